From an optimization exercise on the open Yosys and OpenROAD flow, aimed at small area; shortcuts taken in it are not production practice.
RTL that was checked went through simulation tests only; none was proved equivalent to the original.
The runs stand in the order in which they began. Some may have run side by side, so a run need not build on the results above it, and the first need not be the original design.
Some runs may be left out. An edit can pass the tests and still lose a function that they never use.
No functional check of the RTL was part of runs 3, 6 to 8, 11, 13, 16 to 19, 23 to 27, 31, 33, 35, 38 to 44, 47 to 49, 51 to 53 and 56.

**flow/run.sh**
```bash
#!/bin/bash
# synth_recipe.tcl (not shown) runs the flow's synth.tcl, then flattens the netlist and writes it again
# the make line also repeats each setting of config.mk as NAME=value (left out here)
make -C /OpenROAD-flow-scripts/flow DESIGN_CONFIG=/design/flow/config.mk WORK_HOME=/design/flow/orfs CLKGATE_MAP_FILE= SYNTH_SCRIPT=/design/flow/synth_recipe.tcl finish
```
**flow/config.mk**
```make
export PLATFORM = sky130hd
export DESIGN_NAME = Decoder
export DESIGN_NICKNAME = Decoder
export VERILOG_FILES = /design/flow/design.v
export SDC_FILE = /design/flow/constraint.sdc
export NUM_CORES = 4
export LEC_CHECK = 0
export CAP_MARGIN = 20
export CORE_MARGIN = 2
export CORE_UTILIZATION = 40
export SLEW_MARGIN = 20
```
**flow/constraint.sdc**
```tcl
create_clock -name core_clock -period 10.0 [get_ports {clk}]
set_input_delay 2.0000 -clock core_clock [delete_from_list [all_inputs] [get_ports {clk}]]
set_output_delay 2.0000 -clock core_clock [all_outputs]
set_load 0.01 [all_outputs]
```
**flow/design.v**
```verilog
module Decode_1xEP(
    input wire [15:0] scaledRange,       
    input wire [15:0] m_value_in,
    input wire [16:0] new_m_value_in,
    output reg [16:0] value_shifted_out,
    output reg [15:0] m_value_out, 
    output reg bin_out
);
    always @(*) begin
        bin_out = (new_m_value_in >= scaledRange);
        if (bin_out)
            m_value_out = new_m_value_in - scaledRange;
        else
            m_value_out = new_m_value_in;
        value_shifted_out = m_value_in << 1;
    end
endmodule
module DecodeBinEP #(parameter BIN_WIDTH = 4)(
    input [8:0] m_range,       
    input [15:0] m_value_in,
    input [16:0] new_m_value_in0,
    input [16:0] new_m_value_in1,
    input [16:0] new_m_value_in2,
    input [16:0] new_m_value_in3,
    input [1:0] n_bin,                   
    output wire [16:0] m_value0_out,
    output wire [16:0] m_value1_out, 
    output wire [16:0] m_value2_out,
    output wire [16:0] m_value3_out,
    output reg [BIN_WIDTH - 1:0] bin_out,
    output reg [15:0] m_value_out  
);
    reg [15:0] scaledRange;  
    wire [15:0] m_value1;
    wire [15:0] m_value2;
    wire [15:0] m_value3;
    wire [15:0] m_value4;
    wire bin_out1;
    wire bin_out2;
    wire bin_out3;
    wire bin_out4;
    Decode_1xEP decode1 (
        .scaledRange(scaledRange),
        .m_value_in(m_value_in),
        .new_m_value_in(new_m_value_in0),
        .value_shifted_out(m_value0_out),
        .m_value_out(m_value1),
        .bin_out(bin_out1)
    );
    Decode_1xEP decode2 (
        .scaledRange(scaledRange),
        .m_value_in(m_value1),
        .new_m_value_in(new_m_value_in1),
        .value_shifted_out(m_value1_out),
        .m_value_out(m_value2),
        .bin_out(bin_out2)
    );
    Decode_1xEP decode3 (
        .scaledRange(scaledRange),
        .m_value_in(m_value2),
        .new_m_value_in(new_m_value_in2),
        .value_shifted_out(m_value2_out),
        .m_value_out(m_value3),
        .bin_out(bin_out3)
    );
    Decode_1xEP decode4 (
        .scaledRange(scaledRange),
        .m_value_in(m_value3),
        .new_m_value_in(new_m_value_in3),
        .value_shifted_out(m_value3_out),
        .m_value_out(m_value4),
        .bin_out(bin_out4)
    );
    always @(*) begin
        scaledRange = m_range << 7;
        case (n_bin)
            2'b00: m_value_out = m_value1;
            2'b01: m_value_out = m_value2;
            2'b10: m_value_out = m_value3;
            2'b11: m_value_out = m_value4;
        endcase
        case (n_bin)
            2'b00: bin_out = {3'b000, bin_out1};
            2'b01: bin_out = {2'b00, bin_out2, bin_out1};
            2'b10: bin_out = {1'b0, bin_out3, bin_out2, bin_out1};
            2'b11: bin_out = {bin_out4, bin_out3, bin_out2, bin_out1};
        endcase
    end
endmodule
module RenormTableROM (
    input wire [4:0] addr,        
    output reg [2:0] data_out     
);
    always @(*) begin
        case (addr)
            5'd0:  data_out = 3'd6;
            5'd1:  data_out = 3'd5;
            5'd2:  data_out = 3'd4;
            5'd3:  data_out = 3'd4;
            5'd4:  data_out = 3'd3;
            5'd5:  data_out = 3'd3;
            5'd6:  data_out = 3'd3;
            5'd7:  data_out = 3'd3;
            5'd8:  data_out = 3'd2;
            5'd9:  data_out = 3'd2;
            5'd10: data_out = 3'd2;
            5'd11: data_out = 3'd2;
            5'd12: data_out = 3'd2;
            5'd13: data_out = 3'd2;
            5'd14: data_out = 3'd2;
            5'd15: data_out = 3'd2;
            5'd16: data_out = 3'd1;
            5'd17: data_out = 3'd1;
            5'd18: data_out = 3'd1;
            5'd19: data_out = 3'd1;
            5'd20: data_out = 3'd1;
            5'd21: data_out = 3'd1;
            5'd22: data_out = 3'd1;
            5'd23: data_out = 3'd1;
            5'd24: data_out = 3'd1;
            5'd25: data_out = 3'd1;
            5'd26: data_out = 3'd1;
            5'd27: data_out = 3'd1;
            5'd28: data_out = 3'd1;
            5'd29: data_out = 3'd1;
            5'd30: data_out = 3'd1;
            5'd31: data_out = 3'd1;
            default: data_out = 3'd0;   
        endcase
    end
endmodule
module getLPS(
    input wire [7:0] state,
    input wire [8:0] range,   
    output reg [7:0] lps
);
    reg [15:0] q;
    reg [15:0] q_shifted;
    reg [8:0] range_shifted;
    reg [15:0] mult_result;
    reg [15:0] add_result;
    always @(*) begin
        if (state[7]) 
            q = {8'b0, state} ^ 16'h00FF;
        else 
            q = {8'b0, state};
        q_shifted = q >> 2;
        range_shifted = range >> 5;
        mult_result = q_shifted * {7'b0, range_shifted};
        add_result = mult_result >> 1;
        lps = add_result[7:0] + 4;
    end
endmodule
module DecodeBin #(parameter BIN_WIDTH = 3)(
    input wire [8:0] m_range_in,        
    input wire [15:0] m_value_in,       
    input wire [7:0] pState_in,         
    output reg [BIN_WIDTH - 1:0] bin_out,   
    output reg lps,                
    output reg mps_renorm,             
    output reg [2:0] numBits_out,       
    output reg [8:0] m_range_out,       
    output reg [15:0] m_value_out       
);
    wire [7:0] ivlLpsRange;  
    wire [4:0] romIndex;     
    wire [2:0] renormTableData;  
    reg [15:0] scaledRange;  
    reg [2:0] numBits;       
    RenormTableROM ROM (
        .addr(romIndex), 
        .data_out(renormTableData)
    );
    getLPS getLPS (
        .state(pState_in),
        .range(m_range_in),
        .lps(ivlLpsRange)
    );
    assign romIndex = ivlLpsRange >> 3;
    always @(*) begin
        numBits = 1;
        mps_renorm = 1;      
        lps = 0;         
        scaledRange = (m_range_in - ivlLpsRange) << 7;
        bin_out = pState_in >> 7;  
        m_range_out = m_range_in - ivlLpsRange;
        if (m_value_in >= scaledRange) begin
            numBits = renormTableData;  
            m_value_out = (m_value_in - scaledRange) << numBits;
            m_range_out = ivlLpsRange << numBits;
            bin_out = ~bin_out;  
            lps = 1;
        end
        else begin
            m_value_out = m_value_in;
            if (m_range_out < 256) begin
                mps_renorm = 0;
                numBits = 1;  
                m_range_out = m_range_out << numBits;
                m_value_out = m_value_in << numBits;
            end
        end
        numBits_out = numBits;
    end
endmodule
module Decoder #(parameter BIN_WIDTH = 4)(
    input clk,                
    input reset,              
    input bypass,             
    input [7:0] pState_in,    
    input [1:0] n_bin,              
    input [15:0] m_value_binRE_in,
    input [16:0] m_value_binEP0_in,
    input [16:0] m_value_binEP1_in,
    input [16:0] m_value_binEP2_in,
    input [16:0] m_value_binEP3_in,
    output wire [BIN_WIDTH - 1:0] bin,    
    output wire [15:0] m_value_binRE_out,      
    output wire [16:0] m_value_binEP0_out,
    output wire [16:0] m_value_binEP1_out,
    output wire [16:0] m_value_binEP2_out,
    output wire [16:0] m_value_binEP3_out,
    output wire [2:0] numBits,                  
    output wire mps_renorm,
    output wire lps
);
    reg [8:0] m_range;               
    reg [15:0] m_value;               
    wire [BIN_WIDTH - 1:0] bin_out_binEP;
    wire [BIN_WIDTH - 1:0] bin_out_bin;
    wire [15:0] m_value_out_binEP;            
    wire [15:0] m_value_out;               
    wire [8:0] m_range_out_bin;               
    wire [8:0] m_range_out;               
    DecodeBinEP #(BIN_WIDTH) decodeBinEP (
        .m_range(m_range),
        .m_value_in(m_value),
        .new_m_value_in0(m_value_binEP0_in),
        .new_m_value_in1(m_value_binEP1_in),
        .new_m_value_in2(m_value_binEP2_in),
        .new_m_value_in3(m_value_binEP3_in),
        .m_value_out(m_value_out_binEP),
        .m_value0_out(m_value_binEP0_out),
        .m_value1_out(m_value_binEP1_out),
        .m_value2_out(m_value_binEP2_out),
        .m_value3_out(m_value_binEP3_out),
        .bin_out(bin_out_binEP),
        .n_bin(n_bin)
    );
    DecodeBin #(BIN_WIDTH) decodeBin (
        .m_range_in(m_range),
        .m_value_in(m_value),
        .pState_in(pState_in),
        .bin_out(bin_out_bin),
        .lps(lps),
        .mps_renorm(mps_renorm),
        .numBits_out(numBits),
        .m_range_out(m_range_out_bin),
        .m_value_out(m_value_binRE_out)
    );
    assign m_value_out = bypass ? m_value_out_binEP : m_value_binRE_in;
    assign bin = bypass ? bin_out_binEP : bin_out_bin;
    assign m_range_out = bypass ? m_range : m_range_out_bin;
    always @(posedge clk or posedge reset) begin
        if (reset) begin
            m_range <= 9'd510;           
            m_value <= 16'd36049;        
        end else begin
            m_value <= m_value_out;
            if (!bypass) begin
                m_range <= m_range_out;
            end
        end
    end
endmodule
```
==> impl_metrics.tcl, run 1 <==
set metrics [dict create \
    finalCritPeriodShare 0.979 \
    relSlewSlack 0.315 \
    cp_max_fo 5 \
    hpwl_um 20200 \
    clkTransAtPathRegs_ps 60 \
    cts_tree "done" \
    via_per_inst 5.71 \
    synth_area_um2 6360 \
    slowest_delay_ps 540 \
    antenna_found_initial 0 \
    holdBufCountCts 0 \
    finClkSkew_ps 3.63 \
    routed_wl_um 25100 \
    report.final.setup_viol 0 \
    hold_path_class "flip-flop to flip-flop" \
    tns_ps 0 \
    ys_types 97 \
    outcome "finished clean" \
    avgRoutedWirePerCell_um 20.0 \
    fp.dieH_um 130 \
    drc 0 \
    start_util 0.405 \
    diodes 0 \
    worst_pin_slew_ps 1020 \
    drt_iter0_markers 496 \
    cts_max_level 1 \
    clk_latency_ps 260 \
    critPathCaptureType "output port" \
    grt_pass1_wl_um 37900 \
    grt_usage 0.285 \
    worstPathRequired_ps 8000 \
    fmax_mhz 102 \
    cts_root_buf "clkbuf_16" \
    final_util 0.609 \
    cp.arrival_ps 7790 \
    synthesis.yosys.warnings 6 \
    first_pass_iters 5 \
    grt-ovfl-total 0 \
    fin_crit_ps 9790 \
    synthToLayoutAreaGrowth_pct 50.6 \
    nNetsFinal 1216 \
    path_buf_inv 10 \
    die_x_um 130 \
    syn_inst 784 \
    postSynthAreaPerCell_um2 8.11 \
    async_flop_share 1.00 \
    finalHoldViolations 0 \
    cp.depth 30 \
    coreArea_um2 15700 \
    crit_slowest_cell "fa_1" \
    ys_ff_latch 25 \
    worst_path_most_repeated_cell "buf_4" \
    dp_cells 1223 \
    ys.flop_type "dfstp_2" \
    final_cells 1256 \
    r2r_cells 24 \
    ant_nets 0 \
    synth_enable_flop_cells 0 \
    slew_violations 0 \
    ios 190 \
    max_cap_violations 0 \
    clock-sinks 25 \
    die-area_um2 16900 \
    crit_type "primary input to output port" \
    placementRows 46 \
    layout-drive-gt1-share 0.260 \
    crit_family "adder cells" \
    clockBufferDepth 2 \
    dr_total_vias 7173 \
    hold_depth 2 \
    cp-start-kind "primary input" \
    yosysSeqAreaShare 0.101 \
    grt_pass1_vias 7096 \
    numCtsBuffers 3 \
    place_congestion 0.960 \
    grt_max_degree 35 \
    portBuffers 183 \
]
## worst register-to-register path, delay by kind of cell (launching register included)
family,cells,cell delay [ps]
xor gates and xnor gates,2,350
buffers and inverters,5,630
adders and majority gates,6,2250
and+or+nand+nor,7,1380
AOI/OAI and AO/OA,4,940
DFF,1,600
## cell type report
type | instances | area (µm²)
Fill cell | 1363 | 6140
Multi-Input combinational cell | 648 | 5600
Timing Repair Buffer | 302 | 2740
Sequential cell | 25 | 644
Tap cell | 216 | 270
Inverter | 61 | 234
Clock buffer | 3 | 75.1
Clock inverter | 1 | 5.00
## cell families after synthesis
group,share of synthesized area
xor gates and xnor gates,0.0644
adders and majority gates,0.169
other,0.000590
buffers and inverters,0.0872
and+or+nand+nor,0.182
muxes,0.130
AOI/OAI and AO/OA,0.265
DFF,0.101
## layout by cell type (no fill, tap or decap), types with 19 or more instances in the layout
cell type        instances
o21ai_0                 48
and2_1                  20
nand2_1                 44
xnor2_1                 19
mux2i_1                 25
nor2_1                  40
mux2_2                  32
buf_4                  111
clkdlybuf4s50_1        154
a21oi_1                 32
ha_1                    58
inv_1                   52
## final timing paths
kind	from	endpoint	slack, ps
worst max-delay path	pState_in[7]	m_value_binRE_out[1]	210
worst min-delay path	m_range[0]	m_range[0]	750
worst max register to register	m_range[6]	m_range[2]	3750
worst min register to register	m_range[0]	m_range[0]	750
max in group asynchronous	reset	m_range[0]	7210
min in group asynchronous	reset	m_value[5]	2230
## cells in the mapped netlist (12+ instances only)
library cell	count	share of area
ha_1	66	0.13
inv_1	59	0.035
o21ai_0	50	0.039
nand2_1	49	0.029
nor2_1	43	0.025
a21oi_1	35	0.028
mux2_2	32	0.057
xnor2_1	27	0.037
buf_4	25	0.030
mux2i_1	25	0.039
and2_1	21	0.021
clkbuf_1	18	0.011
nor2b_1	18	0.018
xor2_1	16	0.022
dfstp_2	15	0.062
nor3_1	13	0.010
a22oi_1	12	0.014
fa_1	12	0.038
nand3_1	12	0.0094
## flip-flops by register name (all words and copies together), names as in the netlist
signal	cells
m_value	16
m_range	9
## metrics by stage
step	hold WS (ps)	instance area, µm²	setup WS, ps
after floorplan	530	6380	51.8
after global placement	716	8870	-778
after detailed placement	724	8870	-889
after CTS	736	9250	1.80
after global routing	765	9570	-18.8
final	749	9570	212
## routing by layer
layer	vias to the layer above	track usage	share of wire
li1	3413	-	-
met1	3429	0.376	0.43
met2	291	0.510	0.50
met3	40	0.0189	0.051
met4	0	0.0670	0.022
met5	-	0	0
## what timing repair did
| action | in CTS | in global routing |
|---|---|---|
| setup endpoints to repair | 25 | 25 |
| gates cloned | 1 | 0 |
| resized for setup | 94 | 51 |
| pin swaps | 25 | 40 |
| buffers inserted | 20 | 9 |
Power of run 1 is not shown: default switching activity piles up to over one toggle a cycle in this logic, so the estimate is an artifact.
==> run 2: changes to the inputs <==
--- a/flow/config.mk
+++ b/flow/config.mk
@@ -5,6 +5,7 @@
 export SDC_FILE = /design/flow/constraint.sdc
 export NUM_CORES = 4
 export LEC_CHECK = 0
+export ABC_AREA = 1
 export CAP_MARGIN = 20
 export CORE_MARGIN = 2
 export CORE_UTILIZATION = 40
==> impl_metrics.tcl, run 2 <==
set metrics [dict create \
    outcome "finished clean" \
    yosysMostFrequentCell "nand2_1" \
    slew_violations 0 \
    ys.flop_type "dfstp_2" \
    portBuffers 183 \
    hold_depth 2 \
    die-area_um2 17400 \
    clockBufferDepth 2 \
    ant_nets 0 \
    yosysSeqAreaShare 0.0988 \
    drc 0 \
    slowest_delay_ps 550 \
    ys_types 54 \
    fp.dieH_um 132 \
    worst_path_most_repeated_cell "nand2_1" \
    r2r-end "m_range[8]" \
    crit_type "primary input to output port" \
    r2r_cells 31 \
    clkTransAtPathRegs_ps 70 \
    synth_common_cells "281 x nand2_1, 133 x inv_1, 98 x nand3_1, 79 x nor2_1, 66 x ha_1" \
    die_x_um 132 \
    worst_slack_ps 291 \
    cts_tree "done" \
    ios 190 \
    start_util 0.409 \
    final_common_cell "nand2_1" \
    finalCritPeriodShare 0.971 \
    place_congestion 0.961 \
    synth_enable_flop_cells 0 \
    grt_pass1_wl_um 38500 \
    avgRoutedWirePerCell_um 16.1 \
    first_pass_iters 5 \
    synthToLayoutAreaGrowth_pct 42.4 \
    clk_latency_ps 260 \
    cp.arrival_ps 7710 \
    cp-start-kind "primary input" \
    placementRows 46 \
    relSlewSlack 0.341 \
    cts_root_buf "clkbuf_16" \
    grt-ovfl-total 0 \
    mostFrequentLayoutCells "277 x nand2_1, 157 x clkdlybuf4s50_1, 128 x inv_1" \
    r2r_slack_ps 3800 \
    report.final.setup_viol 0 \
    holdBufCountCts 0 \
    hpwl_um 20100 \
    via_per_inst 5.17 \
    diodes 0 \
    synth_area_um2 6530 \
    holdPathEnd "m_range[7]" \
    finalHoldViolations 0 \
    crit_slowest_cell "fa_1" \
    cp_max_fo 8 \
    synth.area.top_cells "nand2_1 16%, ha_1 13%, inv_1 7.7%" \
    dp_worst_setup_slack_ps -613 \
    top_register "m_value" \
    grt_max_degree 32 \
    finClkSkew_ps 2.54 \
    largest_register_ffs 16 \
    layout-drive-gt1-share 0.171 \
    syn_inst 1058 \
    r2r-start "m_range[6]" \
    critPathCaptureType "output port" \
    hold_path_class "flip-flop to flip-flop" \
    synth.largest_area_cell "nand2_1" \
    worstPathRequired_ps 8000 \
    postSynthAreaPerCell_um2 6.17 \
    numCtsBuffers 3 \
    worstHoldStart "m_range[7]" \
    ys_ff_latch 25 \
    clock-sinks 25 \
    synth_top_area_frac 0.162 \
    fmax_mhz 103 \
    fin_crit_ps 9710 \
    rsz0062_at_grt "yes" \
    async_flop_share 1.00 \
    drt_iter0_markers 495 \
    grt_usage 0.273 \
    antenna_found_initial 0 \
    dr_total_vias 7793 \
    max_cap_violations 0 \
    nNetsFinal 1466 \
    coreArea_um2 15900 \
    routed_wl_um 24200 \
    worst_pin_slew_ps 985 \
    cts_max_level 1 \
    synthesis.yosys.warnings 6 \
    largestRegisters "m_value (16), m_range (9)" \
    grt_pass1_vias 7452 \
]
-- run 2: worst max path at each step --
stage	start	end	slack (ps)	cells past startpoint
after floorplan	pState_in[7]	m_value_binRE_out[12]	340	33
after global placement	pState_in[7]	m_value_binRE_out[12]	-530	33
after detailed placement	pState_in[7]	m_value_binRE_out[9]	-610	35
after CTS	pState_in[2]	m_value_binRE_out[12]	-10	36
after global routing	pState_in[3]	m_value_binRE_out[4]	-90	32
final	pState_in[4]	m_value_binRE_out[5]	290	32
-- run 2: critical path: cells and delay by family --
family / cells / cell delay, ps
adder cells (fa/ha/maj): 6 / 2460
buffers and inverters: 10 / 1460
AND/OR/NAND/NOR: 10 / 1010
AO/OA/AOI/OAI: 4 / 480
XOR/XNOR: 2 / 330
-- run 2: cell type report --
cell class                 instances  area [µm²]
inverter                         137         514
fill                            1639        6650
tap                              216         270
multi-input combinational        845        5250
clock inverter                     1        7.51
clock buffer                       3        75.1
timing repair buffer             279        2530
sequential                        25         644
-- run 2: cell families (layout without fill, tap and decap cells) --
group / count (synthesis) / in the layout / share of synthesized area
fa+ha+maj: 78 / 78 / 0.163
buf+inv: 191 / 420 / 0.135
compound gates: 181 / 181 / 0.176
xor+xnor: 39 / 39 / 0.0523
other cells: 1 / 4 / 0.000575
flops: 25 / 25 / 0.0988
simple gates: 543 / 543 / 0.375
-- run 2: layer usage --
| metal | vias to the layer above | wire (µm) | global-route usage |
|---|---|---|---|
| met5 | - | 0 | 0 |
| met4 | 0 | 634 | 0.0725 |
| met3 | 44 | 1280 | 0.0340 |
| met2 | 246 | 11600 | 0.480 |
| met1 | 3536 | 10600 | 0.351 |
| li1 | 3967 | - | - |
-- run 2: stage by stage --
stage          cell area (µm²)  instances  TNS [ps]  hold WS, ps  utilization
3_5_place_dp              8970       1493    -12550          513        0.562
4_1_cts                   9170       1502     -11.8          525        0.575
3_3_place_gp              8960       1493    -10610          511        0.562
6_report                  9290       1506         0          521        0.583
5_1_grt                   9290       1506      -195          537        0.583
2_1_floorplan             6540       1061         0          491            -
-- run 2: repair_timing --
action / CTS / global route
setup buffers: 5 / 4
gates resized for setup: 60 / 45
pin swaps: 6 / 17
cloned: 0 / 0
setup endpoints to repair: 25 / 25
Power of run 2 is left out for the same reason.
==> run 3: changes to the inputs <==
==> flow/design.v (replaced) <==
module SubRipple #(parameter W = 9)(
    input  wire [W-1:0] a,
    input  wire [W-1:0] b,
    output wire [W-1:0] d,
    output wire         ge
);
    wire [W:0] c;
    assign c[0] = 1'b1;
    genvar i;
    generate
        for (i = 0; i < W; i = i + 1) begin : g
            wire nb = ~b[i];
            assign d[i] = a[i] ^ nb ^ c[i];
            assign c[i+1] = (a[i] & nb) | (c[i] & (a[i] | nb));
        end
    endgenerate
    assign ge = c[W];
endmodule
module Decode_1xEP(
    input  wire [8:0]  m_range,
    input  wire [16:0] e,
    output wire        bin_out,
    output wire [15:0] v
);
    wire [8:0] d;
    wire ge;
    SubRipple #(9) sub (.a(e[15:7]), .b(m_range), .d(d), .ge(ge));
    assign bin_out = e[16] | ge;
    assign v = {bin_out ? d : e[15:7], e[6:0]};
endmodule
module AddRipple #(parameter W = 4)(
    input  wire [W-1:0] a,
    input  wire [W-1:0] b,
    input  wire         ci,
    output wire [W-1:0] s,
    output wire         co
);
    wire [W:0] c;
    assign c[0] = ci;
    genvar i;
    generate
        for (i = 0; i < W; i = i + 1) begin : g
            assign s[i] = a[i] ^ b[i] ^ c[i];
            assign c[i+1] = (a[i] & b[i]) | (c[i] & (a[i] | b[i]));
        end
    endgenerate
    assign co = c[W];
endmodule
module Decoder #(parameter BIN_WIDTH = 4)(
    input clk,
    input reset,
    input bypass,
    input [7:0] pState_in,
    input [1:0] n_bin,
    input [15:0] m_value_binRE_in,
    input [16:0] m_value_binEP0_in,
    input [16:0] m_value_binEP1_in,
    input [16:0] m_value_binEP2_in,
    input [16:0] m_value_binEP3_in,
    output wire [BIN_WIDTH - 1:0] bin,
    output wire [15:0] m_value_binRE_out,
    output wire [16:0] m_value_binEP0_out,
    output wire [16:0] m_value_binEP1_out,
    output wire [16:0] m_value_binEP2_out,
    output wire [16:0] m_value_binEP3_out,
    output wire [2:0] numBits,
    output wire mps_renorm,
    output wire lps
);
    reg [8:0] m_range;
    reg [15:0] m_value;
    wire b0, b1, b2, b3;
    wire [15:0] v0, v1, v2, v3;
    Decode_1xEP ep0 (.m_range(m_range), .e(m_value_binEP0_in), .bin_out(b0), .v(v0));
    Decode_1xEP ep1 (.m_range(m_range), .e(m_value_binEP1_in), .bin_out(b1), .v(v1));
    Decode_1xEP ep2 (.m_range(m_range), .e(m_value_binEP2_in), .bin_out(b2), .v(v2));
    Decode_1xEP ep3 (.m_range(m_range), .e(m_value_binEP3_in), .bin_out(b3), .v(v3));
    assign m_value_binEP0_out = {m_value, 1'b0};
    assign m_value_binEP1_out = {v0, 1'b0};
    assign m_value_binEP2_out = {v1, 1'b0};
    assign m_value_binEP3_out = {v2, 1'b0};
    reg [15:0] v_ep;
    reg [3:0] bin_ep;
    always @(*) begin
        case (n_bin)
            2'd0: begin v_ep = v0; bin_ep = {3'b000, b0}; end
            2'd1: begin v_ep = v1; bin_ep = {2'b00, b1, b0}; end
            2'd2: begin v_ep = v2; bin_ep = {1'b0, b2, b1, b0}; end
            default: begin v_ep = v3; bin_ep = {b3, b2, b1, b0}; end
        endcase
    end
    wire [4:0] q = pState_in[6:2] ^ {5{pState_in[7]}};
    wire [3:0] r = m_range[8:5];
    wire [4:0] pp0 = q & {5{r[0]}};
    wire [4:0] pp1 = q & {5{r[1]}};
    wire [4:0] pp2 = q & {5{r[2]}};
    wire [4:0] pp3 = q & {5{r[3]}};
    wire [4:0] s1; wire c1;
    AddRipple #(5) a1 (.a({1'b0, pp0[4:1]}), .b(pp1), .ci(1'b0), .s(s1), .co(c1));
    wire [4:0] s2; wire c2;
    AddRipple #(5) a2 (.a({c1, s1[4:1]}), .b(pp2), .ci(1'b0), .s(s2), .co(c2));
    wire [4:0] s3; wire c3;
    AddRipple #(5) a3 (.a({c2, s2[4:1]}), .b(pp3), .ci(1'b0), .s(s3), .co(c3));
    wire [8:0] prod = {c3, s3, s2[0], s1[0], pp0[0]};
    wire [5:0] lhi; wire lco;
    AddRipple #(6) a4 (.a(prod[8:3]), .b(6'd0), .ci(1'b1), .s(lhi), .co(lco));
    wire [7:0] lpsr = {lhi, prod[2:1]};
    wire [8:0] rl; wire rl_ge;
    SubRipple #(9) srl (.a(m_range), .b({1'b0, lpsr}), .d(rl), .ge(rl_ge));
    wire [8:0] vd; wire is_lps;
    SubRipple #(9) svd (.a(m_value[15:7]), .b(rl), .d(vd), .ge(is_lps));
    reg [2:0] nb;
    always @(*) begin
        casez (lpsr[7:3])
            5'b1????: nb = 3'd1;
            5'b01???: nb = 3'd2;
            5'b001??: nb = 3'd3;
            5'b0001?: nb = 3'd4;
            5'b00001: nb = 3'd5;
            default:  nb = 3'd6;
        endcase
    end
    assign lps = is_lps;
    assign mps_renorm = is_lps | rl[8];
    assign numBits = is_lps ? nb : 3'd1;
    wire [2:0] sh = {numBits[2:1], is_lps ? nb[0] : ~rl[8]};
    wire [15:0] x = {is_lps ? vd : m_value[15:7], m_value[6:0]};
    assign m_value_binRE_out = x << sh;
    wire [8:0] y = is_lps ? {1'b0, lpsr} : rl;
    wire [8:0] rng_re = y << sh;
    wire [3:0] bin_re = is_lps ? {3'b111, ~pState_in[7]} : {3'b000, pState_in[7]};
    assign bin = bypass ? bin_ep : bin_re;
    always @(posedge clk or posedge reset) begin
        if (reset) begin
            m_range <= 9'd510;
            m_value <= 16'd36049;
        end else begin
            m_value <= bypass ? v_ep : m_value_binRE_in;
            if (!bypass)
                m_range <= rng_re;
        end
    end
endmodule
==> flow/flow/run.sh (new file) <==
#!/bin/bash
# Standard ORFS layout, but the port buffers use the smallest buffer cell.
set -euo pipefail
export BUFFER_PORTS_ARGS="-buffer_cell sky130_fd_sc_hd__buf_1"
bash standard.sh > standard.log 2>&1
==> flow/standard.sh (new file) <==
#!/bin/bash
# synth_recipe.tcl (not shown) runs the flow's synth.tcl, then flattens the netlist and writes it again
# the make line also repeats each setting of config.mk as NAME=value (left out here)
make -C /OpenROAD-flow-scripts/flow DESIGN_CONFIG=/design/flow/config.mk WORK_HOME=/design/flow/orfs CLKGATE_MAP_FILE= SYNTH_SCRIPT=/design/flow/synth_recipe.tcl "${@:-finish}"
--- a/flow/config.mk
+++ b/flow/config.mk
@@ -8,5 +8,5 @@
 export ABC_AREA = 1
 export CAP_MARGIN = 20
 export CORE_MARGIN = 2
-export CORE_UTILIZATION = 40
+export CORE_UTILIZATION = 60
 export SLEW_MARGIN = 20
removed: flow/run.sh
==> impl_metrics.tcl, run 3 <==
set metrics [dict create \
    dr_total_vias 6171 \
    critPathCaptureType "output port" \
    diodes 0 \
    synth_enable_flop_cells 0 \
    r2r_cells 40 \
    synthesis.yosys.warnings 1 \
    clockBufferDepth 2 \
    hpwl_um 12400 \
    relSlewSlack 0.270 \
    cts_tree "done" \
    clk_latency_ps 270 \
    worstPathRequired_ps 8000 \
    ys.flop_type "dfstp_2" \
    ios 190 \
    grt_max_degree 32 \
    fp.dieH_um 94.3 \
    synthToLayoutAreaGrowth_pct 41.0 \
    crit_type "primary input to output port" \
    crit_family "adder cells" \
    finalCritPeriodShare 1.09 \
    synth_area_um2 4890 \
    place_congestion 0.899 \
    synth_top_area_frac 0.209 \
    layout-drive-gt1-share 0.277 \
    clock-sinks 25 \
    largest_register_ffs 16 \
    ys_types 42 \
    final_cells 1012 \
    slowest_delay_ps 560 \
    largestRegisters "m_value (16), m_range (9)" \
    grt-ovfl-total 0 \
    mostFrequentLayoutCells "156 x nand2_1, 156 x buf_1, 90 x inv_1" \
    first_pass_iters 6 \
    synth_common_cells "181 x nand2_1, 102 x inv_1, 51 x fa_1, 49 x nand3_1, 47 x o21ai_0" \
    drt_iter0_markers 589 \
    synth.area.top_cells "fa_1 21%, nand2_1 14%, dfstp_2 8.1%" \
    grt_pass1_vias 5759 \
    grt_usage 0.391 \
    ys_ff_latch 25 \
    coreArea_um2 7810 \
    portBuffers 183 \
    finClkSkew_ps 1.26 \
    cts_max_level 1 \
    syn_inst 697 \
    start_util 0.626 \
    cp_max_fo 5 \
    crit_slowest_cell "fa_2" \
    clkTransAtPathRegs_ps 80 \
    dp_cells 984 \
    final_util 0.883 \
    r2r-start "m_range[6]" \
    worst_path_most_repeated_cell "fa_2" \
    hold_path_class "flip-flop to flip-flop" \
    yosysMostFrequentCell "nand2_1" \
    slew_violations 0 \
    finalHoldViolations 0 \
    postSynthAreaPerCell_um2 7.02 \
    numCtsBuffers 3 \
    cp-start-kind "primary input" \
    holdBufCountCts 0 \
    die_x_um 94.3 \
    holdPathEnd "m_range[6]" \
    async_flop_share 1.00 \
    drc 0 \
    via_per_inst 6.10 \
    outcome "failed layout checks" \
    routed_wl_um 19900 \
    fmax_mhz 91.5 \
    nNetsFinal 1080 \
    dp_worst_setup_slack_ps -655 \
    avgRoutedWirePerCell_um 19.7 \
    fin_area_um2 6900 \
    worstHoldStart "m_range[6]" \
    violatedChecks "negative setup slack" \
    worst_slack_ps -928 \
    yosysSeqAreaShare 0.132 \
    top_register "m_value" \
    report.final.setup_viol 25 \
    die-area_um2 8890 \
    max_cap_violations 0 \
    fin_crit_ps 10930 \
    worst_pin_slew_ps 1090 \
    cp.arrival_ps 8930 \
    rsz0062_at_grt "yes" \
    ant_nets 0 \
    tns_ps -15820 \
    dpl-instance-area_um2 6060 \
    whs_ps 565 \
    cts_root_buf "clkbuf_8" \
    path_buf_inv 10 \
    placementRows 32 \
    hold_depth 2 \
    r2r-end "m_range[6]" \
    synth.largest_area_cell "fa_1" \
    antenna_found_initial 0 \
    grt_pass1_wl_um 27300 \
    r2r_slack_ps 2180 \
]
run 3: changes by cell type after synthesis, moves of 21 or more:
| cell | previous run | this run |
|---|---|---|
| a21oi_1 | 57 | 23 |
| nand2_1 | 281 | 181 |
| nand3_1 | 98 | 49 |
| nor2_1 | 79 | 42 |
| ha_1 | 66 | 21 |
| inv_1 | 133 | 102 |
| o21ai_0 | 26 | 47 |
| fa_1 | 12 | 51 |
run 3: logic make-up after synthesis:
logic type                 synth area share
AOI/OAI and AO/OA                     0.153
adders and majority gates             0.262
muxes                               0.00691
and+or+nand+nor                       0.267
DFF                                   0.132
buffers and inverters                 0.155
xor gates and xnor gates             0.0233
other                              0.000767
run 3: layout make-up:
type	instances	area (µm²)
multi-input cells	519	4190
fillers	428	911
clock buffers	4	45.0
repair buffers	258	1480
flip-flops and latches	25	644
well taps	102	128
inverters	104	404
run 3: how the worst max path moves through the flow:
stage	from	end	slack (ps)	cells past startpoint
final	pState_in[7]	m_value_binRE_out[14]	-930	37
after detailed placement	pState_in[7]	m_value_binRE_out[4]	-650	35
after global routing	pState_in[7]	m_value_binRE_out[14]	-1070	40
after CTS	pState_in[7]	m_value_binRE_out[14]	-410	39
after global placement	pState_in[7]	m_value_binRE_out[8]	-540	33
after floorplan	pState_in[7]	m_value_binRE_out[13]	-90	36
run 3: what timing repair did:
item,4_1_cts,5_1_grt
gates cloned,4,1
pin swaps,36,37
buffers inserted,17,8
endpoints found under the setup margin,23,24
gates resized for setup,105,49
run 3: worst register-to-register path: cells and delay by family, from the launching register on:
| kind | cells | cell delay [ps] |
|---|---|---|
| AND/OR/NAND/NOR | 11 | 1120 |
| adder cells (fa/ha/maj) | 13 | 4290 |
| AO/OA/AOI/OAI | 2 | 340 |
| buffers and inverters | 14 | 1350 |
| flip-flops | 1 | 650 |
run 3: metal layers:
layer | track usage | part of all wire
met1 | 0.467 | 0.35
met4 | 0.179 | 0.068
met3 | 0.0722 | 0.11
met2 | 0.679 | 0.48
met5 | 0 | 0
Power of run 3 is left out for the same reason.
==> run 4: changes to the inputs <==
--- a/flow/design.v
+++ b/flow/design.v
@@ -22,11 +22,16 @@
     output wire        bin_out,
     output wire [15:0] v
 );
-    wire [8:0] d;
-    wire ge;
-    SubRipple #(9) sub (.a(e[15:7]), .b(m_range), .d(d), .ge(ge));
-    assign bin_out = e[16] | ge;
-    assign v = {bin_out ? d : e[15:7], e[6:0]};
+    wire [9:0] br;
+    assign br[0] = 1'b0;
+    genvar i;
+    generate
+        for (i = 0; i < 9; i = i + 1) begin : g
+            assign br[i+1] = (~e[7+i] & m_range[i]) | (~(e[7+i] ^ m_range[i]) & br[i]);
+        end
+    endgenerate
+    assign bin_out = e[16] | ~br[9];
+    assign v = {e[15:7] ^ ({9{bin_out}} & (m_range ^ br[8:0])), e[6:0]};
 endmodule
 module AddRipple #(parameter W = 4)(
     input  wire [W-1:0] a,
@@ -100,15 +105,20 @@
     wire [4:0] s2; wire c2;
     AddRipple #(5) a2 (.a({c1, s1[4:1]}), .b(pp2), .ci(1'b0), .s(s2), .co(c2));
     wire [4:0] s3; wire c3;
-    AddRipple #(5) a3 (.a({c2, s2[4:1]}), .b(pp3), .ci(1'b0), .s(s3), .co(c3));
-    wire [8:0] prod = {c3, s3, s2[0], s1[0], pp0[0]};
-    wire [5:0] lhi; wire lco;
-    AddRipple #(6) a4 (.a(prod[8:3]), .b(6'd0), .ci(1'b1), .s(lhi), .co(lco));
-    wire [7:0] lpsr = {lhi, prod[2:1]};
+    AddRipple #(5) a3 (.a({c2, s2[4:1]}), .b(pp3), .ci(1'b1), .s(s3), .co(c3));
+    wire [7:0] lpsr = {c3, s3, s2[0], s1[0]};
     wire [8:0] rl; wire rl_ge;
     SubRipple #(9) srl (.a(m_range), .b({1'b0, lpsr}), .d(rl), .ge(rl_ge));
-    wire [8:0] vd; wire is_lps;
-    SubRipple #(9) svd (.a(m_value[15:7]), .b(rl), .d(vd), .ge(is_lps));
+    wire [8:0] a_lo; wire a_ge;
+    SubRipple #(9) sva (.a(m_value[15:7]), .b(m_range), .d(a_lo), .ge(a_ge));
+    wire [7:0] t_lo; wire t_c8;
+    AddRipple #(8) at (.a(a_lo[7:0]), .b(lpsr), .ci(1'b0), .s(t_lo), .co(t_c8));
+    wire t8 = a_lo[8] ^ t_c8;
+    wire c9 = a_lo[8] & t_c8;
+    wire t9 = ~a_ge ^ c9;             
+    wire t10 = ~a_ge & ~c9;           
+    wire [8:0] vd = {t8, t_lo};
+    wire is_lps = ~t10 & (rl_ge | t9);
     reg [2:0] nb;
     always @(*) begin
         casez (lpsr[7:3])
--- a/flow/config.mk
+++ b/flow/config.mk
@@ -8,5 +8,5 @@
 export ABC_AREA = 1
 export CAP_MARGIN = 20
 export CORE_MARGIN = 2
-export CORE_UTILIZATION = 60
+export CORE_UTILIZATION = 50
 export SLEW_MARGIN = 20
==> impl_metrics.tcl, run 4 <==
set metrics [dict create \
    die-area_um2 12500 \
    postSynthAreaPerCell_um2 6.36 \
    fillCellCount 1057 \
    synth_area_um2 5830 \
    grt_max_degree 31 \
    place_congestion 0.871 \
    synth.area.top_cells "nand2_1 14%, ha_1 9.7%, fa_1 8.6%" \
    grt-ovfl-total 0 \
    dp_worst_setup_slack_ps -686 \
    yosysSeqAreaShare 0.111 \
    drt_iter0_markers 406 \
    crit_family "adder cells" \
    ys.flop_type "dfstp_2" \
    crit_type "primary input to output port" \
    layout-drive-gt1-share 0.253 \
    worstPathRequired_ps 8000 \
    dp_cells 1236 \
    finalHoldViolations 0 \
    mostFrequentLayoutCells "203 x nand2_1, 160 x buf_1, 120 x inv_1" \
    clockBufferDepth 2 \
    ys_types 39 \
    largestRegisters "m_value (16), m_range (9)" \
    cts_tree "done" \
    start_util 0.510 \
    cp.arrival_ps 8460 \
    first_pass_iters 5 \
    crit_slowest_cell "fa_2" \
    placementRows 39 \
    hold_path_class "flip-flop to flip-flop" \
    dpl-instance-area_um2 6830 \
    slew_violations 0 \
    ys_ff_latch 25 \
    fp.dieH_um 112 \
    fmax_mhz 95.6 \
    fin_crit_ps 10460 \
    hpwl_um 12800 \
    synth.largest_area_cell "nand2_1" \
    ios 190 \
    synthToLayoutAreaGrowth_pct 29.6 \
    violatedChecks "negative setup slack" \
    ant_nets 0 \
    diodes 0 \
    worst_path_most_repeated_cell "fa_2" \
    report.final.setup_viol 17 \
    cp_max_fo 6 \
    avgRoutedWirePerCell_um 12.9 \
    whs_ps 585 \
    path_buf_inv 11 \
    critPathCaptureType "output port" \
    nNetsFinal 1292 \
    synthesis.yosys.warnings 1 \
    clk_latency_ps 260 \
    largest_register_ffs 16 \
    worst_pin_slew_ps 980 \
    drc 0 \
    top_register "m_value" \
    via_per_inst 4.93 \
    yosysMostFrequentCell "nand2_1" \
    portBuffers 183 \
    finalCritPeriodShare 1.05 \
    slowest_delay_ps 610 \
    synth_enable_flop_cells 0 \
    max_cap_violations 0 \
    async_flop_share 1.00 \
    numCtsBuffers 3 \
    clkTransAtPathRegs_ps 60 \
    clock-sinks 25 \
    tns_ps -6290 \
    synth_top_area_frac 0.142 \
    routed_wl_um 16400 \
    rsz0062_at_grt "yes" \
    grt_pass1_wl_um 26500 \
    grt_usage 0.252 \
    antenna_found_initial 0 \
    final_common_cell "nand2_1" \
    grt_pass1_vias 5695 \
    worst_slack_ps -465 \
    dr_total_vias 6241 \
    final_cells 1267 \
    outcome "failed layout checks" \
    final_util 0.662 \
    finClkSkew_ps 4.23 \
    relSlewSlack 0.344 \
    synth_common_cells "221 x nand2_1, 128 x inv_1, 86 x nand3_1, 69 x nor2_1, 58 x o21ai_0" \
    cts_root_buf "clkbuf_16" \
    fin_area_um2 7550 \
    cts_max_level 1 \
    coreArea_um2 11400 \
    cp-start-kind "primary input" \
    syn_inst 916 \
    die_x_um 112 \
]
-- run 4: cell count changes in the layout (fill, tap and decap cells not counted), sizes merged, moves of 15 or more --
cell,delta
nand3,+48
inv,+29
a21oi,-17
ha,+24
o211ai,-15
and2,+29
nand2,+77
xor2,+32
fa,-26
nor2,+26
-- run 4: logic make-up (layout without fill, tap and decap cells) --
logic type                 count (synthesis)  in the layout  synth area share
AOI/OAI and AO/OA                         91             91            0.0895
xor gates and xnor gates                  42             42            0.0631
adders and majority gates                 70             70             0.182
buffers and inverters                    195            399             0.153
DFF                                       25             25             0.111
muxes                                      5              5           0.00859
other                                      1              4          0.000643
and+or+nand+nor                          487            488             0.392
-- run 4: metal layers --
metal	routed length, µm	track usage	vias to the layer above	part of all wire
li1	-	-	3272	-
met1	7500	0.359	2803	0.46
met2	7940	0.428	152	0.48
met3	742	0.0196	14	0.045
met4	195	0.0431	0	0.012
met5	0	0	-	0
-- run 4: area by class of cell --
cell class | count | area, µm² | area share
Inverter | 136 | 520 | 0.0689
Multi-Input combinational cell | 700 | 4690 | 0.621
Timing Repair inverter | 1 | 6.26 | 0.000828
Clock buffer | 3 | 75.1 | 0.00994
Sequential cell | 25 | 644 | 0.0853
Tap cell | 143 | 179 | 0.0237
Clock inverter | 1 | 5.00 | 0.000662
Timing Repair Buffer | 258 | 1430 | 0.189
-- run 4: path summary, 6_finish.rpt --
| path | start | to | slack (ps) | cells past startpoint |
|---|---|---|---|---|
| worst max-delay path | pState_in[2] | m_value_binRE_out[7] | -460 | 37 |
| worst min-delay path | m_range[1] | m_range[1] | 590 | 2 |
| worst max register to register | m_range[5] | m_range[7] | 2580 | 37 |
| worst min register to register | m_range[1] | m_range[1] | 590 | 2 |
| max in group asynchronous | reset | m_value[13] | 7550 | 2 |
| min in group asynchronous | reset | m_value[1] | 1890 | 2 |
-- run 4: timing repair --
action / CTS / global route
pin swaps: 33 / 34
resized for setup: 70 / 61
setup endpoints to repair: 18 / 24
gates cloned: 2 / 1
setup buffers: 18 / 6
hold buffers: 0 / 0
Power of run 4 is left out for the same reason.
==> run 5: changes to the inputs <==
==> flow/flow/run.sh (replaced) <==
#!/bin/bash
# Standard ORFS layout with two changes:
#  1. after the standard synthesis, the combinational logic of its netlist is re-mapped by
#     ABC with an area-oriented script (flip-flops are kept exactly as synthesized);
#  2. the port buffers use the smallest buffer cell.
set -euo pipefail
HERE=$(pwd)
R=$HERE/orfs/results/sky130hd/Decoder/base
LIB=$FLOW_HOME/platforms/sky130hd/lib/sky130_fd_sc_hd__tt_025C_1v80.lib
DU=""
for c in probe_p_8 probec_p_8 lpflow_bleeder_1 lpflow_clkbufkapwr_1 lpflow_clkbufkapwr_16 \
  lpflow_clkbufkapwr_2 lpflow_clkbufkapwr_4 lpflow_clkbufkapwr_8 lpflow_clkinvkapwr_1 \
  lpflow_clkinvkapwr_16 lpflow_clkinvkapwr_2 lpflow_clkinvkapwr_4 lpflow_clkinvkapwr_8 \
  lpflow_inputiso0n_1 lpflow_inputiso0p_1 lpflow_inputiso1n_1 lpflow_inputiso1p_1 \
  lpflow_isobufsrc_1 lpflow_isobufsrc_16 lpflow_isobufsrc_2 lpflow_isobufsrc_4 \
  lpflow_isobufsrc_8 lpflow_isobufsrckapwr_16; do
  DU="$DU -dont_use sky130_fd_sc_hd__$c"
done

bash standard.sh synth > synth.log 2>&1
cp $R/1_2_yosys.v $HERE/std_synth.v

yosys -l $HERE/resyn.log -p "
read_liberty -ignore_miss_func -overwrite -setattr liberty_cell $LIB
blackbox sky130_fd_sc_hd__df*
read_verilog -overwrite $HERE/std_synth.v
hierarchy -top Decoder
flatten
opt_clean
abc -liberty $LIB $DU -script $HERE/flow/resyn.abc
opt_clean -purge
read_liberty -lib -overwrite $LIB
hilomap -singleton -hicell sky130_fd_sc_hd__conb_1 HI -locell sky130_fd_sc_hd__conb_1 LO
insbuf -buf sky130_fd_sc_hd__buf_1 A X
splitnets
opt_clean -purge
check -assert -mapped
stat -liberty $LIB
write_verilog -noattr -nohex -nodec $HERE/resyn.v
" > /dev/null

cp $HERE/resyn.v $R/1_2_yosys.v
rm -f $R/1_synth.odb $R/1_synth.sdc

export BUFFER_PORTS_ARGS="-buffer_cell sky130_fd_sc_hd__buf_1"
bash standard.sh > standard.log 2>&1
==> flow/flow/resyn.abc (new file) <==
strash
dc2
dch -f
amap -F 10 -A 50 -C 5000
topo
==> impl_metrics.tcl, run 5 <==
set metrics [dict create \
    cp.arrival_ps 7650 \
    via_per_inst 5.88 \
    grt.busiest_layer "met2" \
    worst_pin_slew_ps 1120 \
    diodes 0 \
    largest_register_ffs 16 \
    postSynthAreaPerCell_um2 5.56 \
    clock-sinks 25 \
    synth_area_um2 4380 \
    ant_nets 0 \
    fin_crit_ps 9650 \
    ios 190 \
    clk_latency_ps 270 \
    use_met3 0.0252 \
    relSlewSlack 0.256 \
    place_congestion 0.945 \
    cts_max_level 1 \
    dpl-instance-area_um2 5430 \
    whs_ps 727 \
    numCtsBuffers 3 \
    die_x_um 97.6 \
    r2r-start "m_range[6]" \
    clockBufferDepth 2 \
    syn_inst 788 \
    routed_wl_um 16200 \
    synthToLayoutAreaGrowth_pct 31.0 \
    drc 0 \
    r2r_cells 42 \
    grt_max_degree 38 \
    first_pass_iters 5 \
    holdPathEnd "m_range[1]" \
    drt_iter0_markers 416 \
    grt-ovfl-total 0 \
    worstHoldStart "m_range[1]" \
    final_util 0.668 \
    cts_tree "done" \
    r2r_slack_ps 3290 \
    clkTransAtPathRegs_ps 90 \
    cp-start-kind "primary input" \
    layout-drive-gt1-share 0.130 \
    fp.dieH_um 97.6 \
    antenna_found_initial 0 \
    hold_depth 2 \
    nNetsFinal 1090 \
    slowest_delay_ps 360 \
    placementRows 34 \
    worstPathRequired_ps 8000 \
    cts_root_buf "clkbuf_8" \
    slew_violations 0 \
    fin_area_um2 5740 \
    start_util 0.510 \
    r2r-end "m_range[7]" \
    coreArea_um2 8590 \
    final_common_cell "buf_1" \
    fmax_mhz 104 \
    largestRegisters "m_value (16), m_range (9)" \
    mostFrequentLayoutCells "182 x buf_1, 147 x nor2_1, 99 x o21ai_0" \
    portBuffers 183 \
    grtUsageMet1 0.441 \
    finClkSkew_ps 1.67 \
    hold_path_class "flip-flop to flip-flop" \
    max_cap_violations 0 \
    grt_pass1_vias 5530 \
    met2_usage 0.534 \
    cp_max_fo 14 \
    outcome "finished clean" \
    top_register "m_value" \
    grt_pass1_wl_um 25500 \
    finalHoldViolations 0 \
    hpwl_um 12700 \
    synthesis.yosys.warnings 1 \
    report.final.setup_viol 0 \
    grt_usage 0.316 \
    avgRoutedWirePerCell_um 14.7 \
    tns_ps 0 \
    dr_total_vias 6472 \
    crit_type "primary input to output port" \
    critPathCaptureType "output port" \
    die-area_um2 9520 \
    finalCritPeriodShare 0.965 \
    crit_slowest_cell "or3_1" \
]
[run 5: changes by cell type in the layout (fill, tap and decap cells not counted), moves of 77 or more]
cell / before / now
clkinv_1: 4 / 81
inv_1: 120 / 0
nand2_1: 203 / 79
nand3_1: 84 / 2
nor2_1: 61 / 147
[run 5: cell type report]
class                   instances  area [µm²]
clock buffers                   4        45.0
fillers                       836        2860
inverters                      88         340
multi-input cells             637        3470
flip-flops and latches         25         644
well taps                     108         135
repair buffers                238        1100
[run 5: worst max path at each step]
| stage | startpoint | to | slack (ps) | cells after the start |
|---|---|---|---|---|
| 2_1_floorplan | pState_in[7] | m_value_binRE_out[9] | 50 | 39 |
| 3_3_place_gp | pState_in[7] | m_value_binRE_out[9] | 50 | 44 |
| 3_5_place_dp | pState_in[7] | m_value_binRE_out[9] | -220 | 44 |
| 4_1_cts | pState_in[7] | m_value_binRE_out[9] | 80 | 43 |
| 5_1_grt | pState_in[7] | m_value_binRE_out[15] | -160 | 45 |
| 6_report | pState_in[7] | m_value_binRE_out[13] | 350 | 40 |
[run 5: worst max-delay path, delay by kind of cell]
family	cells	cell delay, ps
AOI/OAI and AO/OA	15	2220
xor gates and xnor gates	1	100
buffers and inverters	9	1130
and+or+nand+nor	15	2190
[run 5: layer usage]
layer  vias to the layer above  wire (µm)
li1                       3232          -
met1                      2929       7040
met2                       286       7660
met3                        25       1190
met4                         0        319
met5                         -          0
[run 5: through the flow]
stage	setup WS (ps)	std cells
4_1_cts	84.6	1089
5_1_grt	-163	1100
3_3_place_gp	51.3	1085
6_report	348	1100
3_5_place_dp	-218	1085
2_1_floorplan	54.6	791
[run 5: timing repair]
action,CTS,global route
hold buffers,0,0
setup endpoints to repair,15,24
buffers inserted,0,11
gates resized for setup,11,61
pin swaps,1,14
Power of run 5 is left out for the same reason.
==> run 6: changes to the inputs <==
--- a/flow/design.v
+++ b/flow/design.v
@@ -133,11 +133,13 @@
     assign lps = is_lps;
     assign mps_renorm = is_lps | rl[8];
     assign numBits = is_lps ? nb : 3'd1;
-    wire [2:0] sh = {numBits[2:1], is_lps ? nb[0] : ~rl[8]};
-    wire [15:0] x = {is_lps ? vd : m_value[15:7], m_value[6:0]};
-    assign m_value_binRE_out = x << sh;
-    wire [8:0] y = is_lps ? {1'b0, lpsr} : rl;
-    wire [8:0] rng_re = y << sh;
+    wire [15:0] re_lps = {vd, m_value[6:0]} << nb;
+    wire [15:0] re_mps = rl[8] ? m_value : {m_value[14:0], 1'b0};
+    assign m_value_binRE_out = is_lps ? re_lps : re_mps;
+    wire [7:0] lps_sh = lpsr << nb;
+    wire [8:0] rng_lps = {1'b1, lps_sh};   
+    wire [8:0] rng_mps = rl[8] ? rl : {rl[7:0], 1'b0};
+    wire [8:0] rng_re = is_lps ? rng_lps : rng_mps;
     wire [3:0] bin_re = is_lps ? {3'b111, ~pState_in[7]} : {3'b000, pState_in[7]};
     assign bin = bypass ? bin_ep : bin_re;
     always @(posedge clk or posedge reset) begin
==> impl_metrics.tcl, run 6 <==
set metrics [dict create \
    fp.dieH_um 99.0 \
    postSynthAreaPerCell_um2 5.65 \
    cp.arrival_ps 7600 \
    fmax_mhz 104 \
    drt_iter0_markers 486 \
    ant_nets 0 \
    multi_input_comb_area_um2 3510 \
    grt-ovfl-total 0 \
    r2r_cells 43 \
    r2r_slack_ps 3210 \
    synthToLayoutAreaGrowth_pct 24.8 \
    die-area_um2 9790 \
    cp-start-kind "primary input" \
    coreArea_um2 8720 \
    worstPathRequired_ps 8000 \
    numCtsBuffers 3 \
    mostFrequentLayoutCells "181 x buf_1, 169 x nor2_1, 93 x o21ai_0" \
    slowest_delay_ps 360 \
    cts_max_level 1 \
    via_per_inst 6.08 \
    grt_max_degree 44 \
    crit_type "primary input to output port" \
    grt_pass1_wl_um 26800 \
    layout-drive-gt1-share 0.0949 \
    largestRegisters "m_value (16), m_range (9)" \
    clk_latency_ps 270 \
    synth_area_um2 4510 \
    cts_tree "done" \
    report.final.setup_viol 0 \
    place_congestion 0.985 \
    critPathCaptureType "output port" \
    ios 190 \
    finClkSkew_ps 1.52 \
    syn_inst 798 \
    diodes 0 \
    fillCellCount 904 \
    relSlewSlack 0.250 \
    drc 0 \
    r2r-start "m_range[6]" \
    placementRows 34 \
    clock-sinks 25 \
    hpwl_um 13700 \
    dr_total_vias 6612 \
    die_x_um 99.0 \
    critPathLaunch "pState_in[7]" \
    worst_path_most_repeated_cell "nor2_1" \
    finalHoldViolations 0 \
    worst_pin_slew_ps 1120 \
    portBuffers 183 \
    start_util 0.517 \
    max_cap_violations 0 \
    fin_crit_ps 9600 \
    cts_root_buf "clkbuf_8" \
    slew_violations 0 \
    clkTransAtPathRegs_ps 80 \
    nNetsFinal 1078 \
    routed_wl_um 17500 \
    holdBufCountCts 0 \
    avgRoutedWirePerCell_um 16.1 \
    clockBufferDepth 2 \
    cp_max_fo 7 \
    grt_usage 0.329 \
    antenna_found_initial 0 \
    final_common_cell "buf_1" \
    ff_latch_area_um2 644 \
    crit_slowest_cell "or3_4" \
    first_pass_iters 8 \
    hold_path_class "flip-flop to flip-flop" \
    synthesis.yosys.warnings 1 \
    critical_path.endpoint "m_value_binRE_out[1]" \
    r2r-end "m_range[6]" \
    grt_pass1_vias 5698 \
    top_register "m_value" \
    final_util 0.645 \
    outcome "finished clean" \
    whs_ps 687 \
    tns_ps 0 \
    largest_register_ffs 16 \
    finalCritPeriodShare 0.960 \
]
[run 6: what timing repair did]
item,4_1_cts,5_1_grt
pin swaps,0,5
resized for setup,6,47
setup endpoints to repair,17,25
setup buffers,0,3
[run 6: worst max-delay path, delay by kind of cell]
| family | cells | cell delay, ps |
|---|---|---|
| AO/OA/AOI/OAI | 11 | 1490 |
| XOR/XNOR | 1 | 170 |
| buffers and inverters | 8 | 1020 |
| AND/OR/NAND/NOR | 24 | 2910 |
[run 6: metrics by stage]
| step | instances | instance area (µm²) | worst slack, ps |
|---|---|---|---|
| final | 1088 | 5630 | 396 |
| after global routing | 1088 | 5630 | -82.2 |
| after CTS | 1085 | 5480 | 80.9 |
| after detailed placement | 1081 | 5420 | -427 |
| after global placement | 1081 | 5420 | -177 |
| after floorplan | 801 | 4530 | 33.0 |
[run 6: layout make-up]
class / count / area share
flip-flops and latches: 25 / 0.115
clock buffers: 3 / 0.00734
multi-input cells: 643 / 0.625
inverters: 92 / 0.0620
repair buffers: 216 / 0.167
clock inverters: 1 / 0.000889
well taps: 108 / 0.0240
[run 6: worst min-delay path by stage]
stage | from | to | depth (start not counted)
detailed placement | m_range[1] | m_range[1] | 2
global route | m_range[1] | m_range[1] | 2
floorplan | m_range[1] | m_range[1] | 2
global placement | m_range[1] | m_range[1] | 2
finish | m_range[1] | m_range[1] | 2
CTS | m_range[1] | m_range[1] | 2
[run 6: routing by layer]
metal | vias up | global-route usage | part of all wire | wire length (µm)
met5 | - | 0 | 0 | 0
met4 | 0 | 0.0980 | 0.021 | 368
met3 | 33 | 0.0156 | 0.095 | 1660
met2 | 353 | 0.540 | 0.46 | 8110
met1 | 2986 | 0.468 | 0.42 | 7330
li1 | 3240 | - | - | -
Power of run 6 is left out for the same reason.
==> run 7: changes to the inputs <==
--- a/flow/flow/run.sh
+++ b/flow/flow/run.sh
@@ -43,4 +43,6 @@
 rm -f $R/1_synth.odb $R/1_synth.sdc
 
 export BUFFER_PORTS_ARGS="-buffer_cell sky130_fd_sc_hd__buf_1"
+# remove the pass-through buffers of synthesis at floorplan instead of repairing timing there
+export REMOVE_ABC_BUFFERS=1
 bash standard.sh > standard.log 2>&1
--- a/flow/config.mk
+++ b/flow/config.mk
@@ -9,4 +9,5 @@
 export CAP_MARGIN = 20
 export CORE_MARGIN = 2
 export CORE_UTILIZATION = 50
+export GPL_TIMING_DRIVEN = 0
 export SLEW_MARGIN = 20
==> impl_metrics.tcl, run 7 <==
set metrics [dict create \
    outcome "finished clean" \
    cts_max_level 1 \
    dp_worst_setup_slack_ps -2370 \
    cp_max_fo 12 \
    dr_total_vias 6603 \
    finalHoldViolations 0 \
    fmax_mhz 102 \
    fin_crit_ps 9780 \
    cts_root_buf "clkbuf_8" \
    worst_pin_slew_ps 970 \
    worstHoldStart "m_range[1]" \
    mostFrequentLayoutCells "178 x buf_1, 157 x nor2_1, 89 x o21ai_0" \
    top_register "m_value" \
    drt_iter0_markers 479 \
    clock-sinks 25 \
    report.final.setup_viol 0 \
    final_common_cell "buf_1" \
    drc 0 \
    cts_tree "done" \
    final_cells 1075 \
    cp-start-kind "primary input" \
    routed_wl_um 17200 \
    clkTransAtPathRegs_ps 90 \
    synthesis.yosys.warnings 1 \
    cp.arrival_ps 7780 \
    r2r_cells 42 \
    die-area_um2 9790 \
    via_per_inst 6.14 \
    slowest_delay_ps 380 \
    relSlewSlack 0.351 \
    dp_cells 1055 \
    place_congestion 0.940 \
    largest_register_ffs 16 \
    postSynthAreaPerCell_um2 5.65 \
    grt_pass1_wl_um 26800 \
    grt_pass1_vias 5769 \
    final_util 0.658 \
    hold_path_class "flip-flop to flip-flop" \
    r2r_slack_ps 2860 \
    r2r-start "m_range[6]" \
    antenna_found_initial 0 \
    worstPathRequired_ps 8000 \
    finalCritPeriodShare 0.978 \
    r2r-end "m_range[4]" \
    critPathLaunch "pState_in[7]" \
    grt_usage 0.325 \
    avgRoutedWirePerCell_um 16.0 \
    holdBufCountCts 0 \
    fp.dieH_um 99.0 \
    syn_inst 798 \
    synth_area_um2 4510 \
    crit_slowest_cell "or3_1" \
    layout-drive-gt1-share 0.118 \
    critical_path.endpoint "m_value_binRE_out[15]" \
    clockBufferDepth 2 \
    grt-ovfl-total 0 \
    worst_slack_ps 219 \
    first_pass_iters 5 \
    slew_violations 0 \
    crit_type "primary input to output port" \
    numCtsBuffers 3 \
    ios 190 \
    synthToLayoutAreaGrowth_pct 27.2 \
    diodes 0 \
    placementRows 34 \
    nNetsFinal 1065 \
    finClkSkew_ps 5.02 \
    hpwl_um 13000 \
    max_cap_violations 0 \
    ant_nets 0 \
    critPathCaptureType "output port" \
    start_util 0.517 \
    grt_max_degree 44 \
    portBuffers 183 \
    largestRegisters "m_value (16), m_range (9)" \
    coreArea_um2 8720 \
    clk_latency_ps 270 \
    die_x_um 99.0 \
]
==> run 7: cell type report <==
cell class                 count  area (µm²)
inverter                      92         373
timing repair buffer         202         863
multi-input combinational    643        3670
timing repair inverter         1        5.00
clock buffer                   3        41.3
clock inverter                 1        7.51
fill                         848        2990
sequential                    25         644
tap                          108         135
==> run 7: worst min-delay path by stage <==
stage | depth (start not counted) | slack (ps) | to
4_1_cts | 2 | 670 | m_range[1]
3_5_place_dp | 2 | 660 | m_range[1]
6_report | 2 | 670 | m_range[1]
5_1_grt | 2 | 730 | m_range[1]
3_3_place_gp | 2 | 650 | m_range[1]
2_1_floorplan | 2 | 580 | m_range[1]
==> run 7: repair_timing <==
action / 4_1_cts / 5_1_grt
resized for setup: 43 / 62
setup endpoints to repair: 31 / 25
cloned: 0 / 1
pin swaps: 6 / 16
buffers inserted: 7 / 8
==> run 7: worst max-delay path, delay by kind of cell <==
kind	cells	cell delay, ps
XOR/XNOR	1	160
AND/OR/NAND/NOR	17	2300
buffers and inverters	9	1020
AO/OA/AOI/OAI	16	2290
==> run 7: per-layer routing <==
layer / part of all wire / GRT usage / vias to the layer above / wire, µm
met5: 0 / 0 / - / 0
met4: 0.023 / 0.0917 / 0 / 396
met3: 0.094 / 0.0255 / 37 / 1620
met2: 0.46 / 0.522 / 373 / 7860
met1: 0.43 / 0.467 / 2963 / 7310
li1: - / - / 3230 / -
==> run 7: metrics by stage <==
step	setup TNS [ps]	instance area (µm²)	hold WS (ps)
2_1_floorplan	-1300	4370	581
3_3_place_gp	-41620	5190	655
3_5_place_dp	-39030	5260	660
4_1_cts	0	5500	674
5_1_grt	-2020	5740	728
6_report	0	5740	672
Power of run 7 is left out for the same reason.
==> run 8: changes to the inputs <==
--- a/flow/flow/run.sh
+++ b/flow/flow/run.sh
@@ -1,7 +1,8 @@
 #!/bin/bash
 # Standard ORFS layout with two changes:
 #  1. after the standard synthesis, the combinational logic of its netlist is re-mapped by
-#     ABC with an area-oriented script (flip-flops are kept exactly as synthesized);
+#     ABC with area-oriented scripts, a few rounds, keeping the smallest result (the
+#     flip-flops are kept exactly as the standard synthesis made them);
 #  2. the port buffers use the smallest buffer cell.
 set -euo pipefail
 HERE=$(pwd)
@@ -20,16 +21,45 @@
 bash standard.sh synth > synth.log 2>&1
 cp $R/1_2_yosys.v $HERE/std_synth.v
 
-yosys -l $HERE/resyn.log -p "
+# one round: re-map the combinational logic of $1 with ABC script $3 into $2
+remap() {
+  yosys -l $2.log -p "
 read_liberty -ignore_miss_func -overwrite -setattr liberty_cell $LIB
 blackbox sky130_fd_sc_hd__df*
-read_verilog -overwrite $HERE/std_synth.v
+read_verilog -overwrite $1
 hierarchy -top Decoder
 flatten
 opt_clean
-abc -liberty $LIB $DU -script $HERE/flow/resyn.abc
+abc -liberty $LIB $DU -script $3
 opt_clean -purge
 read_liberty -lib -overwrite $LIB
+tee -o $2.stat stat -liberty $LIB
+write_verilog -noattr -nohex -nodec $2
+" > /dev/null
+  awk '/Chip area/{print $NF}' $2.stat
+}
+
+mkdir -p remap
+best=$HERE/std_synth.v
+best_area=1e9
+cur=$HERE/std_synth.v
+for round in 1 2 3 4 5; do
+  round_best=""; round_area=1e9
+  for s in s5 s9 s10; do
+    out=$HERE/remap/r${round}_$s.v
+    a=$(remap $cur $out $HERE/flow/$s.abc)
+    echo "round $round $s area $a" >> remap/summary.txt
+    if awk "BEGIN{exit !($a < $round_area)}"; then round_area=$a; round_best=$out; fi
+  done
+  cur=$round_best
+  if awk "BEGIN{exit !($round_area < $best_area)}"; then best_area=$round_area; best=$round_best; fi
+done
+echo "best $best $best_area" >> remap/summary.txt
+
+yosys -l $HERE/finalize.log -p "
+read_liberty -lib -overwrite $LIB
+read_verilog $best
+hierarchy -top Decoder
 hilomap -singleton -hicell sky130_fd_sc_hd__conb_1 HI -locell sky130_fd_sc_hd__conb_1 LO
 insbuf -buf sky130_fd_sc_hd__buf_1 A X
 splitnets
@@ -43,6 +73,4 @@
 rm -f $R/1_synth.odb $R/1_synth.sdc
 
 export BUFFER_PORTS_ARGS="-buffer_cell sky130_fd_sc_hd__buf_1"
-# remove the pass-through buffers of synthesis at floorplan instead of repairing timing there
-export REMOVE_ABC_BUFFERS=1
 bash standard.sh > standard.log 2>&1
==> flow/flow/s10.abc (new file) <==
strash
dc2
dch -f
amap -F 10 -A 50 -C 5000
topo
==> flow/flow/s5.abc (new file) <==
strash
balance
 rewrite
 refactor
 balance
 rewrite
 rewrite -z
 balance
 refactor -z
 rewrite -z
 balance
dch -f
amap
topo
==> flow/flow/s9.abc (new file) <==
strash
balance
 rewrite
 refactor
 balance
 rewrite
 rewrite -z
 balance
 refactor -z
 rewrite -z
 balance
balance
 rewrite
 refactor
 balance
 rewrite
 rewrite -z
 balance
 refactor -z
 rewrite -z
 balance
balance
 rewrite
 refactor
 balance
 rewrite
 rewrite -z
 balance
 refactor -z
 rewrite -z
 balance
dch -f
amap
topo
--- a/flow/config.mk
+++ b/flow/config.mk
@@ -9,5 +9,4 @@
 export CAP_MARGIN = 20
 export CORE_MARGIN = 2
 export CORE_UTILIZATION = 50
-export GPL_TIMING_DRIVEN = 0
 export SLEW_MARGIN = 20
removed: flow/flow/resyn.abc
==> impl_metrics.tcl, run 8 <==
set metrics [dict create \
    outcome "finished clean" \
    slew_violations 0 \
    worst_path_most_repeated_cell "nor2_1" \
    crit_slowest_cell "o21ai_1" \
    first_pass_iters 5 \
    place_congestion 0.964 \
    cts_root_buf "clkbuf_8" \
    synthToLayoutAreaGrowth_pct 24.4 \
    fillCellCount 868 \
    final_util 0.636 \
    drt_iter0_markers 537 \
    fin_crit_ps 9550 \
    worstPathRequired_ps 8000 \
    start_util 0.511 \
    largestRegisters "m_value (16), m_range (9)" \
    clock-sinks 25 \
    antenna_found_initial 0 \
    syn_inst 810 \
    coreArea_um2 8680 \
    via_per_inst 6.01 \
    largest_register_ffs 16 \
    layout-drive-gt1-share 0.0762 \
    mostFrequentLayoutCells "237 x nor2_1, 182 x buf_1, 93 x a21oi_1" \
    clk_latency_ps 280 \
    avgRoutedWirePerCell_um 15.4 \
    critPathCaptureType "output port" \
    slowest_delay_ps 360 \
    fp.dieH_um 98.2 \
    cts_max_level 1 \
    max_cap_violations 0 \
    tns_ps 0 \
    final_common_cell "nor2_1" \
    portBuffers 183 \
    postSynthAreaPerCell_um2 5.48 \
    r2r_cells 35 \
    top_register "m_value" \
    hold_path_class "flip-flop to flip-flop" \
    ff_latch_area_um2 644 \
    cts_tree "done" \
    finalCritPeriodShare 0.955 \
    finalHoldViolations 0 \
    cp.arrival_ps 7550 \
    clkTransAtPathRegs_ps 90 \
    relSlewSlack 0.270 \
    drc 0 \
    cp_max_fo 15 \
    worst_slack_ps 452 \
    grt_pass1_vias 5686 \
    numCtsBuffers 3 \
    ant_nets 0 \
    worst_pin_slew_ps 1090 \
    finClkSkew_ps 6.75 \
    placementRows 34 \
    hpwl_um 13500 \
    synth_area_um2 4440 \
    grt_max_degree 33 \
    cp-start-kind "primary input" \
    die_x_um 98.2 \
    whs_ps 663 \
    cp.depth 36 \
    ios 190 \
    clockBufferDepth 2 \
    hold_depth 2 \
    holdBufCountCts 0 \
    grt-ovfl-total 0 \
    crit_type "primary input to output port" \
    die-area_um2 9650 \
    report.final.setup_viol 0 \
    diodes 0 \
    grt_pass1_wl_um 26500 \
    nNetsFinal 1096 \
    fmax_mhz 105 \
    routed_wl_um 17000 \
    crit_family "compound AO/OA/AOI/OAI gates" \
    dp_worst_setup_slack_ps 144 \
    multi_input_comb_area_um2 3470 \
    path_buf_inv 6 \
    dr_total_vias 6651 \
    grt_usage 0.324 \
    synthesis.yosys.warnings 1 \
]
## run 8: changes by cell type in the layout (fill, tap and decap cells not counted), sizes merged, moves of 5 or more
cell    change
a211o       -6
clkinv     -24
o22ai       +6
nor2       +65
inv         -5
a22oi      -12
o21ai      -30
nor2b       +6
o32a        +5
a211oi      +9
nor3       +26
buf        +23
## run 8: area by class of cell
type / instances / area share
clock inverter: 1 / 0.00136
multi-input combinational: 684 / 0.628
timing repair buffer: 222 / 0.178
tap: 108 / 0.0245
sequential: 25 / 0.117
inverter: 63 / 0.0435
clock buffer: 3 / 0.00748
## run 8: path summary, 6_finish.rpt
path | from | endpoint | slack (ps)
worst min-delay path | m_range[2] | m_range[2] | 660
worst max register to register | m_range[5] | m_range[2] | 3700
worst max-delay path | pState_in[7] | bin[3] | 450
worst min register to register | m_range[2] | m_range[2] | 660
min in group asynchronous | reset | m_range[0] | 1750
max in group asynchronous | reset | m_value[14] | 7830
## run 8: timing repair
item	CTS	global route
gates resized for setup	0	25
setup buffers	0	3
setup endpoints to repair	0	25
## run 8: layer usage
layer,part of all wire,GRT usage,up-vias
li1,-,-,3277
met3,0.093,0.0265,34
met1,0.43,0.470,2972
met5,0,0,-
met2,0.46,0.524,368
met4,0.019,0.0790,0
## run 8: tightest hold or removal path: stages, from the launching register on
cell and delay [ps]:
dfstp_2 390, clkinv_1 180, o22ai_1 100
## run 8: stage by stage
step / instances / instance area, µm²
after floorplan: 813 / 4450
after global placement: 1099 / 5390
after detailed placement: 1099 / 5390
after CTS: 1103 / 5440
after global routing: 1106 / 5520
final: 1106 / 5520
Power of run 8 is not shown: the default activity estimate is doubtful for this run.
==> run 9: changes to the inputs <==
--- a/flow/design.v
+++ b/flow/design.v
@@ -84,16 +84,13 @@
     assign m_value_binEP1_out = {v0, 1'b0};
     assign m_value_binEP2_out = {v1, 1'b0};
     assign m_value_binEP3_out = {v2, 1'b0};
-    reg [15:0] v_ep;
-    reg [3:0] bin_ep;
-    always @(*) begin
-        case (n_bin)
-            2'd0: begin v_ep = v0; bin_ep = {3'b000, b0}; end
-            2'd1: begin v_ep = v1; bin_ep = {2'b00, b1, b0}; end
-            2'd2: begin v_ep = v2; bin_ep = {1'b0, b2, b1, b0}; end
-            default: begin v_ep = v3; bin_ep = {b3, b2, b1, b0}; end
-        endcase
-    end
+    wire sel0 = bypass & ~n_bin[1] & ~n_bin[0];
+    wire sel1 = bypass & ~n_bin[1] &  n_bin[0];
+    wire sel2 = bypass &  n_bin[1] & ~n_bin[0];
+    wire sel3 = bypass &  n_bin[1] &  n_bin[0];
+    wire [15:0] v_next = ({16{sel0}} & v0) | ({16{sel1}} & v1) | ({16{sel2}} & v2) |
+                         ({16{sel3}} & v3) | ({16{~bypass}} & m_value_binRE_in);
+    wire [3:0] bin_ep = {sel3 & b3, (sel2 | sel3) & b2, ~sel0 & b1, b0};
     wire [4:0] q = pState_in[6:2] ^ {5{pState_in[7]}};
     wire [3:0] r = m_range[8:5];
     wire [4:0] pp0 = q & {5{r[0]}};
@@ -147,7 +144,7 @@
             m_range <= 9'd510;
             m_value <= 16'd36049;
         end else begin
-            m_value <= bypass ? v_ep : m_value_binRE_in;
+            m_value <= v_next;
             if (!bypass)
                 m_range <= rng_re;
         end
==> impl_metrics.tcl, run 9 <==
set metrics [dict create \
    outcome "finished clean" \
    clockBufferDepth 2 \
    dp_worst_setup_slack_ps 69.6 \
    cts_resized 0 \
    mostFrequentLayoutCells "182 x buf_1, 180 x nor2_1, 106 x nand2_1" \
    critical_path.endpoint "m_value_binRE_out[4]" \
    slowest_delay_ps 300 \
    crit_slowest_cell "or2_0" \
    r2r_cells 32 \
    placementRows 34 \
    post_cts_buffers 0 \
    postSynthAreaPerCell_um2 5.54 \
    drt_iter0_markers 442 \
    ff_latch_area_um2 644 \
    nNetsFinal 1055 \
    cp_max_fo 8 \
    clk_latency_ps 270 \
    critPathCaptureType "output port" \
    crit_type "primary input to output port" \
    coreArea_um2 8590 \
    multi_input_comb_area_um2 3420 \
    finalCritPeriodShare 0.942 \
    largestRegisters "m_value (16), m_range (9)" \
    ios 190 \
    hold_path_class "flip-flop to flip-flop" \
    top_layer "met4" \
    finClkSkew_ps 2.95 \
    synthToLayoutAreaGrowth_pct 21.8 \
    fp.dieH_um 97.3 \
    start_util 0.507 \
    fin_crit_ps 9420 \
    grt_pass1_vias 5614 \
    clkTransAtPathRegs_ps 80 \
    top_register "m_value" \
    largest_register_ffs 16 \
    fillCellCount 877 \
    worst_slack_ps 579 \
    holdBufCountCts 0 \
    die_x_um 97.3 \
    clock-sinks 25 \
    max_cap_violations 0 \
    portBuffers 183 \
    fmax_mhz 106 \
    relSlewSlack 0.247 \
    first_pass_iters 6 \
    report.final.setup_viol 0 \
    grt_usage 0.327 \
    wl_met1_um 7230 \
    worst_path_most_repeated_cell "nor2_1" \
    syn_inst 786 \
    finalHoldViolations 0 \
    worst_pin_slew_ps 1120 \
    layout-drive-gt1-share 0.0606 \
    wl_met2_um 7450 \
    dr_total_vias 6437 \
    hpwl_um 13100 \
    avgRoutedWirePerCell_um 15.5 \
    dr_wl_met3_um 1510 \
    diodes 0 \
    r2r-start "m_range[5]" \
    cts_max_level 1 \
    r2r_slack_ps 3760 \
    via_per_inst 6.04 \
    drc 0 \
    worstPathRequired_ps 8000 \
    final_common_cell "buf_1" \
    place_congestion 0.943 \
    cp.arrival_ps 7420 \
    cts_root_buf "clkbuf_8" \
    r2r-end "m_range[6]" \
    cp-start-kind "primary input" \
    critPathLaunch "pState_in[7]" \
    routed_wl_um 16500 \
    slew_violations 0 \
    grt_max_degree 26 \
    cts_tree "done" \
    numCtsBuffers 3 \
    fin_area_um2 5310 \
    synthesis.yosys.warnings 1 \
    dpl-instance-area_um2 5210 \
    grt_pass1_wl_um 26100 \
    die-area_um2 9470 \
    antenna_found_initial 0 \
    ant_nets 0 \
    synth_area_um2 4360 \
    grt-ovfl-total 0 \
]
-- run 9: per-layer routing --
layer | GRT usage | vias up
met5 | 0 | -
met4 | 0.0962 | 0
met3 | 0.0345 | 30
met2 | 0.533 | 343
met1 | 0.459 | 2893
li1 | - | 3171
-- run 9: cell type report --
class,count,share of cell area
flip-flops and latches,25,0.121
clock inverters,1,0.000943
repair buffers,205,0.161
inverters,54,0.0384
well taps,108,0.0255
clock buffers,3,0.00778
multi-input cells,669,0.645
-- run 9: through the flow --
step / utilization / TNS (ps) / hold WS [ps] / std cells
final: 0.617 / 0 / 712 / 1065
after global routing: 0.617 / -116 / 765 / 1065
after CTS: 0.612 / 0 / 700 / 1065
after detailed placement: 0.606 / 0 / 680 / 1061
after global placement: 0.606 / 0 / 666 / 1061
after floorplan: - / 0 / 586 / 789
-- run 9: worst min path at each step --
stage	startpoint	to	slack, ps	cells after the start
2_1_floorplan	m_range[4]	m_range[4]	590	2
3_3_place_gp	m_range[2]	m_range[2]	670	2
3_5_place_dp	m_range[4]	m_range[4]	680	2
4_1_cts	m_range[4]	m_range[4]	700	2
5_1_grt	m_range[4]	m_range[4]	760	2
6_report	m_range[2]	m_range[2]	710	2
-- run 9: worst max-delay path: cells and delay by family --
| family | cells | cell delay, ps |
|---|---|---|
| compound gates | 18 | 3070 |
| buf+inv | 4 | 610 |
| simple gates | 13 | 1690 |
Power of run 9 is left out: the tool's default activity adds up to more than one toggle a clock period on the data nets, which glitch-free logic cannot reach.
==> run 10: changes to the inputs <==
--- a/flow/flow/run.sh
+++ b/flow/flow/run.sh
@@ -73,4 +73,5 @@
 rm -f $R/1_synth.odb $R/1_synth.sdc
 
 export BUFFER_PORTS_ARGS="-buffer_cell sky130_fd_sc_hd__buf_1"
+export GPL_KEEP_OVERFLOW=0
 bash standard.sh > standard.log 2>&1
==> impl_metrics.tcl, run 10 <==
set metrics [dict create \
    grt_usage 0.330 \
    diodes 0 \
    routed_wl_um 17000 \
    cp.arrival_ps 7590 \
    placementRows 34 \
    max_cap_violations 0 \
    mostFrequentLayoutCells "182 x buf_1, 174 x nor2_1, 104 x nand2_1" \
    start_util 0.507 \
    fin_crit_ps 9590 \
    fp.dieH_um 97.3 \
    outcome "finished clean" \
    final_common_cell "buf_1" \
    finalHoldViolations 0 \
    portBuffers 183 \
    coreArea_um2 8590 \
    crit_type "primary input to output port" \
    fillCellCount 879 \
    worst_path_most_repeated_cell "nand2_1" \
    place_congestion 0.933 \
    fmax_mhz 104 \
    clock-sinks 25 \
    synthToLayoutAreaGrowth_pct 25.2 \
    largestRegisters "m_value (16), m_range (9)" \
    dr_total_vias 6546 \
    postSynthAreaPerCell_um2 5.54 \
    numCtsBuffers 3 \
    report.final.setup_viol 0 \
    nNetsFinal 1049 \
    multi_input_comb_area_um2 3600 \
    cp_max_fo 14 \
    drt_iter0_markers 621 \
    hold_path_class "flip-flop to flip-flop" \
    rsz0062_at_grt "yes" \
    cts_max_level 1 \
    worstHoldStart "m_range[2]" \
    first_pass_iters 7 \
    ant_nets 0 \
    hpwl_um 12900 \
    grt_pass1_vias 5567 \
    avgRoutedWirePerCell_um 16.0 \
    slowest_delay_ps 280 \
    finalCritPeriodShare 0.959 \
    cts_tree "done" \
    synth_area_um2 4360 \
    clk_latency_ps 260 \
    antenna_found_initial 0 \
    crit_slowest_cell "a21oi_4" \
    clockBufferDepth 2 \
    grt-ovfl-total 0 \
    cts_root_buf "clkbuf_8" \
    worst_pin_slew_ps 950 \
    drc 0 \
    critPathCaptureType "output port" \
    via_per_inst 6.18 \
    relSlewSlack 0.364 \
    finClkSkew_ps 2.66 \
    cp-start-kind "primary input" \
    grt_pass1_wl_um 26500 \
    ios 190 \
    slew_violations 0 \
    layout-drive-gt1-share 0.0831 \
    clkTransAtPathRegs_ps 80 \
    syn_inst 786 \
    die_x_um 97.3 \
    top_register "m_value" \
    r2r-start "m_range[5]" \
    worstPathRequired_ps 8000 \
    critPathLaunch "pState_in[7]" \
    ff_latch_area_um2 644 \
    synthesis.yosys.warnings 1 \
    tns_ps 0 \
    grt_max_degree 26 \
    largest_register_ffs 16 \
    die-area_um2 9470 \
]
==> run 10: layout make-up <==
| class | count | area share |
|---|---|---|
| tap | 108 | 0.0248 |
| inverter | 54 | 0.0402 |
| clock buffer | 3 | 0.00757 |
| sequential | 25 | 0.118 |
| timing repair buffer | 196 | 0.147 |
| timing repair inverter | 1 | 0.000918 |
| clock inverter | 1 | 0.000918 |
| multi-input combinational | 671 | 0.661 |
==> run 10: critical path, delay by kind of cell <==
family / cells / cell delay, ps
AO/OA/AOI/OAI: 14 / 2370
buffers and inverters: 7 / 990
AND/OR/NAND/NOR: 17 / 2220
==> run 10: path summary, 6_finish.rpt <==
check | to | slack [ps] | depth (start not counted)
min in group asynchronous | m_value[2] | 1760 | 2
min reg2reg | m_range[2] | 720 | 2
min | m_range[2] | 720 | 2
max in group asynchronous | m_value[13] | 7850 | 2
max reg2reg | m_range[4] | 3480 | 33
max | m_value_binRE_out[13] | 410 | 38
==> run 10: routing by layer <==
layer | global-route usage | part of all wire
met1 | 0.480 | 0.43
met2 | 0.547 | 0.46
met3 | 0.0230 | 0.097
met4 | 0.0588 | 0.018
met5 | 0 | 0
==> run 10: repair_timing <==
action / CTS / global route
hold buffers: 0 / 0
buffers inserted: 5 / 5
gates resized for setup: 23 / 36
pin swaps: 2 / 4
cloned: 1 / 2
endpoints found under the setup margin: 26 / 25
==> run 10: per-stage QoR <==
step,setup slack [ps],instance area [µm²],hold WS [ps],instances,util
after floorplan,16.3,4370,586,789,-
after global placement,-2200,5040,666,1039,0.586
final,408,5450,715,1059,0.635
after detailed placement,-2240,5090,695,1042,0.593
after CTS,6.19,5250,712,1052,0.611
after global routing,-46.9,5450,762,1059,0.635
Power of run 10 is left out for the same reason.
==> run 11: changes to the inputs <==
--- a/flow/design.v
+++ b/flow/design.v
@@ -116,25 +116,23 @@
     wire t10 = ~a_ge & ~c9;           
     wire [8:0] vd = {t8, t_lo};
     wire is_lps = ~t10 & (rl_ge | t9);
-    reg [2:0] nb;
-    always @(*) begin
-        casez (lpsr[7:3])
-            5'b1????: nb = 3'd1;
-            5'b01???: nb = 3'd2;
-            5'b001??: nb = 3'd3;
-            5'b0001?: nb = 3'd4;
-            5'b00001: nb = 3'd5;
-            default:  nb = 3'd6;
-        endcase
-    end
+    wire lz2 = ~|lpsr[7:4];
+    wire [7:0] l1 = lz2 ? {lpsr[3:0], 4'b0000} : lpsr;
+    wire lz1 = ~|l1[7:6];
+    wire [7:0] l2 = lz1 ? {l1[5:0], 2'b00} : l1;
+    wire lz0 = ~l2[7];
+    wire [6:0] l3 = lz0 ? l2[5:0] << 1 : l2[6:0];
+    wire [2:0] nb = {lz2, lz1, lz0} + 3'd1;
     assign lps = is_lps;
     assign mps_renorm = is_lps | rl[8];
     assign numBits = is_lps ? nb : 3'd1;
-    wire [15:0] re_lps = {vd, m_value[6:0]} << nb;
+    wire [15:0] sh0 = {vd[7:0], m_value[6:0], 1'b0};
+    wire [15:0] sh1 = lz2 ? {sh0[11:0], 4'b0000} : sh0;
+    wire [15:0] sh2 = lz1 ? {sh1[13:0], 2'b00} : sh1;
+    wire [15:0] re_lps = lz0 ? {sh2[14:0], 1'b0} : sh2;
     wire [15:0] re_mps = rl[8] ? m_value : {m_value[14:0], 1'b0};
     assign m_value_binRE_out = is_lps ? re_lps : re_mps;
-    wire [7:0] lps_sh = lpsr << nb;
-    wire [8:0] rng_lps = {1'b1, lps_sh};   
+    wire [8:0] rng_lps = {1'b1, l3, 1'b0};
     wire [8:0] rng_mps = rl[8] ? rl : {rl[7:0], 1'b0};
     wire [8:0] rng_re = is_lps ? rng_lps : rng_mps;
     wire [3:0] bin_re = is_lps ? {3'b111, ~pState_in[7]} : {3'b000, pState_in[7]};
--- a/flow/flow/run.sh
+++ b/flow/flow/run.sh
@@ -73,5 +73,4 @@
 rm -f $R/1_synth.odb $R/1_synth.sdc
 
 export BUFFER_PORTS_ARGS="-buffer_cell sky130_fd_sc_hd__buf_1"
-export GPL_KEEP_OVERFLOW=0
 bash standard.sh > standard.log 2>&1
==> impl_metrics.tcl, run 11 <==
set metrics [dict create \
    fin_crit_ps 9540 \
    mostFrequentLayoutCells "212 x nor2_1, 181 x buf_1, 82 x nand2_1" \
    grt-ovfl-total 0 \
    synthToLayoutAreaGrowth_pct 27.9 \
    dr_wl_met3_um 1580 \
    worstHoldStart "m_range[7]" \
    fp.dieH_um 96.4 \
    die_x_um 96.4 \
    critPathCaptureType "output port" \
    dr_total_vias 6502 \
    final_common_cell "nor2_1" \
    max_cap_violations 0 \
    whs_ps 602 \
    clock-sinks 25 \
    nNetsFinal 1068 \
    placementRows 33 \
    worstPathRequired_ps 8000 \
    syn_inst 775 \
    numCtsBuffers 3 \
    hpwl_um 12800 \
    routed_wl_um 16400 \
    portBuffers 183 \
    via_per_inst 6.05 \
    holdBufCountCts 0 \
    cts_tree "done" \
    grt_pass1_wl_um 24500 \
    drt_iter0_markers 547 \
    critPathLaunch "pState_in[7]" \
    relSlewSlack 0.271 \
    ant_nets 0 \
    diodes 0 \
    hold_path_class "flip-flop to flip-flop" \
    crit_type "primary input to output port" \
    avgRoutedWirePerCell_um 15.3 \
    fillCellCount 846 \
    finalHoldViolations 0 \
    cp-start-kind "primary input" \
    cp_max_fo 8 \
    ios 190 \
    die-area_um2 9290 \
    grt_usage 0.329 \
    drc 0 \
    final_util 0.661 \
    antenna_found_initial 1 \
    report.final.setup_viol 0 \
    largest_register_ffs 16 \
    grt_max_degree 29 \
    fmax_mhz 105 \
    first_pass_iters 7 \
    wl_met2_um 7560 \
    layout-drive-gt1-share 0.101 \
    worst_path_most_repeated_cell "o21ai_0" \
    slew_violations 0 \
    cts_root_buf "clkbuf_8" \
    cp.arrival_ps 7540 \
    coreArea_um2 8260 \
    start_util 0.517 \
    cts_max_level 1 \
    synthesis.yosys.warnings 1 \
    slowest_delay_ps 320 \
    finClkSkew_ps 3.64 \
    top_layer "met5" \
    outcome "finished clean" \
    worst_pin_slew_ps 1090 \
    r2r-start "m_range[5]" \
    largestRegisters "m_value (16), m_range (9)" \
    place_congestion 0.996 \
    clk_latency_ps 270 \
    top_register "m_value" \
    postSynthAreaPerCell_um2 5.51 \
    finalCritPeriodShare 0.954 \
    clockBufferDepth 2 \
    grt_pass1_vias 5458 \
    clkTransAtPathRegs_ps 80 \
    wl_met1_um 6800 \
    synth_area_um2 4270 \
    crit_slowest_cell "a32o_1" \
]
==> run 11: metrics by stage <==
step,worst slack [ps],std cells,setup TNS [ps],cell area (µm²)
5_1_grt,-78.5,1075,-186,5460
4_1_cts,85.9,1069,0,5300
6_report,459,1075,0,5460
2_1_floorplan,84.0,778,0,4280
3_3_place_gp,161,1065,0,5260
3_5_place_dp,-44.4,1065,-84.5,5260
==> run 11: metal layers <==
metal / track usage / vias to the layer above
met5: 0 / -
met4: 0.112 / 2
met3: 0.0310 / 50
met2: 0.541 / 395
met1: 0.453 / 2884
li1: - / 3171
==> run 11: worst paths after layout <==
kind | endpoint | slack, ps | depth (start not counted)
max | m_value_binRE_out[5] | 460 | 37
min | m_range[7] | 600 | 1
max reg2reg | m_range[6] | 3210 | 34
min reg2reg | m_range[7] | 600 | 1
max in group asynchronous | m_value[14] | 7850 | 2
min in group asynchronous | m_value[5] | 1750 | 2
==> run 11: timing repair <==
item | in CTS | in global routing
endpoints found under the setup margin | 4 | 25
gates cloned | 0 | 0
pin swaps | 0 | 4
setup buffers | 0 | 6
gates resized for setup | 2 | 39
==> run 11: cell type report <==
cell class,count,area (µm²),share of cell area
clock buffers,4,45.0,0.00825
multi-input cells,664,3420,0.626
repair buffers,229,1030,0.190
well taps,105,131,0.0241
flip-flops and latches,25,644,0.118
inverters,48,185,0.0339
==> run 11: worst max-delay path, delay by kind of cell <==
family	cells	cell delay, ps
compound gates	15	2680
buf+inv	7	970
simple gates	15	1900
Power of run 11 is left out for the same reason.
==> run 12: changes to the inputs <==
--- a/flow/design.v
+++ b/flow/design.v
@@ -116,23 +116,25 @@
     wire t10 = ~a_ge & ~c9;           
     wire [8:0] vd = {t8, t_lo};
     wire is_lps = ~t10 & (rl_ge | t9);
-    wire lz2 = ~|lpsr[7:4];
-    wire [7:0] l1 = lz2 ? {lpsr[3:0], 4'b0000} : lpsr;
-    wire lz1 = ~|l1[7:6];
-    wire [7:0] l2 = lz1 ? {l1[5:0], 2'b00} : l1;
-    wire lz0 = ~l2[7];
-    wire [6:0] l3 = lz0 ? l2[5:0] << 1 : l2[6:0];
-    wire [2:0] nb = {lz2, lz1, lz0} + 3'd1;
+    reg [2:0] nb;
+    always @(*) begin
+        casez (lpsr[7:3])
+            5'b1????: nb = 3'd1;
+            5'b01???: nb = 3'd2;
+            5'b001??: nb = 3'd3;
+            5'b0001?: nb = 3'd4;
+            5'b00001: nb = 3'd5;
+            default:  nb = 3'd6;
+        endcase
+    end
     assign lps = is_lps;
     assign mps_renorm = is_lps | rl[8];
     assign numBits = is_lps ? nb : 3'd1;
-    wire [15:0] sh0 = {vd[7:0], m_value[6:0], 1'b0};
-    wire [15:0] sh1 = lz2 ? {sh0[11:0], 4'b0000} : sh0;
-    wire [15:0] sh2 = lz1 ? {sh1[13:0], 2'b00} : sh1;
-    wire [15:0] re_lps = lz0 ? {sh2[14:0], 1'b0} : sh2;
+    wire [15:0] re_lps = {vd, m_value[6:0]} << nb;
     wire [15:0] re_mps = rl[8] ? m_value : {m_value[14:0], 1'b0};
     assign m_value_binRE_out = is_lps ? re_lps : re_mps;
-    wire [8:0] rng_lps = {1'b1, l3, 1'b0};
+    wire [7:0] lps_sh = lpsr << nb;
+    wire [8:0] rng_lps = {1'b1, lps_sh};   
     wire [8:0] rng_mps = rl[8] ? rl : {rl[7:0], 1'b0};
     wire [8:0] rng_re = is_lps ? rng_lps : rng_mps;
     wire [3:0] bin_re = is_lps ? {3'b111, ~pState_in[7]} : {3'b000, pState_in[7]};
--- a/flow/flow/run.sh
+++ b/flow/flow/run.sh
@@ -73,4 +73,5 @@
 rm -f $R/1_synth.odb $R/1_synth.sdc
 
 export BUFFER_PORTS_ARGS="-buffer_cell sky130_fd_sc_hd__buf_1"
+export SETUP_MOVE_SEQUENCE=unbuffer,sizeup,swap
 bash standard.sh > standard.log 2>&1
==> impl_metrics.tcl, run 12 <==
set metrics [dict create \
    synthesis.yosys.warnings 1 \
    cts_tree "done" \
    numCtsBuffers 3 \
    fmax_mhz 106 \
    portBuffers 183 \
    outcome "finished clean" \
    top_register "m_value" \
    fp.dieH_um 97.3 \
    clkTransAtPathRegs_ps 80 \
    slew_violations 0 \
    ios 190 \
    fillCellCount 877 \
    cts_max_level 1 \
    critPathCaptureType "output port" \
    die-area_um2 9470 \
    finalCritPeriodShare 0.942 \
    synthToLayoutAreaGrowth_pct 21.8 \
    hold_path_class "flip-flop to flip-flop" \
    grt_pass1_vias 5614 \
    drc 0 \
    ant_nets 0 \
    grt_max_degree 26 \
    worst_pin_slew_ps 1120 \
    clock-sinks 25 \
    hpwl_um 13100 \
    worst_path_most_repeated_cell "nor2_1" \
    first_pass_iters 6 \
    worstPathRequired_ps 8000 \
    crit_slowest_cell "or2_0" \
    postSynthAreaPerCell_um2 5.54 \
    nNetsFinal 1055 \
    via_per_inst 6.04 \
    diodes 0 \
    synth_area_um2 4360 \
    routed_wl_um 16500 \
    grt_pass1_wl_um 26100 \
    slowest_delay_ps 300 \
    mostFrequentLayoutCells "182 x buf_1, 180 x nor2_1, 106 x nand2_1" \
    fin_crit_ps 9420 \
    dr_total_vias 6437 \
    cp_max_fo 8 \
    max_cap_violations 0 \
    report.final.setup_viol 0 \
    layout-drive-gt1-share 0.0606 \
    drt_iter0_markers 442 \
    clk_latency_ps 270 \
    cp-start-kind "primary input" \
    crit_type "primary input to output port" \
    start_util 0.507 \
    largest_register_ffs 16 \
    final_common_cell "buf_1" \
    placementRows 34 \
    grt-ovfl-total 0 \
    cts_root_buf "clkbuf_8" \
    clockBufferDepth 2 \
    antenna_found_initial 0 \
    avgRoutedWirePerCell_um 15.5 \
    syn_inst 786 \
    tns_ps 0 \
    cp.arrival_ps 7420 \
    grt_usage 0.327 \
    finClkSkew_ps 2.95 \
    relSlewSlack 0.247 \
    coreArea_um2 8590 \
    die_x_um 97.3 \
    place_congestion 0.943 \
    largestRegisters "m_value (16), m_range (9)" \
    finalHoldViolations 0 \
    holdBufCountCts 0 \
]
==> run 12: cell count changes in the layout (fill, tap and decap cells not counted), moves of 10 or more <==
| cell | before | now |
|---|---|---|
| nor2_1 | 212 | 180 |
| o21ai_0 | 56 | 87 |
| buf_4 | 46 | 22 |
| nand2_1 | 82 | 106 |
| o22a_1 | 2 | 17 |
| o22ai_1 | 64 | 50 |
| a21oi_1 | 79 | 69 |
| clkinv_1 | 42 | 52 |
==> run 12: timing repair <==
item | 4_1_cts | 5_1_grt
buffers inserted | 0 | 0
resized for setup | 0 | 19
setup endpoints to repair | 0 | 25
==> run 12: routing by layer <==
layer | vias up | share of wire | global-route usage
met1 | 2893 | 0.44 | 0.459
li1 | 3171 | - | -
met3 | 30 | 0.091 | 0.0345
met5 | - | 0 | 0
met2 | 343 | 0.45 | 0.533
met4 | 0 | 0.018 | 0.0962
==> run 12: layout make-up <==
class	instances	area (µm²)	share of cell area
well taps	108	135	0.0255
flip-flops and latches	25	644	0.121
multi-input cells	669	3420	0.645
clock buffers	3	41.3	0.00778
repair buffers	205	853	0.161
clock inverters	1	5.00	0.000943
inverters	54	204	0.0384
==> run 12: per-stage QoR <==
stage,area (µm²),utilization,hold slack (ps),setup WS (ps),std cells
2_1_floorplan,4370,-,586,16.3,789
3_3_place_gp,5210,0.606,666,270,1061
3_5_place_dp,5210,0.606,680,69.6,1061
4_1_cts,5260,0.612,700,38.1,1065
5_1_grt,5310,0.617,765,-35.4,1065
6_report,5310,0.617,712,579,1065
==> run 12: final timing paths <==
check	from	slack, ps	depth (start not counted)	end
setup / recovery	pState_in[7]	580	35	m_value_binRE_out[4]
hold / removal	m_range[2]	710	2	m_range[2]
setup reg to reg	m_range[5]	3760	32	m_range[6]
hold reg to reg	m_range[2]	710	2	m_range[2]
max in group asynchronous	reset	7860	2	m_value[14]
min in group asynchronous	reset	1750	2	m_value[1]
==> run 12: worst max-delay path: cells and delay by family <==
| family | cells | cell delay, ps |
|---|---|---|
| AND/OR/NAND/NOR | 13 | 1690 |
| buffers and inverters | 4 | 610 |
| AO/OA/AOI/OAI | 18 | 3070 |
Power of run 12 is left out for the same reason.
==> run 13: changes to the inputs <==
--- a/flow/design.v
+++ b/flow/design.v
@@ -116,25 +116,23 @@
     wire t10 = ~a_ge & ~c9;           
     wire [8:0] vd = {t8, t_lo};
     wire is_lps = ~t10 & (rl_ge | t9);
-    reg [2:0] nb;
-    always @(*) begin
-        casez (lpsr[7:3])
-            5'b1????: nb = 3'd1;
-            5'b01???: nb = 3'd2;
-            5'b001??: nb = 3'd3;
-            5'b0001?: nb = 3'd4;
-            5'b00001: nb = 3'd5;
-            default:  nb = 3'd6;
-        endcase
-    end
+    wire lz2 = ~|lpsr[7:4];
+    wire [7:0] l1 = lz2 ? {lpsr[3:0], 4'b0000} : lpsr;
+    wire lz1 = ~|l1[7:6];
+    wire [7:0] l2 = lz1 ? {l1[5:0], 2'b00} : l1;
+    wire lz0 = ~l2[7];
+    wire [6:0] l3 = lz0 ? l2[5:0] << 1 : l2[6:0];
+    wire [2:0] nb = {lz2, lz1, lz0} + 3'd1;
     assign lps = is_lps;
     assign mps_renorm = is_lps | rl[8];
     assign numBits = is_lps ? nb : 3'd1;
-    wire [15:0] re_lps = {vd, m_value[6:0]} << nb;
+    wire [15:0] sh0 = {vd[7:0], m_value[6:0], 1'b0};
+    wire [15:0] sh1 = lz2 ? {sh0[11:0], 4'b0000} : sh0;
+    wire [15:0] sh2 = lz1 ? {sh1[13:0], 2'b00} : sh1;
+    wire [15:0] re_lps = lz0 ? {sh2[14:0], 1'b0} : sh2;
     wire [15:0] re_mps = rl[8] ? m_value : {m_value[14:0], 1'b0};
     assign m_value_binRE_out = is_lps ? re_lps : re_mps;
-    wire [7:0] lps_sh = lpsr << nb;
-    wire [8:0] rng_lps = {1'b1, lps_sh};   
+    wire [8:0] rng_lps = {1'b1, l3, 1'b0};
     wire [8:0] rng_mps = rl[8] ? rl : {rl[7:0], 1'b0};
     wire [8:0] rng_re = is_lps ? rng_lps : rng_mps;
     wire [3:0] bin_re = is_lps ? {3'b111, ~pState_in[7]} : {3'b000, pState_in[7]};
--- a/flow/flow/run.sh
+++ b/flow/flow/run.sh
@@ -73,5 +73,4 @@
 rm -f $R/1_synth.odb $R/1_synth.sdc
 
 export BUFFER_PORTS_ARGS="-buffer_cell sky130_fd_sc_hd__buf_1"
-export SETUP_MOVE_SEQUENCE=unbuffer,sizeup,swap
 bash standard.sh > standard.log 2>&1
--- a/flow/config.mk
+++ b/flow/config.mk
@@ -6,7 +6,7 @@
 export NUM_CORES = 4
 export LEC_CHECK = 0
 export ABC_AREA = 1
-export CAP_MARGIN = 20
+export CAP_MARGIN = 0
 export CORE_MARGIN = 2
 export CORE_UTILIZATION = 50
-export SLEW_MARGIN = 20
+export SLEW_MARGIN = 0
==> impl_metrics.tcl, run 13 <==
set metrics [dict create \
    worst_slack_ps 502 \
    grt_max_degree 29 \
    syn_inst 775 \
    fmax_mhz 105 \
    fillCellCount 846 \
    holdPathEnd "m_range[7]" \
    placementRows 33 \
    fp.dieH_um 96.4 \
    grt_pass1_wl_um 24500 \
    crit_slowest_cell "a32o_1" \
    nNetsFinal 1068 \
    drt_iter0_markers 525 \
    clk_latency_ps 270 \
    antenna_found_initial 1 \
    slew_violations 0 \
    finClkSkew_ps 2.47 \
    final_util 0.660 \
    top_register "m_value" \
    numCtsBuffers 3 \
    hold_depth 1 \
    grt-ovfl-total 0 \
    first_pass_iters 6 \
    final_common_cell "nor2_1" \
    ant_nets 0 \
    clockBufferDepth 2 \
    avgRoutedWirePerCell_um 15.3 \
    cp-start-kind "primary input" \
    layout-drive-gt1-share 0.0990 \
    die_x_um 96.4 \
    start_util 0.517 \
    grt_usage 0.329 \
    via_per_inst 6.05 \
    r2r-start "m_range[5]" \
    largestRegisters "m_value (16), m_range (9)" \
    relSlewSlack 0.217 \
    worst_pin_slew_ps 1170 \
    postSynthAreaPerCell_um2 5.51 \
    worstHoldStart "m_range[7]" \
    outcome "finished clean" \
    mostFrequentLayoutCells "213 x nor2_1, 181 x buf_1, 82 x nand2_1" \
    portBuffers 183 \
    cts_max_level 1 \
    hpwl_um 12800 \
    synthesis.yosys.warnings 1 \
    worstPathRequired_ps 8000 \
    r2r-end "m_range[6]" \
    critPathCaptureType "output port" \
    dp_worst_setup_slack_ps -44.4 \
    cp_max_fo 8 \
    drc 0 \
    grt_pass1_vias 5458 \
    ios 190 \
    r2r_slack_ps 3250 \
    clkTransAtPathRegs_ps 80 \
    die-area_um2 9290 \
    final_cells 1075 \
    largest_register_ffs 16 \
    finalCritPeriodShare 0.950 \
    hold_path_class "flip-flop to flip-flop" \
    crit_type "primary input to output port" \
    routed_wl_um 16400 \
    dr_total_vias 6503 \
    synth_area_um2 4270 \
    worst_path_most_repeated_cell "nor2_1" \
    coreArea_um2 8260 \
    clock-sinks 25 \
    dp_cells 1065 \
    cp.arrival_ps 7500 \
    synthToLayoutAreaGrowth_pct 27.8 \
    finalHoldViolations 0 \
    cts_root_buf "clkbuf_8" \
    fin_crit_ps 9500 \
    slowest_delay_ps 310 \
    place_congestion 0.996 \
    cts_tree "done" \
    r2r_cells 38 \
    max_cap_violations 0 \
    report.final.setup_viol 0 \
    whs_ps 605 \
    diodes 0 \
]
-- run 13: cell types whose count changed in the layout (fill, tap and decap cells not counted), moves of 14 or more --
cell     previous run  this run
nand2_1           106        82
o22ai_1            50        64
o21ai_0            87        56
nor2_1            180       213
buf_4              22        46
o22a_1             17         2
-- run 13: layout make-up --
type                            instances  area (µm²)  area share
Multi-Input combinational cell        664        3410       0.626
Sequential cell                        25         644       0.118
Inverter                               48         185      0.0340
Tap cell                              105         131      0.0241
Clock buffer                            4        45.0     0.00826
Timing Repair Buffer                  229        1030       0.190
-- run 13: how the worst max path moves through the flow --
stage	startpoint	to	slack, ps	cells past startpoint
2_1_floorplan	pState_in[3]	m_value_binRE_out[5]	80	34
3_5_place_dp	pState_in[7]	m_value_binRE_out[15]	-40	39
3_3_place_gp	pState_in[7]	m_value_binRE_out[15]	160	39
5_1_grt	pState_in[7]	m_value_binRE_out[5]	-80	41
4_1_cts	pState_in[7]	m_value_binRE_out[1]	90	35
6_report	pState_in[7]	m_value_binRE_out[5]	500	41
-- run 13: metal layers --
metal	GRT usage	up-vias	wire [µm]
met3	0.0310	33	1580
met4	0.112	2	303
met5	0	-	7
met2	0.541	376	7640
li1	-	3173	-
met1	0.453	2919	6910
-- run 13: through the flow --
| step | area [µm²] | TNS [ps] |
|---|---|---|
| after floorplan | 4280 | 0 |
| after global placement | 5260 | 0 |
| final | 5450 | 0 |
| after detailed placement | 5260 | -84.5 |
| after CTS | 5300 | 0 |
| after global routing | 5450 | -185 |
-- run 13: repair_timing --
item | 4_1_cts | 5_1_grt
hold buffers | 0 | 0
resized for setup | 2 | 39
pin swaps | 0 | 4
buffers inserted | 0 | 6
setup endpoints to repair | 4 | 25
-- run 13: critical path, delay by kind of cell --
kind	cells	cell delay (ps)
and+or+nand+nor	20	2280
AOI/OAI and AO/OA	15	2320
buffers and inverters	6	890
Power of run 13 is left out for the same reason.
==> run 14: changes to the inputs <==
--- a/flow/design.v
+++ b/flow/design.v
@@ -116,23 +116,25 @@
     wire t10 = ~a_ge & ~c9;           
     wire [8:0] vd = {t8, t_lo};
     wire is_lps = ~t10 & (rl_ge | t9);
-    wire lz2 = ~|lpsr[7:4];
-    wire [7:0] l1 = lz2 ? {lpsr[3:0], 4'b0000} : lpsr;
-    wire lz1 = ~|l1[7:6];
-    wire [7:0] l2 = lz1 ? {l1[5:0], 2'b00} : l1;
-    wire lz0 = ~l2[7];
-    wire [6:0] l3 = lz0 ? l2[5:0] << 1 : l2[6:0];
-    wire [2:0] nb = {lz2, lz1, lz0} + 3'd1;
+    reg [2:0] nb;
+    always @(*) begin
+        casez (lpsr[7:3])
+            5'b1????: nb = 3'd1;
+            5'b01???: nb = 3'd2;
+            5'b001??: nb = 3'd3;
+            5'b0001?: nb = 3'd4;
+            5'b00001: nb = 3'd5;
+            default:  nb = 3'd6;
+        endcase
+    end
     assign lps = is_lps;
     assign mps_renorm = is_lps | rl[8];
     assign numBits = is_lps ? nb : 3'd1;
-    wire [15:0] sh0 = {vd[7:0], m_value[6:0], 1'b0};
-    wire [15:0] sh1 = lz2 ? {sh0[11:0], 4'b0000} : sh0;
-    wire [15:0] sh2 = lz1 ? {sh1[13:0], 2'b00} : sh1;
-    wire [15:0] re_lps = lz0 ? {sh2[14:0], 1'b0} : sh2;
+    wire [15:0] re_lps = {vd, m_value[6:0]} << nb;
     wire [15:0] re_mps = rl[8] ? m_value : {m_value[14:0], 1'b0};
     assign m_value_binRE_out = is_lps ? re_lps : re_mps;
-    wire [8:0] rng_lps = {1'b1, l3, 1'b0};
+    wire [7:0] lps_sh = lpsr << nb;
+    wire [8:0] rng_lps = {1'b1, lps_sh};   
     wire [8:0] rng_mps = rl[8] ? rl : {rl[7:0], 1'b0};
     wire [8:0] rng_re = is_lps ? rng_lps : rng_mps;
     wire [3:0] bin_re = is_lps ? {3'b111, ~pState_in[7]} : {3'b000, pState_in[7]};
==> impl_metrics.tcl, run 14 <==
set metrics [dict create \
    top_register "m_value" \
    finalHoldViolations 0 \
    final_cells 1065 \
    placementRows 34 \
    diodes 0 \
    fp.dieH_um 97.3 \
    clock-sinks 25 \
    holdBufCountCts 0 \
    coreArea_um2 8590 \
    critPathCaptureType "output port" \
    report.final.setup_viol 0 \
    cts_root_buf "clkbuf_8" \
    hpwl_um 13100 \
    drc 0 \
    final_util 0.616 \
    synth_area_um2 4360 \
    clkTransAtPathRegs_ps 80 \
    antenna_found_initial 0 \
    wl_met2_um 7520 \
    slew_violations 0 \
    first_pass_iters 6 \
    top_layer "met4" \
    ant_nets 0 \
    grt_usage 0.327 \
    r2r-end "m_range[4]" \
    finalCritPeriodShare 0.942 \
    cp-start-kind "primary input" \
    numCtsBuffers 3 \
    drt_iter0_markers 451 \
    dr_wl_met3_um 1440 \
    dpl-instance-area_um2 5210 \
    postSynthAreaPerCell_um2 5.54 \
    mostFrequentLayoutCells "182 x buf_1, 181 x nor2_1, 106 x nand2_1" \
    largestRegisters "m_value (16), m_range (9)" \
    die_x_um 97.3 \
    wl_met1_um 7250 \
    routed_wl_um 16500 \
    worst_pin_slew_ps 1300 \
    r2r_slack_ps 3780 \
    holdPathEnd "m_range[0]" \
    synthToLayoutAreaGrowth_pct 21.6 \
    fin_area_um2 5300 \
    dr_total_vias 6409 \
    avgRoutedWirePerCell_um 15.5 \
    crit_type "primary input to output port" \
    start_util 0.507 \
    cts_tree "done" \
    dp_cells 1061 \
    grt-ovfl-total 0 \
    post_cts_buffers 0 \
    clockBufferDepth 2 \
    grt_pass1_wl_um 26100 \
    relSlewSlack 0.129 \
    r2r_cells 34 \
    max_cap_violations 0 \
    via_per_inst 6.02 \
    largest_register_ffs 16 \
    worstHoldStart "m_range[0]" \
    place_congestion 0.943 \
    finClkSkew_ps 0.905 \
    syn_inst 786 \
    grt_max_degree 26 \
    clk_latency_ps 270 \
    nNetsFinal 1055 \
    grt_pass1_vias 5614 \
    worstPathRequired_ps 8000 \
    synthesis.yosys.warnings 1 \
    slowest_delay_ps 300 \
    cts_max_level 1 \
    final_common_cell "buf_1" \
    fin_crit_ps 9420 \
    portBuffers 183 \
    tns_ps 0 \
    r2r-start "m_range[5]" \
    layout-drive-gt1-share 0.0585 \
    outcome "finished clean" \
    cp.arrival_ps 7420 \
    cp_max_fo 8 \
    ios 190 \
    die-area_um2 9470 \
    worst_path_most_repeated_cell "nor2_1" \
    hold_path_class "flip-flop to flip-flop" \
    fmax_mhz 106 \
    fillCellCount 879 \
    cts_resized 0 \
    hold_depth 2 \
    crit_slowest_cell "or2_0" \
]
## run 14: per-layer routing
| metal | track usage | up-vias |
|---|---|---|
| li1 | - | 3176 |
| met1 | 0.459 | 2881 |
| met2 | 0.533 | 327 |
| met3 | 0.0345 | 25 |
| met4 | 0.0962 | 0 |
| met5 | 0 | - |
## run 14: how the worst max path moves through the flow
stage	from	endpoint	cells after the start
floorplan	pState_in[7]	m_value_binRE_out[7]	25
global placement	pState_in[7]	m_value_binRE_out[15]	36
detailed placement	pState_in[7]	m_value_binRE_out[15]	36
CTS	pState_in[7]	m_value_binRE_out[15]	36
global route	pState_in[7]	m_value_binRE_out[4]	36
finish	pState_in[7]	m_value_binRE_out[4]	35
## run 14: area by class of cell
cell class,instances,area [µm²],area share
Clock buffer,3,41.3,0.00779
Tap cell,108,135,0.0255
Sequential cell,25,644,0.122
Multi-Input combinational cell,669,3410,0.645
Timing Repair Buffer,205,853,0.161
Inverter,54,204,0.0385
Clock inverter,1,5.00,0.000945
## run 14: worst max-delay path: cells and delay by family
kind            cells  cell delay (ps)
compound gates     18             3060
simple gates       13             1710
buf+inv             4              610
## run 14: stage by stage
| step | hold slack, ps | setup slack, ps |
|---|---|---|
| after detailed placement | 680 | 69.6 |
| after floorplan | 586 | 16.3 |
| after CTS | 700 | 38.1 |
| final | 713 | 580 |
| after global placement | 666 | 270 |
| after global routing | 765 | -35.4 |
Power of run 14 is left out for the same reason.
==> run 15: changes to the inputs <==
--- a/flow/flow/run.sh
+++ b/flow/flow/run.sh
@@ -73,4 +73,6 @@
 rm -f $R/1_synth.odb $R/1_synth.sdc
 
 export BUFFER_PORTS_ARGS="-buffer_cell sky130_fd_sc_hd__buf_1"
+# size gates for timing before placement with a margin for the wires to come
+SETUP_SLACK_MARGIN=1.0 bash standard.sh floorplan > standard_floorplan.log 2>&1
 bash standard.sh > standard.log 2>&1
==> impl_metrics.tcl, run 15 <==
set metrics [dict create \
    hold_path_class "flip-flop to flip-flop" \
    place_congestion 0.969 \
    drt_iter0_markers 507 \
    critPathLaunch "pState_in[7]" \
    worst_path_most_repeated_cell "nor2_1" \
    first_pass_iters 8 \
    cp-start-kind "primary input" \
    fp.dieH_um 97.3 \
    dp_worst_setup_slack_ps 132 \
    tns_ps 0 \
    grt-ovfl-total 0 \
    dr_total_vias 6488 \
    nNetsFinal 1055 \
    max_cap_violations 0 \
    worst_pin_slew_ps 1240 \
    fmax_mhz 107 \
    top_register "m_value" \
    coreArea_um2 8590 \
    postSynthAreaPerCell_um2 5.54 \
    die_x_um 97.3 \
    drc 0 \
    via_per_inst 6.09 \
    cts_tree "done" \
    syn_inst 786 \
    post_cts_buffers 0 \
    crit_family "compound AO/OA/AOI/OAI gates" \
    antenna_found_initial 0 \
    ff_latch_area_um2 644 \
    synthesis.yosys.warnings 1 \
    crit_slowest_cell "or2_0" \
    mostFrequentLayoutCells "182 x buf_1, 180 x nor2_1, 106 x nand2_1" \
    cp.depth 37 \
    clkTransAtPathRegs_ps 80 \
    finalCritPeriodShare 0.937 \
    grt_pass1_vias 5532 \
    clk_latency_ps 270 \
    finClkSkew_ps 3.63 \
    diodes 0 \
    critPathCaptureType "output port" \
    synthToLayoutAreaGrowth_pct 22.7 \
    cts_max_level 1 \
    final_common_cell "buf_1" \
    avgRoutedWirePerCell_um 15.4 \
    path_buf_inv 4 \
    worstPathRequired_ps 8000 \
    cts_root_buf "clkbuf_8" \
    clockBufferDepth 2 \
    critical_path.endpoint "m_value_binRE_out[4]" \
    finalHoldViolations 0 \
    worst_slack_ps 634 \
    report.final.setup_viol 0 \
    die-area_um2 9470 \
    grt_max_degree 26 \
    grt_usage 0.320 \
    hold_depth 2 \
    multi_input_comb_area_um2 3450 \
    r2r-end "m_range[6]" \
    clock-sinks 25 \
    cp.arrival_ps 7370 \
    relSlewSlack 0.172 \
    hpwl_um 13200 \
    start_util 0.507 \
    r2r_cells 35 \
    layout-drive-gt1-share 0.0637 \
    cp_max_fo 12 \
    portBuffers 183 \
    slew_violations 0 \
    ant_nets 0 \
    ios 190 \
    routed_wl_um 16400 \
    r2r_slack_ps 3600 \
    fillCellCount 865 \
    fin_crit_ps 9370 \
    placementRows 34 \
    synth_area_um2 4360 \
    largestRegisters "m_value (16), m_range (9)" \
    largest_register_ffs 16 \
    grt_pass1_wl_um 25600 \
    slowest_delay_ps 290 \
    numCtsBuffers 3 \
    outcome "finished clean" \
    crit_type "primary input to output port" \
    r2r-start "m_range[6]" \
]
-- run 15: final cells by class --
| class | instances | area share |
|---|---|---|
| clock inverters | 1 | 0.000937 |
| inverters | 54 | 0.0398 |
| well taps | 108 | 0.0253 |
| flip-flops and latches | 25 | 0.121 |
| clock buffers | 3 | 0.00773 |
| multi-input cells | 669 | 0.645 |
| repair buffers | 205 | 0.160 |
-- run 15: per-stage QoR --
step,hold WS [ps],utilization,cells,cell area [µm²]
after global placement,644,0.610,1061,5240
final,679,0.622,1065,5340
after CTS,675,0.615,1065,5290
after global routing,742,0.622,1065,5340
after floorplan,586,-,789,4400
after detailed placement,655,0.610,1061,5240
-- run 15: tightest hold or removal path, cell delays in order (launching register included) --
cell	delay (ps)
dfstp_2	410
clkinv_1	160
a21oi_1	100
-- run 15: timing repair --
item | 4_1_cts | 5_1_grt
hold endpoints to repair | 0 | 0
hold buffers | 0 | 0
gates resized for setup | 0 | 19
setup endpoints to repair | 0 | 25
-- run 15: routing by layer --
metal  vias up  GRT usage  part of all wire
met5         -          0                 0
met4         0      0.115             0.022
met3        33     0.0288             0.091
met2       352      0.518              0.46
met1      2928      0.446              0.42
li1       3175          -                 -
-- run 15: how the worst min path moves through the flow --
stage | to | startpoint | slack, ps
6_report | m_range[4] | m_range[4] | 680
5_1_grt | m_range[2] | m_range[2] | 740
2_1_floorplan | m_range[4] | m_range[4] | 590
4_1_cts | m_range[4] | m_range[4] | 670
3_3_place_gp | m_range[4] | m_range[4] | 640
3_5_place_dp | m_range[4] | m_range[4] | 650
Power of run 15 is left out for the same reason.
==> run 16: changes to the inputs <==
--- a/flow/design.v
+++ b/flow/design.v
@@ -116,25 +116,23 @@
     wire t10 = ~a_ge & ~c9;           
     wire [8:0] vd = {t8, t_lo};
     wire is_lps = ~t10 & (rl_ge | t9);
-    reg [2:0] nb;
-    always @(*) begin
-        casez (lpsr[7:3])
-            5'b1????: nb = 3'd1;
-            5'b01???: nb = 3'd2;
-            5'b001??: nb = 3'd3;
-            5'b0001?: nb = 3'd4;
-            5'b00001: nb = 3'd5;
-            default:  nb = 3'd6;
-        endcase
-    end
+    wire lz2 = ~|lpsr[7:4];
+    wire [7:0] l1 = lz2 ? {lpsr[3:0], 4'b0000} : lpsr;
+    wire lz1 = ~|l1[7:6];
+    wire [7:0] l2 = lz1 ? {l1[5:0], 2'b00} : l1;
+    wire lz0 = ~l2[7];
+    wire [6:0] l3 = lz0 ? l2[5:0] << 1 : l2[6:0];
+    wire [2:0] nb = {lz2, lz1, lz0} + 3'd1;
     assign lps = is_lps;
     assign mps_renorm = is_lps | rl[8];
     assign numBits = is_lps ? nb : 3'd1;
-    wire [15:0] re_lps = {vd, m_value[6:0]} << nb;
+    wire [15:0] sh0 = {vd[7:0], m_value[6:0], 1'b0};
+    wire [15:0] sh1 = lz2 ? {sh0[11:0], 4'b0000} : sh0;
+    wire [15:0] sh2 = lz1 ? {sh1[13:0], 2'b00} : sh1;
+    wire [15:0] re_lps = lz0 ? {sh2[14:0], 1'b0} : sh2;
     wire [15:0] re_mps = rl[8] ? m_value : {m_value[14:0], 1'b0};
     assign m_value_binRE_out = is_lps ? re_lps : re_mps;
-    wire [7:0] lps_sh = lpsr << nb;
-    wire [8:0] rng_lps = {1'b1, lps_sh};   
+    wire [8:0] rng_lps = {1'b1, l3, 1'b0};
     wire [8:0] rng_mps = rl[8] ? rl : {rl[7:0], 1'b0};
     wire [8:0] rng_re = is_lps ? rng_lps : rng_mps;
     wire [3:0] bin_re = is_lps ? {3'b111, ~pState_in[7]} : {3'b000, pState_in[7]};
--- a/flow/flow/run.sh
+++ b/flow/flow/run.sh
@@ -43,9 +43,9 @@
 best=$HERE/std_synth.v
 best_area=1e9
 cur=$HERE/std_synth.v
-for round in 1 2 3 4 5; do
+for round in 1 2 3 4 5 6 7 8; do
   round_best=""; round_area=1e9
-  for s in s5 s9 s10; do
+  for s in s5 s9 s10 s13 s14; do
     out=$HERE/remap/r${round}_$s.v
     a=$(remap $cur $out $HERE/flow/$s.abc)
     echo "round $round $s area $a" >> remap/summary.txt
@@ -73,6 +73,4 @@
 rm -f $R/1_synth.odb $R/1_synth.sdc
 
 export BUFFER_PORTS_ARGS="-buffer_cell sky130_fd_sc_hd__buf_1"
-# size gates for timing before placement with a margin for the wires to come
-SETUP_SLACK_MARGIN=1.0 bash standard.sh floorplan > standard_floorplan.log 2>&1
 bash standard.sh > standard.log 2>&1
==> flow/flow/s13.abc (new file) <==
strash
dc2
dch -f
amap
topo
==> flow/flow/s14.abc (new file) <==
strash
balance
 rewrite
 refactor
 balance
 rewrite
 rewrite -z
 balance
 refactor -z
 rewrite -z
 balance
dc2
dch -f
amap -F 20 -A 100 -C 10000
topo
==> impl_metrics.tcl, run 16 <==
set metrics [dict create \
    outcome "finished clean" \
    fmax_mhz 104 \
    numCtsBuffers 3 \
    layout-drive-gt1-share 0.0998 \
    grt_pass1_wl_um 23800 \
    report.final.setup_viol 0 \
    worst_path_most_repeated_cell "nor2_1" \
    clock-sinks 25 \
    drc 0 \
    start_util 0.516 \
    cp_max_fo 13 \
    grt-ovfl-total 0 \
    routed_wl_um 16300 \
    ant_nets 0 \
    cts_root_buf "clkbuf_8" \
    critPathLaunch "pState_in[7]" \
    r2r_cells 41 \
    relSlewSlack 0.225 \
    synth_area_um2 4240 \
    avgRoutedWirePerCell_um 15.1 \
    multi_input_comb_area_um2 3370 \
    grt_pass1_vias 5270 \
    fin_crit_ps 9650 \
    die_x_um 96.1 \
    finalHoldViolations 0 \
    finClkSkew_ps 1.13 \
    cp-start-kind "primary input" \
    cts_max_level 1 \
    worstPathRequired_ps 8000 \
    max_cap_violations 0 \
    cts_tree "done" \
    grt_max_degree 29 \
    grtUsageMet1 0.438 \
    crit_family "compound AO/OA/AOI/OAI gates" \
    holdBufCountCts 0 \
    drt_iter0_markers 534 \
    ff_latch_area_um2 644 \
    synthToLayoutAreaGrowth_pct 28.6 \
    largestRegisters "m_value (16), m_range (9)" \
    fillCellCount 800 \
    final_common_cell "nor2_1" \
    slowest_delay_ps 220 \
    placementRows 33 \
    path_buf_inv 10 \
    ios 190 \
    die-area_um2 9240 \
    top_register "m_value" \
    nNetsFinal 1070 \
    portBuffers 183 \
    cp.depth 44 \
    clk_latency_ps 270 \
    antenna_found_initial 0 \
    synthesis.yosys.warnings 1 \
    mostFrequentLayoutCells "186 x nor2_1, 182 x buf_1, 103 x nand2_1" \
    r2r_slack_ps 3580 \
    clockBufferDepth 2 \
    place_congestion 0.953 \
    crit_type "primary input to output port" \
    crit_slowest_cell "nor2b_2" \
    largest_register_ffs 16 \
    syn_inst 771 \
    met2_usage 0.556 \
    fp.dieH_um 96.1 \
    clkTransAtPathRegs_ps 90 \
    postSynthAreaPerCell_um2 5.50 \
    grt_usage 0.322 \
    hpwl_um 12900 \
    coreArea_um2 8220 \
    critPathCaptureType "output port" \
    dr_total_vias 6446 \
    first_pass_iters 5 \
    slew_violations 0 \
    fin_area_um2 5460 \
    diodes 0 \
    critical_path.endpoint "m_value_binRE_out[8]" \
    dpl-instance-area_um2 5300 \
    hold_path_class "flip-flop to flip-flop" \
    cp.arrival_ps 7650 \
    r2r-start "m_range[5]" \
    worst_pin_slew_ps 1160 \
    finalCritPeriodShare 0.965 \
    use_met3 0.0211 \
    grt.busiest_layer "met2" \
    via_per_inst 5.99 \
    r2r-end "m_range[1]" \
]
run 16: cell count changes in the layout (fill, tap and decap cells not counted), moves of 5 or more:
| cell | before | now |
|---|---|---|
| nor2b_1 | 16 | 7 |
| a21oi_1 | 70 | 84 |
| o22a_1 | 17 | 3 |
| a211oi_1 | 9 | 24 |
| o221ai_1 | 8 | 1 |
| o21ai_0 | 86 | 95 |
| nor2_1 | 180 | 186 |
| buf_4 | 22 | 51 |
| a21oi_2 | 1 | 6 |
| nor3_1 | 40 | 12 |
run 16: metrics by stage:
step / setup TNS, ps / hold slack (ps) / setup WS, ps / cells / utilization
after floorplan: 0 / 585 / 64.1 / 774 / -
after global placement: 0 / 630 / 59.7 / 1070 / 0.645
after detailed placement: -3020 / 638 / -251 / 1070 / 0.645
after CTS: 0 / 656 / 31.5 / 1074 / 0.653
after global routing: -1450 / 696 / -124 / 1077 / 0.664
final: 0 / 665 / 354 / 1077 / 0.664
run 16: worst min path at each step:
stage | from | slack, ps | depth (start not counted) | end
after floorplan | m_range[4] | 590 | 2 | m_range[4]
after global placement | m_range[2] | 630 | 2 | m_range[2]
after detailed placement | m_range[7] | 640 | 1 | m_range[7]
after CTS | m_range[7] | 660 | 1 | m_range[7]
after global routing | m_range[7] | 700 | 1 | m_range[7]
final | m_range[7] | 670 | 1 | m_range[7]
run 16: repair_timing:
action,in CTS,in global routing
pin swaps,0,3
setup buffers,0,3
endpoints found under the setup margin,20,25
gates resized for setup,4,30
run 16: cell type report:
cell class | instances | share of cell area
multi-input combinational | 659 | 0.617
clock inverter | 1 | 0.000917
inverter | 49 | 0.0339
clock buffer | 3 | 0.00757
tap | 105 | 0.0241
timing repair buffer | 235 | 0.198
sequential | 25 | 0.118
run 16: worst register-to-register path: cells and delay by family, from the launching register on:
kind,cells,cell delay [ps]
simple gates,18,2180
compound gates,16,2340
buf+inv,7,1170
flops,1,660
run 16: layer usage:
| metal | up-vias | share of wire |
|---|---|---|
| met2 | 317 | 0.48 |
| met5 | - | 0 |
| li1 | 3214 | - |
| met3 | 21 | 0.076 |
| met1 | 2894 | 0.43 |
| met4 | 0 | 0.015 |
Power of run 16 is left out for the same reason.
==> run 17: changes to the inputs <==
--- a/flow/flow/run.sh
+++ b/flow/flow/run.sh
@@ -73,4 +73,5 @@
 rm -f $R/1_synth.odb $R/1_synth.sdc
 
 export BUFFER_PORTS_ARGS="-buffer_cell sky130_fd_sc_hd__buf_1"
+export GPL_KEEP_OVERFLOW=0.3
 bash standard.sh > standard.log 2>&1
==> impl_metrics.tcl, run 17 <==
set metrics [dict create \
    r2r-end "m_range[2]" \
    cp.arrival_ps 7530 \
    cp_max_fo 11 \
    routed_wl_um 16300 \
    grt_pass1_wl_um 24100 \
    cp-start-kind "primary input" \
    drt_iter0_markers 461 \
    place_congestion 0.983 \
    synthToLayoutAreaGrowth_pct 34.2 \
    syn_inst 771 \
    top_register "m_value" \
    hpwl_um 13000 \
    dp_cells 1103 \
    r2r_slack_ps 3610 \
    dr_total_vias 6530 \
    hold_depth 2 \
    dp_worst_setup_slack_ps 40.9 \
    layout-drive-gt1-share 0.134 \
    clk_latency_ps 280 \
    final_cells 1107 \
    final_common_cell "nor2_1" \
    fmax_mhz 105 \
    ios 190 \
    clock-sinks 25 \
    cts_max_level 1 \
    crit_slowest_cell "o21ai_0" \
    drc 0 \
    mostFrequentLayoutCells "182 x nor2_1, 180 x buf_1, 104 x nand2_1" \
    clkTransAtPathRegs_ps 80 \
    grt_max_degree 26 \
    worst_path_most_repeated_cell "buf_4" \
    r2r-start "m_range[5]" \
    grt_pass1_vias 5396 \
    fin_crit_ps 9530 \
    finalCritPeriodShare 0.953 \
    via_per_inst 5.90 \
    worstHoldStart "m_range[4]" \
    grt-ovfl-total 0 \
    hold_path_class "flip-flop to flip-flop" \
    largest_register_ffs 16 \
    holdPathEnd "m_range[4]" \
    portBuffers 183 \
    outcome "finished clean" \
    tns_ps 0 \
    cts_root_buf "clkbuf_8" \
    cts_tree "done" \
    relSlewSlack 0.261 \
    r2r_cells 42 \
    postSynthAreaPerCell_um2 5.50 \
    worstPathRequired_ps 8000 \
    slew_violations 0 \
    die_x_um 96.1 \
    slowest_delay_ps 280 \
    first_pass_iters 8 \
    rsz0062_at_grt "no" \
    avgRoutedWirePerCell_um 14.7 \
    synth_area_um2 4240 \
    ant_nets 0 \
    nNetsFinal 1100 \
    holdBufCountCts 0 \
    crit_type "primary input to output port" \
    diodes 0 \
    coreArea_um2 8220 \
    synthesis.yosys.warnings 1 \
    placementRows 33 \
    report.final.setup_viol 0 \
    grt_usage 0.325 \
    critPathCaptureType "output port" \
    numCtsBuffers 3 \
    die-area_um2 9240 \
    start_util 0.516 \
    finClkSkew_ps 4.95 \
    antenna_found_initial 0 \
    finalHoldViolations 0 \
    worst_slack_ps 472 \
    worst_pin_slew_ps 1100 \
    clockBufferDepth 2 \
    largestRegisters "m_value (16), m_range (9)" \
    fp.dieH_um 96.1 \
    max_cap_violations 0 \
]
-- run 17: critical path: cells and delay by family --
kind,cells,cell delay [ps]
AOI/OAI and AO/OA,16,1940
and+or+nand+nor,16,1760
buffers and inverters,13,1810
-- run 17: worst max path at each step --
stage                      start                   end  slack [ps]  cells after the start
finish              pState_in[7]  m_value_binRE_out[8]         470                     45
global route        pState_in[7]  m_value_binRE_out[7]          30                     45
CTS                 pState_in[7]  m_value_binRE_out[8]          70                     47
detailed placement  pState_in[7]  m_value_binRE_out[8]          40                     47
global placement    pState_in[7]  m_value_binRE_out[7]         270                     47
floorplan           pState_in[7]  m_value_binRE_out[8]          60                     35
-- run 17: stage by stage --
step	hold slack, ps	util	area [µm²]
2_1_floorplan	585	-	4260
3_3_place_gp	635	0.675	5550
3_5_place_dp	647	0.675	5550
4_1_cts	659	0.681	5600
5_1_grt	697	0.693	5700
6_report	670	0.693	5700
-- run 17: metal layers --
layer / up-vias / share of wire / track usage
li1: 3251 / - / -
met1: 2918 / 0.42 / 0.444
met2: 330 / 0.48 / 0.541
met3: 31 / 0.084 / 0.0290
met4: 0 / 0.022 / 0.102
met5: - / 0 / 0
-- run 17: repair_timing --
action                                  CTS  global route
gates cloned                              0             0
endpoints found under the setup margin    2            25
setup buffers                             0             0
gates resized for setup                   1            43
pin swaps                                 0             6
-- run 17: layout make-up --
cell class	instances	area, µm²
multi-input combinational	659	3380
timing repair buffer	265	1310
fill	829	2520
sequential	25	644
tap	105	131
inverter	49	185
clock buffer	4	45.0
Power of run 17 is left out for the same reason.
==> run 18: changes to the inputs <==
--- a/flow/design.v
+++ b/flow/design.v
@@ -122,7 +122,17 @@
     wire [7:0] l2 = lz1 ? {l1[5:0], 2'b00} : l1;
     wire lz0 = ~l2[7];
     wire [6:0] l3 = lz0 ? l2[5:0] << 1 : l2[6:0];
-    wire [2:0] nb = {lz2, lz1, lz0} + 3'd1;
+    reg [2:0] nb;
+    always @(*) begin
+        casez (lpsr[7:3])
+            5'b1????: nb = 3'd1;
+            5'b01???: nb = 3'd2;
+            5'b001??: nb = 3'd3;
+            5'b0001?: nb = 3'd4;
+            5'b00001: nb = 3'd5;
+            default:  nb = 3'd6;
+        endcase
+    end
     assign lps = is_lps;
     assign mps_renorm = is_lps | rl[8];
     assign numBits = is_lps ? nb : 3'd1;
==> impl_metrics.tcl, run 18 <==
set metrics [dict create \
    largestRegisters "m_value (16), m_range (9)" \
    worst_path_most_repeated_cell "buf_4" \
    grt_pass1_wl_um 26900 \
    start_util 0.523 \
    worstHoldStart "m_range[1]" \
    first_pass_iters 7 \
    synthesis.yosys.warnings 1 \
    ios 190 \
    worst_pin_slew_ps 1240 \
    top_register "m_value" \
    clk_latency_ps 270 \
    cp.arrival_ps 7650 \
    crit_slowest_cell "or3_4" \
    cts_root_buf "clkbuf_8" \
    fin_crit_ps 9650 \
    worstPathRequired_ps 8000 \
    final_common_cell "buf_1" \
    coreArea_um2 8300 \
    crit_type "primary input to output port" \
    drt_iter0_markers 512 \
    synthToLayoutAreaGrowth_pct 36.9 \
    via_per_inst 6.05 \
    worst_slack_ps 352 \
    holdBufCountCts 0 \
    routed_wl_um 17100 \
    top_layer "met4" \
    avgRoutedWirePerCell_um 15.6 \
    die_x_um 97.1 \
    hpwl_um 13500 \
    nNetsFinal 1086 \
    portBuffers 183 \
    clockBufferDepth 2 \
    dr_wl_met3_um 1550 \
    place_congestion 0.939 \
    tns_ps 0 \
    max_cap_violations 0 \
    whs_ps 697 \
    fmax_mhz 104 \
    fin_area_um2 5940 \
    dr_total_vias 6613 \
    synth_area_um2 4340 \
    slowest_delay_ps 390 \
    outcome "finished clean" \
    layout-drive-gt1-share 0.154 \
    r2r-start "m_range[6]" \
    ant_nets 0 \
    clkTransAtPathRegs_ps 80 \
    cp_max_fo 17 \
    finalCritPeriodShare 0.965 \
    placementRows 33 \
    cts_max_level 1 \
    critPathLaunch "pState_in[7]" \
    wl_met1_um 6980 \
    postSynthAreaPerCell_um2 5.78 \
    finClkSkew_ps 1.77 \
    drc 0 \
    dp_worst_setup_slack_ps -58.8 \
    grt_usage 0.332 \
    report.final.setup_viol 0 \
    slew_violations 0 \
    grt_max_degree 32 \
    grt_pass1_vias 5936 \
    die-area_um2 9440 \
    wl_met2_um 8130 \
    cts_tree "done" \
    hold_path_class "flip-flop to flip-flop" \
    antenna_found_initial 0 \
    grt-ovfl-total 0 \
    finalHoldViolations 0 \
    cp-start-kind "primary input" \
    dpl-instance-area_um2 5670 \
    largest_register_ffs 16 \
    syn_inst 751 \
    diodes 0 \
    critPathCaptureType "output port" \
    relSlewSlack 0.167 \
    mostFrequentLayoutCells "181 x buf_1, 128 x nor2_1, 105 x o21ai_0" \
    clock-sinks 25 \
    fp.dieH_um 97.1 \
    numCtsBuffers 3 \
]
[run 18: area by class of cell]
class | instances | area (µm²)
fillers | 752 | 2360
well taps | 105 | 131
multi-input cells | 601 | 3420
inverters | 87 | 338
clock buffers | 4 | 45.0
flip-flops and latches | 25 | 644
repair buffers | 271 | 1350
[run 18: through the flow]
step,instances,utilization
2_1_floorplan,754,-
3_3_place_gp,1083,0.683
4_1_cts,1087,0.689
5_1_grt,1093,0.715
3_5_place_dp,1083,0.683
6_report,1093,0.715
[run 18: timing repair]
| item | 4_1_cts | 5_1_grt |
|---|---|---|
| gates resized for setup | 3 | 53 |
| setup endpoints to repair | 2 | 25 |
| setup buffers | 0 | 6 |
| pin swaps | 0 | 9 |
[run 18: path summary, 6_finish.rpt]
check	endpoint	slack [ps]	cells after the start
worst min register to register	m_range[1]	700	2
worst min-delay path	m_range[1]	700	2
worst max-delay path	m_value_binRE_out[12]	350	39
worst max register to register	m_range[6]	3290	39
max in group asynchronous	m_value[12]	7850	2
min in group asynchronous	m_value[2]	1760	2
[run 18: routing by layer]
layer | up-vias | GRT usage
met3 | 45 | 0.0317
met5 | - | 0
li1 | 3232 | -
met4 | 0 | 0.105
met2 | 377 | 0.574
met1 | 2959 | 0.436
[run 18: critical path: cells and delay by family]
family / cells / cell delay, ps
simple gates: 14 / 2210
compound gates: 15 / 2190
buf+inv: 10 / 1240
Power of run 18 is not shown: the default activity estimate is doubtful for this run.
==> run 19: changes to the inputs <==
--- a/flow/design.v
+++ b/flow/design.v
@@ -122,17 +122,7 @@
     wire [7:0] l2 = lz1 ? {l1[5:0], 2'b00} : l1;
     wire lz0 = ~l2[7];
     wire [6:0] l3 = lz0 ? l2[5:0] << 1 : l2[6:0];
-    reg [2:0] nb;
-    always @(*) begin
-        casez (lpsr[7:3])
-            5'b1????: nb = 3'd1;
-            5'b01???: nb = 3'd2;
-            5'b001??: nb = 3'd3;
-            5'b0001?: nb = 3'd4;
-            5'b00001: nb = 3'd5;
-            default:  nb = 3'd6;
-        endcase
-    end
+    wire [2:0] nb = {lz2, lz1, lz0} + 3'd1;
     assign lps = is_lps;
     assign mps_renorm = is_lps | rl[8];
     assign numBits = is_lps ? nb : 3'd1;
--- a/flow/flow/run.sh
+++ b/flow/flow/run.sh
@@ -73,5 +73,5 @@
 rm -f $R/1_synth.odb $R/1_synth.sdc
 
 export BUFFER_PORTS_ARGS="-buffer_cell sky130_fd_sc_hd__buf_1"
-export GPL_KEEP_OVERFLOW=0.3
+export RECOVER_POWER=100
 bash standard.sh > standard.log 2>&1
==> impl_metrics.tcl, run 19 <==
set metrics [dict create \
    hold_path_class "flip-flop to flip-flop" \
    coreArea_um2 8220 \
    clockBufferDepth 2 \
    place_congestion 0.953 \
    drc 0 \
    nNetsFinal 1070 \
    worst_pin_slew_ps 2020 \
    die-area_um2 9240 \
    top_register "m_value" \
    hpwl_um 12900 \
    numCtsBuffers 3 \
    layout-drive-gt1-share 0.0895 \
    finalCritPeriodShare 0.965 \
    cp-start-kind "primary input" \
    crit_slowest_cell "a21oi_2" \
    ios 190 \
    cts_root_buf "clkbuf_8" \
    relSlewSlack -0.355 \
    routed_wl_um 16200 \
    max_cap_violations 1 \
    clk_latency_ps 270 \
    start_util 0.516 \
    grt_pass1_wl_um 23800 \
    mostFrequentLayoutCells "186 x nor2_1, 182 x buf_1, 103 x nand2_1" \
    largest_register_ffs 16 \
    postSynthAreaPerCell_um2 5.50 \
    outcome "failed layout checks" \
    cts_tree "done" \
    first_pass_iters 7 \
    critPathCaptureType "output port" \
    fmax_mhz 104 \
    report.final.setup_viol 0 \
    avgRoutedWirePerCell_um 15.0 \
    worstPathRequired_ps 8000 \
    synthesis.yosys.warnings 1 \
    whs_ps 665 \
    fin_crit_ps 9650 \
    synthToLayoutAreaGrowth_pct 28.3 \
    grt_usage 0.322 \
    die_x_um 96.1 \
    placementRows 33 \
    crit_type "primary input to output port" \
    via_per_inst 5.97 \
    violatedChecks "max-capacitance violations, max-slew violations" \
    cp.arrival_ps 7650 \
    grt_pass1_vias 5270 \
    cp_max_fo 13 \
    slowest_delay_ps 220 \
    finalHoldViolations 0 \
    portBuffers 183 \
    synth_area_um2 4240 \
    cts_max_level 1 \
    holdBufCountCts 0 \
    syn_inst 771 \
    ant_nets 0 \
    dr_total_vias 6433 \
    slew_violations 17 \
    final_common_cell "nor2_1" \
    drt_iter0_markers 521 \
    fp.dieH_um 96.1 \
    antenna_found_initial 0 \
    grt-ovfl-total 0 \
    largestRegisters "m_value (16), m_range (9)" \
    clkTransAtPathRegs_ps 90 \
    worst_path_most_repeated_cell "nor2_1" \
    finClkSkew_ps 4.83 \
    clock-sinks 25 \
    grt_max_degree 29 \
    diodes 0 \
]
[run 19: worst paths after layout]
kind	start	endpoint	slack, ps	cells past startpoint
max in group asynchronous	reset	m_value[14]	7830	2
worst min-delay path	m_range[2]	m_range[2]	670	2
worst min register to register	m_range[2]	m_range[2]	670	2
min in group asynchronous	reset	m_value[1]	1760	2
worst max-delay path	pState_in[7]	m_value_binRE_out[8]	350	44
worst max register to register	m_range[5]	m_range[1]	3560	41
[run 19: stage by stage]
step	setup slack (ps)	cell area [µm²]	util	setup TNS, ps	cells
5_1_grt	-124	5440	0.663	-1450	1077
6_report	355	5440	0.663	0	1077
2_1_floorplan	64.1	4260	-	0	774
4_1_cts	31.5	5360	0.653	0	1074
3_5_place_dp	-251	5300	0.645	-3020	1070
3_3_place_gp	59.7	5300	0.645	0	1070
[run 19: metal layers]
metal,part of all wire,track usage,up-vias
met2,0.48,0.556,304
met4,0.016,0.0762,0
met1,0.43,0.438,2909
met3,0.080,0.0211,23
li1,-,-,3197
met5,0,0,-
[run 19: what timing repair did]
action,CTS,global route
gates resized for setup,4,30
pin swaps,0,3
endpoints found under the hold margin,0,0
endpoints found under the setup margin,20,25
setup buffers,0,3
[run 19: cell type report]
| class | count | area (µm²) |
|---|---|---|
| fill | 801 | 2770 |
| tap | 105 | 131 |
| multi-input combinational | 659 | 3360 |
| timing repair buffer | 235 | 1070 |
| sequential | 25 | 644 |
| inverter | 49 | 185 |
| clock inverter | 1 | 5.00 |
| clock buffer | 3 | 41.3 |
[run 19: worst max-delay path, delay by kind of cell]
kind / cells / cell delay (ps)
and+or+nand+nor: 18 / 2010
buffers and inverters: 10 / 1300
AOI/OAI and AO/OA: 16 / 2310
Power of run 19 is left out: the tool's default activity adds up to more than one toggle a clock period on the data nets, which glitch-free logic cannot reach.
==> run 20: changes to the inputs <==
--- a/flow/design.v
+++ b/flow/design.v
@@ -116,23 +116,25 @@
     wire t10 = ~a_ge & ~c9;           
     wire [8:0] vd = {t8, t_lo};
     wire is_lps = ~t10 & (rl_ge | t9);
-    wire lz2 = ~|lpsr[7:4];
-    wire [7:0] l1 = lz2 ? {lpsr[3:0], 4'b0000} : lpsr;
-    wire lz1 = ~|l1[7:6];
-    wire [7:0] l2 = lz1 ? {l1[5:0], 2'b00} : l1;
-    wire lz0 = ~l2[7];
-    wire [6:0] l3 = lz0 ? l2[5:0] << 1 : l2[6:0];
-    wire [2:0] nb = {lz2, lz1, lz0} + 3'd1;
+    reg [2:0] nb;
+    always @(*) begin
+        casez (lpsr[7:3])
+            5'b1????: nb = 3'd1;
+            5'b01???: nb = 3'd2;
+            5'b001??: nb = 3'd3;
+            5'b0001?: nb = 3'd4;
+            5'b00001: nb = 3'd5;
+            default:  nb = 3'd6;
+        endcase
+    end
     assign lps = is_lps;
     assign mps_renorm = is_lps | rl[8];
     assign numBits = is_lps ? nb : 3'd1;
-    wire [15:0] sh0 = {vd[7:0], m_value[6:0], 1'b0};
-    wire [15:0] sh1 = lz2 ? {sh0[11:0], 4'b0000} : sh0;
-    wire [15:0] sh2 = lz1 ? {sh1[13:0], 2'b00} : sh1;
-    wire [15:0] re_lps = lz0 ? {sh2[14:0], 1'b0} : sh2;
+    wire [15:0] re_lps = {vd, m_value[6:0]} << nb;
     wire [15:0] re_mps = rl[8] ? m_value : {m_value[14:0], 1'b0};
     assign m_value_binRE_out = is_lps ? re_lps : re_mps;
-    wire [8:0] rng_lps = {1'b1, l3, 1'b0};
+    wire [7:0] lps_sh = lpsr << nb;
+    wire [8:0] rng_lps = {1'b1, lps_sh};   
     wire [8:0] rng_mps = rl[8] ? rl : {rl[7:0], 1'b0};
     wire [8:0] rng_re = is_lps ? rng_lps : rng_mps;
     wire [3:0] bin_re = is_lps ? {3'b111, ~pState_in[7]} : {3'b000, pState_in[7]};
--- a/flow/flow/run.sh
+++ b/flow/flow/run.sh
@@ -43,9 +43,9 @@
 best=$HERE/std_synth.v
 best_area=1e9
 cur=$HERE/std_synth.v
-for round in 1 2 3 4 5 6 7 8; do
+for round in 1 2 3 4 5; do
   round_best=""; round_area=1e9
-  for s in s5 s9 s10 s13 s14; do
+  for s in s5 s9 s10; do
     out=$HERE/remap/r${round}_$s.v
     a=$(remap $cur $out $HERE/flow/$s.abc)
     echo "round $round $s area $a" >> remap/summary.txt
removed: flow/flow/s13.abc
removed: flow/flow/s14.abc
==> impl_metrics.tcl, run 20 <==
set metrics [dict create \
    outcome "failed layout checks" \
    violatedChecks "max-capacitance violations, max-slew violations" \
    slew_violations 16 \
    worst_path_most_repeated_cell "nor2_1" \
    clock-sinks 25 \
    clk_latency_ps 270 \
    drt_iter0_markers 512 \
    cp.arrival_ps 7410 \
    worstPathRequired_ps 8000 \
    dr_total_vias 6416 \
    cts_tree "done" \
    grt_max_degree 26 \
    crit_family "compound AO/OA/AOI/OAI gates" \
    diodes 0 \
    crit_slowest_cell "o21ai_0" \
    hpwl_um 13100 \
    clkTransAtPathRegs_ps 80 \
    ff_latch_area_um2 644 \
    synthToLayoutAreaGrowth_pct 21.1 \
    cp_max_fo 8 \
    fmax_mhz 106 \
    final_util 0.614 \
    holdBufCountCts 0 \
    synth_area_um2 4360 \
    first_pass_iters 6 \
    die_x_um 97.3 \
    cts_max_level 1 \
    drc 0 \
    relSlewSlack -0.303 \
    cp-start-kind "primary input" \
    grt-ovfl-total 0 \
    final_common_cell "buf_1" \
    mostFrequentLayoutCells "182 x buf_1, 181 x nor2_1, 106 x nand2_1" \
    ios 190 \
    clockBufferDepth 2 \
    die-area_um2 9470 \
    crit_type "primary input to output port" \
    critPathCaptureType "output port" \
    fillCellCount 887 \
    layout-drive-gt1-share 0.0460 \
    portBuffers 183 \
    antenna_found_initial 0 \
    grt_pass1_vias 5614 \
    report.final.setup_viol 0 \
    path_buf_inv 4 \
    avgRoutedWirePerCell_um 15.5 \
    worst_pin_slew_ps 1940 \
    multi_input_comb_area_um2 3410 \
    numCtsBuffers 3 \
    hold_path_class "flip-flop to flip-flop" \
    dp_cells 1061 \
    finClkSkew_ps 1.67 \
    coreArea_um2 8590 \
    largest_register_ffs 16 \
    start_util 0.507 \
    nNetsFinal 1055 \
    post_cts_buffers 0 \
    via_per_inst 6.02 \
    place_congestion 0.943 \
    finalCritPeriodShare 0.941 \
    finalHoldViolations 0 \
    postSynthAreaPerCell_um2 5.54 \
    top_register "m_value" \
    largestRegisters "m_value (16), m_range (9)" \
    placementRows 34 \
    max_cap_violations 1 \
    cts_resized 0 \
    routed_wl_um 16500 \
    fin_crit_ps 9410 \
    grt_pass1_wl_um 26100 \
    fp.dieH_um 97.3 \
    ant_nets 0 \
    cts_root_buf "clkbuf_8" \
    synthesis.yosys.warnings 1 \
    final_cells 1065 \
    syn_inst 786 \
    grt_usage 0.327 \
    slowest_delay_ps 320 \
]
==> run 20: changes by cell type in the layout (fill, tap and decap cells not counted), sizes merged, moves of 3 or more <==
cell	change
a211oi	-14
a21oi	-18
buf	-33
clkbuf	+3
clkinv	+4
nand3	+4
nor2	-8
nor2b	+8
nor3	+28
nor4	-4
o21a	+4
o21ai	-9
o221ai	+7
o22a	+14
==> run 20: per-stage QoR <==
stage | TNS, ps | cell area [µm²] | hold slack [ps] | worst slack, ps
detailed placement | 0 | 5210 | 680 | 69.6
CTS | 0 | 5260 | 700 | 38.1
global route | -121 | 5280 | 765 | -35.8
global placement | 0 | 5210 | 666 | 270
finish | 0 | 5280 | 711 | 595
floorplan | 0 | 4370 | 586 | 16.3
==> run 20: cell type report <==
type / instances / share of cell area
multi-input cells: 669 / 0.646
repair buffers: 205 / 0.158
flip-flops and latches: 25 / 0.122
inverters: 54 / 0.0387
well taps: 108 / 0.0256
clock buffers: 3 / 0.00783
clock inverters: 1 / 0.000949
==> run 20: worst reg2reg max path, delay by kind of cell (launching register included) <==
kind	cells	cell delay, ps
and+or+nand+nor	11	1780
AOI/OAI and AO/OA	17	2770
buffers and inverters	4	1080
DFF	1	600
==> run 20: final timing paths <==
path,from,cells past startpoint,to,slack [ps]
worst max-delay path,pState_in[7],35,m_value_binRE_out[4],590
worst min register to register,m_range[2],2,m_range[2],710
min in group asynchronous,reset,2,m_value[1],1750
worst max register to register,m_range[5],32,m_range[6],3680
worst min-delay path,m_range[2],2,m_range[2],710
max in group asynchronous,reset,2,m_value[14],7860
==> run 20: metal layers <==
metal | GRT usage | routed length (µm) | vias to the layer above
met1 | 0.459 | 7360 | 2910
met4 | 0.0962 | 284 | 0
met2 | 0.533 | 7510 | 311
met5 | 0 | 0 | -
met3 | 0.0345 | 1380 | 23
li1 | - | - | 3172
Power of run 20 is left out for the same reason.
==> run 21: changes to the inputs <==
--- a/flow/flow/run.sh
+++ b/flow/flow/run.sh
@@ -73,5 +73,4 @@
 rm -f $R/1_synth.odb $R/1_synth.sdc
 
 export BUFFER_PORTS_ARGS="-buffer_cell sky130_fd_sc_hd__buf_1"
-export RECOVER_POWER=100
 bash standard.sh > standard.log 2>&1
--- a/flow/config.mk
+++ b/flow/config.mk
@@ -8,5 +8,5 @@
 export ABC_AREA = 1
 export CAP_MARGIN = 0
 export CORE_MARGIN = 2
-export CORE_UTILIZATION = 50
+export CORE_UTILIZATION = 75
 export SLEW_MARGIN = 0
==> impl_metrics.tcl, run 21 <==
set metrics [dict create \
    outcome "aborted with a tool error" \
    lastStage "global placement" \
    tool.error "[ERROR GPL-0301] Utilization 100.163 % exceeds 100%." \
    syn_inst 786 \
    ios 190 \
    synthesis.yosys.warnings 1 \
    die_x_um 80.2 \
    portBuffers 183 \
    synth_area_um2 4360 \
    start_util 0.781 \
    placementRows 27 \
    postSynthAreaPerCell_um2 5.54 \
    fp.dieH_um 80.2 \
]
==> run 22: changes to the inputs <==
--- a/flow/config.mk
+++ b/flow/config.mk
@@ -8,5 +8,5 @@
 export ABC_AREA = 1
 export CAP_MARGIN = 0
 export CORE_MARGIN = 2
-export CORE_UTILIZATION = 75
+export CORE_UTILIZATION = 65
 export SLEW_MARGIN = 0
==> impl_metrics.tcl, run 22 <==
set metrics [dict create \
    outcome "finished clean" \
    hold_depth 2 \
    tns_ps 0 \
    grt_pass1_vias 5743 \
    ant_nets 0 \
    holdBufCountCts 0 \
    numCtsBuffers 3 \
    post_cts_buffers 0 \
    worst_path_most_repeated_cell "o21ai_0" \
    fmax_mhz 106 \
    syn_inst 786 \
    r2r_slack_ps 3360 \
    worstHoldStart "m_range[2]" \
    path_buf_inv 6 \
    antenna_found_initial 0 \
    cp.arrival_ps 7470 \
    die-area_um2 7370 \
    coreArea_um2 6420 \
    largest_register_ffs 16 \
    critPathLaunch "pState_in[7]" \
    nNetsFinal 1055 \
    finClkSkew_ps 5.66 \
    clkTransAtPathRegs_ps 90 \
    clockBufferDepth 2 \
    ff_latch_area_um2 644 \
    finalHoldViolations 0 \
    fin_crit_ps 9470 \
    via_per_inst 6.60 \
    ios 190 \
    grt_usage 0.426 \
    slew_violations 0 \
    synthesis.yosys.warnings 1 \
    r2r-end "m_range[4]" \
    grt-ovfl-total 0 \
    report.final.setup_viol 0 \
    synth_area_um2 4360 \
    first_pass_iters 23 \
    top_register "m_value" \
    clk_latency_ps 270 \
    r2r_cells 35 \
    drt_iter0_markers 894 \
    final_common_cell "buf_1" \
    cts_tree "done" \
    grt_max_degree 26 \
    cp-start-kind "primary input" \
    grt_pass1_wl_um 25800 \
    crit_type "primary input to output port" \
    avgRoutedWirePerCell_um 16.2 \
    mostFrequentLayoutCells "182 x buf_1, 180 x nor2_1, 106 x nand2_1" \
    start_util 0.678 \
    r2r-start "m_range[6]" \
    diodes 0 \
    cp_max_fo 8 \
    cts_resized 0 \
    fillCellCount 486 \
    relSlewSlack 0.101 \
    portBuffers 183 \
    critPathCaptureType "output port" \
    worstPathRequired_ps 8000 \
    worst_pin_slew_ps 1340 \
    fp.dieH_um 85.9 \
    cp.depth 35 \
    clock-sinks 25 \
    place_congestion 1.02 \
    hold_path_class "flip-flop to flip-flop" \
    layout-drive-gt1-share 0.0606 \
    slowest_delay_ps 370 \
    critical_path.endpoint "m_value_binRE_out[4]" \
    routed_wl_um 16800 \
    max_cap_violations 0 \
    cts_max_level 1 \
    largestRegisters "m_value (16), m_range (9)" \
    postSynthAreaPerCell_um2 5.54 \
    synthToLayoutAreaGrowth_pct 21.1 \
    crit_family "compound AO/OA/AOI/OAI gates" \
    finalCritPeriodShare 0.947 \
    die_x_um 85.9 \
    dr_total_vias 6826 \
    cts_root_buf "clkbuf_8" \
    crit_slowest_cell "o21ai_1" \
    hpwl_um 13100 \
    drc 0 \
    placementRows 29 \
    multi_input_comb_area_um2 3430 \
]
==> run 22: routing by layer <==
metal  vias up  part of all wire  global-route usage
met3        80              0.13              0.0616
met1      2975              0.37               0.546
met4         0             0.035               0.186
met2       576              0.46               0.714
met5         -                 0                   0
li1       3195                 -                   -
==> run 22: how the worst min path moves through the flow <==
stage / slack (ps) / endpoint
after floorplan: 590 / m_range[4]
after global placement: 650 / m_range[2]
after detailed placement: 670 / m_range[4]
after CTS: 680 / m_range[4]
after global routing: 760 / m_range[2]
final: 700 / m_range[2]
==> run 22: tightest hold or removal path, cell delays in order (launching register included) <==
cell	delay (ps)
dfstp_2	370
clkinv_1	210
a21oi_1	110
==> run 22: per-stage QoR <==
| step | std cells | hold slack [ps] | util | cell area, µm² | setup WS, ps |
|---|---|---|---|---|---|
| CTS | 1034 | 680 | 0.813 | 5220 | 20.4 |
| detailed placement | 1030 | 666 | 0.805 | 5170 | 44.2 |
| global placement | 1030 | 651 | 0.805 | 5170 | 243 |
| floorplan | 789 | 586 | - | 4370 | 16.3 |
| global route | 1034 | 757 | 0.821 | 5280 | -4.09 |
| finish | 1034 | 701 | 0.821 | 5280 | 532 |
==> run 22: final cells by class <==
cell class / instances / area share
clock buffers: 3 / 0.00783
clock inverters: 1 / 0.00142
inverters: 54 / 0.0387
multi-input cells: 669 / 0.650
flip-flops and latches: 25 / 0.122
well taps: 77 / 0.0183
repair buffers: 205 / 0.162
Power of run 22 is left out for the same reason.
==> run 23: changes to the inputs <==
--- a/flow/design.v
+++ b/flow/design.v
@@ -116,6 +116,12 @@
     wire t10 = ~a_ge & ~c9;           
     wire [8:0] vd = {t8, t_lo};
     wire is_lps = ~t10 & (rl_ge | t9);
+    wire lz2 = ~|lpsr[7:4];
+    wire [7:0] l1 = lz2 ? {lpsr[3:0], 4'b0000} : lpsr;
+    wire lz1 = ~|l1[7:6];
+    wire [7:0] l2 = lz1 ? {l1[5:0], 2'b00} : l1;
+    wire lz0 = ~l2[7];
+    wire [6:0] l3 = lz0 ? l2[5:0] << 1 : l2[6:0];
     reg [2:0] nb;
     always @(*) begin
         casez (lpsr[7:3])
@@ -130,11 +136,13 @@
     assign lps = is_lps;
     assign mps_renorm = is_lps | rl[8];
     assign numBits = is_lps ? nb : 3'd1;
-    wire [15:0] re_lps = {vd, m_value[6:0]} << nb;
+    wire [15:0] sh0 = {vd[7:0], m_value[6:0], 1'b0};
+    wire [15:0] sh1 = lz2 ? {sh0[11:0], 4'b0000} : sh0;
+    wire [15:0] sh2 = lz1 ? {sh1[13:0], 2'b00} : sh1;
+    wire [15:0] re_lps = lz0 ? {sh2[14:0], 1'b0} : sh2;
     wire [15:0] re_mps = rl[8] ? m_value : {m_value[14:0], 1'b0};
     assign m_value_binRE_out = is_lps ? re_lps : re_mps;
-    wire [7:0] lps_sh = lpsr << nb;
-    wire [8:0] rng_lps = {1'b1, lps_sh};   
+    wire [8:0] rng_lps = {1'b1, l3, 1'b0};
     wire [8:0] rng_mps = rl[8] ? rl : {rl[7:0], 1'b0};
     wire [8:0] rng_re = is_lps ? rng_lps : rng_mps;
     wire [3:0] bin_re = is_lps ? {3'b111, ~pState_in[7]} : {3'b000, pState_in[7]};
--- a/flow/flow/run.sh
+++ b/flow/flow/run.sh
@@ -3,6 +3,7 @@
 #  1. after the standard synthesis, the combinational logic of its netlist is re-mapped by
 #     ABC with area-oriented scripts, a few rounds, keeping the smallest result (the
 #     flip-flops are kept exactly as the standard synthesis made them);
+#     then the smallest netlist is re-mapped once more with gate sizing for a delay target;
 #  2. the port buffers use the smallest buffer cell.
 set -euo pipefail
 HERE=$(pwd)
@@ -43,9 +44,9 @@
 best=$HERE/std_synth.v
 best_area=1e9
 cur=$HERE/std_synth.v
-for round in 1 2 3 4 5; do
+for round in 1 2 3 4 5 6 7 8; do
   round_best=""; round_area=1e9
-  for s in s5 s9 s10; do
+  for s in s5 s9 s10 s13 s14; do
     out=$HERE/remap/r${round}_$s.v
     a=$(remap $cur $out $HERE/flow/$s.abc)
     echo "round $round $s area $a" >> remap/summary.txt
@@ -55,6 +56,11 @@
   if awk "BEGIN{exit !($round_area < $best_area)}"; then best_area=$round_area; best=$round_best; fi
 done
 echo "best $best $best_area" >> remap/summary.txt
+
+# re-map the smallest netlist once more and size its gates for a delay target with ABC
+a=$(remap $best $HERE/remap/sized.v $HERE/flow/size.abc)
+echo "sized $a" >> remap/summary.txt
+best=$HERE/remap/sized.v
 
 yosys -l $HERE/finalize.log -p "
 read_liberty -lib -overwrite $LIB
==> flow/flow/s13.abc (new file) <==
strash
dc2
dch -f
amap
topo
==> flow/flow/s14.abc (new file) <==
strash
balance
 rewrite
 refactor
 balance
 rewrite
 rewrite -z
 balance
 refactor -z
 rewrite -z
 balance
dc2
dch -f
amap -F 20 -A 100 -C 10000
topo
==> flow/flow/size.abc (new file) <==
strash
dc2
dch -f
amap -F 10 -A 50 -C 5000
topo
upsize -D 4500
dnsize -D 4500
--- a/flow/config.mk
+++ b/flow/config.mk
@@ -8,5 +8,5 @@
 export ABC_AREA = 1
 export CAP_MARGIN = 0
 export CORE_MARGIN = 2
-export CORE_UTILIZATION = 65
+export CORE_UTILIZATION = 50
 export SLEW_MARGIN = 0
==> impl_metrics.tcl, run 23 <==
set metrics [dict create \
    outcome "finished clean" \
    fin_crit_ps 9580 \
    fillCellCount 958 \
    drt_iter0_markers 505 \
    largest_register_ffs 16 \
    ant_nets 0 \
    place_congestion 0.941 \
    clkTransAtPathRegs_ps 90 \
    grt_max_degree 32 \
    cp_max_fo 11 \
    routed_wl_um 16800 \
    finClkSkew_ps 2.42 \
    grt-ovfl-total 0 \
    numCtsBuffers 3 \
    synthToLayoutAreaGrowth_pct 19.2 \
    report.final.setup_viol 0 \
    antenna_found_initial 1 \
    synthesis.yosys.warnings 1 \
    critical_path.endpoint "m_value_binRE_out[2]" \
    critPathCaptureType "output port" \
    finalHoldViolations 0 \
    hold_path_class "flip-flop to flip-flop" \
    relSlewSlack 0.389 \
    cts_root_buf "clkbuf_8" \
    portBuffers 183 \
    avgRoutedWirePerCell_um 15.9 \
    crit_type "primary input to output port" \
    rsz0062_at_grt "no" \
    crit_family "simple AND/OR/NAND/NOR gates" \
    ios 190 \
    first_pass_iters 11 \
    fp.dieH_um 101 \
    nNetsFinal 1044 \
    grt_pass1_vias 5608 \
    finalCritPeriodShare 0.958 \
    r2r_slack_ps 3900 \
    coreArea_um2 9150 \
    via_per_inst 6.02 \
    final_cells 1057 \
    die-area_um2 10100 \
    slowest_delay_ps 360 \
    holdBufCountCts 0 \
    largestRegisters "m_value (16), m_range (9)" \
    mostFrequentLayoutCells "182 x buf_1, 152 x nor2_1, 82 x o21ai_0" \
    final_common_cell "buf_1" \
    clockBufferDepth 2 \
    postSynthAreaPerCell_um2 6.01 \
    clk_latency_ps 270 \
    cp-start-kind "primary input" \
    start_util 0.511 \
    clock-sinks 25 \
    final_util 0.609 \
    r2r-end "m_range[5]" \
    r2r_cells 36 \
    cp.depth 37 \
    path_buf_inv 5 \
    synth_area_um2 4680 \
    worstPathRequired_ps 8000 \
    grt_usage 0.313 \
    tns_ps 0 \
    syn_inst 779 \
    placementRows 35 \
    cp.arrival_ps 7580 \
    hpwl_um 13100 \
    layout-drive-gt1-share 0.104 \
    die_x_um 101 \
    critPathLaunch "pState_in[7]" \
    max_cap_violations 0 \
    crit_slowest_cell "or3_4" \
    cts_max_level 1 \
    grt_pass1_wl_um 26100 \
    cts_tree "done" \
    fmax_mhz 104 \
    diodes 0 \
    r2r-start "m_range[5]" \
    worst_pin_slew_ps 911 \
    whs_ps 701 \
    slew_violations 0 \
    dr_total_vias 6362 \
    top_register "m_value" \
    dp_cells 1046 \
    worst_path_most_repeated_cell "nor2_1" \
    drc 0 \
]
## run 23: stage by stage
stage,instance area (µm²),setup WS (ps)
floorplan,4690,1310
global placement,5470,530
detailed placement,5470,298
CTS,5510,286
global route,5580,125
finish,5580,424
## run 23: how the worst min path moves through the flow
| stage | endpoint | slack (ps) | from | cells after the start |
|---|---|---|---|---|
| after floorplan | m_range[1] | 590 | m_range[1] | 2 |
| after global placement | m_range[1] | 670 | m_range[1] | 2 |
| after detailed placement | m_range[1] | 680 | m_range[1] | 2 |
| after CTS | m_range[1] | 700 | m_range[1] | 2 |
| after global routing | m_range[1] | 720 | m_range[1] | 2 |
| final | m_range[1] | 700 | m_range[1] | 2 |
## run 23: what timing repair did
action                     4_1_cts  5_1_grt
gates resized for setup          0        3
setup endpoints to repair        0       11
buffers inserted                 0        6
## run 23: worst min-delay path, stage by stage, from the launching register on
cell and delay [ps]:
dfstp_2 400, clkinv_1 170, o22ai_1 120
## run 23: final cells by class
type	count	area (µm²)	share of cell area
inverter	92	374	0.0671
multi-input combinational	625	3560	0.638
tap	111	139	0.0249
sequential	25	644	0.116
clock buffer	4	45.0	0.00808
timing repair buffer	200	816	0.146
## run 23: routing by layer
layer | global-route usage | wire length [µm]
met5 | 0 | 0
met4 | 0.0653 | 178
met3 | 0.0347 | 1510
met2 | 0.534 | 7990
met1 | 0.427 | 7090
Power of run 23 is not shown: the default activity estimate is doubtful for this run.
==> run 24: changes to the inputs <==
--- a/flow/design.v
+++ b/flow/design.v
@@ -122,17 +122,7 @@
     wire [7:0] l2 = lz1 ? {l1[5:0], 2'b00} : l1;
     wire lz0 = ~l2[7];
     wire [6:0] l3 = lz0 ? l2[5:0] << 1 : l2[6:0];
-    reg [2:0] nb;
-    always @(*) begin
-        casez (lpsr[7:3])
-            5'b1????: nb = 3'd1;
-            5'b01???: nb = 3'd2;
-            5'b001??: nb = 3'd3;
-            5'b0001?: nb = 3'd4;
-            5'b00001: nb = 3'd5;
-            default:  nb = 3'd6;
-        endcase
-    end
+    wire [2:0] nb = {lz2, lz1, lz0} + 3'd1;
     assign lps = is_lps;
     assign mps_renorm = is_lps | rl[8];
     assign numBits = is_lps ? nb : 3'd1;
==> impl_metrics.tcl, run 24 <==
set metrics [dict create \
    cts_tree "done" \
    drt_iter0_markers 417 \
    antenna_found_initial 0 \
    fin_crit_ps 9540 \
    avgRoutedWirePerCell_um 16.7 \
    synth_area_um2 4580 \
    critPathCaptureType "output port" \
    slew_violations 0 \
    hold_path_class "flip-flop to flip-flop" \
    clockBufferDepth 2 \
    nNetsFinal 1041 \
    first_pass_iters 7 \
    start_util 0.520 \
    worst_path_most_repeated_cell "nand2_1" \
    crit_family "compound AO/OA/AOI/OAI gates" \
    portBuffers 183 \
    r2r_slack_ps 4010 \
    r2r-start "m_range[5]" \
    hold_depth 2 \
    dp_cells 1040 \
    hpwl_um 14200 \
    largest_register_ffs 16 \
    path_buf_inv 6 \
    fin_area_um2 5550 \
    grt-ovfl-total 0 \
    coreArea_um2 8810 \
    drc 0 \
    dpl-instance-area_um2 5410 \
    largestRegisters "m_value (16), m_range (9)" \
    final_cells 1051 \
    dr_total_vias 6449 \
    finalCritPeriodShare 0.954 \
    tns_ps 0 \
    synthToLayoutAreaGrowth_pct 21.3 \
    finalHoldViolations 0 \
    cp-start-kind "primary input" \
    cp.arrival_ps 7540 \
    finClkSkew_ps 3.96 \
    r2r-end "m_range[6]" \
    grt_pass1_wl_um 27200 \
    cts_max_level 1 \
    final_common_cell "buf_1" \
    outcome "finished clean" \
    top_register "m_value" \
    report.final.setup_viol 0 \
    crit_slowest_cell "or3_4" \
    slowest_delay_ps 360 \
    worst_pin_slew_ps 1200 \
    final_util 0.630 \
    place_congestion 0.925 \
    numCtsBuffers 3 \
    ant_nets 0 \
    clk_latency_ps 270 \
    routed_wl_um 17600 \
    die_x_um 99.7 \
    fp.dieH_um 99.7 \
    clkTransAtPathRegs_ps 80 \
    relSlewSlack 0.196 \
    holdPathEnd "m_range[4]" \
    clock-sinks 25 \
    ios 190 \
    grt_max_degree 26 \
    grt_pass1_vias 5847 \
    worstPathRequired_ps 8000 \
    synthesis.yosys.warnings 1 \
    grt_usage 0.337 \
    syn_inst 767 \
    via_per_inst 6.14 \
    placementRows 34 \
    crit_type "primary input to output port" \
    max_cap_violations 0 \
    worstHoldStart "m_range[4]" \
    r2r_cells 38 \
    cts_root_buf "clkbuf_8" \
    die-area_um2 9940 \
    mostFrequentLayoutCells "181 x buf_1, 152 x nor2_1, 82 x o21ai_0" \
    diodes 0 \
    postSynthAreaPerCell_um2 5.97 \
    cp_max_fo 12 \
    layout-drive-gt1-share 0.106 \
    fmax_mhz 105 \
]
==> run 24: worst register-to-register path: cells and delay by family (launching register included) <==
kind	cells	cell delay, ps
compound gates	17	2630
buf+inv	5	610
simple gates	16	2000
flops	1	690
==> run 24: how the worst max path moves through the flow <==
| stage | endpoint | slack (ps) | cells after the start | start |
|---|---|---|---|---|
| floorplan | m_value_binRE_out[10] | 1320 | 36 | pState_in[7] |
| finish | m_value_binRE_out[12] | 460 | 38 | pState_in[7] |
| CTS | m_value_binRE_out[10] | 130 | 38 | pState_in[7] |
| global placement | m_value_binRE_out[10] | 320 | 38 | pState_in[7] |
| global route | m_value_binRE_out[7] | -4 | 36 | pState_in[7] |
| detailed placement | m_value_binRE_out[10] | 140 | 38 | pState_in[7] |
==> run 24: final cells by class <==
class | count | area [µm²]
multi-input combinational | 626 | 3530
clock buffer | 3 | 41.3
timing repair buffer | 210 | 892
inverter | 78 | 300
clock inverter | 1 | 5.00
fill | 923 | 3250
sequential | 25 | 644
tap | 108 | 135
==> run 24: what timing repair did <==
item / CTS / global route
hold buffers: 0 / 0
setup buffers: 0 / 7
gates resized for setup: 0 / 14
setup endpoints to repair: 0 / 24
hold endpoints to repair: 0 / 0
==> run 24: through the flow <==
stage	hold WS (ps)	worst slack, ps
finish	678	464
global route	717	-4.27
CTS	671	131
detailed placement	657	143
global placement	636	323
floorplan	576	1320
==> run 24: layer usage <==
metal / track usage / wire, µm / vias up
li1: - / - / 3140
met1: 0.432 / 7320 / 2951
met2: 0.588 / 8500 / 320
met5: 0 / 0 / -
met3: 0.0281 / 1330 / 38
met4: 0.131 / 430 / 0
Power of run 24 is left out: the tool's default activity adds up to more than one toggle a clock period on the data nets, which glitch-free logic cannot reach.
==> run 25: changes to the inputs <==
--- a/flow/design.v
+++ b/flow/design.v
@@ -117,10 +117,10 @@
     wire [8:0] vd = {t8, t_lo};
     wire is_lps = ~t10 & (rl_ge | t9);
     wire lz2 = ~|lpsr[7:4];
+    wire lz1 = (lpsr[7:5] == 3'b001) | (lpsr[7:4] == 4'b0001);
+    wire lz0 = (lpsr[7:6] == 2'b01) | (lpsr[7:4] == 4'b0001) | (lpsr[7:2] == 6'b000001);
     wire [7:0] l1 = lz2 ? {lpsr[3:0], 4'b0000} : lpsr;
-    wire lz1 = ~|l1[7:6];
     wire [7:0] l2 = lz1 ? {l1[5:0], 2'b00} : l1;
-    wire lz0 = ~l2[7];
     wire [6:0] l3 = lz0 ? l2[5:0] << 1 : l2[6:0];
     wire [2:0] nb = {lz2, lz1, lz0} + 3'd1;
     assign lps = is_lps;
--- a/flow/flow/run.sh
+++ b/flow/flow/run.sh
@@ -3,7 +3,6 @@
 #  1. after the standard synthesis, the combinational logic of its netlist is re-mapped by
 #     ABC with area-oriented scripts, a few rounds, keeping the smallest result (the
 #     flip-flops are kept exactly as the standard synthesis made them);
-#     then the smallest netlist is re-mapped once more with gate sizing for a delay target;
 #  2. the port buffers use the smallest buffer cell.
 set -euo pipefail
 HERE=$(pwd)
@@ -44,9 +43,9 @@
 best=$HERE/std_synth.v
 best_area=1e9
 cur=$HERE/std_synth.v
-for round in 1 2 3 4 5 6 7 8; do
+for round in 1 2 3 4 5; do
   round_best=""; round_area=1e9
-  for s in s5 s9 s10 s13 s14; do
+  for s in s5 s9 s10; do
     out=$HERE/remap/r${round}_$s.v
     a=$(remap $cur $out $HERE/flow/$s.abc)
     echo "round $round $s area $a" >> remap/summary.txt
@@ -56,11 +55,6 @@
   if awk "BEGIN{exit !($round_area < $best_area)}"; then best_area=$round_area; best=$round_best; fi
 done
 echo "best $best $best_area" >> remap/summary.txt
-
-# re-map the smallest netlist once more and size its gates for a delay target with ABC
-a=$(remap $best $HERE/remap/sized.v $HERE/flow/size.abc)
-echo "sized $a" >> remap/summary.txt
-best=$HERE/remap/sized.v
 
 yosys -l $HERE/finalize.log -p "
 read_liberty -lib -overwrite $LIB
removed: flow/flow/s13.abc
removed: flow/flow/s14.abc
removed: flow/flow/size.abc
==> impl_metrics.tcl, run 25 <==
set metrics [dict create \
    worstHoldStart "m_range[1]" \
    syn_inst 741 \
    routed_wl_um 15900 \
    hold_path_class "flip-flop to flip-flop" \
    r2r_cells 36 \
    die-area_um2 9310 \
    worstPathRequired_ps 8000 \
    finalHoldViolations 0 \
    ios 190 \
    clockBufferDepth 2 \
    fmax_mhz 105 \
    cts_max_level 1 \
    numCtsBuffers 3 \
    avgRoutedWirePerCell_um 15.6 \
    first_pass_iters 9 \
    slew_violations 0 \
    outcome "finished clean" \
    diodes 0 \
    crit_slowest_cell "o41ai_4" \
    drt_iter0_markers 727 \
    drc 0 \
    fin_crit_ps 9560 \
    rsz0062_at_grt "no" \
    largestRegisters "m_value (16), m_range (9)" \
    portBuffers 183 \
    finalCritPeriodShare 0.956 \
    cp-start-kind "primary input" \
    largest_register_ffs 16 \
    clock-sinks 25 \
    grt_pass1_wl_um 23500 \
    mostFrequentLayoutCells "182 x buf_1, 139 x nor2_1, 94 x o21ai_0" \
    postSynthAreaPerCell_um2 5.77 \
    r2r_slack_ps 3210 \
    synthesis.yosys.warnings 1 \
    holdBufCountCts 0 \
    grt_pass1_vias 5087 \
    worst_pin_slew_ps 1200 \
    via_per_inst 6.09 \
    holdPathEnd "m_range[1]" \
    grt_max_degree 35 \
    cts_root_buf "clkbuf_8" \
    max_cap_violations 0 \
    dr_total_vias 6241 \
    die_x_um 96.5 \
    final_cells 1024 \
    antenna_found_initial 0 \
    whs_ps 722 \
    critPathCaptureType "output port" \
    r2r-end "m_range[3]" \
    ant_nets 0 \
    final_common_cell "buf_1" \
    report.final.setup_viol 0 \
    synth_area_um2 4280 \
    clk_latency_ps 270 \
    grt_usage 0.316 \
    nNetsFinal 1017 \
    layout-drive-gt1-share 0.0762 \
    synthToLayoutAreaGrowth_pct 24.5 \
    hold_depth 2 \
    crit_family "simple AND/OR/NAND/NOR gates" \
    cp.arrival_ps 7560 \
    finClkSkew_ps 4.91 \
    crit_type "primary input to output port" \
    tns_ps 0 \
    path_buf_inv 6 \
    coreArea_um2 8260 \
    start_util 0.518 \
    placementRows 33 \
    place_congestion 0.949 \
    hpwl_um 12500 \
    relSlewSlack 0.192 \
    fp.dieH_um 96.5 \
    cp_max_fo 9 \
    clkTransAtPathRegs_ps 90 \
    worst_path_most_repeated_cell "nor2_1" \
    cts_tree "done" \
    slowest_delay_ps 390 \
    top_register "m_value" \
    dp_cells 1018 \
    r2r-start "m_range[5]" \
    grt-ovfl-total 0 \
]
-- run 25: timing repair --
item	in CTS	in global routing
gates resized for setup	3	18
pin swaps	0	7
setup buffers	1	1
setup endpoints to repair	14	24
-- run 25: cell type report --
class | instances | area, µm²
clock buffer | 4 | 45.0
sequential | 25 | 644
multi-input combinational | 599 | 3300
timing repair buffer | 212 | 906
fill | 832 | 2930
tap | 105 | 131
inverter | 79 | 300
-- run 25: per-layer routing --
layer / vias to the layer above / global-route usage / share of wire
met1: 2753 / 0.450 / 0.43
li1: 3079 / - / -
met2: 386 / 0.513 / 0.45
met4: 0 / 0.0810 / 0.016
met5: - / 0 / 0
met3: 23 / 0.0310 / 0.10
-- run 25: stage by stage --
step	util	setup WS, ps	cell area [µm²]
2_1_floorplan	-	21.0	4340
3_3_place_gp	0.632	85.0	5220
3_5_place_dp	0.632	-176	5220
4_1_cts	0.638	80.2	5270
5_1_grt	0.645	1.55	5330
6_report	0.645	439	5330
-- run 25: worst min-delay path: stages (launching register included) --
cell	delay [ps]
dfstp_2	400
clkinv_1	180
a22oi_1	120
-- run 25: worst max path at each step --
stage,startpoint,end,cells after the start
after floorplan,pState_in[7],m_value_binRE_out[5],32
after global placement,pState_in[7],m_value_binRE_out[5],34
after detailed placement,pState_in[7],m_value_binRE_out[5],34
after CTS,pState_in[7],m_value_binRE_out[9],35
after global routing,pState_in[7],m_value_binRE_out[3],34
final,pState_in[7],m_value_binRE_out[3],33
Power of run 25 is not shown: the default activity estimate is doubtful for this run.
==> run 26: changes to the inputs <==
--- a/flow/design.v
+++ b/flow/design.v
@@ -117,12 +117,22 @@
     wire [8:0] vd = {t8, t_lo};
     wire is_lps = ~t10 & (rl_ge | t9);
     wire lz2 = ~|lpsr[7:4];
-    wire lz1 = (lpsr[7:5] == 3'b001) | (lpsr[7:4] == 4'b0001);
-    wire lz0 = (lpsr[7:6] == 2'b01) | (lpsr[7:4] == 4'b0001) | (lpsr[7:2] == 6'b000001);
     wire [7:0] l1 = lz2 ? {lpsr[3:0], 4'b0000} : lpsr;
+    wire lz1 = ~|l1[7:6];
     wire [7:0] l2 = lz1 ? {l1[5:0], 2'b00} : l1;
+    wire lz0 = ~l2[7];
     wire [6:0] l3 = lz0 ? l2[5:0] << 1 : l2[6:0];
-    wire [2:0] nb = {lz2, lz1, lz0} + 3'd1;
+    reg [2:0] nb;
+    always @(*) begin
+        casez (lpsr[7:3])
+            5'b1????: nb = 3'd1;
+            5'b01???: nb = 3'd2;
+            5'b001??: nb = 3'd3;
+            5'b0001?: nb = 3'd4;
+            5'b00001: nb = 3'd5;
+            default:  nb = 3'd6;
+        endcase
+    end
     assign lps = is_lps;
     assign mps_renorm = is_lps | rl[8];
     assign numBits = is_lps ? nb : 3'd1;
==> impl_metrics.tcl, run 26 <==
set metrics [dict create \
    max_cap_violations 0 \
    dp_cells 1053 \
    cp.arrival_ps 7340 \
    cts_root_buf "clkbuf_8" \
    finalHoldViolations 0 \
    via_per_inst 5.99 \
    report.final.setup_viol 0 \
    drc 0 \
    crit_type "primary input to output port" \
    antenna_found_initial 0 \
    grt_pass1_vias 5152 \
    dr_total_vias 6342 \
    hold_path_class "flip-flop to flip-flop" \
    ant_nets 0 \
    grt_pass1_wl_um 23700 \
    clock-sinks 25 \
    coreArea_um2 8220 \
    hpwl_um 12700 \
    numCtsBuffers 3 \
    final_util 0.643 \
    diodes 0 \
    clkTransAtPathRegs_ps 80 \
    worst_path_most_repeated_cell "nor2_1" \
    largest_register_ffs 16 \
    cts_max_level 1 \
    avgRoutedWirePerCell_um 14.8 \
    worstPathRequired_ps 8000 \
    synthesis.yosys.warnings 1 \
    worst_pin_slew_ps 1260 \
    routed_wl_um 15700 \
    cp_max_fo 7 \
    clockBufferDepth 2 \
    worst_slack_ps 660 \
    ios 190 \
    holdBufCountCts 0 \
    slew_violations 0 \
    final_cells 1059 \
    syn_inst 770 \
    top_register "m_value" \
    clk_latency_ps 270 \
    portBuffers 183 \
    dr_wl_met3_um 1380 \
    die-area_um2 9230 \
    crit_slowest_cell "a211oi_1" \
    fin_crit_ps 9340 \
    largestRegisters "m_value (16), m_range (9)" \
    first_pass_iters 7 \
    tns_ps 0 \
    mostFrequentLayoutCells "200 x nor2_1, 181 x buf_1, 103 x nand2_1" \
    placementRows 33 \
    top_layer "met4" \
    fp.dieH_um 96.1 \
    critPathCaptureType "output port" \
    synthToLayoutAreaGrowth_pct 24.7 \
    finalCritPeriodShare 0.934 \
    nNetsFinal 1052 \
    layout-drive-gt1-share 0.0744 \
    finClkSkew_ps 7.06 \
    final_common_cell "nor2_1" \
    fmax_mhz 107 \
    grt-ovfl-total 0 \
    drt_iter0_markers 402 \
    start_util 0.516 \
    grt_usage 0.323 \
    grt_max_degree 27 \
    wl_met1_um 6790 \
    ff_latch_area_um2 644 \
    relSlewSlack 0.155 \
    postSynthAreaPerCell_um2 5.51 \
    slowest_delay_ps 250 \
    die_x_um 96.1 \
    cts_tree "done" \
    fillCellCount 861 \
    wl_met2_um 7270 \
    multi_input_comb_area_um2 3320 \
    synth_area_um2 4240 \
    dp_worst_setup_slack_ps -50.0 \
    cp-start-kind "primary input" \
    place_congestion 0.962 \
    outcome "finished clean" \
]
==> run 26: worst paths after layout <==
kind	cells past startpoint	start	slack [ps]	end
setup reg to reg	39	m_range[6]	3490	m_range[6]
setup / recovery	43	pState_in[7]	660	m_value_binRE_out[2]
max in group asynchronous	2	reset	7840	m_value[14]
hold reg to reg	2	m_range[4]	670	m_range[4]
min in group asynchronous	2	reset	1750	m_value[5]
hold / removal	2	m_range[4]	670	m_range[4]
==> run 26: what timing repair did <==
item / 4_1_cts / 5_1_grt
setup endpoints to repair: 8 / 25
gates resized for setup: 1 / 26
pin swaps: 0 / 3
setup buffers: 0 / 2
==> run 26: per-layer routing <==
layer / track usage / vias up
met2: 0.528 / 308
li1: - / 3156
met5: 0 / -
met1: 0.454 / 2854
met3: 0.0266 / 24
met4: 0.0917 / 0
==> run 26: worst max-delay path, delay by kind of cell <==
kind	cells	cell delay, ps
and+or+nand+nor	19	1890
AOI/OAI and AO/OA	18	2570
buffers and inverters	6	860
==> run 26: metrics by stage <==
step	area [µm²]	hold WS, ps
finish	5290	675
global route	5290	725
CTS	5230	673
detailed placement	5180	650
global placement	5180	630
floorplan	4250	585
==> run 26: layout make-up <==
| class | count | share of cell area |
|---|---|---|
| clock buffers | 3 | 0.00781 |
| clock inverters | 1 | 0.000947 |
| inverters | 47 | 0.0334 |
| multi-input cells | 660 | 0.629 |
| flip-flops and latches | 25 | 0.122 |
| well taps | 105 | 0.0249 |
| repair buffers | 218 | 0.182 |
Power of run 26 is not shown: the default activity estimate is doubtful for this run.
==> run 27: changes to the inputs <==
--- a/flow/flow/run.sh
+++ b/flow/flow/run.sh
@@ -3,7 +3,8 @@
 #  1. after the standard synthesis, the combinational logic of its netlist is re-mapped by
 #     ABC with area-oriented scripts, a few rounds, keeping the smallest result (the
 #     flip-flops are kept exactly as the standard synthesis made them);
-#  2. the port buffers use the smallest buffer cell.
+#  2. the port buffers use the smallest buffer cell, constant outputs share one tie cell and
+#     the clock tree gets no dummy loads.
 set -euo pipefail
 HERE=$(pwd)
 R=$HERE/orfs/results/sky130hd/Decoder/base
@@ -73,4 +74,7 @@
 rm -f $R/1_synth.odb $R/1_synth.sdc
 
 export BUFFER_PORTS_ARGS="-buffer_cell sky130_fd_sc_hd__buf_1"
+export SKIP_REPAIR_TIE_FANOUT=1
+# clock tree without dummy loads
+export CTS_ARGS="-sink_clustering_enable -repair_clock_nets -dont_use_dummy_load"
 bash standard.sh > standard.log 2>&1
==> impl_metrics.tcl, run 27 <==
set metrics [dict create \
    clock-sinks 25 \
    holdPathEnd "m_range[4]" \
    grt_max_degree 27 \
    crit_type "primary input to output port" \
    numCtsBuffers 3 \
    worst_path_most_repeated_cell "nand2_1" \
    hold_depth 2 \
    hpwl_um 12700 \
    r2r_cells 35 \
    synthesis.yosys.warnings 1 \
    critPathCaptureType "output port" \
    syn_inst 770 \
    finClkSkew_ps 11.2 \
    via_per_inst 5.98 \
    cp-start-kind "primary input" \
    die_x_um 96.1 \
    mostFrequentLayoutCells "200 x nor2_1, 180 x buf_1, 103 x nand2_1" \
    grt_pass1_vias 5056 \
    cp.arrival_ps 7540 \
    cts_max_level 1 \
    clkTransAtPathRegs_ps 70 \
    worstPathRequired_ps 8000 \
    grt_usage 0.321 \
    fin_crit_ps 9540 \
    clk_latency_ps 270 \
    ios 190 \
    top_register "m_value" \
    whs_ps 667 \
    antenna_found_initial 0 \
    relSlewSlack 0.157 \
    slew_violations 0 \
    finalHoldViolations 0 \
    cp_max_fo 13 \
    final_common_cell "nor2_1" \
    worstHoldStart "m_range[4]" \
    cts_root_buf "clkbuf_8" \
    max_cap_violations 0 \
    placementRows 33 \
    drt_iter0_markers 489 \
    hold_path_class "flip-flop to flip-flop" \
    dr_total_vias 6314 \
    synth_area_um2 4240 \
    crit_slowest_cell "nor3_1" \
    first_pass_iters 6 \
    outcome "finished clean" \
    grt_pass1_wl_um 23700 \
    synthToLayoutAreaGrowth_pct 24.5 \
    fp.dieH_um 96.1 \
    ant_nets 0 \
    avgRoutedWirePerCell_um 15.1 \
    place_congestion 1.04 \
    postSynthAreaPerCell_um2 5.51 \
    slowest_delay_ps 340 \
    fmax_mhz 105 \
    diodes 0 \
    report.final.setup_viol 0 \
    clockBufferDepth 2 \
    start_util 0.516 \
    largestRegisters "m_value (16), m_range (9)" \
    worst_pin_slew_ps 1260 \
    drc 0 \
    nNetsFinal 1049 \
    cts_tree "done" \
    largest_register_ffs 16 \
    grt-ovfl-total 0 \
    r2r-end "m_range[6]" \
    coreArea_um2 8220 \
    die-area_um2 9230 \
    routed_wl_um 16000 \
    finalCritPeriodShare 0.954 \
    r2r-start "m_range[6]" \
    portBuffers 183 \
    layout-drive-gt1-share 0.0789 \
    r2r_slack_ps 3440 \
]
-- run 27: critical path, delay by kind of cell --
family	cells	cell delay (ps)
compound gates	16	2640
buf+inv	6	1130
simple gates	16	1760
-- run 27: what timing repair did --
item / 4_1_cts / 5_1_grt
hold buffers: 0 / 0
buffers inserted: 0 / 1
resized for setup: 3 / 27
endpoints found under the setup margin: 17 / 25
-- run 27: layout make-up --
| class | count | area, µm² |
|---|---|---|
| inverter | 47 | 176 |
| tap | 105 | 131 |
| timing repair buffer | 218 | 953 |
| sequential | 25 | 644 |
| multi-input combinational | 657 | 3330 |
| fill | 845 | 2940 |
| clock buffer | 3 | 41.3 |
-- run 27: metal layers --
| layer | vias up | GRT usage | wire (µm) |
|---|---|---|---|
| met4 | 0 | 0.0762 | 285 |
| met1 | 2791 | 0.460 | 6850 |
| li1 | 3149 | - | - |
| met2 | 349 | 0.519 | 7350 |
| met3 | 25 | 0.0290 | 1480 |
| met5 | - | 0 | 0 |
-- run 27: worst max-delay path by stage --
stage                 startpoint                    to  depth (start not counted)  slack [ps]
CTS                 pState_in[7]  m_value_binRE_out[3]                         41          40
global placement    pState_in[7]  m_value_binRE_out[3]                         39          50
global route        pState_in[7]  m_value_binRE_out[2]                         40         -60
detailed placement  pState_in[7]  m_value_binRE_out[3]                         39        -260
finish              pState_in[7]  m_value_binRE_out[3]                         38         460
floorplan           pState_in[3]  m_value_binRE_out[5]                         36         120
-- run 27: per-stage QoR --
stage           util  cell area, µm²  std cells  worst slack (ps)  TNS [ps]
4_1_cts        0.634            5210       1054              35.6         0
3_3_place_gp   0.629            5170       1051              48.0         0
2_1_floorplan      -            4240        770               116         0
6_report       0.642            5280       1055               459         0
3_5_place_dp   0.629            5170       1051              -265     -2530
5_1_grt        0.642            5280       1055             -59.7      -249
Power of run 27 is not shown: the default activity estimate is doubtful for this run.
==> run 28: changes to the inputs <==
--- a/flow/design.v
+++ b/flow/design.v
@@ -116,12 +116,6 @@
     wire t10 = ~a_ge & ~c9;           
     wire [8:0] vd = {t8, t_lo};
     wire is_lps = ~t10 & (rl_ge | t9);
-    wire lz2 = ~|lpsr[7:4];
-    wire [7:0] l1 = lz2 ? {lpsr[3:0], 4'b0000} : lpsr;
-    wire lz1 = ~|l1[7:6];
-    wire [7:0] l2 = lz1 ? {l1[5:0], 2'b00} : l1;
-    wire lz0 = ~l2[7];
-    wire [6:0] l3 = lz0 ? l2[5:0] << 1 : l2[6:0];
     reg [2:0] nb;
     always @(*) begin
         casez (lpsr[7:3])
@@ -136,13 +130,11 @@
     assign lps = is_lps;
     assign mps_renorm = is_lps | rl[8];
     assign numBits = is_lps ? nb : 3'd1;
-    wire [15:0] sh0 = {vd[7:0], m_value[6:0], 1'b0};
-    wire [15:0] sh1 = lz2 ? {sh0[11:0], 4'b0000} : sh0;
-    wire [15:0] sh2 = lz1 ? {sh1[13:0], 2'b00} : sh1;
-    wire [15:0] re_lps = lz0 ? {sh2[14:0], 1'b0} : sh2;
+    wire [15:0] re_lps = {vd, m_value[6:0]} << nb;
     wire [15:0] re_mps = rl[8] ? m_value : {m_value[14:0], 1'b0};
     assign m_value_binRE_out = is_lps ? re_lps : re_mps;
-    wire [8:0] rng_lps = {1'b1, l3, 1'b0};
+    wire [7:0] lps_sh = lpsr << nb;
+    wire [8:0] rng_lps = {1'b1, lps_sh};   
     wire [8:0] rng_mps = rl[8] ? rl : {rl[7:0], 1'b0};
     wire [8:0] rng_re = is_lps ? rng_lps : rng_mps;
     wire [3:0] bin_re = is_lps ? {3'b111, ~pState_in[7]} : {3'b000, pState_in[7]};
==> impl_metrics.tcl, run 28 <==
set metrics [dict create \
    fmax_mhz 106 \
    avgRoutedWirePerCell_um 15.4 \
    postSynthAreaPerCell_um2 5.54 \
    numCtsBuffers 3 \
    grt_max_degree 26 \
    worst_slack_ps 588 \
    coreArea_um2 8590 \
    drc 0 \
    clkTransAtPathRegs_ps 80 \
    cts_tree "done" \
    relSlewSlack 0.160 \
    clockBufferDepth 2 \
    grt_pass1_wl_um 25900 \
    antenna_found_initial 0 \
    outcome "finished clean" \
    critPathLaunch "pState_in[7]" \
    via_per_inst 6.08 \
    slowest_delay_ps 250 \
    layout-drive-gt1-share 0.0567 \
    placementRows 34 \
    top_register "m_value" \
    worstHoldStart "m_range[2]" \
    start_util 0.507 \
    worstPathRequired_ps 8000 \
    clock-sinks 25 \
    die-area_um2 9470 \
    grt_pass1_vias 5599 \
    cp.arrival_ps 7410 \
    syn_inst 786 \
    cp-start-kind "primary input" \
    drt_iter0_markers 532 \
    place_congestion 0.926 \
    cp_max_fo 8 \
    ant_nets 0 \
    crit_type "primary input to output port" \
    grt-ovfl-total 0 \
    report.final.setup_viol 0 \
    crit_slowest_cell "o21ai_2" \
    hpwl_um 13000 \
    max_cap_violations 0 \
    cts_max_level 1 \
    r2r-start "m_range[5]" \
    synth_area_um2 4360 \
    worst_path_most_repeated_cell "nor2_1" \
    synthesis.yosys.warnings 1 \
    fp.dieH_um 97.3 \
    dr_total_vias 6451 \
    fillCellCount 908 \
    fin_crit_ps 9410 \
    largest_register_ffs 16 \
    dp_cells 1058 \
    nNetsFinal 1052 \
    holdBufCountCts 0 \
    hold_path_class "flip-flop to flip-flop" \
    cts_root_buf "clkbuf_8" \
    largestRegisters "m_value (16), m_range (9)" \
    die_x_um 97.3 \
    synthToLayoutAreaGrowth_pct 21.1 \
    ios 190 \
    dp_worst_setup_slack_ps -6.44 \
    mostFrequentLayoutCells "182 x nor2_1, 182 x buf_1, 106 x nand2_1" \
    slew_violations 0 \
    tns_ps 0 \
    first_pass_iters 6 \
    finalHoldViolations 0 \
    final_cells 1061 \
    routed_wl_um 16300 \
    finClkSkew_ps 11.8 \
    portBuffers 183 \
    finalCritPeriodShare 0.941 \
    critPathCaptureType "output port" \
    grt_usage 0.322 \
    diodes 0 \
    worst_pin_slew_ps 1260 \
    clk_latency_ps 260 \
]
-- run 28: timing repair --
item / 4_1_cts / 5_1_grt
endpoints found under the setup margin: 2 / 25
cloned: 0 / 0
resized for setup: 1 / 16
pin swaps: 0 / 1
setup buffers: 0 / 0
-- run 28: per-layer routing --
metal | share of wire | global-route usage | up-vias | wire, µm
met5 | 0 | 0 | - | 0
met2 | 0.46 | 0.535 | 365 | 7570
met1 | 0.42 | 0.457 | 2893 | 6860
met4 | 0.010 | 0.0780 | 0 | 168
met3 | 0.11 | 0.0252 | 21 | 1720
li1 | - | - | 3172 | -
-- run 28: worst max-delay path, delay by kind of cell --
kind	cells	cell delay (ps)
buffers and inverters	7	940
AO/OA/AOI/OAI	16	2820
AND/OR/NAND/NOR	13	1650
-- run 28: stage by stage --
stage                util  cell area, µm²  hold slack (ps)
floorplan               -            4360              586
global placement    0.605            5200              667
detailed placement  0.605            5200              696
CTS                 0.610            5250              704
global route        0.614            5280              735
finish              0.614            5280              711
-- run 28: worst paths after layout --
kind                                               to  slack (ps)  cells after the start
worst max-delay path            m_value_binRE_out[13]         590                     36
worst min-delay path                       m_range[2]         710                      2
worst max register to register             m_range[6]        3760                     35
worst min register to register             m_range[2]         710                      2
max in group asynchronous                 m_value[12]        7830                      2
min in group asynchronous                  m_value[3]        1770                      2
-- run 28: layout make-up --
| type | instances | area [µm²] | area share |
|---|---|---|---|
| timing repair buffer | 205 | 853 | 0.162 |
| multi-input combinational | 666 | 3390 | 0.643 |
| inverter | 54 | 208 | 0.0394 |
| clock buffer | 3 | 41.3 | 0.00783 |
| tap | 108 | 135 | 0.0256 |
| sequential | 25 | 644 | 0.122 |
Power of run 28 is not shown: default switching activity piles up to over one toggle a cycle in this logic, so the estimate is an artifact.
==> run 29: changes to the inputs <==
--- a/flow/config.mk
+++ b/flow/config.mk
@@ -9,4 +9,5 @@
 export CAP_MARGIN = 0
 export CORE_MARGIN = 2
 export CORE_UTILIZATION = 50
+export PLACE_DENSITY = 0.75
 export SLEW_MARGIN = 0
==> impl_metrics.tcl, run 29 <==
set metrics [dict create \
    fmax_mhz 106 \
    mostFrequentLayoutCells "182 x buf_1, 181 x nor2_1, 106 x nand2_1" \
    grt_usage 0.303 \
    largest_register_ffs 16 \
    critPathCaptureType "output port" \
    grt_max_degree 26 \
    largestRegisters "m_value (16), m_range (9)" \
    place_congestion 0.948 \
    cp-start-kind "primary input" \
    clock-sinks 25 \
    ios 190 \
    fp.dieH_um 97.3 \
    cp_max_fo 12 \
    cp.arrival_ps 7470 \
    ant_nets 0 \
    relSlewSlack 0.227 \
    cts_resized 0 \
    syn_inst 786 \
    post_cts_buffers 0 \
    layout-drive-gt1-share 0.0586 \
    crit_type "primary input to output port" \
    postSynthAreaPerCell_um2 5.54 \
    routed_wl_um 15400 \
    worst_pin_slew_ps 1150 \
    slew_violations 0 \
    dp_cells 1060 \
    portBuffers 183 \
    dp_worst_setup_slack_ps 65.4 \
    cts_root_buf "clkbuf_8" \
    avgRoutedWirePerCell_um 14.5 \
    worst_path_most_repeated_cell "nor2_1" \
    grt_pass1_wl_um 24600 \
    clockBufferDepth 2 \
    finalHoldViolations 0 \
    synthesis.yosys.warnings 1 \
    synth_area_um2 4360 \
    cts_tree "done" \
    whs_ps 685 \
    drc 0 \
    numCtsBuffers 3 \
    slowest_delay_ps 270 \
    top_register "m_value" \
    r2r_cells 34 \
    r2r-start "m_range[6]" \
    dr_total_vias 6307 \
    cts_max_level 1 \
    die_x_um 97.3 \
    finClkSkew_ps 23.6 \
    first_pass_iters 9 \
    nNetsFinal 1054 \
    report.final.setup_viol 0 \
    hold_path_class "flip-flop to flip-flop" \
    clkTransAtPathRegs_ps 90 \
    synthToLayoutAreaGrowth_pct 21.5 \
    final_common_cell "buf_1" \
    diodes 0 \
    worstPathRequired_ps 8000 \
    finalCritPeriodShare 0.947 \
    start_util 0.507 \
    via_per_inst 5.93 \
    grt_pass1_vias 5248 \
    fin_crit_ps 9470 \
    antenna_found_initial 0 \
    coreArea_um2 8590 \
    placementRows 34 \
    hpwl_um 12200 \
    critPathLaunch "pState_in[7]" \
    crit_slowest_cell "nor2_2" \
    die-area_um2 9470 \
    max_cap_violations 0 \
    critical_path.endpoint "m_value_binRE_out[15]" \
    r2r_slack_ps 3710 \
    worst_slack_ps 528 \
    drt_iter0_markers 602 \
    r2r-end "m_range[4]" \
    final_cells 1063 \
    holdBufCountCts 0 \
    tns_ps 0 \
    outcome "finished clean" \
    clk_latency_ps 270 \
    grt-ovfl-total 0 \
]
-- run 29: stage by stage --
step,cell area (µm²),util
2_1_floorplan,4360,-
3_3_place_gp,5220,0.607
3_5_place_dp,5220,0.607
4_1_cts,5260,0.612
5_1_grt,5290,0.616
6_report,5290,0.616
-- run 29: layout make-up --
cell class	count	area, µm²
Clock buffer	3	41.3
Fill cell	895	3300
Inverter	54	204
Multi-Input combinational cell	666	3400
Sequential cell	25	644
Tap cell	108	135
Timing Repair Buffer	207	868
-- run 29: worst min-delay path by stage --
stage                           from    endpoint  slack (ps)  depth (start not counted)
after detailed placement  m_range[2]  m_range[2]         680                          2
final                     m_range[2]  m_range[2]         690                          2
after global placement    m_range[2]  m_range[2]         660                          2
after floorplan           m_range[4]  m_range[4]         590                          2
after global routing      m_range[1]  m_range[1]         750                          2
after CTS                 m_range[2]  m_range[2]         690                          2
-- run 29: worst max-delay path: cells and delay by family --
| family | cells | cell delay [ps] |
|---|---|---|
| AOI/OAI and AO/OA | 15 | 2410 |
| and+or+nand+nor | 16 | 2090 |
| buffers and inverters | 7 | 960 |
-- run 29: routing by layer --
| layer | up-vias | wire [µm] | GRT usage |
|---|---|---|---|
| met1 | 2754 | 6770 | 0.447 |
| met3 | 56 | 1460 | 0.0288 |
| met5 | - | 0 | 0 |
| met2 | 331 | 6690 | 0.474 |
| met4 | 0 | 442 | 0.0833 |
| li1 | 3166 | - | - |
Power of run 29 is left out for the same reason.
==> run 30: changes to the inputs <==
--- a/flow/flow/run.sh
+++ b/flow/flow/run.sh
@@ -75,6 +75,7 @@
 
 export BUFFER_PORTS_ARGS="-buffer_cell sky130_fd_sc_hd__buf_1"
 export SKIP_REPAIR_TIE_FANOUT=1
+export GLOBAL_PLACEMENT_ARGS="-timing_driven_repair_tns_end_percent 0"
 # clock tree without dummy loads
 export CTS_ARGS="-sink_clustering_enable -repair_clock_nets -dont_use_dummy_load"
 bash standard.sh > standard.log 2>&1
--- a/flow/config.mk
+++ b/flow/config.mk
@@ -9,5 +9,4 @@
 export CAP_MARGIN = 0
 export CORE_MARGIN = 2
 export CORE_UTILIZATION = 50
-export PLACE_DENSITY = 0.75
 export SLEW_MARGIN = 0
==> impl_metrics.tcl, run 30 <==
set metrics [dict create \
    worstPathRequired_ps 8000 \
    fillCellCount 908 \
    report.final.setup_viol 0 \
    worst_slack_ps 588 \
    nNetsFinal 1052 \
    path_buf_inv 7 \
    numCtsBuffers 3 \
    cts_root_buf "clkbuf_8" \
    clkTransAtPathRegs_ps 80 \
    cp_max_fo 8 \
    antenna_found_initial 0 \
    cts_max_level 1 \
    first_pass_iters 6 \
    finalCritPeriodShare 0.941 \
    via_per_inst 6.08 \
    fp.dieH_um 97.3 \
    finClkSkew_ps 11.8 \
    hpwl_um 13000 \
    die_x_um 97.3 \
    relSlewSlack 0.160 \
    die-area_um2 9470 \
    avgRoutedWirePerCell_um 15.4 \
    dp_worst_setup_slack_ps -6.44 \
    clock-sinks 25 \
    diodes 0 \
    tns_ps 0 \
    place_congestion 0.926 \
    hold_path_class "flip-flop to flip-flop" \
    worst_path_most_repeated_cell "nor2_1" \
    ios 190 \
    largestRegisters "m_value (16), m_range (9)" \
    crit_family "compound AO/OA/AOI/OAI gates" \
    worst_pin_slew_ps 1260 \
    slowest_delay_ps 250 \
    grt_pass1_vias 5599 \
    drt_iter0_markers 532 \
    clockBufferDepth 2 \
    grt_usage 0.322 \
    crit_type "primary input to output port" \
    portBuffers 183 \
    synthToLayoutAreaGrowth_pct 21.1 \
    coreArea_um2 8590 \
    grt_pass1_wl_um 25900 \
    critPathCaptureType "output port" \
    finalHoldViolations 0 \
    synth_area_um2 4360 \
    start_util 0.507 \
    top_register "m_value" \
    ant_nets 0 \
    layout-drive-gt1-share 0.0567 \
    placementRows 34 \
    postSynthAreaPerCell_um2 5.54 \
    mostFrequentLayoutCells "182 x nor2_1, 182 x buf_1, 106 x nand2_1" \
    fmax_mhz 106 \
    grt-ovfl-total 0 \
    syn_inst 786 \
    cp-start-kind "primary input" \
    r2r_slack_ps 3760 \
    synthesis.yosys.warnings 1 \
    final_util 0.614 \
    max_cap_violations 0 \
    cts_tree "done" \
    grt_max_degree 26 \
    crit_slowest_cell "o21ai_2" \
    outcome "finished clean" \
    clk_latency_ps 260 \
    routed_wl_um 16300 \
    slew_violations 0 \
    dr_total_vias 6451 \
    fin_crit_ps 9410 \
    drc 0 \
    largest_register_ffs 16 \
    cp.arrival_ps 7410 \
]
run 30: worst paths after layout:
| path | start | endpoint | depth (start not counted) |
|---|---|---|---|
| worst max-delay path | pState_in[7] | m_value_binRE_out[13] | 36 |
| worst min-delay path | m_range[2] | m_range[2] | 2 |
| worst max register to register | m_range[5] | m_range[6] | 35 |
| worst min register to register | m_range[2] | m_range[2] | 2 |
| max in group asynchronous | reset | m_value[12] | 2 |
| min in group asynchronous | reset | m_value[3] | 2 |
run 30: layout make-up:
type,instances,area (µm²),share of cell area
clock buffer,3,41.3,0.00783
tap,108,135,0.0256
inverter,54,208,0.0394
timing repair buffer,205,853,0.162
multi-input combinational,666,3390,0.643
sequential,25,644,0.122
run 30: layer usage:
metal | share of wire | vias to the layer above | global-route usage
met5 | 0 | - | 0
met4 | 0.010 | 0 | 0.0780
met3 | 0.11 | 21 | 0.0252
met2 | 0.46 | 365 | 0.535
met1 | 0.42 | 2893 | 0.457
li1 | - | 3172 | -
run 30: metrics by stage:
step / hold slack (ps) / cell area [µm²] / std cells
after global placement: 667 / 5200 / 1058
after CTS: 704 / 5250 / 1061
after global routing: 735 / 5280 / 1061
after detailed placement: 696 / 5200 / 1058
final: 711 / 5280 / 1061
after floorplan: 586 / 4360 / 786
run 30: what timing repair did:
item / 4_1_cts / 5_1_grt
setup endpoints to repair: 2 / 25
cloned: 0 / 0
hold buffers: 0 / 0
pin swaps: 0 / 1
buffers inserted: 0 / 0
gates resized for setup: 1 / 16
run 30: worst min-delay path, stage by stage, from the launching register on:
cell,delay (ps)
dfstp_2,370
clkinv_1,230
a21oi_1,110
Power of run 30 is left out for the same reason.
==> run 31: changes to the inputs <==
--- a/flow/design.v
+++ b/flow/design.v
@@ -116,6 +116,12 @@
     wire t10 = ~a_ge & ~c9;           
     wire [8:0] vd = {t8, t_lo};
     wire is_lps = ~t10 & (rl_ge | t9);
+    wire lz2 = ~|lpsr[7:4];
+    wire [7:0] l1 = lz2 ? {lpsr[3:0], 4'b0000} : lpsr;
+    wire lz1 = ~|l1[7:6];
+    wire [7:0] l2 = lz1 ? {l1[5:0], 2'b00} : l1;
+    wire lz0 = ~l2[7];
+    wire [6:0] l3 = lz0 ? l2[5:0] << 1 : l2[6:0];
     reg [2:0] nb;
     always @(*) begin
         casez (lpsr[7:3])
@@ -130,11 +136,13 @@
     assign lps = is_lps;
     assign mps_renorm = is_lps | rl[8];
     assign numBits = is_lps ? nb : 3'd1;
-    wire [15:0] re_lps = {vd, m_value[6:0]} << nb;
+    wire [15:0] sh0 = {vd[7:0], m_value[6:0], 1'b0};
+    wire [15:0] sh1 = lz2 ? {sh0[11:0], 4'b0000} : sh0;
+    wire [15:0] sh2 = lz1 ? {sh1[13:0], 2'b00} : sh1;
+    wire [15:0] re_lps = lz0 ? {sh2[14:0], 1'b0} : sh2;
     wire [15:0] re_mps = rl[8] ? m_value : {m_value[14:0], 1'b0};
     assign m_value_binRE_out = is_lps ? re_lps : re_mps;
-    wire [7:0] lps_sh = lpsr << nb;
-    wire [8:0] rng_lps = {1'b1, lps_sh};   
+    wire [8:0] rng_lps = {1'b1, l3, 1'b0};
     wire [8:0] rng_mps = rl[8] ? rl : {rl[7:0], 1'b0};
     wire [8:0] rng_re = is_lps ? rng_lps : rng_mps;
     wire [3:0] bin_re = is_lps ? {3'b111, ~pState_in[7]} : {3'b000, pState_in[7]};
==> impl_metrics.tcl, run 31 <==
set metrics [dict create \
    first_pass_iters 6 \
    die-area_um2 9230 \
    clk_latency_ps 270 \
    synthToLayoutAreaGrowth_pct 24.5 \
    crit_slowest_cell "nor3_1" \
    cts_max_level 1 \
    mostFrequentLayoutCells "200 x nor2_1, 180 x buf_1, 103 x nand2_1" \
    final_util 0.642 \
    ios 190 \
    clkTransAtPathRegs_ps 70 \
    dp_worst_setup_slack_ps -265 \
    worstPathRequired_ps 8000 \
    antenna_found_initial 0 \
    grt_max_degree 27 \
    fp.dieH_um 96.1 \
    outcome "finished clean" \
    worst_slack_ps 459 \
    cts_tree "done" \
    cp_max_fo 13 \
    nNetsFinal 1049 \
    holdBufCountCts 0 \
    via_per_inst 5.98 \
    die_x_um 96.1 \
    slowest_delay_ps 340 \
    coreArea_um2 8220 \
    fin_crit_ps 9540 \
    drt_iter0_markers 489 \
    met2_usage 0.519 \
    synthesis.yosys.warnings 1 \
    cp.arrival_ps 7540 \
    dr_total_vias 6314 \
    postSynthAreaPerCell_um2 5.51 \
    top_register "m_value" \
    placementRows 33 \
    cp-start-kind "primary input" \
    fillCellCount 845 \
    fin_area_um2 5280 \
    cts_root_buf "clkbuf_8" \
    drc 0 \
    max_cap_violations 0 \
    routed_wl_um 16000 \
    grt_usage 0.321 \
    hpwl_um 12700 \
    crit_type "primary input to output port" \
    numCtsBuffers 3 \
    layout-drive-gt1-share 0.0789 \
    grt.busiest_layer "met2" \
    hold_path_class "flip-flop to flip-flop" \
    place_congestion 1.04 \
    report.final.setup_viol 0 \
    synth_area_um2 4240 \
    slew_violations 0 \
    dpl-instance-area_um2 5170 \
    avgRoutedWirePerCell_um 15.1 \
    grtUsageMet1 0.460 \
    grt_pass1_vias 5056 \
    clockBufferDepth 2 \
    portBuffers 183 \
    grt-ovfl-total 0 \
    largestRegisters "m_value (16), m_range (9)" \
    finalCritPeriodShare 0.954 \
    diodes 0 \
    finClkSkew_ps 11.2 \
    whs_ps 667 \
    start_util 0.516 \
    relSlewSlack 0.157 \
    largest_register_ffs 16 \
    use_met3 0.0290 \
    clock-sinks 25 \
    fmax_mhz 105 \
    syn_inst 770 \
    final_common_cell "nor2_1" \
    critPathCaptureType "output port" \
    ant_nets 0 \
    worst_pin_slew_ps 1260 \
    worst_path_most_repeated_cell "nand2_1" \
    grt_pass1_wl_um 23700 \
    finalHoldViolations 0 \
]
==> run 31: final timing paths <==
| path | slack (ps) | to | depth (start not counted) | start |
|---|---|---|---|---|
| worst max-delay path | 460 | m_value_binRE_out[3] | 38 | pState_in[7] |
| worst min-delay path | 670 | m_range[4] | 2 | m_range[4] |
| worst max register to register | 3440 | m_range[6] | 35 | m_range[6] |
| worst min register to register | 670 | m_range[4] | 2 | m_range[4] |
| max in group asynchronous | 7810 | m_value[13] | 2 | reset |
| min in group asynchronous | 1760 | m_value[2] | 2 | reset |
==> run 31: area by class of cell <==
| type | count | area (µm²) | share of cell area |
|---|---|---|---|
| repair buffers | 218 | 953 | 0.181 |
| flip-flops and latches | 25 | 644 | 0.122 |
| well taps | 105 | 131 | 0.0249 |
| multi-input cells | 657 | 3330 | 0.631 |
| inverters | 47 | 176 | 0.0334 |
| clock buffers | 3 | 41.3 | 0.00783 |
==> run 31: what timing repair did <==
action,4_1_cts,5_1_grt
setup endpoints to repair,17,25
hold endpoints to repair,0,0
gates cloned,0,0
buffers inserted,0,1
pin swaps,0,0
resized for setup,3,27
==> run 31: through the flow <==
step / setup TNS, ps / instances
after detailed placement: -2530 / 1051
final: 0 / 1055
after global routing: -249 / 1055
after floorplan: 0 / 770
after global placement: 0 / 1051
after CTS: 0 / 1054
==> run 31: routing by layer <==
layer  vias up  share of wire
met4         0          0.018
met1      2791           0.43
met2       349           0.46
li1       3149              -
met3        25          0.093
met5         -              0
==> run 31: critical path: cells and delay by family <==
kind,cells,cell delay [ps]
AND/OR/NAND/NOR,16,1760
buffers and inverters,6,1130
AO/OA/AOI/OAI,16,2640
Power of run 31 is not shown: the default activity estimate is doubtful for this run.
==> run 32: changes to the inputs <==
--- a/flow/design.v
+++ b/flow/design.v
@@ -116,12 +116,6 @@
     wire t10 = ~a_ge & ~c9;           
     wire [8:0] vd = {t8, t_lo};
     wire is_lps = ~t10 & (rl_ge | t9);
-    wire lz2 = ~|lpsr[7:4];
-    wire [7:0] l1 = lz2 ? {lpsr[3:0], 4'b0000} : lpsr;
-    wire lz1 = ~|l1[7:6];
-    wire [7:0] l2 = lz1 ? {l1[5:0], 2'b00} : l1;
-    wire lz0 = ~l2[7];
-    wire [6:0] l3 = lz0 ? l2[5:0] << 1 : l2[6:0];
     reg [2:0] nb;
     always @(*) begin
         casez (lpsr[7:3])
@@ -136,13 +130,11 @@
     assign lps = is_lps;
     assign mps_renorm = is_lps | rl[8];
     assign numBits = is_lps ? nb : 3'd1;
-    wire [15:0] sh0 = {vd[7:0], m_value[6:0], 1'b0};
-    wire [15:0] sh1 = lz2 ? {sh0[11:0], 4'b0000} : sh0;
-    wire [15:0] sh2 = lz1 ? {sh1[13:0], 2'b00} : sh1;
-    wire [15:0] re_lps = lz0 ? {sh2[14:0], 1'b0} : sh2;
+    wire [15:0] re_lps = {vd, m_value[6:0]} << nb;
     wire [15:0] re_mps = rl[8] ? m_value : {m_value[14:0], 1'b0};
     assign m_value_binRE_out = is_lps ? re_lps : re_mps;
-    wire [8:0] rng_lps = {1'b1, l3, 1'b0};
+    wire [7:0] lps_sh = lpsr << nb;
+    wire [8:0] rng_lps = {1'b1, lps_sh};   
     wire [8:0] rng_mps = rl[8] ? rl : {rl[7:0], 1'b0};
     wire [8:0] rng_re = is_lps ? rng_lps : rng_mps;
     wire [3:0] bin_re = is_lps ? {3'b111, ~pState_in[7]} : {3'b000, pState_in[7]};
--- a/flow/flow/run.sh
+++ b/flow/flow/run.sh
@@ -75,7 +75,6 @@
 
 export BUFFER_PORTS_ARGS="-buffer_cell sky130_fd_sc_hd__buf_1"
 export SKIP_REPAIR_TIE_FANOUT=1
-export GLOBAL_PLACEMENT_ARGS="-timing_driven_repair_tns_end_percent 0"
 # clock tree without dummy loads
-export CTS_ARGS="-sink_clustering_enable -repair_clock_nets -dont_use_dummy_load"
+export CTS_ARGS="-sink_clustering_enable -repair_clock_nets -dont_use_dummy_load -sink_clustering_size 30 -sink_clustering_max_diameter 200"
 bash standard.sh > standard.log 2>&1
==> impl_metrics.tcl, run 32 <==
set metrics [dict create \
    clkTransAtPathRegs_ps 80 \
    start_util 0.507 \
    routed_wl_um 16300 \
    r2r-start "m_range[5]" \
    first_pass_iters 6 \
    finalCritPeriodShare 0.941 \
    cp.arrival_ps 7410 \
    whs_ps 711 \
    r2r-end "m_range[6]" \
    layout-drive-gt1-share 0.0567 \
    critPathLaunch "pState_in[7]" \
    placementRows 34 \
    nNetsFinal 1052 \
    grt_pass1_vias 5599 \
    synth_area_um2 4360 \
    crit_slowest_cell "o21ai_2" \
    syn_inst 786 \
    cts_max_level 1 \
    drt_iter0_markers 532 \
    ant_nets 0 \
    r2r_cells 35 \
    critical_path.endpoint "m_value_binRE_out[13]" \
    clk_latency_ps 260 \
    hpwl_um 13000 \
    postSynthAreaPerCell_um2 5.54 \
    cp-start-kind "primary input" \
    hold_path_class "flip-flop to flip-flop" \
    avgRoutedWirePerCell_um 15.4 \
    grt_pass1_wl_um 25900 \
    slew_violations 0 \
    fin_crit_ps 9410 \
    synthToLayoutAreaGrowth_pct 21.1 \
    place_congestion 0.926 \
    worst_path_most_repeated_cell "nor2_1" \
    antenna_found_initial 0 \
    max_cap_violations 0 \
    coreArea_um2 8590 \
    mostFrequentLayoutCells "182 x nor2_1, 182 x buf_1, 106 x nand2_1" \
    die_x_um 97.3 \
    portBuffers 183 \
    crit_type "primary input to output port" \
    die-area_um2 9470 \
    numCtsBuffers 3 \
    synthesis.yosys.warnings 1 \
    fmax_mhz 106 \
    r2r_slack_ps 3760 \
    drc 0 \
    slowest_delay_ps 250 \
    dr_total_vias 6451 \
    outcome "finished clean" \
    grt_max_degree 26 \
    largest_register_ffs 16 \
    via_per_inst 6.08 \
    cts_root_buf "clkbuf_8" \
    relSlewSlack 0.160 \
    cp_max_fo 8 \
    fillCellCount 908 \
    worst_pin_slew_ps 1260 \
    critPathCaptureType "output port" \
    grt_usage 0.322 \
    diodes 0 \
    clockBufferDepth 2 \
    ios 190 \
    clock-sinks 25 \
    grt-ovfl-total 0 \
    fp.dieH_um 97.3 \
    report.final.setup_viol 0 \
    finClkSkew_ps 11.8 \
    finalHoldViolations 0 \
    worstPathRequired_ps 8000 \
    cts_tree "done" \
    largestRegisters "m_value (16), m_range (9)" \
    top_register "m_value" \
]
## run 32: repair_timing
action,4_1_cts,5_1_grt
resized for setup,1,16
endpoints found under the setup margin,2,25
pin swaps,0,1
hold buffers,0,0
setup buffers,0,0
## run 32: how the worst min path moves through the flow
stage                    start    endpoint  slack [ps]  depth (start not counted)
finish              m_range[2]  m_range[2]         710                          2
global route        m_range[2]  m_range[2]         730                          2
CTS                 m_range[2]  m_range[2]         700                          2
detailed placement  m_range[2]  m_range[2]         700                          2
global placement    m_range[2]  m_range[2]         670                          2
floorplan           m_range[4]  m_range[4]         590                          2
## run 32: layer usage
layer / track usage / vias up / part of all wire
li1: - / 3172 / -
met5: 0 / - / 0
met1: 0.457 / 2893 / 0.42
met2: 0.535 / 365 / 0.46
met4: 0.0780 / 0 / 0.010
met3: 0.0252 / 21 / 0.11
## run 32: layout make-up
class / instances / area [µm²] / area share
Multi-Input combinational cell: 666 / 3390 / 0.643
Clock buffer: 3 / 41.3 / 0.00783
Inverter: 54 / 208 / 0.0394
Timing Repair Buffer: 205 / 853 / 0.162
Sequential cell: 25 / 644 / 0.122
Tap cell: 108 / 135 / 0.0256
## run 32: worst max-delay path, delay by kind of cell
kind	cells	cell delay, ps
AO/OA/AOI/OAI	16	2820
AND/OR/NAND/NOR	13	1650
buffers and inverters	7	940
## run 32: per-stage QoR
| stage | instance area, µm² | cells | TNS [ps] | setup slack [ps] | utilization |
|---|---|---|---|---|---|
| global route | 5280 | 1061 | -5.25 | -5.25 | 0.614 |
| global placement | 5200 | 1058 | 0 | 250 | 0.605 |
| CTS | 5250 | 1061 | 0 | 77.6 | 0.610 |
| detailed placement | 5200 | 1058 | -6.44 | -6.44 | 0.605 |
| finish | 5280 | 1061 | 0 | 588 | 0.614 |
| floorplan | 4360 | 786 | 0 | 16.3 | - |
Power of run 32 is not shown: default switching activity piles up to over one toggle a cycle in this logic, so the estimate is an artifact.
==> run 33: changes to the inputs <==
--- a/flow/design.v
+++ b/flow/design.v
@@ -116,6 +116,12 @@
     wire t10 = ~a_ge & ~c9;           
     wire [8:0] vd = {t8, t_lo};
     wire is_lps = ~t10 & (rl_ge | t9);
+    wire lz2 = ~|lpsr[7:4];
+    wire [7:0] l1 = lz2 ? {lpsr[3:0], 4'b0000} : lpsr;
+    wire lz1 = ~|l1[7:6];
+    wire [7:0] l2 = lz1 ? {l1[5:0], 2'b00} : l1;
+    wire lz0 = ~l2[7];
+    wire [6:0] l3 = lz0 ? l2[5:0] << 1 : l2[6:0];
     reg [2:0] nb;
     always @(*) begin
         casez (lpsr[7:3])
@@ -130,11 +136,13 @@
     assign lps = is_lps;
     assign mps_renorm = is_lps | rl[8];
     assign numBits = is_lps ? nb : 3'd1;
-    wire [15:0] re_lps = {vd, m_value[6:0]} << nb;
+    wire [15:0] sh0 = {vd[7:0], m_value[6:0], 1'b0};
+    wire [15:0] sh1 = lz2 ? {sh0[11:0], 4'b0000} : sh0;
+    wire [15:0] sh2 = lz1 ? {sh1[13:0], 2'b00} : sh1;
+    wire [15:0] re_lps = lz0 ? {sh2[14:0], 1'b0} : sh2;
     wire [15:0] re_mps = rl[8] ? m_value : {m_value[14:0], 1'b0};
     assign m_value_binRE_out = is_lps ? re_lps : re_mps;
-    wire [7:0] lps_sh = lpsr << nb;
-    wire [8:0] rng_lps = {1'b1, lps_sh};   
+    wire [8:0] rng_lps = {1'b1, l3, 1'b0};
     wire [8:0] rng_mps = rl[8] ? rl : {rl[7:0], 1'b0};
     wire [8:0] rng_re = is_lps ? rng_lps : rng_mps;
     wire [3:0] bin_re = is_lps ? {3'b111, ~pState_in[7]} : {3'b000, pState_in[7]};
--- a/flow/flow/run.sh
+++ b/flow/flow/run.sh
@@ -1,7 +1,7 @@
 #!/bin/bash
 # Standard ORFS layout with two changes:
 #  1. after the standard synthesis, the combinational logic of its netlist is re-mapped by
-#     ABC with area-oriented scripts, a few rounds, keeping the smallest result (the
+#     ABC with area-oriented scripts, a few rounds and a last deepsyn round, keeping the smallest result (the
 #     flip-flops are kept exactly as the standard synthesis made them);
 #  2. the port buffers use the smallest buffer cell, constant outputs share one tie cell and
 #     the clock tree gets no dummy loads.
@@ -57,6 +57,12 @@
 done
 echo "best $best $best_area" >> remap/summary.txt
 
+# a last round on the smallest netlist with ABC's deepsyn, kept if it is smaller still
+a=$(remap $best $HERE/remap/deepsyn.v $HERE/flow/deepsyn.abc)
+echo "deepsyn area $a" >> remap/summary.txt
+if awk "BEGIN{exit !($a < $best_area)}"; then best=$HERE/remap/deepsyn.v; best_area=$a; fi
+echo "final $best $best_area" >> remap/summary.txt
+
 yosys -l $HERE/finalize.log -p "
 read_liberty -lib -overwrite $LIB
 read_verilog $best
@@ -76,5 +82,5 @@
 export BUFFER_PORTS_ARGS="-buffer_cell sky130_fd_sc_hd__buf_1"
 export SKIP_REPAIR_TIE_FANOUT=1
 # clock tree without dummy loads
-export CTS_ARGS="-sink_clustering_enable -repair_clock_nets -dont_use_dummy_load -sink_clustering_size 30 -sink_clustering_max_diameter 200"
+export CTS_ARGS="-sink_clustering_enable -repair_clock_nets -dont_use_dummy_load"
 bash standard.sh > standard.log 2>&1
==> flow/flow/deepsyn.abc (new file) <==
strash
&get -n
&deepsyn -T 20
&put
dch -f
amap -F 10 -A 50 -C 5000
topo
==> impl_metrics.tcl, run 33 <==
set metrics [dict create \
    ios 190 \
    crit_slowest_cell "a222oi_1" \
    crit_type "primary input to output port" \
    report.final.setup_viol 0 \
    die_x_um 95.9 \
    holdBufCountCts 0 \
    synth_area_um2 4220 \
    hold_path_class "flip-flop to flip-flop" \
    critPathCaptureType "output port" \
    finalCritPeriodShare 0.951 \
    coreArea_um2 8220 \
    synthesis.yosys.warnings 1 \
    final_cells 1044 \
    grt_max_degree 26 \
    worst_pin_slew_ps 1220 \
    first_pass_iters 8 \
    routed_wl_um 16800 \
    dr_total_vias 6464 \
    final_common_cell "buf_1" \
    mostFrequentLayoutCells "182 x buf_1, 156 x nor2_1, 68 x nand2_1" \
    cts_tree "done" \
    cts_root_buf "clkbuf_8" \
    top_register "m_value" \
    tns_ps 0 \
    via_per_inst 6.19 \
    fp.dieH_um 95.9 \
    nNetsFinal 1038 \
    slowest_delay_ps 370 \
    cp-start-kind "primary input" \
    cp_max_fo 6 \
    clockBufferDepth 2 \
    max_cap_violations 0 \
    finClkSkew_ps 3.29 \
    die-area_um2 9190 \
    worstPathRequired_ps 8000 \
    cts_max_level 1 \
    portBuffers 183 \
    grt_pass1_wl_um 25900 \
    drt_iter0_markers 537 \
    dp_cells 1040 \
    place_congestion 1.00 \
    syn_inst 736 \
    finalHoldViolations 0 \
    numCtsBuffers 3 \
    grt-ovfl-total 0 \
    largestRegisters "m_value (16), m_range (9)" \
    hpwl_um 13400 \
    diodes 0 \
    synthToLayoutAreaGrowth_pct 29.2 \
    relSlewSlack 0.183 \
    cp.arrival_ps 7510 \
    clock-sinks 25 \
    grt_usage 0.352 \
    layout-drive-gt1-share 0.110 \
    grt_pass1_vias 5574 \
    avgRoutedWirePerCell_um 16.1 \
    outcome "finished clean" \
    largest_register_ffs 16 \
    fin_crit_ps 9510 \
    drc 0 \
    slew_violations 0 \
    clk_latency_ps 260 \
    clkTransAtPathRegs_ps 80 \
    final_util 0.664 \
    postSynthAreaPerCell_um2 5.73 \
    ant_nets 0 \
    worst_path_most_repeated_cell "nor2_1" \
    placementRows 33 \
    start_util 0.514 \
    antenna_found_initial 0 \
    fmax_mhz 105 \
]
## run 33: repair_timing
action,CTS,global route
setup endpoints to repair,0,25
hold endpoints to repair,0,0
gates resized for setup,0,34
buffers inserted,0,1
## run 33: final timing paths
kind | start | end | slack (ps) | depth (start not counted)
setup / recovery | pState_in[7] | m_value_binRE_out[6] | 490 | 40
hold / removal | m_range[3] | m_range[3] | 660 | 2
setup reg to reg | m_range[5] | m_range[2] | 3520 | 38
hold reg to reg | m_range[3] | m_range[3] | 660 | 2
max in group asynchronous | reset | m_value[13] | 7860 | 2
min in group asynchronous | reset | m_value[2] | 1760 | 2
## run 33: through the flow
stage               hold WS (ps)  cell area [µm²]  setup WS [ps]
finish                       655             5450            486
global route                 706             5450          -18.7
global placement             625             5320            337
detailed placement           639             5320           76.4
CTS                          655             5360           48.4
floorplan                    574             4230            120
## run 33: layer usage
| metal | track usage | part of all wire | routed length, µm | vias up |
|---|---|---|---|---|
| met5 | 0 | 0 | 0 | - |
| met1 | 0.502 | 0.42 | 6970 | 2905 |
| met2 | 0.558 | 0.46 | 7770 | 435 |
| met3 | 0.0282 | 0.10 | 1700 | 35 |
| li1 | - | - | - | 3089 |
| met4 | 0.121 | 0.020 | 341 | 0 |
## run 33: area by class of cell
class | instances | area [µm²]
Inverter | 73 | 274
Timing Repair Buffer | 241 | 1130
Sequential cell | 25 | 644
Clock buffer | 3 | 41.3
Tap cell | 105 | 131
Multi-Input combinational cell | 597 | 3240
Fill cell | 828 | 2760
## run 33: worst max-delay path, delay by kind of cell
family,cells,cell delay (ps)
AND/OR/NAND/NOR,18,1910
AO/OA/AOI/OAI,16,2810
buffers and inverters,6,780
Power of run 33 is left out for the same reason.
==> run 34: changes to the inputs <==
--- a/flow/design.v
+++ b/flow/design.v
@@ -116,12 +116,6 @@
     wire t10 = ~a_ge & ~c9;           
     wire [8:0] vd = {t8, t_lo};
     wire is_lps = ~t10 & (rl_ge | t9);
-    wire lz2 = ~|lpsr[7:4];
-    wire [7:0] l1 = lz2 ? {lpsr[3:0], 4'b0000} : lpsr;
-    wire lz1 = ~|l1[7:6];
-    wire [7:0] l2 = lz1 ? {l1[5:0], 2'b00} : l1;
-    wire lz0 = ~l2[7];
-    wire [6:0] l3 = lz0 ? l2[5:0] << 1 : l2[6:0];
     reg [2:0] nb;
     always @(*) begin
         casez (lpsr[7:3])
@@ -136,13 +130,11 @@
     assign lps = is_lps;
     assign mps_renorm = is_lps | rl[8];
     assign numBits = is_lps ? nb : 3'd1;
-    wire [15:0] sh0 = {vd[7:0], m_value[6:0], 1'b0};
-    wire [15:0] sh1 = lz2 ? {sh0[11:0], 4'b0000} : sh0;
-    wire [15:0] sh2 = lz1 ? {sh1[13:0], 2'b00} : sh1;
-    wire [15:0] re_lps = lz0 ? {sh2[14:0], 1'b0} : sh2;
+    wire [15:0] re_lps = {vd, m_value[6:0]} << nb;
     wire [15:0] re_mps = rl[8] ? m_value : {m_value[14:0], 1'b0};
     assign m_value_binRE_out = is_lps ? re_lps : re_mps;
-    wire [8:0] rng_lps = {1'b1, l3, 1'b0};
+    wire [7:0] lps_sh = lpsr << nb;
+    wire [8:0] rng_lps = {1'b1, lps_sh};   
     wire [8:0] rng_mps = rl[8] ? rl : {rl[7:0], 1'b0};
     wire [8:0] rng_re = is_lps ? rng_lps : rng_mps;
     wire [3:0] bin_re = is_lps ? {3'b111, ~pState_in[7]} : {3'b000, pState_in[7]};
==> impl_metrics.tcl, run 34 <==
set metrics [dict create \
    crit_type "primary input to output port" \
    slowest_delay_ps 410 \
    report.final.setup_viol 0 \
    dr_total_vias 6578 \
    portBuffers 183 \
    outcome "finished clean" \
    drc 0 \
    finalCritPeriodShare 0.962 \
    drt_iter0_markers 536 \
    clkTransAtPathRegs_ps 80 \
    hpwl_um 13300 \
    synthToLayoutAreaGrowth_pct 31.0 \
    max_cap_violations 0 \
    synth_area_um2 4310 \
    grt_usage 0.338 \
    worstPathRequired_ps 8000 \
    grt_pass1_vias 5966 \
    hold_path_class "flip-flop to flip-flop" \
    start_util 0.519 \
    critPathCaptureType "output port" \
    die_x_um 96.8 \
    clock-sinks 25 \
    diodes 0 \
    crit_slowest_cell "a222oi_1" \
    fmax_mhz 104 \
    cts_max_level 1 \
    cp.arrival_ps 7620 \
    routed_wl_um 17100 \
    tns_ps 0 \
    nNetsFinal 1060 \
    antenna_found_initial 0 \
    worst_pin_slew_ps 1140 \
    relSlewSlack 0.231 \
    fp.dieH_um 96.8 \
    cts_tree "done" \
    fin_crit_ps 9620 \
    fin_area_um2 5640 \
    dpl-instance-area_um2 5410 \
    largestRegisters "m_value (16), m_range (9)" \
    largest_register_ffs 16 \
    cp_max_fo 12 \
    cp-start-kind "primary input" \
    ios 190 \
    final_common_cell "buf_1" \
    clk_latency_ps 270 \
    top_register "m_value" \
    holdBufCountCts 0 \
    finClkSkew_ps 3.80 \
    grt_max_degree 27 \
    grt-ovfl-total 0 \
    cts_root_buf "clkbuf_8" \
    grt_pass1_wl_um 27200 \
    die-area_um2 9370 \
    postSynthAreaPerCell_um2 5.69 \
    whs_ps 640 \
    ant_nets 0 \
    finalHoldViolations 0 \
    synthesis.yosys.warnings 1 \
    placementRows 33 \
    first_pass_iters 8 \
    mostFrequentLayoutCells "182 x buf_1, 135 x nor2_1, 96 x nand2_1" \
    layout-drive-gt1-share 0.134 \
    numCtsBuffers 3 \
    slew_violations 0 \
    clockBufferDepth 2 \
    place_congestion 0.924 \
    avgRoutedWirePerCell_um 16.0 \
    via_per_inst 6.17 \
    syn_inst 757 \
    coreArea_um2 8300 \
]
## run 34: layout make-up
class | instances | area, µm²
Multi-Input combinational cell | 593 | 3320
Fill cell | 771 | 2660
Timing Repair Buffer | 242 | 1130
Sequential cell | 25 | 644
Inverter | 98 | 368
Tap cell | 105 | 131
Clock buffer | 3 | 41.3
## run 34: layer usage
metal | part of all wire | track usage
met1 | 0.40 | 0.444
met2 | 0.47 | 0.563
met3 | 0.099 | 0.0419
met4 | 0.035 | 0.132
met5 | 0 | 0
## run 34: worst max-delay path: cells and delay by family
kind / cells / cell delay (ps)
AND/OR/NAND/NOR: 12 / 1610
AO/OA/AOI/OAI: 18 / 2830
buffers and inverters: 8 / 1170
## run 34: worst paths after layout
check / start / end / slack [ps] / depth (start not counted)
max: pState_in[7] / m_value_binRE_out[11] / 380 / 38
min: m_range[1] / m_range[1] / 640 / 1
max reg2reg: m_range[6] / m_range[4] / 3150 / 38
min reg2reg: m_range[1] / m_range[1] / 640 / 1
max in group asynchronous: reset / m_value[9] / 7820 / 2
min in group asynchronous: reset / m_value[5] / 1770 / 2
## run 34: timing repair
item / in CTS / in global routing
gates resized for setup: 3 / 67
pin swaps: 0 / 9
setup buffers: 0 / 3
endpoints found under the setup margin: 11 / 25
## run 34: metrics by stage
step / instances / worst slack [ps] / util
after floorplan: 757 / 140 / -
after global placement: 1060 / 75.6 / 0.652
after detailed placement: 1060 / -70.4 / 0.652
after CTS: 1063 / 10.5 / 0.657
after global routing: 1066 / -89.5 / 0.680
final: 1066 / 380 / 0.680
Power of run 34 is not shown: the default activity estimate is doubtful for this run.
==> run 35: changes to the inputs <==
--- a/flow/design.v
+++ b/flow/design.v
@@ -116,6 +116,12 @@
     wire t10 = ~a_ge & ~c9;           
     wire [8:0] vd = {t8, t_lo};
     wire is_lps = ~t10 & (rl_ge | t9);
+    wire lz2 = ~|lpsr[7:4];
+    wire [7:0] l1 = lz2 ? {lpsr[3:0], 4'b0000} : lpsr;
+    wire lz1 = ~|l1[7:6];
+    wire [7:0] l2 = lz1 ? {l1[5:0], 2'b00} : l1;
+    wire lz0 = ~l2[7];
+    wire [6:0] l3 = lz0 ? l2[5:0] << 1 : l2[6:0];
     reg [2:0] nb;
     always @(*) begin
         casez (lpsr[7:3])
@@ -130,11 +136,13 @@
     assign lps = is_lps;
     assign mps_renorm = is_lps | rl[8];
     assign numBits = is_lps ? nb : 3'd1;
-    wire [15:0] re_lps = {vd, m_value[6:0]} << nb;
+    wire [15:0] sh0 = {vd[7:0], m_value[6:0], 1'b0};
+    wire [15:0] sh1 = lz2 ? {sh0[11:0], 4'b0000} : sh0;
+    wire [15:0] sh2 = lz1 ? {sh1[13:0], 2'b00} : sh1;
+    wire [15:0] re_lps = lz0 ? {sh2[14:0], 1'b0} : sh2;
     wire [15:0] re_mps = rl[8] ? m_value : {m_value[14:0], 1'b0};
     assign m_value_binRE_out = is_lps ? re_lps : re_mps;
-    wire [7:0] lps_sh = lpsr << nb;
-    wire [8:0] rng_lps = {1'b1, lps_sh};   
+    wire [8:0] rng_lps = {1'b1, l3, 1'b0};
     wire [8:0] rng_mps = rl[8] ? rl : {rl[7:0], 1'b0};
     wire [8:0] rng_re = is_lps ? rng_lps : rng_mps;
     wire [3:0] bin_re = is_lps ? {3'b111, ~pState_in[7]} : {3'b000, pState_in[7]};
--- a/flow/flow/run.sh
+++ b/flow/flow/run.sh
@@ -1,8 +1,9 @@
 #!/bin/bash
 # Standard ORFS layout with two changes:
 #  1. after the standard synthesis, the combinational logic of its netlist is re-mapped by
-#     ABC with area-oriented scripts, a few rounds and a last deepsyn round, keeping the smallest result (the
-#     flip-flops are kept exactly as the standard synthesis made them);
+#     ABC with area-oriented scripts, a few rounds, keeping the result whose area after an
+#     unplaced timing repair (flow/a1.tcl) is smallest; the flip-flops are kept exactly as
+#     the standard synthesis made them;
 #  2. the port buffers use the smallest buffer cell, constant outputs share one tie cell and
 #     the clock tree gets no dummy loads.
 set -euo pipefail
@@ -40,28 +41,26 @@
   awk '/Chip area/{print $NF}' $2.stat
 }
 
+a1() {
+  A1_NETLIST=$1 A1_SDC=$HERE/constraint.sdc openroad -no_init -exit $HERE/flow/a1.tcl > $1.a1.log 2>&1
+  awk '/^A1 /{print $2}' $1.a1.log
+}
+
 mkdir -p remap
-best=$HERE/std_synth.v
-best_area=1e9
 cur=$HERE/std_synth.v
 for round in 1 2 3 4 5; do
   round_best=""; round_area=1e9
   for s in s5 s9 s10; do
     out=$HERE/remap/r${round}_$s.v
     a=$(remap $cur $out $HERE/flow/$s.abc)
-    echo "round $round $s area $a" >> remap/summary.txt
+    c=$(a1 $out)
+    echo "round $round $s area $a cost $c" >> remap/summary.txt
     if awk "BEGIN{exit !($a < $round_area)}"; then round_area=$a; round_best=$out; fi
   done
   cur=$round_best
-  if awk "BEGIN{exit !($round_area < $best_area)}"; then best_area=$round_area; best=$round_best; fi
 done
-echo "best $best $best_area" >> remap/summary.txt
-
-# a last round on the smallest netlist with ABC's deepsyn, kept if it is smaller still
-a=$(remap $best $HERE/remap/deepsyn.v $HERE/flow/deepsyn.abc)
-echo "deepsyn area $a" >> remap/summary.txt
-if awk "BEGIN{exit !($a < $best_area)}"; then best=$HERE/remap/deepsyn.v; best_area=$a; fi
-echo "final $best $best_area" >> remap/summary.txt
+best=$(awk '{print $7, $2, $3}' remap/summary.txt | sort -g | head -1 | awk -v d=$HERE/remap '{print d "/r" $2 "_" $3 ".v"}')
+echo "best $best $(awk '{print $7}' remap/summary.txt | sort -g | head -1)" >> remap/summary.txt
 
 yosys -l $HERE/finalize.log -p "
 read_liberty -lib -overwrite $LIB
==> flow/flow/a1.tcl (new file) <==
set P $::env(FLOW_HOME)/platforms/sky130hd
read_lef $P/lef/sky130_fd_sc_hd.tlef
read_lef $P/lef/sky130_fd_sc_hd_merged.lef
read_liberty $P/lib/sky130_fd_sc_hd__tt_025C_1v80.lib
read_verilog $::env(A1_NETLIST)
link_design Decoder
read_sdc $::env(A1_SDC)
source $P/setRC.tcl
set_driving_cell -lib_cell sky130_fd_sc_hd__buf_1 [delete_from_list [all_inputs] [get_ports clk]]
set_dont_use {sky130_fd_sc_hd__probe_p_8 sky130_fd_sc_hd__probec_p_8 sky130_fd_sc_hd__lpflow_*}
repair_design
repair_timing -setup -setup_margin 1.0
puts "A1 [format %.2f [expr [rsz::design_area] * 1e12]]"
removed: flow/flow/deepsyn.abc
==> impl_metrics.tcl, run 35 <==
set metrics [dict create \
    outcome "finished clean" \
    place_congestion 1.04 \
    largestRegisters "m_value (16), m_range (9)" \
    die_x_um 96.1 \
    critPathLaunch "pState_in[7]" \
    fin_crit_ps 9540 \
    nNetsFinal 1049 \
    portBuffers 183 \
    worstHoldStart "m_range[4]" \
    fin_area_um2 5280 \
    cts_max_level 1 \
    grt_usage 0.321 \
    via_per_inst 5.98 \
    met2_usage 0.519 \
    hpwl_um 12700 \
    grt_pass1_wl_um 23700 \
    finClkSkew_ps 11.2 \
    placementRows 33 \
    clock-sinks 25 \
    hold_path_class "flip-flop to flip-flop" \
    coreArea_um2 8220 \
    largest_register_ffs 16 \
    synthToLayoutAreaGrowth_pct 24.5 \
    r2r-start "m_range[6]" \
    dr_total_vias 6314 \
    mostFrequentLayoutCells "200 x nor2_1, 180 x buf_1, 103 x nand2_1" \
    crit_type "primary input to output port" \
    ant_nets 0 \
    grt_max_degree 27 \
    worst_pin_slew_ps 1260 \
    diodes 0 \
    critPathCaptureType "output port" \
    final_common_cell "nor2_1" \
    report.final.setup_viol 0 \
    start_util 0.516 \
    synth_area_um2 4240 \
    path_buf_inv 6 \
    final_cells 1055 \
    avgRoutedWirePerCell_um 15.1 \
    max_cap_violations 0 \
    dp_cells 1051 \
    top_register "m_value" \
    tns_ps 0 \
    drt_iter0_markers 489 \
    drc 0 \
    clkTransAtPathRegs_ps 70 \
    cts_root_buf "clkbuf_8" \
    worst_path_most_repeated_cell "nand2_1" \
    slowest_delay_ps 340 \
    clockBufferDepth 2 \
    dpl-instance-area_um2 5170 \
    crit_family "compound AO/OA/AOI/OAI gates" \
    layout-drive-gt1-share 0.0789 \
    grtUsageMet1 0.460 \
    antenna_found_initial 0 \
    syn_inst 770 \
    grt-ovfl-total 0 \
    clk_latency_ps 270 \
    use_met3 0.0290 \
    fillCellCount 845 \
    finalCritPeriodShare 0.954 \
    slew_violations 0 \
    routed_wl_um 16000 \
    first_pass_iters 6 \
    cp-start-kind "primary input" \
    crit_slowest_cell "nor3_1" \
    ios 190 \
    cts_tree "done" \
    grt_pass1_vias 5056 \
    postSynthAreaPerCell_um2 5.51 \
    worstPathRequired_ps 8000 \
    fmax_mhz 105 \
    relSlewSlack 0.157 \
    cp_max_fo 13 \
    grt.busiest_layer "met2" \
    finalHoldViolations 0 \
    synthesis.yosys.warnings 1 \
    numCtsBuffers 3 \
    die-area_um2 9230 \
    fp.dieH_um 96.1 \
    cp.arrival_ps 7540 \
    whs_ps 667 \
]
==> run 35: final timing paths <==
| path | endpoint | slack [ps] | cells after the start |
|---|---|---|---|
| min in group asynchronous | m_value[2] | 1760 | 2 |
| min reg2reg | m_range[4] | 670 | 2 |
| max | m_value_binRE_out[3] | 460 | 38 |
| max reg2reg | m_range[6] | 3440 | 35 |
| max in group asynchronous | m_value[13] | 7810 | 2 |
| min | m_range[4] | 670 | 2 |
==> run 35: worst min-delay path, delay by kind of cell (launching register included) <==
family / cells / cell delay [ps]
buf+inv: 1 / 140
compound gates: 1 / 80
flops: 1 / 440
==> run 35: through the flow <==
stage               setup WS [ps]  utilization
CTS                          35.6        0.634
floorplan                     116            -
finish                        459        0.642
global route                -59.7        0.642
global placement             48.0        0.629
detailed placement           -265        0.629
==> run 35: area by class of cell <==
type	count	area (µm²)	area share
multi-input combinational	657	3330	0.631
tap	105	131	0.0249
sequential	25	644	0.122
timing repair buffer	218	953	0.181
inverter	47	176	0.0334
clock buffer	3	41.3	0.00783
==> run 35: what timing repair did <==
| action | 4_1_cts | 5_1_grt |
|---|---|---|
| setup endpoints to repair | 17 | 25 |
| endpoints found under the hold margin | 0 | 0 |
| buffers inserted | 0 | 1 |
| hold buffers | 0 | 0 |
| gates resized for setup | 3 | 27 |
==> run 35: metal layers <==
| metal | up-vias | wire (µm) |
|---|---|---|
| met3 | 25 | 1480 |
| met4 | 0 | 285 |
| li1 | 3149 | - |
| met5 | - | 0 |
| met1 | 2791 | 6850 |
| met2 | 349 | 7350 |
Power of run 35 is not shown: the default activity estimate is doubtful for this run.
==> run 36: changes to the inputs <==
--- a/flow/design.v
+++ b/flow/design.v
@@ -116,12 +116,6 @@
     wire t10 = ~a_ge & ~c9;           
     wire [8:0] vd = {t8, t_lo};
     wire is_lps = ~t10 & (rl_ge | t9);
-    wire lz2 = ~|lpsr[7:4];
-    wire [7:0] l1 = lz2 ? {lpsr[3:0], 4'b0000} : lpsr;
-    wire lz1 = ~|l1[7:6];
-    wire [7:0] l2 = lz1 ? {l1[5:0], 2'b00} : l1;
-    wire lz0 = ~l2[7];
-    wire [6:0] l3 = lz0 ? l2[5:0] << 1 : l2[6:0];
     reg [2:0] nb;
     always @(*) begin
         casez (lpsr[7:3])
@@ -136,13 +130,11 @@
     assign lps = is_lps;
     assign mps_renorm = is_lps | rl[8];
     assign numBits = is_lps ? nb : 3'd1;
-    wire [15:0] sh0 = {vd[7:0], m_value[6:0], 1'b0};
-    wire [15:0] sh1 = lz2 ? {sh0[11:0], 4'b0000} : sh0;
-    wire [15:0] sh2 = lz1 ? {sh1[13:0], 2'b00} : sh1;
-    wire [15:0] re_lps = lz0 ? {sh2[14:0], 1'b0} : sh2;
+    wire [15:0] re_lps = {vd, m_value[6:0]} << nb;
     wire [15:0] re_mps = rl[8] ? m_value : {m_value[14:0], 1'b0};
     assign m_value_binRE_out = is_lps ? re_lps : re_mps;
-    wire [8:0] rng_lps = {1'b1, l3, 1'b0};
+    wire [7:0] lps_sh = lpsr << nb;
+    wire [8:0] rng_lps = {1'b1, lps_sh};   
     wire [8:0] rng_mps = rl[8] ? rl : {rl[7:0], 1'b0};
     wire [8:0] rng_re = is_lps ? rng_lps : rng_mps;
     wire [3:0] bin_re = is_lps ? {3'b111, ~pState_in[7]} : {3'b000, pState_in[7]};
==> impl_metrics.tcl, run 36 <==
set metrics [dict create \
    outcome "finished clean" \
    top_register "m_value" \
    grt_pass1_vias 5404 \
    grt-ovfl-total 0 \
    dp_worst_setup_slack_ps 116 \
    r2r_cells 38 \
    r2r-end "m_range[5]" \
    worst_path_most_repeated_cell "nor2_1" \
    synth_area_um2 4360 \
    critPathCaptureType "output port" \
    placementRows 34 \
    antenna_found_initial 0 \
    crit_slowest_cell "o21ai_1" \
    hold_path_class "flip-flop to flip-flop" \
    clockBufferDepth 2 \
    layout-drive-gt1-share 0.0507 \
    first_pass_iters 6 \
    grt_pass1_wl_um 25500 \
    mostFrequentLayoutCells "191 x nor2_1, 182 x buf_1, 99 x nand2_1" \
    fmax_mhz 107 \
    ant_nets 0 \
    postSynthAreaPerCell_um2 5.59 \
    tns_ps 0 \
    die_x_um 97.4 \
    avgRoutedWirePerCell_um 15.1 \
    syn_inst 780 \
    worst_pin_slew_ps 1290 \
    holdPathEnd "m_range[1]" \
    largestRegisters "m_value (16), m_range (9)" \
    drc 0 \
    fillCellCount 900 \
    start_util 0.507 \
    fp.dieH_um 97.4 \
    worst_slack_ps 659 \
    hpwl_um 12500 \
    fin_crit_ps 9340 \
    clkTransAtPathRegs_ps 80 \
    cp-start-kind "primary input" \
    grt_max_degree 27 \
    crit_family "simple AND/OR/NAND/NOR gates" \
    cp.arrival_ps 7340 \
    nNetsFinal 1045 \
    hold_depth 2 \
    synthToLayoutAreaGrowth_pct 20.6 \
    numCtsBuffers 3 \
    slowest_delay_ps 250 \
    synthesis.yosys.warnings 1 \
    r2r-start "m_range[6]" \
    place_congestion 0.947 \
    cts_max_level 1 \
    largest_register_ffs 16 \
    via_per_inst 6.00 \
    routed_wl_um 15900 \
    report.final.setup_viol 0 \
    cp_max_fo 12 \
    die-area_um2 9480 \
    dr_total_vias 6322 \
    fin_area_um2 5260 \
    multi_input_comb_area_um2 3360 \
    clk_latency_ps 270 \
    clock-sinks 25 \
    cts_root_buf "clkbuf_8" \
    cts_tree "done" \
    diodes 0 \
    post_cts_buffers 0 \
    max_cap_violations 0 \
    ff_latch_area_um2 644 \
    crit_type "primary input to output port" \
    dpl-instance-area_um2 5190 \
    ios 190 \
    finalHoldViolations 0 \
    finClkSkew_ps 10.2 \
    slew_violations 0 \
    portBuffers 183 \
    finalCritPeriodShare 0.934 \
    path_buf_inv 5 \
    worstHoldStart "m_range[1]" \
    grt_usage 0.316 \
    drt_iter0_markers 535 \
    final_common_cell "nor2_1" \
    worstPathRequired_ps 8000 \
    coreArea_um2 8590 \
    r2r_slack_ps 3550 \
    relSlewSlack 0.134 \
    rsz0062_at_grt "no" \
]
-- run 36: cell types whose count changed in the layout (fill, tap and decap cells not counted), moves of 9 or more --
cell and delta:
buf_4 -14, nor2_1 -9, a21oi_1 +25, o22ai_1 -11
clkinv_1 +15, nor3_1 -9, o22a_1 +15
-- run 36: metrics by stage --
step | instances | hold WS [ps] | util
after floorplan | 780 | 571 | -
after global placement | 1051 | 650 | 0.605
after detailed placement | 1051 | 672 | 0.605
after CTS | 1054 | 681 | 0.609
after global routing | 1054 | 719 | 0.612
final | 1054 | 675 | 0.612
-- run 36: repair_timing --
item,CTS,global route
gates resized for setup,0,17
hold endpoints to repair,0,0
endpoints found under the setup margin,0,23
hold buffers,0,0
-- run 36: per-layer routing --
layer  vias up  wire length (µm)  global-route usage
met5         -                 0                   0
met4         0               158              0.0726
met3        15              1370              0.0216
met2       331              7480               0.525
met1      2825              6870               0.450
li1       3151                 -                   -
-- run 36: worst max-delay path by stage --
stage	depth (start not counted)	start	end	slack, ps
after CTS	34	pState_in[7]	m_value_binRE_out[15]	80
final	39	pState_in[7]	m_value_binRE_out[13]	660
after floorplan	33	pState_in[7]	m_value_binRE_out[15]	30
after global routing	38	pState_in[7]	m_value_binRE_out[8]	20
after global placement	34	pState_in[7]	m_value_binRE_out[15]	310
after detailed placement	34	pState_in[7]	m_value_binRE_out[15]	120
-- run 36: worst min-delay path: stages, from the launching register on --
cell and delay (ps):
dfstp_2 420, clkinv_1 170, a21oi_1 90
-- run 36: final cells by class --
class | count | area share
Inverter | 61 | 0.0443
Timing Repair Buffer | 204 | 0.161
Tap cell | 108 | 0.0257
Sequential cell | 25 | 0.123
Clock buffer | 3 | 0.00786
Multi-Input combinational cell | 653 | 0.639
Power of run 36 is not shown: default switching activity piles up to over one toggle a cycle in this logic, so the estimate is an artifact.
==> run 37: changes to the inputs <==
--- a/flow/design.v
+++ b/flow/design.v
@@ -93,17 +93,28 @@
     wire [3:0] bin_ep = {sel3 & b3, (sel2 | sel3) & b2, ~sel0 & b1, b0};
     wire [4:0] q = pState_in[6:2] ^ {5{pState_in[7]}};
     wire [3:0] r = m_range[8:5];
-    wire [4:0] pp0 = q & {5{r[0]}};
-    wire [4:0] pp1 = q & {5{r[1]}};
-    wire [4:0] pp2 = q & {5{r[2]}};
-    wire [4:0] pp3 = q & {5{r[3]}};
-    wire [4:0] s1; wire c1;
-    AddRipple #(5) a1 (.a({1'b0, pp0[4:1]}), .b(pp1), .ci(1'b0), .s(s1), .co(c1));
-    wire [4:0] s2; wire c2;
-    AddRipple #(5) a2 (.a({c1, s1[4:1]}), .b(pp2), .ci(1'b0), .s(s2), .co(c2));
-    wire [4:0] s3; wire c3;
-    AddRipple #(5) a3 (.a({c2, s2[4:1]}), .b(pp3), .ci(1'b1), .s(s3), .co(c3));
-    wire [7:0] lpsr = {c3, s3, s2[0], s1[0]};
+    wire [5:0] r3;  
+    AddRipple #(5) a0 (.a({1'b0, r}), .b({r, 1'b0}), .ci(1'b0), .s(r3[4:0]), .co(r3[5]));
+    wire [3:0] d0 = {q[1] & q[0], q[1] & ~q[0], ~q[1] & q[0], ~q[1] & ~q[0]};
+    wire [3:0] d1 = {q[3] & q[2], q[3] & ~q[2], ~q[3] & q[2], ~q[3] & ~q[2]};
+    wire [5:0] t0 = ({6{d0[1]}} & {2'b00, r}) | ({6{d0[2]}} & {1'b0, r, 1'b0}) | ({6{d0[3]}} & r3);
+    wire [5:0] t1 = ({6{d1[1]}} & {2'b00, r}) | ({6{d1[2]}} & {1'b0, r, 1'b0}) | ({6{d1[3]}} & r3);
+    wire [3:0] t2 = {4{q[4]}} & r;
+    wire [5:0] x = {t1[5:4], t1[3:0]};               
+    wire [5:0] y = {t2, 2'b00};                       
+    wire [3:0] z = t0[5:2];                           
+    wire [6:0] cs_s; wire [6:0] cs_c;
+    assign cs_s[0] = x[0] ^ z[0];  assign cs_c[0] = x[0] & z[0];
+    assign cs_s[1] = ~(x[1] ^ z[1]); assign cs_c[1] = x[1] | z[1];
+    assign cs_s[2] = x[2] ^ y[2] ^ z[2]; assign cs_c[2] = (x[2] & y[2]) | (z[2] & (x[2] | y[2]));
+    assign cs_s[3] = x[3] ^ y[3] ^ z[3]; assign cs_c[3] = (x[3] & y[3]) | (z[3] & (x[3] | y[3]));
+    assign cs_s[4] = x[4] ^ y[4]; assign cs_c[4] = x[4] & y[4];
+    assign cs_s[5] = x[5] ^ y[5]; assign cs_c[5] = x[5] & y[5];
+    assign cs_s[6] = 1'b0; assign cs_c[6] = 1'b0;
+    wire [6:0] fs; wire fco;
+    AddRipple #(6) af (.a(cs_s[6:1]), .b(cs_c[5:0]), .ci(1'b0), .s(fs[6:1]), .co(fco));
+    assign fs[0] = cs_s[0];
+    wire [7:0] lpsr = {fs[6:0], t0[1]};
     wire [8:0] rl; wire rl_ge;
     SubRipple #(9) srl (.a(m_range), .b({1'b0, lpsr}), .d(rl), .ge(rl_ge));
     wire [8:0] a_lo; wire a_ge;
@@ -116,25 +127,23 @@
     wire t10 = ~a_ge & ~c9;           
     wire [8:0] vd = {t8, t_lo};
     wire is_lps = ~t10 & (rl_ge | t9);
-    reg [2:0] nb;
-    always @(*) begin
-        casez (lpsr[7:3])
-            5'b1????: nb = 3'd1;
-            5'b01???: nb = 3'd2;
-            5'b001??: nb = 3'd3;
-            5'b0001?: nb = 3'd4;
-            5'b00001: nb = 3'd5;
-            default:  nb = 3'd6;
-        endcase
-    end
+    wire lz2 = ~|lpsr[7:4];
+    wire [7:0] l1 = lz2 ? {lpsr[3:0], 4'b0000} : lpsr;
+    wire lz1 = ~|l1[7:6];
+    wire [7:0] l2 = lz1 ? {l1[5:0], 2'b00} : l1;
+    wire lz0 = ~l2[7];
+    wire [6:0] l3 = lz0 ? l2[5:0] << 1 : l2[6:0];
+    wire [2:0] nb = {lz2, lz1, lz0} + 3'd1;
     assign lps = is_lps;
     assign mps_renorm = is_lps | rl[8];
     assign numBits = is_lps ? nb : 3'd1;
-    wire [15:0] re_lps = {vd, m_value[6:0]} << nb;
+    wire [15:0] sh0 = {vd[7:0], m_value[6:0], 1'b0};
+    wire [15:0] sh1 = lz2 ? {sh0[11:0], 4'b0000} : sh0;
+    wire [15:0] sh2 = lz1 ? {sh1[13:0], 2'b00} : sh1;
+    wire [15:0] re_lps = lz0 ? {sh2[14:0], 1'b0} : sh2;
     wire [15:0] re_mps = rl[8] ? m_value : {m_value[14:0], 1'b0};
     assign m_value_binRE_out = is_lps ? re_lps : re_mps;
-    wire [7:0] lps_sh = lpsr << nb;
-    wire [8:0] rng_lps = {1'b1, lps_sh};   
+    wire [8:0] rng_lps = {1'b1, l3, 1'b0};
     wire [8:0] rng_mps = rl[8] ? rl : {rl[7:0], 1'b0};
     wire [8:0] rng_re = is_lps ? rng_lps : rng_mps;
     wire [3:0] bin_re = is_lps ? {3'b111, ~pState_in[7]} : {3'b000, pState_in[7]};
==> impl_metrics.tcl, run 37 <==
set metrics [dict create \
    synthesis.yosys.warnings 1 \
    avgRoutedWirePerCell_um 16.0 \
    relSlewSlack 0.151 \
    start_util 0.522 \
    top_register "m_value" \
    diodes 0 \
    clockBufferDepth 2 \
    path_buf_inv 8 \
    final_common_cell "nor2_1" \
    via_per_inst 6.13 \
    grt_max_degree 29 \
    grt-ovfl-total 0 \
    outcome "finished clean" \
    final_cells 1037 \
    coreArea_um2 8300 \
    place_congestion 0.956 \
    max_cap_violations 0 \
    worst_pin_slew_ps 1270 \
    dp_cells 1034 \
    tns_ps 0 \
    critPathCaptureType "output port" \
    final_util 0.627 \
    die-area_um2 9420 \
    drc 0 \
    clkTransAtPathRegs_ps 90 \
    hold_path_class "flip-flop to flip-flop" \
    grt_pass1_wl_um 26500 \
    antenna_found_initial 0 \
    layout-drive-gt1-share 0.0483 \
    slew_violations 0 \
    die_x_um 97.1 \
    fmax_mhz 107 \
    numCtsBuffers 3 \
    post_cts_buffers 0 \
    rsz0062_at_grt "no" \
    dp_worst_setup_slack_ps 397 \
    crit_family "compound AO/OA/AOI/OAI gates" \
    fp.dieH_um 97.1 \
    synth_area_um2 4330 \
    drt_iter0_markers 580 \
    cts_max_level 1 \
    largestRegisters "m_value (16), m_range (9)" \
    finClkSkew_ps 13.7 \
    hpwl_um 13100 \
    cp.arrival_ps 7360 \
    clock-sinks 25 \
    portBuffers 183 \
    ff_latch_area_um2 644 \
    syn_inst 766 \
    largest_register_ffs 16 \
    crit_slowest_cell "o21ai_0" \
    cp_max_fo 10 \
    cts_root_buf "clkbuf_8" \
    worstPathRequired_ps 8000 \
    clk_latency_ps 270 \
    grt_usage 0.330 \
    cp-start-kind "primary input" \
    crit_type "primary input to output port" \
    nNetsFinal 1031 \
    ant_nets 0 \
    mostFrequentLayoutCells "194 x nor2_1, 182 x buf_1, 73 x a21oi_1" \
    placementRows 33 \
    fillCellCount 811 \
    worst_path_most_repeated_cell "o22ai_1" \
    dr_total_vias 6361 \
    finalHoldViolations 0 \
    synthToLayoutAreaGrowth_pct 20.2 \
    first_pass_iters 6 \
    fin_crit_ps 9360 \
    cts_tree "done" \
    routed_wl_um 16600 \
    finalCritPeriodShare 0.936 \
    worst_slack_ps 636 \
    grt_pass1_vias 5723 \
    report.final.setup_viol 0 \
    postSynthAreaPerCell_um2 5.65 \
    slowest_delay_ps 550 \
    multi_input_comb_area_um2 3290 \
    ios 190 \
]
[run 37: cell count changes in the layout (fill, tap and decap cells not counted), moves of 8 or more]
cell,previous run,this run
a21oi_1,85,73
a221o_1,0,16
a222oi_1,18,9
nand2_1,99,70
nor3_1,13,37
o21ai_0,86,71
o22a_1,15,7
o22ai_1,43,52
[run 37: final timing paths]
path,start,end,slack (ps),cells past startpoint
max,pState_in[7],m_value_binRE_out[1],640,29
min,m_range[1],m_range[1],700,2
max reg2reg,m_range[8],m_range[2],3930,28
min reg2reg,m_range[1],m_range[1],700,2
max in group asynchronous,reset,m_value[14],7830,2
min in group asynchronous,reset,m_value[1],1750,2
[run 37: per-layer routing]
layer  wire, µm  track usage  up-vias
li1           -            -     3120
met1       7010        0.456     2852
met2       7710        0.553      353
met3       1480       0.0223       36
met4        373        0.102        0
met5          0            0        -
[run 37: tightest hold or removal path: cells and delay by family, from the launching register on]
family | cells | cell delay (ps)
DFF | 1 | 400
AOI/OAI and AO/OA | 1 | 110
buffers and inverters | 1 | 180
[run 37: stage by stage]
step | hold slack [ps] | instance area [µm²]
2_1_floorplan | 595 | 4330
3_3_place_gp | 661 | 5160
3_5_place_dp | 669 | 5160
4_1_cts | 688 | 5200
5_1_grt | 738 | 5200
6_report | 702 | 5200
[run 37: cell type report]
type | count | share of cell area
clock buffer | 3 | 0.00793
inverter | 67 | 0.0483
multi-input combinational | 633 | 0.632
sequential | 25 | 0.124
tap | 105 | 0.0252
timing repair buffer | 204 | 0.163
[run 37: what timing repair did]
action,in CTS,in global routing
resized for setup,0,9
setup endpoints to repair,0,18
hold buffers,0,0
Power of run 37 is not shown: the default activity estimate is doubtful for this run.
==> run 38: changes to the inputs <==
--- a/flow/design.v
+++ b/flow/design.v
@@ -73,6 +73,22 @@
     output wire lps
 );
     reg [8:0] m_range;
+    function CarryTree8(input [7:0] g, input [7:0] p);
+        reg [3:0] g1, p1;
+        reg [1:0] g2, p2;
+        integer k;
+        begin
+            for (k = 0; k < 4; k = k + 1) begin
+                g1[k] = g[2*k+1] | (p[2*k+1] & g[2*k]);
+                p1[k] = p[2*k+1] & p[2*k];
+            end
+            for (k = 0; k < 2; k = k + 1) begin
+                g2[k] = g1[2*k+1] | (p1[2*k+1] & g1[2*k]);
+                p2[k] = p1[2*k+1] & p1[2*k];
+            end
+            CarryTree8 = g2[1] | (p2[1] & g2[0]);
+        end
+    endfunction
     reg [15:0] m_value;
     wire b0, b1, b2, b3;
     wire [15:0] v0, v1, v2, v3;
@@ -93,34 +109,28 @@
     wire [3:0] bin_ep = {sel3 & b3, (sel2 | sel3) & b2, ~sel0 & b1, b0};
     wire [4:0] q = pState_in[6:2] ^ {5{pState_in[7]}};
     wire [3:0] r = m_range[8:5];
-    wire [5:0] r3;  
-    AddRipple #(5) a0 (.a({1'b0, r}), .b({r, 1'b0}), .ci(1'b0), .s(r3[4:0]), .co(r3[5]));
-    wire [3:0] d0 = {q[1] & q[0], q[1] & ~q[0], ~q[1] & q[0], ~q[1] & ~q[0]};
-    wire [3:0] d1 = {q[3] & q[2], q[3] & ~q[2], ~q[3] & q[2], ~q[3] & ~q[2]};
-    wire [5:0] t0 = ({6{d0[1]}} & {2'b00, r}) | ({6{d0[2]}} & {1'b0, r, 1'b0}) | ({6{d0[3]}} & r3);
-    wire [5:0] t1 = ({6{d1[1]}} & {2'b00, r}) | ({6{d1[2]}} & {1'b0, r, 1'b0}) | ({6{d1[3]}} & r3);
-    wire [3:0] t2 = {4{q[4]}} & r;
-    wire [5:0] x = {t1[5:4], t1[3:0]};               
-    wire [5:0] y = {t2, 2'b00};                       
-    wire [3:0] z = t0[5:2];                           
-    wire [6:0] cs_s; wire [6:0] cs_c;
-    assign cs_s[0] = x[0] ^ z[0];  assign cs_c[0] = x[0] & z[0];
-    assign cs_s[1] = ~(x[1] ^ z[1]); assign cs_c[1] = x[1] | z[1];
-    assign cs_s[2] = x[2] ^ y[2] ^ z[2]; assign cs_c[2] = (x[2] & y[2]) | (z[2] & (x[2] | y[2]));
-    assign cs_s[3] = x[3] ^ y[3] ^ z[3]; assign cs_c[3] = (x[3] & y[3]) | (z[3] & (x[3] | y[3]));
-    assign cs_s[4] = x[4] ^ y[4]; assign cs_c[4] = x[4] & y[4];
-    assign cs_s[5] = x[5] ^ y[5]; assign cs_c[5] = x[5] & y[5];
-    assign cs_s[6] = 1'b0; assign cs_c[6] = 1'b0;
-    wire [6:0] fs; wire fco;
-    AddRipple #(6) af (.a(cs_s[6:1]), .b(cs_c[5:0]), .ci(1'b0), .s(fs[6:1]), .co(fco));
-    assign fs[0] = cs_s[0];
-    wire [7:0] lpsr = {fs[6:0], t0[1]};
+    wire [4:0] pp0 = q & {5{r[0]}};
+    wire [4:0] pp1 = q & {5{r[1]}};
+    wire [4:0] pp2 = q & {5{r[2]}};
+    wire [4:0] pp3 = q & {5{r[3]}};
+    wire [4:0] s1; wire c1;
+    AddRipple #(5) a1 (.a({1'b0, pp0[4:1]}), .b(pp1), .ci(1'b0), .s(s1), .co(c1));
+    wire [4:0] s2; wire c2;
+    AddRipple #(5) a2 (.a({c1, s1[4:1]}), .b(pp2), .ci(1'b0), .s(s2), .co(c2));
+    wire [4:0] s3; wire c3;
+    AddRipple #(5) a3 (.a({c2, s2[4:1]}), .b(pp3), .ci(1'b1), .s(s3), .co(c3));
+    wire [7:0] lpsr = {c3, s3, s2[0], s1[0]};
     wire [8:0] rl; wire rl_ge;
-    SubRipple #(9) srl (.a(m_range), .b({1'b0, lpsr}), .d(rl), .ge(rl_ge));
+    wire rl_ge_ripple;
+    SubRipple #(9) srl (.a(m_range), .b({1'b0, lpsr}), .d(rl), .ge(rl_ge_ripple));
+    wire rl_ge;
     wire [8:0] a_lo; wire a_ge;
     SubRipple #(9) sva (.a(m_value[15:7]), .b(m_range), .d(a_lo), .ge(a_ge));
-    wire [7:0] t_lo; wire t_c8;
-    AddRipple #(8) at (.a(a_lo[7:0]), .b(lpsr), .ci(1'b0), .s(t_lo), .co(t_c8));
+    wire [7:0] t_lo; wire t_c8_ripple;
+    AddRipple #(8) at (.a(a_lo[7:0]), .b(lpsr), .ci(1'b0), .s(t_lo), .co(t_c8_ripple));
+    wire t_c8 = CarryTree8(a_lo[7:0] & lpsr, a_lo[7:0] | lpsr);
+    wire rl_ge8 = CarryTree8(m_range[7:0] & ~lpsr, m_range[7:0] | ~lpsr) | &(m_range[7:0] | ~lpsr);
+    assign rl_ge = m_range[8] | rl_ge8;
     wire t8 = a_lo[8] ^ t_c8;
     wire c9 = a_lo[8] & t_c8;
     wire t9 = ~a_ge ^ c9;             
==> impl_metrics.tcl, run 38 <==
set metrics [dict create \
    outcome "finished clean" \
    mostFrequentLayoutCells "202 x nor2_1, 182 x buf_1, 92 x a21oi_1" \
    max_cap_violations 0 \
    fp.dieH_um 96.9 \
    nNetsFinal 1048 \
    dr_total_vias 6431 \
    place_congestion 0.944 \
    fmax_mhz 106 \
    synthesis.yosys.warnings 1 \
    critPathCaptureType "output port" \
    finalHoldViolations 0 \
    slew_violations 0 \
    crit_slowest_cell "o32ai_1" \
    hold_path_class "flip-flop to flip-flop" \
    ios 190 \
    antenna_found_initial 0 \
    worst_path_most_repeated_cell "nor2_1" \
    synthToLayoutAreaGrowth_pct 23.7 \
    cp-start-kind "primary input" \
    die-area_um2 9380 \
    diodes 0 \
    holdPathEnd "m_range[2]" \
    hold_depth 2 \
    final_common_cell "nor2_1" \
    cts_tree "done" \
    drt_iter0_markers 532 \
    slowest_delay_ps 280 \
    grt_pass1_vias 5628 \
    r2r_cells 37 \
    r2r-end "m_range[7]" \
    cp_max_fo 17 \
    worst_slack_ps 554 \
    cts_max_level 1 \
    drc 0 \
    clk_latency_ps 260 \
    grt-ovfl-total 0 \
    layout-drive-gt1-share 0.0769 \
    routed_wl_um 16500 \
    whs_ps 657 \
    finalCritPeriodShare 0.945 \
    postSynthAreaPerCell_um2 5.54 \
    coreArea_um2 8300 \
    ant_nets 0 \
    report.final.setup_viol 0 \
    worstHoldStart "m_range[2]" \
    cts_root_buf "clkbuf_8" \
    relSlewSlack 0.150 \
    largest_register_ffs 16 \
    top_register "m_value" \
    die_x_um 96.9 \
    grt_usage 0.322 \
    dp_worst_setup_slack_ps -424 \
    grt_pass1_wl_um 25800 \
    clockBufferDepth 2 \
    avgRoutedWirePerCell_um 15.7 \
    clkTransAtPathRegs_ps 80 \
    path_buf_inv 8 \
    crit_family "compound AO/OA/AOI/OAI gates" \
    hpwl_um 13000 \
    worstPathRequired_ps 8000 \
    cp.arrival_ps 7450 \
    placementRows 33 \
    start_util 0.520 \
    worst_pin_slew_ps 1270 \
    first_pass_iters 8 \
    holdBufCountCts 0 \
    largestRegisters "m_value (16), m_range (9)" \
    finClkSkew_ps 2.83 \
    r2r_slack_ps 3510 \
    numCtsBuffers 3 \
    clock-sinks 25 \
    syn_inst 778 \
    grt_max_degree 26 \
    fin_crit_ps 9450 \
    crit_type "primary input to output port" \
    via_per_inst 6.10 \
    portBuffers 183 \
    synth_area_um2 4310 \
    r2r-start "m_range[5]" \
]
## run 38: worst max-delay path by stage
stage                            start                     to  cells past startpoint
after floorplan           pState_in[7]   m_value_binRE_out[9]                     34
after global placement    pState_in[7]                 bin[0]                     38
after detailed placement  pState_in[7]                 bin[0]                     38
after CTS                 pState_in[7]                 bin[0]                     38
after global routing      pState_in[7]   m_value_binRE_out[8]                     43
final                     pState_in[7]  m_value_binRE_out[15]                     36
## run 38: timing repair
item                       4_1_cts  5_1_grt
setup endpoints to repair       20       25
resized for setup                6       35
buffers inserted                 0        4
pin swaps                        0        1
## run 38: final cells by class
cell class	instances	area, µm²
inverter	55	214
sequential	25	644
clock buffer	3	41.3
multi-input combinational	657	3410
fill	828	2970
tap	105	131
timing repair buffer	209	886
## run 38: per-stage QoR
stage / area, µm² / utilization / setup TNS, ps / std cells
after floorplan: 4310 / - / 0 / 778
after global placement: 5150 / 0.621 / -38.7 / 1047
after detailed placement: 5150 / 0.621 / -3010 / 1047
after CTS: 5200 / 0.627 / 0 / 1050
after global routing: 5330 / 0.642 / -46.1 / 1054
final: 5330 / 0.642 / 0 / 1054
## run 38: per-layer routing
metal  share of wire  GRT usage
met1            0.42      0.443
met2            0.46      0.540
met4           0.014     0.0813
met5               0          0
met3            0.11     0.0318
## run 38: worst min-delay path: stages (launching register included)
cell     delay, ps
dfstp_2        410
a21oi_1        130
o21ai_0        100
Power of run 38 is not shown: the default activity estimate is doubtful for this run.
--- run 39: outline of the changes from run 38 ---
flow/design.v: 171 -> 163 lines; modules unchanged: 3
  Decoder: edited, 118 -> 110 lines, shown in part
==> module Decoder, changes in run 39, first 42 of 114 lines <==
@@ -20,22 +20,6 @@
     output wire lps
 );
     reg [8:0] m_range;
-    function CarryTree8(input [7:0] g, input [7:0] p);
-        reg [3:0] g1, p1;
-        reg [1:0] g2, p2;
-        integer k;
-        begin
-            for (k = 0; k < 4; k = k + 1) begin
-                g1[k] = g[2*k+1] | (p[2*k+1] & g[2*k]);
-                p1[k] = p[2*k+1] & p[2*k];
-            end
-            for (k = 0; k < 2; k = k + 1) begin
-                g2[k] = g1[2*k+1] | (p1[2*k+1] & g1[2*k]);
-                p2[k] = p1[2*k+1] & p1[2*k];
-            end
-            CarryTree8 = g2[1] | (p2[1] & g2[0]);
-        end
-    endfunction
     reg [15:0] m_value;
     wire b0, b1, b2, b3;
     wire [15:0] v0, v1, v2, v3;
@@ -56,51 +40,59 @@
     wire [3:0] bin_ep = {sel3 & b3, (sel2 | sel3) & b2, ~sel0 & b1, b0};
     wire [4:0] q = pState_in[6:2] ^ {5{pState_in[7]}};
     wire [3:0] r = m_range[8:5];
-    wire [4:0] pp0 = q & {5{r[0]}};
-    wire [4:0] pp1 = q & {5{r[1]}};
-    wire [4:0] pp2 = q & {5{r[2]}};
-    wire [4:0] pp3 = q & {5{r[3]}};
-    wire [4:0] s1; wire c1;
-    AddRipple #(5) a1 (.a({1'b0, pp0[4:1]}), .b(pp1), .ci(1'b0), .s(s1), .co(c1));
-    wire [4:0] s2; wire c2;
-    AddRipple #(5) a2 (.a({c1, s1[4:1]}), .b(pp2), .ci(1'b0), .s(s2), .co(c2));
-    wire [4:0] s3; wire c3;
-    AddRipple #(5) a3 (.a({c2, s2[4:1]}), .b(pp3), .ci(1'b1), .s(s3), .co(c3));
-    wire [7:0] lpsr = {c3, s3, s2[0], s1[0]};
+    wire [5:0] r3;  
+    AddRipple #(5) a0 (.a({1'b0, r}), .b({r, 1'b0}), .ci(1'b0), .s(r3[4:0]), .co(r3[5]));
+    wire [3:0] d0 = {q[1] & q[0], q[1] & ~q[0], ~q[1] & q[0], ~q[1] & ~q[0]};
+    wire [3:0] d1 = {q[3] & q[2], q[3] & ~q[2], ~q[3] & q[2], ~q[3] & ~q[2]};
==> impl_metrics.tcl, run 39 <==
set metrics [dict create \
    synthesis.yosys.warnings 1 \
    dr_total_vias 6403 \
    die-area_um2 9530 \
    clockBufferDepth 2 \
    grt_pass1_wl_um 25800 \
    portBuffers 183 \
    nNetsFinal 1053 \
    clkTransAtPathRegs_ps 90 \
    relSlewSlack 0.199 \
    avgRoutedWirePerCell_um 15.2 \
    antenna_found_initial 0 \
    grt_max_degree 26 \
    synth_area_um2 4380 \
    drc 0 \
    post_cts_buffers 0 \
    max_cap_violations 0 \
    clock-sinks 25 \
    report.final.setup_viol 0 \
    slew_violations 0 \
    syn_inst 791 \
    holdPathEnd "m_range[4]" \
    slowest_delay_ps 290 \
    grt_pass1_vias 5474 \
    tns_ps 0 \
    rsz0062_at_grt "no" \
    r2r_cells 30 \
    placementRows 34 \
    cts_max_level 1 \
    hold_path_class "flip-flop to flip-flop" \
    coreArea_um2 8590 \
    worstHoldStart "m_range[4]" \
    crit_slowest_cell "o21ai_0" \
    holdBufCountCts 0 \
    hpwl_um 12800 \
    cts_root_buf "clkbuf_8" \
    cp.arrival_ps 7170 \
    outcome "finished clean" \
    clk_latency_ps 270 \
    drt_iter0_markers 517 \
    finalHoldViolations 0 \
    crit_family "compound AO/OA/AOI/OAI gates" \
    mostFrequentLayoutCells "208 x nor2_1, 182 x buf_1, 89 x o21ai_0" \
    die_x_um 97.6 \
    routed_wl_um 16100 \
    grt-ovfl-total 0 \
    largest_register_ffs 16 \
    final_cells 1062 \
    critPathCaptureType "output port" \
    worstPathRequired_ps 8000 \
    whs_ps 677 \
    place_congestion 0.943 \
    top_register "m_value" \
    cp-start-kind "primary input" \
    grt_usage 0.320 \
    hold_depth 2 \
    ios 190 \
    r2r_slack_ps 3890 \
    final_util 0.610 \
    cts_resized 0 \
    fin_crit_ps 9170 \
    first_pass_iters 6 \
    finClkSkew_ps 23.4 \
    postSynthAreaPerCell_um2 5.54 \
    dp_cells 1059 \
    layout-drive-gt1-share 0.0440 \
    synthToLayoutAreaGrowth_pct 19.6 \
    worst_path_most_repeated_cell "nor2_1" \
    cp_max_fo 18 \
    worst_pin_slew_ps 1200 \
    r2r-start "m_range[7]" \
    ant_nets 0 \
    diodes 0 \
    cts_tree "done" \
    numCtsBuffers 3 \
    r2r-end "m_range[7]" \
    start_util 0.510 \
    crit_type "primary input to output port" \
    largestRegisters "m_value (16), m_range (9)" \
    fp.dieH_um 97.6 \
    path_buf_inv 6 \
    final_common_cell "nor2_1" \
    finalCritPeriodShare 0.917 \
    via_per_inst 6.03 \
    fmax_mhz 109 \
]
[run 39: area by class of cell]
class,instances,area (µm²)
Inverter,52,195
Clock buffer,3,41.3
Sequential cell,25,644
Multi-Input combinational cell,673,3400
Tap cell,108,135
Timing Repair Buffer,201,823
Fill cell,913,3350
[run 39: through the flow]
| step | setup WS [ps] | instance area, µm² |
|---|---|---|
| 6_report | 831 | 5240 |
| 5_1_grt | 138 | 5240 |
| 4_1_cts | 371 | 5240 |
| 3_5_place_dp | 393 | 5200 |
| 3_3_place_gp | 565 | 5200 |
| 2_1_floorplan | 486 | 4380 |
[run 39: metal layers]
metal,vias up,GRT usage,part of all wire
li1,3197,-,-
met3,28,0.0209,0.091
met2,354,0.512,0.45
met4,0,0.0865,0.019
met1,2824,0.465,0.44
met5,-,0,0
[run 39: worst reg2reg max path, delay by kind of cell (launching register included)]
kind / cells / cell delay [ps]
buffers and inverters: 7 / 1790
AOI/OAI and AO/OA: 12 / 1980
DFF: 1 / 660
and+or+nand+nor: 11 / 1580
[run 39: worst max-delay path by stage]
stage / from / end / slack [ps] / cells after the start
6_report: pState_in[7] / m_value_binRE_out[15] / 830 / 31
5_1_grt: pState_in[7] / m_value_binRE_out[15] / 140 / 31
4_1_cts: pState_in[7] / m_value_binRE_out[9] / 370 / 31
3_5_place_dp: pState_in[7] / m_value_binRE_out[13] / 390 / 31
3_3_place_gp: pState_in[7] / m_value_binRE_out[9] / 560 / 31
2_1_floorplan: pState_in[7] / m_value_binRE_out[10] / 490 / 24
Power of run 39 is left out: the tool's default activity adds up to more than one toggle a clock period on the data nets, which glitch-free logic cannot reach.
==> run 40: changes to the inputs <==
--- a/flow/design.v
+++ b/flow/design.v
@@ -127,6 +127,12 @@
     wire t10 = ~a_ge & ~c9;           
     wire [8:0] vd = {t8, t_lo};
     wire is_lps = ~t10 & (rl_ge | t9);
+    wire lz2 = ~|lpsr[7:4];
+    wire [7:0] l1 = lz2 ? {lpsr[3:0], 4'b0000} : lpsr;
+    wire lz1 = ~|l1[7:6];
+    wire [7:0] l2 = lz1 ? {l1[5:0], 2'b00} : l1;
+    wire lz0 = ~l2[7];
+    wire [6:0] l3 = lz0 ? l2[5:0] << 1 : l2[6:0];
     reg [2:0] nb;
     always @(*) begin
         casez (lpsr[7:3])
@@ -141,11 +147,13 @@
     assign lps = is_lps;
     assign mps_renorm = is_lps | rl[8];
     assign numBits = is_lps ? nb : 3'd1;
-    wire [15:0] re_lps = {vd, m_value[6:0]} << nb;
+    wire [15:0] sh0 = {vd[7:0], m_value[6:0], 1'b0};
+    wire [15:0] sh1 = lz2 ? {sh0[11:0], 4'b0000} : sh0;
+    wire [15:0] sh2 = lz1 ? {sh1[13:0], 2'b00} : sh1;
+    wire [15:0] re_lps = lz0 ? {sh2[14:0], 1'b0} : sh2;
     wire [15:0] re_mps = rl[8] ? m_value : {m_value[14:0], 1'b0};
     assign m_value_binRE_out = is_lps ? re_lps : re_mps;
-    wire [7:0] lps_sh = lpsr << nb;
-    wire [8:0] rng_lps = {1'b1, lps_sh};   
+    wire [8:0] rng_lps = {1'b1, l3, 1'b0};
     wire [8:0] rng_mps = rl[8] ? rl : {rl[7:0], 1'b0};
     wire [8:0] rng_re = is_lps ? rng_lps : rng_mps;
     wire [3:0] bin_re = is_lps ? {3'b111, ~pState_in[7]} : {3'b000, pState_in[7]};
==> impl_metrics.tcl, run 40 <==
set metrics [dict create \
    dp_cells 1047 \
    top_register "m_value" \
    grt.busiest_layer "met2" \
    worstPathRequired_ps 8000 \
    routed_wl_um 16100 \
    postSynthAreaPerCell_um2 5.58 \
    critPathCaptureType "output port" \
    grt_pass1_wl_um 24100 \
    synthesis.yosys.warnings 1 \
    rsz0062_at_grt "no" \
    syn_inst 767 \
    placementRows 33 \
    r2r_slack_ps 3240 \
    cp-start-kind "primary input" \
    outcome "finished clean" \
    portBuffers 183 \
    layout-drive-gt1-share 0.0624 \
    finClkSkew_ps 10.5 \
    finalHoldViolations 0 \
    fmax_mhz 108 \
    fillCellCount 871 \
    coreArea_um2 8260 \
    ios 190 \
    largestRegisters "m_value (16), m_range (9)" \
    fp.dieH_um 96.5 \
    finalCritPeriodShare 0.926 \
    antenna_found_initial 0 \
    worstHoldStart "m_range[4]" \
    slew_violations 0 \
    grt-ovfl-total 0 \
    grt_pass1_vias 5266 \
    grt_max_degree 27 \
    via_per_inst 6.06 \
    worst_pin_slew_ps 1170 \
    clock-sinks 25 \
    crit_family "compound AO/OA/AOI/OAI gates" \
    diodes 0 \
    crit_slowest_cell "o21ai_0" \
    clk_latency_ps 270 \
    use_met3 0.0256 \
    nNetsFinal 1044 \
    die-area_um2 9310 \
    holdBufCountCts 0 \
    holdPathEnd "m_range[4]" \
    report.final.setup_viol 0 \
    cp.depth 33 \
    fin_crit_ps 9260 \
    final_cells 1050 \
    die_x_um 96.5 \
    numCtsBuffers 3 \
    grt_usage 0.325 \
    hold_depth 2 \
    ant_nets 0 \
    dr_total_vias 6366 \
    largest_register_ffs 16 \
    hold_path_class "flip-flop to flip-flop" \
    clkTransAtPathRegs_ps 90 \
    r2r_cells 34 \
    grtUsageMet1 0.471 \
    synthToLayoutAreaGrowth_pct 22.9 \
    cp.arrival_ps 7260 \
    cts_root_buf "clkbuf_8" \
    hpwl_um 13000 \
    r2r-end "m_range[6]" \
    drt_iter0_markers 615 \
    clockBufferDepth 2 \
    mostFrequentLayoutCells "213 x nor2_1, 182 x buf_1, 84 x a21oi_1" \
    final_common_cell "nor2_1" \
    slowest_delay_ps 300 \
    avgRoutedWirePerCell_um 15.4 \
    path_buf_inv 8 \
    tns_ps 0 \
    synth_area_um2 4280 \
    met2_usage 0.521 \
    worst_path_most_repeated_cell "nor2_1" \
    r2r-start "m_range[5]" \
    cts_max_level 1 \
    first_pass_iters 6 \
    drc 0 \
    relSlewSlack 0.215 \
    cp_max_fo 10 \
    start_util 0.518 \
    cts_tree "done" \
    crit_type "primary input to output port" \
    place_congestion 0.960 \
    max_cap_violations 0 \
]
run 40: cell types whose count changed in the layout (fill, tap and decap cells not counted), sizes merged, moves of 3 or more:
| cell | before | now |
|---|---|---|
| o22a | 12 | 3 |
| a222oi | 14 | 17 |
| a21oi | 80 | 85 |
| buf | 200 | 215 |
| o32ai | 8 | 2 |
| nor2b | 16 | 19 |
| nand2 | 86 | 65 |
| clkinv | 50 | 65 |
| a221oi | 3 | 7 |
| o22ai | 49 | 43 |
| nor2 | 209 | 213 |
| o21ai | 91 | 71 |
| a221o | 2 | 12 |
run 40: area by class of cell:
type | instances | area (µm²) | share of cell area
timing repair buffer | 216 | 936 | 0.178
inverter | 67 | 251 | 0.0478
tap | 105 | 131 | 0.0250
multi-input combinational | 634 | 3250 | 0.619
clock buffer | 3 | 41.3 | 0.00785
sequential | 25 | 644 | 0.123
run 40: metal layers:
layer	part of all wire	wire length, µm	vias to the layer above
met1	0.44	7080	2867
li1	-	-	3133
met5	0	0	-
met2	0.45	7300	321
met4	0.025	409	0
met3	0.083	1340	45
run 40: worst min-delay path: cells and delay by family, from the launching register on:
family                 cells  cell delay [ps]
flip-flops                 1              410
buffers and inverters      1              160
AO/OA/AOI/OAI              1               90
run 40: worst max path at each step:
stage	slack, ps	start	to
2_1_floorplan	10	pState_in[7]	m_value_binRE_out[5]
3_3_place_gp	640	pState_in[7]	m_value_binRE_out[4]
3_5_place_dp	380	pState_in[7]	m_value_binRE_out[4]
4_1_cts	350	pState_in[7]	m_value_binRE_out[4]
5_1_grt	40	pState_in[7]	m_value_binRE_out[13]
6_report	740	pState_in[7]	m_value_binRE_out[12]
run 40: what timing repair did:
item,4_1_cts,5_1_grt
setup endpoints to repair,0,21
buffers inserted,0,0
resized for setup,0,11
run 40: through the flow:
stage / cell area [µm²] / worst slack (ps) / hold WS, ps / util
2_1_floorplan: 4280 / 11.4 / 584 / -
3_3_place_gp: 5200 / 638 / 639 / 0.630
3_5_place_dp: 5200 / 376 / 663 / 0.630
4_1_cts: 5240 / 354 / 673 / 0.635
5_1_grt: 5260 / 43.1 / 715 / 0.637
6_report: 5260 / 739 / 675 / 0.637
Power of run 40 is not shown: the default activity estimate is doubtful for this run.
==> run 41: changes to the inputs <==
--- a/flow/design.v
+++ b/flow/design.v
@@ -128,22 +128,12 @@
     wire [8:0] vd = {t8, t_lo};
     wire is_lps = ~t10 & (rl_ge | t9);
     wire lz2 = ~|lpsr[7:4];
+    wire lz1 = (lpsr[7:5] == 3'b001) | (lpsr[7:4] == 4'b0001);
+    wire lz0 = (lpsr[7:6] == 2'b01) | (lpsr[7:4] == 4'b0001) | (lpsr[7:2] == 6'b000001);
     wire [7:0] l1 = lz2 ? {lpsr[3:0], 4'b0000} : lpsr;
-    wire lz1 = ~|l1[7:6];
     wire [7:0] l2 = lz1 ? {l1[5:0], 2'b00} : l1;
-    wire lz0 = ~l2[7];
     wire [6:0] l3 = lz0 ? l2[5:0] << 1 : l2[6:0];
-    reg [2:0] nb;
-    always @(*) begin
-        casez (lpsr[7:3])
-            5'b1????: nb = 3'd1;
-            5'b01???: nb = 3'd2;
-            5'b001??: nb = 3'd3;
-            5'b0001?: nb = 3'd4;
-            5'b00001: nb = 3'd5;
-            default:  nb = 3'd6;
-        endcase
-    end
+    wire [2:0] nb = {lz2, lz1, lz0} + 3'd1;
     assign lps = is_lps;
     assign mps_renorm = is_lps | rl[8];
     assign numBits = is_lps ? nb : 3'd1;
==> impl_metrics.tcl, run 41 <==
set metrics [dict create \
    slowest_delay_ps 370 \
    crit_slowest_cell "a222oi_1" \
    grt.busiest_layer "met2" \
    clkTransAtPathRegs_ps 80 \
    crit_type "primary input to output port" \
    die-area_um2 9390 \
    start_util 0.520 \
    portBuffers 183 \
    rsz0062_at_grt "no" \
    postSynthAreaPerCell_um2 5.69 \
    antenna_found_initial 0 \
    layout-drive-gt1-share 0.0487 \
    syn_inst 759 \
    cp.arrival_ps 7340 \
    synthesis.yosys.warnings 1 \
    fmax_mhz 107 \
    diodes 0 \
    finalHoldViolations 0 \
    slew_violations 0 \
    drc 0 \
    cts_max_level 1 \
    relSlewSlack 0.151 \
    numCtsBuffers 3 \
    critPathCaptureType "output port" \
    met2_usage 0.546 \
    hpwl_um 12900 \
    cp-start-kind "primary input" \
    grt_usage 0.327 \
    use_met3 0.0412 \
    fin_crit_ps 9340 \
    finClkSkew_ps 8.62 \
    holdBufCountCts 0 \
    grt-ovfl-total 0 \
    avgRoutedWirePerCell_um 15.8 \
    routed_wl_um 16300 \
    synth_area_um2 4320 \
    coreArea_um2 8300 \
    drt_iter0_markers 568 \
    clockBufferDepth 2 \
    top_register "m_value" \
    cp_max_fo 13 \
    grt_max_degree 31 \
    worstPathRequired_ps 8000 \
    largestRegisters "m_value (16), m_range (9)" \
    ant_nets 0 \
    report.final.setup_viol 0 \
    worst_pin_slew_ps 1270 \
    fillCellCount 863 \
    nNetsFinal 1023 \
    synthToLayoutAreaGrowth_pct 20.5 \
    clock-sinks 25 \
    first_pass_iters 8 \
    grt_pass1_vias 5516 \
    grtUsageMet1 0.452 \
    grt_pass1_wl_um 26100 \
    place_congestion 0.939 \
    mostFrequentLayoutCells "183 x buf_1, 160 x nor2_1, 94 x o21ai_0" \
    max_cap_violations 0 \
    dr_total_vias 6210 \
    hold_path_class "flip-flop to flip-flop" \
    tns_ps 0 \
    via_per_inst 6.03 \
    final_common_cell "buf_1" \
    cts_tree "done" \
    outcome "finished clean" \
    placementRows 33 \
    fp.dieH_um 96.9 \
    worst_path_most_repeated_cell "nor2_1" \
    cts_root_buf "clkbuf_8" \
    ios 190 \
    finalCritPeriodShare 0.934 \
    largest_register_ffs 16 \
    clk_latency_ps 260 \
    die_x_um 96.9 \
]
## run 41: routing by layer
metal  part of all wire  vias up
li1                   -     3105
met1               0.42     2747
met2               0.46      333
met3              0.098       25
met4              0.017        0
met5                  0        -
## run 41: cell type report
| cell class | count | area (µm²) | area share |
|---|---|---|---|
| Tap cell | 105 | 131 | 0.0253 |
| Multi-Input combinational cell | 609 | 3230 | 0.620 |
| Clock buffer | 3 | 41.3 | 0.00794 |
| Timing Repair Buffer | 203 | 837 | 0.161 |
| Sequential cell | 25 | 644 | 0.124 |
| Inverter | 84 | 323 | 0.0620 |
## run 41: worst paths after layout
path / from / endpoint / slack, ps / cells after the start
hold reg to reg: m_range[1] / m_range[1] / 720 / 2
setup / recovery: pState_in[7] / m_value_binRE_out[9] / 660 / 31
max in group asynchronous: reset / m_value[14] / 7830 / 2
hold / removal: m_range[1] / m_range[1] / 720 / 2
min in group asynchronous: reset / m_value[3] / 1760 / 2
setup reg to reg: m_range[6] / m_range[3] / 3250 / 31
## run 41: timing repair
item | 4_1_cts | 5_1_grt
endpoints found under the setup margin | 0 | 16
setup buffers | 0 | 1
gates resized for setup | 0 | 7
## run 41: per-stage QoR
step                hold slack, ps  setup slack, ps  utilization  cells  instance area, µm²
floorplan                      578             1200            -    759                4320
global placement               661              664        0.619   1025                5140
detailed placement             699              546        0.619   1025                5140
CTS                            719              472        0.624   1028                5180
global route                   785             27.9        0.627   1029                5200
finish                         720              656        0.627   1029                5200
## run 41: critical path: cells and delay by family
kind	cells	cell delay (ps)
AO/OA/AOI/OAI	13	2660
buffers and inverters	9	1670
AND/OR/NAND/NOR	9	990
Power of run 41 is not shown: the default activity estimate is doubtful for this run.
==> run 42: changes to the inputs <==
--- a/flow/design.v
+++ b/flow/design.v
@@ -73,6 +73,22 @@
     output wire lps
 );
     reg [8:0] m_range;
+    function CarryTree8(input [7:0] g, input [7:0] p);
+        reg [3:0] g1, p1;
+        reg [1:0] g2, p2;
+        integer k;
+        begin
+            for (k = 0; k < 4; k = k + 1) begin
+                g1[k] = g[2*k+1] | (p[2*k+1] & g[2*k]);
+                p1[k] = p[2*k+1] & p[2*k];
+            end
+            for (k = 0; k < 2; k = k + 1) begin
+                g2[k] = g1[2*k+1] | (p1[2*k+1] & g1[2*k]);
+                p2[k] = p1[2*k+1] & p1[2*k];
+            end
+            CarryTree8 = g2[1] | (p2[1] & g2[0]);
+        end
+    endfunction
     reg [15:0] m_value;
     wire b0, b1, b2, b3;
     wire [15:0] v0, v1, v2, v3;
@@ -116,11 +132,16 @@
     assign fs[0] = cs_s[0];
     wire [7:0] lpsr = {fs[6:0], t0[1]};
     wire [8:0] rl; wire rl_ge;
-    SubRipple #(9) srl (.a(m_range), .b({1'b0, lpsr}), .d(rl), .ge(rl_ge));
+    wire rl_ge_ripple;
+    SubRipple #(9) srl (.a(m_range), .b({1'b0, lpsr}), .d(rl), .ge(rl_ge_ripple));
+    wire rl_ge;
     wire [8:0] a_lo; wire a_ge;
     SubRipple #(9) sva (.a(m_value[15:7]), .b(m_range), .d(a_lo), .ge(a_ge));
-    wire [7:0] t_lo; wire t_c8;
-    AddRipple #(8) at (.a(a_lo[7:0]), .b(lpsr), .ci(1'b0), .s(t_lo), .co(t_c8));
+    wire [7:0] t_lo; wire t_c8_ripple;
+    AddRipple #(8) at (.a(a_lo[7:0]), .b(lpsr), .ci(1'b0), .s(t_lo), .co(t_c8_ripple));
+    wire t_c8 = CarryTree8(a_lo[7:0] & lpsr, a_lo[7:0] | lpsr);
+    wire rl_ge8 = CarryTree8(m_range[7:0] & ~lpsr, m_range[7:0] | ~lpsr) | &(m_range[7:0] | ~lpsr);
+    assign rl_ge = m_range[8] | rl_ge8;
     wire t8 = a_lo[8] ^ t_c8;
     wire c9 = a_lo[8] & t_c8;
     wire t9 = ~a_ge ^ c9;             
@@ -128,10 +149,10 @@
     wire [8:0] vd = {t8, t_lo};
     wire is_lps = ~t10 & (rl_ge | t9);
     wire lz2 = ~|lpsr[7:4];
-    wire lz1 = (lpsr[7:5] == 3'b001) | (lpsr[7:4] == 4'b0001);
-    wire lz0 = (lpsr[7:6] == 2'b01) | (lpsr[7:4] == 4'b0001) | (lpsr[7:2] == 6'b000001);
     wire [7:0] l1 = lz2 ? {lpsr[3:0], 4'b0000} : lpsr;
+    wire lz1 = ~|l1[7:6];
     wire [7:0] l2 = lz1 ? {l1[5:0], 2'b00} : l1;
+    wire lz0 = ~l2[7];
     wire [6:0] l3 = lz0 ? l2[5:0] << 1 : l2[6:0];
     wire [2:0] nb = {lz2, lz1, lz0} + 3'd1;
     assign lps = is_lps;
==> impl_metrics.tcl, run 42 <==
set metrics [dict create \
    largest_register_ffs 16 \
    coreArea_um2 8300 \
    hold_path_class "flip-flop to flip-flop" \
    clock-sinks 25 \
    path_buf_inv 6 \
    die_x_um 96.9 \
    crit_slowest_cell "clkinv_1" \
    clkTransAtPathRegs_ps 70 \
    clk_latency_ps 270 \
    layout-drive-gt1-share 0.0472 \
    syn_inst 791 \
    numCtsBuffers 3 \
    crit_type "primary input to output port" \
    grt_pass1_vias 5455 \
    r2r_cells 31 \
    final_util 0.625 \
    postSynthAreaPerCell_um2 5.45 \
    portBuffers 183 \
    whs_ps 705 \
    hpwl_um 13000 \
    worst_pin_slew_ps 1160 \
    ios 190 \
    report.final.setup_viol 0 \
    synthesis.yosys.warnings 1 \
    clockBufferDepth 2 \
    fin_crit_ps 9210 \
    start_util 0.520 \
    grt-ovfl-total 0 \
    finalCritPeriodShare 0.921 \
    hold_depth 2 \
    synth_area_um2 4310 \
    die-area_um2 9380 \
    cts_tree "done" \
    max_cap_violations 0 \
    critPathCaptureType "output port" \
    cts_resized 0 \
    cp.depth 31 \
    drt_iter0_markers 468 \
    nNetsFinal 1053 \
    final_common_cell "nor2_1" \
    top_register "m_value" \
    drc 0 \
    synthToLayoutAreaGrowth_pct 20.3 \
    post_cts_buffers 0 \
    grt_pass1_wl_um 25700 \
    mostFrequentLayoutCells "214 x nor2_1, 182 x buf_1, 81 x nand2_1" \
    tns_ps 0 \
    first_pass_iters 5 \
    fp.dieH_um 96.9 \
    place_congestion 0.996 \
    largestRegisters "m_value (16), m_range (9)" \
    dp_cells 1056 \
    routed_wl_um 16000 \
    antenna_found_initial 0 \
    finalHoldViolations 0 \
    placementRows 33 \
    cts_max_level 1 \
    holdBufCountCts 0 \
    worstPathRequired_ps 8000 \
    cp.arrival_ps 7210 \
    crit_family "compound AO/OA/AOI/OAI gates" \
    worst_path_most_repeated_cell "nor2_1" \
    avgRoutedWirePerCell_um 15.1 \
    outcome "finished clean" \
    slowest_delay_ps 370 \
    via_per_inst 5.86 \
    cts_root_buf "clkbuf_8" \
    relSlewSlack 0.219 \
    fmax_mhz 109 \
    grt_usage 0.321 \
    final_cells 1059 \
    cp-start-kind "primary input" \
    grt_max_degree 30 \
    slew_violations 0 \
    rsz0062_at_grt "no" \
    finClkSkew_ps 9.69 \
    diodes 0 \
    cp_max_fo 16 \
    ant_nets 0 \
    dr_total_vias 6203 \
]
run 42: worst paths after layout:
| check | startpoint | endpoint | slack (ps) |
|---|---|---|---|
| max | pState_in[7] | m_value_binRE_out[5] | 790 |
| max reg2reg | m_range[5] | m_range[4] | 3670 |
| min | m_range[4] | m_range[4] | 700 |
| min reg2reg | m_range[4] | m_range[4] | 700 |
| max in group asynchronous | reset | m_value[13] | 7830 |
| min in group asynchronous | reset | m_value[3] | 1760 |
run 42: layout make-up:
cell class / instances / area [µm²]
Tap cell: 105 / 131
Inverter: 69 / 259
Sequential cell: 25 / 644
Timing Repair Buffer: 201 / 823
Clock buffer: 3 / 41.3
Multi-Input combinational cell: 656 / 3290
Fill cell: 849 / 3110
run 42: metal layers:
metal  vias to the layer above  share of wire  global-route usage
met5                         -              0                   0
met4                         0          0.014              0.0769
met3                        22          0.084              0.0210
met2                       300           0.45               0.511
met1                      2734           0.45               0.473
li1                       3147              -                   -
run 42: per-stage QoR:
stage | area, µm² | setup slack [ps]
CTS | 5160 | 19.9
finish | 5190 | 787
detailed placement | 5120 | 86.9
global route | 5190 | 58.7
global placement | 5120 | 247
floorplan | 4310 | 657
run 42: worst min-delay path, cell delays in order, from the launching register on:
cell      delay, ps
dfstp_2         440
clkinv_1        160
o32ai_1         100
Power of run 42 is not shown: the default activity estimate is doubtful for this run.
==> run 43: changes to the inputs <==
--- a/flow/design.v
+++ b/flow/design.v
@@ -149,10 +149,10 @@
     wire [8:0] vd = {t8, t_lo};
     wire is_lps = ~t10 & (rl_ge | t9);
     wire lz2 = ~|lpsr[7:4];
+    wire lz1 = (lpsr[7:5] == 3'b001) | (lpsr[7:4] == 4'b0001);
+    wire lz0 = (lpsr[7:6] == 2'b01) | (lpsr[7:4] == 4'b0001) | (lpsr[7:2] == 6'b000001);
     wire [7:0] l1 = lz2 ? {lpsr[3:0], 4'b0000} : lpsr;
-    wire lz1 = ~|l1[7:6];
     wire [7:0] l2 = lz1 ? {l1[5:0], 2'b00} : l1;
-    wire lz0 = ~l2[7];
     wire [6:0] l3 = lz0 ? l2[5:0] << 1 : l2[6:0];
     wire [2:0] nb = {lz2, lz1, lz0} + 3'd1;
     assign lps = is_lps;
==> impl_metrics.tcl, run 43 <==
set metrics [dict create \
    hold_depth 3 \
    cp.arrival_ps 7350 \
    clockBufferDepth 2 \
    grt_max_degree 34 \
    relSlewSlack 0.244 \
    slew_violations 0 \
    mostFrequentLayoutCells "193 x nor2_1, 183 x buf_1, 75 x a21oi_1" \
    postSynthAreaPerCell_um2 5.63 \
    synth_area_um2 4260 \
    max_cap_violations 0 \
    grt_pass1_wl_um 24600 \
    hpwl_um 13000 \
    cp_max_fo 13 \
    finalCritPeriodShare 0.935 \
    fp.dieH_um 96.4 \
    r2r_cells 30 \
    critPathCaptureType "output port" \
    numCtsBuffers 3 \
    clkTransAtPathRegs_ps 80 \
    antenna_found_initial 0 \
    first_pass_iters 5 \
    cts_max_level 1 \
    tns_ps 0 \
    r2r_slack_ps 3690 \
    grt_usage 0.332 \
    dr_total_vias 6296 \
    worst_pin_slew_ps 1130 \
    top_register "m_value" \
    worstPathRequired_ps 8000 \
    die-area_um2 9280 \
    clock-sinks 25 \
    clk_latency_ps 270 \
    final_common_cell "nor2_1" \
    slowest_delay_ps 280 \
    crit_slowest_cell "buf_1" \
    via_per_inst 6.12 \
    portBuffers 183 \
    drc 0 \
    fmax_mhz 107 \
    synthesis.yosys.warnings 1 \
    start_util 0.516 \
    hold_path_class "flip-flop to flip-flop" \
    cts_root_buf "clkbuf_8" \
    placementRows 33 \
    outcome "finished clean" \
    grt_pass1_vias 5184 \
    post_cts_buffers 0 \
    grt-ovfl-total 0 \
    cp.depth 31 \
    r2r-start "m_range[6]" \
    crit_type "primary input to output port" \
    avgRoutedWirePerCell_um 15.8 \
    largestRegisters "m_value (16), m_range (9)" \
    report.final.setup_viol 0 \
    cts_resized 0 \
    r2r-end "m_range[3]" \
    finalHoldViolations 0 \
    fin_crit_ps 9350 \
    finClkSkew_ps 12.8 \
    ant_nets 0 \
    holdBufCountCts 0 \
    layout-drive-gt1-share 0.0509 \
    syn_inst 758 \
    rsz0062_at_grt "no" \
    ios 190 \
    cts_tree "done" \
    path_buf_inv 7 \
    die_x_um 96.4 \
    dp_worst_setup_slack_ps 381 \
    worst_slack_ps 651 \
    nNetsFinal 1023 \
    critical_path.endpoint "m_value_binRE_out[8]" \
    coreArea_um2 8260 \
    critPathLaunch "pState_in[7]" \
    synthToLayoutAreaGrowth_pct 20.9 \
    routed_wl_um 16200 \
    cp-start-kind "primary input" \
    diodes 0 \
    drt_iter0_markers 499 \
    place_congestion 1.03 \
    crit_family "compound AO/OA/AOI/OAI gates" \
    largest_register_ffs 16 \
]
## run 43: final cells by class
| class | instances | area, µm² |
|---|---|---|
| inverters | 63 | 236 |
| fillers | 858 | 3100 |
| repair buffers | 204 | 845 |
| multi-input cells | 629 | 3260 |
| flip-flops and latches | 25 | 644 |
| clock buffers | 3 | 41.3 |
| well taps | 105 | 131 |
## run 43: per-stage QoR
step                       util  std cells  area (µm²)  hold slack (ps)
after global placement    0.617       1026        5090              655
after detailed placement  0.617       1026        5090              664
final                     0.624       1029        5150              678
after floorplan               -        758        4260              587
after global routing      0.624       1029        5150              741
after CTS                 0.622       1029        5130              677
## run 43: how the worst min path moves through the flow
stage	from	to
after floorplan	m_range[4]	m_range[4]
after global placement	m_range[0]	m_range[0]
after detailed placement	m_range[0]	m_range[0]
after CTS	m_range[0]	m_range[0]
after global routing	m_range[0]	m_range[0]
final	m_range[0]	m_range[0]
## run 43: layer usage
metal | wire length [µm] | vias to the layer above | GRT usage | share of wire
li1 | - | 3087 | - | -
met3 | 1640 | 35 | 0.0282 | 0.10
met2 | 7740 | 368 | 0.563 | 0.48
met5 | 0 | - | 0 | 0
met1 | 6590 | 2806 | 0.460 | 0.41
met4 | 273 | 0 | 0.0669 | 0.017
## run 43: worst register-to-register path, delay by kind of cell (launching register included)
family                 cells  cell delay, ps
AOI/OAI and AO/OA         15            2740
and+or+nand+nor            9            1450
DFF                        1             670
buffers and inverters      6            1380
Power of run 43 is not shown: the default activity estimate is doubtful for this run.
==> run 44: changes to the inputs <==
--- a/flow/design.v
+++ b/flow/design.v
@@ -149,12 +149,22 @@
     wire [8:0] vd = {t8, t_lo};
     wire is_lps = ~t10 & (rl_ge | t9);
     wire lz2 = ~|lpsr[7:4];
-    wire lz1 = (lpsr[7:5] == 3'b001) | (lpsr[7:4] == 4'b0001);
-    wire lz0 = (lpsr[7:6] == 2'b01) | (lpsr[7:4] == 4'b0001) | (lpsr[7:2] == 6'b000001);
     wire [7:0] l1 = lz2 ? {lpsr[3:0], 4'b0000} : lpsr;
+    wire lz1 = ~|l1[7:6];
     wire [7:0] l2 = lz1 ? {l1[5:0], 2'b00} : l1;
+    wire lz0 = ~l2[7];
     wire [6:0] l3 = lz0 ? l2[5:0] << 1 : l2[6:0];
-    wire [2:0] nb = {lz2, lz1, lz0} + 3'd1;
+    reg [2:0] nb;
+    always @(*) begin
+        casez (lpsr[7:3])
+            5'b1????: nb = 3'd1;
+            5'b01???: nb = 3'd2;
+            5'b001??: nb = 3'd3;
+            5'b0001?: nb = 3'd4;
+            5'b00001: nb = 3'd5;
+            default:  nb = 3'd6;
+        endcase
+    end
     assign lps = is_lps;
     assign mps_renorm = is_lps | rl[8];
     assign numBits = is_lps ? nb : 3'd1;
==> impl_metrics.tcl, run 44 <==
set metrics [dict create \
    clkTransAtPathRegs_ps 70 \
    dr_total_vias 6373 \
    layout-drive-gt1-share 0.0507 \
    clock-sinks 25 \
    slew_violations 0 \
    critPathCaptureType "output port" \
    ios 190 \
    syn_inst 776 \
    finClkSkew_ps 12.0 \
    largest_register_ffs 16 \
    postSynthAreaPerCell_um2 5.58 \
    cts_root_buf "clkbuf_8" \
    die-area_um2 9410 \
    start_util 0.521 \
    ant_nets 0 \
    first_pass_iters 8 \
    nNetsFinal 1046 \
    routed_wl_um 16800 \
    rsz0062_at_grt "no" \
    mostFrequentLayoutCells "214 x nor2_1, 183 x buf_1, 97 x a21oi_1" \
    crit_type "primary input to output port" \
    coreArea_um2 8300 \
    grt_pass1_wl_um 26600 \
    grt_max_degree 30 \
    hold_path_class "flip-flop to flip-flop" \
    numCtsBuffers 3 \
    final_cells 1052 \
    finalHoldViolations 0 \
    clk_latency_ps 270 \
    diodes 0 \
    whs_ps 675 \
    synth_area_um2 4330 \
    use_met3 0.0217 \
    cts_tree "done" \
    final_common_cell "nor2_1" \
    grt.busiest_layer "met2" \
    antenna_found_initial 0 \
    drc 0 \
    report.final.setup_viol 0 \
    largestRegisters "m_value (16), m_range (9)" \
    max_cap_violations 0 \
    die_x_um 97.0 \
    clockBufferDepth 2 \
    dp_cells 1049 \
    tns_ps 0 \
    fp.dieH_um 97.0 \
    synthToLayoutAreaGrowth_pct 21.1 \
    final_util 0.631 \
    cp-start-kind "primary input" \
    hpwl_um 13600 \
    cts_max_level 1 \
    grtUsageMet1 0.458 \
    finalCritPeriodShare 0.930 \
    placementRows 33 \
    avgRoutedWirePerCell_um 16.0 \
    worst_pin_slew_ps 1200 \
    fmax_mhz 108 \
    grt_usage 0.336 \
    worstPathRequired_ps 8000 \
    grt-ovfl-total 0 \
    fillCellCount 856 \
    via_per_inst 6.06 \
    place_congestion 0.972 \
    drt_iter0_markers 488 \
    grt_pass1_vias 5720 \
    fin_crit_ps 9300 \
    portBuffers 183 \
    met2_usage 0.563 \
    relSlewSlack 0.194 \
    cp_max_fo 18 \
    holdBufCountCts 0 \
    cp.arrival_ps 7300 \
    top_register "m_value" \
    post_cts_buffers 0 \
    outcome "finished clean" \
    synthesis.yosys.warnings 1 \
]
==> run 44: cell count changes in the layout (fill, tap and decap cells not counted), sizes merged, moves of 4 or more <==
cell and delta:
a21oi +20, a221oi -7, a222oi -4, a311oi +4, a31oi -6, buf +5, clkinv -5, nand2 +4
nor2 +19, o21ai -10, o22a +5, o32ai +4
==> run 44: through the flow <==
step | area, µm² | worst slack, ps
CTS | 5230 | 356
finish | 5240 | 705
global placement | 5190 | 533
detailed placement | 5190 | 396
floorplan | 4330 | 890
global route | 5240 | 43.0
==> run 44: area by class of cell <==
class,count,area (µm²),share of cell area
clock buffer,3,41.3,0.00788
multi-input combinational,651,3310,0.632
sequential,25,644,0.123
tap,105,131,0.0251
inverter,59,229,0.0437
timing repair buffer,209,882,0.168
==> run 44: metal layers <==
layer | part of all wire | vias to the layer above
li1 | - | 3162
met1 | 0.42 | 2804
met2 | 0.46 | 373
met3 | 0.095 | 34
met4 | 0.026 | 0
met5 | 0 | -
==> run 44: repair_timing <==
item	4_1_cts	5_1_grt
endpoints found under the hold margin	0	0
endpoints found under the setup margin	0	20
resized for setup	0	5
==> run 44: worst paths after layout <==
check / start / to / slack (ps) / cells after the start
min: m_range[4] / m_range[4] / 670 / 2
min in group asynchronous: reset / m_value[5] / 1760 / 2
min reg2reg: m_range[4] / m_range[4] / 670 / 2
max in group asynchronous: reset / m_value[14] / 7830 / 2
max reg2reg: m_range[8] / m_range[3] / 3770 / 29
max: pState_in[7] / m_value_binRE_out[15] / 700 / 28
==> run 44: critical path, cell delays in order <==
cell and delay, ps:
buf_1 170, o21ai_0 460, or2_0 260, o22ai_1 110, and3_1 220, nor2_1 130
nor2_1 60, a21oi_1 200, clkinv_1 90, o22ai_1 190, and2_0 190, nor2_1 50
nor2_1 140, o21ai_0 150, o21ai_1 350, clkinv_1 320, nand2_1 150, nor2_1 50
buf_4 190, clkinv_1 70, buf_4 210, o21ai_0 130, nor2_1 230, clkinvlp_4 310
or3_1 430, o2111ai_1 110, o221ai_1 140, buf_1 150
Power of run 44 is not shown: the default activity estimate is doubtful for this run.
==> run 45: changes to the inputs <==
--- a/flow/design.v
+++ b/flow/design.v
@@ -116,7 +116,7 @@
     wire [5:0] t0 = ({6{d0[1]}} & {2'b00, r}) | ({6{d0[2]}} & {1'b0, r, 1'b0}) | ({6{d0[3]}} & r3);
     wire [5:0] t1 = ({6{d1[1]}} & {2'b00, r}) | ({6{d1[2]}} & {1'b0, r, 1'b0}) | ({6{d1[3]}} & r3);
     wire [3:0] t2 = {4{q[4]}} & r;
-    wire [5:0] x = {t1[5:4], t1[3:0]};               
+    wire [5:0] x = t1;                                
     wire [5:0] y = {t2, 2'b00};                       
     wire [3:0] z = t0[5:2];                           
     wire [6:0] cs_s; wire [6:0] cs_c;
@@ -134,7 +134,6 @@
     wire [8:0] rl; wire rl_ge;
     wire rl_ge_ripple;
     SubRipple #(9) srl (.a(m_range), .b({1'b0, lpsr}), .d(rl), .ge(rl_ge_ripple));
-    wire rl_ge;
     wire [8:0] a_lo; wire a_ge;
     SubRipple #(9) sva (.a(m_value[15:7]), .b(m_range), .d(a_lo), .ge(a_ge));
     wire [7:0] t_lo; wire t_c8_ripple;
@@ -149,22 +148,12 @@
     wire [8:0] vd = {t8, t_lo};
     wire is_lps = ~t10 & (rl_ge | t9);
     wire lz2 = ~|lpsr[7:4];
+    wire lz1 = (lpsr[7:5] == 3'b001) | (lpsr[7:4] == 4'b0001);
+    wire lz0 = (lpsr[7:6] == 2'b01) | (lpsr[7:4] == 4'b0001) | (lpsr[7:2] == 6'b000001);
     wire [7:0] l1 = lz2 ? {lpsr[3:0], 4'b0000} : lpsr;
-    wire lz1 = ~|l1[7:6];
     wire [7:0] l2 = lz1 ? {l1[5:0], 2'b00} : l1;
-    wire lz0 = ~l2[7];
     wire [6:0] l3 = lz0 ? l2[5:0] << 1 : l2[6:0];
-    reg [2:0] nb;
-    always @(*) begin
-        casez (lpsr[7:3])
-            5'b1????: nb = 3'd1;
-            5'b01???: nb = 3'd2;
-            5'b001??: nb = 3'd3;
-            5'b0001?: nb = 3'd4;
-            5'b00001: nb = 3'd5;
-            default:  nb = 3'd6;
-        endcase
-    end
+    wire [2:0] nb = {lz2, lz1, lz0} + 3'd1;
     assign lps = is_lps;
     assign mps_renorm = is_lps | rl[8];
     assign numBits = is_lps ? nb : 3'd1;
==> impl_metrics.tcl, run 45 <==
set metrics [dict create \
    cp.arrival_ps 7350 \
    hpwl_um 13000 \
    multi_input_comb_area_um2 3260 \
    worst_pin_slew_ps 1130 \
    r2r_cells 30 \
    start_util 0.516 \
    coreArea_um2 8260 \
    antenna_found_initial 0 \
    r2r-end "m_range[3]" \
    mostFrequentLayoutCells "193 x nor2_1, 183 x buf_1, 75 x a21oi_1" \
    cts_root_buf "clkbuf_8" \
    holdBufCountCts 0 \
    portBuffers 183 \
    final_cells 1029 \
    rsz0062_at_grt "no" \
    largest_register_ffs 16 \
    hold_depth 3 \
    post_cts_buffers 0 \
    grt_max_degree 34 \
    fin_crit_ps 9350 \
    top_register "m_value" \
    via_per_inst 6.12 \
    largestRegisters "m_value (16), m_range (9)" \
    report.final.setup_viol 0 \
    cts_tree "done" \
    critPathCaptureType "output port" \
    grt_pass1_vias 5184 \
    fillCellCount 858 \
    grt-ovfl-total 0 \
    final_common_cell "nor2_1" \
    syn_inst 758 \
    crit_slowest_cell "buf_1" \
    grt_pass1_wl_um 24600 \
    slowest_delay_ps 280 \
    outcome "finished clean" \
    dr_total_vias 6296 \
    routed_wl_um 16200 \
    clockBufferDepth 2 \
    clk_latency_ps 270 \
    finClkSkew_ps 12.8 \
    finalHoldViolations 0 \
    cp_max_fo 13 \
    diodes 0 \
    slew_violations 0 \
    hold_path_class "flip-flop to flip-flop" \
    synth_area_um2 4260 \
    numCtsBuffers 3 \
    die-area_um2 9280 \
    layout-drive-gt1-share 0.0509 \
    worstHoldStart "m_range[0]" \
    worstPathRequired_ps 8000 \
    drt_iter0_markers 499 \
    ff_latch_area_um2 644 \
    max_cap_violations 0 \
    die_x_um 96.4 \
    first_pass_iters 5 \
    fp.dieH_um 96.4 \
    r2r_slack_ps 3690 \
    tns_ps 0 \
    grt_usage 0.332 \
    drc 0 \
    cts_resized 0 \
    avgRoutedWirePerCell_um 15.8 \
    ios 190 \
    cp-start-kind "primary input" \
    holdPathEnd "m_range[0]" \
    fmax_mhz 107 \
    r2r-start "m_range[6]" \
    cts_max_level 1 \
    synthesis.yosys.warnings 1 \
    finalCritPeriodShare 0.935 \
    crit_type "primary input to output port" \
    ant_nets 0 \
    placementRows 33 \
    relSlewSlack 0.244 \
    postSynthAreaPerCell_um2 5.63 \
    synthToLayoutAreaGrowth_pct 20.9 \
    place_congestion 1.03 \
    clkTransAtPathRegs_ps 80 \
    clock-sinks 25 \
    dp_cells 1026 \
    nNetsFinal 1023 \
]
-- run 45: per-stage QoR --
step	setup slack [ps]	utilization	hold WS, ps	instance area [µm²]
after floorplan	1070	-	587	4260
after global placement	526	0.617	655	5090
after detailed placement	381	0.617	664	5090
after CTS	348	0.622	677	5130
after global routing	82.5	0.624	741	5150
final	651	0.624	678	5150
-- run 45: worst max-delay path by stage --
stage,from,end,slack (ps)
2_1_floorplan,pState_in[3],m_value_binRE_out[4],1070
3_3_place_gp,pState_in[7],m_value_binRE_out[11],530
3_5_place_dp,pState_in[7],m_value_binRE_out[11],380
4_1_cts,pState_in[7],m_value_binRE_out[11],350
5_1_grt,pState_in[7],m_value_binRE_out[8],80
6_report,pState_in[7],m_value_binRE_out[8],650
-- run 45: layout make-up --
cell class,count,share of cell area
sequential,25,0.125
timing repair buffer,204,0.164
clock buffer,3,0.00801
inverter,63,0.0459
multi-input combinational,629,0.632
tap,105,0.0255
-- run 45: critical path, delay by kind of cell --
| family | cells | cell delay (ps) |
|---|---|---|
| simple gates | 10 | 1640 |
| buf+inv | 7 | 1220 |
| compound gates | 14 | 2490 |
-- run 45: metal layers --
| layer | part of all wire | GRT usage | routed length [µm] |
|---|---|---|---|
| met1 | 0.41 | 0.460 | 6590 |
| met5 | 0 | 0 | 0 |
| met4 | 0.017 | 0.0669 | 273 |
| met2 | 0.48 | 0.563 | 7740 |
| met3 | 0.10 | 0.0282 | 1640 |
Power of run 45 is not shown: the default activity estimate is doubtful for this run.
==> run 46: changes to the inputs <==
--- a/flow/flow/a1.tcl
+++ b/flow/flow/a1.tcl
@@ -9,5 +9,5 @@
 set_driving_cell -lib_cell sky130_fd_sc_hd__buf_1 [delete_from_list [all_inputs] [get_ports clk]]
 set_dont_use {sky130_fd_sc_hd__probe_p_8 sky130_fd_sc_hd__probec_p_8 sky130_fd_sc_hd__lpflow_*}
 repair_design
-repair_timing -setup -setup_margin 1.0
+repair_timing -setup -setup_margin 1.5
 puts "A1 [format %.2f [expr [rsz::design_area] * 1e12]]"
==> impl_metrics.tcl, run 46 <==
set metrics [dict create \
    outcome "finished clean" \
    coreArea_um2 8260 \
    ios 190 \
    synth_area_um2 4260 \
    finalCritPeriodShare 0.935 \
    layout-drive-gt1-share 0.0509 \
    top_register "m_value" \
    fin_area_um2 5150 \
    max_cap_violations 0 \
    worstHoldStart "m_range[0]" \
    clk_latency_ps 270 \
    dr_total_vias 6296 \
    finalHoldViolations 0 \
    fp.dieH_um 96.4 \
    placementRows 33 \
    cts_tree "done" \
    fin_crit_ps 9350 \
    fmax_mhz 107 \
    r2r_slack_ps 3690 \
    synthToLayoutAreaGrowth_pct 20.9 \
    cts_max_level 1 \
    worstPathRequired_ps 8000 \
    grt_pass1_vias 5184 \
    slew_violations 0 \
    report.final.setup_viol 0 \
    r2r-start "m_range[6]" \
    slowest_delay_ps 280 \
    postSynthAreaPerCell_um2 5.63 \
    relSlewSlack 0.244 \
    rsz0062_at_grt "no" \
    tns_ps 0 \
    wl_met1_um 6590 \
    r2r-end "m_range[3]" \
    clkTransAtPathRegs_ps 80 \
    worst_pin_slew_ps 1130 \
    ant_nets 0 \
    syn_inst 758 \
    drt_iter0_markers 499 \
    synthesis.yosys.warnings 1 \
    portBuffers 183 \
    largestRegisters "m_value (16), m_range (9)" \
    worst_slack_ps 651 \
    grt_max_degree 34 \
    diodes 0 \
    dpl-instance-area_um2 5090 \
    nNetsFinal 1023 \
    clock-sinks 25 \
    grt_usage 0.332 \
    final_common_cell "nor2_1" \
    start_util 0.516 \
    cp-start-kind "primary input" \
    hpwl_um 13000 \
    post_cts_buffers 0 \
    first_pass_iters 5 \
    dr_wl_met3_um 1640 \
    crit_family "compound AO/OA/AOI/OAI gates" \
    grt_pass1_wl_um 24600 \
    hold_path_class "flip-flop to flip-flop" \
    die_x_um 96.4 \
    drc 0 \
    cp_max_fo 13 \
    place_congestion 1.03 \
    holdPathEnd "m_range[0]" \
    routed_wl_um 16200 \
    path_buf_inv 7 \
    critPathCaptureType "output port" \
    numCtsBuffers 3 \
    antenna_found_initial 0 \
    finClkSkew_ps 12.8 \
    dp_worst_setup_slack_ps 381 \
    wl_met2_um 7740 \
    cts_root_buf "clkbuf_8" \
    crit_slowest_cell "buf_1" \
    largest_register_ffs 16 \
    crit_type "primary input to output port" \
    hold_depth 3 \
    clockBufferDepth 2 \
    die-area_um2 9280 \
    via_per_inst 6.12 \
    mostFrequentLayoutCells "193 x nor2_1, 183 x buf_1, 75 x a21oi_1" \
    grt-ovfl-total 0 \
    cp.arrival_ps 7350 \
    avgRoutedWirePerCell_um 15.8 \
    top_layer "met4" \
    r2r_cells 30 \
]
## run 46: final cells by class
type | instances | area (µm²)
Multi-Input combinational cell | 629 | 3260
Fill cell | 858 | 3100
Timing Repair Buffer | 204 | 845
Sequential cell | 25 | 644
Inverter | 63 | 236
Tap cell | 105 | 131
Clock buffer | 3 | 41.3
## run 46: how the worst max path moves through the flow
| stage | startpoint | end | depth (start not counted) |
|---|---|---|---|
| floorplan | pState_in[3] | m_value_binRE_out[4] | 25 |
| global placement | pState_in[7] | m_value_binRE_out[11] | 30 |
| detailed placement | pState_in[7] | m_value_binRE_out[11] | 31 |
| CTS | pState_in[7] | m_value_binRE_out[11] | 31 |
| global route | pState_in[7] | m_value_binRE_out[8] | 32 |
| finish | pState_in[7] | m_value_binRE_out[8] | 31 |
## run 46: per-layer routing
layer  track usage  vias to the layer above
met5             0                        -
met3        0.0282                       35
met4        0.0669                        0
met2         0.563                      368
li1              -                     3087
met1         0.460                     2806
## run 46: worst reg2reg max path: cells and delay by family (launching register included)
family,cells,cell delay [ps]
buf+inv,6,1380
flops,1,670
simple gates,9,1450
compound gates,15,2740
## run 46: per-stage QoR
step | utilization | cells | hold WS [ps]
2_1_floorplan | - | 758 | 587
3_3_place_gp | 0.617 | 1026 | 655
3_5_place_dp | 0.617 | 1026 | 664
4_1_cts | 0.622 | 1029 | 677
5_1_grt | 0.624 | 1029 | 741
6_report | 0.624 | 1029 | 678
## run 46: what timing repair did
action | in CTS | in global routing
hold buffers | 0 | 0
setup endpoints to repair | 0 | 20
gates resized for setup | 0 | 11
Power of run 46 is not shown: the default activity estimate is doubtful for this run.
==> run 47: changes to the inputs <==
--- a/flow/design.v
+++ b/flow/design.v
@@ -127,8 +127,21 @@
     assign cs_s[4] = x[4] ^ y[4]; assign cs_c[4] = x[4] & y[4];
     assign cs_s[5] = x[5] ^ y[5]; assign cs_c[5] = x[5] & y[5];
     assign cs_s[6] = 1'b0; assign cs_c[6] = 1'b0;
-    wire [6:0] fs; wire fco;
-    AddRipple #(6) af (.a(cs_s[6:1]), .b(cs_c[5:0]), .ci(1'b0), .s(fs[6:1]), .co(fco));
+    wire [6:0] fs;
+    wire [5:0] fa_a = cs_s[6:1], fa_b = cs_c[5:0];
+    wire [5:0] fg = fa_a & fa_b, fp = fa_a ^ fa_b;
+    wire g10 = fg[1] | (fp[1] & fg[0]);
+    wire g32 = fg[3] | (fp[3] & fg[2]), p32 = fp[3] & fp[2];
+    wire g54 = fg[5] | (fp[5] & fg[4]);
+    wire g20 = fg[2] | (fp[2] & g10);
+    wire g30 = g32 | (p32 & g10);
+    wire g40 = fg[4] | (fp[4] & g30);
+    assign fs[1] = fp[0];
+    assign fs[2] = fp[1] ^ fg[0];
+    assign fs[3] = fp[2] ^ g10;
+    assign fs[4] = fp[3] ^ g20;
+    assign fs[5] = fp[4] ^ g30;
+    assign fs[6] = fp[5] ^ g40;
     assign fs[0] = cs_s[0];
     wire [7:0] lpsr = {fs[6:0], t0[1]};
     wire [8:0] rl; wire rl_ge;
--- a/flow/flow/a1.tcl
+++ b/flow/flow/a1.tcl
@@ -9,5 +9,5 @@
 set_driving_cell -lib_cell sky130_fd_sc_hd__buf_1 [delete_from_list [all_inputs] [get_ports clk]]
 set_dont_use {sky130_fd_sc_hd__probe_p_8 sky130_fd_sc_hd__probec_p_8 sky130_fd_sc_hd__lpflow_*}
 repair_design
-repair_timing -setup -setup_margin 1.5
+repair_timing -setup -setup_margin 1.0
 puts "A1 [format %.2f [expr [rsz::design_area] * 1e12]]"
==> impl_metrics.tcl, run 47 <==
set metrics [dict create \
    cp-start-kind "primary input" \
    synthesis.yosys.warnings 1 \
    postSynthAreaPerCell_um2 5.58 \
    fp.dieH_um 96.1 \
    start_util 0.517 \
    largestRegisters "m_value (16), m_range (9)" \
    fmax_mhz 107 \
    ios 190 \
    cts_max_level 1 \
    cp_max_fo 14 \
    portBuffers 183 \
    mostFrequentLayoutCells "197 x nor2_1, 183 x buf_1, 83 x nand2_1" \
    post_cts_buffers 0 \
    grt_pass1_wl_um 24300 \
    drt_iter0_markers 520 \
    grt-ovfl-total 0 \
    finClkSkew_ps 16.6 \
    finalHoldViolations 0 \
    nNetsFinal 1021 \
    clockBufferDepth 2 \
    routed_wl_um 16100 \
    numCtsBuffers 3 \
    slew_violations 0 \
    dr_wl_met3_um 1300 \
    crit_type "primary input to output port" \
    placementRows 33 \
    r2r_cells 26 \
    relSlewSlack 0.147 \
    first_pass_iters 8 \
    synth_area_um2 4240 \
    largest_register_ffs 16 \
    coreArea_um2 8220 \
    die_x_um 96.1 \
    critPathCaptureType "output port" \
    ant_nets 0 \
    slowest_delay_ps 320 \
    grt_usage 0.328 \
    drc 0 \
    hold_path_class "flip-flop to flip-flop" \
    via_per_inst 6.02 \
    rsz0062_at_grt "no" \
    whs_ps 753 \
    top_layer "met4" \
    grt_max_degree 26 \
    antenna_found_initial 0 \
    worst_pin_slew_ps 1270 \
    place_congestion 0.919 \
    report.final.setup_viol 0 \
    clock-sinks 25 \
    crit_slowest_cell "o21ai_0" \
    cts_resized 0 \
    cp.arrival_ps 7310 \
    wl_met1_um 7100 \
    diodes 0 \
    layout-drive-gt1-share 0.0401 \
    dr_total_vias 6178 \
    wl_met2_um 7530 \
    tns_ps 0 \
    finalCritPeriodShare 0.931 \
    synthToLayoutAreaGrowth_pct 20.1 \
    outcome "finished clean" \
    fin_crit_ps 9310 \
    hold_depth 2 \
    cts_root_buf "clkbuf_8" \
    clk_latency_ps 260 \
    grt_pass1_vias 5106 \
    cts_tree "done" \
    max_cap_violations 0 \
    worstPathRequired_ps 8000 \
    die-area_um2 9240 \
    syn_inst 761 \
    clkTransAtPathRegs_ps 90 \
    final_common_cell "nor2_1" \
    hpwl_um 12800 \
    worst_path_most_repeated_cell "nor2_1" \
    top_register "m_value" \
    holdBufCountCts 0 \
    avgRoutedWirePerCell_um 15.7 \
]
run 47: area by class of cell:
class                           count  area [µm²]
Sequential cell                    25         644
Timing Repair Buffer              199         820
Clock buffer                        3        41.3
Fill cell                         848        3120
Inverter                           65         244
Tap cell                          105         131
Multi-Input combinational cell    630        3220
run 47: worst paths after layout:
check	start	end	slack [ps]
max in group asynchronous	reset	m_value[14]	7800
max reg2reg	m_range[7]	m_range[5]	4010
min in group asynchronous	reset	m_value[1]	1770
max	pState_in[7]	m_value_binRE_out[15]	690
min reg2reg	m_range[1]	m_range[1]	750
min	m_range[1]	m_range[1]	750
run 47: through the flow:
stage	cells	setup slack [ps]	utilization	cell area, µm²
6_report	1027	690	0.620	5100
4_1_cts	1027	465	0.620	5090
2_1_floorplan	761	1230	-	4240
3_5_place_dp	1024	453	0.615	5050
3_3_place_gp	1024	791	0.615	5050
5_1_grt	1027	93.5	0.620	5100
run 47: routing by layer:
| metal | vias to the layer above | track usage |
|---|---|---|
| met5 | - | 0 |
| met2 | 320 | 0.546 |
| li1 | 3071 | - |
| met3 | 20 | 0.0266 |
| met1 | 2767 | 0.464 |
| met4 | 0 | 0.0631 |
run 47: worst max-delay path: cells and delay by family:
kind                   cells  cell delay (ps)
AO/OA/AOI/OAI             13             2700
buffers and inverters      7             1330
AND/OR/NAND/NOR            9             1250
Power of run 47 is not shown: the default activity estimate is doubtful for this run.
==> run 48: changes to the inputs <==
--- a/flow/design.v
+++ b/flow/design.v
@@ -149,11 +149,26 @@
     SubRipple #(9) srl (.a(m_range), .b({1'b0, lpsr}), .d(rl), .ge(rl_ge_ripple));
     wire [8:0] a_lo; wire a_ge;
     SubRipple #(9) sva (.a(m_value[15:7]), .b(m_range), .d(a_lo), .ge(a_ge));
-    wire [7:0] t_lo; wire t_c8_ripple;
-    AddRipple #(8) at (.a(a_lo[7:0]), .b(lpsr), .ci(1'b0), .s(t_lo), .co(t_c8_ripple));
-    wire t_c8 = CarryTree8(a_lo[7:0] & lpsr, a_lo[7:0] | lpsr);
+    wire [7:0] tg = a_lo[7:0] & lpsr, tp = a_lo[7:0] ^ lpsr;
+    wire [7:0] tc;   
+    assign tc[0] = tg[0];
+    assign tc[1] = tg[1] | (tp[1] & tg[0]);
+    wire tg32 = tg[3] | (tp[3] & tg[2]), tp32 = tp[3] & tp[2];
+    wire tg54 = tg[5] | (tp[5] & tg[4]), tp54 = tp[5] & tp[4];
+    wire tg76 = tg[7] | (tp[7] & tg[6]), tp76 = tp[7] & tp[6];
+    assign tc[2] = tg[2] | (tp[2] & tc[1]);
+    assign tc[3] = tg32 | (tp32 & tc[1]);
+    wire tg64 = tg[6] | (tp[6] & tg54), tp64 = tp[6] & tp54;
+    wire tg74 = tg76 | (tp76 & tg54), tp74 = tp76 & tp54;
+    assign tc[4] = tg[4] | (tp[4] & tc[3]);
+    assign tc[5] = tg54 | (tp54 & tc[3]);
+    assign tc[6] = tg64 | (tp64 & tc[3]);
+    assign tc[7] = tg74 | (tp74 & tc[3]);
+    wire [7:0] t_lo = tp ^ {tc[6:0], 1'b0};
+    wire t_c8 = tc[7];
     wire rl_ge8 = CarryTree8(m_range[7:0] & ~lpsr, m_range[7:0] | ~lpsr) | &(m_range[7:0] | ~lpsr);
     assign rl_ge = m_range[8] | rl_ge8;
+    wire rl8 = ~(m_range[8] ^ rl_ge8);
     wire t8 = a_lo[8] ^ t_c8;
     wire c9 = a_lo[8] & t_c8;
     wire t9 = ~a_ge ^ c9;             
@@ -168,16 +183,16 @@
     wire [6:0] l3 = lz0 ? l2[5:0] << 1 : l2[6:0];
     wire [2:0] nb = {lz2, lz1, lz0} + 3'd1;
     assign lps = is_lps;
-    assign mps_renorm = is_lps | rl[8];
+    assign mps_renorm = is_lps | rl8;
     assign numBits = is_lps ? nb : 3'd1;
     wire [15:0] sh0 = {vd[7:0], m_value[6:0], 1'b0};
     wire [15:0] sh1 = lz2 ? {sh0[11:0], 4'b0000} : sh0;
     wire [15:0] sh2 = lz1 ? {sh1[13:0], 2'b00} : sh1;
     wire [15:0] re_lps = lz0 ? {sh2[14:0], 1'b0} : sh2;
-    wire [15:0] re_mps = rl[8] ? m_value : {m_value[14:0], 1'b0};
+    wire [15:0] re_mps = rl8 ? m_value : {m_value[14:0], 1'b0};
     assign m_value_binRE_out = is_lps ? re_lps : re_mps;
     wire [8:0] rng_lps = {1'b1, l3, 1'b0};
-    wire [8:0] rng_mps = rl[8] ? rl : {rl[7:0], 1'b0};
+    wire [8:0] rng_mps = rl8 ? {1'b1, rl[7:0]} : {rl[7:0], 1'b0};
     wire [8:0] rng_re = is_lps ? rng_lps : rng_mps;
     wire [3:0] bin_re = is_lps ? {3'b111, ~pState_in[7]} : {3'b000, pState_in[7]};
     assign bin = bypass ? bin_ep : bin_re;
==> impl_metrics.tcl, run 48 <==
set metrics [dict create \
    antenna_found_initial 0 \
    coreArea_um2 8260 \
    numCtsBuffers 3 \
    largestRegisters "m_value (16), m_range (9)" \
    final_cells 1039 \
    crit_family "compound AO/OA/AOI/OAI gates" \
    ff_latch_area_um2 644 \
    place_congestion 0.957 \
    critPathCaptureType "output port" \
    finClkSkew_ps 4.68 \
    r2r_slack_ps 3750 \
    grt_usage 0.321 \
    whs_ps 713 \
    grt_pass1_vias 5110 \
    placementRows 33 \
    nNetsFinal 1033 \
    clk_latency_ps 260 \
    first_pass_iters 8 \
    max_cap_violations 0 \
    tns_ps 0 \
    portBuffers 183 \
    grt-ovfl-total 0 \
    worst_pin_slew_ps 1170 \
    cp-start-kind "primary input" \
    syn_inst 764 \
    r2r-start "m_range[7]" \
    cp.arrival_ps 7420 \
    clockBufferDepth 2 \
    hpwl_um 12700 \
    worstPathRequired_ps 8000 \
    slew_violations 0 \
    start_util 0.517 \
    synth_area_um2 4270 \
    ant_nets 0 \
    fin_crit_ps 9420 \
    path_buf_inv 9 \
    ios 190 \
    cts_max_level 1 \
    diodes 0 \
    drt_iter0_markers 616 \
    cts_resized 0 \
    top_register "m_value" \
    outcome "finished clean" \
    slowest_delay_ps 350 \
    finalCritPeriodShare 0.942 \
    critPathLaunch "pState_in[7]" \
    grt_pass1_wl_um 24000 \
    avgRoutedWirePerCell_um 15.3 \
    cp_max_fo 10 \
    postSynthAreaPerCell_um2 5.58 \
    post_cts_buffers 0 \
    fillCellCount 859 \
    fp.dieH_um 96.4 \
    fmax_mhz 106 \
    drc 0 \
    grt_max_degree 28 \
    die_x_um 96.4 \
    cts_root_buf "clkbuf_8" \
    clkTransAtPathRegs_ps 80 \
    mostFrequentLayoutCells "185 x nor2_1, 182 x buf_1, 87 x nand2_1" \
    dr_total_vias 6310 \
    cts_tree "done" \
    synthesis.yosys.warnings 1 \
    routed_wl_um 15900 \
    worstHoldStart "m_range[2]" \
    die-area_um2 9290 \
    layout-drive-gt1-share 0.0525 \
    via_per_inst 6.07 \
    multi_input_comb_area_um2 3250 \
    worst_path_most_repeated_cell "clkinv_1" \
    holdBufCountCts 0 \
    hold_path_class "flip-flop to flip-flop" \
    clock-sinks 25 \
    largest_register_ffs 16 \
    synthToLayoutAreaGrowth_pct 21.4 \
    report.final.setup_viol 0 \
    relSlewSlack 0.211 \
    final_common_cell "nor2_1" \
    crit_slowest_cell "o21ai_0" \
    dp_cells 1036 \
    crit_type "primary input to output port" \
    finalHoldViolations 0 \
]
[run 48: routing by layer]
layer / global-route usage / vias up / share of wire
met5: 0 / - / 0
met4: 0.0728 / 0 / 0.013
met3: 0.0290 / 18 / 0.10
met2: 0.492 / 377 / 0.45
met1: 0.485 / 2801 / 0.44
li1: - / 3114 / -
[run 48: metrics by stage]
| step | area, µm² | worst slack [ps] | utilization |
|---|---|---|---|
| after floorplan | 4270 | 635 | - |
| after global placement | 5130 | 644 | 0.621 |
| after detailed placement | 5130 | 501 | 0.621 |
| after CTS | 5170 | 473 | 0.626 |
| after global routing | 5180 | -2.21 | 0.627 |
| final | 5180 | 579 | 0.627 |
[run 48: layout make-up]
class,instances,share of cell area
Sequential cell,25,0.124
Clock buffer,3,0.00797
Timing Repair Buffer,208,0.169
Tap cell,105,0.0254
Multi-Input combinational cell,635,0.627
Inverter,63,0.0457
[run 48: path summary, 6_finish.rpt]
check                                            end  depth (start not counted)
min in group asynchronous                 m_value[1]                          2
worst min register to register            m_range[2]                          2
worst max-delay path            m_value_binRE_out[7]                         31
worst max register to register            m_range[3]                         31
max in group asynchronous                m_value[14]                          2
worst min-delay path                      m_range[2]                          2
[run 48: worst min-delay path, cell delays in order (launching register included)]
cell and delay [ps]:
dfstp_2 380, clkinv_1 210, o22ai_1 120
Power of run 48 is not shown: the default activity estimate is doubtful for this run.
==> run 49: changes to the inputs <==
--- a/flow/design.v
+++ b/flow/design.v
@@ -186,9 +186,11 @@
     assign mps_renorm = is_lps | rl8;
     assign numBits = is_lps ? nb : 3'd1;
     wire [15:0] sh0 = {vd[7:0], m_value[6:0], 1'b0};
-    wire [15:0] sh1 = lz2 ? {sh0[11:0], 4'b0000} : sh0;
-    wire [15:0] sh2 = lz1 ? {sh1[13:0], 2'b00} : sh1;
-    wire [15:0] re_lps = lz0 ? {sh2[14:0], 1'b0} : sh2;
+    wire [5:0] oh = {lpsr[7:2] == 6'b000001, lpsr[7:3] == 5'b00001, lpsr[7:4] == 4'b0001,
+                     lpsr[7:5] == 3'b001, lpsr[7:6] == 2'b01, lpsr[7]};
+    wire [15:0] re_lps = ({16{oh[0]}} & sh0) | ({16{oh[1]}} & {sh0[14:0], 1'b0}) |
+                         ({16{oh[2]}} & {sh0[13:0], 2'b0}) | ({16{oh[3]}} & {sh0[12:0], 3'b0}) |
+                         ({16{oh[4]}} & {sh0[11:0], 4'b0}) | ({16{oh[5]}} & {sh0[10:0], 5'b0});
     wire [15:0] re_mps = rl8 ? m_value : {m_value[14:0], 1'b0};
     assign m_value_binRE_out = is_lps ? re_lps : re_mps;
     wire [8:0] rng_lps = {1'b1, l3, 1'b0};
==> impl_metrics.tcl, run 49 <==
set metrics [dict create \
    outcome "finished clean" \
    clock-sinks 25 \
    report.final.setup_viol 0 \
    placementRows 34 \
    cp-start-kind "primary input" \
    synthToLayoutAreaGrowth_pct 18.6 \
    synth_area_um2 4360 \
    cp_max_fo 12 \
    crit_family "compound AO/OA/AOI/OAI gates" \
    fillCellCount 904 \
    crit_type "primary input to output port" \
    wl_met1_um 7140 \
    clk_latency_ps 270 \
    wl_met2_um 7240 \
    tns_ps 0 \
    worstHoldStart "m_range[1]" \
    crit_slowest_cell "nor2_2" \
    top_layer "met4" \
    clockBufferDepth 2 \
    rsz0062_at_grt "no" \
    largestRegisters "m_value (16), m_range (9)" \
    routed_wl_um 15900 \
    path_buf_inv 7 \
    ios 190 \
    place_congestion 0.965 \
    grt_pass1_wl_um 25800 \
    cts_max_level 1 \
    cts_tree "done" \
    portBuffers 183 \
    worst_pin_slew_ps 1310 \
    fin_crit_ps 9320 \
    slew_violations 0 \
    slowest_delay_ps 360 \
    cp.arrival_ps 7320 \
    largest_register_ffs 16 \
    dr_wl_met3_um 1210 \
    mostFrequentLayoutCells "206 x nor2_1, 183 x buf_1, 97 x nand2_1" \
    relSlewSlack 0.120 \
    critPathCaptureType "output port" \
    numCtsBuffers 3 \
    grt_usage 0.316 \
    post_cts_buffers 0 \
    dp_worst_setup_slack_ps 483 \
    grt-ovfl-total 0 \
    grt_pass1_vias 5558 \
    r2r_slack_ps 3600 \
    start_util 0.507 \
    ant_nets 0 \
    finClkSkew_ps 13.8 \
    worstPathRequired_ps 8000 \
    coreArea_um2 8590 \
    syn_inst 798 \
    critical_path.endpoint "m_value_binRE_out[15]" \
    hold_path_class "flip-flop to flip-flop" \
    drt_iter0_markers 590 \
    nNetsFinal 1053 \
    antenna_found_initial 0 \
    worst_path_most_repeated_cell "o21ai_0" \
    avgRoutedWirePerCell_um 14.9 \
    worst_slack_ps 681 \
    final_common_cell "nor2_1" \
    via_per_inst 6.04 \
    dpl-instance-area_um2 5110 \
    clkTransAtPathRegs_ps 80 \
    finalCritPeriodShare 0.932 \
    synthesis.yosys.warnings 1 \
    die_x_um 97.4 \
    cp.depth 26 \
    top_register "m_value" \
    fmax_mhz 107 \
    finalHoldViolations 0 \
    cts_root_buf "clkbuf_8" \
    r2r-end "m_range[4]" \
    dr_total_vias 6412 \
    fp.dieH_um 97.4 \
    drc 0 \
    critPathLaunch "pState_in[7]" \
    diodes 0 \
    grt_max_degree 31 \
    postSynthAreaPerCell_um2 5.46 \
    r2r_cells 25 \
    max_cap_violations 0 \
    fin_area_um2 5170 \
    hpwl_um 12400 \
    layout-drive-gt1-share 0.0356 \
    die-area_um2 9480 \
    r2r-start "m_range[6]" \
    first_pass_iters 7 \
]
[run 49: worst min path at each step]
stage	end	slack, ps	depth (start not counted)
6_report	m_range[1]	690	2
5_1_grt	m_range[1]	740	2
4_1_cts	m_range[1]	690	2
3_5_place_dp	m_range[1]	670	2
3_3_place_gp	m_range[1]	670	2
2_1_floorplan	m_range[1]	580	2
[run 49: per-stage QoR]
stage | instances | utilization | hold slack (ps)
2_1_floorplan | 798 | - | 582
3_3_place_gp | 1059 | 0.595 | 674
3_5_place_dp | 1059 | 0.595 | 671
4_1_cts | 1062 | 0.600 | 688
5_1_grt | 1062 | 0.601 | 737
6_report | 1062 | 0.601 | 689
[run 49: final cells by class]
cell class	instances	area, µm²	area share
tap	108	135	0.0261
timing repair buffer	194	769	0.149
multi-input combinational	660	3310	0.640
inverter	72	270	0.0523
clock buffer	3	41.3	0.00799
sequential	25	644	0.125
[run 49: worst min-delay path, delay by kind of cell (launching register included)]
kind | cells | cell delay, ps
AOI/OAI and AO/OA | 1 | 100
DFF | 1 | 400
buffers and inverters | 1 | 180
[run 49: what timing repair did]
| action | 4_1_cts | 5_1_grt |
|---|---|---|
| hold endpoints to repair | 0 | 0 |
| setup endpoints to repair | 0 | 23 |
| hold buffers | 0 | 0 |
| resized for setup | 0 | 6 |
[run 49: routing by layer]
layer  global-route usage  vias to the layer above
met4               0.0919                        0
li1                     -                     3177
met5                    0                        -
met1                0.454                     2914
met3               0.0259                       25
met2                0.508                      296
Power of run 49 is not shown: the default activity estimate is doubtful for this run.
==> run 50: changes to the inputs <==
--- a/flow/design.v
+++ b/flow/design.v
@@ -165,10 +165,9 @@
     assign tc[6] = tg64 | (tp64 & tc[3]);
     assign tc[7] = tg74 | (tp74 & tc[3]);
     wire [7:0] t_lo = tp ^ {tc[6:0], 1'b0};
-    wire t_c8 = tc[7];
+    wire t_c8 = CarryTree8(a_lo[7:0] & lpsr, a_lo[7:0] | lpsr);
     wire rl_ge8 = CarryTree8(m_range[7:0] & ~lpsr, m_range[7:0] | ~lpsr) | &(m_range[7:0] | ~lpsr);
     assign rl_ge = m_range[8] | rl_ge8;
-    wire rl8 = ~(m_range[8] ^ rl_ge8);
     wire t8 = a_lo[8] ^ t_c8;
     wire c9 = a_lo[8] & t_c8;
     wire t9 = ~a_ge ^ c9;             
@@ -183,18 +182,16 @@
     wire [6:0] l3 = lz0 ? l2[5:0] << 1 : l2[6:0];
     wire [2:0] nb = {lz2, lz1, lz0} + 3'd1;
     assign lps = is_lps;
-    assign mps_renorm = is_lps | rl8;
+    assign mps_renorm = is_lps | rl[8];
     assign numBits = is_lps ? nb : 3'd1;
     wire [15:0] sh0 = {vd[7:0], m_value[6:0], 1'b0};
-    wire [5:0] oh = {lpsr[7:2] == 6'b000001, lpsr[7:3] == 5'b00001, lpsr[7:4] == 4'b0001,
-                     lpsr[7:5] == 3'b001, lpsr[7:6] == 2'b01, lpsr[7]};
-    wire [15:0] re_lps = ({16{oh[0]}} & sh0) | ({16{oh[1]}} & {sh0[14:0], 1'b0}) |
-                         ({16{oh[2]}} & {sh0[13:0], 2'b0}) | ({16{oh[3]}} & {sh0[12:0], 3'b0}) |
-                         ({16{oh[4]}} & {sh0[11:0], 4'b0}) | ({16{oh[5]}} & {sh0[10:0], 5'b0});
-    wire [15:0] re_mps = rl8 ? m_value : {m_value[14:0], 1'b0};
+    wire [15:0] sh1 = lz2 ? {sh0[11:0], 4'b0000} : sh0;
+    wire [15:0] sh2 = lz1 ? {sh1[13:0], 2'b00} : sh1;
+    wire [15:0] re_lps = lz0 ? {sh2[14:0], 1'b0} : sh2;
+    wire [15:0] re_mps = rl[8] ? m_value : {m_value[14:0], 1'b0};
     assign m_value_binRE_out = is_lps ? re_lps : re_mps;
     wire [8:0] rng_lps = {1'b1, l3, 1'b0};
-    wire [8:0] rng_mps = rl8 ? {1'b1, rl[7:0]} : {rl[7:0], 1'b0};
+    wire [8:0] rng_mps = rl[8] ? rl : {rl[7:0], 1'b0};
     wire [8:0] rng_re = is_lps ? rng_lps : rng_mps;
     wire [3:0] bin_re = is_lps ? {3'b111, ~pState_in[7]} : {3'b000, pState_in[7]};
     assign bin = bypass ? bin_ep : bin_re;
==> impl_metrics.tcl, run 50 <==
set metrics [dict create \
    relSlewSlack 0.128 \
    cp.arrival_ps 7200 \
    numCtsBuffers 3 \
    clock-sinks 25 \
    dr_total_vias 6135 \
    critical_path.endpoint "m_value_binRE_out[11]" \
    grt_pass1_wl_um 23500 \
    fin_crit_ps 9200 \
    grt-ovfl-total 0 \
    drt_iter0_markers 432 \
    place_congestion 0.942 \
    layout-drive-gt1-share 0.0423 \
    cp_max_fo 17 \
    largest_register_ffs 16 \
    finClkSkew_ps 8.50 \
    top_register "m_value" \
    fp.dieH_um 95.8 \
    tns_ps 0 \
    avgRoutedWirePerCell_um 15.1 \
    grt_usage 0.322 \
    grt.busiest_layer "met2" \
    first_pass_iters 8 \
    met2_usage 0.526 \
    slowest_delay_ps 470 \
    crit_slowest_cell "clkinv_1" \
    worst_path_most_repeated_cell "nor2_1" \
    post_cts_buffers 0 \
    synthToLayoutAreaGrowth_pct 20.7 \
    clkTransAtPathRegs_ps 80 \
    routed_wl_um 15500 \
    grt_max_degree 26 \
    use_met3 0.0298 \
    mostFrequentLayoutCells "205 x nor2_1, 183 x buf_1, 80 x nand2_1, 80 x a21oi_1, 63 x o22ai_1" \
    syn_inst 757 \
    hpwl_um 12400 \
    drc 0 \
    coreArea_um2 8180 \
    die-area_um2 9170 \
    hold_path_class "flip-flop to flip-flop" \
    r2r-start "m_range[7]" \
    worst_pin_slew_ps 1300 \
    cts_root_buf "clkbuf_8" \
    antenna_found_initial 0 \
    cp-start-kind "primary input" \
    synth_area_um2 4210 \
    portBuffers 183 \
    nNetsFinal 1020 \
    rsz0062_at_grt "no" \
    cts_tree "done" \
    outcome "finished clean" \
    dpl-instance-area_um2 5040 \
    fin_area_um2 5080 \
    cts_max_level 1 \
    diodes 0 \
    cts_resized 0 \
    max_cap_violations 0 \
    slew_violations 0 \
    r2r_slack_ps 3890 \
    grt_pass1_vias 5171 \
    finalHoldViolations 0 \
    via_per_inst 5.98 \
    crit_type "primary input to output port" \
    final_util 0.622 \
    largestRegisters "m_value (16), m_range (9)" \
    postSynthAreaPerCell_um2 5.56 \
    clk_latency_ps 260 \
    critPathCaptureType "output port" \
    clockBufferDepth 2 \
    r2r-end "m_range[7]" \
    ant_nets 0 \
    placementRows 33 \
    critPathLaunch "pState_in[7]" \
    start_util 0.515 \
    final_common_cell "nor2_1" \
    fmax_mhz 109 \
    finalCritPeriodShare 0.920 \
    synthesis.yosys.warnings 1 \
    r2r_cells 28 \
    grtUsageMet1 0.441 \
    worstPathRequired_ps 8000 \
    ios 190 \
    holdBufCountCts 0 \
    die_x_um 95.8 \
    report.final.setup_viol 0 \
]
run 50: changes by cell type in the layout (fill, tap and decap cells not counted), moves of 5 or more:
| cell | previous run | this run |
|---|---|---|
| o21ai_0 | 81 | 59 |
| o22ai_1 | 38 | 63 |
| a211oi_1 | 28 | 15 |
| nand2_1 | 97 | 80 |
| nor2b_1 | 5 | 16 |
| buf_4 | 11 | 18 |
| nor4_1 | 5 | 0 |
| clkinv_1 | 72 | 60 |
| a31oi_1 | 8 | 3 |
| o221ai_1 | 11 | 6 |
run 50: final cells by class:
cell class              count  area [µm²]
clock buffers               3        41.3
inverters                  60         225
fillers                   858        3090
multi-input cells         631        3200
flip-flops and latches     25         644
well taps                 105         131
repair buffers            202         842
run 50: worst min-delay path by stage:
stage               startpoint         end  slack [ps]  cells past startpoint
detailed placement  m_range[0]  m_range[0]         670                      3
CTS                 m_range[0]  m_range[0]         680                      3
global placement    m_range[0]  m_range[0]         660                      3
floorplan           m_range[4]  m_range[4]         600                      2
global route        m_range[0]  m_range[0]         730                      3
finish              m_range[0]  m_range[0]         680                      3
run 50: metrics by stage:
step           setup slack [ps]  hold WS, ps  cells
2_1_floorplan              1220          596    757
3_3_place_gp                847          659   1023
3_5_place_dp                683          671   1023
4_1_cts                     658          681   1026
5_1_grt                    49.5          735   1026
6_report                    799          684   1026
run 50: critical path: cells and delay by family:
| kind | cells | cell delay (ps) |
|---|---|---|
| AO/OA/AOI/OAI | 13 | 2510 |
| AND/OR/NAND/NOR | 9 | 1180 |
| buffers and inverters | 7 | 1520 |
run 50: routing by layer:
metal | up-vias | part of all wire
met5 | - | 0
met1 | 2706 | 0.42
li1 | 3066 | -
met4 | 0 | 0.025
met3 | 39 | 0.093
met2 | 324 | 0.46
Power of run 50 is not shown: the default activity estimate is doubtful for this run.
==> run 51: changes to the inputs <==
--- a/flow/design.v
+++ b/flow/design.v
@@ -168,6 +168,7 @@
     wire t_c8 = CarryTree8(a_lo[7:0] & lpsr, a_lo[7:0] | lpsr);
     wire rl_ge8 = CarryTree8(m_range[7:0] & ~lpsr, m_range[7:0] | ~lpsr) | &(m_range[7:0] | ~lpsr);
     assign rl_ge = m_range[8] | rl_ge8;
+    wire rl8 = ~(m_range[8] ^ rl_ge8);
     wire t8 = a_lo[8] ^ t_c8;
     wire c9 = a_lo[8] & t_c8;
     wire t9 = ~a_ge ^ c9;             
@@ -182,16 +183,16 @@
     wire [6:0] l3 = lz0 ? l2[5:0] << 1 : l2[6:0];
     wire [2:0] nb = {lz2, lz1, lz0} + 3'd1;
     assign lps = is_lps;
-    assign mps_renorm = is_lps | rl[8];
+    assign mps_renorm = is_lps | rl8;
     assign numBits = is_lps ? nb : 3'd1;
     wire [15:0] sh0 = {vd[7:0], m_value[6:0], 1'b0};
     wire [15:0] sh1 = lz2 ? {sh0[11:0], 4'b0000} : sh0;
     wire [15:0] sh2 = lz1 ? {sh1[13:0], 2'b00} : sh1;
     wire [15:0] re_lps = lz0 ? {sh2[14:0], 1'b0} : sh2;
-    wire [15:0] re_mps = rl[8] ? m_value : {m_value[14:0], 1'b0};
+    wire [15:0] re_mps = rl8 ? m_value : {m_value[14:0], 1'b0};
     assign m_value_binRE_out = is_lps ? re_lps : re_mps;
     wire [8:0] rng_lps = {1'b1, l3, 1'b0};
-    wire [8:0] rng_mps = rl[8] ? rl : {rl[7:0], 1'b0};
+    wire [8:0] rng_mps = rl8 ? {1'b1, rl[7:0]} : {rl[7:0], 1'b0};
     wire [8:0] rng_re = is_lps ? rng_lps : rng_mps;
     wire [3:0] bin_re = is_lps ? {3'b111, ~pState_in[7]} : {3'b000, pState_in[7]};
     assign bin = bypass ? bin_ep : bin_re;
==> impl_metrics.tcl, run 51 <==
set metrics [dict create \
    outcome "finished clean" \
    grtUsageMet1 0.466 \
    numCtsBuffers 3 \
    max_cap_violations 0 \
    synthToLayoutAreaGrowth_pct 21.2 \
    grt_max_degree 29 \
    fp.dieH_um 96.3 \
    final_util 0.628 \
    dpl-instance-area_um2 5090 \
    cp-start-kind "primary input" \
    relSlewSlack 0.237 \
    rsz0062_at_grt "no" \
    met2_usage 0.513 \
    tns_ps 0 \
    top_register "m_value" \
    grt_pass1_wl_um 24400 \
    ios 190 \
    largestRegisters "m_value (16), m_range (9)" \
    diodes 0 \
    mostFrequentLayoutCells "183 x buf_1, 150 x nor2_1, 76 x a21oi_1" \
    first_pass_iters 8 \
    die_x_um 96.3 \
    drc 0 \
    hold_path_class "flip-flop to flip-flop" \
    finalCritPeriodShare 0.923 \
    dr_total_vias 6149 \
    finClkSkew_ps 15.8 \
    clkTransAtPathRegs_ps 70 \
    coreArea_um2 8220 \
    cts_max_level 1 \
    worst_path_most_repeated_cell "nor2_1" \
    crit_type "primary input to output port" \
    place_congestion 0.914 \
    crit_slowest_cell "nor3_1" \
    critPathCaptureType "output port" \
    start_util 0.518 \
    routed_wl_um 16000 \
    nNetsFinal 989 \
    post_cts_buffers 0 \
    ant_nets 0 \
    die-area_um2 9270 \
    final_common_cell "buf_1" \
    avgRoutedWirePerCell_um 16.1 \
    portBuffers 183 \
    largest_register_ffs 16 \
    worstPathRequired_ps 8000 \
    placementRows 33 \
    r2r_cells 31 \
    postSynthAreaPerCell_um2 5.87 \
    cp_max_fo 7 \
    worst_pin_slew_ps 1140 \
    clockBufferDepth 2 \
    slew_violations 0 \
    slowest_delay_ps 260 \
    cp.arrival_ps 7230 \
    layout-drive-gt1-share 0.0539 \
    synth_area_um2 4260 \
    syn_inst 726 \
    grt_usage 0.330 \
    hpwl_um 12700 \
    grt_pass1_vias 5156 \
    antenna_found_initial 0 \
    drt_iter0_markers 615 \
    fin_area_um2 5160 \
    grt.busiest_layer "met2" \
    fin_crit_ps 9230 \
    report.final.setup_viol 0 \
    clock-sinks 25 \
    fmax_mhz 108 \
    cts_tree "done" \
    cts_root_buf "clkbuf_8" \
    grt-ovfl-total 0 \
    via_per_inst 6.18 \
    hold_depth 2 \
    synthesis.yosys.warnings 1 \
    finalHoldViolations 0 \
    clk_latency_ps 270 \
    use_met3 0.0415 \
]
## run 51: final timing paths
kind                                   start                   end  slack [ps]
worst min register to register    m_range[4]            m_range[4]         650
worst max register to register    m_range[6]            m_range[2]        3560
min in group asynchronous              reset            m_value[2]        1760
worst max-delay path            pState_in[7]  m_value_binRE_out[6]         770
worst min-delay path              m_range[4]            m_range[4]         650
max in group asynchronous              reset           m_value[14]        7830
## run 51: per-stage QoR
step                worst slack [ps]  instances  hold slack [ps]
floorplan                        871        726              568
detailed placement               367        992              635
global placement                 541        992              619
CTS                              347        995              646
global route                    40.2        995              678
finish                           768        995              651
## run 51: area by class of cell
type | count | area, µm²
multi-input cells | 585 | 3220
fillers | 839 | 3050
repair buffers | 202 | 842
flip-flops and latches | 25 | 644
inverters | 75 | 282
well taps | 105 | 131
clock buffers | 3 | 41.3
## run 51: repair_timing
item / CTS / global route
gates resized for setup: 0 / 11
endpoints found under the setup margin: 0 / 12
hold buffers: 0 / 0
## run 51: critical path: cells and delay by family
family          cells  cell delay (ps)
compound gates      7             1070
buf+inv            11             1910
simple gates       15             2240
## run 51: metal layers
| metal | vias to the layer above | routed length, µm | share of wire |
|---|---|---|---|
| li1 | 3000 | - | - |
| met1 | 2746 | 6590 | 0.41 |
| met2 | 364 | 7290 | 0.45 |
| met3 | 39 | 1680 | 0.10 |
| met4 | 0 | 455 | 0.028 |
| met5 | - | 0 | 0 |
Power of run 51 is not shown: the default activity estimate is doubtful for this run.
==> run 52: changes to the inputs <==
--- a/flow/design.v
+++ b/flow/design.v
@@ -165,10 +165,9 @@
     assign tc[6] = tg64 | (tp64 & tc[3]);
     assign tc[7] = tg74 | (tp74 & tc[3]);
     wire [7:0] t_lo = tp ^ {tc[6:0], 1'b0};
-    wire t_c8 = CarryTree8(a_lo[7:0] & lpsr, a_lo[7:0] | lpsr);
+    wire t_c8 = tc[7];
     wire rl_ge8 = CarryTree8(m_range[7:0] & ~lpsr, m_range[7:0] | ~lpsr) | &(m_range[7:0] | ~lpsr);
     assign rl_ge = m_range[8] | rl_ge8;
-    wire rl8 = ~(m_range[8] ^ rl_ge8);
     wire t8 = a_lo[8] ^ t_c8;
     wire c9 = a_lo[8] & t_c8;
     wire t9 = ~a_ge ^ c9;             
@@ -183,16 +182,16 @@
     wire [6:0] l3 = lz0 ? l2[5:0] << 1 : l2[6:0];
     wire [2:0] nb = {lz2, lz1, lz0} + 3'd1;
     assign lps = is_lps;
-    assign mps_renorm = is_lps | rl8;
+    assign mps_renorm = is_lps | rl[8];
     assign numBits = is_lps ? nb : 3'd1;
     wire [15:0] sh0 = {vd[7:0], m_value[6:0], 1'b0};
     wire [15:0] sh1 = lz2 ? {sh0[11:0], 4'b0000} : sh0;
     wire [15:0] sh2 = lz1 ? {sh1[13:0], 2'b00} : sh1;
     wire [15:0] re_lps = lz0 ? {sh2[14:0], 1'b0} : sh2;
-    wire [15:0] re_mps = rl8 ? m_value : {m_value[14:0], 1'b0};
+    wire [15:0] re_mps = rl[8] ? m_value : {m_value[14:0], 1'b0};
     assign m_value_binRE_out = is_lps ? re_lps : re_mps;
     wire [8:0] rng_lps = {1'b1, l3, 1'b0};
-    wire [8:0] rng_mps = rl8 ? {1'b1, rl[7:0]} : {rl[7:0], 1'b0};
+    wire [8:0] rng_mps = rl[8] ? rl : {rl[7:0], 1'b0};
     wire [8:0] rng_re = is_lps ? rng_lps : rng_mps;
     wire [3:0] bin_re = is_lps ? {3'b111, ~pState_in[7]} : {3'b000, pState_in[7]};
     assign bin = bypass ? bin_ep : bin_re;
==> impl_metrics.tcl, run 52 <==
set metrics [dict create \
    outcome "finished clean" \
    postSynthAreaPerCell_um2 5.61 \
    report.final.setup_viol 0 \
    grt_max_degree 38 \
    critPathCaptureType "output port" \
    cp.arrival_ps 7260 \
    fmax_mhz 108 \
    numCtsBuffers 3 \
    clkTransAtPathRegs_ps 80 \
    placementRows 33 \
    grt_pass1_wl_um 25100 \
    avgRoutedWirePerCell_um 15.5 \
    tns_ps 0 \
    cp_max_fo 12 \
    die-area_um2 9320 \
    worst_path_most_repeated_cell "nor2_1" \
    nNetsFinal 1037 \
    mostFrequentLayoutCells "183 x nor2_1, 183 x buf_1, 77 x nand2_1, 77 x a21oi_1, 76 x o21ai_0" \
    fp.dieH_um 96.5 \
    slowest_delay_ps 340 \
    diodes 0 \
    rsz0062_at_grt "no" \
    grt_pass1_vias 5406 \
    via_per_inst 6.07 \
    start_util 0.518 \
    slew_violations 0 \
    clock-sinks 25 \
    portBuffers 183 \
    crit_type "primary input to output port" \
    hpwl_um 12800 \
    clk_latency_ps 270 \
    cts_tree "done" \
    layout-drive-gt1-share 0.0544 \
    final_util 0.632 \
    largest_register_ffs 16 \
    ios 190 \
    finalHoldViolations 0 \
    drt_iter0_markers 749 \
    first_pass_iters 6 \
    worstPathRequired_ps 8000 \
    finalCritPeriodShare 0.926 \
    fin_crit_ps 9260 \
    grt_usage 0.336 \
    die_x_um 96.5 \
    place_congestion 1.02 \
    clockBufferDepth 2 \
    routed_wl_um 16100 \
    finClkSkew_ps 7.26 \
    ant_nets 0 \
    cts_resized 0 \
    post_cts_buffers 0 \
    antenna_found_initial 0 \
    grt-ovfl-total 0 \
    syn_inst 763 \
    synth_area_um2 4280 \
    worst_slack_ps 742 \
    cp-start-kind "primary input" \
    max_cap_violations 0 \
    relSlewSlack 0.203 \
    holdBufCountCts 0 \
    crit_slowest_cell "buf_1" \
    coreArea_um2 8260 \
    dp_worst_setup_slack_ps 603 \
    cts_root_buf "clkbuf_8" \
    synthToLayoutAreaGrowth_pct 22.0 \
    hold_path_class "flip-flop to flip-flop" \
    synthesis.yosys.warnings 1 \
    worst_pin_slew_ps 1190 \
    largestRegisters "m_value (16), m_range (9)" \
    fillCellCount 858 \
    dr_total_vias 6326 \
    cts_max_level 1 \
    drc 0 \
    top_register "m_value" \
]
==> run 52: worst paths after layout <==
check | end | start | depth (start not counted) | slack, ps
hold reg to reg | m_range[4] | m_range[4] | 2 | 720
min in group asynchronous | m_value[2] | reset | 2 | 1750
max in group asynchronous | m_value[14] | reset | 2 | 7850
setup reg to reg | m_range[5] | m_range[8] | 27 | 4100
hold / removal | m_range[4] | m_range[4] | 2 | 720
setup / recovery | m_value_binRE_out[4] | pState_in[7] | 31 | 740
==> run 52: cell type report <==
class,instances,area (µm²),share of cell area
Inverter,75,282,0.0539
Multi-Input combinational cell,622,3210,0.615
Tap cell,105,131,0.0252
Timing Repair Buffer,213,912,0.175
Clock buffer,3,41.3,0.00791
Sequential cell,25,644,0.123
==> run 52: per-layer routing <==
layer	part of all wire	vias to the layer above	global-route usage	wire, µm
li1	-	3128	-	-
met1	0.42	2780	0.483	6810
met2	0.46	379	0.539	7390
met3	0.097	39	0.0287	1560
met4	0.023	0	0.0927	370
met5	0	-	0	0
==> run 52: worst max-delay path, delay by kind of cell <==
family                 cells  cell delay, ps
AO/OA/AOI/OAI             15            2770
buffers and inverters      6            1150
AND/OR/NAND/NOR           10            1320
==> run 52: stage by stage <==
stage / std cells / area, µm² / hold WS [ps]
5_1_grt: 1043 / 5220 / 767
3_5_place_dp: 1040 / 5180 / 698
6_report: 1043 / 5220 / 718
3_3_place_gp: 1040 / 5180 / 670
4_1_cts: 1043 / 5220 / 715
2_1_floorplan: 763 / 4280 / 599
Power of run 52 is not shown: the default activity estimate is doubtful for this run.
==> run 53: changes to the inputs <==
--- a/flow/design.v
+++ b/flow/design.v
@@ -165,7 +165,7 @@
     assign tc[6] = tg64 | (tp64 & tc[3]);
     assign tc[7] = tg74 | (tp74 & tc[3]);
     wire [7:0] t_lo = tp ^ {tc[6:0], 1'b0};
-    wire t_c8 = tc[7];
+    wire t_c8 = CarryTree8(a_lo[7:0] & lpsr, a_lo[7:0] | lpsr);
     wire rl_ge8 = CarryTree8(m_range[7:0] & ~lpsr, m_range[7:0] | ~lpsr) | &(m_range[7:0] | ~lpsr);
     assign rl_ge = m_range[8] | rl_ge8;
     wire t8 = a_lo[8] ^ t_c8;
@@ -185,9 +185,11 @@
     assign mps_renorm = is_lps | rl[8];
     assign numBits = is_lps ? nb : 3'd1;
     wire [15:0] sh0 = {vd[7:0], m_value[6:0], 1'b0};
-    wire [15:0] sh1 = lz2 ? {sh0[11:0], 4'b0000} : sh0;
-    wire [15:0] sh2 = lz1 ? {sh1[13:0], 2'b00} : sh1;
-    wire [15:0] re_lps = lz0 ? {sh2[14:0], 1'b0} : sh2;
+    wire [5:0] oh = {lpsr[7:2] == 6'b000001, lpsr[7:3] == 5'b00001, lpsr[7:4] == 4'b0001,
+                     lpsr[7:5] == 3'b001, lpsr[7:6] == 2'b01, lpsr[7]};
+    wire [15:0] re_lps = ({16{oh[0]}} & sh0) | ({16{oh[1]}} & {sh0[14:0], 1'b0}) |
+                         ({16{oh[2]}} & {sh0[13:0], 2'b0}) | ({16{oh[3]}} & {sh0[12:0], 3'b0}) |
+                         ({16{oh[4]}} & {sh0[11:0], 4'b0}) | ({16{oh[5]}} & {sh0[10:0], 5'b0});
     wire [15:0] re_mps = rl[8] ? m_value : {m_value[14:0], 1'b0};
     assign m_value_binRE_out = is_lps ? re_lps : re_mps;
     wire [8:0] rng_lps = {1'b1, l3, 1'b0};
==> impl_metrics.tcl, run 53 <==
set metrics [dict create \
    outcome "finished clean" \
    routed_wl_um 16300 \
    cts_tree "done" \
    cts_max_level 1 \
    clock-sinks 25 \
    synth_area_um2 4410 \
    grt_pass1_wl_um 26000 \
    finalCritPeriodShare 0.929 \
    dp_worst_setup_slack_ps 672 \
    fmax_mhz 108 \
    fin_crit_ps 9290 \
    worst_pin_slew_ps 1140 \
    die-area_um2 9590 \
    slew_violations 0 \
    grt_pass1_vias 5601 \
    ant_nets 0 \
    antenna_found_initial 0 \
    slowest_delay_ps 440 \
    cp.arrival_ps 7290 \
    crit_type "primary input to output port" \
    report.final.setup_viol 0 \
    synthesis.yosys.warnings 1 \
    final_common_cell "nor2_1" \
    fp.dieH_um 97.9 \
    finClkSkew_ps 5.70 \
    critPathCaptureType "output port" \
    dr_total_vias 6514 \
    nNetsFinal 1058 \
    max_cap_violations 0 \
    worst_slack_ps 714 \
    crit_family "compound AO/OA/AOI/OAI gates" \
    drt_iter0_markers 471 \
    cp-start-kind "primary input" \
    clockBufferDepth 2 \
    cts_root_buf "clkbuf_8" \
    crit_slowest_cell "nand2_1" \
    via_per_inst 6.10 \
    coreArea_um2 8640 \
    final_util 0.610 \
    finalHoldViolations 0 \
    clk_latency_ps 260 \
    diodes 0 \
    ios 190 \
    largestRegisters "m_value (16), m_range (9)" \
    whs_ps 693 \
    layout-drive-gt1-share 0.0407 \
    avgRoutedWirePerCell_um 15.3 \
    synthToLayoutAreaGrowth_pct 19.4 \
    mostFrequentLayoutCells "198 x nor2_1, 183 x buf_1, 95 x nand2_1" \
    postSynthAreaPerCell_um2 5.54 \
    worst_path_most_repeated_cell "nor2_1" \
    clkTransAtPathRegs_ps 70 \
    portBuffers 183 \
    path_buf_inv 7 \
    top_register "m_value" \
    grt_max_degree 30 \
    syn_inst 796 \
    start_util 0.511 \
    relSlewSlack 0.235 \
    place_congestion 0.975 \
    hpwl_um 12800 \
    first_pass_iters 7 \
    grt_usage 0.320 \
    hold_path_class "flip-flop to flip-flop" \
    grt-ovfl-total 0 \
    die_x_um 97.9 \
    numCtsBuffers 3 \
    drc 0 \
    cp_max_fo 13 \
    placementRows 34 \
    largest_register_ffs 16 \
    worstPathRequired_ps 8000 \
]
==> run 53: per-stage QoR <==
stage	cells	TNS (ps)	cell area [µm²]
floorplan	796	0	4410
global route	1067	-8.02	5270
finish	1067	0	5270
global placement	1064	0	5220
detailed placement	1064	0	5220
CTS	1067	0	5260
==> run 53: worst min-delay path, delay by kind of cell, from the launching register on <==
family | cells | cell delay (ps)
buffers and inverters | 1 | 180
flip-flops | 1 | 410
AO/OA/AOI/OAI | 1 | 90
==> run 53: per-layer routing <==
metal | track usage | share of wire | up-vias
met2 | 0.530 | 0.45 | 403
met4 | 0.0962 | 0.024 | 0
li1 | - | - | 3194
met5 | 0 | 0 | -
met3 | 0.0265 | 0.10 | 49
met1 | 0.445 | 0.42 | 2868
==> run 53: final timing paths <==
kind / from / endpoint / slack, ps / cells past startpoint
min in group asynchronous: reset / m_value[5] / 1760 / 2
hold / removal: m_range[4] / m_range[4] / 690 / 2
hold reg to reg: m_range[4] / m_range[4] / 690 / 2
setup reg to reg: m_range[6] / m_range[2] / 3730 / 24
max in group asynchronous: reset / m_value[13] / 7850 / 2
setup / recovery: pState_in[7] / m_value_binRE_out[11] / 710 / 32
==> run 53: cell type report <==
cell class | count | area [µm²]
multi-input combinational | 659 | 3360
timing repair buffer | 201 | 822
tap | 108 | 135
fill | 884 | 3370
inverter | 71 | 267
sequential | 25 | 644
clock buffer | 3 | 41.3
==> run 53: timing repair <==
action                     CTS  global route
buffers inserted             0             0
hold buffers                 0             0
gates resized for setup      0             4
setup endpoints to repair    0            17
Power of run 53 is not shown: the default activity estimate is doubtful for this run.
==> run 54: changes to the inputs <==
--- a/flow/design.v
+++ b/flow/design.v
@@ -185,11 +185,9 @@
     assign mps_renorm = is_lps | rl[8];
     assign numBits = is_lps ? nb : 3'd1;
     wire [15:0] sh0 = {vd[7:0], m_value[6:0], 1'b0};
-    wire [5:0] oh = {lpsr[7:2] == 6'b000001, lpsr[7:3] == 5'b00001, lpsr[7:4] == 4'b0001,
-                     lpsr[7:5] == 3'b001, lpsr[7:6] == 2'b01, lpsr[7]};
-    wire [15:0] re_lps = ({16{oh[0]}} & sh0) | ({16{oh[1]}} & {sh0[14:0], 1'b0}) |
-                         ({16{oh[2]}} & {sh0[13:0], 2'b0}) | ({16{oh[3]}} & {sh0[12:0], 3'b0}) |
-                         ({16{oh[4]}} & {sh0[11:0], 4'b0}) | ({16{oh[5]}} & {sh0[10:0], 5'b0});
+    wire [15:0] sh1 = lz2 ? {sh0[11:0], 4'b0000} : sh0;
+    wire [15:0] sh2 = lz1 ? {sh1[13:0], 2'b00} : sh1;
+    wire [15:0] re_lps = lz0 ? {sh2[14:0], 1'b0} : sh2;
     wire [15:0] re_mps = rl[8] ? m_value : {m_value[14:0], 1'b0};
     assign m_value_binRE_out = is_lps ? re_lps : re_mps;
     wire [8:0] rng_lps = {1'b1, l3, 1'b0};
--- a/flow/flow/run.sh
+++ b/flow/flow/run.sh
@@ -80,6 +80,7 @@
 
 export BUFFER_PORTS_ARGS="-buffer_cell sky130_fd_sc_hd__buf_1"
 export SKIP_REPAIR_TIE_FANOUT=1
+export RECOVER_POWER=100
 # clock tree without dummy loads
 export CTS_ARGS="-sink_clustering_enable -repair_clock_nets -dont_use_dummy_load"
 bash standard.sh > standard.log 2>&1
--- a/flow/config.mk
+++ b/flow/config.mk
@@ -6,7 +6,7 @@
 export NUM_CORES = 4
 export LEC_CHECK = 0
 export ABC_AREA = 1
-export CAP_MARGIN = 0
+export CAP_MARGIN = 10
 export CORE_MARGIN = 2
 export CORE_UTILIZATION = 50
-export SLEW_MARGIN = 0
+export SLEW_MARGIN = 10
==> impl_metrics.tcl, run 54 <==
set metrics [dict create \
    critPathLaunch "pState_in[7]" \
    cp_max_fo 17 \
    cts_max_level 1 \
    slew_violations 17 \
    hold_path_class "flip-flop to flip-flop" \
    tns_ps 0 \
    ios 190 \
    mostFrequentLayoutCells "205 x nor2_1, 181 x buf_1, 80 x nand2_1, 80 x a21oi_1, 63 x o22ai_1" \
    avgRoutedWirePerCell_um 15.2 \
    r2r_cells 29 \
    first_pass_iters 5 \
    start_util 0.515 \
    dr_total_vias 6168 \
    layout-drive-gt1-share 0.0282 \
    antenna_found_initial 0 \
    placementRows 33 \
    portBuffers 183 \
    largestRegisters "m_value (16), m_range (9)" \
    violatedChecks "max-capacitance violations, max-slew violations" \
    multi_input_comb_area_um2 3190 \
    grt_pass1_wl_um 23500 \
    syn_inst 757 \
    clkTransAtPathRegs_ps 80 \
    outcome "failed layout checks" \
    synthesis.yosys.warnings 1 \
    rsz0062_at_grt "no" \
    largest_register_ffs 16 \
    max_cap_violations 1 \
    top_register "m_value" \
    clockBufferDepth 2 \
    worst_path_most_repeated_cell "nor2_1" \
    fp.dieH_um 95.8 \
    slowest_delay_ps 490 \
    die_x_um 95.8 \
    grt-ovfl-total 0 \
    ant_nets 0 \
    worstPathRequired_ps 8000 \
    finalHoldViolations 0 \
    hpwl_um 12400 \
    routed_wl_um 15600 \
    finClkSkew_ps 8.85 \
    relSlewSlack -0.273 \
    grt_usage 0.322 \
    critPathCaptureType "output port" \
    worst_pin_slew_ps 1900 \
    r2r_slack_ps 3730 \
    grt_max_degree 26 \
    drc 0 \
    crit_type "primary input to output port" \
    synthToLayoutAreaGrowth_pct 20.3 \
    cts_tree "done" \
    cp-start-kind "primary input" \
    whs_ps 685 \
    r2r-end "m_range[4]" \
    numCtsBuffers 3 \
    critical_path.endpoint "m_value_binRE_out[11]" \
    holdBufCountCts 0 \
    fmax_mhz 108 \
    diodes 0 \
    postSynthAreaPerCell_um2 5.56 \
    nNetsFinal 1022 \
    ff_latch_area_um2 644 \
    cp.arrival_ps 7250 \
    fin_crit_ps 9250 \
    via_per_inst 6.00 \
    place_congestion 0.942 \
    die-area_um2 9170 \
    clock-sinks 25 \
    report.final.setup_viol 0 \
    grt_pass1_vias 5171 \
    final_common_cell "nor2_1" \
    crit_slowest_cell "clkinv_1" \
    drt_iter0_markers 438 \
    synth_area_um2 4210 \
    r2r-start "m_range[7]" \
    finalCritPeriodShare 0.925 \
    fillCellCount 860 \
    cts_root_buf "clkbuf_8" \
    clk_latency_ps 260 \
    post_cts_buffers 0 \
    cts_resized 0 \
    coreArea_um2 8180 \
]
-- run 54: layer usage --
layer / routed length, µm / up-vias / share of wire / global-route usage
met1: 6740 / 2753 / 0.43 / 0.441
met4: 384 / 0 / 0.025 / 0.120
li1: - / 3074 / - / -
met2: 7140 / 304 / 0.46 / 0.526
met3: 1330 / 37 / 0.085 / 0.0298
met5: 0 / - / 0 / 0
-- run 54: stage by stage --
stage	cell area, µm²	util	cells	setup WS [ps]
floorplan	4210	-	757	1220
global placement	5040	0.617	1023	847
detailed placement	5040	0.617	1023	683
CTS	5080	0.622	1026	658
global route	5070	0.620	1028	31.4
finish	5070	0.620	1028	749
-- run 54: area by class of cell --
class | count | area share
Clock buffer | 3 | 0.00815
Inverter | 60 | 0.0445
Multi-Input combinational cell | 631 | 0.630
Sequential cell | 25 | 0.127
Tap cell | 105 | 0.0259
Timing Repair Buffer | 204 | 0.164
-- run 54: worst min-delay path by stage --
stage	from	endpoint	slack, ps	cells after the start
5_1_grt	m_range[0]	m_range[0]	730	3
4_1_cts	m_range[0]	m_range[0]	680	3
3_5_place_dp	m_range[0]	m_range[0]	670	3
6_report	m_range[0]	m_range[0]	680	3
3_3_place_gp	m_range[0]	m_range[0]	660	3
2_1_floorplan	m_range[4]	m_range[4]	600	2
-- run 54: worst max-delay path: cells and delay by family --
family,cells,cell delay (ps)
and+or+nand+nor,9,1200
AOI/OAI and AO/OA,13,2500
buffers and inverters,7,1540
Power of run 54 is not shown: the default activity estimate is doubtful for this run.
==> run 55: changes to the inputs <==
--- a/flow/config.mk
+++ b/flow/config.mk
@@ -6,7 +6,7 @@
 export NUM_CORES = 4
 export LEC_CHECK = 0
 export ABC_AREA = 1
-export CAP_MARGIN = 10
+export CAP_MARGIN = 20
 export CORE_MARGIN = 2
 export CORE_UTILIZATION = 50
-export SLEW_MARGIN = 10
+export SLEW_MARGIN = 20
==> impl_metrics.tcl, run 55 <==
set metrics [dict create \
    outcome "failed layout checks" \
    violatedChecks "max-capacitance violations, max-slew violations" \
    holdBufCountCts 0 \
    tns_ps 0 \
    fin_area_um2 5070 \
    rsz0062_at_grt "no" \
    first_pass_iters 7 \
    mostFrequentLayoutCells "204 x nor2_1, 181 x buf_1, 80 x nand2_1, 80 x a21oi_1, 63 x o22ai_1" \
    dr_total_vias 6194 \
    nNetsFinal 1021 \
    via_per_inst 6.03 \
    postSynthAreaPerCell_um2 5.56 \
    numCtsBuffers 3 \
    cp_max_fo 16 \
    clockBufferDepth 2 \
    fin_crit_ps 9270 \
    avgRoutedWirePerCell_um 15.1 \
    synthToLayoutAreaGrowth_pct 20.3 \
    layout-drive-gt1-share 0.0304 \
    syn_inst 757 \
    worst_slack_ps 733 \
    coreArea_um2 8180 \
    grt-ovfl-total 0 \
    finalCritPeriodShare 0.927 \
    portBuffers 183 \
    cp-start-kind "primary input" \
    fillCellCount 855 \
    drt_iter0_markers 463 \
    relSlewSlack -0.226 \
    dpl-instance-area_um2 5050 \
    worst_pin_slew_ps 1820 \
    start_util 0.515 \
    cp.arrival_ps 7270 \
    place_congestion 0.942 \
    cts_root_buf "clkbuf_8" \
    critPathCaptureType "output port" \
    antenna_found_initial 0 \
    dp_worst_setup_slack_ps 668 \
    routed_wl_um 15500 \
    ant_nets 0 \
    finClkSkew_ps 16.4 \
    post_cts_buffers 0 \
    grt_usage 0.320 \
    largestRegisters "m_value (16), m_range (9)" \
    clkTransAtPathRegs_ps 90 \
    synth_area_um2 4210 \
    hpwl_um 12300 \
    crit_type "primary input to output port" \
    grt_pass1_vias 5114 \
    final_common_cell "nor2_1" \
    worstPathRequired_ps 8000 \
    cts_max_level 1 \
    clk_latency_ps 270 \
    hold_path_class "flip-flop to flip-flop" \
    die_x_um 95.8 \
    die-area_um2 9170 \
    finalHoldViolations 0 \
    clock-sinks 25 \
    grt_max_degree 26 \
    report.final.setup_viol 0 \
    fmax_mhz 108 \
    largest_register_ffs 16 \
    max_cap_violations 1 \
    synthesis.yosys.warnings 1 \
    fp.dieH_um 95.8 \
    diodes 0 \
    slew_violations 17 \
    cts_tree "done" \
    top_register "m_value" \
    drc 0 \
    grt_pass1_wl_um 23500 \
    ios 190 \
    placementRows 33 \
]
[run 55: layer usage]
| layer | global-route usage | share of wire | vias to the layer above |
|---|---|---|---|
| met5 | 0 | 0 | - |
| met4 | 0.101 | 0.022 | 0 |
| met3 | 0.0251 | 0.090 | 31 |
| met2 | 0.533 | 0.47 | 342 |
| met1 | 0.441 | 0.42 | 2752 |
| li1 | - | - | 3069 |
[run 55: stage by stage]
step                hold WS [ps]   util  std cells
floorplan                    596      -        757
global placement             659  0.617       1023
detailed placement           662  0.617       1023
CTS                          676  0.622       1026
global route                 727  0.620       1027
finish                       680  0.620       1027
[run 55: final timing paths]
kind                              start                    to  slack (ps)  cells after the start
max                        pState_in[7]  m_value_binRE_out[2]         730                     27
min                          m_range[0]            m_range[0]         680                      3
max reg2reg                  m_range[7]            m_range[6]        3700                     29
min reg2reg                  m_range[0]            m_range[0]         680                      3
max in group asynchronous         reset           m_value[14]        7850                      2
min in group asynchronous         reset            m_value[3]        1750                      2
[run 55: cell type report]
| type | count | area, µm² | area share |
|---|---|---|---|
| Clock buffer | 3 | 41.3 | 0.00815 |
| Timing Repair Buffer | 203 | 828 | 0.163 |
| Sequential cell | 25 | 644 | 0.127 |
| Tap cell | 105 | 131 | 0.0259 |
| Inverter | 60 | 225 | 0.0445 |
| Multi-Input combinational cell | 631 | 3200 | 0.631 |
[run 55: critical path: stages]
cell	delay [ps]
clkbuf_1	270
clkinv_1	170
a21oi_1	310
clkinv_1	140
nand2_1	160
nor2_1	60
a31oi_1	150
o21ai_0	140
o22ai_1	280
o22ai_1	160
o21ai_0	240
nor2_1	60
a21oi_1	340
clkinv_1	290
o22ai_1	310
o21bai_1	140
nand2_1	80
o21ai_0	130
o21ai_0	280
nand2_1	80
a21oi_1	180
clkinv_1	160
or2_0	240
clkbuf_1	330
o22a_1	310
o21ai_0	80
buf_1	170
[run 55: repair_timing]
| action | CTS | global route |
|---|---|---|
| setup endpoints to repair | 0 | 11 |
| resized for setup | 0 | 1 |
| hold endpoints to repair | 0 | 0 |
Power of run 55 is not shown: the default activity estimate is doubtful for this run.
==> run 56: changes to the inputs <==
==> flow/design.v: back to that of run 43 <==
--- a/flow/flow/run.sh
+++ b/flow/flow/run.sh
@@ -48,9 +48,9 @@
 
 mkdir -p remap
 cur=$HERE/std_synth.v
-for round in 1 2 3 4 5; do
+for round in 1 2 3 4 5 6 7 8; do
   round_best=""; round_area=1e9
-  for s in s5 s9 s10; do
+  for s in s5 s9 s10 s13 s14; do
     out=$HERE/remap/r${round}_$s.v
     a=$(remap $cur $out $HERE/flow/$s.abc)
     c=$(a1 $out)
@@ -80,7 +80,6 @@
 
 export BUFFER_PORTS_ARGS="-buffer_cell sky130_fd_sc_hd__buf_1"
 export SKIP_REPAIR_TIE_FANOUT=1
-export RECOVER_POWER=100
 # clock tree without dummy loads
 export CTS_ARGS="-sink_clustering_enable -repair_clock_nets -dont_use_dummy_load"
 bash standard.sh > standard.log 2>&1
==> flow/flow/s13.abc (new file) <==
strash
dc2
dch -f
amap
topo
==> flow/flow/s14.abc (new file) <==
strash
balance
 rewrite
 refactor
 balance
 rewrite
 rewrite -z
 balance
 refactor -z
 rewrite -z
 balance
dc2
dch -f
amap -F 20 -A 100 -C 10000
topo
--- a/flow/config.mk
+++ b/flow/config.mk
@@ -6,7 +6,7 @@
 export NUM_CORES = 4
 export LEC_CHECK = 0
 export ABC_AREA = 1
-export CAP_MARGIN = 20
+export CAP_MARGIN = 0
 export CORE_MARGIN = 2
 export CORE_UTILIZATION = 50
-export SLEW_MARGIN = 20
+export SLEW_MARGIN = 0
==> impl_metrics.tcl, run 56 <==
set metrics [dict create \
    outcome "finished clean" \
    postSynthAreaPerCell_um2 5.58 \
    r2r-end "m_range[4]" \
    dr_total_vias 6291 \
    antenna_found_initial 0 \
    grt-ovfl-total 0 \
    worstHoldStart "m_range[1]" \
    clock-sinks 25 \
    grtUsageMet1 0.462 \
    synthesis.yosys.warnings 1 \
    place_congestion 0.949 \
    final_common_cell "nor2_1" \
    grt_pass1_wl_um 24400 \
    syn_inst 763 \
    ios 190 \
    drc 0 \
    diodes 0 \
    clkTransAtPathRegs_ps 80 \
    avgRoutedWirePerCell_um 15.4 \
    largest_register_ffs 16 \
    worst_path_most_repeated_cell "nor2_1" \
    cts_root_buf "clkbuf_8" \
    via_per_inst 6.06 \
    fp.dieH_um 96.3 \
    r2r-start "m_range[7]" \
    first_pass_iters 7 \
    die-area_um2 9270 \
    worst_pin_slew_ps 1300 \
    grt_usage 0.329 \
    path_buf_inv 9 \
    hold_depth 2 \
    grt.busiest_layer "met2" \
    critPathLaunch "pState_in[7]" \
    crit_slowest_cell "or2_0" \
    placementRows 33 \
    crit_family "compound AO/OA/AOI/OAI gates" \
    slowest_delay_ps 320 \
    mostFrequentLayoutCells "188 x nor2_1, 183 x buf_1, 78 x nand2_1" \
    max_cap_violations 0 \
    worstPathRequired_ps 8000 \
    nNetsFinal 1032 \
    top_register "m_value" \
    numCtsBuffers 3 \
    r2r_cells 32 \
    final_util 0.631 \
    slew_violations 0 \
    cts_max_level 1 \
    critPathCaptureType "output port" \
    fin_crit_ps 9360 \
    synthToLayoutAreaGrowth_pct 21.8 \
    use_met3 0.0266 \
    synth_area_um2 4260 \
    clockBufferDepth 2 \
    met2_usage 0.530 \
    grt_pass1_vias 5269 \
    routed_wl_um 16000 \
    clk_latency_ps 260 \
    relSlewSlack 0.130 \
    report.final.setup_viol 0 \
    grt_max_degree 32 \
    whs_ps 708 \
    crit_type "primary input to output port" \
    r2r_slack_ps 3460 \
    holdPathEnd "m_range[1]" \
    finClkSkew_ps 6.24 \
    hpwl_um 12800 \
    ant_nets 0 \
    cp-start-kind "primary input" \
    tns_ps 0 \
    die_x_um 96.3 \
    cp_max_fo 10 \
    drt_iter0_markers 568 \
    cts_tree "done" \
    fmax_mhz 107 \
    finalCritPeriodShare 0.936 \
    hold_path_class "flip-flop to flip-flop" \
    rsz0062_at_grt "no" \
    portBuffers 183 \
    finalHoldViolations 0 \
    layout-drive-gt1-share 0.0579 \
    cp.arrival_ps 7360 \
    coreArea_um2 8220 \
    largestRegisters "m_value (16), m_range (9)" \
    start_util 0.518 \
]
==> run 56: cell count changes in the layout (fill, tap and decap cells not counted), moves of 6 or more <==
cell      before  now
a21oi_1       80   71
a222oi_1      22   16
buf_4         13   25
clkbuf_1       7    0
dfstp_1        7    0
dfstp_2        8   15
nand3_1       10    4
nor2_1       204  188
o21ai_0       59   77
==> run 56: worst register-to-register path, delay by kind of cell (launching register included) <==
family / cells / cell delay (ps)
DFF: 1 / 670
and+or+nand+nor: 12 / 1640
AOI/OAI and AO/OA: 15 / 2910
buffers and inverters: 5 / 1220
==> run 56: worst max-delay path by stage <==
stage | cells after the start | to
after floorplan | 28 | m_value_binRE_out[14]
after global placement | 30 | m_value_binRE_out[15]
after detailed placement | 30 | m_value_binRE_out[15]
after CTS | 30 | m_value_binRE_out[12]
after global routing | 35 | m_value_binRE_out[3]
final | 35 | m_value_binRE_out[3]
==> run 56: layout make-up <==
type | instances | area, µm²
fillers | 860 | 3030
inverters | 66 | 251
repair buffers | 208 | 875
multi-input cells | 631 | 3240
clock buffers | 3 | 41.3
well taps | 105 | 131
flip-flops and latches | 25 | 644
==> run 56: repair_timing <==
action | in CTS | in global routing
hold buffers | 0 | 0
resized for setup | 0 | 10
endpoints found under the setup margin | 0 | 19
setup buffers | 0 | 3
hold endpoints to repair | 0 | 0
==> run 56: routing by layer <==
| layer | share of wire | up-vias |
|---|---|---|
| met5 | 0 | - |
| met1 | 0.43 | 2799 |
| met2 | 0.46 | 350 |
| met4 | 0.023 | 0 |
| met3 | 0.091 | 37 |
| li1 | - | 3105 |
==> run 56: through the flow <==
stage | area [µm²] | cells | setup WS [ps]
finish | 5190 | 1038 | 639
global placement | 5100 | 1032 | 551
CTS | 5140 | 1035 | 220
floorplan | 4260 | 763 | 747
detailed placement | 5100 | 1032 | 254
global route | 5190 | 1038 | 147
Power of run 56 is not shown: the default activity estimate is doubtful for this run.
==> run 57: changes to the inputs <==
==> flow/design.v: back to that of run 50 <==
==> impl_metrics.tcl, run 57 <==
set metrics [dict create \
    portBuffers 183 \
    ios 190 \
    cts_max_level 1 \
    antenna_found_initial 0 \
    fin_crit_ps 9180 \
    slowest_delay_ps 350 \
    worstPathRequired_ps 8000 \
    dpl-instance-area_um2 5100 \
    fmax_mhz 109 \
    cp_max_fo 10 \
    finalHoldViolations 0 \
    finalCritPeriodShare 0.918 \
    syn_inst 742 \
    clockBufferDepth 2 \
    grt-ovfl-total 0 \
    via_per_inst 6.12 \
    grt_pass1_vias 5214 \
    report.final.setup_viol 0 \
    drc 0 \
    synth_area_um2 4210 \
    coreArea_um2 8180 \
    avgRoutedWirePerCell_um 15.9 \
    cts_resized 0 \
    worst_pin_slew_ps 1260 \
    place_congestion 0.940 \
    numCtsBuffers 3 \
    ant_nets 0 \
    synthToLayoutAreaGrowth_pct 22.5 \
    drt_iter0_markers 553 \
    final_common_cell "buf_1" \
    cp-start-kind "primary input" \
    fillCellCount 796 \
    post_cts_buffers 0 \
    hpwl_um 12600 \
    whs_ps 691 \
    outcome "finished clean" \
    worst_slack_ps 825 \
    crit_type "primary input to output port" \
    dr_total_vias 6252 \
    critPathCaptureType "output port" \
    worst_path_most_repeated_cell "nor2_1" \
    routed_wl_um 16200 \
    postSynthAreaPerCell_um2 5.67 \
    largestRegisters "m_value (16), m_range (9)" \
    fin_area_um2 5150 \
    cts_tree "done" \
    slew_violations 0 \
    start_util 0.515 \
    clock-sinks 25 \
    grt_usage 0.334 \
    grt_max_degree 34 \
    finClkSkew_ps 3.54 \
    clkTransAtPathRegs_ps 90 \
    r2r_slack_ps 3660 \
    rsz0062_at_grt "no" \
    clk_latency_ps 270 \
    diodes 0 \
    largest_register_ffs 16 \
    fp.dieH_um 95.7 \
    cp.arrival_ps 7180 \
    hold_path_class "flip-flop to flip-flop" \
    top_register "m_value" \
    relSlewSlack 0.152 \
    dp_worst_setup_slack_ps 521 \
    cts_root_buf "clkbuf_8" \
    ff_latch_area_um2 644 \
    multi_input_comb_area_um2 3220 \
    layout-drive-gt1-share 0.0568 \
    placementRows 33 \
    max_cap_violations 0 \
    die_x_um 95.7 \
    holdBufCountCts 0 \
    die-area_um2 9160 \
    grt_pass1_wl_um 24600 \
    synthesis.yosys.warnings 1 \
    nNetsFinal 1015 \
    mostFrequentLayoutCells "182 x buf_1, 180 x nor2_1, 89 x o21ai_0" \
    tns_ps 0 \
    crit_slowest_cell "nor4_1" \
    first_pass_iters 7 \
]
-- run 57: changes by cell type in the layout (fill, tap and decap cells not counted), sizes merged, moves of 4 or more --
cell    before  now
nor2b       20   14
a21oi       74   78
nor2       188  180
nor3        37   16
o32ai        5    9
o22a         4    0
a222oi      16   23
o21ai       78   91
clkinv      63   56
a211oi      10   28
o22ai       69   43
a22oi        6   12
nand2       80   84
-- run 57: cell type report --
type,count,area share
multi-input combinational,620,0.625
timing repair buffer,212,0.176
sequential,25,0.125
inverter,56,0.0408
tap,105,0.0255
clock buffer,3,0.00801
-- run 57: metal layers --
metal  part of all wire  routed length [µm]  track usage  up-vias
met2               0.47                7680        0.563      357
met1               0.42                6840        0.473     2819
met4             0.0082                 133       0.0560        0
met3              0.097                1570       0.0298       14
met5                  0                   0            0        -
li1                   -                   -            -     3062
-- run 57: worst paths after layout --
| check | start | to | cells past startpoint |
|---|---|---|---|
| worst max-delay path | pState_in[7] | m_value_binRE_out[11] | 31 |
| worst min-delay path | m_range[4] | m_range[4] | 2 |
| worst max register to register | m_range[6] | m_range[1] | 30 |
| worst min register to register | m_range[4] | m_range[4] | 2 |
| max in group asynchronous | reset | m_value[9] | 2 |
| min in group asynchronous | reset | m_value[1] | 2 |
-- run 57: critical path: cells and delay by family --
kind | cells | cell delay (ps)
buf+inv | 8 | 1420
compound gates | 12 | 2480
simple gates | 11 | 1260
-- run 57: per-stage QoR --
step           cells   util
2_1_floorplan    742      -
3_3_place_gp    1018  0.624
3_5_place_dp    1018  0.624
4_1_cts         1021  0.629
5_1_grt         1021  0.630
6_report        1021  0.630
Power of run 57 is not shown: the default activity estimate is doubtful for this run.

## port drivers added, routing unchanged
The results above use ideal ports. As a check the final layouts listed here were re-extracted and re-timed, cells and wires unchanged.
Step 1: set_driving_cell puts a clkbuf_16 on clk and a buf_2 on each other input, an assumption about the parent block.
Step 2, shift: input delay + t, output delay - t, t = (earliest + latest rising clock arrival at the registers) / 2. This alone moves slack from input paths to output paths.
Three values: ideal, step 1, step 2; two values: the first two.
run | t, ns | setup slack, ns | hold slack, ns | clock arrival spread, ns | pins driven straight from the clock port
run 1 | 0.290 | 0.212 / 0.185 / 0.185 | 0.749 / 0.749 / 0.749 | 0.003 / 0.004 | 1
run 2 | 0.295 | 0.291 / 0.263 / 0.263 | 0.521 / 0.521 / 0.521 | 0.002 / 0.002 | 1
run 3 | 0.291 | -0.928 / -0.981 / -0.981 | 0.565 / 0.565 / 0.565 | 0.002 / 0.001 | 1
run 4 | 0.287 | -0.465 / -0.510 / -0.510 | 0.585 / 0.585 / 0.585 | 0.005 / 0.005 | 1
run 5 | 0.296 | 0.348 / 0.326 / 0.326 | 0.727 / 0.727 / 0.727 | 0.001 / 0.002 | 1
run 6 | 0.291 | 0.396 / 0.375 / 0.375 | 0.687 / 0.687 / 0.687 | 0.002 / 0.002 | 1
run 7 | 0.291 | 0.219 / 0.182 / 0.182 | 0.672 / 0.672 / 0.672 | 0.005 / 0.005 | 1
run 8 | 0.302 | 0.452 / 0.423 / 0.423 | 0.663 / 0.663 / 0.663 | 0.006 / 0.007 | 1
run 9 | 0.298 | 0.579 / 0.559 / 0.559 | 0.712 / 0.712 / 0.712 | 0.003 / 0.003 | 1
run 10 | 0.291 | 0.408 / 0.385 / 0.385 | 0.715 / 0.715 / 0.715 | 0.003 / 0.003 | 1
run 11 | 0.297 | 0.459 / 0.437 / 0.437 | 0.602 / 0.602 / 0.602 | 0.003 / 0.004 | 1
run 12 | 0.298 | 0.579 / 0.559 / 0.559 | 0.712 / 0.712 / 0.712 | 0.003 / 0.003 | 1
run 13 | 0.297 | 0.502 / 0.480 / 0.480 | 0.605 / 0.605 / 0.605 | 0.003 / 0.002 | 1
run 14 | 0.298 | 0.580 / 0.560 / 0.560 | 0.713 / 0.713 / 0.713 | 0.001 / 0.001 | 1
run 15 | 0.299 | 0.634 / 0.614 / 0.614 | 0.679 / 0.679 / 0.679 | 0.004 / 0.004 | 1
run 16 | 0.295 | 0.354 / 0.322 / 0.322 | 0.665 / 0.665 / 0.665 | 0.001 / 0.001 | 1
run 17 | 0.300 | 0.472 / 0.451 / 0.451 | 0.670 / 0.670 / 0.670 | 0.005 / 0.005 | 1
run 18 | 0.296 | 0.352 / 0.330 / 0.330 | 0.697 / 0.697 / 0.697 | 0.002 / 0.002 | 1
run 19 | 0.296 | 0.355 / 0.323 / 0.323 | 0.665 / 0.665 / 0.665 | 0.005 / 0.005 | 1
run 20 | 0.298 | 0.595 / 0.574 / 0.574 | 0.711 / 0.711 / 0.711 | 0.001 / 0.001 | 1
run 22 | 0.299 | 0.532 / 0.512 / 0.512 | 0.701 / 0.701 / 0.701 | 0.006 / 0.006 | 1
run 23 | 0.297 | 0.424 / 0.402 / 0.402 | 0.701 / 0.701 / 0.701 | 0.003 / 0.003 | 1
run 24 | 0.292 | 0.464 / 0.443 / 0.443 | 0.678 / 0.678 / 0.678 | 0.004 / 0.004 | 1
run 25 | 0.297 | 0.439 / 0.417 / 0.417 | 0.722 / 0.722 / 0.722 | 0.005 / 0.006 | 1
run 26 | 0.296 | 0.660 / 0.640 / 0.640 | 0.675 / 0.675 / 0.675 | 0.007 / 0.007 | 1
run 27 | 0.297 | 0.459 / 0.439 / 0.439 | 0.667 / 0.667 / 0.667 | 0.012 / 0.012 | 1
run 28 | 0.287 | 0.588 / 0.567 / 0.567 | 0.711 / 0.711 / 0.711 | 0.012 / 0.012 | 1
run 29 | 0.287 | 0.528 / 0.507 / 0.507 | 0.685 / 0.685 / 0.685 | 0.024 / 0.024 | 1
run 30 | 0.287 | 0.588 / 0.567 / 0.567 | 0.711 / 0.711 / 0.711 | 0.012 / 0.012 | 1
run 31 | 0.297 | 0.459 / 0.439 / 0.439 | 0.667 / 0.667 / 0.667 | 0.012 / 0.012 | 1
run 32 | 0.287 | 0.588 / 0.567 / 0.567 | 0.711 / 0.711 / 0.711 | 0.012 / 0.012 | 1
run 33 | 0.286 | 0.486 / 0.453 / 0.453 | 0.655 / 0.655 / 0.655 | 0.003 / 0.003 | 1
run 34 | 0.297 | 0.380 / 0.347 / 0.347 | 0.640 / 0.640 / 0.640 | 0.004 / 0.003 | 1
run 35 | 0.297 | 0.459 / 0.439 / 0.439 | 0.667 / 0.667 / 0.667 | 0.012 / 0.012 | 1
run 36 | 0.294 | 0.659 / 0.635 / 0.635 | 0.675 / 0.675 / 0.675 | 0.010 / 0.010 | 1
run 37 | 0.291 | 0.636 / 0.613 / 0.613 | 0.702 / 0.702 / 0.702 | 0.014 / 0.015 | 1
run 38 | 0.287 | 0.554 / 0.529 / 0.529 | 0.657 / 0.657 / 0.657 | 0.003 / 0.003 | 1
run 39 | 0.292 | 0.831 / 0.809 / 0.809 | 0.677 / 0.677 / 0.677 | 0.024 / 0.024 | 1
run 40 | 0.292 | 0.739 / 0.719 / 0.719 | 0.675 / 0.675 / 0.675 | 0.010 / 0.010 | 1
run 41 | 0.285 | 0.656 / 0.631 / 0.631 | 0.720 / 0.720 / 0.720 | 0.009 / 0.010 | 1
run 42 | 0.293 | 0.787 / 0.765 / 0.765 | 0.705 / 0.705 / 0.705 | 0.010 / 0.010 | 1
run 43 | 0.290 | 0.651 / 0.629 / 0.629 | 0.678 / 0.678 / 0.678 | 0.013 / 0.014 | 1
run 44 | 0.291 | 0.705 / 0.685 / 0.685 | 0.675 / 0.675 / 0.675 | 0.012 / 0.012 | 1
run 45 | 0.290 | 0.651 / 0.629 / 0.629 | 0.678 / 0.678 / 0.678 | 0.013 / 0.014 | 1
run 46 | 0.290 | 0.651 / 0.629 / 0.629 | 0.678 / 0.678 / 0.678 | 0.013 / 0.014 | 1
run 47 | 0.284 | 0.690 / 0.668 / 0.668 | 0.753 / 0.753 / 0.753 | 0.017 / 0.017 | 1
run 48 | 0.288 | 0.579 / 0.553 / 0.553 | 0.713 / 0.713 / 0.713 | 0.005 / 0.005 | 1
run 49 | 0.292 | 0.681 / 0.658 / 0.658 | 0.689 / 0.689 / 0.689 | 0.014 / 0.014 | 1
run 50 | 0.285 | 0.799 / 0.777 / 0.777 | 0.684 / 0.684 / 0.684 | 0.008 / 0.009 | 1
run 51 | 0.293 | 0.768 / 0.746 / 0.746 | 0.651 / 0.651 / 0.651 | 0.016 / 0.016 | 1
run 52 | 0.297 | 0.742 / 0.720 / 0.720 | 0.718 / 0.718 / 0.718 | 0.007 / 0.007 | 1
run 53 | 0.286 | 0.714 / 0.693 / 0.693 | 0.693 / 0.693 / 0.693 | 0.005 / 0.006 | 1
run 54 | 0.285 | 0.749 / 0.727 / 0.727 | 0.685 / 0.685 / 0.685 | 0.009 / 0.009 | 1
run 55 | 0.288 | 0.733 / 0.711 / 0.711 | 0.680 / 0.680 / 0.680 | 0.016 / 0.016 | 1
run 56 | 0.291 | 0.639 / 0.616 / 0.616 | 0.708 / 0.708 / 0.708 | 0.007 / 0.006 | 1
run 57 | 0.303 | 0.825 / 0.803 / 0.803 | 0.691 / 0.691 / 0.691 | 0.004 / 0.005 | 1
For run 3, which loses most, drivers alone change the setup slack by -0.053 ns; drivers and shift together by -0.053 ns.
